Background: an optimization exercise with open tools, aiming at small area, a short achievable clock period and few clock cycles per item. Do not read the settings as production practice.
RTL that was checked went through simulation tests only; none was proved equivalent to the original.
Order is by start time. A run may have started before the one above it ended, and the first run may already hold edits.
The series may have gaps, and a smaller design here may also do less where the tests do not look.
Only the layout flow was run in runs 1 to 4, 6 to 9, 14, 15, 17 to 22, 27, 31, 34, 35, 41 and 44; the RTL was not checked for function there.
No activity file was given, so power comes from the tool's default toggle rates.

### config.mk
export PLATFORM = sky130hd
export DESIGN_NAME = execute_divide
export DESIGN_NICKNAME = execute_divide
export VERILOG_FILES = /design/flow/design.v
export SDC_FILE = /design/flow/constraint.sdc
export NUM_CORES = 4
export LEC_CHECK = 0
export CAP_MARGIN = 20
export CORE_MARGIN = 2
export CORE_UTILIZATION = 40
export SLEW_MARGIN = 20
### constraint.sdc
create_clock -name core_clock -period 7.0 [get_ports {clk}]
set_input_delay 1.4000 -clock core_clock [delete_from_list [all_inputs] [get_ports {clk}]]
set_output_delay 1.4000 -clock core_clock [all_outputs]
set_load 0.01 [all_outputs]
### design.v
module execute_divide(input wire              clk,
                      input wire              reset,
                      input wire              enable,
                      input wire 	      unsigned_div,
                      output wire             done,
                      input wire [32-1:0] in_a,
                      input wire [32-1:0] in_b,
                      output reg [32-1:0] out,
                      output reg              ov
                      );
   reg [1:0]                                   state;
   reg [5:0]                                   count;
   reg [31:0]                                  R;
   reg [31:0]                                  Q;
   reg [31:0]                                  N;  
   reg [31:0]                                  D;  
   reg                                         negate;
   always @(posedge clk) begin
      if (state == 0) begin
         if (enable) begin
            if (in_b == 32'h0) begin
               if (unsigned_div) begin
                  out	<= 32'hffffffff;
               end else if (in_a[31]) begin
                  out <= 32'h80000000;
               end else begin
                  out <= 32'h7fffffff;
               end
               ov 	<= 1;
               state 	<= 2;
            end else if (!unsigned_div &&
                         in_a == 32'h80000000 && in_b == 32'hffffffff) begin
               ov 	<= 1;
               out 	<= 32'h7fffffff;
               state 	<= 2;
            end else begin
               ov 	<= 0;
               state  <= 1;
               count  <= 32;
               Q 	<= 0;
               if (unsigned_div) begin
                  R 	<= {31'h0, in_a[31]};  
                  N   <= {in_a[30:0], 1'b0};
                  D   <= in_b;
               end else begin
                  negate	<= in_a[31] ^ in_b[31];
                  if (in_a[31]) begin  
                     N	<= {-in_a[30:0], 1'b0};
                     R 	<= (in_a == 32'h80000000) ?
                           32'h00000001 :
                           32'h00000000;
                  end else begin
                     N   	<= {in_a[30:0], 1'b0};
                     R 	<= 32'h0;
                  end
                  if (in_b[31]) begin  
                     D   	<= -in_b;
                  end else begin
                     D   	<= in_b;
                  end
               end
            end
         end
      end else if (state == 1) begin
         if (!enable) begin
            state 	<= 0;
         end else begin
            if (R >= D) begin
               Q 	<= {Q[30:0], 1'b1};
               R 	<= {(R-D), N[31]};
            end else begin
               Q    	<= {Q[30:0], 1'b0};
               R    	<= {R[30:0], N[31]};
            end
            N <= {N[30:0], 1'b0};
            if (count != 0) begin
               count 	<= count - 1;
            end else begin
               state 	<= 2;
               if (unsigned_div) begin
                  out <= Q;
               end else begin
                  if (negate)
                    out <= -Q;
                  else
                    out <= Q;
               end
            end
         end
      end else begin  
         if (!enable) begin
            state 	<= 0;
         end
      end
      if (reset) begin
         state  	<= 0;
      end
   end
   assign done = (state == 2);
endmodule  
### run.sh
#!/bin/bash
# synth_recipe.tcl (not shown) runs the flow's synth.tcl, then flattens the netlist and writes it again
# the make line also repeats each setting of config.mk as NAME=value (left out here)
make -C /OpenROAD-flow-scripts/flow DESIGN_CONFIG=/design/flow/config.mk WORK_HOME=/design/flow/orfs CLKGATE_MAP_FILE= SYNTH_SCRIPT=/design/flow/synth_recipe.tcl finish
==> metrics.md, run 1 <==
| Metric | Value |
|---|---|
| Status | `no timing/DRC/antenna violations` |
| Layout Nets | `1227` |
| Async SR Flop Fraction | `0%` |
| Count leader, synth | `edfxtp_1` |
| Synth top area cells | `edfxtp_1, o21ai_0, xnor2_1` |
| Max incr delay on CP | `0.56 ns` |
| Postcts setup bufs | `0` |
| Clk_skew | `0.01406 ns` |
| CTS resizes | `0` |
| Crit path max-delay family | `simple AND/OR/NAND/NOR gates` |
| Vias per Instance | `5.318` |
| Final setup TNS | `0 ns` |
| Inserted Diodes | `0` |
| First-pass GRT wire length | `37690 microns` |
| Initial antenna violation count | `0` |
| Crit-path max FO | `80` |
| CP Capture Point | `N[27]` |
| Mean Syn Cell Area | `9.905 sq um` |
| Hold WC Path Type | `register to register` |
| Slowest CP cell | `or4_4` |
| Final Hold Vio Count | `0` |
| Mapped Nets | `1144` |
| Pleak | `4.448 nW` |
| Reg2reg path depth | `11` |
| Area growth, synth to finish | `19.48%` |
| Clk buf depth | `2` |
| Die area | `0.02697 sq mm` |
| Final setup viols | `0` |
| Post-synthesis cell area | `0.01027 sq mm` |
| Total routing usage reported by global routing | `17.67%` |
| Seq/Total Area, Yosys | `49.21%` |
| Root Driver | `clkbuf_16` |
| DP Area | `0.01162 sq mm` |
| Final min period | `5.110 ns` |
| WP depth | `10` |
| Core ar. | `0.02518 sq mm` |
| Horiz. Die Dim | `164.2 microns` |
| Max-slew violation count | `0` |
| Slew @ Worst Pin | `0.9033 ns` |
| Max cap viols | `0` |
| Most frequent cells after synthesis | `edfxtp_1, nand2_1, o21ai_0` |
| Slew HR | `38.22%` |
| CP Launch Type | `input port` |
| Largest net degree at the start of global routing | `81` |
| CP Class | `input port to register` |
| Later-pin clock latency in the skew report | `0.44 ns` |
| Die Y | `164.2 microns` |
| FF-to-FF End | `R[30]` |
| DRC viols | `0` |
| Pwr per Cell Area | `221.8 mW/mm^2` |
| Max H-tree Level | `4` |
| Synth Flop Type | `edfxtp_1` |
| RSZ-0062 raised after global routing | `no` |
| Hpwl dp | `16340 microns` |
| GP Congestion | `0.8295` |
| Post-Layout Inst Area | `0.01227 sq mm` |
| Worst EP required | `7.09 ns` |
| CP endpoint kind | `register` |
| Most used cell, CP | `or4_4` |
| Worst reg2reg startpoint | `D[0]` |
| DRT Pass-1 Iters | `5` |
| Warnings, synthesis | `1` |
| Post-route ant nets | `0` |
| WL final | `23040 microns` |
| PortBufs | `101` |
| Arr. time, crit path | `5.20 ns` |
| CP cell instances | `clkdlybuf4s50_1 > or4_4 > or3_4 > or4_4 > or4_4 > or4_4 > o21a_1 > inv_1 > a21oi_4 > buf_6` |
| Initial Util | `40.79%` |
| 1st-iter DRT viols | `612` |
| Synth Register Bits | `169` |
| Vias | `7780` |
| Final global-route overflow total | `0` |
| Placed instance count | `1431` |
| Worst R2R Setup Slack | `3.36 ns` |
| Post-synth top area cell | `edfxtp_1` |
| Final non-filler cell total | `1463` |
| Fmax | `195.7 MHz` |
| Beginning of the critical path | `in_a[19]` |
| Number of synthesized flops with an enable pin | `167` |
| Num ports | `102` |
| Yosys top cell area share | `48.82%` |
| WP buf/inv | `3` |
| Cell Rows | `58` |
| CTS tree | `built` |
| Clk sink count | `169` |
| Fin crit share | `73.00%` |
| Synthesized instance count | `1037` |
| Number of global-route vias before repair | `7420` |
| VDD IR-drop max | `0.1334 mV` |
| Clk slew on worst S/H paths | `0.08 ns` |
| Hold Path Cell Cnt | `2` |
| Share of layout cells above drive strength 1 | `5.384%` |
| Hold Buf Count CTS | `0` |
| WL per Instance | `15.75 microns` |
| Num CTS Buffers | `17` |
| Post-synthesis cell type count | `57` |
[how the worst min path moves through the flow]
stage,slack [ns],endpoint,start
6_report,0.53,N[30],N[29]
5_1_grt,0.55,N[12],N[11]
4_1_cts,0.53,N[30],N[29]
3_5_place_dp,0.51,N[13],N[12]
3_3_place_gp,0.50,N[13],N[12]
2_1_floorplan,0.48,N[13],N[12]
[layer usage]
metal / track usage [%] / vias up / wire length (microns)
li1: - / 3925 / -
met1: 24.56 / 3674 / 11260
met2: 28.30 / 160 / 10570
met3: 3.586 / 21 / 956
met4: 4.386 / 0 / 254
met5: 0 / - / 0
[registers in the layout (all words and copies together), names as in the netlist]
name    flops
out        32
Q          32
count       6
ov          1
N          31
negate      1
R          32
D          32
state       2
[per-stage QoR]
step	hold slack (ns)	setup slack, ns	total power [mW]	utilization, %
global placement	0.4968	1.290	1.727	46.12
CTS	0.5320	1.719	2.746	48.72
finish	0.5279	1.890	2.722	48.73
detailed placement	0.5116	1.263	1.731	46.13
global route	0.5547	1.757	2.853	48.73
floorplan	0.4836	1.063	1.578	-
[placed cells by master (no fill, tap or decap), drive strengths merged, types with 8 or more instances in the layout]
| master | synthesis | layout |
|---|---|---|
| nand4 | 14 | 14 |
| o41ai | 11 | 11 |
| a31oi | 11 | 11 |
| clkbuf | 47 | 17 |
| nor3 | 19 | 19 |
| or4 | 10 | 10 |
| or3 | 8 | 8 |
| and2 | 31 | 31 |
| inv | 55 | 59 |
| o31ai | 16 | 16 |
| nor2b | 11 | 11 |
| o21ai | 113 | 113 |
| xor2 | 53 | 53 |
| clkinv | 0 | 10 |
| nand2b | 13 | 13 |
| nand3 | 21 | 21 |
| xnor2 | 63 | 63 |
| nor2 | 59 | 59 |
| nand2 | 116 | 116 |
| nor4 | 9 | 9 |
| buf | 0 | 10 |
| a21o | 14 | 14 |
| edfxtp | 167 | 167 |
| ha | 38 | 38 |
| clkdlybuf4s50 | 0 | 101 |
| a21oi | 69 | 69 |
[area by class of cell]
type                            instances  area (sq um)
Timing Repair Buffer                  111          1090
Inverter                               55         206.4
Clock buffer                           17         425.4
Tap cell                              330         412.9
Clock inverter                         15         225.2
Multi-Input combinational cell        766          4857
Sequential cell                       169          5055
Fill cell                            2293         12910
[logic make-up (layout without fill, tap and decap cells)]
| group | count (synthesis) | count (layout) | synth area share [%] |
|---|---|---|---|
| AND/OR/NAND/NOR | 333 | 333 | 16.06 |
| AO/OA/AOI/OAI | 275 | 275 | 15.97 |
| flip-flops | 169 | 169 | 49.21 |
| XOR/XNOR | 116 | 116 | 9.892 |
| buffers and inverters | 102 | 198 | 3.728 |
| adder cells (fa/ha/maj) | 39 | 39 | 4.824 |
| multiplexers | 3 | 3 | 0.3167 |
[report_power, final]
group	total (mW)	switching, mW	internal (mW)	leakage (nW)
sequential	1.22	0.0324	1.19	1.65
clock	1.01	0.487	0.527	0.311
combinational	0.488	0.284	0.205	2.49
[tightest hold or removal path: stages (launching register included)]
cell	delay, ns
edfxtp_1	0.33
nand2_1	0.04
o21ai_0	0.06
==> run 2, diff against run 1 <==
==> design.v (replaced) <==
module execute_divide(input wire              clk,
                      input wire              reset,
                      input wire              enable,
                      input wire 	      unsigned_div,
                      output wire             done,
                      input wire [32-1:0] in_a,
                      input wire [32-1:0] in_b,
                      output reg [32-1:0] out,
                      output reg              ov
                      );
   reg [1:0]                                   state;
   reg [31:0]                                  R;      
   reg [31:0]                                  D;      
   reg [4:0]                                   count;
   reg                                         b_neg;  
   reg                                         negate;
   wire        a_neg = !unsigned_div && in_a[31];
   wire        b_negi = !unsigned_div && in_b[31];
   wire        b_zero = (in_b == 32'h0);
   wire        s_ovf = !unsigned_div && (in_a == 32'h80000000) &&
               (in_b == 32'hffffffff);
   wire [32:0] sum = {1'b0, R} + {1'b0, D} + {32'h0, !b_neg};
   wire        ge = sum[32];
   function [4:0] lzc(input [31:0] x);
      reg [31:0] y;
      reg [4:0]  n;
      begin
         y = x | 32'h1;
         n[4] = (y[31:16] == 16'h0);  y = n[4] ? {y[15:0], 16'h0} : y;
         n[3] = (y[31:24] == 8'h0);   y = n[3] ? {y[23:0], 8'h0} : y;
         n[2] = (y[31:28] == 4'h0);   y = n[2] ? {y[27:0], 4'h0} : y;
         n[1] = (y[31:30] == 2'h0);   y = n[1] ? {y[29:0], 2'h0} : y;
         n[0] = !y[31];
         lzc = n;
      end
   endfunction
   wire [4:0]  lz_a = lzc(R);
   wire [4:0]  lz_b = lzc(~D);
   wire [4:0]  shamt = lz_b - lz_a;
   wire        f = !b_neg;
   wire [31:0] sh0 = shamt[0] ? {D[30:0], f} : D;
   wire [31:0] sh1 = shamt[1] ? {sh0[29:0], {2{f}}} : sh0;
   wire [31:0] sh2 = shamt[2] ? {sh1[27:0], {4{f}}} : sh1;
   wire [31:0] sh3 = shamt[3] ? {sh2[23:0], {8{f}}} : sh2;
   wire [31:0] sh4 = shamt[4] ? {sh3[15:0], {16{f}}} : sh3;
   always @(posedge clk) begin
      case (state)
        2'd0: begin
           if (enable) begin
              R 	<= a_neg ? -in_a : in_a;
              D 	<= b_negi ? in_b : ~in_b;
              b_neg 	<= b_negi;
              negate 	<= a_neg ^ b_negi;
              if (b_zero) begin
                 if (unsigned_div)
                   out 	<= 32'hffffffff;
                 else if (in_a[31])
                   out 	<= 32'h80000000;
                 else
                   out 	<= 32'h7fffffff;
                 ov 	<= 1;
                 state 	<= 2'd3;
              end else if (s_ovf) begin
                 out 	<= 32'h7fffffff;
                 ov 	<= 1;
                 state 	<= 2'd3;
              end else begin
                 ov 	<= 0;
                 state 	<= 2'd1;
              end
           end
        end
        2'd1: begin
           if (!enable) begin
              state 	<= 2'd0;
           end else if (!ge) begin
              out 	<= 32'h0;
              state 	<= 2'd3;
           end else begin
              if (negate)
                R 	<= sum[31:0];
              D 	<= sh4;
              count 	<= shamt;
              out 	<= {32{negate}};
              state 	<= 2'd2;
           end
        end
        2'd2: begin
           if (!enable) begin
              state 	<= 2'd0;
           end else begin
              if (ge)
                R 	<= sum[31:0];
              out 	<= {out[30:0], ge ^ negate};
              D 	<= {1'b1, D[31:1]};
              count 	<= count - 1;
              if (count == 0)
                state 	<= 2'd3;
           end
        end
        default: begin  
           if (!enable)
             state 	<= 2'd0;
        end
      endcase
      if (reset) begin
         state  	<= 2'd0;
      end
   end
   assign done = (state == 2'd3);
endmodule  
==> run 2 against run 1 <==
Area after synthesis is 2.1% lower. Hold slack better by 0.016 ns. Critical path depth increased by 7. Die area shrank 2.1%. Sequential share of layout area decreased by 14 points. Non-clock buffer count grew 2. Cell area decreased by 4.9%. Flip-flop and latch count decreased by 63. Final cell count rose by 3.4%. Highest routed layer unchanged.
==> metrics.md, run 2 <==
| Metric | Value |
|---|---|
| WL per Instance | `22.23 microns (+41%)` |
| Final setup viols | `0 (unchanged)` |
| Core ar. | `0.02496 sq mm (-0.86%)` |
| PortBufs | `101 (unchanged)` |
| Hpwl dp | `24780 microns (+52%)` |
| Count leader, synth | `a21oi_1` |
| Post-synthesis cell area | `0.01005 sq mm (-2.1%)` |
| Post-route ant nets | `0 (unchanged)` |
| Arr. time, crit path | `6.23 ns (+1.03 ns)` |
| Hold Path Cell Cnt | `2 (unchanged)` |
| CP Launch Type | `register` |
| Num ports | `102 (unchanged)` |
| Die Y | `162.5 microns (-1.0%)` |
| Final Hold Vio Count | `0 (unchanged)` |
| Commonest non-fill, non-tap cell in the layout | `a21oi_1` |
| Layout Nets | `1292 (+5.3%)` |
| Num CTS Buffers | `9 (-8)` |
| Max incr delay on CP | `0.87 ns (+0.31 ns)` |
| Seq/Total Area, Yosys | `31.46% (-18 points)` |
| Initial Util | `40.28% (-0.51 points)` |
| Fmax | `162.7 MHz (-17%)` |
| Synth Register Bits | `106 (-37%)` |
| Async SR Flop Fraction | `0% (unchanged)` |
| Worst EP required | `7.08 ns (about the same)` |
| Later-pin clock latency in the skew report | `0.38 ns (-0.06 ns)` |
| Vias per Instance | `6.283 (+18%)` |
| DRC viols | `0 (unchanged)` |
| Number of global-route vias before repair | `8947 (+21%)` |
| Number of synthesized flops with an enable pin | `104 (-38%)` |
| Mapped Nets | `1230 (+7.5%)` |
| Fin crit share | `87.83% (+15 points)` |
| Clk_skew | `0.01646 ns (+0.002400 ns)` |
| Area growth, synth to finish | `16.04%` |
| Slowest CP cell | `fa_1` |
| WL final | `33630 microns (+46%)` |
| Clk slew on worst S/H paths | `0.09 ns (about the same)` |
| Reg2reg path depth | `17 (+6)` |
| Max cap viols | `0 (unchanged)` |
| CP endpoint kind | `register` |
| First-pass GRT wire length | `51670 microns (+37%)` |
| Inserted Diodes | `0 (unchanged)` |
| Fillers | `2460 (+7.3%)` |
| DRT Pass-1 Iters | `7 (+2)` |
| Crit-path max FO | `25 (-69%)` |
| RSZ-0062 raised after global routing | `no` |
| CP Class | `register to register` |
| Synth top area cells | `edfxtp_1, a21oi_1, mux2i_1` |
| Slew @ Worst Pin | `1.070 ns (+0.1665 ns)` |
| Max-slew violation count | `0 (unchanged)` |
| Synth Flop Type | `edfxtp_1` |
| Horiz. Die Dim | `162.5 microns (-1.0%)` |
| Max H-tree Level | `3 (-1)` |
| Initial antenna violation count | `0 (unchanged)` |
| Postcts setup bufs | `0 (unchanged)` |
| Post-synth top area cell | `edfxtp_1` |
| Clk buf depth | `2 (unchanged)` |
| Final global-route overflow total | `0 (unchanged)` |
| Slew HR | `28.68% (-9.5 points)` |
| Final setup TNS | `0 ns (unchanged)` |
| Most frequent cells in the layout | `a21oi_1, nand2_1, edfxtp_1` |
| Largest net degree at the start of global routing | `54 (-33%)` |
| Yosys top cell area share | `31.06% (-18 points)` |
| Mean Syn Cell Area | `9.010 sq um (-9.0%)` |
| Status | `no timing/DRC/antenna violations` |
| Die area | `0.02642 sq mm (-2.1%)` |
| Vias | `9506 (+22%)` |
| CP cell instances | `or4_4 > nor3_2 > and2_1 > inv_1 > a21oi_1 > a211o_1 > o221a_2 > a21boi_0 > ha_1 > inv_1 > fa_1 > buf_4 > mux4_2 > mux2i_1 > mux2i_1 > mux2i_1 > o221ai_1` |
| Hold WC Path Type | `register to register` |
| Total routing usage reported by global routing | `25.19% (+7.5 points)` |
| GP Congestion | `0.9709 (+17%)` |
| Most used cell, CP | `mux2i_1` |
| Warnings, synthesis | `1 (unchanged)` |
| 1st-iter DRT viols | `1130 (+85%)` |
| Hold Buf Count CTS | `0 (unchanged)` |
| Clk sink count | `106 (-37%)` |
| Top flop regs | `D x32, R x32, out x32` |
| Post-synthesis cell type count | `80 (+40%)` |
| CTS resizes | `0 (unchanged)` |
| Root Driver | `clkbuf_16` |
| CTS tree | `built` |
| Final min period | `6.148 ns (+1.038 ns)` |
| Most frequent cells after synthesis | `a21oi_1, nand2_1, edfxtp_1` |
| Cell Rows | `58 (unchanged)` |
| Synthesized instance count | `1116 (+7.6%)` |
| Share of layout cells above drive strength 1 | `8.453% (+3.1 points)` |
## run 2: path summary, 6_finish.rpt
check	start	to	slack, ns
worst min register to register	state[1]	state[1]	0.54
worst max register to register	R[29]	D[24]	0.85
worst max-delay path	R[29]	D[24]	0.85
worst min-delay path	state[1]	state[1]	0.54
## run 2: layout make-up
type,count,area (sq um),area share (%)
timing repair buffer,113,1101,9.437
multi-input combinational,924,6586,56.45
tap,330,412.9,3.539
sequential,106,3163,27.11
clock buffer,9,225.2,1.930
inverter,24,90.09,0.7721
clock inverter,7,88.84,0.7614
## run 2: cells by family after synthesis
logic type / after synthesis / share of synthesized area [%]
buf+inv: 86 / 3.658
xor+xnor: 90 / 8.176
fa+ha+maj: 46 / 5.948
simple gates: 356 / 17.58
mux: 90 / 11.88
flops: 106 / 31.46
compound gates: 342 / 21.29
## run 2: layer usage
| metal | share of wire, % | track usage (%) | up-vias |
|---|---|---|---|
| met5 | 0 | 0 | - |
| met4 | 2.6 | 8.648 | 0 |
| met3 | 7.8 | 4.456 | 57 |
| met2 | 46 | 39.03 | 403 |
| met1 | 44 | 35.56 | 4663 |
| li1 | - | - | 4383 |
## run 2: metrics by stage
step                      area [sq um]  worst slack (ns)  hold WS [ns]  instances  util, %
after CTS                        11670            0.9524        0.5373       1513    46.74
after global placement           11350            0.9708        0.4971       1497    45.48
after detailed placement         11350            0.9979        0.5211       1497    45.48
after global routing             11670            0.4472        0.5837       1513    46.74
after floorplan                  10050             2.147        0.4587       1116        -
final                            11670            0.8519        0.5440       1513    46.74
## run 2: worst max-delay path: cells and delay by family (launching register included)
family / cells / cell delay [ns]
mux: 4 / 1.23
flops: 1 / 0.45
compound gates: 5 / 1.07
simple gates: 3 / 1.32
fa+ha+maj: 2 / 1.13
buf+inv: 3 / 0.63
Power of run 2 is not shown: the default activity estimate is doubtful for this run.
==> run 3, diff against run 2 <==
--- a/config.mk
+++ b/config.mk
@@ -5,7 +5,9 @@
 export SDC_FILE = /design/flow/constraint.sdc
 export NUM_CORES = 4
 export LEC_CHECK = 0
+export ABC_AREA = 1
 export CAP_MARGIN = 20
 export CORE_MARGIN = 2
 export CORE_UTILIZATION = 40
+export SETUP_SLACK_MARGIN = 4
 export SLEW_MARGIN = 20
==> run 3 against run 2 <==
Clock-buffer cell count is the same. First-iteration DRC count grew 16%. Setup slack gained 1.8 ns. Critical path depth grew 9. Area after synthesis grew 5.4%. Clock skew grew 0.0010 ns. Non-clock buffer count grew 152. Synthesized cell count grew 38%.
==> metrics.md, run 3 <==
| Metric | Value |
|---|---|
| Slew @ Worst Pin | `0.8080 ns (-0.2618 ns)` |
| Clk_skew | `0.01746 ns (+0.0009972 ns)` |
| Hold WC Path Type | `register to register` |
| 1st-iter DRT viols | `1311 (+16%)` |
| CP Launch Type | `register` |
| DRC viols | `0 (unchanged)` |
| Total routing usage reported by global routing | `30.94% (+5.7 points)` |
| WL final | `45680 microns (+36%)` |
| Vias | `12384 (+30%)` |
| Max H-tree Level | `3 (unchanged)` |
| RSZ-0062 raised after global routing | `yes` |
| Fmax | `228.4 MHz (+40%)` |
| WP buf/inv | `5 (+2)` |
| Max-slew violation count | `0 (unchanged)` |
| Die Y | `166.8 microns (+2.6%)` |
| Clk sink count | `106 (unchanged)` |
| Clk slew on worst S/H paths | `0.10 ns (about the same)` |
| Horiz. Die Dim | `166.8 microns (+2.6%)` |
| Fin crit share | `62.54% (-25 points)` |
| Arr. time, crit path | `4.50 ns (-1.73 ns)` |
| Num ports | `102 (unchanged)` |
| Top flop regs | `D x32, R x32, out x32` |
| Vias per Instance | `5.872 (-6.5%)` |
| Synthesized instance count | `1544 (+38%)` |
| Synth Flop Type | `edfxtp_1` |
| Largest net degree at the start of global routing | `73 (+35%)` |
| Most frequent cells in the layout | `nand2_1, inv_1, a21oi_1` |
| Area growth, synth to finish | `44.79%` |
| Max incr delay on CP | `0.51 ns (-0.36 ns)` |
| Layout Nets | `1882 (+46%)` |
| Cell Rows | `59 (+1.7%)` |
| Warnings, synthesis | `1 (unchanged)` |
| Final setup viols | `0 (unchanged)` |
| Fillers | `2351 (-4.4%)` |
| Final global-route overflow total | `0 (unchanged)` |
| Root Driver | `clkbuf_16` |
| Synth Register Bits | `106 (unchanged)` |
| CP Class | `register to register` |
| Crit-path max FO | `9 (-64%)` |
| Async SR Flop Fraction | `0% (unchanged)` |
| WL per Instance | `21.66 microns (-2.5%)` |
| Share of layout cells above drive strength 1 | `28.54% (+20 points)` |
| Number of global-route vias before repair | `11421 (+28%)` |
| Hpwl dp | `29860 microns (+20%)` |
| Synth top area cells | `edfxtp_1, nand2_1, o21ai_0` |
| Later-pin clock latency in the skew report | `0.38 ns (about the same)` |
| Core ar. | `0.02606 sq mm (+4.4%)` |
| Most used cell, CP | `nand2_1` |
| Max cap viols | `0 (unchanged)` |
| Dpl ws | `1.795 ns (+0.7966 ns)` |
| Post-synth top area cell | `edfxtp_1` |
| PortBufs | `101 (unchanged)` |
| First-pass GRT wire length | `66750 microns (+29%)` |
| Count leader, synth | `nand2_1` |
| Final Hold Vio Count | `0 (unchanged)` |
| Yosys top cell area share | `29.46% (-1.6 points)` |
| Status | `no timing/DRC/antenna violations` |
| Final setup TNS | `0 ns (unchanged)` |
| GP Congestion | `0.9413 (-3.0%)` |
| Slowest CP cell | `edfxtp_1` |
| Initial Util | `40.68% (+0.41 points)` |
| Crit path max-delay family | `simple AND/OR/NAND/NOR gates` |
| Worst EP required | `7.12 ns (+0.04 ns)` |
| Initial antenna violation count | `0 (unchanged)` |
| Most frequent cells after synthesis | `nand2_1, o21ai_0, inv_1` |
| Post-synthesis cell area | `0.01060 sq mm (+5.4%)` |
| DRT Pass-1 Iters | `5 (-2)` |
| Hold slack | `0.5140 ns (-0.03001 ns)` |
| Post-route ant nets | `0 (unchanged)` |
| Die area | `0.02782 sq mm (+5.3%)` |
| Slew HR | `46.13% (+17 points)` |
| Final worst setup slack | `2.622 ns (+1.770 ns)` |
| Clk buf depth | `2 (unchanged)` |
| Final min period | `4.378 ns (-1.770 ns)` |
| Seq/Total Area, Yosys | `29.84% (-1.6 points)` |
| Mean Syn Cell Area | `6.866 sq um (-24%)` |
| Number of synthesized flops with an enable pin | `104 (unchanged)` |
| Post-synthesis cell type count | `59 (-26%)` |
| CP endpoint kind | `register` |
| Mapped Nets | `1658 (+35%)` |
| Commonest non-fill, non-tap cell in the layout | `nand2_1` |
| CTS tree | `built` |
| Num CTS Buffers | `9 (unchanged)` |
## run 3: cell count changes in the layout (fill, tap and decap cells not counted), sizes merged, moves of 42 or more
cell	before	now
nand3	12	61
nand2	130	466
o21ai	60	168
inv	28	162
nor2	83	127
clkdlybuf4s50	101	59
buf	12	159
## run 3: logic make-up after synthesis
logic type | after synthesis | share of synthesized area (%)
mux | 28 | 2.644
xor+xnor | 28 | 2.313
compound gates | 402 | 22.41
simple gates | 708 | 28.47
fa+ha+maj | 46 | 5.642
buf+inv | 226 | 8.686
flops | 106 | 29.84
## run 3: per-stage QoR
step,std cells,instance area [sq um],util [%]
2_1_floorplan,1544,10870,-
3_3_place_gp,1925,12000,46.07
3_5_place_dp,1925,12000,46.07
4_1_cts,2054,14220,54.57
5_1_grt,2108,15350,58.89
6_report,2109,15350,58.90
## run 3: layout make-up
| cell class | instances | area, sq um | area share (%) |
|---|---|---|---|
| Timing Repair Buffer | 265 | 2739 | 17.84 |
| Timing Repair inverter | 7 | 65.06 | 0.4239 |
| Tap cell | 335 | 419.2 | 2.731 |
| Sequential cell | 106 | 3166 | 20.62 |
| Multi-Input combinational cell | 1219 | 7958 | 51.84 |
| Antenna cell | 1 | 2.502 | 0.01630 |
| Clock buffer | 9 | 225.2 | 1.467 |
| Inverter | 160 | 686.9 | 4.475 |
| Clock inverter | 7 | 88.84 | 0.5787 |
## run 3: path summary, 6_finish.rpt
path | endpoint | slack [ns] | from | depth (start not counted)
setup / recovery | D[24] | 2.62 | D[26] | 26
hold / removal | state[0] | 0.51 | state[0] | 2
setup reg to reg | D[24] | 2.62 | D[26] | 26
hold reg to reg | state[0] | 0.51 | state[0] | 2
## run 3: per-layer routing
metal	wire, microns	vias up	global-route usage, %
met1	18550	5806	41.73
met4	2272	0	12.74
met5	0	-	0
met3	4476	140	6.606
met2	20380	712	48.28
li1	-	5726	-
## run 3: worst register-to-register path: cells and delay by family (launching register included)
family,cells,cell delay [ns]
compound gates,4,0.45
fa+ha+maj,2,0.62
buf+inv,5,0.63
flops,1,0.51
mux,3,0.71
simple gates,12,1.21
## run 3: repair_timing
| action | in CTS | in global routing |
|---|---|---|
| buffers inserted | 93 | 51 |
| hold endpoints to repair | 0 | 0 |
| pin swaps | 64 | 86 |
| cloned | 20 | 3 |
| setup endpoints to repair | 197 | 191 |
| hold buffers | 0 | 0 |
| gates resized for setup | 254 | 190 |
Power of run 3 is left out: the tool's default activity adds up to more than one toggle a clock period on the data nets, which glitch-free logic cannot reach.
==> run 4, diff against run 3 <==
--- a/config.mk
+++ b/config.mk
@@ -5,7 +5,6 @@
 export SDC_FILE = /design/flow/constraint.sdc
 export NUM_CORES = 4
 export LEC_CHECK = 0
-export ABC_AREA = 1
 export CAP_MARGIN = 20
 export CORE_MARGIN = 2
 export CORE_UTILIZATION = 40
==> run 4 against run 3 <==
Critical path depth shrank 8. Final cell count shrank 18%. Critical path type unchanged. Utilization grew 2.0 points. Clock skew shrank 0.0010 ns. Clock-buffer cell count is the same. Area after synthesis shrank 5.2%. Setup slack lost 0.45 ns. Hold slack gained 0.011 ns. First-iteration DRC count shrank 3.1%. Fmax shrank 9.4%. Still clean.
==> metrics.md, run 4 <==
| Metric | Value |
|---|---|
| Number of global-route vias before repair | `10240 (-10%)` |
| Arr. time, crit path | `4.91 ns (+0.41 ns)` |
| Slowest CP cell | `fa_2` |
| Clk buf depth | `2 (unchanged)` |
| Mean Syn Cell Area | `9.010 sq um (+31%)` |
| PortBufs | `101 (unchanged)` |
| Post-synthesis cell type count | `80 (+36%)` |
| Hpwl dp | `25010 microns (-16%)` |
| Synth Area in Simple Gates | `17.58% (-11 points)` |
| Layout Nets | `1504 (-20%)` |
| Post-synthesis xor/xnor area fraction | `8.176% (+5.9 points)` |
| Slew @ Worst Pin | `1.071 ns (+0.2631 ns)` |
| CP Class | `register to register` |
| Hold Buf Count CTS | `0 (unchanged)` |
| CP Launch Type | `register` |
| Clk sink count | `106 (unchanged)` |
| Final min period | `4.832 ns (+0.4542 ns)` |
| WL per Instance | `23.56 microns (+8.8%)` |
| Horiz. Die Dim | `162.5 microns (-2.6%)` |
| Area growth, synth to finish | `51.18%` |
| DRC viols | `0 (unchanged)` |
| Top flop regs | `D x32, R x32, out x32` |
| DRT Pass-1 Iters | `6 (+1)` |
| Num ports | `102 (unchanged)` |
| Vias | `10896 (-12%)` |
| Slew HR | `28.59% (-18 points)` |
| Initial Util | `40.28% (-0.41 points)` |
| Commonest non-fill, non-tap cell in the layout | `buf_4` |
| Max cap viols | `0 (unchanged)` |
| Synth Area in Compound Gates | `21.29% (-1.1 points)` |
| Adder-cell share of the synthesized area | `5.948% (+0.31 points)` |
| Post-synthesis cell area | `0.01005 sq mm (-5.2%)` |
| Root Driver | `clkbuf_16` |
| Final setup TNS | `0 ns (unchanged)` |
| CTS tree | `built` |
| Cell Rows | `58 (-1.7%)` |
| Final setup viols | `0 (unchanged)` |
| Async SR Flop Fraction | `0% (unchanged)` |
| CP cell instances | `or4_4 > o211ai_1 > and2_4 > buf_12 > a21oi_2 > o21ai_2 > a31oi_1 > buf_4 > a21boi_4 > ha_4 > inv_2 > fa_2 > buf_6 > mux4_2 > mux2i_2 > mux2i_1 > a22oi_2 > o221ai_1` |
| Seq/Total Area, Yosys | `31.46% (+1.6 points)` |
| First-pass GRT wire length | `59230 microns (-11%)` |
| Synthesized instance count | `1116 (-28%)` |
| Warnings, synthesis | `1 (unchanged)` |
| Post-synthesis mux area share | `11.88% (+9.2 points)` |
| Synth top area cells | `edfxtp_1, a21oi_1, mux2i_1` |
| Clk_skew | `0.01646 ns (-0.001001 ns)` |
| Post-route ant nets | `0 (unchanged)` |
| 1st-iter DRT viols | `1271 (-3.1%)` |
| Fin crit share | `69.03% (+6.5 points)` |
| Share of layout cells above drive strength 1 | `36.63% (+8.1 points)` |
| Later-pin clock latency in the skew report | `0.37 ns (about the same)` |
| Total routing usage reported by global routing | `29.09% (-1.8 points)` |
| Num CTS Buffers | `9 (unchanged)` |
| Status | `no timing/DRC/antenna violations` |
| Final Hold Vio Count | `0 (unchanged)` |
| Max H-tree Level | `3 (unchanged)` |
| WP buf/inv | `4 (-1)` |
| Max incr delay on CP | `0.64 ns (+0.13 ns)` |
| Most frequent cells after synthesis | `a21oi_1, nand2_1, edfxtp_1` |
| Most frequent cells in the layout | `buf_4, nand2_1, edfxtp_1` |
| Vias per Instance | `6.317 (+7.6%)` |
| Die area | `0.02642 sq mm (-5.0%)` |
| Initial antenna violation count | `0 (unchanged)` |
| Die Y | `162.5 microns (-2.6%)` |
| Mapped Nets | `1230 (-26%)` |
| Max-slew violation count | `0 (unchanged)` |
| Inserted Diodes | `0 (-1)` |
| Largest family of logic cells by synthesized area | `compound AO/OA/AOI/OAI gates` |
| Core ar. | `0.02496 sq mm (-4.2%)` |
| Hold WC Path Type | `register to register` |
| Synth Flop Type | `edfxtp_1` |
| Crit-path max FO | `6 (-3)` |
| GP Congestion | `0.9657 (+2.6%)` |
| CP endpoint kind | `register` |
| Final global-route overflow total | `0 (unchanged)` |
| Crit path max-delay family | `compound AO/OA/AOI/OAI gates` |
| Synth Register Bits | `106 (unchanged)` |
| Clk slew on worst S/H paths | `0.09 ns (about the same)` |
| Number of synthesized flops with an enable pin | `104 (unchanged)` |
| RSZ-0062 raised after global routing | `yes` |
| Fmax | `206.9 MHz (-9.4%)` |
| Worst EP required | `7.08 ns (-0.04 ns)` |
| Count leader, synth | `a21oi_1` |
| Post-synth top area cell | `edfxtp_1` |
| Largest net degree at the start of global routing | `53 (-27%)` |
| Yosys top cell area share | `31.06% (+1.6 points)` |
| WL final | `40650 microns (-11%)` |
run 4: cell types whose count changed in the layout (fill, tap and decap cells not counted), moves of 24 or more:
| cell | change |
|---|---|
| nand2_1 | -260 |
| inv_1 | -117 |
| o21ai_0 | -62 |
| nand2_2 | -53 |
| a21oi_1 | -50 |
| buf_6 | +45 |
| mux2i_1 | +38 |
| a21oi_2 | +35 |
| xor2_1 | +33 |
| nand3_1 | -27 |
| xnor2_1 | +26 |
| o21ai_1 | -25 |
| dlygate4sd2_1 | -24 |
| o221ai_1 | +24 |
run 4: worst register-to-register path, delay by kind of cell, from the launching register on:
family | cells | cell delay (ns)
AND/OR/NAND/NOR | 2 | 0.76
multiplexers | 3 | 0.98
flip-flops | 1 | 0.42
buffers and inverters | 4 | 0.49
AO/OA/AOI/OAI | 7 | 1.08
adder cells (fa/ha/maj) | 2 | 0.81
run 4: area by class of cell:
class                           instances  area (sq um)
Clock buffer                            9         225.2
Clock inverter                          7         88.84
Fill cell                            2059          9763
Inverter                               24         115.1
Multi-Input combinational cell        929          7940
Sequential cell                       106          3163
Tap cell                              330         412.9
Timing Repair Buffer                  320          3256
run 4: repair_timing:
action / 4_1_cts / 5_1_grt
pin swaps: 88 / 69
gates resized for setup: 255 / 131
endpoints found under the setup margin: 201 / 201
setup buffers: 139 / 54
gates cloned: 11 / 4
run 4: routing by layer:
metal	GRT usage, %	up-vias	wire length [microns]
li1	-	4829	-
met1	39.08	5252	16260
met2	45.57	645	18470
met3	5.093	170	3744
met4	13.96	0	2165
met5	0	-	0
run 4: cell families after synthesis:
| kind of cell | count (synthesis) |
|---|---|
| buf+inv | 86 |
| xor+xnor | 90 |
| flops | 106 |
| simple gates | 356 |
| compound gates | 342 |
| mux | 90 |
| fa+ha+maj | 46 |
run 4: final timing paths:
path,depth (start not counted),slack [ns],from,endpoint
worst max-delay path,18,2.17,R[12],D[16]
worst min register to register,2,0.53,state[1],state[1]
worst min-delay path,2,0.53,state[1],state[1]
worst max register to register,18,2.17,R[12],D[16]
run 4: through the flow:
step                      cells  worst slack [ns]  hold WS (ns)  instance area [sq um]  util [%]
after floorplan            1116             2.747        0.4631                  10540         -
after global placement     1500             1.204        0.5062                  11700     46.87
after detailed placement   1501             1.365        0.5111                  11730     46.98
after CTS                  1667             2.451        0.5246                  14180     56.79
after global routing       1725             2.116        0.5593                  15200     60.89
final                      1725             2.168        0.5253                  15200     60.89
Power of run 4 is left out for the same reason.
==> run 5, diff against run 4 <==
==> design.v (replaced) <==
module execute_divide(input wire              clk,
                      input wire              reset,
                      input wire              enable,
                      input wire 	      unsigned_div,
                      output wire             done,
                      input wire [32-1:0] in_a,
                      input wire [32-1:0] in_b,
                      output reg [32-1:0] out,
                      output reg              ov
                      );
   reg [2:0]                                   state;
   reg [31:0]                                  R;      
   reg [31:0]                                  D;      
   reg [4:0]                                   count;  
   reg                                         b_neg;  
   reg                                         negate;
   function [4:0] lzc(input [31:0] x);
      reg [31:0] y;
      reg [3:0]  q;
      reg [7:0]  nz;
      reg [15:0] l;
      reg        found;
      integer    g;
      begin
         y = x | 32'h1;
         for (g = 0; g < 8; g = g + 1) begin
            q = y[4*g +: 4];
            nz[g] = |q;
            l[2*g +: 2] = q[3] ? 2'd0 : q[2] ? 2'd1 : q[1] ? 2'd2 : 2'd3;
         end
         lzc = 5'd31;
         found = 0;
         for (g = 7; g >= 0; g = g - 1)
           if (!found && nz[g]) begin
              lzc = {3'd7 - g[2:0], l[2*g +: 2]};
              found = 1;
           end
      end
   endfunction
   function [32:0] add33(input [31:0] x, input [31:0] y, input c);
      reg [32:0] g, p, gn, pn, p0;
      integer    i, lvl, d;
      begin
         g = {x & y, c};
         p0 = {x ^ y, 1'b0};
         p = p0;
         for (lvl = 0; lvl < 6; lvl = lvl + 1) begin
            d = 1 << lvl;
            gn = g; pn = p;
            for (i = 0; i < 33; i = i + 1)
              if (i >= d) begin
                 gn[i] = g[i] | (p[i] & g[i-d]);
                 pn[i] = p[i] & p[i-d];
              end
            g = gn; p = pn;
         end
         add33 = {g[32], p0[32:1] ^ g[31:0]};
      end
   endfunction
   wire        a_neg = !unsigned_div && in_a[31];
   wire        b_negi = !unsigned_div && in_b[31];
   wire        b_zero = (in_b == 32'h0);
   wire        s_ovf = !unsigned_div && (in_a == 32'h80000000) &&
               (in_b == 32'hffffffff);
   wire [31:0] b_form = b_negi ? in_b : ~in_b;
   wire [4:0]  lz_a = lzc(a_neg ? {~in_a[30:0], 1'b1} : in_a);
   wire [4:0]  lz_b = lzc(~b_form);
   wire        a_short = lz_a > lz_b;       
   wire        cin = !b_neg || (state == 3'd1);
   wire [32:0] sum = add33(R, D, cin);
   wire        ge = sum[32];
   wire [4:0]  shamt = out[4:0] - count;
   wire        f = !b_neg;
   wire [31:0] sh0 = shamt[0] ? {D[30:0], f} : D;
   wire [31:0] sh1 = shamt[1] ? {sh0[29:0], {2{f}}} : sh0;
   wire [31:0] sh2 = shamt[2] ? {sh1[27:0], {4{f}}} : sh1;
   wire [31:0] sh3 = shamt[3] ? {sh2[23:0], {8{f}}} : sh2;
   wire [31:0] sh4 = shamt[4] ? {sh3[15:0], {16{f}}} : sh3;
   always @(posedge clk) begin
      case (state)
        3'd0: begin
           if (enable) begin
              R 	<= a_neg ? ~in_a : in_a;
              D 	<= a_neg ? 32'h0 : b_form;
              b_neg 	<= b_negi;
              negate 	<= a_neg ^ b_negi;
              count 	<= lz_a;
              if (b_zero) begin
                 if (unsigned_div)
                   out 	<= 32'hffffffff;
                 else if (in_a[31])
                   out 	<= 32'h80000000;
                 else
                   out 	<= 32'h7fffffff;
                 ov 	<= 1;
                 state 	<= 3'd4;
              end else if (s_ovf) begin
                 out 	<= 32'h7fffffff;
                 ov 	<= 1;
                 state 	<= 3'd4;
              end else if (a_short) begin
                 out 	<= 32'h0;
                 ov 	<= 0;
                 state 	<= 3'd4;
              end else begin
                 out 	<= {27'h0, lz_b};
                 ov 	<= 0;
                 state 	<= a_neg ? 3'd1 : 3'd2;
              end
           end
        end
        3'd1: begin
           if (!enable) begin
              state 	<= 3'd0;
           end else begin
              R 	<= sum[31:0];
              D 	<= b_form;
              state 	<= 3'd2;
           end
        end
        3'd2: begin
           if (!enable) begin
              state 	<= 3'd0;
           end else if (!ge) begin
              out 	<= 32'h0;
              state 	<= 3'd4;
           end else begin
              if (negate)
                R 	<= sum[31:0];
              D 	<= sh4;
              count 	<= shamt;
              out 	<= {32{negate}};
              state 	<= 3'd3;
           end
        end
        3'd3: begin
           if (!enable) begin
              state 	<= 3'd0;
           end else begin
              if (ge)
                R 	<= sum[31:0];
              out 	<= {out[30:0], ge ^ negate};
              D 	<= {1'b1, D[31:1]};
              count 	<= count - 1;
              if (count == 0)
                state 	<= 3'd4;
           end
        end
        default: begin  
           if (!enable)
             state 	<= 3'd0;
        end
      endcase
      if (reset) begin
         state  	<= 3'd0;
      end
   end
   assign done = (state == 3'd4);
endmodule  
==> run 5 against run 4 <==
Still clean. Via count decreased by 4.7%. Area after synthesis increased by 0.92%. Sequential share of layout area increased by 2.4 points. Clock skew about the same. Final cell count decreased by 2.4%. Setup slack improved by 0.53 ns. Critical path depth unchanged. Utilization decreased by 6.0 points. Flip-flop and latch count increased by 1. First-iteration DRC count decreased by 25%. Register-to-register slack improved by 1.4 ns. Routed wire length decreased by 7.4%.
==> metrics.md, run 5 <==
| Metric | Value |
|---|---|
| Synth top area cells | `edfxtp_1, xnor2_1, ha_1` |
| Final global-route overflow total | `0 (unchanged)` |
| Async SR Flop Fraction | `0% (unchanged)` |
| Cell Rows | `58 (unchanged)` |
| Placed instance count | `1552 (+3.4%)` |
| Fin crit share | `61.42% (-7.6 points)` |
| GP Congestion | `0.9817 (+1.7%)` |
| Worst EP required | `7.28 ns (+0.20 ns)` |
| Die area | `0.02666 sq mm (+0.90%)` |
| Slew HR | `38.58% (+10 points)` |
| Mapped Nets | `1297 (+5.4%)` |
| Synthesized instance count | `1183 (+6.0%)` |
| Synth Register Bits | `107 (+0.94%)` |
| Post-synthesis cell type count | `75 (-6.3%)` |
| Max cap viols | `0 (unchanged)` |
| Number of global-route vias before repair | `9670 (-5.6%)` |
| Clk slew on worst S/H paths | `0.08 ns (about the same)` |
| Num CTS Buffers | `9 (unchanged)` |
| Hold Buf Count CTS | `0 (unchanged)` |
| Status | `no timing/DRC/antenna violations` |
| Vias per Instance | `6.173 (-2.3%)` |
| 1st-iter DRT viols | `957 (-25%)` |
| DRT Pass-1 Iters | `5 (-1)` |
| Crit-path max FO | `5 (-1)` |
| Total routing usage reported by global routing | `27.47% (-1.6 points)` |
| Share of layout cells above drive strength 1 | `26.76% (-9.9 points)` |
| Max-slew violation count | `0 (unchanged)` |
| Warnings, synthesis | `1 (unchanged)` |
| Mean Syn Cell Area | `8.578 sq um (-4.8%)` |
| Root Driver | `clkbuf_16` |
| Post-layout util | `54.94% (-6.0 points)` |
| Num ports | `102 (unchanged)` |
| Reg2reg path depth | `14 (-4)` |
| Clk buf depth | `2 (unchanged)` |
| Later-pin clock latency in the skew report | `0.37 ns (about the same)` |
| Vias | `10389 (-4.7%)` |
| Most frequent cells in the layout | `nand2_1, edfxtp_1, a21oi_1` |
| Area growth, synth to finish | `35.55%` |
| Core ar. | `0.02504 sq mm (+0.29%)` |
| Max H-tree Level | `3 (unchanged)` |
| Hold slack | `0.5608 ns (+0.03544 ns)` |
| Inserted Diodes | `0 (unchanged)` |
| Final min period | `4.300 ns (-0.5324 ns)` |
| CP endpoint kind | `register` |
| Seq/Total Area, Yosys | `31.37% (-0.090 points)` |
| WL final | `37630 microns (-7.4%)` |
| Largest net degree at the start of global routing | `64 (+21%)` |
| Synth Flop Type | `edfxtp_1` |
| Final non-filler cell total | `1683 (-2.4%)` |
| Horiz. Die Dim | `163.3 microns (+0.45%)` |
| Hold Path Cell Cnt | `1 (-1)` |
| WL per Instance | `22.36 microns (-5.1%)` |
| RSZ-0062 raised after global routing | `yes` |
| CTS tree | `built` |
| PortBufs | `101 (unchanged)` |
| Arr. time, crit path | `4.58 ns (-0.33 ns)` |
| Most frequent cells after synthesis | `nand2_1, a21oi_1, edfxtp_1, o21ai_0, xnor2_1` |
| Initial antenna violation count | `0 (unchanged)` |
| DRC viols | `0 (unchanged)` |
| Yosys top cell area share | `30.78% (-0.28 points)` |
| Post-synthesis cell area | `0.01015 sq mm (+0.92%)` |
| Slew @ Worst Pin | `0.9190 ns (-0.1521 ns)` |
| Post-route ant nets | `0 (unchanged)` |
| Commonest non-fill, non-tap cell in the layout | `nand2_1` |
| Die Y | `163.3 microns (+0.45%)` |
| Clk_skew | `0.01627 ns (-0.0001829 ns)` |
| CP Launch Type | `input port` |
| Count leader, synth | `nand2_1` |
| Layout Nets | `1462 (-2.8%)` |
| Hold WC Path Type | `register to register` |
| Hpwl dp | `24940 microns (-0.28%)` |
| Post-synth top area cell | `edfxtp_1` |
| Final setup viols | `0 (unchanged)` |
| Initial Util | `40.53% (+0.25 points)` |
| Final Hold Vio Count | `0 (unchanged)` |
| Worst R2R Setup Slack | `3.61 ns (+1.44 ns)` |
| Fmax | `232.6 MHz (+12%)` |
| Clk sink count | `107 (+0.94%)` |
| CP Class | `input port to register` |
| Final setup TNS | `0 ns (unchanged)` |
| First-pass GRT wire length | `56220 microns (-5.1%)` |
| Number of synthesized flops with an enable pin | `104 (unchanged)` |
| Top flop regs | `D x32, R x32, out x32` |
-- run 5: cell count changes after synthesis, sizes merged, moves of 16 or more --
cell / change
a21oi: -34
mux4: -22
xnor2: +39
a21o: +32
o21ai: +47
a22oi: +16
a221o: +16
xor2: -35
-- run 5: worst paths after layout --
kind	start	to
setup / recovery	in_a[31]	state[1]
setup reg to reg	D[13]	out[28]
hold reg to reg	out[13]	out[14]
hold / removal	out[13]	out[14]
-- run 5: layout make-up --
cell class / count / area [sq um]
inverters: 33 / 150.1
clock inverters: 7 / 68.82
fillers: 2184 / 11280
multi-input cells: 968 / 7565
flip-flops and latches: 107 / 3188
clock buffers: 9 / 225.2
repair buffers: 227 / 2127
repair inverters: 2 / 17.52
well taps: 330 / 412.9
-- run 5: metal layers --
metal	wire (microns)	vias to the layer above	global-route usage [%]	share of wire (%)
li1	-	4830	-	-
met1	16290	4978	37.79	43
met2	16870	480	42.25	45
met3	2689	101	4.545	7.1
met4	1786	0	12.55	4.7
met5	0	-	0	0
-- run 5: logic make-up after synthesis --
| kind of cell | count (synthesis) | share of synthesized area (%) |
|---|---|---|
| AOI/OAI and AO/OA | 428 | 28.00 |
| xor gates and xnor gates | 94 | 8.113 |
| adders and majority gates | 46 | 5.820 |
| buffers and inverters | 112 | 4.784 |
| DFF | 107 | 31.37 |
| muxes | 61 | 6.215 |
| and+or+nand+nor | 335 | 15.70 |
-- run 5: critical path: stages --
cell      delay (ns)
buf_6           0.07
buf_6           0.10
nor2b_4         0.18
buf_8           0.14
and3_4          0.20
a32oi_4         0.12
nor3b_4         0.26
nand3_2         0.12
o221a_4         0.31
ha_4            0.24
nor2b_4         0.12
o21ai_2         0.11
nand2b_1        0.09
a211oi_2        0.27
nor2_4          0.09
or3_4           0.34
o221a_4         0.24
o31ai_2         0.16
-- run 5: timing repair --
action                                  in CTS  in global routing
setup buffers                               74                 31
resized for setup                          308                117
pin swaps                                   59                 33
cloned                                      10                  0
endpoints found under the setup margin     172                175
-- run 5: through the flow --
step	setup WS, ns	instance area, sq um
global placement	1.214	11520
floorplan	2.551	10340
CTS	2.764	13160
detailed placement	1.150	11520
global route	2.589	13750
finish	2.700	13750
Testbench counts for the RTL of run 5, summed over its fixed seeds: cycles 31,511, items 3,200.
Power of run 5 is not shown: the default activity estimate is doubtful for this run.
==> run 6, diff against run 5 <==
--- a/design.v
+++ b/design.v
@@ -65,7 +65,6 @@
    wire [31:0] b_form = b_negi ? in_b : ~in_b;
    wire [4:0]  lz_a = lzc(a_neg ? {~in_a[30:0], 1'b1} : in_a);
    wire [4:0]  lz_b = lzc(~b_form);
-   wire        a_short = lz_a > lz_b;       
    wire        cin = !b_neg || (state == 3'd1);
    wire [32:0] sum = add33(R, D, cin);
    wire        ge = sum[32];
@@ -97,10 +96,6 @@
               end else if (s_ovf) begin
                  out 	<= 32'h7fffffff;
                  ov 	<= 1;
-                 state 	<= 3'd4;
-              end else if (a_short) begin
-                 out 	<= 32'h0;
-                 ov 	<= 0;
                  state 	<= 3'd4;
               end else begin
                  out 	<= {27'h0, lz_b};
--- a/config.mk
+++ b/config.mk
@@ -8,5 +8,5 @@
 export CAP_MARGIN = 20
 export CORE_MARGIN = 2
 export CORE_UTILIZATION = 40
-export SETUP_SLACK_MARGIN = 4
+export SETUP_SLACK_MARGIN = 2.5
 export SLEW_MARGIN = 20
==> run 6 against run 5 <==
Largest cell class unchanged. Highest routed layer is now met5. First-iteration DRC count increased by 18%. Fmax down 1.3%. Clock-buffer cell count is the same. Critical path depth shrank 8. Routed wire length is 8.3% lower. Hold slack got worse by 0.00071 ns. Non-clock buffer count is 112 lower. Utilization shrank 7.3 points. Global-route usage down 1.9 points. Clock skew is essentially flat. Final cell count is 7.7% lower. Cell area shrank 15%.
==> metrics.md, run 6 <==
| Metric | Value |
|---|---|
| Mean Syn Cell Area | `8.551 sq um (-0.31%)` |
| Vias per Instance | `6.182 (+0.15%)` |
| DRC viols | `0 (unchanged)` |
| Die area | `0.02638 sq mm (-1.1%)` |
| Seq/Total Area, Yosys | `31.71% (+0.34 points)` |
| Post-route ant nets | `0 (unchanged)` |
| Synth top area cells | `edfxtp_1, xnor2_1, o21ai_0` |
| Max incr delay on CP | `0.61 ns (+0.27 ns)` |
| Number of synthesized flops with an enable pin | `104 (unchanged)` |
| Num CTS Buffers | `9 (unchanged)` |
| Slew @ Worst Pin | `1.083 ns (+0.1637 ns)` |
| Slew HR | `27.55% (-11 points)` |
| Area growth, synth to finish | `16.02%` |
| Most frequent cells in the layout | `o21ai_0, nand2_1, edfxtp_1` |
| Initial Util | `41.04% (+0.51 points)` |
| FF-to-FF End | `D[30]` |
| Final setup TNS | `0 ns (unchanged)` |
| Most frequent cells after synthesis | `o21ai_0, nand2_1, edfxtp_1` |
| Cell Rows | `57 (-1.7%)` |
| Max cap viols | `0 (unchanged)` |
| Final min period | `4.355 ns (+0.05482 ns)` |
| CP cell instances | `clkdlybuf4s50_1 > nand2b_1 > inv_4 > buf_4 > mux2i_1 > o311a_1 > o21a_1 > nor3_1 > a311oi_1 > o21ai_1` |
| Beginning of the critical path | `unsigned_div` |
| Vias | `9601 (-7.6%)` |
| Clk buf depth | `2 (unchanged)` |
| Final setup viols | `0 (unchanged)` |
| RSZ-0062 raised after global routing | `yes` |
| Worst reg2reg startpoint | `state[0]` |
| Synthesized instance count | `1174 (-0.76%)` |
| WL final | `34520 microns (-8.3%)` |
| Status | `no timing/DRC/antenna violations` |
| Crit-path max FO | `32 (+27)` |
| Arr. time, crit path | `4.48 ns (-0.10 ns)` |
| Post-Layout Inst Area | `0.01165 sq mm (-15%)` |
| Async SR Flop Fraction | `0% (unchanged)` |
| WP buf/inv | `3 (unchanged)` |
| Reg2reg path depth | `8 (-6)` |
| Post-synth top area cell | `edfxtp_1` |
| Root Driver | `clkbuf_16` |
| Max H-tree Level | `3 (unchanged)` |
| Hold Path Cell Cnt | `1 (unchanged)` |
| Share of layout cells above drive strength 1 | `7.166% (-20 points)` |
| Die Y | `162.4 microns (-0.53%)` |
| Initial antenna violation count | `2 (+2)` |
| Postcts setup bufs | `0 (-100%)` |
| Final non-filler cell total | `1553 (-7.7%)` |
| Max-slew violation count | `0 (unchanged)` |
| Worst EP required | `7.12 ns (-0.16 ns)` |
| Crit path max-delay family | `buffers and inverters` |
| Hpwl dp | `26020 microns (+4.3%)` |
| Worst R2R Setup Slack | `2.83 ns (-0.78 ns)` |
| Horiz. Die Dim | `162.4 microns (-0.53%)` |
| Yosys top cell area share | `31.11% (+0.33 points)` |
| CP Launch Type | `input port` |
| WL per Instance | `22.23 microns (-0.60%)` |
| Post-synthesis cell area | `0.01004 sq mm (-1.1%)` |
| Commonest non-fill, non-tap cell in the layout | `o21ai_0` |
| GP Congestion | `0.9420 (-4.0%)` |
| Post-synthesis cell type count | `81 (+8.0%)` |
| Core ar. | `0.02446 sq mm (-2.3%)` |
| Fin crit share | `62.21% (+0.78 points)` |
| Warnings, synthesis | `1 (unchanged)` |
| Clk sink count | `107 (unchanged)` |
| Layout Nets | `1331 (-9.0%)` |
| Mapped Nets | `1282 (-1.2%)` |
| Num ports | `102 (unchanged)` |
| Number of global-route vias before repair | `8625 (-11%)` |
| First-pass GRT wire length | `51840 microns (-7.8%)` |
| DRT Pass-1 Iters | `7 (+2)` |
| Hold Crit Endpoint | `out[30]` |
| Later-pin clock latency in the skew report | `0.37 ns (about the same)` |
| CP Class | `input port to register` |
| Slowest CP cell | `clkdlybuf4s50_1` |
| Hold_sp | `out[29]` |
| Final Hold Vio Count | `0 (unchanged)` |
| Total routing usage reported by global routing | `25.62% (-1.9 points)` |
| Synth Flop Type | `edfxtp_1` |
| DP Area | `0.01125 sq mm (-2.3%)` |
| PortBufs | `101 (unchanged)` |
| Final global-route overflow total | `0 (unchanged)` |
| Fmax | `229.6 MHz (-1.3%)` |
| Placed instance count | `1533 (-1.2%)` |
| Synth Register Bits | `107 (unchanged)` |
| Count leader, synth | `o21ai_0` |
| Largest net degree at the start of global routing | `61 (-4.7%)` |
| Clk slew on worst S/H paths | `0.09 ns (about the same)` |
| Top flop regs | `D x32, R x32, out x32` |
| 1st-iter DRT viols | `1133 (+18%)` |
| CP endpoint kind | `register` |
| Hold WC Path Type | `register to register` |
| CTS tree | `built` |
| Clk_skew | `0.01626 ns (-0.00001570 ns)` |
run 6: changes by cell type in the layout (fill, tap and decap cells not counted), moves of 15 or more:
cell / previous run / this run
o221ai_1: 18 / 1
buf_2: 16 / 0
buf_6: 29 / 0
dlygate4sd2_1: 22 / 0
o21ai_0: 79 / 124
clkdlybuf4s50_1: 37 / 101
a22oi_1: 17 / 2
buf_4: 91 / 12
run 6: worst max-delay path by stage:
| stage | cells past startpoint | end | slack [ns] |
|---|---|---|---|
| final | 10 | out[0] | 2.65 |
| after global routing | 10 | out[0] | 2.40 |
| after CTS | 10 | out[0] | 2.59 |
| after detailed placement | 10 | out[0] | 2.19 |
| after global placement | 9 | count[2] | 2.29 |
| after floorplan | 9 | R[0] | 2.90 |
run 6: cell families (layout without fill, tap and decap cells):
logic type | count (synthesis) | after routing | share of synthesized area, %
AOI/OAI and AO/OA | 419 | 420 | 26.82
and+or+nand+nor | 345 | 345 | 17.00
DFF | 107 | 107 | 31.71
buffers and inverters | 105 | 158 | 4.475
xor gates and xnor gates | 95 | 95 | 8.364
muxes | 63 | 63 | 6.494
adders and majority gates | 40 | 40 | 5.135
other | 0 | 1 | 0
run 6: repair_timing:
action,4_1_cts,5_1_grt
hold buffers,0,0
endpoints found under the setup margin,0,32
gates resized for setup,0,4
run 6: cell type report:
type / count / area, sq um
repair buffers: 115 / 1156
diodes: 1 / 2.502
well taps: 324 / 405.4
inverters: 27 / 103.9
clock inverters: 7 / 83.83
flip-flops and latches: 107 / 3183
multi-input cells: 963 / 6486
clock buffers: 9 / 225.2
fillers: 2359 / 12820
run 6: stage by stage:
| stage | setup slack [ns] | util, % | hold WS (ns) |
|---|---|---|---|
| after floorplan | 2.899 | - | 0.5758 |
| after global placement | 2.286 | 46.01 | 0.5432 |
| after detailed placement | 2.194 | 46.01 | 0.5363 |
| after CTS | 2.587 | 47.27 | 0.5662 |
| after global routing | 2.397 | 47.61 | 0.5906 |
| final | 2.645 | 47.61 | 0.5601 |
run 6: layer usage:
metal	GRT usage [%]	vias up	part of all wire (%)
li1	-	4552	-
met1	37.33	4541	45
met2	39.28	449	45
met3	3.641	57	7.2
met4	8.045	2	2.7
met5	0	-	0.038
run 6: worst register-to-register path, cell delays in order (launching register included):
cell	delay, ns
dfxtp_1	0.93
or3b_1	0.50
a22oi_2	0.32
a22oi_1	0.18
nand2_1	0.19
a31oi_1	0.19
o21ai_2	0.42
o21ba_2	0.79
a21boi_1	0.35
Power of run 6 is not shown: the default activity estimate is doubtful for this run.
==> run 7, diff against run 6 <==
--- a/config.mk
+++ b/config.mk
@@ -8,5 +8,4 @@
 export CAP_MARGIN = 20
 export CORE_MARGIN = 2
 export CORE_UTILIZATION = 40
-export SETUP_SLACK_MARGIN = 2.5
 export SLEW_MARGIN = 20
==> run 7 against run 6 <==
Still clean. Flip-flop and latch count unchanged. Global-route usage unchanged. Final cell count about the same. Via count shrank 0.39%. Die area unchanged. Critical path depth unchanged. Register-to-register slack lost 0.02 ns. Setup slack got worse by 0.17 ns. Area after synthesis did not move. Largest cell class unchanged.
==> metrics.md, run 7 <==
| Metric | Value |
|---|---|
| Status | `no timing/DRC/antenna violations` |
| Clk slew on worst S/H paths | `0.09 ns (about the same)` |
| Die Y | `162.4 microns (unchanged)` |
| Layout Nets | `1330 (-0.075%)` |
| Total routing usage reported by global routing | `25.62% (unchanged)` |
| Max-slew violation count | `0 (unchanged)` |
| Slew HR | `26.38% (-1.2 points)` |
| CTS tree | `built` |
| Area growth, synth to finish | `15.80%` |
| Yosys top cell area share | `31.11% (unchanged)` |
| Share of layout cells above drive strength 1 | `7.090% (-0.076 points)` |
| Clk sink count | `107 (unchanged)` |
| GP Congestion | `0.9420 (unchanged)` |
| Final global-route overflow total | `0 (unchanged)` |
| Arr. time, crit path | `4.65 ns (+0.17 ns)` |
| Num CTS Buffers | `9 (unchanged)` |
| Initial Util | `41.04% (unchanged)` |
| Synth top area cells | `edfxtp_1, xnor2_1, o21ai_0` |
| Initial antenna violation count | `2 (unchanged)` |
| Post-synth top area cell | `edfxtp_1` |
| Hold Buf Count CTS | `0 (unchanged)` |
| Worst R2R Setup Slack | `2.81 ns (-0.02 ns)` |
| WL final | `34310 microns (-0.61%)` |
| Num ports | `102 (unchanged)` |
| Number of global-route vias before repair | `8625 (unchanged)` |
| Vias | `9564 (-0.39%)` |
| Mean Syn Cell Area | `8.551 sq um (unchanged)` |
| Synth Flop Type | `edfxtp_1` |
| RSZ-0062 raised after global routing | `no` |
| Top flop regs | `D x32, R x32, out x32` |
| Later-pin clock latency in the skew report | `0.37 ns (about the same)` |
| Reg2reg path depth | `8 (unchanged)` |
| Max cap viols | `0 (unchanged)` |
| Count leader, synth | `o21ai_0` |
| CP endpoint kind | `register` |
| Final Hold Vio Count | `0 (unchanged)` |
| Hold Path Cell Cnt | `1 (unchanged)` |
| Mapped Nets | `1282 (unchanged)` |
| Postcts setup bufs | `0 (unchanged)` |
| Async SR Flop Fraction | `0% (unchanged)` |
| Post-synthesis cell type count | `81 (unchanged)` |
| Cell Rows | `57 (unchanged)` |
| Number of synthesized flops with an enable pin | `104 (unchanged)` |
| Commonest non-fill, non-tap cell in the layout | `o21ai_0` |
| Max H-tree Level | `3 (unchanged)` |
| Most frequent cells in the layout | `o21ai_0, nand2_1, edfxtp_1` |
| Fmax | `221.0 MHz (-3.8%)` |
| WL per Instance | `22.11 microns (-0.54%)` |
| Synth Register Bits | `107 (unchanged)` |
| 1st-iter DRT viols | `1056 (-6.8%)` |
| CTS resizes | `0 (unchanged)` |
| Hpwl dp | `26020 microns (unchanged)` |
| Vias per Instance | `6.162 (-0.32%)` |
| Post-route ant nets | `0 (unchanged)` |
| Root Driver | `clkbuf_16` |
| Final setup viols | `0 (unchanged)` |
| Synthesized instance count | `1174 (unchanged)` |
| Clk buf depth | `2 (unchanged)` |
| Post-synthesis cell area | `0.01004 sq mm (unchanged)` |
| First-pass GRT wire length | `51840 microns (unchanged)` |
| Crit-path max FO | `32 (unchanged)` |
| Clk_skew | `0.01577 ns (-0.0004907 ns)` |
| Seq/Total Area, Yosys | `31.71% (unchanged)` |
| Die area | `0.02638 sq mm (unchanged)` |
| Hold WC Path Type | `register to register` |
| CP Class | `input port to register` |
| Warnings, synthesis | `1 (unchanged)` |
| CP Launch Type | `input port` |
| Final min period | `4.524 ns (+0.1698 ns)` |
| Most frequent cells after synthesis | `o21ai_0, nand2_1, edfxtp_1` |
| Fin crit share | `64.63% (+2.4 points)` |
| Largest net degree at the start of global routing | `61 (unchanged)` |
| Worst EP required | `7.12 ns (about the same)` |
| Core ar. | `0.02446 sq mm (unchanged)` |
| PortBufs | `101 (unchanged)` |
| Slew @ Worst Pin | `1.100 ns (+0.01756 ns)` |
| Horiz. Die Dim | `162.4 microns (unchanged)` |
| Final setup TNS | `0 ns (unchanged)` |
| DRC viols | `0 (unchanged)` |
| DRT Pass-1 Iters | `5 (-2)` |
==> run 7: cell counts after synthesis <==
No cell type changed its count.
==> run 7: area by class of cell <==
cell class | count | area (sq um)
Antenna cell | 1 | 2.502
Clock inverter | 7 | 83.83
Inverter | 27 | 101.3
Tap cell | 324 | 405.4
Sequential cell | 107 | 3183
Multi-Input combinational cell | 962 | 6467
Timing Repair Buffer | 115 | 1156
Clock buffer | 9 | 225.2
Fill cell | 2358 | 12840
==> run 7: through the flow <==
step | utilization (%) | cells | hold slack, ns | instance area (sq um) | worst slack, ns
final | 47.52 | 1552 | 0.5637 | 11620 | 2.476
after global routing | 47.52 | 1552 | 0.5906 | 11620 | 2.214
after CTS | 47.27 | 1549 | 0.5662 | 11560 | 2.587
after detailed placement | 46.01 | 1533 | 0.5363 | 11250 | 2.194
after global placement | 46.01 | 1533 | 0.5432 | 11250 | 2.286
after floorplan | - | 1174 | 0.5758 | 10040 | 2.899
==> run 7: per-layer routing <==
| metal | track usage, % | share of wire [%] | up-vias |
|---|---|---|---|
| met3 | 3.641 | 7.3 | 52 |
| met5 | 0 | 0.038 | - |
| li1 | - | - | 4536 |
| met2 | 39.28 | 45 | 431 |
| met1 | 37.33 | 45 | 4543 |
| met4 | 8.045 | 2.5 | 2 |
==> run 7: logic make-up after synthesis <==
logic type	count (synthesis)	synth area share, %
adders and majority gates	40	5.135
xor gates and xnor gates	95	8.364
buffers and inverters	105	4.475
muxes	63	6.494
and+or+nand+nor	345	17.00
DFF	107	31.71
AOI/OAI and AO/OA	419	26.82
==> run 7: worst paths after layout <==
kind | startpoint | to
worst max register to register | state[0] | D[30]
worst min register to register | out[29] | out[30]
worst max-delay path | unsigned_div | out[0]
worst min-delay path | out[29] | out[30]
==> run 7: critical path: stages <==
cell and delay, ns:
clkdlybuf4s50_1 0.58, nand2b_1 0.42, inv_2 0.58, buf_4 0.49, mux2i_1 0.40, o311a_1 0.23, o21a_1 0.12, nor3_1 0.05
a311oi_1 0.28, o21ai_1 0.09
Power of run 7 is not shown: the default activity estimate is doubtful for this run.
==> run 8, diff against run 7 <==
==> design.v (replaced) <==
module execute_divide(input wire              clk,
                      input wire              reset,
                      input wire              enable,
                      input wire 	      unsigned_div,
                      output wire             done,
                      input wire [32-1:0] in_a,
                      input wire [32-1:0] in_b,
                      output reg [32-1:0] out,
                      output reg              ov
                      );
   reg                                         st_idle;
   reg                                         st_neg;
   reg                                         st_prep;
   reg                                         st_iter;
   reg                                         st_done;
   reg [32:0]                                  R;      
   reg [31:0]                                  D;      
   reg [4:0]                                   count;  
   reg                                         b_neg;  
   reg                                         negate;
   function [4:0] lzc(input [31:0] x);
      reg [31:0] y;
      reg [3:0]  q;
      reg [7:0]  nz;
      reg [15:0] l;
      reg        found;
      integer    g;
      begin
         y = x | 32'h1;
         for (g = 0; g < 8; g = g + 1) begin
            q = y[4*g +: 4];
            nz[g] = |q;
            l[2*g +: 2] = q[3] ? 2'd0 : q[2] ? 2'd1 : q[1] ? 2'd2 : 2'd3;
         end
         lzc = 5'd31;
         found = 0;
         for (g = 7; g >= 0; g = g - 1)
           if (!found && nz[g]) begin
              lzc = {3'd7 - g[2:0], l[2*g +: 2]};
              found = 1;
           end
      end
   endfunction
   function [32:0] add33(input [32:0] x, input [32:0] y, input c);
      reg [33:0] g, p, gn, pn, p0;
      integer    i, lvl, d;
      begin
         g = {x & y, c};
         p0 = {x ^ y, 1'b0};
         p = p0;
         for (lvl = 0; lvl < 6; lvl = lvl + 1) begin
            d = 1 << lvl;
            gn = g; pn = p;
            for (i = 0; i < 34; i = i + 1)
              if (i >= d) begin
                 gn[i] = g[i] | (p[i] & g[i-d]);
                 pn[i] = p[i] & p[i-d];
              end
            g = gn; p = pn;
         end
         add33 = p0[33:1] ^ g[32:0];
      end
   endfunction
   wire        a_neg = !unsigned_div && in_a[31];
   wire        b_negi = !unsigned_div && in_b[31];
   wire        b_zero = (in_b == 32'h0);
   wire        s_ovf = !unsigned_div && (in_a == 32'h80000000) &&
               (in_b == 32'hffffffff);
   wire        special = b_zero || s_ovf;
   wire [31:0] b_form = b_negi ? in_b : ~in_b;
   wire [4:0]  lz_a = lzc(in_a ^ {!unsigned_div && in_a[31], in_a[31:1]});
   wire [4:0]  lz_b = lzc(in_b ^ {!unsigned_div && in_b[31], in_b[31:1]});
   wire        r_neg = R[32];
   wire [32:0] dsub = {!st_neg, D};
   wire [32:0] sum = add33(R, r_neg ? ~dsub : dsub,
                           st_neg || (r_neg ? b_neg : !b_neg));
   wire        ge = !sum[32];
   wire [4:0]  shamt = out[4:0] - count;
   wire        f = !b_neg;
   wire [31:0] sh0 = shamt[0] ? {D[30:0], f} : D;
   wire [31:0] sh1 = shamt[1] ? {sh0[29:0], {2{f}}} : sh0;
   wire [31:0] sh2 = shamt[2] ? {sh1[27:0], {4{f}}} : sh1;
   wire [31:0] sh3 = shamt[3] ? {sh2[23:0], {8{f}}} : sh2;
   wire [31:0] sh4 = shamt[4] ? {sh3[15:0], {16{f}}} : sh3;
   always @(posedge clk) begin
      st_idle 	<= reset || !enable;
      st_neg 	<= !reset && enable && st_idle && !special && a_neg;
      st_prep 	<= !reset && enable && ((st_idle && !special && !a_neg) || st_neg);
      st_iter 	<= !reset && enable && ((st_prep && ge) || (st_iter && count != 0));
      st_done 	<= !reset && enable && ((st_idle && special) || (st_prep && !ge) ||
                                        (st_iter && count == 0) || st_done);
   end
   always @(posedge clk) begin
      if (st_idle) begin
         R 	<= {1'b0, a_neg ? ~in_a : in_a};
         D 	<= a_neg ? 32'h0 : b_form;
         b_neg 	<= b_negi;
         negate <= a_neg ^ b_negi;
         count 	<= lz_a;
         ov 	<= special;
         if (b_zero) begin
            if (unsigned_div)
              out <= 32'hffffffff;
            else if (in_a[31])
              out <= 32'h80000000;
            else
              out <= 32'h7fffffff;
         end else if (s_ovf) begin
            out <= 32'h7fffffff;
         end else begin
            out <= {27'h0, lz_b};
         end
      end
      if (st_neg) begin
         R 	<= sum;
         D 	<= b_form;
         count 	<= count - 1;
      end
      if (st_prep) begin
         if (negate)
           R 	<= sum;
         D 	<= sh4;
         count 	<= shamt;
         out 	<= {32{negate && ge}};
      end
      if (st_iter) begin
         R 	<= sum;
         D 	<= {1'b1, D[31:1]};
         count 	<= count - 1;
         out 	<= {out[30:0], ge ^ negate};
      end
   end
   assign done = st_done;
endmodule  
--- a/config.mk
+++ b/config.mk
@@ -8,4 +8,5 @@
 export CAP_MARGIN = 20
 export CORE_MARGIN = 2
 export CORE_UTILIZATION = 40
+export SETUP_SLACK_MARGIN = 2.5
 export SLEW_MARGIN = 20
==> run 8 against run 7 <==
Still clean. Global-route usage fell by 1.5 points. Register-to-register slack about the same. Routed wire length rose by 2.1%. Setup slack better by 0.33 ns. Non-clock buffer count is 3 higher. Cell area is 8.1% higher. Critical path depth is 1 higher. Utilization decreased by 0.90 points. Area after synthesis rose by 9.4%. Fmax grew 8.0%. Critical path type is now register to register.
==> metrics.md, run 8 <==
| Metric | Value |
|---|---|
| Largest net degree at the start of global routing | `76 (+25%)` |
| Fin crit share | `59.87% (-4.8 points)` |
| Final non-filler cell total | `1732 (+12%)` |
| Clk_skew | `0.01603 ns (+0.0002627 ns)` |
| Inserted Diodes | `0 (-1)` |
| Arr. time, crit path | `4.33 ns (-0.32 ns)` |
| Mean Syn Cell Area | `8.223 sq um (-3.8%)` |
| CP endpoint kind | `register` |
| Pleak | `5.513 nW` |
| WL final | `35020 microns (+2.1%)` |
| Synth top area cells | `edfxtp_1, ha_1, dfxtp_1` |
| Top flop regs | `R x33, D x32, out x32` |
| Slew HR | `22.81% (-3.6 points)` |
| Num ports | `102 (unchanged)` |
| 1st-iter DRT viols | `1152 (+9.1%)` |
| Post-synthesis cell area | `0.01099 sq mm (+9.4%)` |
| Mapped Nets | `1489 (+16%)` |
| DP Area | `0.01224 sq mm (+8.8%)` |
| Max H-tree Level | `3 (unchanged)` |
| DRC viols | `0 (unchanged)` |
| Yosys top cell area share | `19.41% (-12 points)` |
| Most frequent cells after synthesis | `nand2_1, o21ai_0, inv_1` |
| Dpl ws | `2.522 ns (+0.3288 ns)` |
| Later-pin clock latency in the skew report | `0.38 ns (about the same)` |
| Core ar. | `0.02695 sq mm (+10%)` |
| Crit-path max FO | `34 (+6.3%)` |
| Post-synth top area cell | `edfxtp_1` |
| Num CTS Buffers | `9 (unchanged)` |
| Clk slew on worst S/H paths | `0.10 ns (about the same)` |
| Initial Util | `40.76% (-0.27 points)` |
| Most frequent cells in the layout | `nand2_1, clkdlybuf4s50_1, o21ai_0` |
| Final global-route overflow total | `0 (unchanged)` |
| Hold Buf Count CTS | `0 (unchanged)` |
| GP Congestion | `0.9429 (about the same)` |
| Worst reg2reg startpoint | `out[0]` |
| Pwr per Cell Area | `338.3 mW/mm^2` |
| Fmax | `238.6 MHz (+8.0%)` |
| Area growth, synth to finish | `14.38%` |
| Hold_sp | `R[8]` |
| Final Hold Vio Count | `0 (unchanged)` |
| CP Class | `register to register` |
| Post-route ant nets | `0 (unchanged)` |
| Horiz. Die Dim | `169.7 microns (+4.5%)` |
| Count leader, synth | `nand2_1` |
| Number of synthesized flops with an enable pin | `71 (-32%)` |
| Die area | `0.02880 sq mm (+9.2%)` |
| Hold WC Path Type | `register to register` |
| Clk sink count | `110 (+2.8%)` |
| Cell Rows | `60 (+5.3%)` |
| Slew @ Worst Pin | `1.147 ns (+0.04705 ns)` |
| Vias | `10267 (+7.4%)` |
| Share of layout cells above drive strength 1 | `7.189% (+0.099 points)` |
| Initial antenna violation count | `0 (-2)` |
| Most flops, register | `R` |
| PortBufs | `101 (unchanged)` |
| Status | `no timing/DRC/antenna violations` |
| Synth Register Bits | `110 (+2.8%)` |
| Async SR Flop Fraction | `0% (unchanged)` |
| Commonest non-fill, non-tap cell in the layout | `nand2_1` |
| Synthesized instance count | `1336 (+14%)` |
| RSZ-0062 raised after global routing | `no` |
| Beginning of the critical path | `out[0]` |
| First-pass GRT wire length | `54300 microns (+4.8%)` |
| Warnings, synthesis | `1 (unchanged)` |
| Placed instance count | `1716 (+12%)` |
| Number of global-route vias before repair | `9608 (+11%)` |
| Synth Flop Type | `edfxtp_1` |
| Final worst setup slack | `2.809 ns (+0.3335 ns)` |
| Clk buf depth | `2 (unchanged)` |
| WL per Instance | `20.22 microns (-8.5%)` |
| Final setup TNS | `0 ns (unchanged)` |
| Seq/Total Area, Yosys | `26.51% (-5.2 points)` |
| Number of flip-flops in the largest register | `33` |
| Worst R2R Setup Slack | `2.81 ns (about the same)` |
| Fillers | `2669 (+13%)` |
| Die Y | `169.7 microns (+4.5%)` |
| CTS tree | `built` |
| Worst EP required | `7.14 ns (+0.02 ns)` |
| Vias per Instance | `5.928 (-3.8%)` |
| Max-slew violation count | `0 (unchanged)` |
| Max cap viols | `0 (unchanged)` |
| Final min period | `4.191 ns (-0.3335 ns)` |
| DRT Pass-1 Iters | `6 (+1)` |
| Total routing usage reported by global routing | `24.15% (-1.5 points)` |
| Post-Layout Inst Area | `0.01257 sq mm (+8.1%)` |
| CP Launch Type | `register` |
| Hpwl dp | `26320 microns (+1.1%)` |
| Layout Nets | `1539 (+16%)` |
| Post-synthesis cell type count | `75 (-7.4%)` |
| Final setup viols | `0 (unchanged)` |
| VDD IR-drop max | `0.1536 mV` |
| Root Driver | `clkbuf_16` |
## run 8: changes by cell type after synthesis, moves of 29 or more
cell and change:
inv_1 +59, nand2_1 +52, xor2_1 +47, ha_1 +45
dfxtp_1 +36, edfxtp_1 -33, a21oi_1 -32, nand3_2 +29
## run 8: area by class of cell
class | count | area [sq um] | area share, %
Tap cell | 341 | 426.7 | 3.395
Multi-Input combinational cell | 1060 | 7441 | 59.22
Clock buffer | 9 | 225.2 | 1.792
Timing Repair Buffer | 118 | 1139 | 9.061
Clock inverter | 7 | 88.84 | 0.7070
Inverter | 87 | 326.6 | 2.599
Sequential cell | 110 | 2919 | 23.23
## run 8: layer usage
layer	up-vias	global-route usage (%)	share of wire (%)	routed length, microns
met2	404	36.89	44	15230
met3	41	3.521	7.6	2670
met5	-	0	0	0
met1	4904	35.04	47	16340
li1	4918	-	-	-
met4	0	7.507	2.2	771
## run 8: logic make-up after synthesis
family	after synthesis	share of synthesized area (%)
and+or+nand+nor	424	19.32
xor gates and xnor gates	141	11.24
AOI/OAI and AO/OA	362	21.83
buffers and inverters	166	6.219
muxes	48	5.057
DFF	110	26.51
adders and majority gates	85	9.818
## run 8: critical path, stage by stage (launching register included)
cell,delay (ns)
edfxtp_1,0.47
inv_1,0.11
ha_1,0.15
inv_1,0.06
fa_2,0.78
buf_4,0.47
mux2_2,0.40
o21ai_0,0.27
o21ai_0,0.26
o21ai_0,0.47
o22ai_1,0.18
a221o_1,0.30
## run 8: repair_timing
| item | 4_1_cts | 5_1_grt |
|---|---|---|
| endpoints found under the setup margin | 0 | 31 |
| gates resized for setup | 0 | 1 |
| buffers inserted | 0 | 0 |
## run 8: path summary, 6_finish.rpt
| check | depth (start not counted) | endpoint |
|---|---|---|
| setup / recovery | 11 | D[26] |
| hold / removal | 2 | R[8] |
| setup reg to reg | 11 | D[26] |
| hold reg to reg | 2 | R[8] |
## run 8: where the power goes
part	leakage [nW]	internal, mW	switching (mW)
registers	1.11	0.843	0.165
clock network	0.153	0.262	0.308
logic	4.25	1.06	1.61
## run 8: through the flow
step / hold slack [ns] / total power, mW / utilization, %
2_1_floorplan: 0.4686 / 2.894 / -
3_3_place_gp: 0.4837 / 3.611 / 45.43
3_5_place_dp: 0.4898 / 3.626 / 45.43
4_1_cts: 0.5142 / 4.210 / 46.60
5_1_grt: 0.5409 / 4.556 / 46.62
6_report: 0.5124 / 4.251 / 46.62
==> run 9, diff against run 8 <==
--- a/config.mk
+++ b/config.mk
@@ -8,5 +8,4 @@
 export CAP_MARGIN = 20
 export CORE_MARGIN = 2
 export CORE_UTILIZATION = 40
-export SETUP_SLACK_MARGIN = 2.5
 export SLEW_MARGIN = 20
==> run 9 against run 8 <==
Largest power group unchanged. Critical path depth did not move. Critical path type unchanged. Still clean on timing, DRC and antenna. Sequential share of layout area barely moved. Sequential power barely moved. Clock-buffer cell count did not move. Global-route usage did not move. Cell area barely moved. Setup slack got worse by 0.20 ns.
==> metrics.md, run 9 <==
| Metric | Value |
|---|---|
| Slew @ Worst Pin | `1.131 ns (-0.01679 ns)` |
| CTS resizes | `0 (unchanged)` |
| Post-route ant nets | `0 (unchanged)` |
| Most frequent cells in the layout | `nand2_1, clkdlybuf4s50_1, o21ai_0` |
| Final setup TNS | `0 ns (unchanged)` |
| Num ports | `102 (unchanged)` |
| Hold slack | `0.5115 ns (-0.0008670 ns)` |
| Total power | `4.250 mW (about the same)` |
| Vias | `10268 (+0.0097%)` |
| VDD IR-drop max | `0.1537 mV (about the same)` |
| Area growth, synth to finish | `14.36% (about the same)` |
| PortBufs | `101 (unchanged)` |
| DP Area | `0.01224 sq mm (unchanged)` |
| Final Hold Vio Count | `0 (unchanged)` |
| Multi-input gate area | `0.007441 sq mm (unchanged)` |
| Status | `no timing/DRC/antenna violations` |
| Hold WC Path Type | `register to register` |
| Seq. cell area | `0.002917 sq mm (about the same)` |
| WL per Instance | `20.19 microns (-0.11%)` |
| Clk sink count | `110 (unchanged)` |
| Share of layout cells above drive strength 1 | `7.189% (unchanged)` |
| Later-pin clock latency in the skew report | `0.39 ns (about the same)` |
| WP buf/inv | `1 (-2)` |
| CP cell instances | `xor2_1 > ha_1 > a21oi_1 > a21oi_1 > o21ai_0 > nor2_1 > a2111o_1 > a211oi_2 > or3_1 > buf_4 > nand3_1` |
| Reg2reg path depth | `11 (unchanged)` |
| CTS tree | `built` |
| Mapped Nets | `1489 (unchanged)` |
| Top flop regs | `R x33, D x32, out x32` |
| Yosys top cell area share | `19.41% (unchanged)` |
| Max cap viols | `0 (unchanged)` |
| Fmax | `227.8 MHz (-4.5%)` |
| Max-slew violation count | `0 (unchanged)` |
| Hold Path Cell Cnt | `2 (unchanged)` |
| Max incr delay on CP | `0.95 ns (+0.17 ns)` |
| Most flops, register | `R` |
| Hold Buf Count CTS | `0 (unchanged)` |
| Synthesized instance count | `1336 (unchanged)` |
| Horiz. Die Dim | `169.7 microns (unchanged)` |
| Switching Share | `49.06% (about the same)` |
| CP Class | `register to register` |
| Number of synthesized flops with an enable pin | `71 (unchanged)` |
| Die Y | `169.7 microns (unchanged)` |
| DRT Pass-1 Iters | `5 (-1)` |
| GP Congestion | `0.9429 (unchanged)` |
| Slew HR | `23.93% (+1.1 points)` |
| Die area | `0.02880 sq mm (unchanged)` |
| Slowest CP cell | `dfxtp_2` |
| Warnings, synthesis | `1 (unchanged)` |
| Post-Layout Inst Area | `0.01256 sq mm (about the same)` |
| Core ar. | `0.02695 sq mm (unchanged)` |
| Post-synthesis cell type count | `75 (unchanged)` |
| Cell Rows | `60 (unchanged)` |
| Worst EP required | `7.12 ns (-0.02 ns)` |
| Pint | `2.165 mW (about the same)` |
| Logic pwr share | `62.9% (about the same)` |
| Vias per Instance | `5.928 (about the same)` |
| Count leader, synth | `nand2_1` |
| Part of the power in registers | `23.7% (about the same)` |
| Final setup viols | `0 (unchanged)` |
| Largest net degree at the start of global routing | `76 (unchanged)` |
| Pleak | `5.513 nW (about the same)` |
| Clock Power Share | `13.4% (about the same)` |
| Number of global-route vias before repair | `9608 (unchanged)` |
| Max H-tree Level | `3 (unchanged)` |
| WL final | `34980 microns (-0.11%)` |
| Clk buf depth | `2 (unchanged)` |
| Clk slew on worst S/H paths | `0.09 ns (about the same)` |
| Fillers | `2668 (-0.037%)` |
| Synth Flop Type | `edfxtp_1` |
| Post-synth top area cell | `edfxtp_1` |
| DRC viols | `0 (unchanged)` |
| Crit-path max FO | `34 (unchanged)` |
| Fin crit share | `62.71% (+2.8 points)` |
| Postcts setup bufs | `0 (unchanged)` |
| First-pass GRT wire length | `54300 microns (unchanged)` |
| Crit path max-delay family | `compound AO/OA/AOI/OAI gates` |
| Number of flip-flops in the largest register | `33 (unchanged)` |
| Worst R2R Setup Slack | `2.61 ns (-0.20 ns)` |
| Hold_sp | `R[8]` |
| Initial Util | `40.76% (unchanged)` |
| CP endpoint kind | `register` |
| Async SR Flop Fraction | `0% (unchanged)` |
| Hold Crit Endpoint | `R[8]` |
| Mean Syn Cell Area | `8.223 sq um (unchanged)` |
| Hpwl dp | `26320 microns (unchanged)` |
| Initial antenna violation count | `0 (unchanged)` |
| Dpl ws | `2.522 ns (unchanged)` |
| Synth Register Bits | `110 (unchanged)` |
| Layout Nets | `1539 (unchanged)` |
| Beginning of the critical path | `R[32]` |
| 1st-iter DRT viols | `1152 (unchanged)` |
| Arr. time, crit path | `4.51 ns (+0.18 ns)` |
| RSZ-0062 raised after global routing | `no` |
| Final worst setup slack | `2.610 ns (-0.1991 ns)` |
| Commonest non-fill, non-tap cell in the layout | `nand2_1` |
| Seq/Total Area, Yosys | `26.51% (unchanged)` |
| Synth top area cells | `edfxtp_1, ha_1, dfxtp_1` |
| Num CTS Buffers | `9 (unchanged)` |
| Root Driver | `clkbuf_16` |
| Post-synthesis cell area | `0.01099 sq mm (unchanged)` |
| Clk_skew | `0.01933 ns (+0.003301 ns)` |
| Total routing usage reported by global routing | `24.15% (unchanged)` |
| Net Switching | `2.085 mW (about the same)` |
| Most used cell, CP | `a21oi_1` |
| Final global-route overflow total | `0 (unchanged)` |
| CP Launch Type | `register` |
| Worst reg2reg startpoint | `R[32]` |
| Final min period | `4.390 ns (+0.1991 ns)` |
| Most frequent cells after synthesis | `nand2_1, o21ai_0, inv_1` |
| Inserted Diodes | `0 (unchanged)` |
| FF-to-FF End | `out[1]` |
| Pwr per Cell Area | `338.3 mW/mm^2 (about the same)` |
run 9: cell counts after synthesis:
No cell type changed its count.
run 9: how the worst max path moves through the flow:
stage,slack (ns),endpoint,cells after the start
after floorplan,3.15,out[11],9
after CTS,2.64,out[1],11
after detailed placement,2.52,out[0],9
after global routing,2.29,out[1],11
final,2.61,out[1],11
after global placement,2.58,out[0],9
run 9: per-stage QoR:
stage / utilization [%] / cells
detailed placement: 45.43 / 1716
global route: 46.62 / 1732
CTS: 46.60 / 1732
finish: 46.62 / 1732
floorplan: - / 1336
global placement: 45.43 / 1716
run 9: power groups by stage:
stage	sequential (mW)	combinational [mW]	clock (mW)
floorplan	0.946	1.95	0
global placement	1.01	2.60	0
detailed placement	1.02	2.61	0
CTS	1.00	2.63	0.582
global route	1.02	2.93	0.603
finish	1.01	2.67	0.570
run 9: worst min-delay path, stage by stage (launching register included):
cell      delay (ns)
dfxtp_1         0.34
o211ai_1        0.08
o21ai_0         0.06
run 9: area by class of cell:
| type | instances | share of cell area, % |
|---|---|---|
| Multi-Input combinational cell | 1060 | 59.23 |
| Sequential cell | 110 | 23.21 |
| Timing Repair Buffer | 118 | 9.063 |
| Tap cell | 341 | 3.396 |
| Inverter | 87 | 2.599 |
| Clock buffer | 9 | 1.793 |
| Clock inverter | 7 | 0.7071 |
run 9: layer usage:
| layer | share of wire [%] | global-route usage [%] |
|---|---|---|
| met5 | 0 | 0 |
| met4 | 2.2 | 7.507 |
| met3 | 7.6 | 3.521 |
| met2 | 44 | 36.89 |
| met1 | 47 | 35.04 |
run 9: logic make-up after synthesis:
| logic type | Yosys count | synth area share [%] |
|---|---|---|
| AND/OR/NAND/NOR | 424 | 19.32 |
| buffers and inverters | 166 | 6.219 |
| multiplexers | 48 | 5.057 |
| adder cells (fa/ha/maj) | 85 | 9.818 |
| XOR/XNOR | 141 | 11.24 |
| flip-flops | 110 | 26.51 |
| AO/OA/AOI/OAI | 362 | 21.83 |
==> run 10, diff against run 9 <==
==> design.v: back to that of run 5 <==
--- a/config.mk
+++ b/config.mk
@@ -8,4 +8,5 @@
 export CAP_MARGIN = 20
 export CORE_MARGIN = 2
 export CORE_UTILIZATION = 40
+export SETUP_SLACK_MARGIN = 2.5
 export SLEW_MARGIN = 20
==> run 10 against run 9 <==
Clock skew fell by 0.0044 ns. Fmax rose by 0.62%. Synthesized cell count fell by 11%. Still clean on timing, DRC and antenna. Die area fell by 7.5%. Via count fell by 4.0%. First-iteration DRC count fell by 4.5%. Utilization rose by 3.0 points. Clock-buffer cell count did not move.
==> metrics.md, run 10 <==
| Metric | Value |
|---|---|
| Crit-path max FO | `6 (-82%)` |
| Num CTS Buffers | `9 (unchanged)` |
| Horiz. Die Dim | `163.3 microns (-3.8%)` |
| Total routing usage reported by global routing | `25.58% (+1.4 points)` |
| Clk_skew | `0.01495 ns (-0.004385 ns)` |
| Arr. time, crit path | `4.65 ns (+0.14 ns)` |
| Root Driver | `clkbuf_16` |
| Vias per Instance | `6.105 (+3.0%)` |
| Slew HR | `48.10% (+24 points)` |
| Most frequent cells in the layout | `nand2_1, edfxtp_1, a21oi_1` |
| Fin crit share | `62.32% (-0.39 points)` |
| Synth Register Bits | `107 (-2.7%)` |
| GP Congestion | `0.9141 (-3.1%)` |
| Post-synthesis cell area | `0.01015 sq mm (-7.6%)` |
| Slowest CP cell | `clkdlybuf4s50_1` |
| Clk sink count | `107 (-2.7%)` |
| Worst EP required | `7.29 ns (+0.17 ns)` |
| Post-route ant nets | `0 (unchanged)` |
| Most frequent cells after synthesis | `nand2_1, a21oi_1, edfxtp_1, o21ai_0, xnor2_1` |
| FF-to-FF End | `out[0]` |
| Core ar. | `0.02504 sq mm (-7.1%)` |
| CP cell instances | `clkdlybuf4s50_1 > nor4_2 > nand2_1 > o21ai_2 > o2111ai_1 > a21oi_1 > o21ai_0 > o2bb2ai_2 > ha_1 > nand3_1 > o22ai_1 > nor2_4 > or3_4 > o31a_1 > o21ai_1` |
| Final global-route overflow total | `0 (unchanged)` |
| Final setup TNS | `0 ns (unchanged)` |
| Async SR Flop Fraction | `0% (unchanged)` |
| Met3 WL post-DR | `2246 microns (-16%)` |
| Die Y | `163.3 microns (-3.8%)` |
| Die area | `0.02666 sq mm (-7.5%)` |
| Top flop regs | `D x32, R x32, out x32` |
| DRC viols | `0 (unchanged)` |
| Initial Util | `40.53% (-0.23 points)` |
| Reg2reg path depth | `12 (+1)` |
| Cell Rows | `58 (-3.3%)` |
| Hpwl dp | `25130 microns (-4.5%)` |
| Inserted Diodes | `0 (unchanged)` |
| Synth Flop Type | `edfxtp_1` |
| PortBufs | `101 (unchanged)` |
| Num ports | `102 (unchanged)` |
| Final min period | `4.363 ns (-0.02725 ns)` |
| Max H-tree Level | `3 (unchanged)` |
| CP Launch Type | `input port` |
| Highest metal used | `met4` |
| Hold Buf Count CTS | `0 (unchanged)` |
| WL final | `35030 microns (+0.16%)` |
| Post-layout util | `49.61% (+3.0 points)` |
| Clk slew on worst S/H paths | `0.08 ns (about the same)` |
| Synthesized instance count | `1183 (-11%)` |
| 1st-iter DRT viols | `1100 (-4.5%)` |
| Fmax | `229.2 MHz (+0.62%)` |
| Met2 WL | `16250 microns (+6.5%)` |
| Commonest non-fill, non-tap cell in the layout | `nand2_1` |
| Post-synthesis cell type count | `75 (unchanged)` |
| Status | `no timing/DRC/antenna violations` |
| Number of global-route vias before repair | `9177 (-4.5%)` |
| Max cap viols | `0 (unchanged)` |
| Count leader, synth | `nand2_1` |
| Warnings, synthesis | `1 (unchanged)` |
| Hold WC Path Type | `register to register` |
| Post-synth top area cell | `edfxtp_1` |
| Worst reg2reg startpoint | `D[0]` |
| CP Class | `input port to register` |
| Initial antenna violation count | `0 (unchanged)` |
| Final Hold Vio Count | `0 (unchanged)` |
| CP endpoint kind | `register` |
| Worst R2R Setup Slack | `2.91 ns (+0.30 ns)` |
| Max-slew violation count | `0 (unchanged)` |
| DRT Pass-1 Iters | `6 (+1)` |
| RSZ-0062 raised after global routing | `no` |
| Vias | `9860 (-4.0%)` |
| Hold Crit Endpoint | `out[20]` |
| Slew @ Worst Pin | `0.7677 ns (-0.3628 ns)` |
| Final setup viols | `0 (unchanged)` |
| Number of synthesized flops with an enable pin | `104 (+46%)` |
| Mapped Nets | `1297 (-13%)` |
| Area growth, synth to finish | `22.39%` |
| Hold_sp | `out[19]` |
| Hold Path Cell Cnt | `1 (-1)` |
| Wl on met1 | `15190 microns (-6.7%)` |
| First-pass GRT wire length | `52430 microns (-3.5%)` |
| Crit path max-delay family | `compound AO/OA/AOI/OAI gates` |
| Yosys top cell area share | `30.78% (+11 points)` |
| WL per Instance | `21.69 microns (+7.4%)` |
| WP buf/inv | `1 (unchanged)` |
| Max incr delay on CP | `0.53 ns (-0.42 ns)` |
| Synth top area cells | `edfxtp_1, xnor2_1, ha_1` |
| Mean Syn Cell Area | `8.578 sq um (+4.3%)` |
| Layout Nets | `1394 (-9.4%)` |
| CTS tree | `built` |
| Clk buf depth | `2 (unchanged)` |
| Largest net degree at the start of global routing | `60 (-21%)` |
| Share of layout cells above drive strength 1 | `15.72% (+8.5 points)` |
| Seq/Total Area, Yosys | `31.37% (+4.9 points)` |
| Later-pin clock latency in the skew report | `0.37 ns (-0.02 ns)` |
run 10: cell count changes after synthesis, sizes merged, moves of 19 or more:
cell	delta
edfxtp	+33
xor2	-51
a221oi	-21
nand2	-48
nand3	-37
o211ai	-36
ha	-39
dfxtp	-36
a21oi	+41
o221ai	+19
a21o	+21
inv	-53
run 10: final cells by class:
type,instances,area (sq um)
flip-flops and latches,107,3183
clock inverters,7,85.08
fillers,2381,12620
repair buffers,162,1469
well taps,330,412.9
clock buffers,9,225.2
multi-input cells,965,6874
inverters,33,150.1
repair inverters,2,20.02
run 10: logic make-up after synthesis:
kind of cell | after synthesis | synth area share, %
mux | 61 | 6.215
buf+inv | 112 | 4.784
flops | 107 | 31.37
compound gates | 428 | 28.00
simple gates | 335 | 15.70
xor+xnor | 94 | 8.113
fa+ha+maj | 46 | 5.820
run 10: worst max-delay path by stage:
| stage | startpoint | endpoint | cells past startpoint | slack (ns) |
|---|---|---|---|---|
| 2_1_floorplan | unsigned_div | state[1] | 18 | 2.51 |
| 3_3_place_gp | unsigned_div | state[1] | 16 | 1.15 |
| 3_5_place_dp | unsigned_div | state[1] | 16 | 1.01 |
| 4_1_cts | in_a[16] | state[1] | 15 | 2.50 |
| 5_1_grt | in_a[10] | out[0] | 17 | 2.45 |
| 6_report | in_a[11] | state[0] | 15 | 2.64 |
run 10: repair_timing:
action | in CTS | in global routing
cloned | 1 | 2
buffers inserted | 25 | 17
setup endpoints to repair | 34 | 34
gates resized for setup | 94 | 85
pin swaps | 19 | 25
run 10: per-layer routing:
metal  vias up  GRT usage (%)
met5         -              0
met4         0          9.574
met3        83          3.758
met2       406          40.51
met1      4692          35.35
li1       4679              -
run 10: metrics by stage:
stage          hold slack, ns  instance area (sq um)  setup slack, ns  cells
6_report               0.5626                  12420            2.637   1615
5_1_grt                0.5902                  12420            2.454   1615
4_1_cts                0.5605                  12120            2.504   1595
3_5_place_dp           0.5351                  11450            1.015   1553
3_3_place_gp           0.5317                  11450            1.150   1553
2_1_floorplan          0.5577                  10220            2.507   1183
Testbench counts for the RTL of run 10, summed over its fixed seeds: cycles 31,511, items 3,200.
Power of run 10 is not shown: the default activity estimate is doubtful for this run.
==> run 11, diff against run 10 <==
==> design.v (replaced) <==
module execute_divide(input wire              clk,
                      input wire              reset,
                      input wire              enable,
                      input wire 	      unsigned_div,
                      output wire             done,
                      input wire [32-1:0] in_a,
                      input wire [32-1:0] in_b,
                      output reg [32-1:0] out,
                      output reg              ov
                      );
   reg                                         st_idle;
   reg                                         st_neg;
   reg                                         st_prep;
   reg                                         st_iter;
   reg                                         st_done;
   reg [32:0]                                  R;      
   reg [31:0]                                  D;      
   reg [4:0]                                   lza;    
   reg [4:0]                                   lzb;    
   reg [4:0]                                   count;  
   reg                                         b_neg;  
   reg                                         negate;
   function [4:0] lzc(input [31:0] x);
      reg [31:0] y;
      reg [3:0]  q;
      reg [7:0]  nz;
      reg [15:0] l;
      reg        found;
      integer    g;
      begin
         y = x | 32'h1;
         for (g = 0; g < 8; g = g + 1) begin
            q = y[4*g +: 4];
            nz[g] = |q;
            l[2*g +: 2] = q[3] ? 2'd0 : q[2] ? 2'd1 : q[1] ? 2'd2 : 2'd3;
         end
         lzc = 5'd31;
         found = 0;
         for (g = 7; g >= 0; g = g - 1)
           if (!found && nz[g]) begin
              lzc = {3'd7 - g[2:0], l[2*g +: 2]};
              found = 1;
           end
      end
   endfunction
   function [32:0] add33(input [32:0] x, input [32:0] y, input c);
      reg [33:0] g, p, gn, pn, p0;
      integer    i, lvl, d;
      begin
         g = {x & y, c};
         p0 = {x ^ y, 1'b0};
         p = p0;
         for (lvl = 0; lvl < 6; lvl = lvl + 1) begin
            d = 1 << lvl;
            gn = g; pn = p;
            for (i = 0; i < 34; i = i + 1)
              if (i >= d) begin
                 gn[i] = g[i] | (p[i] & g[i-d]);
                 pn[i] = p[i] & p[i-d];
              end
            g = gn; p = pn;
         end
         add33 = p0[33:1] ^ g[32:0];
      end
   endfunction
   wire        a_neg = !unsigned_div && in_a[31];
   wire        b_negi = !unsigned_div && in_b[31];
   wire        b_zero = (in_b == 32'h0);
   wire        s_ovf = !unsigned_div && (in_a == 32'h80000000) &&
               (in_b == 32'hffffffff);
   wire        special = b_zero || s_ovf;
   wire [31:0] b_form = b_negi ? in_b : ~in_b;
   wire [4:0]  lz_a = lzc(in_a ^ {!unsigned_div && in_a[31], in_a[31:1]});
   wire [4:0]  lz_b = lzc(in_b ^ {!unsigned_div && in_b[31], in_b[31:1]});
   wire        r_neg = R[32];
   wire [32:0] dsub = {!st_neg, D};
   wire [32:0] sum = add33(R, r_neg ? ~dsub : dsub,
                           st_neg || (r_neg ? b_neg : !b_neg));
   wire        ge = !sum[32];
   wire [4:0]  sg = lzb & ~lza;
   wire [4:0]  sp = lzb ^ ~lza;
   wire [4:0]  sc = {sg[3] | (sp[3] & sg[2]) | (sp[3] & sp[2] & sg[1]) |
                     (sp[3] & sp[2] & sp[1] & sg[0]) | (sp[3] & sp[2] & sp[1] & sp[0]),
                     sg[2] | (sp[2] & sg[1]) | (sp[2] & sp[1] & sg[0]) | (sp[2] & sp[1] & sp[0]),
                     sg[1] | (sp[1] & sg[0]) | (sp[1] & sp[0]),
                     sg[0] | sp[0],
                     1'b1};
   wire [4:0]  shamt = sp ^ sc;
   wire        a_short = lza > lzb;
   wire        f = !b_neg;
   wire [31:0] sh0 = shamt[0] ? {D[30:0], f} : D;
   wire [31:0] sh1 = shamt[1] ? {sh0[29:0], {2{f}}} : sh0;
   wire [31:0] sh2 = shamt[2] ? {sh1[27:0], {4{f}}} : sh1;
   wire [31:0] sh3 = shamt[3] ? {sh2[23:0], {8{f}}} : sh2;
   wire [31:0] sh4 = shamt[4] ? {sh3[15:0], {16{f}}} : sh3;
   always @(posedge clk) begin
      st_idle 	<= reset || !enable;
      st_neg 	<= !reset && enable && st_idle && !special && a_neg;
      st_prep 	<= !reset && enable && ((st_idle && !special && !a_neg) || st_neg);
      st_iter 	<= !reset && enable && ((st_prep && ge) || (st_iter && count != 0));
      st_done 	<= !reset && enable && ((st_idle && special) || (st_prep && !ge) ||
                                        (st_iter && count == 0) || st_done);
   end
   always @(posedge clk) begin
      if (st_idle) begin
         R 	<= {1'b0, a_neg ? ~in_a : in_a};
         D 	<= a_neg ? 32'h0 : b_form;
         b_neg 	<= b_negi;
         negate <= a_neg ^ b_negi;
         lza 	<= lz_a;
         lzb 	<= lz_b;
         ov 	<= special;
         if (b_zero) begin
            if (unsigned_div)
              out <= 32'hffffffff;
            else if (in_a[31])
              out <= 32'h80000000;
            else
              out <= 32'h7fffffff;
         end else if (s_ovf) begin
            out <= 32'h7fffffff;
         end else begin
            out <= 32'h0;
         end
      end
      if (st_neg) begin
         R 	<= sum;
         D 	<= b_form;
         lza 	<= lza - 1;
      end
      if (st_prep) begin
         if (negate)
           R 	<= sum;
         D 	<= sh4;
         count 	<= shamt;
         out 	<= {32{negate && ge}};
      end
      if (st_iter) begin
         R 	<= sum;
         D 	<= {1'b1, D[31:1]};
         count 	<= count - 1;
         out 	<= {out[30:0], ge ^ negate};
      end
   end
   assign done = st_done || (st_prep && a_short);
endmodule  
--- a/config.mk
+++ b/config.mk
@@ -8,5 +8,4 @@
 export CAP_MARGIN = 20
 export CORE_MARGIN = 2
 export CORE_UTILIZATION = 40
-export SETUP_SLACK_MARGIN = 2.5
 export SLEW_MARGIN = 20
==> run 11 against run 10 <==
Still clean. Routed wire length shrank 1.3%. Non-clock buffer count shrank 40. First-iteration DRC count shrank 0.91%. Clock skew shrank 0.0047 ns. Hold slack lost 0.057 ns. Sequential share of layout area shrank 1.7 points. Register-to-register slack lost 0.08 ns. Fmax shrank 5.2%. Utilization shrank 2.3 points. Area after synthesis grew 13%. Critical path depth shrank 9. Setup slack lost 0.24 ns.
==> metrics.md, run 11 <==
| Metric | Value |
|---|---|
| Synth top area cells | `edfxtp_1, ha_1, dfxtp_1` |
| Mean Syn Cell Area | `8.340 sq um (-2.8%)` |
| Initial antenna violation count | `0 (unchanged)` |
| WL per Instance | `18.83 microns (-13%)` |
| Number of flip-flops in the largest register | `33` |
| Number of synthesized flops with an enable pin | `81 (-22%)` |
| Most frequent cells after synthesis | `nand2_1, nor2_1, o21ai_0` |
| Synthesized instance count | `1379 (+17%)` |
| Synth Flop Type | `edfxtp_1` |
| Post-synthesis cell type count | `73 (-2.7%)` |
| Total routing usage reported by global routing | `22.62% (-3.0 points)` |
| Final non-filler cell total | `1836 (+14%)` |
| GP Congestion | `0.9226 (+0.93%)` |
| First-pass GRT wire length | `54540 microns (+4.0%)` |
| Inserted Diodes | `0 (unchanged)` |
| Total power | `4.043 mW` |
| Hold WC Path Type | `register to register` |
| Met3 usage | `2.939% (-0.82 points)` |
| Most flops, register | `R` |
| Final min period | `4.602 ns (+0.2392 ns)` |
| Cell Rows | `62 (+6.9%)` |
| Hold_sp | `R[12]` |
| Commonest non-fill, non-tap cell in the layout | `nand2_1` |
| DRC viols | `0 (unchanged)` |
| Max H-tree Level | `4 (+1)` |
| Die Y | `173.6 microns (+6.3%)` |
| Warnings, synthesis | `1 (unchanged)` |
| Clk buf depth | `2 (unchanged)` |
| PortBufs | `101 (unchanged)` |
| Final worst setup slack | `2.398 ns (-0.2392 ns)` |
| GR Util met1 | `32.53% (-2.8 points)` |
| Fillers | `2789 (+17%)` |
| Max cap viols | `0 (unchanged)` |
| Die area | `0.03012 sq mm (+13%)` |
| Later-pin clock latency in the skew report | `0.43 ns (+0.06 ns)` |
| Worst EP required | `5.60 ns (-1.69 ns)` |
| Fmax | `217.3 MHz (-5.2%)` |
| Fin crit share | `65.74% (+3.4 points)` |
| 1st-iter DRT viols | `1090 (-0.91%)` |
| Number of global-route vias before repair | `9843 (+7.3%)` |
| RSZ-0062 raised after global routing | `no` |
| Final global-route overflow total | `0 (unchanged)` |
| Worst R2R Setup Slack | `2.83 ns (-0.08 ns)` |
| Yosys top cell area share | `21.15% (-9.6 points)` |
| Seq/Total Area, Yosys | `27.94% (-3.4 points)` |
| Hpwl dp | `26230 microns (+4.4%)` |
| Num ports | `102 (unchanged)` |
| Slew @ Worst Pin | `1.068 ns (+0.3004 ns)` |
| Count leader, synth | `nand2_1` |
| Met2 GRT Util | `35.27% (-5.2 points)` |
| Final setup viols | `0 (unchanged)` |
| Clk_skew | `0.01029 ns (-0.004660 ns)` |
| Status | `no timing/DRC/antenna violations` |
| Vias | `10553 (+7.0%)` |
| WP buf/inv | `2 (+1)` |
| Layout Nets | `1597 (+15%)` |
| Mapped Nets | `1537 (+19%)` |
| VDD IR-drop max | `0.1886 mV` |
| Horiz. Die Dim | `173.6 microns (+6.3%)` |
| Arr. time, crit path | `3.20 ns (-1.45 ns)` |
| WL final | `34570 microns (-1.3%)` |
| CTS tree | `built` |
| Hold Path Cell Cnt | `2 (+1)` |
| Final setup TNS | `0 ns (unchanged)` |
| Top flop regs | `R x33, D x32, out x32` |
| Pleak | `5.773 nW` |
| Share of layout cells above drive strength 1 | `7.025% (-8.7 points)` |
| Vias per Instance | `5.748 (-5.9%)` |
| Final Hold Vio Count | `0 (unchanged)` |
| Hold Buf Count CTS | `0 (unchanged)` |
| Synth Register Bits | `120 (+12%)` |
| Pwr per Cell Area | `300.4 mW/mm^2` |
| Crit-path max FO | `44 (+38)` |
| Worst reg2reg startpoint | `lza[0]` |
| Area growth, synth to finish | `17.04%` |
| Gr busiest metal | `met2` |
| Slew HR | `28.79% (-19 points)` |
| CP cell instances | `inv_1 > ha_2 > nand2_1 > o21ai_0 > o21bai_1 > clkdlybuf4s50_1` |
| Largest net degree at the start of global routing | `78 (+30%)` |
| Clk slew on worst S/H paths | `0.07 ns (about the same)` |
| Clk sink count | `120 (+12%)` |
| Slowest CP cell | `ha_2` |
| Root Driver | `clkbuf_16` |
| Core ar. | `0.02847 sq mm (+14%)` |
| CP endpoint kind | `output port` |
| Max incr delay on CP | `1.04 ns (+0.51 ns)` |
| Postcts setup bufs | `0 (-100%)` |
| CTS resizes | `0 (-100%)` |
| Placed instance count | `1803 (+16%)` |
| Max-slew violation count | `0 (unchanged)` |
| WP depth | `6 (-9)` |
| Initial Util | `40.40% (-0.13 points)` |
| Most frequent cells in the layout | `nand2_1, clkdlybuf4s50_1, o21ai_0` |
| Async SR Flop Fraction | `0% (unchanged)` |
| Post-route ant nets | `0 (unchanged)` |
| CP Class | `register to output port` |
| FF-to-FF End | `D[16]` |
| CP Launch Type | `register` |
| Dpl ws | `2.569 ns (+1.554 ns)` |
| DRT Pass-1 Iters | `5 (-1)` |
| Post-layout util | `47.28% (-2.3 points)` |
| Hold Crit Endpoint | `R[12]` |
| Reg2reg path depth | `11 (-1)` |
| Post-synth top area cell | `edfxtp_1` |
| Crit path max-delay family | `adder cells` |
| Post-synthesis cell area | `0.01150 sq mm (+13%)` |
| Num CTS Buffers | `17 (+8)` |
run 11: cell count changes after synthesis, sizes merged, moves of 32 or more:
cell	before	now
inv	33	91
xor2	17	68
ha	44	89
nand3	27	69
dfxtp	3	39
a21oi	107	72
o211ai	3	37
nor2	68	100
run 11: worst max-delay path by stage:
stage                     endpoint  slack, ns  startpoint
after global placement      lza[0]       2.70    in_a[31]
final                         done       2.40      lza[0]
after floorplan               done       3.36      lza[0]
after CTS                     done       2.40      lza[0]
after detailed placement    lza[0]       2.57    in_a[31]
after global routing          done       2.23      lza[0]
run 11: kinds of logic after synthesis:
logic type                 Yosys count  share of synthesized area (%)
and+or+nand+nor                    427                          17.25
AOI/OAI and AO/OA                  356                          20.15
buffers and inverters              172                          5.984
xor gates and xnor gates           132                          10.24
DFF                                120                          27.94
adders and majority gates           90                          9.856
muxes                               82                          8.584
run 11: per-layer routing:
metal  share of wire, %  vias to the layer above
li1                   -                     5126
met1                 47                     5007
met2                 45                      379
met3                6.1                       41
met4                2.1                        0
met5                  0                        -
run 11: worst reg2reg max path, stage by stage (launching register included):
cell and delay [ns]:
edfxtp_1 0.43, inv_1 0.09, ha_2 1.04, o21a_1 0.30
o21a_1 0.42, o21a_1 0.22, nor2_1 0.06, buf_4 0.22
nor3_1 0.47, a31oi_1 0.23, a21oi_1 0.29, o21ai_0 0.12
run 11: metrics by stage:
stage | instance area (sq um) | hold slack [ns]
CTS | 13430 | 0.5134
floorplan | 11500 | 0.4686
global route | 13460 | 0.5288
detailed placement | 12830 | 0.4985
global placement | 12830 | 0.4857
finish | 13460 | 0.5061
run 11: where the power goes:
part	internal (mW)	switching [mW]	leakage, nW	total, mW
Combinational	0.885	1.22	4.27	2.11
Clock	0.511	0.405	0.290	0.917
Sequential	0.888	0.132	1.21	1.02
Total	2.28	1.76	5.77	4.04
run 11: cell type report:
| cell class | instances | area, sq um | area share [%] |
|---|---|---|---|
| clock buffer | 17 | 425.4 | 3.160 |
| clock inverter | 15 | 172.7 | 1.283 |
| inverter | 91 | 341.6 | 2.538 |
| multi-input combinational | 1087 | 7642 | 56.78 |
| sequential | 120 | 3217 | 23.90 |
| tap | 384 | 480.5 | 3.569 |
| timing repair buffer | 122 | 1181 | 8.775 |
Testbench counts for the RTL of run 11, summed over its fixed seeds: cycles 31,700, items 3,200.
==> run 12, diff against run 11 <==
--- a/config.mk
+++ b/config.mk
@@ -8,4 +8,5 @@
 export CAP_MARGIN = 20
 export CORE_MARGIN = 2
 export CORE_UTILIZATION = 40
+export SETUP_SLACK_MARGIN = 4.2
 export SLEW_MARGIN = 20
==> run 12 against run 11 <==
First-iteration DRC count rose by 7.2%. Critical endpoint unchanged. Register-to-register slack better by 0.87 ns. Cell area grew 31%. Via count rose by 16%. Critical path type unchanged. Flip-flop and latch count unchanged. Setup slack better by 1.0 ns. Area after synthesis unchanged. Final cell count is 11% higher.
==> metrics.md, run 12 <==
| Metric | Value |
|---|---|
| Max-slew violation count | `0 (unchanged)` |
| Fmax | `279.2 MHz (+28%)` |
| Initial Util | `40.40% (unchanged)` |
| First-pass GRT wire length | `64720 microns (+19%)` |
| Fillers | `2238 (-20%)` |
| Layout Nets | `1794 (+12%)` |
| Hold Path Cell Cnt | `2 (unchanged)` |
| Final global-route overflow total | `0 (unchanged)` |
| Synth top area cells | `edfxtp_1, ha_1, dfxtp_1` |
| Num CTS Buffers | `17 (unchanged)` |
| Worst R2R Setup Slack | `3.70 ns (+0.87 ns)` |
| Hpwl dp | `26610 microns (+1.5%)` |
| Core ar. | `0.02847 sq mm (unchanged)` |
| Root Driver | `clkbuf_16` |
| Final Hold Vio Count | `0 (unchanged)` |
| Warnings, synthesis | `1 (unchanged)` |
| Status | `no timing/DRC/antenna violations` |
| Die Y | `173.6 microns (unchanged)` |
| Post-route ant nets | `0 (unchanged)` |
| Post-layout util | `61.93% (+15 points)` |
| FF-to-FF End | `D[20]` |
| Hold slack | `0.5095 ns (+0.003421 ns)` |
| Commonest non-fill, non-tap cell in the layout | `buf_4` |
| Synth Register Bits | `120 (unchanged)` |
| WL per Instance | `21.69 microns (+15%)` |
| Largest net degree at the start of global routing | `80 (+2.6%)` |
| Max cap viols | `0 (unchanged)` |
| DRC viols | `0 (unchanged)` |
| Slew @ Worst Pin | `0.9426 ns (-0.1255 ns)` |
| Vias per Instance | `6.041 (+5.1%)` |
| Clk sink count | `120 (unchanged)` |
| Synthesized instance count | `1379 (unchanged)` |
| Share of layout cells above drive strength 1 | `40.57% (+34 points)` |
| Clk slew on worst S/H paths | `0.07 ns (about the same)` |
| Worst reg2reg startpoint | `lzb[1]` |
| Hold Buf Count CTS | `0 (unchanged)` |
| Yosys top cell area share | `21.15% (unchanged)` |
| Post-synthesis cell type count | `73 (unchanged)` |
| Most flops, register | `R` |
| Most frequent cells in the layout | `buf_4, nand2_1, nor2_1` |
| Pleak | `7.477 nW (+30%)` |
| Max H-tree Level | `4 (unchanged)` |
| Total routing usage reported by global routing | `27.20% (+4.6 points)` |
| Number of synthesized flops with an enable pin | `81 (unchanged)` |
| Arr. time, crit path | `2.18 ns (-1.02 ns)` |
| Seq/Total Area, Yosys | `27.94% (unchanged)` |
| Reg2reg path depth | `12 (+1)` |
| Later-pin clock latency in the skew report | `0.44 ns (about the same)` |
| DP Area | `0.01327 sq mm (+3.4%)` |
| Post-synth top area cell | `edfxtp_1` |
| Fin crit share | `51.16% (-15 points)` |
| WL final | `44100 microns (+28%)` |
| Hold Crit Endpoint | `R[4]` |
| Top flop regs | `R x33, D x32, out x32` |
| Count leader, synth | `nand2_1` |
| DRT Pass-1 Iters | `6 (+1)` |
| Cell Rows | `62 (unchanged)` |
| Final min period | `3.581 ns (-1.020 ns)` |
| Hold_sp | `R[4]` |
| Worst EP required | `5.60 ns (about the same)` |
| Synth Flop Type | `edfxtp_1` |
| Pwr per Cell Area | `317.5 mW/mm^2 (+5.7%)` |
| Post-synthesis cell area | `0.01150 sq mm (unchanged)` |
| Async SR Flop Fraction | `0% (unchanged)` |
| Final non-filler cell total | `2033 (+11%)` |
| Final setup TNS | `0 ns (unchanged)` |
| Post-Layout Inst Area | `0.01763 sq mm (+31%)` |
| GP Congestion | `0.9227 (about the same)` |
| Area growth, synth to finish | `53.31%` |
| CP Class | `register to output port` |
| VDD IR-drop max | `0.2111 mV (+12%)` |
| Inserted Diodes | `0 (unchanged)` |
| Clk_skew | `0.01479 ns (+0.004508 ns)` |
| PortBufs | `101 (unchanged)` |
| 1st-iter DRT viols | `1169 (+7.2%)` |
| Number of global-route vias before repair | `11632 (+18%)` |
| Placed instance count | `1801 (-0.11%)` |
| Num ports | `102 (unchanged)` |
| Die area | `0.03012 sq mm (unchanged)` |
| Slew HR | `37.16% (+8.4 points)` |
| Clk buf depth | `2 (unchanged)` |
| Vias | `12281 (+16%)` |
| Hold WC Path Type | `register to register` |
| Initial antenna violation count | `0 (unchanged)` |
| Most frequent cells after synthesis | `nand2_1, nor2_1, o21ai_0` |
| Mean Syn Cell Area | `8.340 sq um (unchanged)` |
| Crit-path max FO | `2 (-95%)` |
| CP Launch Type | `register` |
| Final setup viols | `0 (unchanged)` |
| Mapped Nets | `1537 (unchanged)` |
| Number of flip-flops in the largest register | `33 (unchanged)` |
| CTS tree | `built` |
| Horiz. Die Dim | `173.6 microns (unchanged)` |
| CP endpoint kind | `output port` |
| RSZ-0062 raised after global routing | `yes` |
-- run 12: cell count changes in the layout (fill, tap and decap cells not counted), sizes merged, moves of 4 or more --
cell | before | now
clkdlybuf4s50 | 101 | 35
dlygate4sd2 | 0 | 6
clkdlybuf4s15 | 0 | 13
bufbuf | 0 | 4
clkinv | 1 | 5
clkbuf | 17 | 26
buf | 21 | 248
-- run 12: worst max path at each step --
| stage | start | endpoint | slack [ns] |
|---|---|---|---|
| finish | lzb[1] | done | 3.42 |
| global route | lzb[1] | done | 3.37 |
| CTS | lzb[1] | done | 3.50 |
| detailed placement | in_b[15] | out[0] | 2.54 |
| global placement | in_b[15] | out[0] | 2.55 |
| floorplan | in_b[31] | lzb[0] | 3.75 |
-- run 12: worst max-delay path, cell delays in order, from the launching register on --
cell	delay, ns
edfxtp_1	0.50
ha_4	0.33
nor2b_4	0.14
o21a_1	0.15
o21ai_2	0.05
nand2b_1	0.12
a21oi_2	0.07
o21bai_2	0.20
buf_2	0.18
-- run 12: per-stage QoR --
stage          setup WS [ns]  power, mW
2_1_floorplan          3.748      2.600
3_3_place_gp           2.550      3.121
3_5_place_dp           2.544      3.135
4_1_cts                3.503      4.851
5_1_grt                3.368      5.830
6_report               3.419      5.599
-- run 12: area by class of cell --
cell class / count / area (sq um) / share of cell area [%]
well taps: 384 / 480.5 / 2.725
repair buffers: 316 / 3109 / 17.63
clock inverters: 15 / 175.2 / 0.9935
clock buffers: 17 / 425.4 / 2.413
multi-input cells: 1090 / 9813 / 55.66
flip-flops and latches: 120 / 3219 / 18.26
inverters: 91 / 409.1 / 2.320
-- run 12: routing by layer --
metal / part of all wire (%) / vias to the layer above / GRT usage, %
met4: 4.5 / 0 / 10.77
met2: 47 / 659 / 44.25
li1: - / 5543 / -
met3: 7.9 / 166 / 4.408
met5: 0 / - / 0
met1: 40 / 5913 / 36.20
-- run 12: report_power, final --
part | switching (mW) | internal [mW] | leakage, nW
Clock | 0.428 | 0.482 | 0.291
Sequential | 0.135 | 0.888 | 1.21
Combinational | 1.88 | 1.78 | 5.97
-- run 12: cells by family (layout without fill, tap and decap cells) --
| logic type | Yosys count | in the layout | synth area share (%) |
|---|---|---|---|
| compound gates | 356 | 356 | 20.15 |
| fa+ha+maj | 90 | 90 | 9.856 |
| mux | 82 | 82 | 8.584 |
| flops | 120 | 120 | 27.94 |
| xor+xnor | 132 | 132 | 10.24 |
| buf+inv | 172 | 439 | 5.984 |
| simple gates | 427 | 430 | 17.25 |
-- run 12: repair_timing --
item,in CTS,in global routing
setup endpoints to repair,118,92
buffers inserted,123,62
gates resized for setup,507,243
cloned,14,1
pin swaps,100,129
hold endpoints to repair,0,0
==> run 13, diff against run 12 <==
--- a/config.mk
+++ b/config.mk
@@ -7,6 +7,6 @@
 export LEC_CHECK = 0
 export CAP_MARGIN = 20
 export CORE_MARGIN = 2
-export CORE_UTILIZATION = 40
-export SETUP_SLACK_MARGIN = 4.2
+export CORE_UTILIZATION = 55
+export SETUP_SLACK_MARGIN = 3.5
 export SLEW_MARGIN = 20
==> run 13 against run 12 <==
Still clean on timing, DRC and antenna. Fmax increased by 0.29%. Area after synthesis unchanged. Utilization up 5.5 points. Register-to-register slack got worse by 0.13 ns.
==> metrics.md, run 13 <==
| Metric | Value |
|---|---|
| Top flop regs | `R x33, D x32, out x32` |
| Cell Rows | `52 (-16%)` |
| Mean Syn Cell Area | `8.340 sq um (unchanged)` |
| 1st-iter DRT viols | `1141 (-2.4%)` |
| Part of the power in registers | `25.1% (+6.8 points)` |
| Pleak | `6.008 nW (-20%)` |
| Crit-path max FO | `4 (+2)` |
| Hpwl dp | `27190 microns (+2.2%)` |
| Pwr per Cell Area | `297.1 mW/mm^2 (-6.4%)` |
| Slew @ Worst Pin | `1.044 ns (+0.1017 ns)` |
| Horiz. Die Dim | `148.6 microns (-14%)` |
| RSZ-0062 raised after global routing | `yes` |
| WL per Instance | `21.46 microns (-1.1%)` |
| Synthesized instance count | `1379 (unchanged)` |
| Post-synthesis cell area | `0.01150 sq mm (unchanged)` |
| Total power | `4.079 mW (-27%)` |
| Async SR Flop Fraction | `0% (unchanged)` |
| Hold WC Path Type | `register to register` |
| GP Congestion | `1.032 (+12%)` |
| Clock Power Share | `20.6% (+4.3 points)` |
| Num ports | `102 (unchanged)` |
| Commonest non-fill, non-tap cell in the layout | `nand2_1` |
| Clk sink count | `120 (unchanged)` |
| Fin crit share | `51.01% (-0.15 points)` |
| Synth Register Bits | `120 (unchanged)` |
| CP endpoint kind | `output port` |
| Pint | `2.312 mW (-27%)` |
| Initial antenna violation count | `0 (unchanged)` |
| Number of flip-flops in the largest register | `33 (unchanged)` |
| Num CTS Buffers | `17 (unchanged)` |
| VDD IR-drop max | `0.1882 mV (-11%)` |
| Clk_skew | `0.01471 ns (-0.00008760 ns)` |
| Slew HR | `29.64% (-7.5 points)` |
| Logic pwr share | `54.3% (-11 points)` |
| Fillers | `1752 (-22%)` |
| DP Area | `0.01267 sq mm (-4.5%)` |
| Area growth, synth to finish | `19.38%` |
| CP Class | `register to output port` |
| DRT Pass-1 Iters | `5 (-1)` |
| Hold Buf Count CTS | `0 (unchanged)` |
| Yosys top cell area share | `21.15% (unchanged)` |
| Final setup viols | `0 (unchanged)` |
| Die Y | `148.6 microns (-14%)` |
| Root Driver | `clkbuf_16` |
| Final setup TNS | `0 ns (unchanged)` |
| Most flops, register | `R` |
| Final min period | `3.571 ns (-0.01051 ns)` |
| Core ar. | `0.02036 sq mm (-28%)` |
| Switching Share | `43.33% (-0.40 points)` |
| Worst EP required | `5.60 ns (about the same)` |
| Post-synthesis cell type count | `73 (unchanged)` |
| Largest net degree at the start of global routing | `79 (-1.3%)` |
| Count leader, synth | `nand2_1` |
| Max-slew violation count | `0 (unchanged)` |
| PortBufs | `101 (unchanged)` |
| Max H-tree Level | `4 (unchanged)` |
| Seq/Total Area, Yosys | `27.94% (unchanged)` |
| Layout Nets | `1616 (-9.9%)` |
| Later-pin clock latency in the skew report | `0.43 ns (about the same)` |
| Final global-route overflow total | `0 (unchanged)` |
| Final Hold Vio Count | `0 (unchanged)` |
| Net Switching | `1.767 mW (-28%)` |
| Synth top area cells | `edfxtp_1, ha_1, dfxtp_1` |
| Total routing usage reported by global routing | `33.49% (+6.3 points)` |
| Max cap viols | `0 (unchanged)` |
| Fmax | `280.0 MHz (+0.29%)` |
| Mapped Nets | `1537 (unchanged)` |
| Share of layout cells above drive strength 1 | `10.54% (-30 points)` |
| CTS tree | `built` |
| Most frequent cells in the layout | `nand2_1, nor2_1, o21ai_0` |
| Post-layout util | `67.42% (+5.5 points)` |
| Vias | `10916 (-11%)` |
| Status | `no timing/DRC/antenna violations` |
| Synth Flop Type | `edfxtp_1` |
| CP Launch Type | `register` |
| Number of global-route vias before repair | `10406 (-11%)` |
| Clk slew on worst S/H paths | `0.06 ns (about the same)` |
| Die area | `0.02208 sq mm (-27%)` |
| Vias per Instance | `6.270 (+3.8%)` |
| Most frequent cells after synthesis | `nand2_1, nor2_1, o21ai_0` |
| WL final | `37360 microns (-15%)` |
| Warnings, synthesis | `1 (unchanged)` |
| Number of synthesized flops with an enable pin | `81 (unchanged)` |
| Clk buf depth | `2 (unchanged)` |
| DRC viols | `0 (unchanged)` |
| Initial Util | `56.48% (+16 points)` |
| Arr. time, crit path | `2.17 ns (about the same)` |
| Inserted Diodes | `0 (unchanged)` |
| Post-route ant nets | `0 (unchanged)` |
| First-pass GRT wire length | `57360 microns (-11%)` |
| Post-synth top area cell | `edfxtp_1` |
| Post-Layout Inst Area | `0.01373 sq mm (-22%)` |
[run 13: cell counts after synthesis]
No cell type changed its count.
[run 13: critical path, cell delays in order (launching register included)]
cell and delay, ns:
edfxtp_1 0.44, inv_1 0.11, ha_2 0.32, o21a_1 0.15
o21ai_1 0.14, nand2b_1 0.12, a21oi_4 0.23, o21bai_4 0.10
buf_6 0.14
[run 13: cells by family (layout without fill, tap and decap cells)]
group,count (synthesis),count (layout),share of synthesized area (%)
simple gates,427,427,17.25
compound gates,356,356,20.15
buf+inv,172,264,5.984
xor+xnor,132,132,10.24
flops,120,120,27.94
fa+ha+maj,90,90,9.856
mux,82,82,8.584
[run 13: area by class of cell]
| cell class | instances | area [sq um] | area share [%] |
|---|---|---|---|
| Sequential cell | 120 | 3221 | 23.46 |
| Multi-Input combinational cell | 1087 | 7890 | 57.47 |
| Inverter | 91 | 341.6 | 2.488 |
| Clock inverter | 14 | 127.6 | 0.9296 |
| Clock buffer | 18 | 429.2 | 3.126 |
| Timing Repair Buffer | 141 | 1383 | 10.07 |
| Tap cell | 270 | 337.8 | 2.461 |
[run 13: metal layers]
metal	GRT usage (%)	share of wire, %	vias up
met1	45.44	43	5185
met2	53.24	46	484
li1	-	-	5163
met5	0	0	-
met3	5.215	6.6	84
met4	14.48	4.2	0
[run 13: through the flow]
step	setup slack [ns]	std cells	hold WS, ns
after floorplan	3.516	1379	0.4686
after global placement	2.560	1686	0.4879
after detailed placement	2.505	1686	0.4959
after CTS	3.431	1727	0.5117
after global routing	3.396	1741	0.5486
final	3.429	1741	0.5109
[run 13: final timing paths]
kind / from / end / cells after the start / slack, ns
max: lza[2] / done / 8 / 3.43
max reg2reg: lza[0] / D[5] / 10 / 3.57
min reg2reg: R[5] / R[5] / 2 / 0.51
min: R[5] / R[5] / 2 / 0.51
[run 13: power by group through the flow]
stage          registers, mW  logic (mW)  clock network [mW]
2_1_floorplan          0.978        1.57                   0
3_3_place_gp            1.04        2.05                   0
3_5_place_dp            1.04        2.06                   0
4_1_cts                 1.02        2.11               0.844
5_1_grt                 1.04        2.40               0.875
6_report                1.02        2.21               0.841
[run 13: timing repair]
action | CTS | global route
endpoints found under the setup margin | 80 | 65
resized for setup | 35 | 48
setup buffers | 9 | 13
cloned | 0 | 1
hold endpoints to repair | 0 | 0
pin swaps | 9 | 16
==> run 14, diff against run 13 <==
--- a/design.v
+++ b/design.v
@@ -19,7 +19,8 @@
    reg [4:0]                                   lzb;    
    reg [4:0]                                   count;  
    reg                                         b_neg;  
-   reg                                         negate;
+   reg                                         negate;  
+   reg                                         inv_q;   
    function [4:0] lzc(input [31:0] x);
       reg [31:0] y;
       reg [3:0]  q;
@@ -68,10 +69,21 @@
    wire        b_zero = (in_b == 32'h0);
    wire        s_ovf = !unsigned_div && (in_a == 32'h80000000) &&
                (in_b == 32'hffffffff);
-   wire        special = b_zero || s_ovf;
    wire [31:0] b_form = b_negi ? in_b : ~in_b;
-   wire [4:0]  lz_a = lzc(in_a ^ {!unsigned_div && in_a[31], in_a[31:1]});
-   wire [4:0]  lz_b = lzc(in_b ^ {!unsigned_div && in_b[31], in_b[31:1]});
+   wire [31:0] t_a = in_a ^ {!unsigned_div && in_a[31], in_a[31:1]};
+   wire [31:0] t_b = in_b ^ {!unsigned_div && in_b[31], in_b[31:1]};
+   wire [4:0]  lz_a = lzc(t_a);
+   wire [4:0]  lz_b = lzc(t_b);
+   reg  [31:0] a_clear;    
+   integer     k;
+   always @(*) begin
+      a_clear[31] = !t_a[31];
+      for (k = 30; k >= 0; k = k - 1)
+        a_clear[k] = a_clear[k+1] && !t_a[k];
+   end
+   wire        a_short = |(t_b & a_clear) && !a_neg;
+   wire [4:0]  lza_in = b_zero ? {3'b0, !unsigned_div && in_a[31],
+                                  !unsigned_div && !in_a[31]} : lz_a;
    wire        r_neg = R[32];
    wire [32:0] dsub = {!st_neg, D};
    wire [32:0] sum = add33(R, r_neg ? ~dsub : dsub,
@@ -86,7 +98,6 @@
                      sg[0] | sp[0],
                      1'b1};
    wire [4:0]  shamt = sp ^ sc;
-   wire        a_short = lza > lzb;
    wire        f = !b_neg;
    wire [31:0] sh0 = shamt[0] ? {D[30:0], f} : D;
    wire [31:0] sh1 = shamt[1] ? {sh0[29:0], {2{f}}} : sh0;
@@ -95,10 +106,10 @@
    wire [31:0] sh4 = shamt[4] ? {sh3[15:0], {16{f}}} : sh3;
    always @(posedge clk) begin
       st_idle 	<= reset || !enable;
-      st_neg 	<= !reset && enable && st_idle && !special && a_neg;
-      st_prep 	<= !reset && enable && ((st_idle && !special && !a_neg) || st_neg);
+      st_neg 	<= !reset && enable && st_idle && !a_short && a_neg;
+      st_prep 	<= !reset && enable && ((st_idle && !a_short && !a_neg) || st_neg);
       st_iter 	<= !reset && enable && ((st_prep && ge) || (st_iter && count != 0));
-      st_done 	<= !reset && enable && ((st_idle && special) || (st_prep && !ge) ||
+      st_done 	<= !reset && enable && ((st_idle && a_short) || (st_prep && !ge) ||
                                         (st_iter && count == 0) || st_done);
    end
    always @(posedge clk) begin
@@ -107,21 +118,11 @@
          D 	<= a_neg ? 32'h0 : b_form;
          b_neg 	<= b_negi;
          negate <= a_neg ^ b_negi;
-         lza 	<= lz_a;
+         inv_q 	<= (a_neg ^ b_negi) || s_ovf;
+         lza 	<= lza_in;
          lzb 	<= lz_b;
-         ov 	<= special;
-         if (b_zero) begin
-            if (unsigned_div)
-              out <= 32'hffffffff;
-            else if (in_a[31])
-              out <= 32'h80000000;
-            else
-              out <= 32'h7fffffff;
-         end else if (s_ovf) begin
-            out <= 32'h7fffffff;
-         end else begin
-            out <= 32'h0;
-         end
+         ov 	<= b_zero || s_ovf;
+         out 	<= 32'h0;
       end
       if (st_neg) begin
          R 	<= sum;
@@ -133,14 +134,14 @@
            R 	<= sum;
          D 	<= sh4;
          count 	<= shamt;
-         out 	<= {32{negate && ge}};
+         out 	<= {32{inv_q && ge}};
       end
       if (st_iter) begin
          R 	<= sum;
          D 	<= {1'b1, D[31:1]};
          count 	<= count - 1;
-         out 	<= {out[30:0], ge ^ negate};
+         out 	<= {out[30:0], ge ^ inv_q};
       end
    end
-   assign done = st_done || (st_prep && a_short);
+   assign done = st_done;
 endmodule  
--- a/config.mk
+++ b/config.mk
@@ -7,6 +7,6 @@
 export LEC_CHECK = 0
 export CAP_MARGIN = 20
 export CORE_MARGIN = 2
-export CORE_UTILIZATION = 55
+export CORE_UTILIZATION = 40
 export SETUP_SLACK_MARGIN = 3.5
 export SLEW_MARGIN = 20
==> run 14 against run 13 <==
Still clean on timing, DRC and antenna. Sequential share of layout area fell by 0.36 points. Final cell count up 9.3%. First-iteration DRC count rose by 6.9%. Synthesized cell count grew 2.3%. Combinational power increased by 3%. Total power is 4.3% higher. Critical path type is now input port to register. Critical endpoint is now st_done.
==> metrics.md, run 14 <==
| Metric | Value |
|---|---|
| CP endpoint kind | `register` |
| Reg2reg path depth | `12 (+2)` |
| Horiz. Die Dim | `172.5 microns (+16%)` |
| Fmax | `284.6 MHz (+1.6%)` |
| Max-slew violation count | `0 (unchanged)` |
| Seq/Total Area, Yosys | `28.55% (+0.61 points)` |
| Synth Flop Type | `edfxtp_1` |
| CP Class | `input port to register` |
| Num ports | `102 (unchanged)` |
| Warnings, synthesis | `1 (unchanged)` |
| Arr. time, crit path | `3.84 ns (+1.67 ns)` |
| Final setup TNS | `0 ns (unchanged)` |
| Number of flip-flops in the largest register | `33 (unchanged)` |
| DRC viols | `0 (unchanged)` |
| Most flops, register | `R` |
| Initial antenna violation count | `0 (unchanged)` |
| Slew HR | `10.01% (-20 points)` |
| VDD IR-drop max | `0.1810 mV (-3.8%)` |
| Final non-filler cell total | `1903 (+9.3%)` |
| Die area | `0.02977 sq mm (+35%)` |
| FF-to-FF End | `out[10]` |
| CTS tree | `built` |
| CP Launch Type | `input port` |
| Post-route ant nets | `0 (unchanged)` |
| Number of synthesized flops with an enable pin | `82 (+1.2%)` |
| Hold_sp | `R[21]` |
| Core ar. | `0.02786 sq mm (+37%)` |
| Most frequent cells after synthesis | `nand2_1, inv_1, ha_1` |
| Hold Buf Count CTS | `0 (unchanged)` |
| Largest net degree at the start of global routing | `72 (-8.9%)` |
| Root Driver | `clkbuf_16` |
| Hold WC Path Type | `register to register` |
| WL per Instance | `20.74 microns (-3.4%)` |
| Clk slew on worst S/H paths | `0.06 ns (about the same)` |
| PortBufs | `101 (unchanged)` |
| GP Congestion | `0.9594 (-7.0%)` |
| Vias | `10845 (-0.65%)` |
| Crit-path max FO | `4 (unchanged)` |
| Total power | `4.253 mW (+4.3%)` |
| Hold Path Cell Cnt | `2 (unchanged)` |
| Total routing usage reported by global routing | `25.89% (-7.6 points)` |
| Clk sink count | `121 (+0.83%)` |
| Post-synthesis cell area | `0.01136 sq mm (-1.2%)` |
| Synth Register Bits | `121 (+0.83%)` |
| Max H-tree Level | `4 (unchanged)` |
| DRT Pass-1 Iters | `7 (+2)` |
| Final setup viols | `0 (unchanged)` |
| WL final | `39470 microns (+5.6%)` |
| Die Y | `172.5 microns (+16%)` |
| Mean Syn Cell Area | `8.052 sq um (-3.5%)` |
| Clk buf depth | `2 (unchanged)` |
| Yosys top cell area share | `21.67% (+0.53 points)` |
| Post-synthesis cell type count | `73 (unchanged)` |
| Later-pin clock latency in the skew report | `0.44 ns (about the same)` |
| Post-layout util | `50.51% (-17 points)` |
| Async SR Flop Fraction | `0% (unchanged)` |
| Post-synth top area cell | `edfxtp_1` |
| Clk_skew | `0.01581 ns (+0.001101 ns)` |
| Worst reg2reg startpoint | `D[4]` |
| Slew @ Worst Pin | `1.347 ns (+0.3027 ns)` |
| Count leader, synth | `nand2_1` |
| Most frequent cells in the layout | `nand2_1, inv_1, edfxtp_1` |
| Number of global-route vias before repair | `10313 (-0.89%)` |
| Initial Util | `40.78% (-16 points)` |
| Status | `no timing/DRC/antenna violations` |
| Hold slack | `0.5055 ns (-0.005410 ns)` |
| 1st-iter DRT viols | `1220 (+6.9%)` |
| First-pass GRT wire length | `59820 microns (+4.3%)` |
| Pwr per Cell Area | `302.3 mW/mm^2 (+1.7%)` |
| Placed instance count | `1833 (+8.7%)` |
| Fillers | `2711 (+55%)` |
| Inserted Diodes | `0 (unchanged)` |
| Commonest non-fill, non-tap cell in the layout | `nand2_1` |
| Vias per Instance | `5.699 (-9.1%)` |
| Final min period | `3.514 ns (-0.05681 ns)` |
| Final Hold Vio Count | `0 (unchanged)` |
| Mapped Nets | `1569 (+2.1%)` |
| Area growth, synth to finish | `23.84%` |
| Synth top area cells | `edfxtp_1, ha_1, nand2_1` |
| Fin crit share | `50.20% (-0.81 points)` |
| Worst EP required | `7.32 ns (+1.72 ns)` |
| Layout Nets | `1670 (+3.3%)` |
| Num CTS Buffers | `17 (unchanged)` |
| Hpwl dp | `29610 microns (+8.9%)` |
| Worst R2R Setup Slack | `3.57 ns (about the same)` |
| Synthesized instance count | `1411 (+2.3%)` |
| Max cap viols | `0 (unchanged)` |
| Final global-route overflow total | `0 (unchanged)` |
| Share of layout cells above drive strength 1 | `11.54% (+1.0 points)` |
| RSZ-0062 raised after global routing | `yes` |
| Hold Crit Endpoint | `R[21]` |
| Pleak | `6.362 nW (+5.9%)` |
| Cell Rows | `61 (+17%)` |
| Top flop regs | `R x33, D x32, out x32` |
-- run 14: cell count changes in the layout (fill, tap and decap cells not counted), moves of 12 or more --
cell / delta
o21ai_1: +38
nand2_1: +71
mux4_2: -12
clkdlybuf4s50_1: -25
o21ai_0: -28
inv_1: +15
nor2_1: -25
mux2i_1: +18
buf_4: +17
nand3_1: -20
-- run 14: cell families after synthesis --
group,synth area share [%]
AO/OA/AOI/OAI,20.34
XOR/XNOR,10.72
adder cells (fa/ha/maj),9.978
buffers and inverters,6.300
flip-flops,28.55
multiplexers,6.718
AND/OR/NAND/NOR,17.40
-- run 14: how the worst max path moves through the flow --
| stage | from | end | slack, ns | cells past startpoint |
|---|---|---|---|---|
| 4_1_cts | in_b[24] | lzb[0] | 3.50 | 11 |
| 3_3_place_gp | in_a[17] | lza[1] | 2.43 | 11 |
| 3_5_place_dp | R[32] | out[25] | 2.33 | 13 |
| 5_1_grt | in_b[27] | lzb[0] | 3.42 | 11 |
| 2_1_floorplan | in_a[17] | lza[1] | 3.31 | 11 |
| 6_report | in_b[13] | st_done | 3.49 | 9 |
-- run 14: where the power goes --
part	switching [mW]	leakage, nW	total, mW	internal (mW)
clock network	0.374	0.302	0.977	0.603
registers	0.117	1.22	1.00	0.887
logic	1.35	4.84	2.27	0.927
total	1.84	6.36	4.25	2.42
-- run 14: worst max-delay path, stage by stage --
cell             delay, ns
clkdlybuf4s50_1       0.53
xnor2_1               0.58
nor2_1                0.07
o21ai_0               0.17
a31oi_1               0.14
nor4_2                0.31
o31a_1                0.36
o22ai_1               0.11
o21bai_1              0.16
-- run 14: per-layer routing --
| metal | routed length (microns) | up-vias | global-route usage [%] | part of all wire [%] |
|---|---|---|---|---|
| met5 | 0 | - | 0 | 0 |
| met4 | 1824 | 0 | 12.36 | 4.6 |
| met3 | 2640 | 80 | 3.892 | 6.7 |
| met2 | 17840 | 442 | 41.08 | 45 |
| met1 | 17160 | 5103 | 34.62 | 43 |
| li1 | - | 5220 | - | - |
-- run 14: timing repair --
action	4_1_cts	5_1_grt
setup endpoints to repair	75	63
setup buffers	19	16
pin swaps	13	22
gates resized for setup	98	63
gates cloned	1	2
-- run 14: final cells by class --
class | instances | area, sq um | share of cell area (%)
Tap cell | 378 | 473.0 | 3.362
Inverter | 113 | 444.2 | 3.157
Timing Repair Buffer | 155 | 1450 | 10.31
Multi-Input combinational cell | 1104 | 7815 | 55.54
Clock inverter | 15 | 212.7 | 1.512
Sequential cell | 121 | 3249 | 23.09
Clock buffer | 17 | 425.4 | 3.024
-- run 14: metrics by stage --
stage	cell area [sq um]	setup WS [ns]
after CTS	13750	3.503
final	14070	3.486
after global placement	12820	2.434
after global routing	14070	3.422
after detailed placement	12820	2.330
after floorplan	11440	3.308
==> run 15, diff against run 14 <==
--- a/config.mk
+++ b/config.mk
@@ -8,5 +8,5 @@
 export CAP_MARGIN = 20
 export CORE_MARGIN = 2
 export CORE_UTILIZATION = 40
-export SETUP_SLACK_MARGIN = 3.5
+export SETUP_SLACK_MARGIN = 3.8
 export SLEW_MARGIN = 20
==> run 15 against run 14 <==
Global-route usage up 1.1 points. Clock skew down 0.0028 ns. Critical path depth up 2. Area after synthesis unchanged. Cell area up 3.8%. Non-clock buffer count up 20. Fmax up 2.7%. Clock-buffer cell count unchanged. Sequential share of layout area down 0.84 points. Setup slack better by 0.091 ns. Hold slack about the same. Clock power down 8.1%. Critical endpoint is now st_prep. Largest cell class unchanged. Largest power group unchanged. Highest routed layer unchanged.
==> metrics.md, run 15 <==
| Metric | Value |
|---|---|
| Reg2reg path depth | `11 (-1)` |
| Number of global-route vias before repair | `10609 (+2.9%)` |
| Placed instance count | `1831 (-0.11%)` |
| Wl on met1 | `17720 microns (+3.3%)` |
| Fmax | `292.1 MHz (+2.7%)` |
| Hold_sp | `R[2]` |
| Multi-input gate area | `0.008165 sq mm (+4.5%)` |
| Clk_skew | `0.01302 ns (-0.002789 ns)` |
| CTS tree | `built` |
| Vias | `11037 (+1.8%)` |
| Fillers | `2636 (-2.8%)` |
| WP depth | `11 (+2)` |
| Number of flip-flops in the largest register | `33 (unchanged)` |
| Number of synthesized flops with an enable pin | `82 (unchanged)` |
| Crit-path max FO | `2 (-2)` |
| Area growth, synth to finish | `28.56%` |
| Pleak | `6.455 nW (+1.5%)` |
| Num ports | `102 (unchanged)` |
| Post-synthesis cell area | `0.01136 sq mm (unchanged)` |
| Hold Crit Endpoint | `R[2]` |
| Post-synthesis cell type count | `73 (unchanged)` |
| GP Congestion | `0.9736 (+1.5%)` |
| Vias per Instance | `5.736 (+0.66%)` |
| CP cell instances | `clkdlybuf4s50_1 > inv_1 > ha_4 > o21ai_2 > a21oi_1 > o21ai_0 > a21oi_1 > o21a_1 > o31a_1 > a31oi_1 > nor2_1` |
| Hpwl dp | `30100 microns (+1.6%)` |
| Clk slew on worst S/H paths | `0.06 ns (about the same)` |
| Slowest CP cell | `clkdlybuf4s50_1` |
| CP Class | `input port to register` |
| DP Area | `0.01285 sq mm (+0.17%)` |
| Initial Util | `40.78% (unchanged)` |
| Fin crit share | `48.91% (-1.3 points)` |
| Slew @ Worst Pin | `0.9511 ns (-0.3960 ns)` |
| WL per Instance | `21.34 microns (+2.9%)` |
| Top flop regs | `R x33, D x32, out x32` |
| Mean Syn Cell Area | `8.052 sq um (unchanged)` |
| Num CTS Buffers | `17 (unchanged)` |
| Clk sink count | `121 (unchanged)` |
| VDD IR-drop max | `0.2078 mV (+15%)` |
| Status | `no timing/DRC/antenna violations` |
| Max H-tree Level | `4 (unchanged)` |
| FF-to-FF End | `out[0]` |
| CP Launch Type | `input port` |
| Final setup TNS | `0 ns (unchanged)` |
| Later-pin clock latency in the skew report | `0.43 ns (about the same)` |
| Commonest non-fill, non-tap cell in the layout | `nand2_1` |
| Hold WC Path Type | `register to register` |
| Seq. cell area | `0.003251 sq mm (about the same)` |
| Most flops, register | `R` |
| 1st-iter DRT viols | `1194 (-2.1%)` |
| Inserted Diodes | `0 (unchanged)` |
| Hold slack | `0.5054 ns (-0.00009600 ns)` |
| Total routing usage reported by global routing | `26.95% (+1.1 points)` |
| Synth Flop Type | `edfxtp_1` |
| Die Y | `172.5 microns (unchanged)` |
| Share of layout cells above drive strength 1 | `17.27% (+5.7 points)` |
| Highest metal used | `met4` |
| Synth Register Bits | `121 (unchanged)` |
| Core ar. | `0.02786 sq mm (unchanged)` |
| Cell Rows | `61 (unchanged)` |
| Clk buf depth | `2 (unchanged)` |
| Final global-route overflow total | `0 (unchanged)` |
| First-pass GRT wire length | `61870 microns (+3.4%)` |
| Async SR Flop Fraction | `0% (unchanged)` |
| Final setup viols | `0 (unchanged)` |
| Crit path max-delay family | `compound AO/OA/AOI/OAI gates` |
| Slew HR | `36.53% (+27 points)` |
| Most frequent cells in the layout | `nand2_1, inv_1, edfxtp_1` |
| Root Driver | `clkbuf_16` |
| Post-synth top area cell | `edfxtp_1` |
| Met3 WL post-DR | `2616 microns (-0.91%)` |
| Initial antenna violation count | `1 (+1)` |
| Seq/Total Area, Yosys | `28.55% (unchanged)` |
| PortBufs | `101 (unchanged)` |
| Synthesized instance count | `1411 (unchanged)` |
| Max incr delay on CP | `0.53 ns (-0.05 ns)` |
| Max-slew violation count | `0 (unchanged)` |
| Pwr per Cell Area | `298.7 mW/mm^2 (-1.2%)` |
| Worst R2R Setup Slack | `3.61 ns (+0.04 ns)` |
| Final non-filler cell total | `1924 (+1.1%)` |
| Post-Layout Inst Area | `0.01461 sq mm (+3.8%)` |
| Synth top area cells | `edfxtp_1, ha_1, nand2_1` |
| DRC viols | `0 (unchanged)` |
| DRT Pass-1 Iters | `8 (+1)` |
| Most frequent cells after synthesis | `nand2_1, inv_1, ha_1` |
| Warnings, synthesis | `1 (unchanged)` |
| Horiz. Die Dim | `172.5 microns (unchanged)` |
| Yosys top cell area share | `21.67% (unchanged)` |
| Final Hold Vio Count | `0 (unchanged)` |
| Die area | `0.02977 sq mm (unchanged)` |
| Mapped Nets | `1569 (unchanged)` |
| Met2 WL | `18780 microns (+5.3%)` |
| Final min period | `3.423 ns (-0.09072 ns)` |
| Max cap viols | `0 (unchanged)` |
| CP endpoint kind | `register` |
| WP buf/inv | `2 (+1)` |
| Largest net degree at the start of global routing | `72 (unchanged)` |
| Most used cell, CP | `a21oi_1` |
| Worst EP required | `7.31 ns (about the same)` |
| RSZ-0062 raised after global routing | `yes` |
| Post-route ant nets | `0 (unchanged)` |
| WL final | `41060 microns (+4.0%)` |
| Layout Nets | `1691 (+1.3%)` |
| Count leader, synth | `nand2_1` |
| Hold Path Cell Cnt | `2 (unchanged)` |
| Arr. time, crit path | `3.74 ns (-0.10 ns)` |
| Worst reg2reg startpoint | `D[5]` |
## run 15: cell counts after synthesis
No cell type changed its count.
## run 15: report_power, final
part           switching, mW  total, mW  internal, mW
clock network          0.368      0.898         0.531
logic                   1.43       2.46          1.03
registers              0.120       1.01         0.887
total                   1.91       4.36          2.45
## run 15: worst register-to-register path: stages, from the launching register on
cell      delay, ns
edfxtp_1       0.55
xor2_1         0.24
ha_1           0.35
nand2_2        0.08
or4b_4         0.56
a21boi_4       0.22
a31oi_4        0.12
o21a_4         0.24
o311ai_4       0.34
ha_4           0.34
nand2_8        0.13
nand2_2        0.09
## run 15: logic make-up after synthesis
group | count (synthesis) | share of synthesized area (%)
compound gates | 359 | 20.34
xor+xnor | 139 | 10.72
fa+ha+maj | 90 | 9.978
buf+inv | 189 | 6.300
flops | 121 | 28.55
mux | 76 | 6.718
simple gates | 437 | 17.40
## run 15: routing by layer
layer / global-route usage, % / vias to the layer above
met5: 0 / -
met4: 13.53 / 0
met3: 4.024 / 85
met2: 43.14 / 447
met1: 35.50 / 5252
li1: - / 5253
## run 15: cell type report
cell class                      instances  share of cell area (%)
Sequential cell                       121                   22.26
Timing Repair Buffer                  175                   11.49
Multi-Input combinational cell       1105                   55.91
Clock inverter                         15                   1.122
Clock buffer                           17                   2.913
Inverter                              113                   3.075
Tap cell                              378                   3.238
## run 15: through the flow
step / util [%] / total power [mW] / worst slack [ns]
after detailed placement: 46.11 / 3.095 / 2.435
after floorplan: - / 2.504 / 3.309
final: 52.43 / 4.363 / 3.577
after CTS: 50.89 / 4.176 / 3.625
after global placement: 46.11 / 3.078 / 2.450
after global routing: 52.43 / 4.606 / 3.497
## run 15: what timing repair did
action,in CTS,in global routing
hold buffers,0,0
gates cloned,5,3
gates resized for setup,191,82
endpoints found under the setup margin,96,63
buffers inserted,31,22
pin swaps,26,31
## run 15: worst max path at each step
stage | endpoint | start
floorplan | lza[1] | in_a[17]
global placement | lza[1] | in_a[17]
detailed placement | lza[1] | in_a[17]
CTS | st_prep | in_a[19]
global route | out[0] | D[5]
finish | st_prep | in_a[0]
==> run 16, diff against run 15 <==
==> design.v: back to that of run 11 <==
--- a/config.mk
+++ b/config.mk
@@ -8,5 +8,5 @@
 export CAP_MARGIN = 20
 export CORE_MARGIN = 2
 export CORE_UTILIZATION = 40
-export SETUP_SLACK_MARGIN = 3.8
+export SETUP_SLACK_MARGIN = 3.5
 export SLEW_MARGIN = 20
==> run 16 against run 15 <==
Still clean on timing, DRC and antenna. Via count down 2.5%. Register-to-register slack better by 0.02 ns. Setup slack worse by 0.083 ns. Sequential share of layout area grew 0.82 points. Fmax is 2.4% lower. Combinational power is 9.8% lower. Synthesized cell count decreased by 2.3%. Final cell count fell by 3.4%. Area after synthesis increased by 1.2%. Sequential power barely moved. Critical path type is now register to output port. Largest cell class unchanged.
==> metrics.md, run 16 <==
| Metric | Value |
|---|---|
| Status | `no timing/DRC/antenna violations` |
| Final min period | `3.507 ns (+0.08336 ns)` |
| Clk_skew | `0.01419 ns (+0.001176 ns)` |
| Max cap viols | `0 (unchanged)` |
| Clk sink count | `120 (-0.83%)` |
| Reg2reg path depth | `12 (+1)` |
| Clk slew on worst S/H paths | `0.07 ns (about the same)` |
| Hold WC Path Type | `register to register` |
| Fillers | `2771 (+5.1%)` |
| Number of flip-flops in the largest register | `33 (unchanged)` |
| Async SR Flop Fraction | `0% (unchanged)` |
| CTS tree | `built` |
| Hold Buf Count CTS | `0 (unchanged)` |
| RSZ-0062 raised after global routing | `yes` |
| Crit path max-delay family | `flip-flops` |
| Num CTS Buffers | `17 (unchanged)` |
| VDD IR-drop max | `0.1847 mV (-11%)` |
| Synth Flop Type | `edfxtp_1` |
| CP cell instances | `ha_4 > nor2b_4 > o21a_1 > o21ai_1 > nand2b_1 > a21oi_2 > o21bai_2 > buf_2` |
| Count leader, synth | `nand2_1` |
| Final worst setup slack | `3.493 ns (-0.08336 ns)` |
| Largest net degree at the start of global routing | `79 (+9.7%)` |
| Slowest CP cell | `edfxtp_1` |
| Most frequent cells in the layout | `nand2_1, nor2_1, o21ai_0` |
| FF-to-FF End | `D[24]` |
| Post-synthesis cell type count | `73 (unchanged)` |
| Layout Nets | `1619 (-4.3%)` |
| Vias per Instance | `5.794 (+1.0%)` |
| Dpl ws | `2.614 ns (+0.1787 ns)` |
| Final setup TNS | `0 ns (unchanged)` |
| Total power | `4.131 mW (-5.3%)` |
| Pleak | `6.028 nW (-6.6%)` |
| Seq/Total Area, Yosys | `27.94% (-0.61 points)` |
| DRC viols | `0 (unchanged)` |
| Core ar. | `0.02847 sq mm (+2.2%)` |
| Post-synth top area cell | `edfxtp_1` |
| Final non-filler cell total | `1858 (-3.4%)` |
| Max incr delay on CP | `0.50 ns (-0.03 ns)` |
| Top flop regs | `R x33, D x32, out x32` |
| Synth top area cells | `edfxtp_1, ha_1, dfxtp_1` |
| Synth Register Bits | `120 (-0.83%)` |
| DRT Pass-1 Iters | `7 (-1)` |
| Number of global-route vias before repair | `10143 (-4.4%)` |
| Later-pin clock latency in the skew report | `0.44 ns (about the same)` |
| Num ports | `102 (unchanged)` |
| First-pass GRT wire length | `55560 microns (-10%)` |
| Area growth, synth to finish | `21.30%` |
| Hpwl dp | `26220 microns (-13%)` |
| Max-slew violation count | `0 (unchanged)` |
| Synthesized instance count | `1379 (-2.3%)` |
| Initial Util | `40.40% (-0.38 points)` |
| Cell Rows | `62 (+1.6%)` |
| WP buf/inv | `1 (-1)` |
| Initial antenna violation count | `0 (-1)` |
| Placed instance count | `1803 (-1.5%)` |
| CP Capture Point | `done` |
| Post-Layout Inst Area | `0.01395 sq mm (-4.5%)` |
| Met3 WL post-DR | `2239 microns (-14%)` |
| Horiz. Die Dim | `173.6 microns (+0.60%)` |
| Root Driver | `clkbuf_16` |
| Vias | `10766 (-2.5%)` |
| Inserted Diodes | `0 (unchanged)` |
| Multi-input gate area | `0.007885 sq mm (-3.4%)` |
| CP endpoint kind | `output port` |
| DP Area | `0.01283 sq mm (about the same)` |
| Post-layout util | `49.00% (-3.4 points)` |
| CP Launch Type | `register` |
| PortBufs | `101 (unchanged)` |
| Number of synthesized flops with an enable pin | `81 (-1.2%)` |
| GP Congestion | `0.9163 (-5.9%)` |
| Worst R2R Setup Slack | `3.63 ns (+0.02 ns)` |
| Wl on met1 | `16150 microns (-8.8%)` |
| Beginning of the critical path | `lzb[1]` |
| Most flops, register | `R` |
| Mapped Nets | `1537 (-2.0%)` |
| Final Hold Vio Count | `0 (unchanged)` |
| 1st-iter DRT viols | `928 (-22%)` |
| Warnings, synthesis | `1 (unchanged)` |
| Slew @ Worst Pin | `1.041 ns (+0.09022 ns)` |
| Crit-path max FO | `2 (unchanged)` |
| Die Y | `173.6 microns (+0.60%)` |
| Most frequent cells after synthesis | `nand2_1, nor2_1, o21ai_0` |
| Worst reg2reg startpoint | `lza[0]` |
| Max H-tree Level | `4 (unchanged)` |
| Yosys top cell area share | `21.15% (-0.53 points)` |
| Mean Syn Cell Area | `8.340 sq um (+3.6%)` |
| CP Class | `register to output port` |
| Fmax | `285.2 MHz (-2.4%)` |
| Die area | `0.03012 sq mm (+1.2%)` |
| Pwr per Cell Area | `296.1 mW/mm^2 (-0.87%)` |
| Post-synthesis cell area | `0.01150 sq mm (+1.2%)` |
| Arr. time, crit path | `2.11 ns (-1.63 ns)` |
| Fin crit share | `50.10% (+1.2 points)` |
| Share of layout cells above drive strength 1 | `10.99% (-6.3 points)` |
| Met2 WL | `16290 microns (-13%)` |
| Seq. cell area | `0.003219 sq mm (-0.96%)` |
| Total routing usage reported by global routing | `23.20% (-3.8 points)` |
| WL per Instance | `19.21 microns (-10%)` |
| Clk buf depth | `2 (unchanged)` |
| WL final | `35700 microns (-13%)` |
| Final global-route overflow total | `0 (unchanged)` |
| Slew HR | `30.41% (-6.1 points)` |
| Post-route ant nets | `0 (unchanged)` |
| Final setup viols | `0 (unchanged)` |
| Highest metal used | `met4` |
| Worst EP required | `5.60 ns (-1.71 ns)` |
| WP depth | `8 (-3)` |
| Hold slack | `0.5070 ns (+0.001660 ns)` |
| Commonest non-fill, non-tap cell in the layout | `nand2_1` |
| Hold Path Cell Cnt | `2 (unchanged)` |
==> run 16: cell types whose count changed after synthesis, moves of 21 or more <==
cell | before | now
nor2_1 | 73 | 98
nand2_1 | 223 | 151
inv_1 | 113 | 91
o21ai_1 | 42 | 1
nand3_1 | 48 | 69
o21ai_0 | 68 | 98
==> run 16: timing repair <==
action                     in CTS  in global routing
setup buffers                   6                 14
resized for setup              38                 43
pin swaps                       4                 17
setup endpoints to repair      86                 61
gates cloned                    1                  2
==> run 16: final cells by class <==
| class | instances | area share, % |
|---|---|---|
| clock buffer | 17 | 3.049 |
| clock inverter | 15 | 1.256 |
| inverter | 91 | 2.448 |
| multi-input combinational | 1087 | 56.52 |
| sequential | 120 | 23.08 |
| tap | 384 | 3.444 |
| timing repair buffer | 144 | 10.21 |
==> run 16: worst min path at each step <==
stage | from | endpoint | slack [ns]
floorplan | R[12] | R[12] | 0.47
global placement | R[10] | R[10] | 0.49
detailed placement | R[23] | R[23] | 0.50
CTS | R[15] | R[15] | 0.51
global route | R[24] | R[24] | 0.53
finish | R[26] | R[26] | 0.51
==> run 16: cells by family after synthesis <==
logic type	synth area share [%]
mux	8.584
simple gates	17.25
flops	27.94
compound gates	20.15
xor+xnor	10.24
buf+inv	5.984
fa+ha+maj	9.856
==> run 16: worst min-delay path: cells and delay by family, from the launching register on <==
kind | cells | cell delay [ns]
AOI/OAI and AO/OA | 2 | 0.14
DFF | 1 | 0.34
==> run 16: power breakdown <==
part,total (mW),internal [mW],switching (mW),leakage [nW]
clock network,0.901,0.482,0.419,0.291
registers,1.01,0.888,0.126,1.21
logic,2.22,0.947,1.27,4.53
total,4.13,2.32,1.81,6.03
==> run 16: metal layers <==
metal | GRT usage (%) | vias to the layer above
met5 | 0 | -
met3 | 3.004 | 52
met2 | 37.20 | 398
met4 | 8.086 | 0
met1 | 32.18 | 5138
li1 | - | 5178
Testbench counts for the RTL of run 16, summed over its fixed seeds: cycles 31,700, items 3,200.
==> run 17, diff against run 16 <==
--- a/design.v
+++ b/design.v
@@ -17,9 +17,9 @@
    reg [31:0]                                  D;      
    reg [4:0]                                   lza;    
    reg [4:0]                                   lzb;    
-   reg [4:0]                                   count;  
    reg                                         b_neg;  
-   reg                                         negate;
+   reg                                         negate;  
+   reg                                         inv_q;   
    function [4:0] lzc(input [31:0] x);
       reg [31:0] y;
       reg [3:0]  q;
@@ -68,10 +68,21 @@
    wire        b_zero = (in_b == 32'h0);
    wire        s_ovf = !unsigned_div && (in_a == 32'h80000000) &&
                (in_b == 32'hffffffff);
-   wire        special = b_zero || s_ovf;
    wire [31:0] b_form = b_negi ? in_b : ~in_b;
-   wire [4:0]  lz_a = lzc(in_a ^ {!unsigned_div && in_a[31], in_a[31:1]});
-   wire [4:0]  lz_b = lzc(in_b ^ {!unsigned_div && in_b[31], in_b[31:1]});
+   wire [31:0] t_a = in_a ^ {!unsigned_div && in_a[31], in_a[31:1]};
+   wire [31:0] t_b = in_b ^ {!unsigned_div && in_b[31], in_b[31:1]};
+   wire [4:0]  lz_a = lzc(t_a);
+   wire [4:0]  lz_b = lzc(t_b);
+   reg  [31:0] a_clear;    
+   integer     k;
+   always @(*) begin
+      a_clear[31] = !t_a[31];
+      for (k = 30; k >= 0; k = k - 1)
+        a_clear[k] = a_clear[k+1] && !t_a[k];
+   end
+   wire        a_short = |(t_b & a_clear) && !a_neg;
+   wire [4:0]  lza_in = b_zero ? {3'b0, !unsigned_div && in_a[31],
+                                  !unsigned_div && !in_a[31]} : lz_a;
    wire        r_neg = R[32];
    wire [32:0] dsub = {!st_neg, D};
    wire [32:0] sum = add33(R, r_neg ? ~dsub : dsub,
@@ -86,7 +97,6 @@
                      sg[0] | sp[0],
                      1'b1};
    wire [4:0]  shamt = sp ^ sc;
-   wire        a_short = lza > lzb;
    wire        f = !b_neg;
    wire [31:0] sh0 = shamt[0] ? {D[30:0], f} : D;
    wire [31:0] sh1 = shamt[1] ? {sh0[29:0], {2{f}}} : sh0;
@@ -95,52 +105,39 @@
    wire [31:0] sh4 = shamt[4] ? {sh3[15:0], {16{f}}} : sh3;
    always @(posedge clk) begin
       st_idle 	<= reset || !enable;
-      st_neg 	<= !reset && enable && st_idle && !special && a_neg;
-      st_prep 	<= !reset && enable && ((st_idle && !special && !a_neg) || st_neg);
-      st_iter 	<= !reset && enable && ((st_prep && ge) || (st_iter && count != 0));
-      st_done 	<= !reset && enable && ((st_idle && special) || (st_prep && !ge) ||
-                                        (st_iter && count == 0) || st_done);
+      st_neg 	<= !reset && enable && st_idle && !a_short && a_neg;
+      st_prep 	<= !reset && enable && ((st_idle && !a_short && !a_neg) || st_neg);
+      st_iter 	<= !reset && enable && ((st_prep && ge) || (st_iter && lza != 0));
+      st_done 	<= !reset && enable && ((st_idle && a_short) || (st_prep && !ge) ||
+                                        (st_iter && lza == 0) || st_done);
    end
    always @(posedge clk) begin
+      lza 	<= st_idle ? lza_in : st_prep ? shamt : lza - 1;
       if (st_idle) begin
          R 	<= {1'b0, a_neg ? ~in_a : in_a};
          D 	<= a_neg ? 32'h0 : b_form;
          b_neg 	<= b_negi;
          negate <= a_neg ^ b_negi;
-         lza 	<= lz_a;
+         inv_q 	<= (a_neg ^ b_negi) || s_ovf;
          lzb 	<= lz_b;
-         ov 	<= special;
-         if (b_zero) begin
-            if (unsigned_div)
-              out <= 32'hffffffff;
-            else if (in_a[31])
-              out <= 32'h80000000;
-            else
-              out <= 32'h7fffffff;
-         end else if (s_ovf) begin
-            out <= 32'h7fffffff;
-         end else begin
-            out <= 32'h0;
-         end
+         ov 	<= b_zero || s_ovf;
+         out 	<= 32'h0;
       end
       if (st_neg) begin
          R 	<= sum;
          D 	<= b_form;
-         lza 	<= lza - 1;
       end
       if (st_prep) begin
          if (negate)
            R 	<= sum;
          D 	<= sh4;
-         count 	<= shamt;
-         out 	<= {32{negate && ge}};
+         out 	<= {32{inv_q && ge}};
       end
       if (st_iter) begin
          R 	<= sum;
          D 	<= {1'b1, D[31:1]};
-         count 	<= count - 1;
-         out 	<= {out[30:0], ge ^ negate};
+         out 	<= {out[30:0], ge ^ inv_q};
       end
    end
-   assign done = st_done || (st_prep && a_short);
+   assign done = st_done;
 endmodule  
==> run 17 against run 16 <==
Still clean on timing, DRC and antenna. First-iteration DRC count rose by 26%. Combinational power rose by 8%. Hold slack improved by 0.0029 ns. Fmax rose by 0.10%. Global-route usage increased by 2.9 points. Critical path depth increased by 5. Die area decreased by 3.0%. Largest cell class unchanged. Highest routed layer unchanged.
==> metrics.md, run 17 <==
| Metric | Value |
|---|---|
| Vias per Instance | `5.754 (-0.69%)` |
| Initial Util | `40.35% (-0.052 points)` |
| Number of synthesized flops with an enable pin | `72 (-11%)` |
| Root Driver | `clkbuf_16` |
| Number of global-route vias before repair | `10121 (-0.22%)` |
| Total routing usage reported by global routing | `26.14% (+2.9 points)` |
| Clock Power Share | `22.1% (+0.3 points)` |
| Crit-path max FO | `8 (+6)` |
| Commonest non-fill, non-tap cell in the layout | `nand2_1` |
| Arr. time, crit path | `3.80 ns (+1.69 ns)` |
| Most frequent cells after synthesis | `nand2_1, o21ai_0, inv_1` |
| VDD IR-drop max | `0.1941 mV (+5.1%)` |
| Vias | `10801 (+0.33%)` |
| CP Class | `register to register` |
| Fillers | `2633 (-5.0%)` |
| Pleak | `6.242 nW (+3.6%)` |
| Net Switching | `1.877 mW (+3.5%)` |
| Most used cell, CP | `ha_4` |
| Max cap viols | `0 (unchanged)` |
| Post-layout util | `50.85% (+1.8 points)` |
| Later-pin clock latency in the skew report | `0.44 ns (about the same)` |
| Fmax | `285.5 MHz (+0.10%)` |
| CTS tree | `built` |
| Multi-input gate area | `0.008044 sq mm (+2.0%)` |
| Seq. cell area | `0.003049 sq mm (-5.3%)` |
| Area growth, synth to finish | `26.03%` |
| GP Congestion | `0.9419 (+2.8%)` |
| Initial antenna violation count | `0 (unchanged)` |
| Async SR Flop Fraction | `0% (unchanged)` |
| First-pass GRT wire length | `58020 microns (+4.4%)` |
| Post-synth top area cell | `edfxtp_1` |
| WL final | `39010 microns (+9.3%)` |
| Post-route ant nets | `0 (unchanged)` |
| Final min period | `3.503 ns (-0.003620 ns)` |
| Layout Nets | `1643 (+1.5%)` |
| Hold Crit Endpoint | `R[25]` |
| Final Hold Vio Count | `0 (unchanged)` |
| Crit path max-delay family | `compound AO/OA/AOI/OAI gates` |
| 1st-iter DRT viols | `1168 (+26%)` |
| WP buf/inv | `0 (-1)` |
| Num ports | `102 (unchanged)` |
| Fin crit share | `50.05% (-0.052 points)` |
| Final setup TNS | `0 ns (unchanged)` |
| Synthesized instance count | `1383 (+0.29%)` |
| Clk buf depth | `2 (unchanged)` |
| Highest metal used | `met4` |
| Horiz. Die Dim | `170.9 microns (-1.5%)` |
| Clk sink count | `116 (-3.3%)` |
| Seq/Total Area, Yosys | `27.30% (-0.64 points)` |
| Num CTS Buffers | `17 (unchanged)` |
| Max H-tree Level | `4 (unchanged)` |
| DRT Pass-1 Iters | `5 (-2)` |
| Inserted Diodes | `0 (unchanged)` |
| WL per Instance | `20.79 microns (+8.2%)` |
| RSZ-0062 raised after global routing | `yes` |
| Hold WC Path Type | `register to register` |
| CP Launch Type | `register` |
| Die Y | `170.9 microns (-1.5%)` |
| Pwr per Cell Area | `306.5 mW/mm^2 (+3.5%)` |
| Slew HR | `29.96% (-0.46 points)` |
| Hold Buf Count CTS | `0 (unchanged)` |
| Reg2reg path depth | `13 (+1)` |
| Max incr delay on CP | `0.47 ns (-0.03 ns)` |
| Final global-route overflow total | `0 (unchanged)` |
| Hold_sp | `R[25]` |
| Clk slew on worst S/H paths | `0.06 ns (about the same)` |
| Max-slew violation count | `0 (unchanged)` |
| Mapped Nets | `1540 (+0.20%)` |
| CP cell instances | `xor2_2 > ha_4 > nor2_4 > a2111oi_4 > nand4_1 > o22ai_4 > a311oi_4 > o31ai_4 > a31oi_4 > xnor2_2 > ha_4 > nand2_8 > nand2_4` |
| Hold Path Cell Cnt | `2 (unchanged)` |
| FF-to-FF End | `out[28]` |
| Logic pwr share | `55.5% (+1.8 points)` |
| Clk_skew | `0.01521 ns (+0.001020 ns)` |
| Slew @ Worst Pin | `1.050 ns (+0.008205 ns)` |
| Status | `no timing/DRC/antenna violations` |
| Met2 WL | `17590 microns (+8.0%)` |
| Worst EP required | `7.30 ns (+1.70 ns)` |
| Die area | `0.02922 sq mm (-3.0%)` |
| Hpwl dp | `28410 microns (+8.4%)` |
| Top flop regs | `R x33, D x32, out x32` |
| Cell Rows | `61 (-1.6%)` |
| DRC viols | `0 (unchanged)` |
| Number of flip-flops in the largest register | `33 (unchanged)` |
| Final setup viols | `0 (unchanged)` |
| Synth Flop Type | `edfxtp_1` |
| Worst R2R Setup Slack | `3.50 ns (-0.13 ns)` |
| Slowest CP cell | `edfxtp_1` |
| Post-synthesis cell area | `0.01115 sq mm (-3.1%)` |
| Switching Share | `43.60% (-0.31 points)` |
| Count leader, synth | `nand2_1` |
| Synth top area cells | `edfxtp_1, ha_1, dfxtp_1` |
| Wl on met1 | `17140 microns (+6.1%)` |
| CP endpoint kind | `register` |
| Total power | `4.305 mW (+4.2%)` |
| Part of the power in registers | `22.4% (-2.1 points)` |
| Share of layout cells above drive strength 1 | `13.14% (+2.2 points)` |
| Post-synthesis cell type count | `73 (unchanged)` |
| Warnings, synthesis | `1 (unchanged)` |
| Mean Syn Cell Area | `8.060 sq um (-3.4%)` |
| Synth Register Bits | `116 (-3.3%)` |
| Hold slack | `0.5100 ns (+0.002906 ns)` |
| Worst reg2reg startpoint | `D[1]` |
| Pint | `2.428 mW (+4.8%)` |
| Most flops, register | `R` |
| Yosys top cell area share | `19.40% (-1.8 points)` |
| Most frequent cells in the layout | `nand2_1, o21ai_0, inv_1` |
| Largest net degree at the start of global routing | `87 (+10%)` |
| Met3 WL post-DR | `2615 microns (+17%)` |
| Core ar. | `0.02763 sq mm (-3.0%)` |
| PortBufs | `101 (unchanged)` |
-- run 17: worst max path at each step --
stage / from / endpoint / slack [ns] / depth (start not counted)
2_1_floorplan: in_a[24] / st_done / 3.51 / 10
3_3_place_gp: R[32] / out[26] / 2.31 / 13
3_5_place_dp: R[32] / out[30] / 2.17 / 13
4_1_cts: in_b[31] / lzb[3] / 3.46 / 8
5_1_grt: D[1] / out[22] / 3.43 / 13
6_report: D[1] / out[28] / 3.50 / 13
-- run 17: worst reg2reg max path, cell delays in order, from the launching register on --
cell and delay, ns:
edfxtp_1 0.47, xor2_2 0.20, ha_4 0.31, nor2_4 0.04, a2111oi_4 0.38, nand4_1 0.27, o22ai_4 0.27, a311oi_4 0.16
o31ai_4 0.32, a31oi_4 0.16, xnor2_2 0.24, ha_4 0.32, nand2_8 0.13, nand2_4 0.10
-- run 17: metal layers --
| metal | global-route usage [%] | vias to the layer above |
|---|---|---|
| met5 | 0 | - |
| met4 | 13.04 | 0 |
| met3 | 2.660 | 81 |
| met2 | 41.31 | 439 |
| met1 | 35.57 | 5141 |
| li1 | - | 5140 |
-- run 17: final cells by class --
| type | instances | share of cell area [%] |
|---|---|---|
| Clock buffer | 20 | 3.180 |
| Clock inverter | 12 | 1.274 |
| Inverter | 97 | 2.592 |
| Multi-Input combinational cell | 1101 | 57.26 |
| Sequential cell | 116 | 21.70 |
| Tap cell | 378 | 3.367 |
| Timing Repair Buffer | 153 | 10.63 |
-- run 17: logic make-up after synthesis --
kind of cell | after synthesis | share of synthesized area [%]
simple gates | 437 | 17.87
xor+xnor | 133 | 10.52
buf+inv | 171 | 5.915
flops | 116 | 27.30
compound gates | 366 | 21.43
mux | 71 | 6.914
fa+ha+maj | 89 | 10.06
-- run 17: what timing repair did --
| action | 4_1_cts | 5_1_grt |
|---|---|---|
| endpoints found under the hold margin | 0 | 0 |
| pin swaps | 13 | 27 |
| cloned | 2 | 3 |
| setup buffers | 21 | 17 |
| setup endpoints to repair | 75 | 67 |
| gates resized for setup | 46 | 98 |
-- run 17: power by group through the flow --
stage	Sequential, mW	Combinational (mW)	Clock [mW]
3_3_place_gp	0.989	2.07	0
6_report	0.965	2.39	0.951
3_5_place_dp	0.988	2.08	0
5_1_grt	0.972	2.59	0.980
4_1_cts	0.961	2.18	0.953
2_1_floorplan	0.921	1.57	0
-- run 17: per-stage QoR --
step / cells / setup WS (ns) / cell area (sq um)
final: 1877 / 3.497 / 14050
after global routing: 1877 / 3.426 / 14050
after CTS: 1856 / 3.464 / 13520
after detailed placement: 1801 / 2.167 / 12510
after global placement: 1801 / 2.307 / 12510
after floorplan: 1383 / 3.507 / 11190
==> run 18, diff against run 17 <==
--- a/design.v
+++ b/design.v
@@ -68,7 +68,6 @@
    wire        b_zero = (in_b == 32'h0);
    wire        s_ovf = !unsigned_div && (in_a == 32'h80000000) &&
                (in_b == 32'hffffffff);
-   wire [31:0] b_form = b_negi ? in_b : ~in_b;
    wire [31:0] t_a = in_a ^ {!unsigned_div && in_a[31], in_a[31:1]};
    wire [31:0] t_b = in_b ^ {!unsigned_div && in_b[31], in_b[31:1]};
    wire [4:0]  lz_a = lzc(t_a);
@@ -83,10 +82,9 @@
    wire        a_short = |(t_b & a_clear) && !a_neg;
    wire [4:0]  lza_in = b_zero ? {3'b0, !unsigned_div && in_a[31],
                                   !unsigned_div && !in_a[31]} : lz_a;
-   wire        r_neg = R[32];
-   wire [32:0] dsub = {!st_neg, D};
-   wire [32:0] sum = add33(R, r_neg ? ~dsub : dsub,
-                           st_neg || (r_neg ? b_neg : !b_neg));
+   wire        sub = R[32] ^ !b_neg;
+   wire [32:0] dsub = {b_neg ^ st_neg, D};
+   wire [32:0] sum = add33(R, sub ? ~dsub : dsub, sub || st_neg);
    wire        ge = !sum[32];
    wire [4:0]  sg = lzb & ~lza;
    wire [4:0]  sp = lzb ^ ~lza;
@@ -97,7 +95,7 @@
                      sg[0] | sp[0],
                      1'b1};
    wire [4:0]  shamt = sp ^ sc;
-   wire        f = !b_neg;
+   wire        f = 1'b0;
    wire [31:0] sh0 = shamt[0] ? {D[30:0], f} : D;
    wire [31:0] sh1 = shamt[1] ? {sh0[29:0], {2{f}}} : sh0;
    wire [31:0] sh2 = shamt[2] ? {sh1[27:0], {4{f}}} : sh1;
@@ -114,8 +112,8 @@
    always @(posedge clk) begin
       lza 	<= st_idle ? lza_in : st_prep ? shamt : lza - 1;
       if (st_idle) begin
-         R 	<= {1'b0, a_neg ? ~in_a : in_a};
-         D 	<= a_neg ? 32'h0 : b_form;
+         R 	<= {a_neg && !b_negi, a_neg ? ~in_a : in_a};
+         D 	<= a_neg ? 32'h0 : in_b;
          b_neg 	<= b_negi;
          negate <= a_neg ^ b_negi;
          inv_q 	<= (a_neg ^ b_negi) || s_ovf;
@@ -125,7 +123,7 @@
       end
       if (st_neg) begin
          R 	<= sum;
-         D 	<= b_form;
+         D 	<= in_b;
       end
       if (st_prep) begin
          if (negate)
@@ -135,7 +133,7 @@
       end
       if (st_iter) begin
          R 	<= sum;
-         D 	<= {1'b1, D[31:1]};
+         D 	<= {b_neg, D[31:1]};
          out 	<= {out[30:0], ge ^ inv_q};
       end
    end
==> run 18 against run 17 <==
Still clean. Final cell count shrank 6.0%. Clock skew fell by 0.0047 ns. Non-clock buffer count down 7. Fmax fell by 0.49%. Sequential share of layout area up 0.82 points. Flip-flop and latch count is the same. Via count fell by 4.6%. Global-route usage decreased by 0.095 points. Area after synthesis down 2.3%. Routed wire length shrank 5.0%. Critical path depth up 1. Clock power fell by 0.6%. Critical path type unchanged. Critical endpoint is now out[13]. Highest routed layer unchanged.
==> metrics.md, run 18 <==
| Metric | Value |
|---|---|
| Status | `no timing/DRC/antenna violations` |
| Final Hold Vio Count | `0 (unchanged)` |
| CP Class | `register to register` |
| Warnings, synthesis | `1 (unchanged)` |
| Pint | `2.492 mW (+2.6%)` |
| Num CTS Buffers | `17 (unchanged)` |
| Pleak | `5.891 nW (-5.6%)` |
| Max-slew violation count | `0 (unchanged)` |
| Post-synth top area cell | `edfxtp_1` |
| Later-pin clock latency in the skew report | `0.43 ns (about the same)` |
| Final non-filler cell total | `1765 (-6.0%)` |
| Final global-route overflow total | `0 (unchanged)` |
| Seq. cell area | `0.003057 sq mm (+0.25%)` |
| Seq/Total Area, Yosys | `28.02% (+0.72 points)` |
| Synthesized instance count | `1309 (-5.4%)` |
| Layout Nets | `1569 (-4.5%)` |
| GP Congestion | `0.9401 (-0.19%)` |
| Post-route ant nets | `0 (unchanged)` |
| CTS tree | `built` |
| PortBufs | `101 (unchanged)` |
| Clk_skew | `0.01050 ns (-0.004709 ns)` |
| RSZ-0062 raised after global routing | `yes` |
| Pwr per Cell Area | `328.7 mW/mm^2 (+7.2%)` |
| WL per Instance | `20.99 microns (+0.99%)` |
| Net Switching | `1.968 mW (+4.9%)` |
| CP Launch Type | `register` |
| Post-synthesis cell area | `0.01090 sq mm (-2.3%)` |
| Hold Path Cell Cnt | `2 (unchanged)` |
| Final setup TNS | `0 ns (unchanged)` |
| Largest net degree at the start of global routing | `70 (-20%)` |
| Vias per Instance | `5.835 (+1.4%)` |
| 1st-iter DRT viols | `1033 (-12%)` |
| Post-synthesis cell type count | `81 (+11%)` |
| Mean Syn Cell Area | `8.323 sq um (+3.3%)` |
| Most flops, register | `R` |
| Reg2reg path depth | `14 (+1)` |
| Switching Share | `44.13% (+0.53 points)` |
| Fillers | `2596 (-1.4%)` |
| Hold WC Path Type | `register to register` |
| Hold Buf Count CTS | `0 (unchanged)` |
| Arr. time, crit path | `3.81 ns (about the same)` |
| Initial antenna violation count | `0 (unchanged)` |
| Most frequent cells after synthesis | `nand2_1, inv_1, ha_1` |
| Area growth, synth to finish | `24.56%` |
| Clock Power Share | `21.2% (-0.9 points)` |
| Crit-path max FO | `16 (+8)` |
| Most frequent cells in the layout | `nand2_1, inv_1, ha_1` |
| Yosys top cell area share | `20.12% (+0.72 points)` |
| Part of the power in registers | `21.7% (-0.7 points)` |
| Core ar. | `0.02688 sq mm (-2.7%)` |
| Top flop regs | `R x33, D x32, out x32` |
| Synth top area cells | `edfxtp_1, ha_1, dfxtp_1` |
| Final min period | `3.520 ns (+0.01711 ns)` |
| Slew @ Worst Pin | `1.101 ns (+0.05123 ns)` |
| Max cap viols | `0 (unchanged)` |
| Commonest non-fill, non-tap cell in the layout | `nand2_1` |
| Die area | `0.02857 sq mm (-2.2%)` |
| WL final | `37050 microns (-5.0%)` |
| Fin crit share | `50.29% (+0.24 points)` |
| Slew HR | `26.47% (-3.5 points)` |
| Total routing usage reported by global routing | `26.04% (-0.095 points)` |
| DRC viols | `0 (unchanged)` |
| Async SR Flop Fraction | `0% (unchanged)` |
| CP endpoint kind | `register` |
| Initial Util | `40.54% (+0.19 points)` |
| Number of flip-flops in the largest register | `33 (unchanged)` |
| DRT Pass-1 Iters | `6 (+1)` |
| Number of synthesized flops with an enable pin | `73 (+1.4%)` |
| Clk sink count | `116 (unchanged)` |
| Final setup viols | `0 (unchanged)` |
| Share of layout cells above drive strength 1 | `13.34% (+0.20 points)` |
| Hpwl dp | `27720 microns (-2.4%)` |
| Max H-tree Level | `4 (unchanged)` |
| Mapped Nets | `1467 (-4.7%)` |
| Die Y | `169.0 microns (-1.1%)` |
| Logic pwr share | `57.1% (+1.6 points)` |
| Synth Flop Type | `edfxtp_1` |
| Multi-input gate area | `0.007676 sq mm (-4.6%)` |
| VDD IR-drop max | `0.1621 mV (-16%)` |
| Worst EP required | `7.29 ns (about the same)` |
| Clk slew on worst S/H paths | `0.07 ns (about the same)` |
| Horiz. Die Dim | `169.0 microns (-1.1%)` |
| Count leader, synth | `nand2_1` |
| Cell Rows | `60 (-1.6%)` |
| Fmax | `284.1 MHz (-0.49%)` |
| Clk buf depth | `2 (unchanged)` |
| Vias | `10299 (-4.6%)` |
| Inserted Diodes | `0 (unchanged)` |
| Root Driver | `clkbuf_16` |
| First-pass GRT wire length | `57320 microns (-1.2%)` |
| Number of global-route vias before repair | `9782 (-3.3%)` |
| Synth Register Bits | `116 (unchanged)` |
| Placed instance count | `1696 (-5.8%)` |
| Num ports | `102 (unchanged)` |
-- run 18: routing by layer --
metal / global-route usage [%] / up-vias / share of wire (%)
li1: - / 4970 / -
met1: 36.86 / 4913 / 46
met2: 41.34 / 363 / 45
met3: 3.156 / 53 / 5.6
met4: 8.584 / 0 / 2.8
met5: 0 / - / 0
-- run 18: critical path, stage by stage, from the launching register on --
cell	delay [ns]
edfxtp_1	0.47
buf_4	0.22
xor2_4	0.19
buf_12	0.16
xnor2_1	0.16
ha_1	0.40
nand2_1	0.18
nor4_2	0.36
o2bb2ai_2	0.17
o21ai_2	0.10
o21ai_2	0.23
xor2_2	0.24
ha_4	0.25
nand2_8	0.12
nand2_1	0.13
-- run 18: power groups by stage --
stage / logic, mW / registers (mW) / clock network, mW
after floorplan: 1.73 / 0.929 / 0
after global placement: 2.28 / 0.979 / 0
after detailed placement: 2.28 / 0.979 / 0
after CTS: 2.38 / 0.969 / 0.954
after global routing: 2.79 / 0.980 / 0.989
final: 2.55 / 0.970 / 0.945
-- run 18: final cells by class --
cell class	instances	area share [%]
clock inverter	15	1.374
inverter	103	2.904
sequential	116	22.52
tap	341	3.144
multi-input combinational	1027	56.56
clock buffer	17	3.134
timing repair buffer	146	10.36
-- run 18: metrics by stage --
| step | setup WS, ns | cell area (sq um) | hold WS, ns | utilization (%) | power, mW |
|---|---|---|---|---|---|
| 6_report | 3.480 | 13570 | 0.5063 | 50.50 | 4.461 |
| 5_1_grt | 3.374 | 13570 | 0.5498 | 50.50 | 4.764 |
| 4_1_cts | 3.383 | 13220 | 0.5091 | 49.19 | 4.307 |
| 3_5_place_dp | 2.190 | 12180 | 0.4907 | 45.30 | 3.257 |
| 3_3_place_gp | 2.327 | 12180 | 0.4868 | 45.30 | 3.258 |
| 2_1_floorplan | 3.483 | 10920 | 0.4651 | - | 2.662 |
-- run 18: what timing repair did --
| action | in CTS | in global routing |
|---|---|---|
| gates resized for setup | 65 | 57 |
| setup endpoints to repair | 77 | 63 |
| pin swaps | 10 | 22 |
| buffers inserted | 20 | 14 |
| cloned | 2 | 0 |
-- run 18: worst paths after layout --
| kind | from | end | slack, ns |
|---|---|---|---|
| min | R[18] | R[18] | 0.51 |
| max reg2reg | b_neg | out[13] | 3.48 |
| max | b_neg | out[13] | 3.48 |
| min reg2reg | R[18] | R[18] | 0.51 |
-- run 18: logic make-up (layout without fill, tap and decap cells) --
logic type | Yosys count | after routing | synth area share, %
compound gates | 358 | 358 | 21.45
xor+xnor | 102 | 103 | 8.268
simple gates | 392 | 393 | 16.86
mux | 83 | 83 | 8.980
fa+ha+maj | 90 | 90 | 10.40
flops | 116 | 116 | 28.02
buf+inv | 168 | 281 | 6.017
==> run 19, diff against run 18 <==
--- a/config.mk
+++ b/config.mk
@@ -8,5 +8,5 @@
 export CAP_MARGIN = 20
 export CORE_MARGIN = 2
 export CORE_UTILIZATION = 40
-export SETUP_SLACK_MARGIN = 3.5
+export SETUP_SLACK_MARGIN = 3.0
 export SLEW_MARGIN = 20
==> run 19 against run 18 <==
Largest power group unchanged. Area after synthesis did not move. Total power fell by 4.1%. Sequential power fell by 0.4%. Setup slack got worse by 0.36 ns. Die area did not move. Routed wire length fell by 1.6%. Critical path type is now input port to register. Sequential share of layout area rose by 0.91 points. Clock-buffer cell count did not move. Clock skew barely moved. Still clean on timing, DRC and antenna. Register-to-register slack got worse by 0.29 ns. Fmax fell by 9.2%.
==> metrics.md, run 19 <==
| Metric | Value |
|---|---|
| Inserted Diodes | `0 (unchanged)` |
| Logic pwr share | `56.0% (-1.1 points)` |
| Pwr per Cell Area | `327.9 mW/mm^2 (-0.24%)` |
| Core ar. | `0.02688 sq mm (unchanged)` |
| Slew @ Worst Pin | `0.8903 ns (-0.2105 ns)` |
| Beginning of the critical path | `unsigned_div` |
| Initial Util | `40.54% (unchanged)` |
| Num CTS Buffers | `17 (unchanged)` |
| CP Launch Type | `input port` |
| Async SR Flop Fraction | `0% (unchanged)` |
| PortBufs | `101 (unchanged)` |
| Synth Register Bits | `116 (unchanged)` |
| Multi-input gate area | `0.007356 sq mm (-4.2%)` |
| Most frequent cells after synthesis | `nand2_1, inv_1, ha_1` |
| GP Congestion | `0.9634 (+2.5%)` |
| Pint | `2.373 mW (-4.8%)` |
| Warnings, synthesis | `1 (unchanged)` |
| 1st-iter DRT viols | `833 (-19%)` |
| Die Y | `169.0 microns (unchanged)` |
| Cell Rows | `60 (unchanged)` |
| Arr. time, crit path | `4.21 ns (+0.40 ns)` |
| Number of flip-flops in the largest register | `33 (unchanged)` |
| Worst reg2reg startpoint | `b_neg` |
| Crit-path max FO | `34 (+18)` |
| Hold_sp | `R[7]` |
| Post-route ant nets | `0 (unchanged)` |
| Final setup viols | `0 (unchanged)` |
| Part of the power in registers | `22.6% (+0.9 points)` |
| Post-synthesis cell area | `0.01090 sq mm (unchanged)` |
| Layout Nets | `1546 (-1.5%)` |
| Final setup TNS | `0 ns (unchanged)` |
| Num ports | `102 (unchanged)` |
| Clk buf depth | `2 (unchanged)` |
| Later-pin clock latency in the skew report | `0.44 ns (about the same)` |
| Hold Buf Count CTS | `0 (unchanged)` |
| Synth top area cells | `edfxtp_1, ha_1, dfxtp_1` |
| Final worst setup slack | `3.125 ns (-0.3552 ns)` |
| Max-slew violation count | `0 (unchanged)` |
| DRC viols | `0 (unchanged)` |
| Largest net degree at the start of global routing | `70 (unchanged)` |
| Seq. cell area | `0.003057 sq mm (unchanged)` |
| Post-synthesis cell type count | `81 (unchanged)` |
| Die area | `0.02857 sq mm (unchanged)` |
| Net Switching | `1.904 mW (-3.3%)` |
| Fillers | `2623 (+1.0%)` |
| Slew HR | `40.50% (+14 points)` |
| Seq/Total Area, Yosys | `28.02% (unchanged)` |
| CP endpoint kind | `register` |
| Final min period | `3.875 ns (+0.3552 ns)` |
| DRT Pass-1 Iters | `5 (-1)` |
| Share of layout cells above drive strength 1 | `9.208% (-4.1 points)` |
| Number of synthesized flops with an enable pin | `73 (unchanged)` |
| WL per Instance | `20.94 microns (-0.25%)` |
| Clk_skew | `0.01087 ns (+0.0003685 ns)` |
| Switching Share | `44.52% (+0.39 points)` |
| Most frequent cells in the layout | `nand2_1, inv_1, clkdlybuf4s50_1` |
| Mean Syn Cell Area | `8.323 sq um (unchanged)` |
| Hpwl dp | `27610 microns (-0.40%)` |
| Top flop regs | `R x33, D x32, out x32` |
| Clock Power Share | `21.4% (+0.2 points)` |
| Clk slew on worst S/H paths | `0.06 ns (about the same)` |
| Vias | `10259 (-0.39%)` |
| RSZ-0062 raised after global routing | `no` |
| Max cap viols | `0 (unchanged)` |
| Status | `no timing/DRC/antenna violations` |
| Fin crit share | `55.36% (+5.1 points)` |
| WL final | `36480 microns (-1.6%)` |
| CTS tree | `built` |
| Count leader, synth | `nand2_1` |
| Pleak | `5.570 nW (-5.4%)` |
| Yosys top cell area share | `20.12% (unchanged)` |
| Mapped Nets | `1467 (unchanged)` |
| Final global-route overflow total | `0 (unchanged)` |
| Synth Flop Type | `edfxtp_1` |
| Clk sink count | `116 (unchanged)` |
| Synthesized instance count | `1309 (unchanged)` |
| Vias per Instance | `5.889 (+0.93%)` |
| Area growth, synth to finish | `19.71%` |
| First-pass GRT wire length | `55880 microns (-2.5%)` |
| Most flops, register | `R` |
| CP Class | `input port to register` |
| Fmax | `258.0 MHz (-9.2%)` |
| Commonest non-fill, non-tap cell in the layout | `nand2_1` |
| VDD IR-drop max | `0.1720 mV (+6.1%)` |
| Dpl ws | `2.191 ns (+0.001550 ns)` |
| Max H-tree Level | `4 (unchanged)` |
| Final Hold Vio Count | `0 (unchanged)` |
| Number of global-route vias before repair | `9717 (-0.66%)` |
| Root Driver | `clkbuf_16` |
| Hold WC Path Type | `register to register` |
| Total routing usage reported by global routing | `25.50% (-0.54 points)` |
| Worst EP required | `7.33 ns (+0.04 ns)` |
| Post-synth top area cell | `edfxtp_1` |
| Initial antenna violation count | `0 (unchanged)` |
| Horiz. Die Dim | `169.0 microns (unchanged)` |
run 19: cell count changes in the layout (fill, tap and decap cells not counted), moves of 3 or more:
| cell | change |
|---|---|
| nor3_1 | +4 |
| dlymetal6s2s_1 | -11 |
| o21ai_2 | -3 |
| clkinvlp_4 | +3 |
| nor4_1 | +3 |
| ha_4 | -6 |
| ha_1 | +6 |
| dlygate4sd2_1 | -16 |
| clkdlybuf4s50_1 | +30 |
| buf_4 | -19 |
| nand2_1 | +3 |
run 19: timing repair:
item | in CTS | in global routing
endpoints found under the setup margin | 36 | 40
buffers inserted | 3 | 8
resized for setup | 5 | 21
cloned | 1 | 0
pin swaps | 1 | 3
run 19: kinds of logic (layout without fill, tap and decap cells):
logic type / after synthesis / count (layout) / share of synthesized area, %
DFF: 116 / 116 / 28.02
adders and majority gates: 90 / 90 / 10.40
buffers and inverters: 168 / 259 / 6.017
xor gates and xnor gates: 102 / 103 / 8.268
and+or+nand+nor: 392 / 392 / 16.86
AOI/OAI and AO/OA: 358 / 358 / 21.45
muxes: 83 / 83 / 8.980
run 19: metal layers:
metal	up-vias	GRT usage, %	routed length (microns)
met4	0	8.175	903
li1	4935	-	-
met2	353	40.97	16640
met3	52	4.068	2307
met1	4919	35.18	16620
met5	-	0	0
run 19: power groups by stage:
stage	combinational [mW]	sequential, mW	clock, mW
floorplan	1.73	0.928	0
global placement	2.26	0.979	0
detailed placement	2.28	0.979	0
CTS	2.31	0.968	0.927
global route	2.63	0.977	0.951
finish	2.39	0.966	0.916
run 19: area by class of cell:
cell class                 instances  share of cell area, %
multi-input combinational       1026                  56.40
clock inverter                    15                  1.218
clock buffer                      17                  3.262
tap                              341                  3.271
inverter                         103                  2.974
sequential                       116                  23.44
timing repair buffer             124                  9.440
run 19: worst max-delay path, stage by stage:
cell	delay [ns]
clkdlybuf4s50_1	0.73
nand2b_1	0.17
buf_4	0.36
clkinv_2	0.60
ha_1	0.44
a211oi_1	0.24
a211oi_1	0.08
a21o_1	0.18
run 19: path summary, 6_finish.rpt:
| path | endpoint | slack, ns | cells after the start |
|---|---|---|---|
| hold / removal | R[7] | 0.51 | 2 |
| hold reg to reg | R[7] | 0.51 | 2 |
| setup reg to reg | out[0] | 3.19 | 14 |
| setup / recovery | R[32] | 3.12 | 8 |
run 19: stage by stage:
stage	util (%)	instance area, sq um	power [mW]	hold WS, ns	cells
after global placement	45.33	12180	3.242	0.4877	1697
after global routing	48.53	13040	4.560	0.5366	1742
after floorplan	-	10900	2.657	0.4651	1309
final	48.53	13040	4.277	0.5063	1742
after detailed placement	45.43	12210	3.255	0.4911	1698
after CTS	47.91	12880	4.203	0.5092	1734
==> run 20, diff against run 19 <==
--- a/design.v
+++ b/design.v
@@ -12,6 +12,7 @@
    reg                                         st_neg;
    reg                                         st_prep;
    reg                                         st_iter;
+   reg                                         st_zero;
    reg                                         st_done;
    reg [32:0]                                  R;      
    reg [31:0]                                  D;      
@@ -106,7 +107,8 @@
       st_neg 	<= !reset && enable && st_idle && !a_short && a_neg;
       st_prep 	<= !reset && enable && ((st_idle && !a_short && !a_neg) || st_neg);
       st_iter 	<= !reset && enable && ((st_prep && ge) || (st_iter && lza != 0));
-      st_done 	<= !reset && enable && ((st_idle && a_short) || (st_prep && !ge) ||
+      st_zero 	<= !reset && enable && st_prep && !ge && inv_q;
+      st_done 	<= !reset && enable && ((st_idle && a_short) || (st_prep && !ge && !inv_q) || st_zero ||
                                         (st_iter && lza == 0) || st_done);
    end
    always @(posedge clk) begin
@@ -129,13 +131,15 @@
          if (negate)
            R 	<= sum;
          D 	<= sh4;
-         out 	<= {32{inv_q && ge}};
+         out 	<= {32{inv_q}};
       end
       if (st_iter) begin
          R 	<= sum;
          D 	<= {b_neg, D[31:1]};
          out 	<= {out[30:0], ge ^ inv_q};
       end
+      if (st_zero)
+        out 	<= 32'h0;
    end
    assign done = st_done;
 endmodule  
--- a/config.mk
+++ b/config.mk
@@ -8,5 +8,5 @@
 export CAP_MARGIN = 20
 export CORE_MARGIN = 2
 export CORE_UTILIZATION = 40
-export SETUP_SLACK_MARGIN = 3.0
+export SETUP_SLACK_MARGIN = 3.5
 export SLEW_MARGIN = 20
==> run 20 against run 19 <==
Via count is 4.6% higher. Sequential power fell by 3.2%. Global-route usage rose by 1.1 points. First-iteration DRC count is 28% higher. Combinational power rose by 7%. Cell area grew 3.1%. Die area down 1.8%. Area after synthesis decreased by 1.8%. Utilization grew 2.9 points. Still clean. Critical path type unchanged.
==> metrics.md, run 20 <==
| Metric | Value |
|---|---|
| Warnings, synthesis | `1 (unchanged)` |
| Final min period | `3.611 ns (-0.2649 ns)` |
| Slowest CP cell | `clkdlybuf4s50_1` |
| First-pass GRT wire length | `57210 microns (+2.4%)` |
| Fin crit share | `51.58% (-3.8 points)` |
| Mapped Nets | `1530 (+4.3%)` |
| Share of layout cells above drive strength 1 | `14.88% (+5.7 points)` |
| PortBufs | `101 (unchanged)` |
| Most flops, register | `R` |
| Worst EP required | `7.33 ns (about the same)` |
| Clk_skew | `0.01441 ns (+0.003539 ns)` |
| Cell Rows | `59 (-1.7%)` |
| Most frequent cells in the layout | `nand2_1, a21oi_1, o21ai_0` |
| Hpwl dp | `28740 microns (+4.1%)` |
| CP cell instances | `clkdlybuf4s50_1 > xor2_1 > a21oi_1 > o21ai_0 > a31oi_1 > o21ai_1 > a221oi_2 > buf_4 > or3_1 > a31oi_1` |
| Total routing usage reported by global routing | `26.57% (+1.1 points)` |
| CP Class | `input port to register` |
| Hold_sp | `out[31]` |
| Worst reg2reg startpoint | `b_neg` |
| Max incr delay on CP | `0.63 ns (-0.10 ns)` |
| Synth Register Bits | `117 (+0.86%)` |
| Die area | `0.02806 sq mm (-1.8%)` |
| Arr. time, crit path | `3.94 ns (-0.27 ns)` |
| Seq/Total Area, Yosys | `25.74% (-2.3 points)` |
| Pleak | `5.687 nW (+2.1%)` |
| Number of flip-flops in the largest register | `33 (unchanged)` |
| Final non-filler cell total | `1813 (+4.1%)` |
| Placed instance count | `1747 (+2.9%)` |
| RSZ-0062 raised after global routing | `yes` |
| Clk buf depth | `2 (unchanged)` |
| Num CTS Buffers | `17 (unchanged)` |
| Async SR Flop Fraction | `0% (unchanged)` |
| Number of global-route vias before repair | `9820 (+1.1%)` |
| Hold WC Path Type | `register to register` |
| Max-slew violation count | `0 (unchanged)` |
| Final Hold Vio Count | `0 (unchanged)` |
| Die Y | `167.5 microns (-0.90%)` |
| Initial antenna violation count | `1 (+1)` |
| Final setup viols | `0 (unchanged)` |
| DRT Pass-1 Iters | `16 (+11)` |
| Fmax | `277.0 MHz (+7.3%)` |
| Later-pin clock latency in the skew report | `0.42 ns (-0.02 ns)` |
| Largest net degree at the start of global routing | `82 (+17%)` |
| Fillers | `2560 (-2.4%)` |
| Slew HR | `31.41% (-9.1 points)` |
| Count leader, synth | `nand2_1` |
| Pwr per Cell Area | `317.3 mW/mm^2 (-3.2%)` |
| Yosys top cell area share | `14.23% (-5.9 points)` |
| Vias | `10729 (+4.6%)` |
| Num ports | `102 (unchanged)` |
| Mean Syn Cell Area | `7.790 sq um (-6.4%)` |
| Final global-route overflow total | `0 (unchanged)` |
| Most used cell, CP | `a31oi_1` |
| CP endpoint kind | `register` |
| Area growth, synth to finish | `25.74%` |
| Clk sink count | `117 (+0.86%)` |
| Most frequent cells after synthesis | `nand2_1, a21oi_1, o21ai_0` |
| Top flop regs | `R x33, D x32, out x32` |
| WL final | `38110 microns (+4.5%)` |
| Slew @ Worst Pin | `1.029 ns (+0.1386 ns)` |
| Post-synth top area cell | `dfxtp_1` |
| Max cap viols | `0 (unchanged)` |
| DRC viols | `0 (unchanged)` |
| GP Congestion | `1.021 (+6.0%)` |
| 1st-iter DRT viols | `1065 (+28%)` |
| Commonest non-fill, non-tap cell in the layout | `nand2_1` |
| Synth top area cells | `dfxtp_1, edfxtp_1, ha_1` |
| Core ar. | `0.02613 sq mm (-2.8%)` |
| Number of synthesized flops with an enable pin | `41 (-44%)` |
| Synth Flop Type | `dfxtp_1` |
| Beginning of the critical path | `in_b[16]` |
| WL per Instance | `21.02 microns (+0.39%)` |
| Status | `no timing/DRC/antenna violations` |
| Vias per Instance | `5.918 (+0.49%)` |
| Post-synthesis cell area | `0.01070 sq mm (-1.8%)` |
| VDD IR-drop max | `0.2082 mV (+21%)` |
| Post-route ant nets | `0 (unchanged)` |
| Post-synthesis cell type count | `70 (-14%)` |
| Horiz. Die Dim | `167.5 microns (-0.90%)` |
| Synthesized instance count | `1373 (+4.9%)` |
| Inserted Diodes | `0 (unchanged)` |
| CP Launch Type | `input port` |
| Root Driver | `clkbuf_16` |
| Initial Util | `40.93% (+0.39 points)` |
| Crit-path max FO | `4 (-88%)` |
| Clk slew on worst S/H paths | `0.05 ns (about the same)` |
| Final setup TNS | `0 ns (unchanged)` |
| CTS tree | `built` |
| Max H-tree Level | `4 (unchanged)` |
| Layout Nets | `1622 (+4.9%)` |
-- run 20: final cells by class --
cell class	instances	area, sq um	area share (%)
multi-input cells	1081	7943	59.06
flip-flops and latches	117	2759	20.52
inverters	101	412.9	3.070
well taps	335	419.2	3.117
repair inverters	1	5.005	0.03722
repair buffers	146	1386	10.31
clock inverters	9	55.05	0.4094
clock buffers	23	467.9	3.480
-- run 20: repair_timing --
action / in CTS / in global routing
hold endpoints to repair: 0 / 0
resized for setup: 125 / 89
buffers inserted: 15 / 15
pin swaps: 12 / 23
gates cloned: 3 / 1
endpoints found under the setup margin: 66 / 44
hold buffers: 0 / 0
-- run 20: path summary, 6_finish.rpt --
path,to,slack (ns),cells after the start
worst max-delay path,st_done,3.39,10
worst min-delay path,out[31],0.50,2
worst max register to register,st_done,3.41,14
worst min register to register,out[31],0.50,2
-- run 20: cell families (layout without fill, tap and decap cells) --
logic type      count (synthesis)  in the layout  synth area share [%]
flops                         117            117                 25.74
simple gates                  417            417                 18.47
fa+ha+maj                      89             89                 10.48
compound gates                380            380                 21.51
buf+inv                       177            280                 6.247
mux                            82             82                 8.388
xor+xnor                      111            113                 9.160
-- run 20: metrics by stage --
step                      cell area [sq um]  util, %  setup slack, ns  hold WS (ns)  power [mW]
after detailed placement              12070    46.17            2.313        0.4843       3.182
final                                 13450    51.46            3.389        0.4969       4.266
after global placement                12070    46.17            2.365        0.4817       3.158
after global routing                  13450    51.46            3.288        0.5114       4.544
after CTS                             13020    49.80            3.475        0.4961       4.087
after floorplan                       10780        -            3.303        0.4686       2.582
-- run 20: metal layers --
layer,vias to the layer above,wire length [microns],GRT usage [%]
met1,5150,16990,37.03
met2,406,16880,40.23
met4,2,1344,9.376
met5,-,12,0
li1,5101,-,-
met3,70,2884,6.169
-- run 20: power breakdown --
part	leakage [nW]	switching [mW]	total (mW)	internal, mW
sequential	1.08	0.115	0.935	0.819
clock	0.260	0.317	0.784	0.467
combinational	4.35	1.44	2.55	1.10
-- run 20: critical path, delay by kind of cell --
kind,cells,cell delay [ns]
AOI/OAI and AO/OA,6,1.00
xor gates and xnor gates,1,0.42
buffers and inverters,2,0.80
and+or+nand+nor,1,0.32
==> run 21, diff against run 20 <==
--- a/design.v
+++ b/design.v
@@ -113,33 +113,24 @@
    end
    always @(posedge clk) begin
       lza 	<= st_idle ? lza_in : st_prep ? shamt : lza - 1;
+      lzb 	<= lz_b;
+      D 	<= st_idle ? (a_neg ? 32'h0 : in_b) :
+                   st_neg ? in_b :
+                   st_prep ? sh4 :
+                   {b_neg, D[31:1]};
+      if (st_idle)
+        R 	<= {a_neg && !b_negi, a_neg ? ~in_a : in_a};
+      else if (!st_prep || negate)
+        R 	<= sum;
+      out 	<= (st_idle || st_zero) ? 32'h0 :
+                   st_prep ? {32{inv_q}} :
+                   {out[30:0], ge ^ inv_q};
       if (st_idle) begin
-         R 	<= {a_neg && !b_negi, a_neg ? ~in_a : in_a};
-         D 	<= a_neg ? 32'h0 : in_b;
          b_neg 	<= b_negi;
          negate <= a_neg ^ b_negi;
          inv_q 	<= (a_neg ^ b_negi) || s_ovf;
-         lzb 	<= lz_b;
          ov 	<= b_zero || s_ovf;
-         out 	<= 32'h0;
       end
-      if (st_neg) begin
-         R 	<= sum;
-         D 	<= in_b;
-      end
-      if (st_prep) begin
-         if (negate)
-           R 	<= sum;
-         D 	<= sh4;
-         out 	<= {32{inv_q}};
-      end
-      if (st_iter) begin
-         R 	<= sum;
-         D 	<= {b_neg, D[31:1]};
-         out 	<= {out[30:0], ge ^ inv_q};
-      end
-      if (st_zero)
-        out 	<= 32'h0;
    end
    assign done = st_done;
 endmodule  
==> run 21 against run 20 <==
Clock-buffer cell count is 6 lower. Sequential power barely moved. Global-route usage down 1.3 points. Total power rose by 22%. Setup slack lost 0.12 ns. Register-to-register slack got worse by 0.14 ns. Flip-flop and latch count stayed put. Synthesized cell count is 10% lower. Critical path type is now register to register. Critical endpoint is now R[32]. Largest cell class unchanged.
==> metrics.md, run 21 <==
| Metric | Value |
|---|---|
| Share of layout cells above drive strength 1 | `19.43% (+4.5 points)` |
| Pwr per Cell Area | `378.9 mW/mm^2 (+19%)` |
| Clk sink count | `117 (unchanged)` |
| Yosys top cell area share | `14.94% (+0.72 points)` |
| Num ports | `102 (unchanged)` |
| Reg2reg path depth | `15 (+1)` |
| Final non-filler cell total | `1694 (-6.6%)` |
| Initial antenna violation count | `0 (-1)` |
| WL final | `36290 microns (-4.8%)` |
| Seq. cell area | `0.002735 sq mm (-0.86%)` |
| Warnings, synthesis | `1 (unchanged)` |
| Mean Syn Cell Area | `8.467 sq um (+8.7%)` |
| Synth Register Bits | `117 (unchanged)` |
| CTS tree | `built` |
| VDD IR-drop max | `0.1795 mV (-14%)` |
| Layout Nets | `1503 (-7.3%)` |
| Root Driver | `clkbuf_16` |
| FF-to-FF End | `R[32]` |
| Placed instance count | `1620 (-7.3%)` |
| Hpwl dp | `25420 microns (-12%)` |
| CP Class | `register to register` |
| Max H-tree Level | `4 (unchanged)` |
| Clk_skew | `0.01013 ns (-0.004285 ns)` |
| Seq/Total Area, Yosys | `26.15% (+0.42 points)` |
| Post-layout util | `53.02% (+1.6 points)` |
| DP Area | `0.01179 sq mm (-2.3%)` |
| Later-pin clock latency in the skew report | `0.43 ns (about the same)` |
| Worst reg2reg startpoint | `b_neg` |
| First-pass GRT wire length | `54630 microns (-4.5%)` |
| Clk slew on worst S/H paths | `0.07 ns (+0.02 ns)` |
| DRT Pass-1 Iters | `5 (-11)` |
| Total power | `5.191 mW (+22%)` |
| Horiz. Die Dim | `165.6 microns (-1.1%)` |
| Final Hold Vio Count | `0 (unchanged)` |
| Beginning of the critical path | `b_neg` |
| Hold_sp | `out[17]` |
| CP Launch Type | `register` |
| Slew @ Worst Pin | `1.091 ns (+0.06178 ns)` |
| Core ar. | `0.02584 sq mm (-1.1%)` |
| Inserted Diodes | `0 (unchanged)` |
| GP Congestion | `0.9283 (-9.1%)` |
| Arr. time, crit path | `3.90 ns (-0.04 ns)` |
| Die area | `0.02743 sq mm (-2.3%)` |
| Met3 WL post-DR | `2886 microns (about the same)` |
| Num CTS Buffers | `17 (unchanged)` |
| Status | `no timing/DRC/antenna violations` |
| Vias | `10152 (-5.4%)` |
| Cell Rows | `59 (unchanged)` |
| 1st-iter DRT viols | `1061 (-0.38%)` |
| RSZ-0062 raised after global routing | `yes` |
| Mapped Nets | `1391 (-9.1%)` |
| Async SR Flop Fraction | `0% (unchanged)` |
| Final min period | `3.726 ns (+0.1158 ns)` |
| Worst R2R Setup Slack | `3.27 ns (-0.14 ns)` |
| Wl on met1 | `15540 microns (-8.5%)` |
| Highest metal used | `met4` |
| Synth Flop Type | `dfxtp_1` |
| Count leader, synth | `nor2_1` |
| Final setup TNS | `0 ns (unchanged)` |
| Post-synthesis cell area | `0.01045 sq mm (-2.3%)` |
| Max cap viols | `0 (unchanged)` |
| Initial Util | `40.44% (-0.49 points)` |
| Number of flip-flops in the largest register | `33 (unchanged)` |
| Commonest non-fill, non-tap cell in the layout | `nor2_1` |
| Most frequent cells after synthesis | `nor2_1, inv_1, xnor2_1` |
| Hold Crit Endpoint | `out[18]` |
| Worst EP required | `7.18 ns (-0.15 ns)` |
| Post-synthesis cell type count | `71 (+1.4%)` |
| Max-slew violation count | `0 (unchanged)` |
| Hold Path Cell Cnt | `2 (unchanged)` |
| Most flops, register | `R` |
| Synth top area cells | `dfxtp_1, edfxtp_1, ha_1` |
| DRC viols | `0 (unchanged)` |
| Post-synth top area cell | `dfxtp_1` |
| Clk buf depth | `2 (unchanged)` |
| Total routing usage reported by global routing | `25.24% (-1.3 points)` |
| Top flop regs | `R x33, D x32, out x32` |
| Most frequent cells in the layout | `nor2_1, inv_1, o21ai_0` |
| Fillers | `2413 (-5.7%)` |
| Multi-input gate area | `0.008114 sq mm (+2.2%)` |
| CP endpoint kind | `register` |
| Post-route ant nets | `0 (unchanged)` |
| Synthesized instance count | `1234 (-10%)` |
| Pleak | `5.673 nW (-0.24%)` |
| Hold WC Path Type | `register to register` |
| PortBufs | `101 (unchanged)` |
| Crit-path max FO | `7 (+3)` |
| Hold Buf Count CTS | `0 (unchanged)` |
| Number of global-route vias before repair | `9581 (-2.4%)` |
| Slew HR | `27.21% (-4.2 points)` |
| WL per Instance | `21.42 microns (+1.9%)` |
| Final global-route overflow total | `0 (unchanged)` |
| Final setup viols | `0 (unchanged)` |
| Area growth, synth to finish | `31.11%` |
| Post-Layout Inst Area | `0.01370 sq mm (+1.9%)` |
| Fin crit share | `53.23% (+1.7 points)` |
| Die Y | `165.6 microns (-1.1%)` |
| Number of synthesized flops with an enable pin | `39 (-4.9%)` |
| Largest net degree at the start of global routing | `75 (-8.5%)` |
| Fmax | `268.4 MHz (-3.1%)` |
| Met2 WL | `16200 microns (-4.1%)` |
| Vias per Instance | `5.993 (+1.3%)` |
run 21: cell count changes after synthesis, moves of 16 or more:
| cell | before | now |
|---|---|---|
| o21ai_0 | 113 | 93 |
| nand2_1 | 133 | 68 |
| nor2_1 | 101 | 139 |
| clkbuf_1 | 64 | 44 |
| mux4_2 | 4 | 23 |
| nand3_1 | 35 | 19 |
| o211ai_1 | 37 | 18 |
| a21oi_1 | 121 | 69 |
| a22oi_1 | 29 | 0 |
| nor3_1 | 54 | 19 |
| mux2i_1 | 57 | 41 |
| xnor2_1 | 73 | 96 |
run 21: stage by stage:
stage                     setup slack [ns]  hold slack, ns
after floorplan                      3.514          0.4482
after global placement               2.370          0.4476
after detailed placement             2.355          0.4490
after CTS                            3.404          0.4671
after global routing                 3.184          0.4831
final                                3.274          0.4607
run 21: layer usage:
metal	up-vias	global-route usage [%]
li1	4695	-
met1	4862	34.09
met2	510	39.22
met3	85	4.755
met4	0	11.57
met5	-	0
run 21: cell type report:
| type | count | area share [%] |
|---|---|---|
| Clock inverter | 15 | 1.133 |
| Timing Repair Buffer | 150 | 10.85 |
| Multi-Input combinational cell | 963 | 59.23 |
| Clock buffer | 17 | 3.105 |
| Sequential cell | 117 | 19.97 |
| Tap cell | 335 | 3.060 |
| Inverter | 97 | 2.658 |
run 21: cells by family after synthesis:
family / Yosys count / synth area share (%)
and+or+nand+nor: 329 / 14.62
AOI/OAI and AO/OA: 328 / 20.79
buffers and inverters: 158 / 5.832
xor gates and xnor gates: 131 / 11.05
DFF: 117 / 26.15
adders and majority gates: 89 / 10.73
muxes: 82 / 10.83
run 21: critical path, cell delays in order, from the launching register on:
cell      delay [ns]
edfxtp_1        0.41
buf_6           0.15
xor2_4          0.28
buf_12          0.20
buf_4           0.14
xnor2_1         0.06
ha_1            0.33
a211oi_2        0.22
nor2_2          0.08
o41ai_2         0.31
buf_4           0.19
o211a_4         0.19
o211ai_4        0.09
a221oi_4        0.40
xor2_1          0.14
mux2_2          0.28
run 21: worst max path at each step:
stage	end	slack, ns	depth (start not counted)
finish	R[32]	3.27	15
detailed placement	lzb[0]	2.36	10
global route	R[31]	3.18	14
floorplan	R[31]	3.51	12
global placement	lzb[0]	2.37	10
CTS	R[29]	3.40	14
run 21: what timing repair did:
item,4_1_cts,5_1_grt
endpoints found under the setup margin,73,52
pin swaps,26,35
gates resized for setup,94,114
buffers inserted,23,14
gates cloned,3,2
run 21: power breakdown:
part	internal, mW	switching, mW
sequential	0.839	0.0949
clock	0.475	0.404
combinational	1.54	1.84
total	2.86	2.33
==> run 22, diff against run 21 <==
--- a/design.v
+++ b/design.v
@@ -19,6 +19,7 @@
    reg [4:0]                                   lza;    
    reg [4:0]                                   lzb;    
    reg                                         b_neg;  
+   reg                                         sub;    
    reg                                         negate;  
    reg                                         inv_q;   
    function [4:0] lzc(input [31:0] x);
@@ -83,8 +84,7 @@
    wire        a_short = |(t_b & a_clear) && !a_neg;
    wire [4:0]  lza_in = b_zero ? {3'b0, !unsigned_div && in_a[31],
                                   !unsigned_div && !in_a[31]} : lz_a;
-   wire        sub = R[32] ^ !b_neg;
-   wire [32:0] dsub = {b_neg ^ st_neg, D};
+   wire [32:0] dsub = {b_neg && !st_neg, D};
    wire [32:0] sum = add33(R, sub ? ~dsub : dsub, sub || st_neg);
    wire        ge = !sum[32];
    wire [4:0]  sg = lzb & ~lza;
@@ -113,24 +113,38 @@
    end
    always @(posedge clk) begin
       lza 	<= st_idle ? lza_in : st_prep ? shamt : lza - 1;
-      lzb 	<= lz_b;
-      D 	<= st_idle ? (a_neg ? 32'h0 : in_b) :
-                   st_neg ? in_b :
-                   st_prep ? sh4 :
-                   {b_neg, D[31:1]};
-      if (st_idle)
-        R 	<= {a_neg && !b_negi, a_neg ? ~in_a : in_a};
-      else if (!st_prep || negate)
-        R 	<= sum;
-      out 	<= (st_idle || st_zero) ? 32'h0 :
-                   st_prep ? {32{inv_q}} :
-                   {out[30:0], ge ^ inv_q};
       if (st_idle) begin
+         R 	<= {1'b0, a_neg ? ~in_a : in_a};
+         sub 	<= !a_neg && !b_negi;
+         D 	<= a_neg ? 32'h0 : in_b;
          b_neg 	<= b_negi;
          negate <= a_neg ^ b_negi;
          inv_q 	<= (a_neg ^ b_negi) || s_ovf;
+         lzb 	<= lz_b;
          ov 	<= b_zero || s_ovf;
+         out 	<= 32'h0;
       end
+      if (st_neg) begin
+         R 	<= sum;
+         sub 	<= sum[32] ^ !b_neg;
+         D 	<= in_b;
+      end
+      if (st_prep) begin
+         if (negate) begin
+            R 	<= sum;
+            sub <= sum[32] ^ !b_neg;
+         end
+         D 	<= sh4;
+         out 	<= {32{inv_q}};
+      end
+      if (st_iter) begin
+         R 	<= sum;
+         sub 	<= sum[32] ^ !b_neg;
+         D 	<= {b_neg, D[31:1]};
+         out 	<= {out[30:0], ge ^ inv_q};
+      end
+      if (st_zero)
+        out 	<= 32'h0;
    end
    assign done = st_done;
 endmodule  
==> run 22 against run 21 <==
Area after synthesis grew 4.5%. Largest power group unchanged. Global-route usage grew 0.25 points. Largest cell class unchanged. Routed wire length grew 2.2%. Total power shrank 15%.
==> metrics.md, run 22 <==
| Metric | Value |
|---|---|
| Status | `no timing/DRC/antenna violations` |
| GP Congestion | `0.9734 (+4.9%)` |
| Die area | `0.02863 sq mm (+4.4%)` |
| Die Y | `169.2 microns (+2.2%)` |
| Later-pin clock latency in the skew report | `0.43 ns (about the same)` |
| Pwr per Cell Area | `330.2 mW/mm^2 (-13%)` |
| Num ports | `102 (unchanged)` |
| Hpwl dp | `27570 microns (+8.4%)` |
| Async SR Flop Fraction | `0% (unchanged)` |
| Share of layout cells above drive strength 1 | `11.91% (-7.5 points)` |
| Post-synthesis cell area | `0.01092 sq mm (+4.5%)` |
| Number of global-route vias before repair | `9972 (+4.1%)` |
| Most frequent cells after synthesis | `nand2_1, a21oi_1, nor2_1` |
| Most flops, register | `R` |
| Inserted Diodes | `0 (unchanged)` |
| Hold WC Path Type | `register to register` |
| Final min period | `3.496 ns (-0.2300 ns)` |
| Clk_skew | `0.01300 ns (+0.002877 ns)` |
| Area growth, synth to finish | `21.90%` |
| Number of flip-flops in the largest register | `33 (unchanged)` |
| CP endpoint kind | `register` |
| Max cap viols | `0 (unchanged)` |
| Count leader, synth | `nand2_1` |
| Crit-path max FO | `4 (-3)` |
| Slew HR | `43.85% (+17 points)` |
| Clk buf depth | `2 (unchanged)` |
| Total routing usage reported by global routing | `25.49% (+0.25 points)` |
| Final setup TNS | `0 ns (unchanged)` |
| Fmax | `286.0 MHz (+6.6%)` |
| Pleak | `5.651 nW (-0.38%)` |
| Vias per Instance | `5.972 (-0.36%)` |
| Hold Buf Count CTS | `0 (unchanged)` |
| Synthesized instance count | `1373 (+11%)` |
| Num CTS Buffers | `17 (unchanged)` |
| Synth top area cells | `dfxtp_1, edfxtp_1, ha_1` |
| Fillers | `2645 (+9.6%)` |
| WL per Instance | `20.68 microns (-3.5%)` |
| Commonest non-fill, non-tap cell in the layout | `nand2_1` |
| Synth Flop Type | `dfxtp_1` |
| Layout Nets | `1598 (+6.3%)` |
| Mean Syn Cell Area | `7.952 sq um (-6.1%)` |
| Post-synthesis cell type count | `71 (unchanged)` |
| Final setup viols | `0 (unchanged)` |
| Cell Rows | `60 (+1.7%)` |
| CP Class | `input port to register` |
| Root Driver | `clkbuf_16` |
| Initial antenna violation count | `0 (unchanged)` |
| Final Hold Vio Count | `0 (unchanged)` |
| DRC viols | `0 (unchanged)` |
| Top flop regs | `R x33, D x32, out x32` |
| Largest net degree at the start of global routing | `74 (-1.3%)` |
| Max H-tree Level | `4 (unchanged)` |
| Post-route ant nets | `0 (unchanged)` |
| Clk sink count | `118 (+0.85%)` |
| Horiz. Die Dim | `169.2 microns (+2.2%)` |
| Multi-input gate area | `0.008021 sq mm (-1.1%)` |
| Arr. time, crit path | `3.81 ns (-0.09 ns)` |
| Post-synth top area cell | `dfxtp_1` |
| Number of synthesized flops with an enable pin | `41 (+5.1%)` |
| Most frequent cells in the layout | `nand2_1, a21oi_1, o21ai_0` |
| Mapped Nets | `1530 (+10%)` |
| Seq. cell area | `0.002779 sq mm (+1.6%)` |
| Synth Register Bits | `118 (+0.85%)` |
| Max-slew violation count | `0 (unchanged)` |
| 1st-iter DRT viols | `1117 (+5.3%)` |
| WL final | `37090 microns (+2.2%)` |
| RSZ-0062 raised after global routing | `yes` |
| Final global-route overflow total | `0 (unchanged)` |
| DRT Pass-1 Iters | `5 (unchanged)` |
| Core ar. | `0.02688 sq mm (+4.0%)` |
| Initial Util | `40.62% (+0.18 points)` |
| First-pass GRT wire length | `56460 microns (+3.3%)` |
| Vias | `10713 (+5.5%)` |
| CP Launch Type | `input port` |
| Warnings, synthesis | `1 (unchanged)` |
| Fin crit share | `49.95% (-3.3 points)` |
| Yosys top cell area share | `14.12% (-0.83 points)` |
| PortBufs | `101 (unchanged)` |
| Hold slack | `0.4955 ns (+0.03477 ns)` |
| Seq/Total Area, Yosys | `25.40% (-0.76 points)` |
| Clk slew on worst S/H paths | `0.06 ns (about the same)` |
| VDD IR-drop max | `0.1531 mV (-15%)` |
| CTS tree | `built` |
| Slew @ Worst Pin | `0.8411 ns (-0.2495 ns)` |
| Worst EP required | `7.32 ns (+0.14 ns)` |
[run 22: cell types whose count changed after synthesis, moves of 27 or more]
| cell | change |
|---|---|
| a22oi_1 | +30 |
| xnor2_1 | -66 |
| xor2_1 | +30 |
| nor3_1 | +32 |
| nor2_1 | -35 |
| nand2_1 | +39 |
| nand3_1 | +27 |
| a21oi_1 | +36 |
[run 22: timing repair]
item | CTS | global route
endpoints found under the setup margin | 59 | 25
buffers inserted | 10 | 1
pin swaps | 15 | 15
gates cloned | 1 | 0
resized for setup | 88 | 66
[run 22: kinds of logic (layout without fill, tap and decap cells)]
family | after synthesis | after routing | share of synthesized area, %
multiplexers | 85 | 85 | 9.145
AO/OA/AOI/OAI | 405 | 405 | 23.50
buffers and inverters | 175 | 254 | 6.154
adder cells (fa/ha/maj) | 89 | 89 | 10.27
flip-flops | 118 | 118 | 25.40
AND/OR/NAND/NOR | 406 | 407 | 17.79
XOR/XNOR | 95 | 95 | 7.747
[run 22: layout make-up]
cell class / count / area share, %
Clock buffer: 20 / 3.516
Clock inverter: 11 / 0.5359
Inverter: 96 / 2.717
Multi-Input combinational cell: 1081 / 60.27
Sequential cell: 118 / 20.88
Tap cell: 341 / 3.206
Timing Repair Buffer: 127 / 8.875
[run 22: through the flow]
step	power (mW)	area, sq um	std cells	utilization, %	worst slack, ns
after floorplan	2.725	10940	1373	-	3.505
after global placement	3.342	12210	1751	45.45	2.452
after detailed placement	3.355	12210	1751	45.45	2.383
after CTS	4.272	13110	1793	48.78	3.501
after global routing	4.668	13310	1794	49.52	3.459
final	4.395	13310	1794	49.52	3.504
[run 22: power by group]
group | switching [mW] | leakage (nW) | internal [mW] | total [mW]
registers | 0.124 | 1.09 | 0.838 | 0.961
clock network | 0.350 | 0.268 | 0.479 | 0.829
logic | 1.52 | 4.30 | 1.08 | 2.60
[run 22: worst paths after layout]
path / from / to / slack, ns / depth (start not counted)
max: in_a[15] / st_done / 3.50 / 9
min reg2reg: out[31] / out[31] / 0.50 / 2
min: out[31] / out[31] / 0.50 / 2
max reg2reg: sub / st_done / 3.60 / 10
[run 22: routing by layer]
layer	track usage, %	routed length, microns
met4	7.692	914
met1	36.61	17100
met3	3.685	2667
met2	39.61	16410
met5	0	0
[run 22: critical path, cell delays in order]
cell	delay [ns]
clkdlybuf4s50_1	0.51
xor2_1	0.47
nor2_1	0.10
a221o_1	0.33
a211o_1	0.29
a21oi_1	0.18
o211ai_1	0.20
a31oi_1	0.23
a31oi_1	0.10
==> run 23, diff against run 22 <==
--- a/design.v
+++ b/design.v
@@ -113,38 +113,27 @@
    end
    always @(posedge clk) begin
       lza 	<= st_idle ? lza_in : st_prep ? shamt : lza - 1;
+      lzb 	<= lz_b;
+      D 	<= st_idle ? (a_neg ? 32'h0 : in_b) :
+                   st_neg ? in_b :
+                   st_prep ? sh4 :
+                   {b_neg, D[31:1]};
       if (st_idle) begin
          R 	<= {1'b0, a_neg ? ~in_a : in_a};
          sub 	<= !a_neg && !b_negi;
-         D 	<= a_neg ? 32'h0 : in_b;
+      end else if (!st_prep || negate) begin
+         R 	<= sum;
+         sub 	<= sum[32] ^ !b_neg;
+      end
+      out 	<= (st_idle || st_zero) ? 32'h0 :
+                   st_prep ? {32{inv_q}} :
+                   {out[30:0], ge ^ inv_q};
+      if (st_idle) begin
          b_neg 	<= b_negi;
          negate <= a_neg ^ b_negi;
          inv_q 	<= (a_neg ^ b_negi) || s_ovf;
-         lzb 	<= lz_b;
          ov 	<= b_zero || s_ovf;
-         out 	<= 32'h0;
       end
-      if (st_neg) begin
-         R 	<= sum;
-         sub 	<= sum[32] ^ !b_neg;
-         D 	<= in_b;
-      end
-      if (st_prep) begin
-         if (negate) begin
-            R 	<= sum;
-            sub <= sum[32] ^ !b_neg;
-         end
-         D 	<= sh4;
-         out 	<= {32{inv_q}};
-      end
-      if (st_iter) begin
-         R 	<= sum;
-         sub 	<= sum[32] ^ !b_neg;
-         D 	<= {b_neg, D[31:1]};
-         out 	<= {out[30:0], ge ^ inv_q};
-      end
-      if (st_zero)
-        out 	<= 32'h0;
    end
    assign done = st_done;
 endmodule  
==> run 23 against run 22 <==
Flip-flop and latch count unchanged. Synthesized cell count shrank 6.3%. Largest power group unchanged. Combinational power rose by 8.8%. Still clean on timing, DRC and antenna. Highest routed layer unchanged. Largest cell class unchanged. Utilization up 0.60 points. Critical path type is now register to register. Routed wire length shrank 7.3%. Non-clock buffer count rose by 6. Global-route usage is 1.0 points lower. Hold slack got worse by 0.038 ns. Total power grew 5.6%. Clock skew is 0.0037 ns lower. Clock power grew 6.8%.
==> metrics.md, run 23 <==
| Metric | Value |
|---|---|
| Status | `no timing/DRC/antenna violations` |
| Core ar. | `0.02591 sq mm (-3.6%)` |
| Hold slack | `0.4578 ns (-0.03764 ns)` |
| Final setup viols | `0 (unchanged)` |
| Synthesized instance count | `1286 (-6.3%)` |
| Post-synthesis cell area | `0.01049 sq mm (-3.9%)` |
| FF-to-FF End | `R[20]` |
| Largest net degree at the start of global routing | `81 (+9.5%)` |
| Synth Area in Compound Gates | `19.97% (-3.5 points)` |
| Synth Flop Type | `dfxtp_1` |
| Later-pin clock latency in the skew report | `0.43 ns (about the same)` |
| Top flop regs | `R x33, D x32, out x32` |
| Async SR Flop Fraction | `0% (unchanged)` |
| Horiz. Die Dim | `165.9 microns (-1.9%)` |
| Die Y | `165.9 microns (-1.9%)` |
| Hold_sp | `out[30]` |
| Seq. cell area | `0.002755 sq mm (-0.86%)` |
| Commonest non-fill, non-tap cell in the layout | `nor2_1` |
| Post-route ant nets | `0 (unchanged)` |
| Total routing usage reported by global routing | `24.45% (-1.0 points)` |
| Post-synthesis cell type count | `73 (+2.8%)` |
| Mapped Nets | `1443 (-5.7%)` |
| Final global-route overflow total | `0 (unchanged)` |
| WL final | `34390 microns (-7.3%)` |
| Logic pwr share | `61.0% (+1.7 points)` |
| DRC viols | `0 (unchanged)` |
| Max cap viols | `0 (unchanged)` |
| Switching Share | `46.25% (+0.83 points)` |
| Count leader, synth | `nor2_1` |
| Layout Nets | `1534 (-4.0%)` |
| RSZ-0062 raised after global routing | `yes` |
| Hpwl dp | `25760 microns (-6.6%)` |
| Final non-filler cell total | `1725 (-3.8%)` |
| Initial Util | `40.48% (-0.15 points)` |
| Hold Path Cell Cnt | `2 (unchanged)` |
| Num ports | `102 (unchanged)` |
| Clk slew on worst S/H paths | `0.07 ns (about the same)` |
| DRT Pass-1 Iters | `5 (unchanged)` |
| Hold Buf Count CTS | `0 (unchanged)` |
| CP Launch Type | `register` |
| Inserted Diodes | `0 (unchanged)` |
| Max H-tree Level | `4 (unchanged)` |
| Clk sink count | `118 (unchanged)` |
| Part of the power in registers | `19.9% (-2.0 points)` |
| Post-synthesis xor/xnor area fraction | `10.06% (+2.3 points)` |
| PortBufs | `101 (unchanged)` |
| Pwr per Cell Area | `357.4 mW/mm^2 (+8.2%)` |
| Most frequent cells after synthesis | `nor2_1, inv_1, nand2_1` |
| Die area | `0.02753 sq mm (-3.9%)` |
| Yosys top cell area share | `15.08% (+0.96 points)` |
| Seq/Total Area, Yosys | `26.25% (+0.85 points)` |
| Largest family of logic cells by synthesized area | `compound AO/OA/AOI/OAI gates` |
| Fmax | `284.5 MHz (-0.53%)` |
| Pint | `2.495 mW (+4.0%)` |
| Synth Area in Simple Gates | `17.01% (-0.77 points)` |
| Most frequent cells in the layout | `nor2_1, inv_1, nand2_1` |
| Number of global-route vias before repair | `9280 (-6.9%)` |
| Crit-path max FO | `16 (+12)` |
| Vias per Instance | `5.654 (-5.3%)` |
| Final setup TNS | `0 ns (unchanged)` |
| GP Congestion | `0.9273 (-4.7%)` |
| Worst R2R Setup Slack | `3.48 ns (-0.12 ns)` |
| Hold Crit Endpoint | `out[31]` |
| Cell Rows | `59 (-1.7%)` |
| Number of synthesized flops with an enable pin | `39 (-4.9%)` |
| Clock Power Share | `19.1% (+0.2 points)` |
| VDD IR-drop max | `0.1823 mV (+19%)` |
| Multi-input gate area | `0.007614 sq mm (-5.1%)` |
| First-pass GRT wire length | `52900 microns (-6.3%)` |
| Mean Syn Cell Area | `8.155 sq um (+2.6%)` |
| Number of flip-flops in the largest register | `33 (unchanged)` |
| Post-synth top area cell | `dfxtp_1` |
| Root Driver | `clkbuf_16` |
| Worst EP required | `7.15 ns (-0.17 ns)` |
| Worst reg2reg startpoint | `sub` |
| Pleak | `5.571 nW (-1.4%)` |
| Share of layout cells above drive strength 1 | `13.31% (+1.4 points)` |
| Warnings, synthesis | `1 (unchanged)` |
| WL per Instance | `19.94 microns (-3.6%)` |
| Synth top area cells | `dfxtp_1, edfxtp_1, ha_1` |
| Clk buf depth | `2 (unchanged)` |
| CTS tree | `built` |
| Final Hold Vio Count | `0 (unchanged)` |
| Synth Register Bits | `118 (unchanged)` |
| CP Class | `register to register` |
| Most flops, register | `R` |
| Initial antenna violation count | `0 (unchanged)` |
| Max-slew violation count | `0 (unchanged)` |
| CP endpoint kind | `register` |
| Arr. time, crit path | `3.66 ns (-0.15 ns)` |
| Fillers | `2454 (-7.2%)` |
| Post-synthesis mux area share | `9.807% (+0.66 points)` |
| Clk_skew | `0.009301 ns (-0.003703 ns)` |
| Final min period | `3.515 ns (+0.01880 ns)` |
| Area growth, synth to finish | `23.84%` |
| Adder-cell share of the synthesized area | `10.69% (+0.42 points)` |
| Net Switching | `2.147 mW (+7.5%)` |
| Fin crit share | `50.22% (+0.27 points)` |
| Reg2reg path depth | `11 (+1)` |
| Slew HR | `44.18% (+0.33 points)` |
| Num CTS Buffers | `17 (unchanged)` |
| Total power | `4.641 mW (+5.6%)` |
| Hold WC Path Type | `register to register` |
| Placed instance count | `1673 (-4.5%)` |
| 1st-iter DRT viols | `785 (-30%)` |
| Vias | `9754 (-9.0%)` |
| Slew @ Worst Pin | `0.8373 ns (-0.003858 ns)` |
==> run 23: cell count changes in the layout (fill, tap and decap cells not counted), sizes merged, moves of 9 or more <==
cell         before  now
mux2i            57   69
o21ai           112   97
nand3            46   16
a21oi           105   63
o211ai           33    7
nor3             51   26
a311oi           11    2
inv              98  116
xnor2            30   53
nor2            104  139
a22oi            31    7
dlygate4sd2      19    8
==> run 23: kinds of logic after synthesis <==
family / after synthesis
AOI/OAI and AO/OA: 321
xor gates and xnor gates: 118
adders and majority gates: 89
buffers and inverters: 166
DFF: 118
muxes: 94
and+or+nand+nor: 380
==> run 23: worst max-delay path by stage <==
stage	startpoint	endpoint	slack (ns)	cells past startpoint
floorplan	sub	R[20]	3.52	12
global placement	in_a[22]	lza[2]	2.71	9
detailed placement	in_a[22]	lza[2]	2.59	9
CTS	in_a[17]	st_done	3.50	10
global route	sub	R[20]	3.26	11
finish	sub	R[20]	3.48	11
==> run 23: power groups by stage <==
stage / Combinational (mW) / Sequential, mW / Clock (mW)
floorplan: 1.96 / 0.907 / 0
global placement: 2.49 / 0.946 / 0
detailed placement: 2.50 / 0.947 / 0
CTS: 2.64 / 0.924 / 0.898
global route: 3.09 / 0.936 / 0.923
finish: 2.83 / 0.924 / 0.885
==> run 23: per-stage QoR <==
step	cell area, sq um	util, %	setup slack, ns
final	12990	50.12	3.485
after global routing	12990	50.12	3.263
after CTS	12720	49.08	3.500
after detailed placement	11820	45.62	2.594
after global placement	11820	45.62	2.709
after floorplan	10530	-	3.523
==> run 23: area by class of cell <==
class                      instances  share of cell area (%)
multi-input combinational       1003                   58.62
clock inverter                    15                   1.137
timing repair buffer             133                   9.518
tap                              335                   3.227
clock buffer                      17                   3.276
inverter                         104                   3.006
sequential                       118                   21.21
==> run 23: what timing repair did <==
action	CTS	global route
setup endpoints to repair	54	39
pin swaps	8	12
cloned	1	0
resized for setup	83	83
buffers inserted	8	11
==> run 23: metal layers <==
metal	track usage, %	up-vias	part of all wire [%]
li1	-	4760	-
met1	33.57	4600	45
met2	39.55	357	46
met3	4.314	37	6.6
met4	6.843	0	1.9
met5	0	-	0
==> run 23: critical path, cell delays in order, from the launching register on <==
cell       delay (ns)
edfxtp_1         0.36
buf_4            0.18
buf_8            0.17
xor2_1           0.17
ha_1             0.39
a211o_1          0.36
a211o_1          0.35
nor3_2           0.35
o21bai_1         0.18
a2111oi_2        0.47
o21a_1           0.19
a211oi_1         0.04
Testbench counts for the RTL of run 23, summed over its fixed seeds: cycles 32,040, items 3,200.
==> run 24, diff against run 23 <==
--- a/config.mk
+++ b/config.mk
@@ -8,5 +8,5 @@
 export CAP_MARGIN = 20
 export CORE_MARGIN = 2
 export CORE_UTILIZATION = 40
-export SETUP_SLACK_MARGIN = 3.5
+export SETUP_SLACK_MARGIN = 3.7
 export SLEW_MARGIN = 20
==> run 24 against run 23 <==
Clock skew up 0.0020 ns. Area after synthesis unchanged. Non-clock buffer count up 35. Flip-flop and latch count unchanged. Setup slack better by 0.23 ns.
==> metrics.md, run 24 <==
| Metric | Value |
|---|---|
| Crit path max-delay family | `simple AND/OR/NAND/NOR gates` |
| FF-to-FF End | `R[29]` |
| Max incr delay on CP | `0.53 ns (+0.06 ns)` |
| Final Hold Vio Count | `0 (unchanged)` |
| Die Y | `165.9 microns (unchanged)` |
| CP Launch Type | `input port` |
| Async SR Flop Fraction | `0% (unchanged)` |
| Final global-route overflow total | `0 (unchanged)` |
| Final min period | `3.285 ns (-0.2297 ns)` |
| Mean Syn Cell Area | `8.155 sq um (unchanged)` |
| Max-slew violation count | `0 (unchanged)` |
| CTS tree | `built` |
| Initial antenna violation count | `0 (unchanged)` |
| Most frequent cells after synthesis | `nor2_1, inv_1, nand2_1` |
| Synth Register Bits | `118 (unchanged)` |
| Hpwl dp | `25970 microns (+0.81%)` |
| Number of flip-flops in the largest register | `33 (unchanged)` |
| Total power | `5.123 mW (+10%)` |
| Final setup viols | `0 (unchanged)` |
| Worst reg2reg startpoint | `sub` |
| WP buf/inv | `2 (unchanged)` |
| Post-synthesis cell type count | `73 (unchanged)` |
| Cell Rows | `59 (unchanged)` |
| Later-pin clock latency in the skew report | `0.43 ns (about the same)` |
| CP Class | `input port to register` |
| Num CTS Buffers | `17 (unchanged)` |
| GP Congestion | `0.9428 (+1.7%)` |
| Number of synthesized flops with an enable pin | `39 (unchanged)` |
| Number of global-route vias before repair | `9484 (+2.2%)` |
| Slowest CP cell | `or4_1` |
| Horiz. Die Dim | `165.9 microns (unchanged)` |
| Pleak | `5.873 nW (+5.4%)` |
| Max cap viols | `0 (unchanged)` |
| Commonest non-fill, non-tap cell in the layout | `nor2_1` |
| Post-synth top area cell | `dfxtp_1` |
| Status | `no timing/DRC/antenna violations` |
| VDD IR-drop max | `0.1965 mV (+7.8%)` |
| Yosys top cell area share | `15.08% (unchanged)` |
| Total routing usage reported by global routing | `25.02% (+0.57 points)` |
| WL final | `36290 microns (+5.5%)` |
| Largest net degree at the start of global routing | `89 (+9.9%)` |
| Pwr per Cell Area | `368.8 mW/mm^2 (+3.2%)` |
| Area growth, synth to finish | `32.45%` |
| Most frequent cells in the layout | `nor2_1, nand2_1, o21ai_0` |
| Final worst setup slack | `3.715 ns (+0.2297 ns)` |
| Crit-path max FO | `5 (-11)` |
| Vias | `10109 (+3.6%)` |
| Most flops, register | `R` |
| Slew @ Worst Pin | `0.9601 ns (+0.1228 ns)` |
| Fin crit share | `46.93% (-3.3 points)` |
| Clk_skew | `0.01132 ns (+0.002015 ns)` |
| WL per Instance | `20.61 microns (+3.4%)` |
| Root Driver | `clkbuf_16` |
| Hold Crit Endpoint | `out[25]` |
| Clk slew on worst S/H paths | `0.07 ns (about the same)` |
| Synthesized instance count | `1286 (unchanged)` |
| PortBufs | `101 (unchanged)` |
| CP cell instances | `buf_12 > inv_6 > ha_4 > a21o_1 > nor3b_4 > nand3_2 > or4_1 > o31a_1 > nor4b_2 > nor2_1 > o32ai_2` |
| Inserted Diodes | `0 (unchanged)` |
| Hold WC Path Type | `register to register` |
| Hold slack | `0.4576 ns (-0.0001970 ns)` |
| Warnings, synthesis | `1 (unchanged)` |
| Max H-tree Level | `4 (unchanged)` |
| Reg2reg path depth | `12 (+1)` |
| Hold_sp | `out[24]` |
| Worst R2R Setup Slack | `3.72 ns (+0.24 ns)` |
| Count leader, synth | `nor2_1` |
| Num ports | `102 (unchanged)` |
| Fillers | `2412 (-1.7%)` |
| Arr. time, crit path | `3.62 ns (-0.04 ns)` |
| Die area | `0.02753 sq mm (unchanged)` |
| Seq/Total Area, Yosys | `26.25% (unchanged)` |
| Initial Util | `40.48% (unchanged)` |
| DRC viols | `0 (unchanged)` |
| Vias per Instance | `5.740 (+1.5%)` |
| Post-layout util | `53.61% (+3.5 points)` |
| Synth Flop Type | `dfxtp_1` |
| Fmax | `304.4 MHz (+7.0%)` |
| Core ar. | `0.02591 sq mm (unchanged)` |
| Mapped Nets | `1443 (unchanged)` |
| Worst EP required | `7.34 ns (+0.19 ns)` |
| Slew HR | `35.85% (-8.3 points)` |
| CP endpoint kind | `register` |
| DRT Pass-1 Iters | `7 (+2)` |
| First-pass GRT wire length | `54120 microns (+2.3%)` |
| Synth top area cells | `dfxtp_1, edfxtp_1, ha_1` |
| Top flop regs | `R x33, D x32, out x32` |
| RSZ-0062 raised after global routing | `yes` |
| 1st-iter DRT viols | `898 (+14%)` |
| Post-synthesis cell area | `0.01049 sq mm (unchanged)` |
| Clk buf depth | `2 (unchanged)` |
| Hold Path Cell Cnt | `2 (unchanged)` |
| Layout Nets | `1570 (+2.3%)` |
| Post-route ant nets | `0 (unchanged)` |
| Dpl ws | `2.603 ns (+0.009400 ns)` |
| Clk sink count | `118 (unchanged)` |
| Share of layout cells above drive strength 1 | `21.32% (+8.0 points)` |
| Final setup TNS | `0 ns (unchanged)` |
## run 24: cell count changes in the layout (fill, tap and decap cells not counted), moves of 5 or more
cell             delta
ha_4               +19
buf_6               +5
a21oi_1             -5
ha_1               -22
inv_1              -17
dlygate4sd2_1       +9
inv_2              +13
buf_4              +32
clkdlybuf4s50_1    -21
## run 24: final cells by class
cell class,count,area (sq um),share of cell area [%]
timing repair buffer,168,1558,11.21
clock inverter,15,177.7,1.279
inverter,104,405.4,2.918
clock buffer,17,425.4,3.063
multi-input combinational,1004,8149,58.67
tap,335,419.2,3.017
sequential,118,2756,19.84
## run 24: through the flow
step	instance area [sq um]	instances
floorplan	10620	1286
global placement	11910	1672
detailed placement	11910	1672
CTS	13210	1735
global route	13890	1761
finish	13890	1761
## run 24: worst max path at each step
stage	from	end	slack, ns	cells past startpoint
after floorplan	in_b[26]	lzb[1]	3.54	9
after global placement	in_a[30]	lza[2]	2.71	11
after detailed placement	in_b[31]	lzb[1]	2.60	11
after CTS	in_b[28]	lzb[1]	3.50	10
after global routing	sub	R[29]	3.62	12
final	in_b[31]	lzb[1]	3.71	11
## run 24: what timing repair did
action,CTS,global route
endpoints found under the setup margin,64,54
setup buffers,29,24
gates cloned,2,2
hold buffers,0,0
pin swaps,24,52
gates resized for setup,168,189
## run 24: tightest hold or removal path, stage by stage, from the launching register on
cell,delay [ns]
dfxtp_1,0.33
nor2_1,0.04
nor2_1,0.06
## run 24: metal layers
layer  track usage (%)  up-vias  wire [microns]
li1                  -     4842               -
met1             34.30     4844           16340
met2             41.08      374           16820
met3             4.290       49            2286
met4             6.087        0             838
met5                 0        -               0
## run 24: cells by family (layout without fill, tap and decap cells)
logic type | after synthesis | count (layout) | synth area share [%]
adder cells (fa/ha/maj) | 89 | 89 | 10.69
XOR/XNOR | 118 | 118 | 10.06
multiplexers | 94 | 94 | 9.807
AND/OR/NAND/NOR | 380 | 382 | 17.01
AO/OA/AOI/OAI | 321 | 321 | 19.97
buffers and inverters | 166 | 304 | 6.216
flip-flops | 118 | 118 | 26.25
## run 24: report_power, final
group	internal [mW]	total, mW	switching (mW)	leakage (nW)
registers	0.845	0.940	0.0954	1.07
clock network	0.539	0.930	0.391	0.294
logic	1.44	3.25	1.81	4.51
total	2.83	5.12	2.30	5.87
==> run 25, diff against run 24 <==
--- a/config.mk
+++ b/config.mk
@@ -8,5 +8,5 @@
 export CAP_MARGIN = 20
 export CORE_MARGIN = 2
 export CORE_UTILIZATION = 40
-export SETUP_SLACK_MARGIN = 3.7
+export SETUP_SLACK_MARGIN = 3.9
 export SLEW_MARGIN = 20
==> run 25 against run 24 <==
Die area stayed put. Clock power is 4.4% lower. Still clean. Area after synthesis stayed put. Utilization is 1.8 points higher. Clock-buffer cell count stayed put. Sequential share of layout area is 0.63 points lower. Global-route usage is 0.70 points higher. Largest cell class unchanged. Total power is 5.7% higher. Sequential power is 0.5% higher.
==> metrics.md, run 25 <==
| Metric | Value |
|---|---|
| Status | `no timing/DRC/antenna violations` |
| Layout Nets | `1580 (+0.64%)` |
| Count leader, synth | `nor2_1` |
| CP endpoint kind | `register` |
| GP Congestion | `0.9505 (+0.82%)` |
| Mean Syn Cell Area | `8.155 sq um (unchanged)` |
| WL per Instance | `20.62 microns (about the same)` |
| First-pass GRT wire length | `55340 microns (+2.2%)` |
| Logic pwr share | `66.1% (+2.6 points)` |
| Slew HR | `36.89% (+1.0 points)` |
| Met2 GRT Util | `40.38% (-0.70 points)` |
| Num ports | `102 (unchanged)` |
| DRC viols | `0 (unchanged)` |
| Mapped Nets | `1443 (unchanged)` |
| Synth Register Bits | `118 (unchanged)` |
| Yosys top cell area share | `15.08% (unchanged)` |
| Final setup viols | `0 (unchanged)` |
| Arr. time, crit path | `3.65 ns (+0.03 ns)` |
| Net Switching | `2.452 mW (+6.8%)` |
| Reg2reg path depth | `15 (+3)` |
| Final setup TNS | `0 ns (unchanged)` |
| Clk_skew | `0.01085 ns (-0.0004630 ns)` |
| Final Hold Vio Count | `0 (unchanged)` |
| Clk sink count | `118 (unchanged)` |
| Number of synthesized flops with an enable pin | `39 (unchanged)` |
| Pwr per Cell Area | `377.4 mW/mm^2 (+2.3%)` |
| CP Class | `register to register` |
| Commonest non-fill, non-tap cell in the layout | `nor2_1` |
| Clk buf depth | `2 (unchanged)` |
| GR Util met1 | `34.70% (+0.41 points)` |
| Async SR Flop Fraction | `0% (unchanged)` |
| 1st-iter DRT viols | `853 (-5.0%)` |
| Gr busiest metal | `met2` |
| Post-synth top area cell | `dfxtp_1` |
| Number of flip-flops in the largest register | `33 (unchanged)` |
| Final min period | `3.342 ns (+0.05611 ns)` |
| Hold Buf Count CTS | `0 (unchanged)` |
| Synth top area cells | `dfxtp_1, edfxtp_1, ha_1` |
| Most frequent cells in the layout | `nor2_1, nand2_1, o21ai_0` |
| Pleak | `5.868 nW (about the same)` |
| Most flops, register | `R` |
| DRT Pass-1 Iters | `5 (-2)` |
| Initial Util | `40.48% (unchanged)` |
| CTS tree | `built` |
| VDD IR-drop max | `0.1711 mV (-13%)` |
| Switching Share | `45.29% (+0.46 points)` |
| Vias | `10045 (-0.63%)` |
| Post-synthesis cell type count | `73 (unchanged)` |
| Most frequent cells after synthesis | `nor2_1, inv_1, nand2_1` |
| Post-route ant nets | `0 (unchanged)` |
| Number of global-route vias before repair | `9619 (+1.4%)` |
| Die Y | `165.9 microns (unchanged)` |
| Area growth, synth to finish | `36.79%` |
| Pint | `2.962 mW (+4.8%)` |
| RSZ-0062 raised after global routing | `yes` |
| Share of layout cells above drive strength 1 | `25.56% (+4.2 points)` |
| Total routing usage reported by global routing | `25.72% (+0.70 points)` |
| Hold Path Cell Cnt | `2 (unchanged)` |
| Core ar. | `0.02591 sq mm (unchanged)` |
| Clk slew on worst S/H paths | `0.07 ns (about the same)` |
| Max-slew violation count | `0 (unchanged)` |
| Vias per Instance | `5.669 (-1.2%)` |
| Hold WC Path Type | `register to register` |
| Worst EP required | `7.31 ns (-0.03 ns)` |
| CP Launch Type | `register` |
| Warnings, synthesis | `1 (unchanged)` |
| Max cap viols | `0 (unchanged)` |
| Final global-route overflow total | `0 (unchanged)` |
| PortBufs | `101 (unchanged)` |
| Synth Flop Type | `dfxtp_1` |
| Final worst setup slack | `3.659 ns (-0.05611 ns)` |
| Hpwl dp | `26080 microns (+0.44%)` |
| Slew @ Worst Pin | `0.9445 ns (-0.01559 ns)` |
| Part of the power in registers | `17.5% (-0.8 points)` |
| Met3 usage | `4.838% (+0.55 points)` |
| Clock Power Share | `16.4% (-1.8 points)` |
| Die area | `0.02753 sq mm (unchanged)` |
| Total power | `5.414 mW (+5.7%)` |
| Fmax | `299.3 MHz (-1.7%)` |
| Later-pin clock latency in the skew report | `0.43 ns (about the same)` |
| Dpl ws | `2.699 ns (+0.09558 ns)` |
| Initial antenna violation count | `2 (+2)` |
| Post-synthesis cell area | `0.01049 sq mm (unchanged)` |
| Horiz. Die Dim | `165.9 microns (unchanged)` |
| WL final | `36530 microns (+0.68%)` |
| Largest net degree at the start of global routing | `81 (-9.0%)` |
| Max H-tree Level | `4 (unchanged)` |
| Top flop regs | `R x33, D x32, out x32` |
| Cell Rows | `59 (unchanged)` |
| Crit-path max FO | `8 (+3)` |
| Fin crit share | `47.74% (+0.80 points)` |
| Synthesized instance count | `1286 (unchanged)` |
| Seq/Total Area, Yosys | `26.25% (unchanged)` |
| Num CTS Buffers | `17 (unchanged)` |
| Root Driver | `clkbuf_16` |
[run 25: cell counts after synthesis]
Identical to the previous run, type by type.
[run 25: kinds of logic after synthesis]
family,Yosys count,share of synthesized area (%)
compound gates,321,19.97
buf+inv,166,6.216
mux,94,9.807
flops,118,26.25
fa+ha+maj,89,10.69
simple gates,380,17.01
xor+xnor,118,10.06
[run 25: metal layers]
| layer | part of all wire [%] | up-vias |
|---|---|---|
| met1 | 44 | 4741 |
| met5 | 0.027 | - |
| li1 | - | 4838 |
| met3 | 6.7 | 67 |
| met4 | 3.7 | 2 |
| met2 | 45 | 397 |
[run 25: final timing paths]
kind | startpoint | to | slack, ns
min | out[1] | out[2] | 0.46
max reg2reg | sub | out[0] | 3.66
max | sub | out[0] | 3.66
min reg2reg | out[1] | out[2] | 0.46
[run 25: worst max-delay path: stages (launching register included)]
cell	delay, ns
edfxtp_1	0.38
buf_6	0.17
buf_12	0.16
buf_6	0.13
xor2_4	0.20
ha_4	0.33
and4_4	0.24
nand4_1	0.17
a211oi_2	0.26
o31ai_4	0.16
buf_4	0.16
buf_4	0.13
a21oi_4	0.16
mux2i_1	0.26
a21oi_1	0.09
o21a_1	0.21
[run 25: stage by stage]
| stage | area (sq um) | hold slack (ns) | util, % | std cells |
|---|---|---|---|---|
| floorplan | 10690 | 0.4733 | - | 1286 |
| global route | 14340 | 0.4895 | 55.36 | 1771 |
| global placement | 11980 | 0.4400 | 46.24 | 1672 |
| detailed placement | 11980 | 0.4509 | 46.24 | 1672 |
| CTS | 13820 | 0.4626 | 53.34 | 1756 |
| finish | 14350 | 0.4578 | 55.37 | 1772 |
[run 25: power groups by stage]
stage,clock network [mW],registers [mW],logic [mW]
finish,0.889,0.945,3.58
global route,0.925,0.958,3.85
CTS,0.892,0.933,3.18
detailed placement,0,0.935,2.57
global placement,0,0.934,2.56
floorplan,0,0.907,1.99
[run 25: cell type report]
cell class / instances / area (sq um)
Timing Repair Buffer: 179 / 1614
Clock inverter: 15 / 145.1
Tap cell: 335 / 419.2
Inverter: 104 / 402.9
Fill cell: 2343 / 11560
Multi-Input combinational cell: 1003 / 8581
Antenna cell: 1 / 2.502
Sequential cell: 118 / 2756
Clock buffer: 17 / 425.4
[run 25: repair_timing]
item	4_1_cts	5_1_grt
endpoints found under the setup margin	53	59
buffers inserted	47	15
resized for setup	328	113
pin swaps	43	44
cloned	5	0
==> run 26, diff against run 25 <==
--- a/config.mk
+++ b/config.mk
@@ -7,6 +7,7 @@
 export LEC_CHECK = 0
 export CAP_MARGIN = 20
 export CORE_MARGIN = 2
-export CORE_UTILIZATION = 40
-export SETUP_SLACK_MARGIN = 3.9
+export CORE_UTILIZATION = 65
+export PLACE_DENSITY = 0.85
+export SETUP_SLACK_MARGIN = 3.5
 export SLEW_MARGIN = 20
==> run 26 against run 25 <==
Via count rose by 7.2%. Combinational power fell by 17%. Largest power group unchanged. Setup slack got worse by 0.33 ns. Clock power barely moved. Largest cell class unchanged. Clock-buffer cell count did not move. Still clean on timing, DRC and antenna.
==> metrics.md, run 26 <==
| Metric | Value |
|---|---|
| Status | `no timing/DRC/antenna violations` |
| Hold slack | `0.4614 ns (+0.003553 ns)` |
| Share of layout cells above drive strength 1 | `13.89% (-12 points)` |
| Adder-cell share of the synthesized area | `10.69% (unchanged)` |
| DRT Pass-1 Iters | `7 (+2)` |
| Crit-path max FO | `8 (unchanged)` |
| Clk slew on worst S/H paths | `0.07 ns (about the same)` |
| Inserted Diodes | `0 (-1)` |
| Post-synth top area cell | `dfxtp_1` |
| Total routing usage reported by global routing | `38.63% (+13 points)` |
| Core ar. | `0.01583 sq mm (-39%)` |
| GR Util met1 | `48.03% (+13 points)` |
| Async SR Flop Fraction | `0% (unchanged)` |
| Slew @ Worst Pin | `0.8215 ns (-0.1230 ns)` |
| Max H-tree Level | `4 (unchanged)` |
| Initial Util | `66.26% (+26 points)` |
| Clk buf depth | `2 (unchanged)` |
| Final global-route overflow total | `0 (unchanged)` |
| Final setup TNS | `0 ns (unchanged)` |
| Max cap viols | `0 (unchanged)` |
| Number of global-route vias before repair | `9672 (+0.55%)` |
| Hold Path Cell Cnt | `2 (unchanged)` |
| Mapped Nets | `1443 (unchanged)` |
| Most frequent cells after synthesis | `nor2_1, inv_1, nand2_1` |
| Slew HR | `44.84% (+7.9 points)` |
| Synth Area in Compound Gates | `19.97% (unchanged)` |
| Final Hold Vio Count | `0 (unchanged)` |
| Num ports | `102 (unchanged)` |
| Seq/Total Area, Yosys | `26.25% (unchanged)` |
| Clk sink count | `118 (unchanged)` |
| Met3 usage | `7.980% (+3.1 points)` |
| Root Driver | `clkbuf_16` |
| Synthesized instance count | `1286 (unchanged)` |
| Synth Register Bits | `118 (unchanged)` |
| Gr busiest metal | `met2` |
| Post-synthesis mux area share | `9.807% (unchanged)` |
| VDD IR-drop max | `0.2529 mV (+48%)` |
| Met2 GRT Util | `63.06% (+23 points)` |
| First-pass GRT wire length | `50580 microns (-8.6%)` |
| Hold_sp | `out[18]` |
| CP endpoint kind | `register` |
| 1st-iter DRT viols | `1554 (+82%)` |
| Max-slew violation count | `0 (unchanged)` |
| CTS tree | `built` |
| Cell Rows | `46 (-22%)` |
| Worst EP required | `7.37 ns (+0.06 ns)` |
| Largest net degree at the start of global routing | `75 (-7.4%)` |
| Die area | `0.01717 sq mm (-38%)` |
| Count leader, synth | `nor2_1` |
| Hold WC Path Type | `register to register` |
| GP Congestion | `0.9789 (+3.0%)` |
| Most flops, register | `R` |
| Synth top area cells | `dfxtp_1, edfxtp_1, ha_1` |
| Worst reg2reg startpoint | `sub` |
| CP Class | `register to register` |
| Synth Area in Simple Gates | `17.01% (unchanged)` |
| Final worst setup slack | `3.326 ns (-0.3326 ns)` |
| Later-pin clock latency in the skew report | `0.44 ns (about the same)` |
| Num CTS Buffers | `17 (unchanged)` |
| Area growth, synth to finish | `22.82%` |
| Mean Syn Cell Area | `8.155 sq um (unchanged)` |
| Top flop regs | `R x33, D x32, out x32` |
| DP Area | `0.01166 sq mm (-2.7%)` |
| WL per Instance | `22.45 microns (+8.9%)` |
| Horiz. Die Dim | `131.0 microns (-21%)` |
| Final setup viols | `0 (unchanged)` |
| Number of flip-flops in the largest register | `33 (unchanged)` |
| Post-synthesis cell area | `0.01049 sq mm (unchanged)` |
| Vias | `10768 (+7.2%)` |
| Post-synthesis cell type count | `73 (unchanged)` |
| Fmax | `272.2 MHz (-9.1%)` |
| Post-synthesis xor/xnor area fraction | `10.06% (unchanged)` |
| Dpl ws | `2.669 ns (-0.03023 ns)` |
| Pwr per Cell Area | `372.7 mW/mm^2 (-1.2%)` |
| Die Y | `131.0 microns (-21%)` |
| Fin crit share | `52.49% (+4.8 points)` |
| Pleak | `5.483 nW (-6.6%)` |
| Placed instance count | `1553 (-7.1%)` |
| Hpwl dp | `24020 microns (-7.9%)` |
| Commonest non-fill, non-tap cell in the layout | `nor2_1` |
| CP Launch Type | `register` |
| Vias per Instance | `6.709 (+18%)` |
| FF-to-FF End | `R[32]` |
| Warnings, synthesis | `1 (unchanged)` |
| Most frequent cells in the layout | `nor2_1, inv_1, nand2_1` |
| Final min period | `3.674 ns (+0.3326 ns)` |
| Post-route ant nets | `0 (unchanged)` |
| Initial antenna violation count | `0 (-2)` |
| Arr. time, crit path | `4.05 ns (+0.40 ns)` |
| Reg2reg path depth | `13 (-2)` |
| Hold Crit Endpoint | `out[19]` |
| DRC viols | `0 (unchanged)` |
| Largest family of logic cells by synthesized area | `compound AO/OA/AOI/OAI gates` |
| Number of synthesized flops with an enable pin | `39 (unchanged)` |
| Clk_skew | `0.01145 ns (+0.0006017 ns)` |
| WL final | `36030 microns (-1.4%)` |
| Yosys top cell area share | `15.08% (unchanged)` |
| PortBufs | `101 (unchanged)` |
| Post-Layout Inst Area | `0.01288 sq mm (-10%)` |
| Layout Nets | `1533 (-3.0%)` |
| Synth Flop Type | `dfxtp_1` |
| Worst R2R Setup Slack | `3.33 ns (-0.33 ns)` |
| Final non-filler cell total | `1605 (-9.4%)` |
| RSZ-0062 raised after global routing | `yes` |
==> run 26: how the worst max path moves through the flow <==
| stage | start | end | cells after the start |
|---|---|---|---|
| detailed placement | in_a[22] | lza[2] | 9 |
| CTS | sub | R[29] | 11 |
| global placement | in_a[22] | lza[2] | 9 |
| finish | sub | R[32] | 13 |
| global route | sub | st_done | 13 |
| floorplan | sub | R[20] | 12 |
==> run 26: worst max-delay path, cell delays in order (launching register included) <==
cell and delay [ns]:
edfxtp_1 0.54, buf_6 0.21, buf_4 0.25, xor2_1 0.39, ha_4 0.24, and4_4 0.23
nand4_1 0.15, a211oi_2 0.32, o31ai_4 0.15, a211oi_2 0.22, buf_4 0.18, a21oi_4 0.07
or4_1 0.53, nand3_1 0.10
==> run 26: metrics by stage <==
stage / util [%] / power, mW
final: 81.38 / 4.801
after floorplan: - / 2.862
after CTS: 78.64 / 4.384
after detailed placement: 73.69 / 3.428
after global routing: 81.38 / 5.027
after global placement: 73.69 / 3.363
==> run 26: routing by layer <==
layer	part of all wire (%)	vias up
met5	0	-
met4	6.1	0
met3	12	202
met2	46	813
met1	36	4989
li1	-	4764
==> run 26: timing repair <==
action	in CTS	in global routing
pin swaps	9	27
setup endpoints to repair	53	36
endpoints found under the hold margin	0	0
setup buffers	7	12
gates resized for setup	58	108
cloned	0	1
hold buffers	0	0
==> run 26: cell type report <==
class / count / area, sq um
Clock buffer: 17 / 425.4
Clock inverter: 15 / 152.6
Fill cell: 985 / 2947
Inverter: 104 / 390.4
Multi-Input combinational cell: 1003 / 7696
Sequential cell: 118 / 2755
Tap cell: 216 / 270.3
Timing Repair Buffer: 132 / 1191
==> run 26: logic make-up (layout without fill, tap and decap cells) <==
group	Yosys count	in the layout
muxes	94	94
AOI/OAI and AO/OA	321	321
buffers and inverters	166	268
and+or+nand+nor	380	381
adders and majority gates	89	89
DFF	118	118
xor gates and xnor gates	118	118
==> run 26: report_power, final <==
part | total (mW) | switching (mW) | leakage [nW] | internal [mW]
logic | 2.97 | 1.77 | 4.13 | 1.21
clock network | 0.887 | 0.410 | 0.286 | 0.477
registers | 0.940 | 0.0964 | 1.07 | 0.844
==> run 27, diff against run 26 <==
--- a/design.v
+++ b/design.v
@@ -20,6 +20,7 @@
    reg [4:0]                                   lzb;    
    reg                                         b_neg;  
    reg                                         sub;    
+   reg                                         nsub;   
    reg                                         negate;  
    reg                                         inv_q;   
    function [4:0] lzc(input [31:0] x);
@@ -85,7 +86,8 @@
    wire [4:0]  lza_in = b_zero ? {3'b0, !unsigned_div && in_a[31],
                                   !unsigned_div && !in_a[31]} : lz_a;
    wire [32:0] dsub = {b_neg && !st_neg, D};
-   wire [32:0] sum = add33(R, sub ? ~dsub : dsub, sub || st_neg);
+   wire [32:0] sum = add33(R, {dsub[32:16] ^ {17{!nsub}}, dsub[15:0] ^ {16{sub}}},
+                           sub || st_neg);
    wire        ge = !sum[32];
    wire [4:0]  sg = lzb & ~lza;
    wire [4:0]  sp = lzb ^ ~lza;
@@ -121,9 +123,11 @@
       if (st_idle) begin
          R 	<= {1'b0, a_neg ? ~in_a : in_a};
          sub 	<= !a_neg && !b_negi;
+         nsub 	<= a_neg || b_negi;
       end else if (!st_prep || negate) begin
          R 	<= sum;
          sub 	<= sum[32] ^ !b_neg;
+         nsub 	<= sum[32] ^ b_neg;
       end
       out 	<= (st_idle || st_zero) ? 32'h0 :
                    st_prep ? {32{inv_q}} :
--- a/config.mk
+++ b/config.mk
@@ -7,7 +7,7 @@
 export LEC_CHECK = 0
 export CAP_MARGIN = 20
 export CORE_MARGIN = 2
-export CORE_UTILIZATION = 65
-export PLACE_DENSITY = 0.85
+export CORE_UTILIZATION = 55
+export PLACE_DENSITY = 0.75
 export SETUP_SLACK_MARGIN = 3.5
 export SLEW_MARGIN = 20
==> run 27 against run 26 <==
Routed wire length is 8.9% lower. Via count down 6.9%. Setup slack better by 0.20 ns. Flip-flop and latch count increased by 1. Final cell count is 2.0% higher. Total power rose by 8.5%. First-iteration DRC count is 35% lower. Fmax up 5.7%. Register-to-register slack improved by 0.20 ns. Critical path depth is 1 lower. Clock skew barely moved. Critical endpoint is now sub. Largest cell class unchanged.
==> metrics.md, run 27 <==
| Metric | Value |
|---|---|
| Status | `no timing/DRC/antenna violations` |
| Synth top area cells | `dfxtp_1, edfxtp_1, ha_1` |
| GP Congestion | `0.9720 (-0.70%)` |
| Post-synthesis cell area | `0.01022 sq mm (-2.5%)` |
| Final min period | `3.477 ns (-0.1974 ns)` |
| Hold Crit Endpoint | `out[10]` |
| Synthesized instance count | `1290 (+0.31%)` |
| Layout Nets | `1552 (+1.2%)` |
| Hold slack | `0.4566 ns (-0.004814 ns)` |
| Post-route ant nets | `0 (unchanged)` |
| Warnings, synthesis | `1 (unchanged)` |
| Hpwl dp | `24060 microns (+0.15%)` |
| Yosys top cell area share | `15.47% (+0.39 points)` |
| Fillers | `1425 (+45%)` |
| Clk sink count | `119 (+0.85%)` |
| Adder-cell share of the synthesized area | `10.96% (+0.27 points)` |
| Die area | `0.01970 sq mm (+15%)` |
| Crit-path max FO | `13 (+5)` |
| Count leader, synth | `nor2_1` |
| VDD IR-drop max | `0.1985 mV (-22%)` |
| CP endpoint kind | `register` |
| Area growth, synth to finish | `24.72%` |
| Fmax | `287.6 MHz (+5.7%)` |
| Vias per Instance | `6.125 (-8.7%)` |
| Worst R2R Setup Slack | `3.52 ns (+0.20 ns)` |
| Hold_sp | `out[9]` |
| Seq/Total Area, Yosys | `27.21% (+0.97 points)` |
| Largest family of logic cells by synthesized area | `compound AO/OA/AOI/OAI gates` |
| Most frequent cells after synthesis | `nor2_1, nand2_1, inv_1` |
| Most flops, register | `R` |
| Mean Syn Cell Area | `7.926 sq um (-2.8%)` |
| Max-slew violation count | `0 (unchanged)` |
| Hold Buf Count CTS | `0 (unchanged)` |
| Arr. time, crit path | `3.66 ns (-0.39 ns)` |
| Largest net degree at the start of global routing | `71 (-5.3%)` |
| Final Hold Vio Count | `0 (unchanged)` |
| First-pass GRT wire length | `50410 microns (-0.33%)` |
| Num CTS Buffers | `17 (unchanged)` |
| Slew HR | `42.33% (-2.5 points)` |
| Initial Util | `56.53% (-9.7 points)` |
| Seq. cell area | `0.002785 sq mm (+1.1%)` |
| Hold WC Path Type | `register to register` |
| PortBufs | `101 (unchanged)` |
| Clk buf depth | `2 (unchanged)` |
| DRT Pass-1 Iters | `7 (unchanged)` |
| Num ports | `102 (unchanged)` |
| CTS tree | `built` |
| Die Y | `140.3 microns (+7.1%)` |
| Worst reg2reg startpoint | `sub` |
| WL per Instance | `20.06 microns (-11%)` |
| Initial antenna violation count | `0 (unchanged)` |
| Top flop regs | `R x33, D x32, out x32` |
| FF-to-FF End | `sub` |
| Worst EP required | `7.19 ns (-0.18 ns)` |
| Vias | `10027 (-6.9%)` |
| Final setup TNS | `0 ns (unchanged)` |
| Share of layout cells above drive strength 1 | `11.36% (-2.5 points)` |
| Number of global-route vias before repair | `9378 (-3.0%)` |
| Reg2reg path depth | `12 (-1)` |
| RSZ-0062 raised after global routing | `yes` |
| Core ar. | `0.01809 sq mm (+14%)` |
| Commonest non-fill, non-tap cell in the layout | `nor2_1` |
| Clk slew on worst S/H paths | `0.06 ns (about the same)` |
| Final global-route overflow total | `0 (unchanged)` |
| CP Class | `register to register` |
| Async SR Flop Fraction | `0% (unchanged)` |
| Pwr per Cell Area | `408.4 mW/mm^2 (+9.6%)` |
| Final setup viols | `0 (unchanged)` |
| WL final | `32840 microns (-8.9%)` |
| DRC viols | `0 (unchanged)` |
| Post-synth top area cell | `dfxtp_1` |
| Post-synthesis xor/xnor area fraction | `11.47% (+1.4 points)` |
| Slew @ Worst Pin | `0.8641 ns (+0.04261 ns)` |
| Total routing usage reported by global routing | `32.66% (-6.0 points)` |
| Synth Register Bits | `119 (+0.85%)` |
| Most frequent cells in the layout | `nor2_1, nand2_1, inv_1` |
| Post-synthesis mux area share | `7.942% (-1.9 points)` |
| Max H-tree Level | `4 (unchanged)` |
| Max cap viols | `0 (unchanged)` |
| Synth Area in Simple Gates | `17.88% (+0.87 points)` |
| Mapped Nets | `1447 (+0.28%)` |
| Synth Flop Type | `dfxtp_1` |
| Number of synthesized flops with an enable pin | `40 (+2.6%)` |
| Multi-input gate area | `0.007356 sq mm (-4.4%)` |
| Fin crit share | `49.67% (-2.8 points)` |
| Root Driver | `clkbuf_16` |
| Inserted Diodes | `0 (unchanged)` |
| Pleak | `5.564 nW (+1.5%)` |
| Clk_skew | `0.01174 ns (+0.0002894 ns)` |
| Post-synthesis cell type count | `67 (-8.2%)` |
| CP Launch Type | `register` |
| Synth Area in Compound Gates | `18.58% (-1.4 points)` |
| Horiz. Die Dim | `140.3 microns (+7.1%)` |
| Later-pin clock latency in the skew report | `0.43 ns (about the same)` |
| Cell Rows | `49 (+6.5%)` |
| Beginning of the critical path | `sub` |
| Hold Path Cell Cnt | `2 (unchanged)` |
| 1st-iter DRT viols | `1003 (-35%)` |
| Number of flip-flops in the largest register | `33 (unchanged)` |
run 27: cell count changes in the layout (fill, tap and decap cells not counted), sizes merged, moves of 11 or more:
cell | previous run | this run
clkbuf | 33 | 18
mux2 | 20 | 9
nand2 | 99 | 131
a21oi | 63 | 82
xnor2 | 53 | 83
nor2 | 139 | 157
o21a | 19 | 3
xor2 | 64 | 50
run 27: routing by layer:
metal	vias to the layer above	routed length, microns	GRT usage (%)
met2	564	14560	50.80
met4	0	1539	14.62
met5	-	0	0
met1	4639	13710	44.69
met3	97	3027	5.368
li1	4727	-	-
run 27: cells by family after synthesis:
group,count (synthesis)
AOI/OAI and AO/OA,304
and+or+nand+nor,410
xor gates and xnor gates,133
adders and majority gates,89
muxes,80
buffers and inverters,155
DFF,119
run 27: worst max-delay path by stage:
stage	to	depth (start not counted)
after floorplan	sub	13
after global placement	st_done	11
after detailed placement	st_done	11
after CTS	sub	12
after global routing	sub	12
final	sub	12
run 27: critical path: stages (launching register included):
cell      delay, ns
edfxtp_1       0.42
buf_12         0.18
buf_4          0.16
xor2_4         0.19
ha_4           0.33
nand4_1        0.18
a2111o_1       0.45
nand2_1        0.12
nand4_1        0.20
a31o_2         0.27
a211oi_4       0.32
xnor2_1        0.13
mux2_2         0.27
run 27: where the power goes:
part	total [mW]	switching (mW)	internal, mW
logic	3.37	1.95	1.42
clock network	0.872	0.397	0.475
registers	0.965	0.0892	0.876
run 27: what timing repair did:
item,in CTS,in global routing
pin swaps,11,27
cloned,0,1
gates resized for setup,45,74
buffers inserted,17,9
endpoints found under the setup margin,49,39
run 27: cell type report:
| class | instances | area share, % |
|---|---|---|
| Clock buffer | 17 | 3.336 |
| Clock inverter | 15 | 1.168 |
| Inverter | 98 | 2.885 |
| Multi-Input combinational cell | 1017 | 57.68 |
| Sequential cell | 119 | 21.84 |
| Tap cell | 229 | 2.247 |
| Timing Repair Buffer | 142 | 10.84 |
run 27: through the flow:
| step | power (mW) | area [sq um] | utilization [%] | setup WS (ns) | instances |
|---|---|---|---|---|---|
| after global routing | 5.531 | 12750 | 70.51 | 3.426 | 1637 |
| after global placement | 3.854 | 11420 | 63.13 | 2.719 | 1577 |
| after floorplan | 3.223 | 10230 | - | 3.497 | 1290 |
| after detailed placement | 3.893 | 11430 | 63.19 | 2.523 | 1578 |
| final | 5.208 | 12750 | 70.51 | 3.523 | 1637 |
| after CTS | 4.884 | 12350 | 68.28 | 3.408 | 1627 |
==> run 28, diff against run 27 <==
--- a/design.v
+++ b/design.v
@@ -20,7 +20,6 @@
    reg [4:0]                                   lzb;    
    reg                                         b_neg;  
    reg                                         sub;    
-   reg                                         nsub;   
    reg                                         negate;  
    reg                                         inv_q;   
    function [4:0] lzc(input [31:0] x);
@@ -86,8 +85,7 @@
    wire [4:0]  lza_in = b_zero ? {3'b0, !unsigned_div && in_a[31],
                                   !unsigned_div && !in_a[31]} : lz_a;
    wire [32:0] dsub = {b_neg && !st_neg, D};
-   wire [32:0] sum = add33(R, {dsub[32:16] ^ {17{!nsub}}, dsub[15:0] ^ {16{sub}}},
-                           sub || st_neg);
+   wire [32:0] sum = add33(R, sub ? ~dsub : dsub, sub || st_neg);
    wire        ge = !sum[32];
    wire [4:0]  sg = lzb & ~lza;
    wire [4:0]  sp = lzb ^ ~lza;
@@ -123,11 +121,9 @@
       if (st_idle) begin
          R 	<= {1'b0, a_neg ? ~in_a : in_a};
          sub 	<= !a_neg && !b_negi;
-         nsub 	<= a_neg || b_negi;
       end else if (!st_prep || negate) begin
          R 	<= sum;
          sub 	<= sum[32] ^ !b_neg;
-         nsub 	<= sum[32] ^ b_neg;
       end
       out 	<= (st_idle || st_zero) ? 32'h0 :
                    st_prep ? {32{inv_q}} :
==> run 28 against run 27 <==
Largest cell class unchanged. Critical path depth fell by 1. First-iteration DRC count rose by 9.4%. Sequential power fell by 4.0%. Synthesized cell count fell by 0.31%. Global-route usage fell by 0.39 points. Still clean. Register-to-register slack got worse by 0.02 ns. Setup slack got worse by 0.017 ns. Flip-flop and latch count fell by 1.
==> metrics.md, run 28 <==
| Metric | Value |
|---|---|
| Warnings, synthesis | `1 (unchanged)` |
| GP Congestion | `0.9952 (+2.4%)` |
| Final non-filler cell total | `1620 (-1.0%)` |
| Vias per Instance | `6.218 (+1.5%)` |
| Later-pin clock latency in the skew report | `0.44 ns (about the same)` |
| Pwr per Cell Area | `359.4 mW/mm^2 (-12%)` |
| Clk_skew | `0.01191 ns (+0.0001655 ns)` |
| FF-to-FF End | `lza[4]` |
| DRT Pass-1 Iters | `7 (unchanged)` |
| DRC viols | `0 (unchanged)` |
| Vias | `10073 (+0.46%)` |
| Fin crit share | `49.91% (+0.24 points)` |
| WL final | `32960 microns (+0.37%)` |
| Post-synthesis cell type count | `73 (+9.0%)` |
| Final setup viols | `0 (unchanged)` |
| CTS tree | `built` |
| Core ar. | `0.01871 sq mm (+3.4%)` |
| Initial Util | `56.07% (-0.47 points)` |
| Most frequent cells in the layout | `nor2_1, inv_1, nand2_1` |
| Die area | `0.02019 sq mm (+2.5%)` |
| Share of layout cells above drive strength 1 | `11.47% (+0.11 points)` |
| Final Hold Vio Count | `0 (unchanged)` |
| Hold Crit Endpoint | `out[26]` |
| Root Driver | `clkbuf_16` |
| 1st-iter DRT viols | `1097 (+9.4%)` |
| Worst R2R Setup Slack | `3.51 ns (-0.02 ns)` |
| Status | `no timing/DRC/antenna violations` |
| Synth Area in Compound Gates | `19.97% (+1.4 points)` |
| Async SR Flop Fraction | `0% (unchanged)` |
| Hold Path Cell Cnt | `2 (unchanged)` |
| Most flops, register | `R` |
| Num CTS Buffers | `17 (unchanged)` |
| Synthesized instance count | `1286 (-0.31%)` |
| Number of global-route vias before repair | `9403 (+0.27%)` |
| Reg2reg path depth | `11 (-1)` |
| Synth Area in Simple Gates | `17.01% (-0.87 points)` |
| First-pass GRT wire length | `50240 microns (-0.34%)` |
| Final min period | `3.494 ns (+0.01701 ns)` |
| Seq/Total Area, Yosys | `26.25% (-0.97 points)` |
| Initial antenna violation count | `0 (unchanged)` |
| Count leader, synth | `nor2_1` |
| Area growth, synth to finish | `20.41%` |
| Post-synthesis cell area | `0.01049 sq mm (+2.6%)` |
| Clk buf depth | `2 (unchanged)` |
| Slew @ Worst Pin | `0.8164 ns (-0.04772 ns)` |
| Final global-route overflow total | `0 (unchanged)` |
| WL per Instance | `20.34 microns (+1.4%)` |
| Dpl ws | `2.600 ns (+0.07775 ns)` |
| Crit-path max FO | `37 (+24)` |
| Cell Rows | `50 (+2.0%)` |
| Hpwl dp | `23870 microns (-0.81%)` |
| Adder-cell share of the synthesized area | `10.69% (-0.27 points)` |
| Largest net degree at the start of global routing | `74 (+4.2%)` |
| Post-synth top area cell | `dfxtp_1` |
| Post-synthesis mux area share | `9.807% (+1.9 points)` |
| Hold WC Path Type | `register to register` |
| Clk sink count | `118 (-0.84%)` |
| Max H-tree Level | `4 (unchanged)` |
| Max-slew violation count | `0 (unchanged)` |
| Synth Flop Type | `dfxtp_1` |
| Commonest non-fill, non-tap cell in the layout | `nor2_1` |
| Post-synthesis xor/xnor area fraction | `10.06% (-1.4 points)` |
| CP endpoint kind | `register` |
| Fmax | `286.2 MHz (-0.49%)` |
| PortBufs | `101 (unchanged)` |
| Die Y | `142.1 microns (+1.2%)` |
| Final setup TNS | `0 ns (unchanged)` |
| Worst reg2reg startpoint | `lza[0]` |
| Hold Buf Count CTS | `0 (unchanged)` |
| Final worst setup slack | `3.506 ns (-0.01701 ns)` |
| Clk slew on worst S/H paths | `0.06 ns (about the same)` |
| Num ports | `102 (unchanged)` |
| Yosys top cell area share | `15.08% (-0.39 points)` |
| Largest family of logic cells by synthesized area | `compound AO/OA/AOI/OAI gates` |
| Inserted Diodes | `0 (unchanged)` |
| CP Class | `register to register` |
| Pleak | `5.459 nW (-1.9%)` |
| Mapped Nets | `1443 (-0.28%)` |
| Arr. time, crit path | `3.82 ns (+0.16 ns)` |
| Worst EP required | `7.33 ns (+0.14 ns)` |
| CP Launch Type | `register` |
| Number of flip-flops in the largest register | `33 (unchanged)` |
| Number of synthesized flops with an enable pin | `39 (-2.5%)` |
| Horiz. Die Dim | `142.1 microns (+1.2%)` |
| Most frequent cells after synthesis | `nor2_1, inv_1, nand2_1` |
| Post-layout util | `67.51% (-3.0 points)` |
| Layout Nets | `1530 (-1.4%)` |
| Placed instance count | `1570 (-0.51%)` |
| RSZ-0062 raised after global routing | `yes` |
| Mean Syn Cell Area | `8.155 sq um (+2.9%)` |
| Post-route ant nets | `0 (unchanged)` |
| Fillers | `1586 (+11%)` |
| Total routing usage reported by global routing | `32.27% (-0.39 points)` |
| VDD IR-drop max | `0.2183 mV (+10%)` |
| Synth Register Bits | `118 (-0.84%)` |
| Slew HR | `45.18% (+2.9 points)` |
| Synth top area cells | `dfxtp_1, edfxtp_1, ha_1` |
| Hold_sp | `out[25]` |
| Max cap viols | `0 (unchanged)` |
| Top flop regs | `R x33, D x32, out x32` |
run 28: cell count changes after synthesis, sizes merged, moves of 11 or more:
cell and delta:
nand2 -32, xnor2 -30, a21oi -19, nor2 -18
o21a +16, xor2 +14, mux2 +11
run 28: metal layers:
metal | part of all wire [%] | global-route usage [%] | vias up
met5 | 0 | 0 | -
met4 | 4.8 | 15.74 | 0
met3 | 9.3 | 4.711 | 92
met2 | 45 | 52.10 | 580
met1 | 41 | 42.39 | 4652
li1 | - | - | 4749
run 28: per-stage QoR:
| step | cell area (sq um) | hold WS [ns] | total power [mW] |
|---|---|---|---|
| 6_report | 12630 | 0.4622 | 4.539 |
| 5_1_grt | 12630 | 0.4885 | 4.814 |
| 4_1_cts | 12400 | 0.4629 | 4.350 |
| 3_5_place_dp | 11680 | 0.4484 | 3.425 |
| 3_3_place_gp | 11680 | 0.4414 | 3.373 |
| 2_1_floorplan | 10530 | 0.4733 | 2.862 |
run 28: kinds of logic after synthesis:
kind of cell | after synthesis
fa+ha+maj | 89
buf+inv | 166
xor+xnor | 118
compound gates | 321
flops | 118
simple gates | 380
mux | 94
run 28: what timing repair did:
item                       in CTS  in global routing
setup buffers                   5                 12
gates resized for setup        54                 73
pin swaps                       6                  9
cloned                          0                  1
setup endpoints to repair      55                 43
run 28: how the worst max path moves through the flow:
stage	startpoint	to	slack (ns)	cells after the start
floorplan	sub	R[20]	3.52	12
global placement	in_a[22]	lza[2]	2.74	9
detailed placement	in_a[22]	lza[2]	2.60	9
CTS	in_b[16]	st_done	3.50	9
global route	sub	R[20]	3.35	11
finish	lza[0]	lza[4]	3.51	11
run 28: area by class of cell:
class / count / area (sq um) / area share [%]
multi-input combinational: 1003 / 7438 / 58.90
timing repair buffer: 129 / 1176 / 9.313
clock inverter: 15 / 150.1 / 1.189
sequential: 118 / 2755 / 21.82
clock buffer: 17 / 425.4 / 3.369
tap: 234 / 292.8 / 2.318
inverter: 104 / 390.4 / 3.091
run 28: critical path, cell delays in order (launching register included):
cell,delay (ns)
dfxtp_1,0.41
inv_1,0.11
ha_1,0.32
buf_6,0.24
o21a_1,0.24
o21a_1,0.23
o21a_1,0.22
o21ai_1,0.40
nand2_4,0.32
nand2_1,0.40
o21ai_0,0.22
o22ai_1,0.27
run 28: report_power, final:
part           internal [mW]  switching (mW)  total [mW]
sequential             0.843          0.0828       0.926
combinational           1.12            1.61        2.73
clock                  0.476           0.407       0.883
Testbench counts for the RTL of run 28, summed over its fixed seeds: cycles 32,040, items 3,200.
==> run 29, diff against run 28 <==
--- a/config.mk
+++ b/config.mk
@@ -11,3 +11,4 @@
 export PLACE_DENSITY = 0.75
 export SETUP_SLACK_MARGIN = 3.5
 export SLEW_MARGIN = 20
+export TNS_END_PERCENT = 10
==> run 29 against run 28 <==
Sequential power fell by 0.6%. Clock skew barely moved. Synthesized cell count did not move. Area after synthesis did not move. Non-clock buffer count rose by 10. Cell area rose by 1.2%. Utilization rose by 0.79 points. Clock-buffer cell count did not move. Combinational power barely moved. Clock power barely moved. Sequential share of layout area fell by 0.25 points. Critical path depth fell by 1. Critical endpoint is now D[29].
==> metrics.md, run 29 <==
| Metric | Value |
|---|---|
| Status | `no timing/DRC/antenna violations` |
| Hold slack | `0.4589 ns (-0.003241 ns)` |
| Hold Buf Count CTS | `0 (unchanged)` |
| Vias per Instance | `6.159 (-0.94%)` |
| Beginning of the critical path | `lza[0]` |
| Horiz. Die Dim | `142.1 microns (unchanged)` |
| Logic pwr share | `60.4% (+0.2 points)` |
| Root Driver | `clkbuf_16` |
| CP endpoint kind | `register` |
| CP cell instances | `inv_1 > ha_1 > buf_6 > o21a_1 > o21a_1 > or2_2 > o31ai_1 > mux2i_1 > o211a_1 > o21ai_0` |
| WL per Instance | `19.89 microns (-2.2%)` |
| Worst reg2reg startpoint | `lza[0]` |
| Clock Power Share | `19.4% (about the same)` |
| Final min period | `3.579 ns (+0.08505 ns)` |
| Commonest non-fill, non-tap cell in the layout | `nor2_1` |
| Layout Nets | `1540 (+0.65%)` |
| Fillers | `1529 (-3.6%)` |
| Pwr per Cell Area | `356.5 mW/mm^2 (-0.81%)` |
| Initial Util | `56.07% (unchanged)` |
| Hold WC Path Type | `register to register` |
| GP Congestion | `0.9969 (+0.17%)` |
| Post-route ant nets | `0 (unchanged)` |
| Clk_skew | `0.01143 ns (-0.0004813 ns)` |
| Synth Flop Type | `dfxtp_1` |
| Number of flip-flops in the largest register | `33 (unchanged)` |
| Clk buf depth | `2 (unchanged)` |
| Slowest CP cell | `o31ai_1` |
| Switching Share | `46.25% (-0.056 points)` |
| Die area | `0.02019 sq mm (unchanged)` |
| Warnings, synthesis | `1 (unchanged)` |
| Async SR Flop Fraction | `0% (unchanged)` |
| First-pass GRT wire length | `50210 microns (about the same)` |
| CTS tree | `built` |
| VDD IR-drop max | `0.2293 mV (+5.0%)` |
| Synth Register Bits | `118 (unchanged)` |
| Clk sink count | `118 (unchanged)` |
| Fin crit share | `51.13% (+1.2 points)` |
| Final setup viols | `0 (unchanged)` |
| Most frequent cells in the layout | `nor2_1, inv_1, nand2_1` |
| Max-slew violation count | `0 (unchanged)` |
| Final setup TNS | `0 ns (unchanged)` |
| Pleak | `5.467 nW (+0.14%)` |
| Seq. cell area | `0.002755 sq mm (unchanged)` |
| Fmax | `279.4 MHz (-2.4%)` |
| Most frequent cells after synthesis | `nor2_1, inv_1, nand2_1` |
| 1st-iter DRT viols | `908 (-17%)` |
| Synthesized instance count | `1286 (unchanged)` |
| Core ar. | `0.01871 sq mm (unchanged)` |
| Final global-route overflow total | `0 (unchanged)` |
| Die Y | `142.1 microns (unchanged)` |
| Crit path max-delay family | `compound AO/OA/AOI/OAI gates` |
| DRT Pass-1 Iters | `5 (-2)` |
| Synth top area cells | `dfxtp_1, edfxtp_1, ha_1` |
| Number of synthesized flops with an enable pin | `39 (unchanged)` |
| Seq/Total Area, Yosys | `26.25% (unchanged)` |
| Initial antenna violation count | `2 (+2)` |
| Max H-tree Level | `4 (unchanged)` |
| Multi-input gate area | `0.007487 sq mm (+0.66%)` |
| Num CTS Buffers | `17 (unchanged)` |
| Slew @ Worst Pin | `0.8093 ns (-0.007053 ns)` |
| Vias | `10052 (-0.21%)` |
| Final Hold Vio Count | `0 (unchanged)` |
| Post-synthesis cell type count | `73 (unchanged)` |
| Crit-path max FO | `37 (unchanged)` |
| Num ports | `102 (unchanged)` |
| Post-synth top area cell | `dfxtp_1` |
| Pint | `2.448 mW (+0.46%)` |
| Count leader, synth | `nor2_1` |
| Later-pin clock latency in the skew report | `0.43 ns (about the same)` |
| WP buf/inv | `2 (unchanged)` |
| DRC viols | `0 (unchanged)` |
| RSZ-0062 raised after global routing | `yes` |
| Largest net degree at the start of global routing | `61 (-18%)` |
| Cell Rows | `50 (unchanged)` |
| PortBufs | `101 (unchanged)` |
| Yosys top cell area share | `15.08% (unchanged)` |
| Top flop regs | `R x33, D x32, out x32` |
| Most used cell, CP | `o21a_1` |
| CP Class | `register to register` |
| Area growth, synth to finish | `21.82%` |
| Most flops, register | `R` |
| Hold_sp | `out[27]` |
| Part of the power in registers | `20.2% (-0.2 points)` |
| Share of layout cells above drive strength 1 | `12.68% (+1.2 points)` |
| Net Switching | `2.107 mW (+0.23%)` |
| Clk slew on worst S/H paths | `0.07 ns (about the same)` |
| CP Launch Type | `register` |
| Mapped Nets | `1443 (unchanged)` |
| Hpwl dp | `23780 microns (-0.37%)` |
| Max cap viols | `0 (unchanged)` |
| Max incr delay on CP | `0.69 ns (+0.28 ns)` |
| WL final | `32450 microns (-1.5%)` |
| Slew HR | `45.66% (+0.47 points)` |
| Total routing usage reported by global routing | `32.05% (-0.22 points)` |
| Worst EP required | `7.36 ns (+0.03 ns)` |
| Mean Syn Cell Area | `8.155 sq um (unchanged)` |
| Arr. time, crit path | `3.94 ns (+0.12 ns)` |
| Post-synthesis cell area | `0.01049 sq mm (unchanged)` |
| Number of global-route vias before repair | `9431 (+0.30%)` |
-- run 29: changes by cell type in the layout (fill, tap and decap cells not counted), moves of 4 or more --
cell,delta
buf_4,+11
clkbuf_2,-6
clkdlybuf4s50_1,+5
ha_4,+5
clkdlybuf4s15_2,+4
dlymetal6s2s_1,-4
inv_1,-4
-- run 29: cells by family (layout without fill, tap and decap cells) --
kind of cell / after synthesis / after routing / synth area share (%)
AND/OR/NAND/NOR: 380 / 381 / 17.01
AO/OA/AOI/OAI: 321 / 321 / 19.97
adder cells (fa/ha/maj): 89 / 89 / 10.69
flip-flops: 118 / 118 / 26.25
XOR/XNOR: 118 / 118 / 10.06
other: 0 / 2 / 0
buffers and inverters: 166 / 275 / 6.216
multiplexers: 94 / 94 / 9.807
-- run 29: worst reg2reg max path: stages, from the launching register on --
cell	delay, ns
dfxtp_1	0.41
inv_1	0.11
ha_1	0.32
buf_6	0.23
o21a_1	0.24
o21a_1	0.24
or2_2	0.50
o31ai_1	0.70
mux2i_1	0.32
o211a_1	0.30
o21ai_0	0.14
-- run 29: path summary, 6_finish.rpt --
check / slack, ns / endpoint / cells after the start
max: 3.42 / D[29] / 10
min: 0.46 / out[28] / 2
max reg2reg: 3.42 / D[29] / 10
min reg2reg: 0.46 / out[28] / 2
-- run 29: layout make-up --
type,instances,area share (%)
Timing Repair Buffer,139,9.921
Multi-Input combinational cell,1003,58.60
Clock buffer,17,3.330
Clock inverter,15,1.175
Inverter,104,3.075
Tap cell,234,2.292
Antenna cell,2,0.03917
Sequential cell,118,21.56
-- run 29: through the flow --
stage | utilization (%) | instance area, sq um | setup WS (ns) | power, mW | std cells
floorplan | - | 10530 | 3.499 | 2.862 | 1286
global placement | 62.47 | 11690 | 2.718 | 3.400 | 1571
detailed placement | 62.47 | 11690 | 2.659 | 3.425 | 1571
CTS | 66.38 | 12420 | 3.385 | 4.363 | 1611
global route | 68.29 | 12770 | 3.381 | 4.841 | 1631
finish | 68.30 | 12780 | 3.421 | 4.555 | 1632
-- run 29: timing repair --
action | in CTS | in global routing
setup endpoints to repair | 50 | 44
buffers inserted | 8 | 18
gates cloned | 0 | 1
pin swaps | 5 | 12
gates resized for setup | 56 | 79
-- run 29: power by group through the flow --
| stage | clock, mW | sequential, mW | combinational, mW |
|---|---|---|---|
| floorplan | 0 | 0.907 | 1.96 |
| global placement | 0 | 0.946 | 2.45 |
| detailed placement | 0 | 0.948 | 2.48 |
| CTS | 0.884 | 0.919 | 2.56 |
| global route | 0.910 | 0.932 | 3.00 |
| finish | 0.883 | 0.920 | 2.75 |
-- run 29: metal layers --
layer,routed length (microns),part of all wire [%],global-route usage [%],vias up
li1,-,-,-,4792
met1,13660,42,41.52,4658
met2,14290,44,49.66,510
met3,2663,8.2,6.763,92
met4,1838,5.7,18.16,0
met5,0,0,0,-
==> run 30, diff against run 29 <==
--- a/config.mk
+++ b/config.mk
@@ -8,7 +8,7 @@
 export CAP_MARGIN = 20
 export CORE_MARGIN = 2
 export CORE_UTILIZATION = 55
+export CTS_BUF_LIST = sky130_fd_sc_hd__clkbuf_4 sky130_fd_sc_hd__clkbuf_8
 export PLACE_DENSITY = 0.75
 export SETUP_SLACK_MARGIN = 3.5
 export SLEW_MARGIN = 20
-export TNS_END_PERCENT = 10
==> run 30 against run 29 <==
Total power is 4.5% lower. Sequential power is 0.7% higher. Final cell count is 0.74% lower. Still clean. Clock power is 27% lower.
==> metrics.md, run 30 <==
| Metric | Value |
|---|---|
| Root Driver | `clkbuf_8` |
| Final setup TNS | `0 ns (unchanged)` |
| Max H-tree Level | `4 (unchanged)` |
| Mapped Nets | `1443 (unchanged)` |
| Most flops, register | `R` |
| Num CTS Buffers | `17 (unchanged)` |
| Area growth, synth to finish | `18.85%` |
| Count leader, synth | `nor2_1` |
| Beginning of the critical path | `sub` |
| Seq/Total Area, Yosys | `26.25% (unchanged)` |
| Post-synthesis cell type count | `73 (unchanged)` |
| GP Congestion | `0.9952 (-0.17%)` |
| Synth top area cells | `dfxtp_1, edfxtp_1, ha_1` |
| Hold WC Path Type | `register to register` |
| Final global-route overflow total | `0 (unchanged)` |
| Num ports | `102 (unchanged)` |
| Max-slew violation count | `0 (unchanged)` |
| Yosys top cell area share | `15.08% (unchanged)` |
| CP Class | `register to register` |
| Worst R2R Setup Slack | `3.52 ns (+0.09 ns)` |
| Commonest non-fill, non-tap cell in the layout | `nor2_1` |
| Inserted Diodes | `0 (-2)` |
| Synth Register Bits | `118 (unchanged)` |
| Clk buf depth | `2 (unchanged)` |
| Number of flip-flops in the largest register | `33 (unchanged)` |
| Die Y | `142.1 microns (unchanged)` |
| Vias | `10062 (+0.099%)` |
| Initial Util | `56.07% (unchanged)` |
| Mean Syn Cell Area | `8.155 sq um (unchanged)` |
| Slew @ Worst Pin | `0.8086 ns (-0.0007557 ns)` |
| Fmax | `287.0 MHz (+2.7%)` |
| PortBufs | `101 (unchanged)` |
| Total power | `4.349 mW (-4.5%)` |
| Crit-path max FO | `10 (-73%)` |
| Pleak | `5.369 nW (-1.8%)` |
| Top flop regs | `R x33, D x32, out x32` |
| First-pass GRT wire length | `49820 microns (-0.78%)` |
| DRT Pass-1 Iters | `6 (+1)` |
| WL final | `32600 microns (+0.46%)` |
| Core ar. | `0.01871 sq mm (unchanged)` |
| CTS tree | `built` |
| Arr. time, crit path | `3.78 ns (-0.16 ns)` |
| RSZ-0062 raised after global routing | `yes` |
| Vias per Instance | `6.211 (+0.84%)` |
| Fin crit share | `49.78% (-1.3 points)` |
| DRC viols | `0 (unchanged)` |
| CP endpoint kind | `register` |
| CP Launch Type | `register` |
| Share of layout cells above drive strength 1 | `11.83% (-0.85 points)` |
| Reg2reg path depth | `10 (unchanged)` |
| WL per Instance | `20.13 microns (+1.2%)` |
| Number of global-route vias before repair | `9389 (-0.45%)` |
| Synth Flop Type | `dfxtp_1` |
| CP Capture Point | `R[20]` |
| Cell Rows | `50 (unchanged)` |
| Dpl ws | `2.600 ns (-0.05851 ns)` |
| Die area | `0.02019 sq mm (unchanged)` |
| Synthesized instance count | `1286 (unchanged)` |
| Worst EP required | `7.29 ns (-0.07 ns)` |
| Horiz. Die Dim | `142.1 microns (unchanged)` |
| FF-to-FF End | `R[20]` |
| Most frequent cells in the layout | `nor2_1, inv_1, nand2_1` |
| Total routing usage reported by global routing | `31.77% (-0.28 points)` |
| Final setup viols | `0 (unchanged)` |
| Clk sink count | `118 (unchanged)` |
| 1st-iter DRT viols | `873 (-3.9%)` |
| Post-synth top area cell | `dfxtp_1` |
| Max cap viols | `0 (unchanged)` |
| Final min period | `3.485 ns (-0.09398 ns)` |
| Warnings, synthesis | `1 (unchanged)` |
| Clk slew on worst S/H paths | `0.09 ns (+0.02 ns)` |
| Hold Buf Count CTS | `0 (unchanged)` |
| Initial antenna violation count | `0 (-2)` |
| Worst reg2reg startpoint | `sub` |
| Post-route ant nets | `0 (unchanged)` |
| Async SR Flop Fraction | `0% (unchanged)` |
| Layout Nets | `1530 (-0.65%)` |
| Number of synthesized flops with an enable pin | `39 (unchanged)` |
| Largest net degree at the start of global routing | `74 (+21%)` |
| Final Hold Vio Count | `0 (unchanged)` |
| Pwr per Cell Area | `348.9 mW/mm^2 (-2.1%)` |
| Later-pin clock latency in the skew report | `0.47 ns (+0.04 ns)` |
| Status | `no timing/DRC/antenna violations` |
| Hpwl dp | `23870 microns (+0.37%)` |
| Most frequent cells after synthesis | `nor2_1, inv_1, nand2_1` |
| Clk_skew | `0.01878 ns (+0.007353 ns)` |
| Final worst setup slack | `3.515 ns (+0.09398 ns)` |
| Post-synthesis cell area | `0.01049 sq mm (unchanged)` |
| Slew HR | `45.71% (+0.051 points)` |
| VDD IR-drop max | `0.2047 mV (-11%)` |
==> run 30: cell counts after synthesis <==
Identical to the previous run, type by type.
==> run 30: final cells by class <==
type                       count  area, sq um
multi-input combinational   1003         7461
clock inverter                15        150.1
tap                          234        292.8
fill                        1638         6241
inverter                     104        390.4
timing repair buffer         129         1181
clock buffer                  17        234.0
sequential                   118         2755
==> run 30: worst min-delay path by stage <==
stage | startpoint | end | slack (ns) | depth (start not counted)
finish | out[25] | out[26] | 0.46 | 2
global route | out[30] | out[31] | 0.49 | 2
CTS | out[25] | out[26] | 0.46 | 2
detailed placement | out[26] | out[27] | 0.45 | 2
global placement | out[9] | out[10] | 0.44 | 2
floorplan | st_iter | st_iter | 0.47 | 2
==> run 30: per-layer routing <==
| layer | global-route usage (%) | up-vias | part of all wire (%) |
|---|---|---|---|
| met5 | 0 | - | 0 |
| met4 | 16.74 | 0 | 5.2 |
| met3 | 5.720 | 103 | 8.6 |
| met2 | 49.63 | 536 | 45 |
| met1 | 41.94 | 4662 | 42 |
| li1 | - | 4761 | - |
==> run 30: cell families after synthesis <==
kind of cell	count (synthesis)	share of synthesized area, %
AOI/OAI and AO/OA	321	19.97
muxes	94	9.807
DFF	118	26.25
buffers and inverters	166	6.216
xor gates and xnor gates	118	10.06
and+or+nand+nor	380	17.01
adders and majority gates	89	10.69
==> run 30: timing repair <==
action                     4_1_cts  5_1_grt
setup buffers                    5       12
gates resized for setup         50       76
setup endpoints to repair       55       45
cloned                           1        0
pin swaps                        5       11
==> run 30: worst max-delay path: stages (launching register included) <==
cell       delay, ns
edfxtp_1        0.45
buf_12          0.19
xor2_1          0.24
ha_1            0.36
a211o_1         0.36
a211o_1         0.35
nor3_2          0.36
o21bai_1        0.18
a2111oi_2       0.42
nor4b_1         0.12
a211oi_1        0.28
==> run 30: power by group <==
group	switching, mW	internal (mW)	total, mW
clock	0.380	0.268	0.648
combinational	1.63	1.15	2.78
sequential	0.0839	0.842	0.926
total	2.09	2.26	4.35
==> run 30: metrics by stage <==
step | instance area [sq um] | hold slack (ns) | cells | utilization, %
4_1_cts | 12230 | 0.4594 | 1608 | 65.36
5_1_grt | 12460 | 0.4921 | 1620 | 66.64
6_report | 12460 | 0.4559 | 1620 | 66.64
3_3_place_gp | 11680 | 0.4414 | 1570 | 62.43
2_1_floorplan | 10530 | 0.4733 | 1286 | -
3_5_place_dp | 11680 | 0.4484 | 1570 | 62.43
==> run 31, diff against run 30 <==
--- a/design.v
+++ b/design.v
@@ -106,13 +106,13 @@
       st_idle 	<= reset || !enable;
       st_neg 	<= !reset && enable && st_idle && !a_short && a_neg;
       st_prep 	<= !reset && enable && ((st_idle && !a_short && !a_neg) || st_neg);
-      st_iter 	<= !reset && enable && ((st_prep && ge) || (st_iter && lza != 0));
+      st_iter 	<= !reset && enable && ((st_prep && ge) || (st_iter && lza != lzb));
       st_zero 	<= !reset && enable && st_prep && !ge && inv_q;
       st_done 	<= !reset && enable && ((st_idle && a_short) || (st_prep && !ge && !inv_q) || st_zero ||
-                                        (st_iter && lza == 0) || st_done);
+                                        (st_iter && lza == lzb) || st_done);
    end
    always @(posedge clk) begin
-      lza 	<= st_idle ? lza_in : st_prep ? shamt : lza - 1;
+      lza 	<= st_idle ? lza_in : st_neg ? lza - 1 : st_iter ? lza + 1 : lza;
       lzb 	<= lz_b;
       D 	<= st_idle ? (a_neg ? 32'h0 : in_b) :
                    st_neg ? in_b :
--- a/config.mk
+++ b/config.mk
@@ -8,7 +8,7 @@
 export CAP_MARGIN = 20
 export CORE_MARGIN = 2
 export CORE_UTILIZATION = 55
-export CTS_BUF_LIST = sky130_fd_sc_hd__clkbuf_4 sky130_fd_sc_hd__clkbuf_8
+export CTS_BUF_LIST = sky130_fd_sc_hd__clkbuf_8
 export PLACE_DENSITY = 0.75
 export SETUP_SLACK_MARGIN = 3.5
 export SLEW_MARGIN = 20
==> run 31 against run 30 <==
Critical path depth is 5 higher. Fmax is 3.7% lower. Synthesized cell count is 0.39% higher. Non-clock buffer count is 9 higher. Total power is 6.7% lower. Combinational power is about 10% lower. First-iteration DRC count is 9.6% higher. Sequential power is 0.6% lower. Largest power group unchanged. Global-route usage is 0.20 points higher. Utilization is 0.70 points higher. Area after synthesis is 1.8% lower. Routed wire length is 1.4% higher. Highest routed layer unchanged.
==> metrics.md, run 31 <==
| Metric | Value |
|---|---|
| Root Driver | `clkbuf_8` |
| Initial antenna violation count | `0 (unchanged)` |
| VDD IR-drop max | `0.1903 mV (-7.0%)` |
| Vias per Instance | `6.093 (-1.9%)` |
| Final setup TNS | `0 ns (unchanged)` |
| CP Class | `register to register` |
| Post-synthesis cell area | `0.01030 sq mm (-1.8%)` |
| Number of global-route vias before repair | `9266 (-1.3%)` |
| Count leader, synth | `nor2_1` |
| Final min period | `3.618 ns (+0.1328 ns)` |
| Post-Layout Inst Area | `0.01247 sq mm (about the same)` |
| DRC viols | `0 (unchanged)` |
| Num ports | `102 (unchanged)` |
| Hold Buf Count CTS | `0 (unchanged)` |
| Horiz. Die Dim | `140.9 microns (-0.86%)` |
| Total power | `4.060 mW (-6.7%)` |
| PortBufs | `101 (unchanged)` |
| CTS tree | `built` |
| Final Hold Vio Count | `0 (unchanged)` |
| Warnings, synthesis | `1 (unchanged)` |
| Clk_skew | `0.02062 ns (+0.001840 ns)` |
| Crit-path max FO | `5 (-5)` |
| Met3 usage | `5.061% (-0.66 points)` |
| Vias | `9974 (-0.87%)` |
| Total routing usage reported by global routing | `31.97% (+0.20 points)` |
| WL final | `33050 microns (+1.4%)` |
| Seq/Total Area, Yosys | `27.20% (+0.96 points)` |
| Post-route ant nets | `0 (unchanged)` |
| Area growth, synth to finish | `21.02%` |
| Final global-route overflow total | `0 (unchanged)` |
| Cell Rows | `50 (unchanged)` |
| Max H-tree Level | `4 (unchanged)` |
| Number of synthesized flops with an enable pin | `44 (+13%)` |
| Max-slew violation count | `0 (unchanged)` |
| Later-pin clock latency in the skew report | `0.48 ns (about the same)` |
| Status | `no timing/DRC/antenna violations` |
| Most frequent cells in the layout | `nor2_1, nand2_1, clkdlybuf4s50_1` |
| Most flops, register | `R` |
| Synth top area cells | `dfxtp_1, edfxtp_1, ha_1` |
| Post-synthesis cell type count | `74 (+1.4%)` |
| Mean Syn Cell Area | `7.980 sq um (-2.1%)` |
| Clk slew on worst S/H paths | `0.09 ns (about the same)` |
| Gr busiest metal | `met2` |
| 1st-iter DRT viols | `957 (+9.6%)` |
| Synth Flop Type | `dfxtp_1` |
| Number of flip-flops in the largest register | `33 (unchanged)` |
| CP endpoint kind | `register` |
| Hold WC Path Type | `register to register` |
| Die Y | `140.9 microns (-0.86%)` |
| Async SR Flop Fraction | `0% (unchanged)` |
| CP Launch Type | `register` |
| Most frequent cells after synthesis | `nor2_1, nand2_1, inv_1` |
| Clk sink count | `118 (unchanged)` |
| WL per Instance | `20.19 microns (+0.31%)` |
| First-pass GRT wire length | `49450 microns (-0.75%)` |
| Die area | `0.01984 sq mm (-1.7%)` |
| Mapped Nets | `1450 (+0.49%)` |
| Max cap viols | `0 (unchanged)` |
| Post-synth top area cell | `dfxtp_1` |
| Layout Nets | `1549 (+1.2%)` |
| GP Congestion | `0.9858 (-0.94%)` |
| Met2 GRT Util | `54.48% (+4.8 points)` |
| Yosys top cell area share | `14.38% (-0.70 points)` |
| Hpwl dp | `24310 microns (+1.9%)` |
| Pleak | `5.475 nW (+2.0%)` |
| Inserted Diodes | `0 (unchanged)` |
| Slew HR | `31.02% (-15 points)` |
| Share of layout cells above drive strength 1 | `9.622% (-2.2 points)` |
| Pwr per Cell Area | `325.6 mW/mm^2 (-6.7%)` |
| Fmax | `276.4 MHz (-3.7%)` |
| Final setup viols | `0 (unchanged)` |
| Synthesized instance count | `1291 (+0.39%)` |
| Commonest non-fill, non-tap cell in the layout | `nor2_1` |
| RSZ-0062 raised after global routing | `yes` |
| Fin crit share | `51.68% (+1.9 points)` |
| Arr. time, crit path | `4.02 ns (+0.24 ns)` |
| DP Area | `0.01149 sq mm (-1.6%)` |
| Top flop regs | `R x33, D x32, out x32` |
| Num CTS Buffers | `17 (unchanged)` |
| Slew @ Worst Pin | `1.033 ns (+0.2249 ns)` |
| Initial Util | `55.64% (-0.43 points)` |
| DRT Pass-1 Iters | `6 (unchanged)` |
| GR Util met1 | `40.10% (-1.8 points)` |
| Clk buf depth | `2 (unchanged)` |
| Synth Register Bits | `118 (unchanged)` |
| Core ar. | `0.01852 sq mm (-1.0%)` |
| Worst EP required | `7.40 ns (+0.11 ns)` |
| Largest net degree at the start of global routing | `68 (-8.1%)` |
[run 31: routing by layer]
metal  share of wire (%)  vias up
li1                    -     4722
met1                  40     4644
met2                  47      521
met3                 8.6       87
met4                 4.6        0
met5                   0        -
[run 31: path summary, 6_finish.rpt]
kind	cells past startpoint	slack (ns)	to	startpoint
worst max-delay path	15	3.38	out[0]	sub
worst min-delay path	2	0.47	out[20]	out[19]
worst max register to register	15	3.38	out[0]	sub
worst min register to register	2	0.47	out[20]	out[19]
[run 31: area by class of cell]
cell class	instances	area, sq um
Timing Repair Buffer	138	1404
Multi-Input combinational cell	1024	7236
Clock inverter	15	155.1
Fill cell	1572	6050
Clock buffer	17	234.0
Inverter	91	341.6
Tap cell	234	292.8
Sequential cell	118	2805
[run 31: metrics by stage]
step | util [%] | std cells | hold slack, ns | worst slack (ns)
after floorplan | - | 1291 | 0.4819 | 3.606
final | 67.33 | 1637 | 0.4667 | 3.382
after detailed placement | 62.07 | 1579 | 0.4549 | 2.438
after global routing | 67.33 | 1637 | 0.4864 | 3.313
after CTS | 64.97 | 1617 | 0.4640 | 3.444
after global placement | 62.07 | 1579 | 0.4438 | 2.555
[run 31: repair_timing]
action,4_1_cts,5_1_grt
pin swaps,7,16
setup buffers,6,16
endpoints found under the hold margin,0,0
setup endpoints to repair,34,50
gates cloned,0,4
gates resized for setup,20,51
[run 31: cells by family after synthesis]
| family | synth area share, % |
|---|---|
| multiplexers | 7.748 |
| AND/OR/NAND/NOR | 17.97 |
| adder cells (fa/ha/maj) | 11.20 |
| buffers and inverters | 5.550 |
| flip-flops | 27.20 |
| AO/OA/AOI/OAI | 18.79 |
| XOR/XNOR | 11.54 |
[run 31: power by group]
part           total (mW)  switching [mW]  internal, mW
Clock               0.636           0.369         0.267
Combinational        2.50            1.46          1.04
Sequential          0.920          0.0826         0.838
Total                4.06            1.91          2.15
[run 31: worst max-delay path, stage by stage, from the launching register on]
cell and delay [ns]:
edfxtp_1 0.45, buf_4 0.19, buf_12 0.14, xor2_1 0.16, ha_1 0.39, nand3_2 0.10, or3_4 0.40, a211o_1 0.29
a21oi_4 0.22, o21ba_4 0.19, o2111a_1 0.23, a211oi_4 0.07, buf_4 0.14, buf_4 0.13, or3_1 0.30, a21boi_1 0.14
==> run 32, diff against run 31 <==
--- a/design.v
+++ b/design.v
@@ -106,13 +106,13 @@
       st_idle 	<= reset || !enable;
       st_neg 	<= !reset && enable && st_idle && !a_short && a_neg;
       st_prep 	<= !reset && enable && ((st_idle && !a_short && !a_neg) || st_neg);
-      st_iter 	<= !reset && enable && ((st_prep && ge) || (st_iter && lza != lzb));
+      st_iter 	<= !reset && enable && ((st_prep && ge) || (st_iter && lza != 0));
       st_zero 	<= !reset && enable && st_prep && !ge && inv_q;
       st_done 	<= !reset && enable && ((st_idle && a_short) || (st_prep && !ge && !inv_q) || st_zero ||
-                                        (st_iter && lza == lzb) || st_done);
+                                        (st_iter && lza == 0) || st_done);
    end
    always @(posedge clk) begin
-      lza 	<= st_idle ? lza_in : st_neg ? lza - 1 : st_iter ? lza + 1 : lza;
+      lza 	<= st_idle ? lza_in : st_prep ? shamt : lza - 1;
       lzb 	<= lz_b;
       D 	<= st_idle ? (a_neg ? 32'h0 : in_b) :
                    st_neg ? in_b :
==> run 32 against run 31 <==
Setup slack better by 0.13 ns. Total power up 7.1%. Sequential share of layout area down 0.39 points. Cell area about the same. Synthesized cell count down 0.39%. Hold slack worse by 0.011 ns. Global-route usage down 0.20 points. Largest power group unchanged. Clock skew down 0.0018 ns. First-iteration DRC count down 8.8%. Die area up 1.7%. Critical path type unchanged.
==> metrics.md, run 32 <==
| Metric | Value |
|---|---|
| Status | `no timing/DRC/antenna violations` |
| Later-pin clock latency in the skew report | `0.47 ns (about the same)` |
| Largest net degree at the start of global routing | `74 (+8.8%)` |
| Number of flip-flops in the largest register | `33 (unchanged)` |
| Pwr per Cell Area | `348.9 mW/mm^2 (+7.2%)` |
| Slew HR | `45.71% (+15 points)` |
| Cell Rows | `50 (unchanged)` |
| Hpwl dp | `23870 microns (-1.8%)` |
| Core ar. | `0.01871 sq mm (+1.0%)` |
| Clk sink count | `118 (unchanged)` |
| Count leader, synth | `nor2_1` |
| Clk_skew | `0.01878 ns (-0.001840 ns)` |
| Final min period | `3.485 ns (-0.1328 ns)` |
| CP Class | `register to register` |
| Final setup TNS | `0 ns (unchanged)` |
| Post-synth top area cell | `dfxtp_1` |
| Total routing usage reported by global routing | `31.77% (-0.20 points)` |
| Vias per Instance | `6.211 (+1.9%)` |
| Arr. time, crit path | `3.78 ns (-0.24 ns)` |
| Clk slew on worst S/H paths | `0.09 ns (about the same)` |
| Root Driver | `clkbuf_8` |
| Fmax | `287.0 MHz (+3.8%)` |
| Post-synthesis cell type count | `73 (-1.4%)` |
| Total power | `4.349 mW (+7.1%)` |
| Num CTS Buffers | `17 (unchanged)` |
| Number of synthesized flops with an enable pin | `39 (-11%)` |
| Commonest non-fill, non-tap cell in the layout | `nor2_1` |
| Mean Syn Cell Area | `8.155 sq um (+2.2%)` |
| Clk buf depth | `2 (unchanged)` |
| Most frequent cells in the layout | `nor2_1, inv_1, nand2_1` |
| DRC viols | `0 (unchanged)` |
| Worst EP required | `7.29 ns (-0.11 ns)` |
| Mapped Nets | `1443 (-0.48%)` |
| Async SR Flop Fraction | `0% (unchanged)` |
| WL per Instance | `20.13 microns (-0.31%)` |
| Top flop regs | `R x33, D x32, out x32` |
| Initial Util | `56.07% (+0.43 points)` |
| Max-slew violation count | `0 (unchanged)` |
| Final non-filler cell total | `1620 (-1.0%)` |
| Met2 WL | `14510 microns (-6.4%)` |
| Post-layout util | `66.64% (-0.70 points)` |
| Pleak | `5.369 nW (-1.9%)` |
| Share of layout cells above drive strength 1 | `11.83% (+2.2 points)` |
| CP Launch Type | `register` |
| Yosys top cell area share | `15.08% (+0.70 points)` |
| Placed instance count | `1570 (-0.57%)` |
| Final Hold Vio Count | `0 (unchanged)` |
| Die area | `0.02019 sq mm (+1.7%)` |
| Hold WC Path Type | `register to register` |
| Inserted Diodes | `0 (unchanged)` |
| Vias | `10062 (+0.88%)` |
| Die Y | `142.1 microns (+0.87%)` |
| Most frequent cells after synthesis | `nor2_1, inv_1, nand2_1` |
| Most flops, register | `R` |
| Synth Flop Type | `dfxtp_1` |
| Horiz. Die Dim | `142.1 microns (+0.87%)` |
| Crit-path max FO | `10 (+5)` |
| Synth top area cells | `dfxtp_1, edfxtp_1, ha_1` |
| Final global-route overflow total | `0 (unchanged)` |
| Warnings, synthesis | `1 (unchanged)` |
| Slew @ Worst Pin | `0.8086 ns (-0.2249 ns)` |
| Worst R2R Setup Slack | `3.52 ns (+0.13 ns)` |
| PortBufs | `101 (unchanged)` |
| Number of global-route vias before repair | `9389 (+1.3%)` |
| RSZ-0062 raised after global routing | `yes` |
| Layout Nets | `1530 (-1.2%)` |
| Highest metal used | `met4` |
| CTS tree | `built` |
| Final setup viols | `0 (unchanged)` |
| Initial antenna violation count | `0 (unchanged)` |
| Area growth, synth to finish | `18.85%` |
| Hold slack | `0.4559 ns (-0.01080 ns)` |
| Synth Register Bits | `118 (unchanged)` |
| Fin crit share | `49.78% (-1.9 points)` |
| 1st-iter DRT viols | `873 (-8.8%)` |
| CP endpoint kind | `register` |
| WL final | `32600 microns (-1.3%)` |
| GP Congestion | `0.9952 (+0.95%)` |
| Wl on met1 | `13620 microns (+3.1%)` |
| Num ports | `102 (unchanged)` |
| Met3 WL post-DR | `2789 microns (-1.4%)` |
| Max cap viols | `0 (unchanged)` |
| Post-synthesis cell area | `0.01049 sq mm (+1.8%)` |
| DRT Pass-1 Iters | `6 (unchanged)` |
| VDD IR-drop max | `0.2047 mV (+7.6%)` |
| Post-route ant nets | `0 (unchanged)` |
| Seq/Total Area, Yosys | `26.25% (-0.96 points)` |
| Synthesized instance count | `1286 (-0.39%)` |
| Max H-tree Level | `4 (unchanged)` |
| First-pass GRT wire length | `49820 microns (+0.75%)` |
-- run 32: cell families (layout without fill, tap and decap cells) --
group | Yosys count | count (layout) | synth area share (%)
AOI/OAI and AO/OA | 321 | 321 | 19.97
xor gates and xnor gates | 118 | 118 | 10.06
adders and majority gates | 89 | 89 | 10.69
buffers and inverters | 166 | 265 | 6.216
DFF | 118 | 118 | 26.25
muxes | 94 | 94 | 9.807
and+or+nand+nor | 380 | 381 | 17.01
-- run 32: stage by stage --
stage	setup WS, ns	instance area [sq um]
finish	3.515	12460
global route	3.276	12460
CTS	3.503	12230
detailed placement	2.600	11680
global placement	2.743	11680
floorplan	3.523	10530
-- run 32: critical path: stages, from the launching register on --
cell	delay [ns]
edfxtp_1	0.45
buf_12	0.19
xor2_1	0.24
ha_1	0.36
a211o_1	0.36
a211o_1	0.35
nor3_2	0.36
o21bai_1	0.18
a2111oi_2	0.42
nor4b_1	0.12
a211oi_1	0.28
-- run 32: path summary, 6_finish.rpt --
| check | start | endpoint | depth (start not counted) |
|---|---|---|---|
| worst min-delay path | out[25] | out[26] | 2 |
| worst min register to register | out[25] | out[26] | 2 |
| worst max register to register | sub | R[20] | 10 |
| worst max-delay path | sub | R[20] | 10 |
-- run 32: layout make-up --
| class | instances | area [sq um] |
|---|---|---|
| multi-input combinational | 1003 | 7461 |
| fill | 1638 | 6241 |
| sequential | 118 | 2755 |
| timing repair buffer | 129 | 1181 |
| inverter | 104 | 390.4 |
| tap | 234 | 292.8 |
| clock buffer | 17 | 234.0 |
| clock inverter | 15 | 150.1 |
-- run 32: repair_timing --
item / CTS / global route
hold buffers: 0 / 0
pin swaps: 5 / 11
endpoints found under the hold margin: 0 / 0
cloned: 1 / 0
setup endpoints to repair: 55 / 45
buffers inserted: 5 / 12
resized for setup: 50 / 76
-- run 32: power by group --
| part | total (mW) | internal, mW | switching [mW] |
|---|---|---|---|
| sequential | 0.926 | 0.842 | 0.0839 |
| combinational | 2.78 | 1.15 | 1.63 |
| clock | 0.648 | 0.268 | 0.380 |
| total | 4.35 | 2.26 | 2.09 |
-- run 32: per-layer routing --
metal  GRT usage (%)  vias up
li1                -     4761
met1           41.94     4662
met2           49.63      536
met3           5.720      103
met4           16.74        0
met5               0        -
Testbench counts for the RTL of run 32, summed over its fixed seeds: cycles 32,040, items 3,200.
==> run 33, diff against run 32 <==
--- a/config.mk
+++ b/config.mk
@@ -10,5 +10,5 @@
 export CORE_UTILIZATION = 55
 export CTS_BUF_LIST = sky130_fd_sc_hd__clkbuf_8
 export PLACE_DENSITY = 0.75
-export SETUP_SLACK_MARGIN = 3.5
+export SETUP_SLACK_MARGIN = 3.6
 export SLEW_MARGIN = 20
==> run 33 against run 32 <==
Global-route usage grew 0.31 points. Die area stayed put. Combinational power rose by 5%. Final cell count is 0.25% higher. Sequential power is 0.5% lower. Largest cell class unchanged. Clock-buffer cell count stayed put. First-iteration DRC count fell by 3.3%. Fmax rose by 1.8%. Sequential share of layout area shrank 0.64 points. Via count fell by 0.79%. Flip-flop and latch count unchanged. Register-to-register slack gained 0.06 ns.
==> metrics.md, run 33 <==
| Metric | Value |
|---|---|
| Hpwl dp | `24090 microns (+0.94%)` |
| Core ar. | `0.01871 sq mm (unchanged)` |
| Clk_skew | `0.01706 ns (-0.001722 ns)` |
| Reg2reg path depth | `11 (+1)` |
| Number of flip-flops in the largest register | `33 (unchanged)` |
| Max H-tree Level | `4 (unchanged)` |
| Clk buf depth | `2 (unchanged)` |
| Post-synth top area cell | `dfxtp_1` |
| Total routing usage reported by global routing | `32.08% (+0.31 points)` |
| Pleak | `5.439 nW (+1.3%)` |
| Pint | `2.310 mW (+2.4%)` |
| Num CTS Buffers | `17 (unchanged)` |
| Clock Power Share | `14.0% (-0.9 points)` |
| Synthesized instance count | `1286 (unchanged)` |
| Mean Syn Cell Area | `8.155 sq um (unchanged)` |
| Vias | `9983 (-0.79%)` |
| Slew @ Worst Pin | `0.8660 ns (+0.05740 ns)` |
| Final min period | `3.423 ns (-0.06207 ns)` |
| Slew HR | `42.27% (-3.4 points)` |
| Share of layout cells above drive strength 1 | `15.25% (+3.4 points)` |
| Net Switching | `2.156 mW (+3.0%)` |
| GP Congestion | `0.9785 (-1.7%)` |
| VDD IR-drop max | `0.2516 mV (+23%)` |
| Fin crit share | `48.90% (-0.89 points)` |
| Fmax | `292.2 MHz (+1.8%)` |
| CTS tree | `built` |
| DRC viols | `0 (unchanged)` |
| PortBufs | `101 (unchanged)` |
| Beginning of the critical path | `sub` |
| Top flop regs | `R x33, D x32, out x32` |
| Count leader, synth | `nor2_1` |
| Part of the power in registers | `20.6% (-0.7 points)` |
| Most frequent cells in the layout | `nor2_1, inv_1, nand2_1` |
| Area growth, synth to finish | `22.37%` |
| Number of synthesized flops with an enable pin | `39 (unchanged)` |
| Post-synthesis cell type count | `73 (unchanged)` |
| Max-slew violation count | `0 (unchanged)` |
| Async SR Flop Fraction | `0% (unchanged)` |
| Hold Crit Endpoint | `out[31]` |
| Most flops, register | `R` |
| Hold Path Cell Cnt | `2 (unchanged)` |
| First-pass GRT wire length | `50270 microns (+0.91%)` |
| Largest net degree at the start of global routing | `61 (-18%)` |
| Hold_sp | `out[30]` |
| Layout Nets | `1534 (+0.26%)` |
| Arr. time, crit path | `3.73 ns (-0.05 ns)` |
| Initial antenna violation count | `0 (unchanged)` |
| Hold WC Path Type | `register to register` |
| Horiz. Die Dim | `142.1 microns (unchanged)` |
| Post-layout util | `68.61% (+2.0 points)` |
| Synth Flop Type | `dfxtp_1` |
| Post-synthesis cell area | `0.01049 sq mm (unchanged)` |
| Worst R2R Setup Slack | `3.58 ns (+0.06 ns)` |
| Post-route ant nets | `0 (unchanged)` |
| Status | `no timing/DRC/antenna violations` |
| Placed instance count | `1572 (+0.13%)` |
| Pwr per Cell Area | `348.0 mW/mm^2 (-0.27%)` |
| 1st-iter DRT viols | `844 (-3.3%)` |
| RSZ-0062 raised after global routing | `yes` |
| DP Area | `0.01170 sq mm (+0.21%)` |
| Yosys top cell area share | `15.08% (unchanged)` |
| Warnings, synthesis | `1 (unchanged)` |
| Num ports | `102 (unchanged)` |
| Post-Layout Inst Area | `0.01283 sq mm (+3.0%)` |
| Max cap viols | `0 (unchanged)` |
| Worst reg2reg startpoint | `sub` |
| CP Class | `register to register` |
| Synth Register Bits | `118 (unchanged)` |
| Final global-route overflow total | `0 (unchanged)` |
| Crit-path max FO | `13 (+3)` |
| Initial Util | `56.07% (unchanged)` |
| Hold slack | `0.4677 ns (+0.01180 ns)` |
| Later-pin clock latency in the skew report | `0.46 ns (about the same)` |
| Commonest non-fill, non-tap cell in the layout | `nor2_1` |
| Seq/Total Area, Yosys | `26.25% (unchanged)` |
| CP Launch Type | `register` |
| Most frequent cells after synthesis | `nor2_1, inv_1, nand2_1` |
| Die area | `0.02019 sq mm (unchanged)` |
| Die Y | `142.1 microns (unchanged)` |
| CP endpoint kind | `register` |
| Cell Rows | `50 (unchanged)` |
| Mapped Nets | `1443 (unchanged)` |
| Clk slew on worst S/H paths | `0.09 ns (about the same)` |
| Synth top area cells | `dfxtp_1, edfxtp_1, ha_1` |
| Inserted Diodes | `0 (unchanged)` |
| Final setup viols | `0 (unchanged)` |
| FF-to-FF End | `sub` |
| WL final | `32790 microns (+0.58%)` |
| Switching Share | `48.27% (+0.16 points)` |
| Number of global-route vias before repair | `9272 (-1.2%)` |
| Final non-filler cell total | `1624 (+0.25%)` |
| Worst EP required | `7.31 ns (+0.02 ns)` |
| Vias per Instance | `6.147 (-1.0%)` |
| Root Driver | `clkbuf_8` |
| WL per Instance | `20.19 microns (+0.33%)` |
| Logic pwr share | `65.3% (+1.5 points)` |
| Final setup TNS | `0 ns (unchanged)` |
| DRT Pass-1 Iters | `6 (unchanged)` |
| Clk sink count | `118 (unchanged)` |
| Final Hold Vio Count | `0 (unchanged)` |
## run 33: cell counts after synthesis
Identical to the previous run, type by type.
## run 33: critical path, cell delays in order, from the launching register on
cell	delay, ns
edfxtp_1	0.44
buf_6	0.25
xor2_1	0.33
ha_1	0.36
a21o_1	0.22
a21oi_2	0.23
o311ai_4	0.17
o31ai_4	0.41
a211oi_4	0.15
a21oi_4	0.24
xnor3_1	0.34
o21ai_1	0.13
## run 33: repair_timing
action | in CTS | in global routing
hold endpoints to repair | 0 | 0
buffers inserted | 3 | 16
cloned | 1 | 0
endpoints found under the setup margin | 48 | 56
pin swaps | 6 | 20
hold buffers | 0 | 0
gates resized for setup | 93 | 127
## run 33: power groups by stage
stage / sequential (mW) / combinational (mW) / clock (mW)
global placement: 0.930 / 2.49 / 0
CTS: 0.920 / 2.65 / 0.634
global route: 0.936 / 3.14 / 0.665
finish: 0.921 / 2.92 / 0.626
detailed placement: 0.932 / 2.52 / 0
floorplan: 0.907 / 1.96 / 0
## run 33: layout make-up
cell class | instances | area [sq um]
inverters | 104 | 395.4
well taps | 234 | 292.8
clock buffers | 17 | 234.0
clock inverters | 15 | 150.1
flip-flops and latches | 118 | 2755
multi-input cells | 1003 | 7764
fillers | 1561 | 5872
repair buffers | 133 | 1242
## run 33: worst max path at each step
stage / end / depth (start not counted)
floorplan: lzb[1] / 9
global placement: lza[2] / 9
detailed placement: lzb[1] / 11
CTS: D[31] / 9
global route: R[29] / 11
finish: sub / 11
## run 33: layer usage
metal | global-route usage [%] | wire (microns) | vias up
li1 | - | - | 4761
met1 | 43.22 | 13930 | 4641
met2 | 49.00 | 14330 | 499
met3 | 6.427 | 2786 | 82
met4 | 16.11 | 1744 | 0
met5 | 0 | 0 | -
## run 33: cell families (layout without fill, tap and decap cells)
| kind of cell | count (synthesis) | after routing | synth area share, % |
|---|---|---|---|
| and+or+nand+nor | 380 | 381 | 17.01 |
| AOI/OAI and AO/OA | 321 | 321 | 19.97 |
| buffers and inverters | 166 | 269 | 6.216 |
| xor gates and xnor gates | 118 | 118 | 10.06 |
| DFF | 118 | 118 | 26.25 |
| muxes | 94 | 94 | 9.807 |
| adders and majority gates | 89 | 89 | 10.69 |
## run 33: through the flow
stage	setup WS (ns)	total power [mW]
after CTS	3.559	4.205
after detailed placement	2.705	3.452
after global routing	3.477	4.741
final	3.577	4.466
after global placement	2.759	3.419
after floorplan	3.537	2.863
==> run 34, diff against run 33 <==
--- a/design.v
+++ b/design.v
@@ -113,27 +113,38 @@
    end
    always @(posedge clk) begin
       lza 	<= st_idle ? lza_in : st_prep ? shamt : lza - 1;
-      lzb 	<= lz_b;
-      D 	<= st_idle ? (a_neg ? 32'h0 : in_b) :
-                   st_neg ? in_b :
-                   st_prep ? sh4 :
-                   {b_neg, D[31:1]};
       if (st_idle) begin
          R 	<= {1'b0, a_neg ? ~in_a : in_a};
          sub 	<= !a_neg && !b_negi;
-      end else if (!st_prep || negate) begin
-         R 	<= sum;
-         sub 	<= sum[32] ^ !b_neg;
-      end
-      out 	<= (st_idle || st_zero) ? 32'h0 :
-                   st_prep ? {32{inv_q}} :
-                   {out[30:0], ge ^ inv_q};
-      if (st_idle) begin
+         D 	<= a_neg ? 32'h0 : in_b;
          b_neg 	<= b_negi;
          negate <= a_neg ^ b_negi;
          inv_q 	<= (a_neg ^ b_negi) || s_ovf;
+         lzb 	<= lz_b;
          ov 	<= b_zero || s_ovf;
+         out 	<= 32'h0;
       end
+      if (st_neg) begin
+         R 	<= sum;
+         sub 	<= sum[32] ^ !b_neg;
+         D 	<= in_b;
+      end
+      if (st_prep) begin
+         if (negate) begin
+            R 	<= sum;
+            sub <= sum[32] ^ !b_neg;
+         end
+         D 	<= sh4;
+         out 	<= {32{inv_q}};
+      end
+      if (st_iter) begin
+         R 	<= sum;
+         sub 	<= sum[32] ^ !b_neg;
+         D 	<= {b_neg, D[31:1]};
+         out 	<= {out[30:0], ge ^ inv_q};
+      end
+      if (st_zero)
+        out 	<= 32'h0;
    end
    assign done = st_done;
 endmodule  
--- a/config.mk
+++ b/config.mk
@@ -10,5 +10,5 @@
 export CORE_UTILIZATION = 55
 export CTS_BUF_LIST = sky130_fd_sc_hd__clkbuf_8
 export PLACE_DENSITY = 0.75
-export SETUP_SLACK_MARGIN = 3.6
+export SETUP_SLACK_MARGIN = 3.5
 export SLEW_MARGIN = 20
==> run 34 against run 33 <==
Critical path type unchanged. Total power shrank 3.6%. First-iteration DRC count grew 52%. Sequential power grew 4.9%. Via count grew 12%. Area after synthesis grew 4.1%. Routed wire length grew 9.8%. Global-route usage grew 1.3 points. Still clean on timing, DRC and antenna. Largest power group unchanged. Clock power grew 7.7%. Fmax shrank 1.8%. Flip-flop and latch count is the same. Clock skew shrank 0.00061 ns. Cell area grew 2.9%.
==> metrics.md, run 34 <==
| Metric | Value |
|---|---|
| Most frequent cells after synthesis | `nand2_1, a21oi_1, nor2_1` |
| Status | `no timing/DRC/antenna violations` |
| PortBufs | `101 (unchanged)` |
| Final global-route overflow total | `0 (unchanged)` |
| WL final | `36000 microns (+9.8%)` |
| Switching Share | `47.15% (-1.1 points)` |
| Final non-filler cell total | `1729 (+6.5%)` |
| Post-synthesis xor/xnor area fraction | `7.747% (-2.3 points)` |
| WL per Instance | `20.82 microns (+3.1%)` |
| Seq/Total Area, Yosys | `25.40% (-0.85 points)` |
| Yosys top cell area share | `14.12% (-0.96 points)` |
| Hold Path Cell Cnt | `2 (unchanged)` |
| VDD IR-drop max | `0.1745 mV (-31%)` |
| Number of synthesized flops with an enable pin | `41 (+5.1%)` |
| Crit-path max FO | `8 (-5)` |
| Worst reg2reg startpoint | `sub` |
| DRC viols | `0 (unchanged)` |
| Most flops, register | `R` |
| CTS tree | `built` |
| Worst EP required | `7.36 ns (+0.05 ns)` |
| Share of layout cells above drive strength 1 | `12.91% (-2.3 points)` |
| Placed instance count | `1674 (+6.5%)` |
| Clk_skew | `0.01645 ns (-0.0006120 ns)` |
| CP Class | `register to register` |
| Final Hold Vio Count | `0 (unchanged)` |
| Pint | `2.276 mW (-1.5%)` |
| Fin crit share | `49.79% (+0.90 points)` |
| Final worst setup slack | `3.514 ns (-0.06286 ns)` |
| Commonest non-fill, non-tap cell in the layout | `nand2_1` |
| Final setup TNS | `0 ns (unchanged)` |
| Area growth, synth to finish | `20.95%` |
| Part of the power in registers | `22.4% (+1.8 points)` |
| Post-route ant nets | `0 (unchanged)` |
| Synth Register Bits | `118 (unchanged)` |
| RSZ-0062 raised after global routing | `yes` |
| Max cap viols | `0 (unchanged)` |
| Hold_sp | `out[31]` |
| Post-synth top area cell | `dfxtp_1` |
| CP endpoint kind | `register` |
| Total routing usage reported by global routing | `33.40% (+1.3 points)` |
| Async SR Flop Fraction | `0% (unchanged)` |
| Number of flip-flops in the largest register | `33 (unchanged)` |
| Largest family of logic cells by synthesized area | `compound AO/OA/AOI/OAI gates` |
| Largest net degree at the start of global routing | `91 (+49%)` |
| CP Launch Type | `register` |
| Post-synthesis cell area | `0.01092 sq mm (+4.1%)` |
| Later-pin clock latency in the skew report | `0.47 ns (about the same)` |
| 1st-iter DRT viols | `1280 (+52%)` |
| Clock Power Share | `15.7% (+1.7 points)` |
| Clk slew on worst S/H paths | `0.09 ns (about the same)` |
| Worst R2R Setup Slack | `3.51 ns (-0.06 ns)` |
| Inserted Diodes | `0 (unchanged)` |
| Vias | `11159 (+12%)` |
| Arr. time, crit path | `3.84 ns (+0.11 ns)` |
| Warnings, synthesis | `1 (unchanged)` |
| Horiz. Die Dim | `144.9 microns (+2.0%)` |
| Count leader, synth | `nand2_1` |
| FF-to-FF End | `R[25]` |
| Hold WC Path Type | `register to register` |
| Reg2reg path depth | `11 (unchanged)` |
| Beginning of the critical path | `sub` |
| Root Driver | `clkbuf_8` |
| Synth Area in Simple Gates | `17.79% (+0.77 points)` |
| Number of global-route vias before repair | `9940 (+7.2%)` |
| Cell Rows | `51 (+2.0%)` |
| Num CTS Buffers | `17 (unchanged)` |
| Pwr per Cell Area | `326.0 mW/mm^2 (-6.3%)` |
| Clk sink count | `118 (unchanged)` |
| Hpwl dp | `25870 microns (+7.4%)` |
| Synthesized instance count | `1373 (+6.8%)` |
| Vias per Instance | `6.454 (+5.0%)` |
| Hold Crit Endpoint | `out[31]` |
| Logic pwr share | `61.9% (-3.4 points)` |
| Slew @ Worst Pin | `0.9644 ns (+0.09839 ns)` |
| Net Switching | `2.030 mW (-5.8%)` |
| Max-slew violation count | `0 (unchanged)` |
| Layout Nets | `1608 (+4.8%)` |
| Synth top area cells | `dfxtp_1, edfxtp_1, ha_1` |
| Post-synthesis mux area share | `9.145% (-0.66 points)` |
| Post-layout util | `67.85% (-0.76 points)` |
| Core ar. | `0.01946 sq mm (+4.0%)` |
| GP Congestion | `1.059 (+8.3%)` |
| Most frequent cells in the layout | `nand2_1, a21oi_1, nor2_1` |
| Die area | `0.02099 sq mm (+4.0%)` |
| Mean Syn Cell Area | `7.952 sq um (-2.5%)` |
| Fmax | `286.9 MHz (-1.8%)` |
| Final min period | `3.486 ns (+0.06286 ns)` |
| Max H-tree Level | `4 (unchanged)` |
| Synth Flop Type | `dfxtp_1` |
| Top flop regs | `R x33, D x32, out x32` |
| Synth Area in Compound Gates | `23.50% (+3.5 points)` |
| First-pass GRT wire length | `53570 microns (+6.6%)` |
| Mapped Nets | `1530 (+6.0%)` |
| Num ports | `102 (unchanged)` |
| Final setup viols | `0 (unchanged)` |
| DRT Pass-1 Iters | `6 (unchanged)` |
| Post-synthesis cell type count | `71 (-2.7%)` |
| Dpl ws | `2.550 ns (-0.1543 ns)` |
| Adder-cell share of the synthesized area | `10.27% (-0.42 points)` |
| Die Y | `144.9 microns (+2.0%)` |
| Initial Util | `56.10% (about the same)` |
| Pleak | `5.682 nW (+4.5%)` |
| Slew HR | `35.71% (-6.6 points)` |
| Initial antenna violation count | `0 (unchanged)` |
| Clk buf depth | `2 (unchanged)` |
==> run 34: cell count changes after synthesis, moves of 10 or more <==
cell / change
a22oi_1: +23
clkbuf_1: +24
nor2_1: -35
nand3_1: +30
xnor2_1: -23
mux2i_1: -12
inv_1: -10
o211ai_1: +25
nor3_1: +25
a21oi_1: +43
==> run 34: worst max-delay path by stage <==
| stage | end | slack [ns] | depth (start not counted) |
|---|---|---|---|
| floorplan | lza[1] | 3.51 | 9 |
| global placement | lza[1] | 2.64 | 10 |
| detailed placement | lza[1] | 2.55 | 10 |
| CTS | R[17] | 3.50 | 12 |
| global route | R[17] | 3.39 | 12 |
| finish | R[25] | 3.51 | 11 |
==> run 34: cell families (layout without fill, tap and decap cells) <==
family                     Yosys count  in the layout
AOI/OAI and AO/OA                  405            405
xor gates and xnor gates            95             95
adders and majority gates           89             89
buffers and inverters              175            265
DFF                                118            118
muxes                               85             85
and+or+nand+nor                    406            407
==> run 34: final cells by class <==
class / instances / area, sq um
clock inverters: 15 / 163.9
clock buffers: 17 / 234.0
multi-input cells: 1081 / 8035
well taps: 265 / 331.6
inverters: 96 / 360.3
fillers: 1604 / 6257
repair buffers: 137 / 1301
flip-flops and latches: 118 / 2779
==> run 34: what timing repair did <==
item                       4_1_cts  5_1_grt
cloned                           0        1
hold endpoints to repair         0        0
pin swaps                       11       19
buffers inserted                11       11
resized for setup               53       98
hold buffers                     0        0
setup endpoints to repair       58       35
==> run 34: worst max-delay path, stage by stage, from the launching register on <==
cell      delay, ns
dfxtp_4        0.45
buf_4          0.16
xor2_1         0.31
ha_1           0.40
a21oi_1        0.24
o21ai_1        0.13
a311oi_1       0.41
nor3b_2        0.34
a211oi_1       0.12
o31ai_1        0.43
nand3_1        0.13
a31o_2         0.25
==> run 34: through the flow <==
stage	hold slack, ns	total power [mW]	cell area [sq um]
finish	0.4916	4.305	13210
CTS	0.4951	4.059	12710
detailed placement	0.4782	3.326	12110
global route	0.5232	4.558	13210
floorplan	0.4657	2.725	10940
global placement	0.4771	3.294	12110
==> run 34: layer usage <==
layer  share of wire [%]  global-route usage [%]
met1                  41                   45.61
met2                  45                   51.61
met3                  10                   8.259
met4                 3.7                   11.39
met5                   0                       0
==> run 34: power groups by stage <==
stage / clock (mW) / sequential (mW) / combinational [mW]
after CTS: 0.682 / 0.954 / 2.42
after global placement: 0 / 0.971 / 2.32
after floorplan: 0 / 0.928 / 1.80
after detailed placement: 0 / 0.972 / 2.35
after global routing: 0.711 / 0.981 / 2.87
final: 0.674 / 0.966 / 2.67
==> run 35, diff against run 34 <==
--- a/design.v
+++ b/design.v
@@ -20,6 +20,7 @@
    reg [4:0]                                   lzb;    
    reg                                         b_neg;  
    reg                                         sub;    
+   reg                                         nsub;   
    reg                                         negate;  
    reg                                         inv_q;   
    function [4:0] lzc(input [31:0] x);
@@ -85,7 +86,8 @@
    wire [4:0]  lza_in = b_zero ? {3'b0, !unsigned_div && in_a[31],
                                   !unsigned_div && !in_a[31]} : lz_a;
    wire [32:0] dsub = {b_neg && !st_neg, D};
-   wire [32:0] sum = add33(R, sub ? ~dsub : dsub, sub || st_neg);
+   wire [32:0] sum = add33(R, {dsub[32:16] ^ {17{!nsub}}, dsub[15:0] ^ {16{sub}}},
+                           sub || st_neg);
    wire        ge = !sum[32];
    wire [4:0]  sg = lzb & ~lza;
    wire [4:0]  sp = lzb ^ ~lza;
@@ -113,38 +115,29 @@
    end
    always @(posedge clk) begin
       lza 	<= st_idle ? lza_in : st_prep ? shamt : lza - 1;
+      lzb 	<= lz_b;
+      D 	<= st_idle ? (a_neg ? 32'h0 : in_b) :
+                   st_neg ? in_b :
+                   st_prep ? sh4 :
+                   {b_neg, D[31:1]};
       if (st_idle) begin
          R 	<= {1'b0, a_neg ? ~in_a : in_a};
          sub 	<= !a_neg && !b_negi;
-         D 	<= a_neg ? 32'h0 : in_b;
+         nsub 	<= a_neg || b_negi;
+      end else if (!st_prep || negate) begin
+         R 	<= sum;
+         sub 	<= sum[32] ^ !b_neg;
+         nsub 	<= sum[32] ^ b_neg;
+      end
+      out 	<= (st_idle || st_zero) ? 32'h0 :
+                   st_prep ? {32{inv_q}} :
+                   {out[30:0], ge ^ inv_q};
+      if (st_idle) begin
          b_neg 	<= b_negi;
          negate <= a_neg ^ b_negi;
          inv_q 	<= (a_neg ^ b_negi) || s_ovf;
-         lzb 	<= lz_b;
          ov 	<= b_zero || s_ovf;
-         out 	<= 32'h0;
       end
-      if (st_neg) begin
-         R 	<= sum;
-         sub 	<= sum[32] ^ !b_neg;
-         D 	<= in_b;
-      end
-      if (st_prep) begin
-         if (negate) begin
-            R 	<= sum;
-            sub <= sum[32] ^ !b_neg;
-         end
-         D 	<= sh4;
-         out 	<= {32{inv_q}};
-      end
-      if (st_iter) begin
-         R 	<= sum;
-         sub 	<= sum[32] ^ !b_neg;
-         D 	<= {b_neg, D[31:1]};
-         out 	<= {out[30:0], ge ^ inv_q};
-      end
-      if (st_zero)
-        out 	<= 32'h0;
    end
    assign done = st_done;
 endmodule  
==> run 35 against run 34 <==
Global-route usage shrank 1.1 points. Sequential share of layout area grew 1.1 points. Setup slack gained 0.0072 ns. Cell area shrank 4.9%. Hold slack lost 0.030 ns. Die area shrank 6.2%. First-iteration DRC count shrank 27%. Clock power shrank 5.6%. Combinational power grew 27%. Utilization grew 1.6 points. Clock skew grew 0.0012 ns. Clock-buffer cell count is the same. Highest routed layer unchanged.
==> metrics.md, run 35 <==
| Metric | Value |
|---|---|
| Status | `no timing/DRC/antenna violations` |
| Met2 GRT Util | `49.64% (-2.0 points)` |
| Root Driver | `clkbuf_8` |
| Max cap viols | `0 (unchanged)` |
| Final setup viols | `0 (unchanged)` |
| Warnings, synthesis | `1 (unchanged)` |
| PortBufs | `101 (unchanged)` |
| Met3 usage | `4.718% (-3.5 points)` |
| Clk sink count | `119 (+0.85%)` |
| Count leader, synth | `nor2_1` |
| Max H-tree Level | `4 (unchanged)` |
| Crit-path max FO | `13 (+5)` |
| Synth top area cells | `dfxtp_1, edfxtp_1, ha_1` |
| 1st-iter DRT viols | `930 (-27%)` |
| First-pass GRT wire length | `49940 microns (-6.8%)` |
| CP endpoint kind | `register` |
| Area growth, synth to finish | `22.77%` |
| Async SR Flop Fraction | `0% (unchanged)` |
| Post-route ant nets | `0 (unchanged)` |
| CTS tree | `built` |
| Hold Buf Count CTS | `0 (unchanged)` |
| RSZ-0062 raised after global routing | `yes` |
| Total routing usage reported by global routing | `32.32% (-1.1 points)` |
| Synth Register Bits | `119 (+0.85%)` |
| Pwr per Cell Area | `398.1 mW/mm^2 (+22%)` |
| Final worst setup slack | `3.522 ns (+0.007230 ns)` |
| Arr. time, crit path | `3.71 ns (-0.13 ns)` |
| WL per Instance | `19.76 microns (-5.1%)` |
| Pleak | `5.416 nW (-4.7%)` |
| Fmax | `287.5 MHz (+0.21%)` |
| Num CTS Buffers | `17 (unchanged)` |
| Inserted Diodes | `0 (unchanged)` |
| Synthesized instance count | `1290 (-6.0%)` |
| Layout Nets | `1551 (-3.5%)` |
| Max-slew violation count | `0 (unchanged)` |
| Mapped Nets | `1447 (-5.4%)` |
| VDD IR-drop max | `0.1990 mV (+14%)` |
| Final min period | `3.478 ns (-0.007230 ns)` |
| Later-pin clock latency in the skew report | `0.47 ns (about the same)` |
| Share of layout cells above drive strength 1 | `11.51% (-1.4 points)` |
| Hpwl dp | `24060 microns (-7.0%)` |
| Post-synthesis cell area | `0.01022 sq mm (-6.3%)` |
| CP Class | `register to register` |
| Core ar. | `0.01809 sq mm (-7.1%)` |
| Post-synth top area cell | `dfxtp_1` |
| Final global-route overflow total | `0 (unchanged)` |
| Number of flip-flops in the largest register | `33 (unchanged)` |
| Synth Flop Type | `dfxtp_1` |
| GR Util met1 | `44.66% (-0.95 points)` |
| Post-layout util | `69.41% (+1.6 points)` |
| Number of global-route vias before repair | `9296 (-6.5%)` |
| Vias | `9986 (-11%)` |
| Initial Util | `56.53% (+0.44 points)` |
| DRT Pass-1 Iters | `7 (+1)` |
| Initial antenna violation count | `0 (unchanged)` |
| Slew HR | `41.61% (+5.9 points)` |
| Hold WC Path Type | `register to register` |
| Num ports | `102 (unchanged)` |
| Clk slew on worst S/H paths | `0.09 ns (about the same)` |
| Dpl ws | `2.523 ns (-0.02789 ns)` |
| Final Hold Vio Count | `0 (unchanged)` |
| Yosys top cell area share | `15.47% (+1.3 points)` |
| Clk_skew | `0.01761 ns (+0.001158 ns)` |
| Largest net degree at the start of global routing | `71 (-22%)` |
| Die Y | `140.3 microns (-3.1%)` |
| Cell Rows | `49 (-3.9%)` |
| Die area | `0.01970 sq mm (-6.2%)` |
| Most frequent cells in the layout | `nor2_1, nand2_1, inv_1` |
| CP Launch Type | `register` |
| Horiz. Die Dim | `140.3 microns (-3.1%)` |
| Commonest non-fill, non-tap cell in the layout | `nor2_1` |
| WL final | `32330 microns (-10%)` |
| DRC viols | `0 (unchanged)` |
| Most flops, register | `R` |
| Most frequent cells after synthesis | `nor2_1, nand2_1, inv_1` |
| Top flop regs | `R x33, D x32, out x32` |
| Clk buf depth | `2 (unchanged)` |
| Gr busiest metal | `met2` |
| Slew @ Worst Pin | `0.8749 ns (-0.08943 ns)` |
| Final setup TNS | `0 ns (unchanged)` |
| Vias per Instance | `6.104 (-5.4%)` |
| Worst EP required | `7.23 ns (-0.13 ns)` |
| GP Congestion | `0.9720 (-8.2%)` |
| Post-synthesis cell type count | `67 (-5.6%)` |
| Number of synthesized flops with an enable pin | `40 (-2.4%)` |
| Mean Syn Cell Area | `7.926 sq um (-0.32%)` |
| Seq/Total Area, Yosys | `27.21% (+1.8 points)` |
| Fin crit share | `49.69% (-0.10 points)` |
| Worst R2R Setup Slack | `3.52 ns (about the same)` |
==> run 35: cell types whose count changed in the layout (fill, tap and decap cells not counted), sizes merged, moves of 10 or more <==
cell	delta
mux4	-10
a22oi	-31
o21ai	-17
nand3	-24
xnor2	+53
clkdlybuf4s50	+22
nor2	+53
mux2i	+14
xor2	-14
nor3	-33
nand2	+24
o211ai	-22
a21oi	-23
a311oi	-10
==> run 35: cells by family after synthesis <==
logic type / synth area share (%)
XOR/XNOR: 11.47
adder cells (fa/ha/maj): 10.96
AO/OA/AOI/OAI: 18.58
AND/OR/NAND/NOR: 17.88
multiplexers: 7.942
flip-flops: 27.21
buffers and inverters: 5.959
==> run 35: power breakdown <==
group	leakage (nW)	total, mW	internal [mW]	switching (mW)
sequential	1.08	0.966	0.875	0.0910
clock	0.193	0.636	0.267	0.369
combinational	4.14	3.40	1.44	1.95
total	5.42	5.00	2.58	2.41
==> run 35: area by class of cell <==
type                    count  area (sq um)
clock buffers              17         234.0
clock inverters            15         148.9
fillers                  1449          5533
inverters                  98         367.9
multi-input cells        1017          7370
flip-flops and latches    119          2785
well taps                 229         286.5
repair buffers            141          1361
==> run 35: timing repair <==
| item | CTS | global route |
|---|---|---|
| endpoints found under the setup margin | 46 | 38 |
| gates resized for setup | 38 | 77 |
| pin swaps | 11 | 26 |
| setup buffers | 15 | 10 |
| cloned | 0 | 1 |
==> run 35: path summary, 6_finish.rpt <==
kind	endpoint	depth (start not counted)	from
worst max-delay path	sub	12	sub
worst min-delay path	out[10]	2	out[9]
worst max register to register	sub	12	sub
worst min register to register	out[10]	2	out[9]
==> run 35: layer usage <==
| layer | vias to the layer above | wire [microns] |
|---|---|---|
| li1 | 4717 | - |
| met1 | 4650 | 13630 |
| met3 | 96 | 2992 |
| met4 | 0 | 1498 |
| met2 | 523 | 14210 |
| met5 | - | 0 |
==> run 35: critical path, cell delays in order, from the launching register on <==
cell and delay [ns]:
edfxtp_1 0.43, buf_12 0.18, buf_4 0.16, xor2_4 0.19, ha_4 0.33, nand4_1 0.18, a2111o_1 0.47, nand2_2 0.09
nand4_1 0.19, a31o_2 0.28, a211oi_4 0.32, xnor2_1 0.13, mux2_2 0.27
==> run 35: through the flow <==
step                std cells  hold WS (ns)  total power [mW]  area, sq um
finish                   1636        0.4621             4.998        12550
global route             1636        0.4952             5.322        12550
CTS                      1625        0.4638             4.627        12100
detailed placement       1578        0.4472             3.893        11430
global placement         1577        0.4389             3.854        11420
floorplan                1290        0.4588             3.223        10230
==> run 36, diff against run 35 <==
--- a/design.v
+++ b/design.v
@@ -20,7 +20,6 @@
    reg [4:0]                                   lzb;    
    reg                                         b_neg;  
    reg                                         sub;    
-   reg                                         nsub;   
    reg                                         negate;  
    reg                                         inv_q;   
    function [4:0] lzc(input [31:0] x);
@@ -86,8 +85,7 @@
    wire [4:0]  lza_in = b_zero ? {3'b0, !unsigned_div && in_a[31],
                                   !unsigned_div && !in_a[31]} : lz_a;
    wire [32:0] dsub = {b_neg && !st_neg, D};
-   wire [32:0] sum = add33(R, {dsub[32:16] ^ {17{!nsub}}, dsub[15:0] ^ {16{sub}}},
-                           sub || st_neg);
+   wire [32:0] sum = add33(R, sub ? ~dsub : dsub, sub || st_neg);
    wire        ge = !sum[32];
    wire [4:0]  sg = lzb & ~lza;
    wire [4:0]  sp = lzb ^ ~lza;
@@ -104,13 +102,15 @@
    wire [31:0] sh2 = shamt[2] ? {sh1[27:0], {4{f}}} : sh1;
    wire [31:0] sh3 = shamt[3] ? {sh2[23:0], {8{f}}} : sh2;
    wire [31:0] sh4 = shamt[4] ? {sh3[15:0], {16{f}}} : sh3;
+   wire        neg_short = {1'b0, lza} > {1'b0, lzb} + 6'd1;
    always @(posedge clk) begin
       st_idle 	<= reset || !enable;
       st_neg 	<= !reset && enable && st_idle && !a_short && a_neg;
-      st_prep 	<= !reset && enable && ((st_idle && !a_short && !a_neg) || st_neg);
+      st_prep 	<= !reset && enable && ((st_idle && !a_short && !a_neg) || (st_neg && !neg_short));
       st_iter 	<= !reset && enable && ((st_prep && ge) || (st_iter && lza != 0));
       st_zero 	<= !reset && enable && st_prep && !ge && inv_q;
-      st_done 	<= !reset && enable && ((st_idle && a_short) || (st_prep && !ge && !inv_q) || st_zero ||
+      st_done 	<= !reset && enable && ((st_idle && a_short) || (st_neg && neg_short) ||
+                                        (st_prep && !ge && !inv_q) || st_zero ||
                                         (st_iter && lza == 0) || st_done);
    end
    always @(posedge clk) begin
@@ -123,13 +123,11 @@
       if (st_idle) begin
          R 	<= {1'b0, a_neg ? ~in_a : in_a};
          sub 	<= !a_neg && !b_negi;
-         nsub 	<= a_neg || b_negi;
       end else if (!st_prep || negate) begin
          R 	<= sum;
          sub 	<= sum[32] ^ !b_neg;
-         nsub 	<= sum[32] ^ b_neg;
       end
-      out 	<= (st_idle || st_zero) ? 32'h0 :
+      out 	<= (st_idle || st_neg || st_zero) ? 32'h0 :
                    st_prep ? {32{inv_q}} :
                    {out[30:0], ge ^ inv_q};
       if (st_idle) begin
--- a/config.mk
+++ b/config.mk
@@ -10,5 +10,5 @@
 export CORE_UTILIZATION = 55
 export CTS_BUF_LIST = sky130_fd_sc_hd__clkbuf_8
 export PLACE_DENSITY = 0.75
-export SETUP_SLACK_MARGIN = 3.5
+export SETUP_SLACK_MARGIN = 3.4
 export SLEW_MARGIN = 20
==> run 36 against run 35 <==
Fmax decreased by 1.1%. Sequential share of layout area increased by 0.054 points. Flip-flop and latch count decreased by 1. Final cell count increased by 1.3%. Clock power about the same. Hold slack got worse by 0.0047 ns. Cell area decreased by 1.4%. Total power decreased by 14%. Routed wire length increased by 5.9%. Clock skew decreased by 0.00069 ns. Die area increased by 3.5%. Utilization decreased by 3.7 points. Critical path type is now input port to register.
==> metrics.md, run 36 <==
| Metric | Value |
|---|---|
| Status | `no timing/DRC/antenna violations` |
| Yosys top cell area share | `14.92% (-0.54 points)` |
| Post-synth top area cell | `dfxtp_1` |
| Horiz. Die Dim | `142.8 microns (+1.8%)` |
| Count leader, synth | `nand2_1` |
| Die area | `0.02039 sq mm (+3.5%)` |
| Vias | `10138 (+1.5%)` |
| Pleak | `5.283 nW (-2.5%)` |
| Clk sink count | `118 (-0.84%)` |
| Hold_sp | `out[29]` |
| Hold WC Path Type | `register to register` |
| Mean Syn Cell Area | `8.115 sq um (+2.4%)` |
| Pwr per Cell Area | `347.2 mW/mm^2 (-13%)` |
| Part of the power in registers | `21.7% (+2.4 points)` |
| Fillers | `1684 (+16%)` |
| Core ar. | `0.01883 sq mm (+4.1%)` |
| Crit-path max FO | `4 (-9)` |
| Final Hold Vio Count | `0 (unchanged)` |
| CP Launch Type | `input port` |
| Post-synthesis mux area share | `7.851% (-0.091 points)` |
| Hold Crit Endpoint | `out[30]` |
| Post-route ant nets | `0 (unchanged)` |
| Met3 usage | `4.829% (+0.11 points)` |
| Seq/Total Area, Yosys | `25.97% (-1.2 points)` |
| Warnings, synthesis | `1 (unchanged)` |
| Post-synthesis cell type count | `75 (+12%)` |
| Post-synthesis cell area | `0.01060 sq mm (+3.6%)` |
| Layout Nets | `1548 (-0.19%)` |
| Mapped Nets | `1469 (+1.5%)` |
| Reg2reg path depth | `13 (+1)` |
| Synth Area in Simple Gates | `16.62% (-1.3 points)` |
| Slew @ Worst Pin | `0.9537 ns (+0.07872 ns)` |
| Final global-route overflow total | `0 (unchanged)` |
| Number of flip-flops in the largest register | `33 (unchanged)` |
| VDD IR-drop max | `0.1941 mV (-2.5%)` |
| Arr. time, crit path | `3.91 ns (+0.20 ns)` |
| Final min period | `3.515 ns (+0.03702 ns)` |
| Root Driver | `clkbuf_8` |
| Switching Share | `47.87% (-0.42 points)` |
| FF-to-FF End | `R[25]` |
| Cell Rows | `50 (+2.0%)` |
| Synth top area cells | `dfxtp_1, ha_1, edfxtp_1` |
| Pint | `2.241 mW (-13%)` |
| Worst reg2reg startpoint | `sub` |
| Clk_skew | `0.01692 ns (-0.0006858 ns)` |
| Post-synthesis xor/xnor area fraction | `11.82% (+0.35 points)` |
| Num ports | `102 (unchanged)` |
| Largest family of logic cells by synthesized area | `compound AO/OA/AOI/OAI gates` |
| CP Class | `input port to register` |
| Hpwl dp | `26960 microns (+12%)` |
| Synth Area in Compound Gates | `20.52% (+1.9 points)` |
| Most flops, register | `R` |
| Max cap viols | `0 (unchanged)` |
| DRT Pass-1 Iters | `6 (-1)` |
| Most frequent cells in the layout | `nand2_1, a21oi_1, clkdlybuf4s50_1` |
| Clock Power Share | `14.7% (+2.0 points)` |
| Synth Register Bits | `118 (-0.84%)` |
| Most frequent cells after synthesis | `nand2_1, a21oi_1, inv_1` |
| Vias per Instance | `6.115 (+0.18%)` |
| Final setup viols | `0 (unchanged)` |
| Fin crit share | `50.22% (+0.53 points)` |
| Fmax | `284.5 MHz (-1.1%)` |
| Slowest CP cell | `clkdlybuf4s50_1` |
| Share of layout cells above drive strength 1 | `7.439% (-4.1 points)` |
| Number of synthesized flops with an enable pin | `39 (-2.5%)` |
| Net Switching | `2.058 mW (-15%)` |
| Largest net degree at the start of global routing | `103 (+45%)` |
| Final worst setup slack | `3.485 ns (-0.03702 ns)` |
| Max H-tree Level | `4 (unchanged)` |
| Dpl ws | `2.684 ns (+0.1618 ns)` |
| Worst R2R Setup Slack | `3.52 ns (about the same)` |
| Initial Util | `56.28% (-0.25 points)` |
| Met2 GRT Util | `52.58% (+2.9 points)` |
| Number of global-route vias before repair | `9299 (+0.032%)` |
| Async SR Flop Fraction | `0% (unchanged)` |
| Num CTS Buffers | `17 (unchanged)` |
| DRC viols | `0 (unchanged)` |
| GR Util met1 | `45.03% (+0.37 points)` |
| WL final | `34220 microns (+5.9%)` |
| Logic pwr share | `63.6% (-4.4 points)` |
| Total power | `4.299 mW (-14%)` |
| Worst EP required | `7.40 ns (+0.17 ns)` |
| GP Congestion | `0.9921 (+2.1%)` |
| Inserted Diodes | `0 (unchanged)` |
| WL per Instance | `20.64 microns (+4.5%)` |
| PortBufs | `101 (unchanged)` |
| Synth Flop Type | `dfxtp_1` |
| Hold Buf Count CTS | `0 (unchanged)` |
| Clk slew on worst S/H paths | `0.08 ns (about the same)` |
| Slew HR | `36.42% (-5.2 points)` |
| CTS tree | `built` |
| Later-pin clock latency in the skew report | `0.46 ns (about the same)` |
| Clk buf depth | `2 (unchanged)` |
| Area growth, synth to finish | `16.84%` |
| Initial antenna violation count | `0 (unchanged)` |
| Commonest non-fill, non-tap cell in the layout | `nand2_1` |
| Max-slew violation count | `0 (unchanged)` |
| Total routing usage reported by global routing | `33.42% (+1.1 points)` |
| CP endpoint kind | `register` |
| Final setup TNS | `0 ns (unchanged)` |
| Synthesized instance count | `1306 (+1.2%)` |
| Top flop regs | `R x33, D x32, out x32` |
| Die Y | `142.8 microns (+1.8%)` |
| Max incr delay on CP | `0.50 ns (+0.03 ns)` |
| Hold Path Cell Cnt | `2 (unchanged)` |
| 1st-iter DRT viols | `1055 (+13%)` |
| First-pass GRT wire length | `51510 microns (+3.1%)` |
| Hold slack | `0.4574 ns (-0.004716 ns)` |
| Gr busiest metal | `met2` |
| Adder-cell share of the synthesized area | `11.29% (+0.32 points)` |
| CP cell instances | `clkdlybuf4s50_1 > xnor2_1 > and4b_1 > and2_4 > nand3_2 > nor3_1 > a2111oi_4 > o211ai_1 > o21a_1` |
| Post-layout util | `65.75% (-3.7 points)` |
| RSZ-0062 raised after global routing | `yes` |
[run 36: changes by cell type after synthesis, moves of 8 or more]
cell      previous run  this run
a211oi_1            13        21
xor2_1              50        72
mux2i_1             71        82
nor2_1             157        75
a22oi_1              0        10
nand3_1             22        11
a21oi_1             82       118
o21ai_0             95        74
o32ai_1              1         9
mux2_2               9         1
nand2_1            131       140
nor3_1              18        40
xnor2_1             82        66
[run 36: what timing repair did]
action / 4_1_cts / 5_1_grt
gates resized for setup: 10 / 15
buffers inserted: 5 / 1
setup endpoints to repair: 44 / 31
pin swaps: 0 / 2
[run 36: critical path: cells and delay by family]
kind	cells	cell delay, ns
AO/OA/AOI/OAI	3	0.41
buffers and inverters	1	0.50
XOR/XNOR	1	0.49
AND/OR/NAND/NOR	4	1.12
[run 36: power groups by stage]
stage / registers, mW / logic (mW) / clock network (mW)
after global routing: 0.940 / 2.99 / 0.662
after CTS: 0.930 / 2.64 / 0.633
after detailed placement: 0.955 / 2.59 / 0
final: 0.932 / 2.73 / 0.633
after global placement: 0.950 / 2.56 / 0
after floorplan: 0.904 / 2.03 / 0
[run 36: cell families after synthesis]
kind of cell             count (synthesis)
flip-flops                             118
AO/OA/AOI/OAI                          343
buffers and inverters                  159
XOR/XNOR                               140
adder cells (fa/ha/maj)                 95
multiplexers                            83
AND/OR/NAND/NOR                        368
[run 36: how the worst max path moves through the flow]
| stage | from | endpoint |
|---|---|---|
| after floorplan | in_a[22] | lza[0] |
| after global placement | unsigned_div | lza[0] |
| after detailed placement | in_a[22] | lza[0] |
| after CTS | in_a[26] | lza[0] |
| after global routing | sub | R[25] |
| final | in_a[29] | lza[0] |
[run 36: metal layers]
layer / vias to the layer above / share of wire [%] / routed length (microns)
met5: - / 0 / 0
met4: 0 / 5.7 / 1967
met3: 98 / 8.4 / 2870
met2: 540 / 44 / 14980
met1: 4682 / 42 / 14400
li1: 4818 / - / -
[run 36: cell type report]
| cell class | instances | area (sq um) | share of cell area (%) |
|---|---|---|---|
| Multi-Input combinational cell | 1029 | 7376 | 59.57 |
| Tap cell | 260 | 325.3 | 2.627 |
| Inverter | 99 | 371.6 | 3.001 |
| Timing Repair Buffer | 120 | 1165 | 9.408 |
| Clock inverter | 15 | 156.4 | 1.263 |
| Sequential cell | 118 | 2754 | 22.24 |
| Clock buffer | 17 | 234.0 | 1.890 |
[run 36: metrics by stage]
step                      area (sq um)  instances
after global routing             12380       1658
after CTS                        12260       1656
after floorplan                  10600       1306
after global placement           11790       1619
after detailed placement         11790       1619
final                            12380       1658
Testbench counts for the RTL of run 36, summed over its fixed seeds: cycles 31,717, items 3,200.
==> run 37, diff against run 36 <==
--- a/design.v
+++ b/design.v
@@ -127,7 +127,8 @@
          R 	<= sum;
          sub 	<= sum[32] ^ !b_neg;
       end
-      out 	<= (st_idle || st_neg || st_zero) ? 32'h0 :
+      if (!st_done)
+        out 	<= (st_idle || st_neg || st_zero) ? 32'h0 :
                    st_prep ? {32{inv_q}} :
                    {out[30:0], ge ^ inv_q};
       if (st_idle) begin
==> run 37 against run 36 <==
Total power rose by 6.1%. Flip-flop and latch count did not move. Clock-buffer cell count did not move. Fmax fell by 0.14%. Cell area rose by 4.5%. Clock skew barely moved. Largest power group unchanged.
==> metrics.md, run 37 <==
| Metric | Value |
|---|---|
| Max cap viols | `0 (unchanged)` |
| Final setup viols | `0 (unchanged)` |
| Mapped Nets | `1478 (+0.61%)` |
| VDD IR-drop max | `0.1756 mV (-9.5%)` |
| Seq/Total Area, Yosys | `27.86% (+1.9 points)` |
| Synth Register Bits | `118 (unchanged)` |
| Die Y | `145.6 microns (+2.0%)` |
| Most used cell, CP | `nor3_1` |
| Worst R2R Setup Slack | `3.54 ns (+0.02 ns)` |
| Slew HR | `34.27% (-2.2 points)` |
| Area growth, synth to finish | `17.31%` |
| Max H-tree Level | `4 (unchanged)` |
| Layout Nets | `1566 (+1.2%)` |
| Switching Share | `46.91% (-0.97 points)` |
| Root Driver | `clkbuf_8` |
| Max incr delay on CP | `0.57 ns (+0.07 ns)` |
| Initial Util | `56.31% (about the same)` |
| Synth top area cells | `edfxtp_1, ha_1, dfxtp_1` |
| Pwr per Cell Area | `352.5 mW/mm^2 (+1.5%)` |
| Synthesized instance count | `1315 (+0.69%)` |
| Share of layout cells above drive strength 1 | `7.910% (+0.47 points)` |
| Beginning of the critical path | `in_a[13]` |
| Clk slew on worst S/H paths | `0.07 ns (about the same)` |
| Core ar. | `0.01959 sq mm (+4.0%)` |
| Hold Buf Count CTS | `0 (unchanged)` |
| Final Hold Vio Count | `0 (unchanged)` |
| CTS tree | `built` |
| Vias per Instance | `6.069 (-0.75%)` |
| PortBufs | `101 (unchanged)` |
| Final non-filler cell total | `1681 (+1.4%)` |
| Part of the power in registers | `22.1% (+0.4 points)` |
| Final worst setup slack | `3.480 ns (-0.004950 ns)` |
| Placed instance count | `1633 (+0.86%)` |
| DRT Pass-1 Iters | `5 (-1)` |
| CP Launch Type | `input port` |
| Later-pin clock latency in the skew report | `0.47 ns (about the same)` |
| Total power | `4.561 mW (+6.1%)` |
| GP Congestion | `0.9717 (-2.1%)` |
| WL per Instance | `20.77 microns (+0.64%)` |
| Worst EP required | `7.32 ns (-0.08 ns)` |
| Worst reg2reg startpoint | `sub` |
| Cell Rows | `51 (+2.0%)` |
| Pleak | `5.601 nW (+6.0%)` |
| Status | `no timing/DRC/antenna violations` |
| Yosys top cell area share | `19.33% (+4.4 points)` |
| Hold Path Cell Cnt | `2 (unchanged)` |
| Fin crit share | `50.29% (+0.071 points)` |
| Number of synthesized flops with an enable pin | `71 (+82%)` |
| Async SR Flop Fraction | `0% (unchanged)` |
| Arr. time, crit path | `3.84 ns (-0.07 ns)` |
| RSZ-0062 raised after global routing | `yes` |
| CP endpoint kind | `register` |
| Most frequent cells in the layout | `nand2_1, a21oi_1, inv_1` |
| Post-route ant nets | `0 (unchanged)` |
| Hpwl dp | `27470 microns (+1.9%)` |
| FF-to-FF End | `out[0]` |
| Post-synthesis cell area | `0.01103 sq mm (+4.1%)` |
| Num ports | `102 (unchanged)` |
| 1st-iter DRT viols | `899 (-15%)` |
| Inserted Diodes | `0 (unchanged)` |
| DRC viols | `0 (unchanged)` |
| Final min period | `3.520 ns (+0.004950 ns)` |
| Clk sink count | `118 (unchanged)` |
| Initial antenna violation count | `0 (unchanged)` |
| Largest net degree at the start of global routing | `64 (-38%)` |
| Max-slew violation count | `0 (unchanged)` |
| WL final | `34920 microns (+2.0%)` |
| Mean Syn Cell Area | `8.388 sq um (+3.4%)` |
| Most flops, register | `R` |
| Count leader, synth | `nand2_1` |
| Most frequent cells after synthesis | `nand2_1, a21oi_1, inv_1` |
| Clock Power Share | `13.0% (-1.7 points)` |
| Slowest CP cell | `o41ai_1` |
| First-pass GRT wire length | `53080 microns (+3.1%)` |
| Hold WC Path Type | `register to register` |
| Clk_skew | `0.01702 ns (+0.0001048 ns)` |
| Logic pwr share | `64.9% (+1.3 points)` |
| Net Switching | `2.140 mW (+4.0%)` |
| Final setup TNS | `0 ns (unchanged)` |
| Number of global-route vias before repair | `9640 (+3.7%)` |
| Pint | `2.422 mW (+8.1%)` |
| Top flop regs | `R x33, D x32, out x32` |
| Dpl ws | `2.572 ns (-0.1127 ns)` |
| Horiz. Die Dim | `145.6 microns (+2.0%)` |
| Vias | `10202 (+0.63%)` |
| Slew @ Worst Pin | `0.9848 ns (+0.03117 ns)` |
| Crit path max-delay family | `simple AND/OR/NAND/NOR gates` |
| Die area | `0.02120 sq mm (+4.0%)` |
| Total routing usage reported by global routing | `32.45% (-0.97 points)` |
| WP buf/inv | `2 (+1)` |
| Reg2reg path depth | `12 (-1)` |
| Post-synth top area cell | `edfxtp_1` |
| Synth Flop Type | `edfxtp_1` |
| CP Class | `input port to register` |
| Final global-route overflow total | `0 (unchanged)` |
| Number of flip-flops in the largest register | `33 (unchanged)` |
| Fmax | `284.1 MHz (-0.14%)` |
| Fillers | `1680 (-0.24%)` |
| Hold slack | `0.5150 ns (+0.05755 ns)` |
| Num CTS Buffers | `17 (unchanged)` |
| Clk buf depth | `2 (unchanged)` |
| Hold Crit Endpoint | `R[32]` |
| Commonest non-fill, non-tap cell in the layout | `nand2_1` |
| Crit-path max FO | `4 (unchanged)` |
| CP cell instances | `clkdlybuf4s50_1 > inv_1 > ha_1 > nor2_1 > nor3_1 > nor3_1 > nor4_1 > o41ai_1 > a21oi_1` |
| Post-synthesis cell type count | `76 (+1.3%)` |
| Warnings, synthesis | `1 (unchanged)` |
| Hold_sp | `R[32]` |
==> run 37: metrics by stage <==
step                cell area, sq um  util, %
floorplan                      11030        -
detailed placement             12280    62.66
CTS                            12750    65.10
finish                         12940    66.05
global placement               12260    62.59
global route                   12940    66.05
==> run 37: tightest hold or removal path: stages (launching register included) <==
cell and delay, ns:
dfxtp_1 0.33, nand3b_1 0.08, o31ai_1 0.06
==> run 37: how the worst max path moves through the flow <==
stage	cells past startpoint	to	slack, ns
after detailed placement	10	st_done	2.57
after global placement	10	st_done	2.66
after floorplan	10	st_done	3.47
after global routing	12	out[0]	3.38
after CTS	10	st_done	3.40
final	9	lza[1]	3.48
==> run 37: power groups by stage <==
stage	combinational, mW	sequential [mW]	clock [mW]
after floorplan	2.18	0.990	0
after global placement	2.79	1.03	0
after detailed placement	2.82	1.03	0
after CTS	2.86	1.01	0.599
after global routing	3.22	1.02	0.623
final	2.96	1.01	0.595
==> run 37: final cells by class <==
cell class | count | area [sq um] | area share [%]
Multi-Input combinational cell | 1032 | 7508 | 58.03
Sequential cell | 118 | 3074 | 23.76
Timing Repair Buffer | 132 | 1277 | 9.872
Inverter | 102 | 382.9 | 2.959
Tap cell | 265 | 331.6 | 2.562
Clock buffer | 17 | 234.0 | 1.808
Clock inverter | 15 | 131.4 | 1.015
==> run 37: cell families (layout without fill, tap and decap cells) <==
kind of cell | count (synthesis) | in the layout | share of synthesized area (%)
AOI/OAI and AO/OA | 365 | 365 | 20.49
and+or+nand+nor | 337 | 337 | 14.97
buffers and inverters | 165 | 266 | 5.762
xor gates and xnor gates | 142 | 142 | 11.60
DFF | 118 | 118 | 27.86
adders and majority gates | 95 | 95 | 10.84
muxes | 93 | 93 | 8.473
==> run 37: layer usage <==
| layer | part of all wire [%] | wire length, microns | global-route usage, % |
|---|---|---|---|
| met1 | 42 | 14780 | 42.89 |
| met2 | 46 | 16080 | 52.56 |
| met3 | 7.5 | 2615 | 4.984 |
| met4 | 4.1 | 1445 | 14.90 |
| met5 | 0 | 0 | 0 |
==> run 37: what timing repair did <==
item | CTS | global route
hold endpoints to repair | 0 | 0
gates resized for setup | 21 | 32
pin swaps | 11 | 6
cloned | 0 | 0
buffers inserted | 9 | 6
endpoints found under the setup margin | 41 | 38
Testbench counts for the RTL of run 37, summed over its fixed seeds: cycles 31,717, items 3,200.
==> run 38, diff against run 37 <==
--- a/design.v
+++ b/design.v
@@ -127,8 +127,7 @@
          R 	<= sum;
          sub 	<= sum[32] ^ !b_neg;
       end
-      if (!st_done)
-        out 	<= (st_idle || st_neg || st_zero) ? 32'h0 :
+      out 	<= (st_idle || st_neg || st_zero) ? 32'h0 :
                    st_prep ? {32{inv_q}} :
                    {out[30:0], ge ^ inv_q};
       if (st_idle) begin
--- a/config.mk
+++ b/config.mk
@@ -10,5 +10,5 @@
 export CORE_UTILIZATION = 55
 export CTS_BUF_LIST = sky130_fd_sc_hd__clkbuf_8
 export PLACE_DENSITY = 0.75
-export SETUP_SLACK_MARGIN = 3.4
+export SETUP_SLACK_MARGIN = 3.5
 export SLEW_MARGIN = 20
==> run 38 against run 37 <==
Still clean on timing, DRC and antenna. First-iteration DRC count rose by 8.1%. Area after synthesis decreased by 3.9%. Final cell count shrank 1.0%. Largest cell class unchanged.
==> metrics.md, run 38 <==
| Metric | Value |
|---|---|
| Most frequent cells in the layout | `nand2_1, a21oi_1, inv_1` |
| Max-slew violation count | `0 (unchanged)` |
| Synth top area cells | `dfxtp_1, ha_1, edfxtp_1` |
| Crit-path max FO | `4 (unchanged)` |
| Later-pin clock latency in the skew report | `0.46 ns (about the same)` |
| Switching Share | `47.83% (+0.92 points)` |
| Met3 usage | `4.594% (-0.39 points)` |
| Number of flip-flops in the largest register | `33 (unchanged)` |
| Net Switching | `2.076 mW (-3.0%)` |
| First-pass GRT wire length | `51610 microns (-2.8%)` |
| PortBufs | `101 (unchanged)` |
| Clock Power Share | `14.6% (+1.6 points)` |
| Number of global-route vias before repair | `9320 (-3.3%)` |
| Post-layout util | `66.39% (+0.33 points)` |
| CP Class | `input port to register` |
| Post-synthesis cell type count | `75 (-1.3%)` |
| Number of synthesized flops with an enable pin | `39 (-45%)` |
| Pwr per Cell Area | `347.2 mW/mm^2 (-1.5%)` |
| Top flop regs | `R x33, D x32, out x32` |
| Mean Syn Cell Area | `8.115 sq um (-3.3%)` |
| Max H-tree Level | `4 (unchanged)` |
| Max cap viols | `0 (unchanged)` |
| WL per Instance | `20.63 microns (-0.70%)` |
| VDD IR-drop max | `0.1945 mV (+11%)` |
| Yosys top cell area share | `14.92% (-4.4 points)` |
| Die area | `0.02039 sq mm (-3.8%)` |
| Total power | `4.340 mW (-4.8%)` |
| Status | `no timing/DRC/antenna violations` |
| Final min period | `3.436 ns (-0.08470 ns)` |
| Pint | `2.264 mW (-6.5%)` |
| Max incr delay on CP | `0.50 ns (-0.07 ns)` |
| WL final | `34330 microns (-1.7%)` |
| Slew HR | `36.73% (+2.5 points)` |
| Count leader, synth | `nand2_1` |
| Final Hold Vio Count | `0 (unchanged)` |
| Clk buf depth | `2 (unchanged)` |
| Initial Util | `56.28% (about the same)` |
| Most frequent cells after synthesis | `nand2_1, a21oi_1, inv_1` |
| Warnings, synthesis | `1 (unchanged)` |
| Vias | `10179 (-0.23%)` |
| Initial antenna violation count | `0 (unchanged)` |
| Largest net degree at the start of global routing | `103 (+61%)` |
| CTS tree | `built` |
| Vias per Instance | `6.117 (+0.79%)` |
| Post-synthesis cell area | `0.01060 sq mm (-3.9%)` |
| Layout Nets | `1554 (-0.77%)` |
| RSZ-0062 raised after global routing | `yes` |
| Fmax | `291.1 MHz (+2.5%)` |
| 1st-iter DRT viols | `972 (+8.1%)` |
| GR Util met1 | `45.22% (+2.3 points)` |
| Seq/Total Area, Yosys | `25.97% (-1.9 points)` |
| Fin crit share | `49.08% (-1.2 points)` |
| Post-synth top area cell | `dfxtp_1` |
| Gr busiest metal | `met2` |
| Synthesized instance count | `1306 (-0.68%)` |
| Slew @ Worst Pin | `0.9480 ns (-0.03687 ns)` |
| Worst EP required | `7.40 ns (+0.08 ns)` |
| Hold slack | `0.4575 ns (-0.05748 ns)` |
| Met2 GRT Util | `52.63% (+0.072 points)` |
| Post-route ant nets | `0 (unchanged)` |
| Root Driver | `clkbuf_8` |
| Core ar. | `0.01883 sq mm (-3.9%)` |
| Hold WC Path Type | `register to register` |
| Most flops, register | `R` |
| Area growth, synth to finish | `17.96%` |
| Clk sink count | `118 (unchanged)` |
| Num CTS Buffers | `17 (unchanged)` |
| Async SR Flop Fraction | `0% (unchanged)` |
| Mapped Nets | `1469 (-0.61%)` |
| Arr. time, crit path | `3.83 ns (about the same)` |
| Final global-route overflow total | `0 (unchanged)` |
| Slowest CP cell | `clkdlybuf4s50_1` |
| Logic pwr share | `64.0% (-0.9 points)` |
| Part of the power in registers | `21.5% (-0.6 points)` |
| CP Launch Type | `input port` |
| DRT Pass-1 Iters | `7 (+2)` |
| Die Y | `142.8 microns (-1.9%)` |
| Synth Flop Type | `dfxtp_1` |
| Final setup TNS | `0 ns (unchanged)` |
| Clk slew on worst S/H paths | `0.08 ns (about the same)` |
| Pleak | `5.347 nW (-4.5%)` |
| Hpwl dp | `26960 microns (-1.8%)` |
| Synth Register Bits | `118 (unchanged)` |
| CP cell instances | `clkdlybuf4s50_1 > xnor2_1 > and4b_1 > and2_4 > nand3_4 > nor2b_4 > and3_4 > a2111oi_2 > o211ai_1 > o21a_1` |
| Inserted Diodes | `0 (unchanged)` |
| Cell Rows | `50 (-2.0%)` |
| GP Congestion | `0.9921 (+2.1%)` |
| Total routing usage reported by global routing | `33.48% (+1.0 points)` |
| Share of layout cells above drive strength 1 | `8.262% (+0.35 points)` |
| DRC viols | `0 (unchanged)` |
| Commonest non-fill, non-tap cell in the layout | `nand2_1` |
| Clk_skew | `0.01597 ns (-0.001053 ns)` |
| Final setup viols | `0 (unchanged)` |
| Num ports | `102 (unchanged)` |
| CP endpoint kind | `register` |
| Horiz. Die Dim | `142.8 microns (-1.9%)` |
[run 38: area by class of cell]
class	instances	area, sq um
multi-input cells	1029	7435
repair buffers	126	1225
clock buffers	17	234.0
flip-flops and latches	118	2754
clock inverters	15	156.4
fillers	1656	6330
well taps	260	325.3
inverters	99	371.6
[run 38: metrics by stage]
stage	cells	cell area (sq um)	setup slack, ns
after floorplan	1306	10600	3.684
after global placement	1619	11790	2.784
after detailed placement	1619	11790	2.684
after CTS	1656	12290	3.515
after global routing	1664	12500	3.364
final	1664	12500	3.564
[run 38: critical path, delay by kind of cell]
family                    cells  cell delay (ns)
xor gates and xnor gates      1             0.48
buffers and inverters         1             0.50
AOI/OAI and AO/OA             3             0.39
and+or+nand+nor               5             1.06
[run 38: path summary, 6_finish.rpt]
check,startpoint,endpoint,slack [ns],cells after the start
hold / removal,out[29],out[30],0.46,2
setup reg to reg,sub,sub,3.57,12
hold reg to reg,out[29],out[30],0.46,2
setup / recovery,in_a[29],lza[0],3.56,10
[run 38: repair_timing]
action,in CTS,in global routing
hold buffers,0,0
endpoints found under the setup margin,58,24
setup buffers,5,7
gates resized for setup,14,25
pin swaps,0,7
[run 38: per-layer routing]
layer | vias to the layer above | part of all wire, %
met5 | - | 0
met4 | 0 | 5.7
met3 | 101 | 8.0
met2 | 573 | 44
met1 | 4680 | 42
li1 | 4825 | -
[run 38: cells by family after synthesis]
kind of cell / share of synthesized area (%)
multiplexers: 7.851
AO/OA/AOI/OAI: 20.52
adder cells (fa/ha/maj): 11.29
buffers and inverters: 5.927
flip-flops: 25.97
XOR/XNOR: 11.82
AND/OR/NAND/NOR: 16.62
[run 38: power by group through the flow]
stage / clock network, mW / logic [mW] / registers, mW
6_report: 0.632 / 2.78 / 0.932
5_1_grt: 0.662 / 3.03 / 0.940
4_1_cts: 0.633 / 2.65 / 0.930
3_5_place_dp: 0 / 2.59 / 0.955
3_3_place_gp: 0 / 2.56 / 0.950
2_1_floorplan: 0 / 2.03 / 0.904
Testbench counts for the RTL of run 38, summed over its fixed seeds: cycles 31,717, items 3,200.
==> run 39, diff against run 38 <==
--- a/config.mk
+++ b/config.mk
@@ -7,8 +7,8 @@
 export LEC_CHECK = 0
 export CAP_MARGIN = 20
 export CORE_MARGIN = 2
-export CORE_UTILIZATION = 55
+export CORE_UTILIZATION = 50
 export CTS_BUF_LIST = sky130_fd_sc_hd__clkbuf_8
-export PLACE_DENSITY = 0.75
+export PLACE_DENSITY = 0.7
 export SETUP_SLACK_MARGIN = 3.5
 export SLEW_MARGIN = 20
==> run 39 against run 38 <==
Largest power group unchanged. Total power is 1.7% higher. Non-clock buffer count fell by 2. Still clean on timing, DRC and antenna. Critical endpoint is now st_prep. Cell area increased by 0.76%. Clock skew rose by 0.0010 ns.
==> metrics.md, run 39 <==
| Metric | Value |
|---|---|
| Post-synth top area cell | `dfxtp_1` |
| Area growth, synth to finish | `18.85%` |
| Largest family of logic cells by synthesized area | `compound AO/OA/AOI/OAI gates` |
| Num ports | `102 (unchanged)` |
| Hold Path Cell Cnt | `2 (unchanged)` |
| Post-synthesis cell area | `0.01060 sq mm (unchanged)` |
| Most flops, register | `R` |
| Final min period | `3.415 ns (-0.02094 ns)` |
| Pwr per Cell Area | `350.6 mW/mm^2 (+0.97%)` |
| Core ar. | `0.02089 sq mm (+11%)` |
| First-pass GRT wire length | `52200 microns (+1.1%)` |
| Number of flip-flops in the largest register | `33 (unchanged)` |
| DRC viols | `0 (unchanged)` |
| Initial Util | `50.73% (-5.5 points)` |
| Most frequent cells in the layout | `nand2_1, a21oi_1, inv_1` |
| FF-to-FF End | `lza[4]` |
| Slew HR | `28.26% (-8.5 points)` |
| WL per Instance | `20.67 microns (+0.20%)` |
| Max cap viols | `0 (unchanged)` |
| Hpwl dp | `26960 microns (about the same)` |
| Final setup viols | `0 (unchanged)` |
| Fillers | `1879 (+13%)` |
| Largest net degree at the start of global routing | `103 (unchanged)` |
| Layout Nets | `1552 (-0.13%)` |
| Pleak | `5.384 nW (+0.68%)` |
| Root Driver | `clkbuf_8` |
| Crit-path max FO | `5 (+1)` |
| Die area | `0.02238 sq mm (+9.7%)` |
| Hold Buf Count CTS | `0 (unchanged)` |
| DRT Pass-1 Iters | `5 (-2)` |
| Clk_skew | `0.01698 ns (+0.001010 ns)` |
| Synth top area cells | `dfxtp_1, ha_1, edfxtp_1` |
| Reg2reg path depth | `11 (-1)` |
| Cell Rows | `53 (+6.0%)` |
| Die Y | `149.6 microns (+4.7%)` |
| Top flop regs | `R x33, D x32, out x32` |
| Total routing usage reported by global routing | `30.91% (-2.6 points)` |
| Fin crit share | `48.78% (-0.30 points)` |
| Synth Register Bits | `118 (unchanged)` |
| Later-pin clock latency in the skew report | `0.47 ns (about the same)` |
| Arr. time, crit path | `3.80 ns (-0.03 ns)` |
| Yosys top cell area share | `14.92% (unchanged)` |
| Post-layout util | `60.30% (-6.1 points)` |
| Warnings, synthesis | `1 (unchanged)` |
| Max-slew violation count | `0 (unchanged)` |
| Hold Crit Endpoint | `out[30]` |
| Worst reg2reg startpoint | `lza[0]` |
| 1st-iter DRT viols | `977 (+0.51%)` |
| Number of synthesized flops with an enable pin | `39 (unchanged)` |
| Mapped Nets | `1469 (unchanged)` |
| Synth Flop Type | `dfxtp_1` |
| Synth Area in Compound Gates | `20.52% (unchanged)` |
| Clk slew on worst S/H paths | `0.08 ns (about the same)` |
| RSZ-0062 raised after global routing | `yes` |
| Clk buf depth | `2 (unchanged)` |
| Post-Layout Inst Area | `0.01260 sq mm (+0.76%)` |
| Vias per Instance | `5.951 (-2.7%)` |
| Commonest non-fill, non-tap cell in the layout | `nand2_1` |
| Number of global-route vias before repair | `9368 (+0.52%)` |
| Inserted Diodes | `0 (unchanged)` |
| PortBufs | `101 (unchanged)` |
| Final Hold Vio Count | `0 (unchanged)` |
| Post-synthesis cell type count | `75 (unchanged)` |
| Clk sink count | `118 (unchanged)` |
| VDD IR-drop max | `0.1536 mV (-21%)` |
| Synthesized instance count | `1306 (unchanged)` |
| Initial antenna violation count | `0 (unchanged)` |
| GP Congestion | `0.9825 (-0.97%)` |
| Post-synthesis xor/xnor area fraction | `11.82% (unchanged)` |
| WL final | `34670 microns (+0.99%)` |
| Vias | `9980 (-2.0%)` |
| Num CTS Buffers | `17 (unchanged)` |
| Worst EP required | `7.39 ns (about the same)` |
| CP endpoint kind | `register` |
| Synth Area in Simple Gates | `16.62% (unchanged)` |
| DP Area | `0.01183 sq mm (+0.31%)` |
| Slew @ Worst Pin | `1.076 ns (+0.1281 ns)` |
| Hold WC Path Type | `register to register` |
| Most frequent cells after synthesis | `nand2_1, a21oi_1, inv_1` |
| Status | `no timing/DRC/antenna violations` |
| Seq/Total Area, Yosys | `25.97% (unchanged)` |
| Async SR Flop Fraction | `0% (unchanged)` |
| Fmax | `292.9 MHz (+0.61%)` |
| Share of layout cells above drive strength 1 | `8.702% (+0.44 points)` |
| CP Launch Type | `input port` |
| Final global-route overflow total | `0 (unchanged)` |
| Final setup TNS | `0 ns (unchanged)` |
| Count leader, synth | `nand2_1` |
| Max H-tree Level | `4 (unchanged)` |
| Adder-cell share of the synthesized area | `11.29% (unchanged)` |
| CTS tree | `built` |
| Post-synthesis mux area share | `7.851% (unchanged)` |
| CP Class | `input port to register` |
| Post-route ant nets | `0 (unchanged)` |
| Worst R2R Setup Slack | `3.60 ns (+0.03 ns)` |
| Mean Syn Cell Area | `8.115 sq um (unchanged)` |
| Hold_sp | `out[29]` |
| Horiz. Die Dim | `149.6 microns (+4.7%)` |
[run 39: changes by cell type in the layout (fill, tap and decap cells not counted), moves of 3 or more]
cell	change
a21oi_1	-3
a21oi_2	+4
clkinv_4	+3
buf_4	-6
xor2_1	-3
[run 39: worst max-delay path, cell delays in order]
cell and delay [ns]:
clkdlybuf4s50_1 0.53, xnor2_1 0.44, a21oi_1 0.23, nor2_1 0.27
nor2_1 0.13, o211ai_1 0.18, o21ai_1 0.12, or3_1 0.36
a21oi_1 0.14
[run 39: final cells by class]
class	count	area, sq um	share of cell area [%]
Tap cell	275	344.1	2.732
Timing Repair Buffer	124	1265	10.04
Clock buffer	17	234.0	1.858
Inverter	99	375.4	2.980
Sequential cell	118	2754	21.86
Clock inverter	15	168.9	1.341
Multi-Input combinational cell	1029	7455	59.18
[run 39: logic make-up (layout without fill, tap and decap cells)]
family,after synthesis,after routing
adders and majority gates,95,95
xor gates and xnor gates,140,140
and+or+nand+nor,368,368
DFF,118,118
buffers and inverters,159,255
AOI/OAI and AO/OA,343,343
muxes,83,83
[run 39: worst max-delay path by stage]
stage | startpoint | endpoint | slack [ns] | cells after the start
4_1_cts | unsigned_div | D[7] | 3.50 | 6
6_report | in_b[10] | st_prep | 3.59 | 9
3_5_place_dp | in_a[22] | st_done | 2.74 | 10
3_3_place_gp | in_a[26] | lza[0] | 2.83 | 11
2_1_floorplan | in_a[22] | lza[0] | 3.68 | 9
5_1_grt | sub | sub | 3.46 | 12
[run 39: metal layers]
layer / part of all wire, % / up-vias / track usage (%)
li1: - / 4808 / -
met1: 43 / 4608 / 40.15
met2: 45 / 462 / 49.24
met3: 6.6 / 102 / 4.268
met4: 6.2 / 0 / 17.67
met5: 0 / - / 0
[run 39: through the flow]
| stage | setup slack, ns | hold slack (ns) | std cells | power [mW] |
|---|---|---|---|---|
| 3_5_place_dp | 2.744 | 0.4492 | 1636 | 3.549 |
| 6_report | 3.585 | 0.4574 | 1677 | 4.416 |
| 2_1_floorplan | 3.684 | 0.4706 | 1306 | 2.936 |
| 4_1_cts | 3.499 | 0.4601 | 1670 | 4.258 |
| 3_3_place_gp | 2.830 | 0.4500 | 1636 | 3.522 |
| 5_1_grt | 3.463 | 0.4820 | 1677 | 4.703 |
[run 39: where the power goes]
part	switching [mW]	total, mW	internal (mW)	leakage (nW)
clock	0.337	0.662	0.325	0.204
sequential	0.0855	0.926	0.840	1.07
combinational	1.68	2.83	1.15	4.11
[run 39: what timing repair did]
| item | in CTS | in global routing |
|---|---|---|
| pin swaps | 1 | 7 |
| setup buffers | 1 | 5 |
| endpoints found under the setup margin | 23 | 28 |
| gates cloned | 1 | 0 |
| gates resized for setup | 13 | 41 |
==> run 40, diff against run 39 <==
--- a/design.v
+++ b/design.v
@@ -127,7 +127,8 @@
          R 	<= sum;
          sub 	<= sum[32] ^ !b_neg;
       end
-      out 	<= (st_idle || st_neg || st_zero) ? 32'h0 :
+      if (!st_done)
+        out 	<= (st_idle || st_neg || st_zero) ? 32'h0 :
                    st_prep ? {32{inv_q}} :
                    {out[30:0], ge ^ inv_q};
       if (st_idle) begin
--- a/config.mk
+++ b/config.mk
@@ -7,8 +7,8 @@
 export LEC_CHECK = 0
 export CAP_MARGIN = 20
 export CORE_MARGIN = 2
-export CORE_UTILIZATION = 50
+export CORE_UTILIZATION = 55
 export CTS_BUF_LIST = sky130_fd_sc_hd__clkbuf_8
-export PLACE_DENSITY = 0.7
+export PLACE_DENSITY = 0.75
 export SETUP_SLACK_MARGIN = 3.5
 export SLEW_MARGIN = 20
==> run 40 against run 39 <==
Largest power group unchanged. Sequential power grew 9%. Sequential share of layout area grew 1.6 points. Total power grew 4.9%. Final cell count is essentially flat. Still clean on timing, DRC and antenna. First-iteration DRC count shrank 10%. Clock-buffer cell count is the same. Critical endpoint is now st_done. Setup slack lost 0.071 ns. Routed wire length grew 2.1%. Area after synthesis grew 4.1%. Via count grew 2.1%. Non-clock buffer count grew 5.
==> metrics.md, run 40 <==
| Metric | Value |
|---|---|
| Most used cell, CP | `a21oi_1` |
| Final worst setup slack | `3.514 ns (-0.07092 ns)` |
| Pwr per Cell Area | `353.6 mW/mm^2 (+0.85%)` |
| Slew @ Worst Pin | `0.9574 ns (-0.1186 ns)` |
| Share of layout cells above drive strength 1 | `9.837% (+1.1 points)` |
| CP cell instances | `clkdlybuf4s50_1 > inv_1 > ha_1 > a21oi_1 > o21bai_1 > a21oi_1 > a31o_2 > a21oi_2 > a211oi_2 > o221a_1 > o22ai_1` |
| Yosys top cell area share | `19.33% (+4.4 points)` |
| Final setup TNS | `0 ns (unchanged)` |
| Max cap viols | `0 (unchanged)` |
| CP endpoint kind | `register` |
| Root Driver | `clkbuf_8` |
| Number of flip-flops in the largest register | `33 (unchanged)` |
| Die Y | `145.6 microns (-2.7%)` |
| Dpl ws | `2.531 ns (-0.2132 ns)` |
| 1st-iter DRT viols | `875 (-10%)` |
| Crit-path max FO | `4 (-1)` |
| Pleak | `5.723 nW (+6.3%)` |
| CP Class | `input port to register` |
| Arr. time, crit path | `3.81 ns (about the same)` |
| Core ar. | `0.01959 sq mm (-6.2%)` |
| WL per Instance | `21.10 microns (+2.1%)` |
| Seq/Total Area, Yosys | `27.86% (+1.9 points)` |
| Synthesized instance count | `1315 (+0.69%)` |
| Top flop regs | `R x33, D x32, out x32` |
| Initial antenna violation count | `0 (unchanged)` |
| Commonest non-fill, non-tap cell in the layout | `nand2_1` |
| Cell Rows | `51 (-3.8%)` |
| Largest net degree at the start of global routing | `82 (-20%)` |
| Clk slew on worst S/H paths | `0.07 ns (about the same)` |
| Synth top area cells | `edfxtp_1, ha_1, dfxtp_1` |
| Number of synthesized flops with an enable pin | `71 (+82%)` |
| Fmax | `286.9 MHz (-2.0%)` |
| Count leader, synth | `nand2_1` |
| CTS tree | `built` |
| Post-route ant nets | `0 (unchanged)` |
| Slowest CP cell | `clkdlybuf4s50_1` |
| Die area | `0.02120 sq mm (-5.2%)` |
| DRC viols | `0 (unchanged)` |
| CP Launch Type | `input port` |
| Number of global-route vias before repair | `9723 (+3.8%)` |
| Final Hold Vio Count | `0 (unchanged)` |
| Area growth, synth to finish | `18.77% (about the same)` |
| Post-synthesis cell area | `0.01103 sq mm (+4.1%)` |
| Synth Flop Type | `edfxtp_1` |
| Hold WC Path Type | `register to register` |
| Status | `no timing/DRC/antenna violations` |
| Post-synthesis cell type count | `76 (+1.3%)` |
| Hpwl dp | `27510 microns (+2.1%)` |
| Clk_skew | `0.01276 ns (-0.004224 ns)` |
| WL final | `35400 microns (+2.1%)` |
| Worst EP required | `7.33 ns (-0.06 ns)` |
| Fin crit share | `49.79% (+1.0 points)` |
| Horiz. Die Dim | `145.6 microns (-2.7%)` |
| Num ports | `102 (unchanged)` |
| PortBufs | `101 (unchanged)` |
| First-pass GRT wire length | `54020 microns (+3.5%)` |
| Final setup viols | `0 (unchanged)` |
| Mapped Nets | `1478 (+0.61%)` |
| GP Congestion | `1.029 (+4.7%)` |
| Max H-tree Level | `4 (unchanged)` |
| Mean Syn Cell Area | `8.388 sq um (+3.4%)` |
| RSZ-0062 raised after global routing | `yes` |
| Slew HR | `36.10% (+7.8 points)` |
| Total power | `4.632 mW (+4.9%)` |
| Most frequent cells in the layout | `nand2_1, a21oi_1, inv_1` |
| Post-synth top area cell | `edfxtp_1` |
| Final min period | `3.486 ns (+0.07092 ns)` |
| Final global-route overflow total | `0 (unchanged)` |
| Most frequent cells after synthesis | `nand2_1, a21oi_1, inv_1` |
| Num CTS Buffers | `17 (unchanged)` |
| Hold slack | `0.4975 ns (+0.04012 ns)` |
| Inserted Diodes | `0 (unchanged)` |
| Total routing usage reported by global routing | `32.89% (+2.0 points)` |
| Vias per Instance | `6.071 (+2.0%)` |
| Warnings, synthesis | `1 (unchanged)` |
| VDD IR-drop max | `0.1696 mV (+10%)` |
| Layout Nets | `1563 (+0.71%)` |
| Most flops, register | `R` |
| Clk buf depth | `2 (unchanged)` |
| DRT Pass-1 Iters | `5 (unchanged)` |
| Later-pin clock latency in the skew report | `0.46 ns (about the same)` |
| Initial Util | `56.31% (+5.6 points)` |
| Async SR Flop Fraction | `0% (unchanged)` |
| Max incr delay on CP | `0.56 ns (+0.03 ns)` |
| Vias | `10187 (+2.1%)` |
| Max-slew violation count | `0 (unchanged)` |
| Clk sink count | `118 (unchanged)` |
| Synth Register Bits | `118 (unchanged)` |
## run 40: cell types whose count changed after synthesis, sizes merged, moves of 9 or more
cell	change
nand2	-9
o21ai	+16
nor3	-14
a31oi	-10
dfxtp	-32
edfxtp	+32
## run 40: cell families after synthesis
group	count (synthesis)	synth area share (%)
AO/OA/AOI/OAI	365	20.49
XOR/XNOR	142	11.60
adder cells (fa/ha/maj)	95	10.84
buffers and inverters	165	5.762
flip-flops	118	27.86
multiplexers	93	8.473
AND/OR/NAND/NOR	337	14.97
## run 40: area by class of cell
| cell class | instances | area, sq um |
|---|---|---|
| clock inverter | 15 | 130.1 |
| fill | 1721 | 6489 |
| timing repair buffer | 129 | 1297 |
| clock buffer | 17 | 234.0 |
| inverter | 102 | 382.9 |
| multi-input combinational | 1032 | 7651 |
| sequential | 118 | 3074 |
| tap | 265 | 331.6 |
## run 40: routing by layer
layer	global-route usage [%]	part of all wire, %	up-vias
met3	4.734	6.8	78
met1	43.55	42	4811
met4	15.34	4.6	0
met2	53.29	47	416
li1	-	-	4882
met5	0	0	-
## run 40: power breakdown
group          internal (mW)  switching [mW]  leakage (nW)  total [mW]
Clock                  0.280           0.313         0.176       0.593
Sequential             0.904           0.101          1.19        1.01
Combinational           1.27            1.76          4.36        3.03
## run 40: final timing paths
| kind | start | endpoint | slack [ns] | cells past startpoint |
|---|---|---|---|---|
| worst min-delay path | st_iter | st_iter | 0.50 | 1 |
| worst max register to register | sub | out[0] | 3.55 | 12 |
| worst min register to register | st_iter | st_iter | 0.50 | 1 |
| worst max-delay path | in_b[22] | st_done | 3.51 | 11 |
## run 40: repair_timing
| item | CTS | global route |
|---|---|---|
| setup buffers | 9 | 2 |
| hold buffers | 0 | 0 |
| gates cloned | 0 | 1 |
| endpoints found under the setup margin | 47 | 46 |
| resized for setup | 38 | 71 |
| pin swaps | 9 | 9 |
## run 40: stage by stage
step           instance area, sq um  utilization [%]  instances
2_1_floorplan                 11040                -       1315
3_3_place_gp                  12280            62.69       1633
3_5_place_dp                  12280            62.69       1633
4_1_cts                       12840            65.53       1674
5_1_grt                       13100            66.88       1678
6_report                      13100            66.88       1678
## run 40: worst max-delay path, delay by kind of cell
| kind | cells | cell delay, ns |
|---|---|---|
| compound gates | 8 | 1.45 |
| buf+inv | 2 | 0.63 |
| fa+ha+maj | 1 | 0.33 |
Testbench counts for the RTL of run 40, summed over its fixed seeds: cycles 31,717, items 3,200.
==> run 41, diff against run 40 <==
--- a/design.v
+++ b/design.v
@@ -45,26 +45,6 @@
            end
       end
    endfunction
-   function [32:0] add33(input [32:0] x, input [32:0] y, input c);
-      reg [33:0] g, p, gn, pn, p0;
-      integer    i, lvl, d;
-      begin
-         g = {x & y, c};
-         p0 = {x ^ y, 1'b0};
-         p = p0;
-         for (lvl = 0; lvl < 6; lvl = lvl + 1) begin
-            d = 1 << lvl;
-            gn = g; pn = p;
-            for (i = 0; i < 34; i = i + 1)
-              if (i >= d) begin
-                 gn[i] = g[i] | (p[i] & g[i-d]);
-                 pn[i] = p[i] & p[i-d];
-              end
-            g = gn; p = pn;
-         end
-         add33 = p0[33:1] ^ g[32:0];
-      end
-   endfunction
    wire        a_neg = !unsigned_div && in_a[31];
    wire        b_negi = !unsigned_div && in_b[31];
    wire        b_zero = (in_b == 32'h0);
@@ -85,7 +65,7 @@
    wire [4:0]  lza_in = b_zero ? {3'b0, !unsigned_div && in_a[31],
                                   !unsigned_div && !in_a[31]} : lz_a;
    wire [32:0] dsub = {b_neg && !st_neg, D};
-   wire [32:0] sum = add33(R, sub ? ~dsub : dsub, sub || st_neg);
+   wire [32:0] sum = R + (sub ? ~dsub : dsub) + {32'h0, sub || st_neg};
    wire        ge = !sum[32];
    wire [4:0]  sg = lzb & ~lza;
    wire [4:0]  sp = lzb ^ ~lza;
@@ -127,8 +107,7 @@
          R 	<= sum;
          sub 	<= sum[32] ^ !b_neg;
       end
-      if (!st_done)
-        out 	<= (st_idle || st_neg || st_zero) ? 32'h0 :
+      out 	<= (st_idle || st_neg || st_zero) ? 32'h0 :
                    st_prep ? {32{inv_q}} :
                    {out[30:0], ge ^ inv_q};
       if (st_idle) begin
==> run 41 against run 40 <==
Still clean on timing, DRC and antenna. Area after synthesis down 3.9%. Synthesized cell count down 0.91%. Die area down 3.8%. Clock-buffer cell count up 1. Total power up 1.6%. Critical path depth up 4. Clock skew up 0.011 ns. Register-to-register slack worse by 0.08 ns. Routed wire length up 2.4%.
==> metrics.md, run 41 <==
| Metric | Value |
|---|---|
| Status | `no timing/DRC/antenna violations` |
| WL final | `36240 microns (+2.4%)` |
| Mean Syn Cell Area | `8.138 sq um (-3.0%)` |
| Final setup viols | `0 (unchanged)` |
| Initial Util | `56.31% (about the same)` |
| Count leader, synth | `nand2_1` |
| Clk slew on worst S/H paths | `0.08 ns (about the same)` |
| First-pass GRT wire length | `54590 microns (+1.1%)` |
| Max cap viols | `0 (unchanged)` |
| Root Driver | `clkbuf_8` |
| Pleak | `5.637 nW (-1.5%)` |
| Hpwl dp | `27440 microns (-0.28%)` |
| Fmax | `283.2 MHz (-1.3%)` |
| Area growth, synth to finish | `23.08%` |
| Commonest non-fill, non-tap cell in the layout | `nand2_1` |
| Mapped Nets | `1466 (-0.81%)` |
| Inserted Diodes | `0 (unchanged)` |
| Layout Nets | `1567 (+0.26%)` |
| Seq/Total Area, Yosys | `25.96% (-1.9 points)` |
| Slew HR | `30.34% (-5.8 points)` |
| Most frequent cells after synthesis | `nand2_1, a21oi_1, inv_1` |
| Num CTS Buffers | `17 (unchanged)` |
| Multi-input gate area | `0.007740 sq mm (+1.2%)` |
| Slew @ Worst Pin | `1.042 ns (+0.08492 ns)` |
| Post-synthesis cell type count | `89 (+17%)` |
| Max incr delay on CP | `0.43 ns (-0.13 ns)` |
| Hold WC Path Type | `register to register` |
| Async SR Flop Fraction | `0% (unchanged)` |
| CP endpoint kind | `register` |
| Final min period | `3.530 ns (+0.04486 ns)` |
| CP cell instances | `buf_6 > buf_6 > xnor2_4 > fa_2 > fa_2 > nor2b_2 > o31a_1 > o221a_4 > o21ai_4 > a21oi_4 > o2111ai_4 > a31oi_4 > buf_12 > mux2i_1 > mux2_1` |
| Max H-tree Level | `4 (unchanged)` |
| Yosys top cell area share | `14.91% (-4.4 points)` |
| Clk_skew | `0.02382 ns (+0.01106 ns)` |
| CP Launch Type | `register` |
| CTS tree | `built` |
| Core ar. | `0.01883 sq mm (-3.9%)` |
| Post-route ant nets | `0 (unchanged)` |
| Later-pin clock latency in the skew report | `0.47 ns (about the same)` |
| Die area | `0.02041 sq mm (-3.8%)` |
| Placed instance count | `1618 (-0.92%)` |
| Number of synthesized flops with an enable pin | `39 (-45%)` |
| Horiz. Die Dim | `142.9 microns (-1.9%)` |
| 1st-iter DRT viols | `1075 (+23%)` |
| Slowest CP cell | `edfxtp_1` |
| Worst EP required | `7.36 ns (+0.03 ns)` |
| Total routing usage reported by global routing | `35.46% (+2.6 points)` |
| Number of flip-flops in the largest register | `33 (unchanged)` |
| DRC viols | `0 (unchanged)` |
| Clk buf depth | `2 (unchanged)` |
| Fillers | `1540 (-11%)` |
| Top flop regs | `R x33, D x32, out x32` |
| Synth top area cells | `dfxtp_1, edfxtp_1, ha_1` |
| Vias per Instance | `6.151 (+1.3%)` |
| DRT Pass-1 Iters | `6 (+1)` |
| RSZ-0062 raised after global routing | `yes` |
| Seq. cell area | `0.002758 sq mm (-10%)` |
| Max-slew violation count | `0 (unchanged)` |
| Warnings, synthesis | `1 (unchanged)` |
| Final non-filler cell total | `1677 (-0.060%)` |
| Synthesized instance count | `1303 (-0.91%)` |
| WL per Instance | `21.61 microns (+2.4%)` |
| Fin crit share | `50.44% (+0.64 points)` |
| Arr. time, crit path | `3.89 ns (+0.08 ns)` |
| Cell Rows | `50 (-2.0%)` |
| Post-synthesis cell area | `0.01060 sq mm (-3.9%)` |
| Final Hold Vio Count | `0 (unchanged)` |
| Initial antenna violation count | `0 (unchanged)` |
| PortBufs | `101 (unchanged)` |
| Crit-path max FO | `4 (unchanged)` |
| Final global-route overflow total | `0 (unchanged)` |
| Num ports | `102 (unchanged)` |
| Number of global-route vias before repair | `9768 (+0.46%)` |
| GP Congestion | `1.007 (-2.1%)` |
| Pwr per Cell Area | `360.5 mW/mm^2 (+2.0%)` |
| Vias | `10316 (+1.3%)` |
| Final setup TNS | `0 ns (unchanged)` |
| Synth Register Bits | `118 (unchanged)` |
| Post-layout util | `69.31% (+2.4 points)` |
| CP Class | `register to register` |
| Post-synth top area cell | `dfxtp_1` |
| Synth Flop Type | `dfxtp_1` |
| VDD IR-drop max | `0.1987 mV (+17%)` |
| Most frequent cells in the layout | `nand2_1, a21oi_1, inv_1` |
| Largest net degree at the start of global routing | `98 (+20%)` |
| Die Y | `142.9 microns (-1.9%)` |
| Clk sink count | `118 (unchanged)` |
| Share of layout cells above drive strength 1 | `11.79% (+1.9 points)` |
| Most flops, register | `R` |
| Total power | `4.705 mW (+1.6%)` |
-- run 41: changes by cell type in the layout (fill, tap and decap cells not counted), sizes merged, moves of 10 or more --
cell	previous run	this run
o21ai	91	70
edfxtp	71	39
nor2	68	89
a31oi	4	14
buf	27	41
dfxtp	47	79
-- run 41: layout make-up --
type | count | share of cell area, %
timing repair buffer | 142 | 11.07
multi-input combinational | 1021 | 59.30
tap | 260 | 2.493
sequential | 118 | 21.13
clock inverter | 14 | 1.112
inverter | 104 | 2.991
clock buffer | 18 | 1.898
-- run 41: through the flow --
stage	cell area [sq um]	setup slack (ns)	hold WS (ns)
after CTS	12550	3.398	0.4575
after global routing	13050	3.308	0.4721
after global placement	11830	2.148	0.4489
after detailed placement	11830	2.329	0.4558
final	13050	3.470	0.4559
after floorplan	10610	3.506	0.4805
-- run 41: where the power goes --
group / switching (mW) / total [mW] / internal, mW
registers: 0.0829 / 0.932 / 0.849
logic: 1.79 / 3.12 / 1.32
clock network: 0.302 / 0.655 / 0.353
-- run 41: path summary, 6_finish.rpt --
path / cells after the start / slack, ns / to / startpoint
max: 15 / 3.47 / out[0] / sub
min: 2 / 0.46 / out[30] / out[29]
max reg2reg: 15 / 3.47 / out[0] / sub
min reg2reg: 2 / 0.46 / out[30] / out[29]
-- run 41: cell families (layout without fill, tap and decap cells) --
group | Yosys count | count (layout) | share of synthesized area (%)
xor gates and xnor gates | 131 | 131 | 11.16
buffers and inverters | 164 | 278 | 6.006
muxes | 85 | 85 | 8.047
and+or+nand+nor | 378 | 378 | 17.55
DFF | 118 | 118 | 25.96
AOI/OAI and AO/OA | 332 | 332 | 19.93
adders and majority gates | 95 | 95 | 11.35
-- run 41: what timing repair did --
item                       CTS  global route
pin swaps                   18            25
gates cloned                 1             0
buffers inserted             9            17
hold buffers                 0             0
gates resized for setup     70            65
setup endpoints to repair   56            34
-- run 41: worst max-delay path: cells and delay by family, from the launching register on --
family / cells / cell delay [ns]
adder cells (fa/ha/maj): 2 / 0.78
AO/OA/AOI/OAI: 6 / 1.02
XOR/XNOR: 1 / 0.12
buffers and inverters: 3 / 0.41
multiplexers: 2 / 0.53
flip-flops: 1 / 0.43
AND/OR/NAND/NOR: 1 / 0.14
-- run 41: layer usage --
layer  routed length, microns  GRT usage [%]  vias to the layer above
li1                         -              -                     4825
met1                    15330          48.44                     4836
met2                    16140          54.18                      548
met3                     3047          5.768                      107
met4                     1718          18.08                        0
met5                        0              0                        -
==> run 42, diff against run 41 <==
--- a/design.v
+++ b/design.v
@@ -45,6 +45,26 @@
            end
       end
    endfunction
+   function [32:0] add33(input [32:0] x, input [32:0] y, input c);
+      reg [33:0] g, p, gn, pn, p0;
+      integer    i, lvl, d;
+      begin
+         g = {x & y, c};
+         p0 = {x ^ y, 1'b0};
+         p = p0;
+         for (lvl = 0; lvl < 6; lvl = lvl + 1) begin
+            d = 1 << lvl;
+            gn = g; pn = p;
+            for (i = 0; i < 34; i = i + 1)
+              if (i >= d) begin
+                 gn[i] = g[i] | (p[i] & g[i-d]);
+                 pn[i] = p[i] & p[i-d];
+              end
+            g = gn; p = pn;
+         end
+         add33 = p0[33:1] ^ g[32:0];
+      end
+   endfunction
    wire        a_neg = !unsigned_div && in_a[31];
    wire        b_negi = !unsigned_div && in_b[31];
    wire        b_zero = (in_b == 32'h0);
@@ -65,7 +85,7 @@
    wire [4:0]  lza_in = b_zero ? {3'b0, !unsigned_div && in_a[31],
                                   !unsigned_div && !in_a[31]} : lz_a;
    wire [32:0] dsub = {b_neg && !st_neg, D};
-   wire [32:0] sum = R + (sub ? ~dsub : dsub) + {32'h0, sub || st_neg};
+   wire [32:0] sum = add33(R, sub ? ~dsub : dsub, sub || st_neg);
    wire        ge = !sum[32];
    wire [4:0]  sg = lzb & ~lza;
    wire [4:0]  sp = lzb ^ ~lza;
--- a/config.mk
+++ b/config.mk
@@ -9,6 +9,7 @@
 export CORE_MARGIN = 2
 export CORE_UTILIZATION = 55
 export CTS_BUF_LIST = sky130_fd_sc_hd__clkbuf_8
+export GPL_ROUTABILITY_DRIVEN = 0
 export PLACE_DENSITY = 0.75
 export SETUP_SLACK_MARGIN = 3.5
 export SLEW_MARGIN = 20
==> run 42 against run 41 <==
Highest routed layer is now met5. Critical path type is now input port to register. Total power decreased by 5.8%. Largest cell class unchanged. Clock skew fell by 0.0033 ns. Synthesized cell count up 0.23%. Non-clock buffer count down 17. Fmax rose by 0.99%.
==> metrics.md, run 42 <==
| Metric | Value |
|---|---|
| Status | `no timing/DRC/antenna violations` |
| Mean Syn Cell Area | `8.115 sq um (-0.29%)` |
| DRT Pass-1 Iters | `5 (-1)` |
| Final setup viols | `0 (unchanged)` |
| Commonest non-fill, non-tap cell in the layout | `nand2_1` |
| Pwr per Cell Area | `353.0 mW/mm^2 (-2.1%)` |
| Count leader, synth | `nand2_1` |
| Final global-route overflow total | `0 (unchanged)` |
| Async SR Flop Fraction | `0% (unchanged)` |
| Number of synthesized flops with an enable pin | `39 (unchanged)` |
| WL per Instance | `20.33 microns (-5.9%)` |
| Post-synthesis cell area | `0.01060 sq mm (about the same)` |
| Synth Register Bits | `118 (unchanged)` |
| Initial antenna violation count | `1 (+1)` |
| Final non-filler cell total | `1664 (-0.78%)` |
| Hold Path Cell Cnt | `2 (unchanged)` |
| Number of global-route vias before repair | `9419 (-3.6%)` |
| Root Driver | `clkbuf_8` |
| Worst R2R Setup Slack | `3.60 ns (+0.13 ns)` |
| Max-slew violation count | `0 (unchanged)` |
| Total routing usage reported by global routing | `33.11% (-2.3 points)` |
| Num CTS Buffers | `17 (unchanged)` |
| Max H-tree Level | `4 (unchanged)` |
| FF-to-FF End | `D[30]` |
| Seq/Total Area, Yosys | `25.97% (about the same)` |
| CP Class | `input port to register` |
| Clk buf depth | `2 (unchanged)` |
| Max cap viols | `0 (unchanged)` |
| Warnings, synthesis | `1 (unchanged)` |
| Share of layout cells above drive strength 1 | `9.052% (-2.7 points)` |
| Clk sink count | `118 (unchanged)` |
| WL final | `33820 microns (-6.7%)` |
| Largest net degree at the start of global routing | `59 (-40%)` |
| Final worst setup slack | `3.504 ns (+0.03471 ns)` |
| Most frequent cells after synthesis | `nand2_1, a21oi_1, inv_1` |
| Horiz. Die Dim | `142.8 microns (about the same)` |
| CP Launch Type | `input port` |
| DRC viols | `0 (unchanged)` |
| Reg2reg path depth | `11 (-4)` |
| Most flops, register | `R` |
| Final Hold Vio Count | `0 (unchanged)` |
| Dpl ws | `2.815 ns (+0.4860 ns)` |
| Clk slew on worst S/H paths | `0.09 ns (about the same)` |
| Post-synthesis cell type count | `75 (-16%)` |
| Hold_sp | `out[16]` |
| Initial Util | `56.28% (about the same)` |
| Layout Nets | `1553 (-0.89%)` |
| Post-route ant nets | `0 (unchanged)` |
| Worst EP required | `7.40 ns (+0.04 ns)` |
| Area growth, synth to finish | `18.52%` |
| Slew @ Worst Pin | `1.071 ns (+0.02885 ns)` |
| RSZ-0062 raised after global routing | `yes` |
| Crit-path max FO | `4 (unchanged)` |
| VDD IR-drop max | `0.1725 mV (-13%)` |
| Vias per Instance | `6.091 (-0.98%)` |
| Top flop regs | `R x33, D x32, out x32` |
| Synth top area cells | `dfxtp_1, ha_1, edfxtp_1` |
| First-pass GRT wire length | `51460 microns (-5.7%)` |
| Num ports | `102 (unchanged)` |
| Pleak | `5.362 nW (-4.9%)` |
| Die Y | `142.8 microns (about the same)` |
| Synthesized instance count | `1306 (+0.23%)` |
| Most frequent cells in the layout | `nand2_1, a21oi_1, inv_1, clkdlybuf4s50_1, ha_1` |
| Hpwl dp | `25770 microns (-6.1%)` |
| PortBufs | `101 (unchanged)` |
| Final min period | `3.496 ns (-0.03471 ns)` |
| Yosys top cell area share | `14.92% (about the same)` |
| Core ar. | `0.01883 sq mm (unchanged)` |
| Post-synth top area cell | `dfxtp_1` |
| 1st-iter DRT viols | `1167 (+8.6%)` |
| Synth Flop Type | `dfxtp_1` |
| Worst reg2reg startpoint | `lza[0]` |
| Number of flip-flops in the largest register | `33 (unchanged)` |
| Hold Crit Endpoint | `out[17]` |
| CTS tree | `built` |
| Placed instance count | `1619 (+0.062%)` |
| Later-pin clock latency in the skew report | `0.47 ns (about the same)` |
| Fmax | `286.1 MHz (+0.99%)` |
| Vias | `10136 (-1.7%)` |
| Hold WC Path Type | `register to register` |
| Cell Rows | `50 (unchanged)` |
| CP endpoint kind | `register` |
| Final setup TNS | `0 ns (unchanged)` |
| Slew HR | `28.59% (-1.8 points)` |
| Die area | `0.02039 sq mm (about the same)` |
| Arr. time, crit path | `3.89 ns (about the same)` |
| Mapped Nets | `1469 (+0.20%)` |
| Fin crit share | `49.94% (-0.50 points)` |
| Clk_skew | `0.02051 ns (-0.003306 ns)` |
[run 42: repair_timing]
action / 4_1_cts / 5_1_grt
buffers inserted: 2 / 8
cloned: 0 / 1
pin swaps: 1 / 17
setup endpoints to repair: 25 / 24
hold buffers: 0 / 0
gates resized for setup: 11 / 41
[run 42: power by group]
group          switching (mW)  total (mW)  internal (mW)
logic                    1.68        2.87           1.19
registers              0.0925       0.933          0.840
clock network           0.359       0.626          0.267
total                    2.14        4.43           2.30
[run 42: worst max-delay path, stage by stage]
cell,delay [ns]
clkdlybuf4s50_1,0.63
inv_1,0.08
ha_1,0.36
nor4_1,0.44
and3_1,0.29
nand3_1,0.15
nor3_1,0.24
o31ai_1,0.11
a21oi_1,0.19
[run 42: layer usage]
layer  vias up  track usage (%)  part of all wire (%)
met5         -                0                  0.15
met4         2            17.51                   5.6
met3       102            5.533                   7.9
met2       531            52.56                    45
met1      4682            43.26                    41
li1       4819                -                     -
[run 42: worst max-delay path by stage]
stage                      start  cells past startpoint       to  slack (ns)
global route                 sub                     12    R[20]        3.41
finish                  in_b[25]                      9   lzb[1]        3.50
floorplan               in_a[22]                      9   lza[0]        3.68
global placement        in_a[22]                     10   lza[0]        2.92
CTS                 unsigned_div                      5    inv_q        3.49
detailed placement      in_a[22]                     10  st_done        2.81
[run 42: kinds of logic (layout without fill, tap and decap cells)]
logic type,Yosys count,count (layout),synth area share [%]
other,0,1,0
multiplexers,83,83,7.851
adder cells (fa/ha/maj),95,95,11.29
flip-flops,118,118,25.97
buffers and inverters,159,256,5.927
AO/OA/AOI/OAI,343,343,20.52
AND/OR/NAND/NOR,368,368,16.62
XOR/XNOR,140,140,11.82
[run 42: metrics by stage]
step	total power, mW	instance area, sq um	util [%]	hold WS, ns
floorplan	2.936	10600	-	0.4706
global placement	3.488	11790	62.62	0.4506
detailed placement	3.532	11790	62.62	0.4540
CTS	4.192	12250	65.04	0.4638
global route	4.704	12560	66.69	0.4851
finish	4.433	12560	66.70	0.4629
[run 42: final cells by class]
| cell class | count | area (sq um) |
|---|---|---|
| Clock buffer | 17 | 234.0 |
| Antenna cell | 1 | 2.502 |
| Multi-Input combinational cell | 1029 | 7481 |
| Fill cell | 1617 | 6270 |
| Sequential cell | 118 | 2754 |
| Clock inverter | 15 | 147.6 |
| Timing Repair Buffer | 125 | 1241 |
| Tap cell | 260 | 325.3 |
| Inverter | 99 | 375.4 |
Testbench counts for the RTL of run 42, summed over its fixed seeds: cycles 31,717, items 3,200.
==> run 43, diff against run 42 <==
--- a/config.mk
+++ b/config.mk
@@ -5,11 +5,10 @@
 export SDC_FILE = /design/flow/constraint.sdc
 export NUM_CORES = 4
 export LEC_CHECK = 0
-export CAP_MARGIN = 20
+export CAP_MARGIN = 5
 export CORE_MARGIN = 2
 export CORE_UTILIZATION = 55
 export CTS_BUF_LIST = sky130_fd_sc_hd__clkbuf_8
-export GPL_ROUTABILITY_DRIVEN = 0
 export PLACE_DENSITY = 0.75
 export SETUP_SLACK_MARGIN = 3.5
-export SLEW_MARGIN = 20
+export SLEW_MARGIN = 5
==> run 43 against run 42 <==
Utilization is 0.41 points lower. Register-to-register slack worse by 0.02 ns. Final cell count stayed put. Clock skew is 0.0030 ns lower. Critical path depth is 1 higher. Flip-flop and latch count stayed put. First-iteration DRC count is 12% lower. Synthesized cell count stayed put. Die area stayed put. Critical path type unchanged. Critical endpoint is now lza[0].
==> metrics.md, run 43 <==
| Metric | Value |
|---|---|
| Status | `no timing/DRC/antenna violations` |
| Core ar. | `0.01883 sq mm (unchanged)` |
| Mapped Nets | `1469 (unchanged)` |
| Slew HR | `22.19% (-6.4 points)` |
| Num ports | `102 (unchanged)` |
| Pleak | `5.341 nW (-0.39%)` |
| PortBufs | `101 (unchanged)` |
| Fin crit share | `49.09% (-0.85 points)` |
| CP endpoint kind | `register` |
| VDD IR-drop max | `0.1929 mV (+12%)` |
| WL final | `34460 microns (+1.9%)` |
| Vias | `10145 (+0.089%)` |
| Post-synth top area cell | `dfxtp_1` |
| Max cap viols | `0 (unchanged)` |
| Max-slew violation count | `0 (unchanged)` |
| Later-pin clock latency in the skew report | `0.46 ns (about the same)` |
| Slowest CP cell | `clkdlybuf4s50_1` |
| Clk sink count | `118 (unchanged)` |
| Fmax | `291.0 MHz (+1.7%)` |
| Post-synthesis cell area | `0.01060 sq mm (unchanged)` |
| Cell Rows | `50 (unchanged)` |
| WL per Instance | `20.71 microns (+1.9%)` |
| Final Hold Vio Count | `0 (unchanged)` |
| Number of flip-flops in the largest register | `33 (unchanged)` |
| Layout Nets | `1554 (+0.064%)` |
| Hold WC Path Type | `register to register` |
| Crit-path max FO | `4 (unchanged)` |
| Post-layout util | `66.29% (-0.41 points)` |
| Most frequent cells in the layout | `nand2_1, a21oi_1, inv_1` |
| Clk slew on worst S/H paths | `0.08 ns (about the same)` |
| Hpwl dp | `26960 microns (+4.6%)` |
| Final global-route overflow total | `0 (unchanged)` |
| Largest net degree at the start of global routing | `103 (+75%)` |
| Initial antenna violation count | `0 (-1)` |
| Slew @ Worst Pin | `1.163 ns (+0.09165 ns)` |
| Max H-tree Level | `4 (unchanged)` |
| Synth Register Bits | `118 (unchanged)` |
| CP Launch Type | `input port` |
| Mean Syn Cell Area | `8.115 sq um (unchanged)` |
| DRT Pass-1 Iters | `5 (unchanged)` |
| Top flop regs | `R x33, D x32, out x32` |
| Number of synthesized flops with an enable pin | `39 (unchanged)` |
| Hold slack | `0.4574 ns (-0.005443 ns)` |
| RSZ-0062 raised after global routing | `yes` |
| Hold Buf Count CTS | `0 (unchanged)` |
| Seq/Total Area, Yosys | `25.97% (unchanged)` |
| Max incr delay on CP | `0.51 ns (-0.12 ns)` |
| CP Class | `input port to register` |
| Initial Util | `56.28% (unchanged)` |
| Worst R2R Setup Slack | `3.58 ns (-0.02 ns)` |
| CTS tree | `built` |
| Total routing usage reported by global routing | `33.48% (+0.37 points)` |
| Arr. time, crit path | `3.83 ns (-0.06 ns)` |
| Horiz. Die Dim | `142.8 microns (unchanged)` |
| Synthesized instance count | `1306 (unchanged)` |
| Num CTS Buffers | `17 (unchanged)` |
| Pwr per Cell Area | `347.5 mW/mm^2 (-1.6%)` |
| Worst EP required | `7.39 ns (about the same)` |
| Inserted Diodes | `0 (-1)` |
| Most frequent cells after synthesis | `nand2_1, a21oi_1, inv_1` |
| Final setup viols | `0 (unchanged)` |
| Async SR Flop Fraction | `0% (unchanged)` |
| Vias per Instance | `6.097 (about the same)` |
| Clk_skew | `0.01754 ns (-0.002972 ns)` |
| Die area | `0.02039 sq mm (unchanged)` |
| Count leader, synth | `nand2_1` |
| Root Driver | `clkbuf_8` |
| Yosys top cell area share | `14.92% (unchanged)` |
| Final min period | `3.436 ns (-0.05962 ns)` |
| Die Y | `142.8 microns (unchanged)` |
| Total power | `4.338 mW (-2.2%)` |
| Post-synthesis cell type count | `75 (unchanged)` |
| Commonest non-fill, non-tap cell in the layout | `nand2_1` |
| Clk buf depth | `2 (unchanged)` |
| CP cell instances | `clkdlybuf4s50_1 > xnor2_1 > and4b_1 > and2_4 > nand3_4 > nor2b_4 > and3_4 > a2111oi_2 > o211ai_1 > o21a_1` |
| Area growth, synth to finish | `17.79%` |
| Synth top area cells | `dfxtp_1, ha_1, edfxtp_1` |
| Most flops, register | `R` |
| Final setup TNS | `0 ns (unchanged)` |
| First-pass GRT wire length | `51610 microns (+0.30%)` |
| Synth Flop Type | `dfxtp_1` |
| Share of layout cells above drive strength 1 | `8.048% (-1.0 points)` |
| DRC viols | `0 (unchanged)` |
| GP Congestion | `0.9921` |
| 1st-iter DRT viols | `1027 (-12%)` |
| Number of global-route vias before repair | `9320 (-1.1%)` |
| Post-route ant nets | `0 (unchanged)` |
| Warnings, synthesis | `1 (unchanged)` |
==> run 43: cell counts after synthesis <==
No cell type changed its count.
==> run 43: repair_timing <==
item / in CTS / in global routing
buffers inserted: 5 / 7
pin swaps: 0 / 7
gates resized for setup: 14 / 25
endpoints found under the setup margin: 58 / 30
cloned: 0 / 1
==> run 43: cells by family (layout without fill, tap and decap cells) <==
logic type      count (synthesis)  after routing  synth area share, %
simple gates                  368            369                16.62
buf+inv                       159            256                5.927
xor+xnor                      140            140                11.82
flops                         118            118                25.97
mux                            83             83                7.851
compound gates                343            343                20.52
fa+ha+maj                      95             95                11.29
==> run 43: worst max-delay path: cells and delay by family <==
kind | cells | cell delay (ns)
compound gates | 3 | 0.39
buf+inv | 1 | 0.51
simple gates | 5 | 1.05
xor+xnor | 1 | 0.47
==> run 43: layout make-up <==
cell class,instances,area (sq um)
multi-input combinational,1030,7437
fill,1663,6347
sequential,118,2754
timing repair buffer,125,1205
inverter,99,371.6
tap,260,325.3
clock buffer,17,234.0
clock inverter,15,156.4
==> run 43: routing by layer <==
metal	up-vias	wire length (microns)	GRT usage, %
met2	534	15290	52.63
met5	-	0	0
met4	0	1821	16.62
met3	89	2752	4.594
li1	4827	-	-
met1	4695	14600	45.22
==> run 43: path summary, 6_finish.rpt <==
check | from | to | depth (start not counted)
hold reg to reg | out[29] | out[30] | 2
setup / recovery | in_a[29] | lza[0] | 10
setup reg to reg | sub | sub | 12
hold / removal | out[29] | out[30] | 2
==> run 43: power breakdown <==
| group | total, mW | switching (mW) | internal (mW) |
|---|---|---|---|
| Sequential | 0.931 | 0.0906 | 0.841 |
| Clock | 0.630 | 0.335 | 0.295 |
| Combinational | 2.78 | 1.65 | 1.13 |
| Total | 4.34 | 2.07 | 2.26 |
==> run 43: through the flow <==
stage | setup slack, ns | cells | cell area [sq um]
after floorplan | 3.684 | 1306 | 10600
after global placement | 2.784 | 1619 | 11790
after detailed placement | 2.684 | 1619 | 11790
after CTS | 3.515 | 1656 | 12290
after global routing | 3.364 | 1664 | 12480
final | 3.564 | 1664 | 12480
==> run 44, diff against run 43 <==
--- a/design.v
+++ b/design.v
@@ -107,14 +107,14 @@
       st_idle 	<= reset || !enable;
       st_neg 	<= !reset && enable && st_idle && !a_short && a_neg;
       st_prep 	<= !reset && enable && ((st_idle && !a_short && !a_neg) || (st_neg && !neg_short));
-      st_iter 	<= !reset && enable && ((st_prep && ge) || (st_iter && lza != 0));
+      st_iter 	<= !reset && enable && ((st_prep && ge) || (st_iter && lza != lzb));
       st_zero 	<= !reset && enable && st_prep && !ge && inv_q;
       st_done 	<= !reset && enable && ((st_idle && a_short) || (st_neg && neg_short) ||
                                         (st_prep && !ge && !inv_q) || st_zero ||
-                                        (st_iter && lza == 0) || st_done);
+                                        (st_iter && lza == lzb) || st_done);
    end
    always @(posedge clk) begin
-      lza 	<= st_idle ? lza_in : st_prep ? shamt : lza - 1;
+      lza 	<= st_idle ? lza_in : st_neg ? lza - 1 : st_iter ? lza + 1 : lza;
       lzb 	<= lz_b;
       D 	<= st_idle ? (a_neg ? 32'h0 : in_b) :
                    st_neg ? in_b :
==> run 44 against run 43 <==
Still clean. Area after synthesis grew 1.7%. Clock skew shrank 0.0021 ns. Critical path depth grew 4. Cell area increased by 6.3%. Flip-flop and latch count unchanged. Sequential power fell by 0.6%. Die area rose by 1.6%. Fmax decreased by 2.3%. Synthesized cell count rose by 1.0%. Setup slack got worse by 0.083 ns. Critical path type is now register to register. Critical endpoint is now sub.
==> metrics.md, run 44 <==
| Metric | Value |
|---|---|
| First-pass GRT wire length | `52410 microns (+1.6%)` |
| Number of global-route vias before repair | `9811 (+5.3%)` |
| Slew HR | `31.44% (+9.2 points)` |
| CP Class | `register to register` |
| Initial antenna violation count | `0 (unchanged)` |
| Vias per Instance | `6.100 (about the same)` |
| Cell Rows | `51 (+2.0%)` |
| Most frequent cells in the layout | `nand2_1, a21oi_1, inv_1, mux2i_1, clkdlybuf4s50_1` |
| Post-synth top area cell | `dfxtp_1` |
| DRT Pass-1 Iters | `7 (+2)` |
| Fmax | `284.2 MHz (-2.3%)` |
| Number of synthesized flops with an enable pin | `44 (+13%)` |
| Worst EP required | `7.31 ns (-0.08 ns)` |
| Seq/Total Area, Yosys | `26.01% (+0.036 points)` |
| Pleak | `5.722 nW (+7.1%)` |
| Inserted Diodes | `0 (unchanged)` |
| Pwr per Cell Area | `356.2 mW/mm^2 (+2.5%)` |
| Share of layout cells above drive strength 1 | `11.17% (+3.1 points)` |
| Mean Syn Cell Area | `8.169 sq um (+0.67%)` |
| Highest metal used | `met4` |
| Synthesized instance count | `1319 (+1.0%)` |
| 1st-iter DRT viols | `1033 (+0.58%)` |
| Arr. time, crit path | `3.82 ns (about the same)` |
| Commonest non-fill, non-tap cell in the layout | `nand2_1` |
| Max-slew violation count | `0 (unchanged)` |
| Post-route ant nets | `0 (unchanged)` |
| Count leader, synth | `nand2_1` |
| Die Y | `144.0 microns (+0.81%)` |
| CP cell instances | `buf_6 > buf_12 > xor2_4 > ha_1 > o21ai_2 > nor4b_4 > nor4b_4 > o41ai_4 > buf_4 > o21ai_4 > a21oi_4 > o311a_4 > xnor3_1 > o21ai_1` |
| CTS tree | `built` |
| Most flops, register | `R` |
| Area growth, synth to finish | `23.17%` |
| Max H-tree Level | `4 (unchanged)` |
| Crit-path max FO | `9 (+5)` |
| DRC viols | `0 (unchanged)` |
| Status | `no timing/DRC/antenna violations` |
| Top flop regs | `R x33, D x32, out x32` |
| Num CTS Buffers | `17 (unchanged)` |
| WL per Instance | `20.31 microns (-2.0%)` |
| Met3 WL post-DR | `2442 microns (-11%)` |
| Vias | `10351 (+2.0%)` |
| Warnings, synthesis | `1 (unchanged)` |
| Root Driver | `clkbuf_8` |
| PortBufs | `101 (unchanged)` |
| Most used cell, CP | `nor4b_4` |
| Hpwl dp | `25480 microns (-5.5%)` |
| Num ports | `102 (unchanged)` |
| Synth Register Bits | `118 (unchanged)` |
| Final Hold Vio Count | `0 (unchanged)` |
| Hold WC Path Type | `register to register` |
| Multi-input gate area | `0.007910 sq mm (+6.4%)` |
| CP Launch Type | `register` |
| Later-pin clock latency in the skew report | `0.47 ns (about the same)` |
| Clk_skew | `0.01544 ns (-0.002096 ns)` |
| GP Congestion | `0.9740 (-1.8%)` |
| Synth Flop Type | `dfxtp_1` |
| Clk buf depth | `2 (unchanged)` |
| Initial Util | `55.73% (-0.55 points)` |
| Post-synthesis cell type count | `79 (+5.3%)` |
| Synth top area cells | `dfxtp_1, edfxtp_1, ha_1` |
| Post-synthesis cell area | `0.01078 sq mm (+1.7%)` |
| Die area | `0.02073 sq mm (+1.6%)` |
| Final setup TNS | `0 ns (unchanged)` |
| Seq. cell area | `0.002804 sq mm (+1.8%)` |
| Final setup viols | `0 (unchanged)` |
| Clk sink count | `118 (unchanged)` |
| Final min period | `3.519 ns (+0.08263 ns)` |
| Mapped Nets | `1484 (+1.0%)` |
| Core ar. | `0.01933 sq mm (+2.7%)` |
| Hold slack | `0.4621 ns (+0.004666 ns)` |
| Number of flip-flops in the largest register | `33 (unchanged)` |
| Final global-route overflow total | `0 (unchanged)` |
| CP endpoint kind | `register` |
| Yosys top cell area share | `13.75% (-1.2 points)` |
| Most frequent cells after synthesis | `nand2_1, a21oi_1, ha_1` |
| Horiz. Die Dim | `144.0 microns (+0.81%)` |
| Total routing usage reported by global routing | `33.13% (-0.35 points)` |
| Largest net degree at the start of global routing | `66 (-36%)` |
| RSZ-0062 raised after global routing | `yes` |
| Fillers | `1583 (-4.8%)` |
| Clk slew on worst S/H paths | `0.09 ns (about the same)` |
| Slew @ Worst Pin | `1.026 ns (-0.1369 ns)` |
| Wl on met1 | `14070 microns (-3.6%)` |
| Layout Nets | `1584 (+1.9%)` |
| Slowest CP cell | `nor4b_4` |
| Max incr delay on CP | `0.39 ns (-0.12 ns)` |
| VDD IR-drop max | `0.2041 mV (+5.8%)` |
| Fin crit share | `50.27% (+1.2 points)` |
| Met2 WL | `16210 microns (+6.0%)` |
| WL final | `34460 microns (about the same)` |
| Async SR Flop Fraction | `0% (unchanged)` |
| Max cap viols | `0 (unchanged)` |
## run 44: cell count changes in the layout (fill, tap and decap cells not counted), moves of 10 or more
cell             before  now
ha_4                  3   13
nand2_1             140  157
buf_4                22   38
xor2_1               70   54
dlymetal6s2s_1        3   13
inv_1                99   87
nor3_1               39   25
ha_1                 90   80
clkdlybuf4s50_1      97   83
## run 44: per-layer routing
layer	track usage [%]	vias up
met2	55.31	496
li1	-	4904
met4	17.13	0
met3	4.735	101
met5	0	-
met1	41.75	4850
## run 44: layout make-up
class                   count  area share, %
inverters                  94          2.659
multi-input cells        1043          59.60
clock buffers              17          1.763
clock inverters            15          1.546
flip-flops and latches    118          21.13
well taps                 265          2.498
repair buffers            145          10.80
## run 44: final timing paths
kind / startpoint / end / slack [ns] / depth (start not counted)
worst max-delay path: sub / sub / 3.48 / 14
worst min-delay path: out[28] / out[29] / 0.46 / 2
worst max register to register: sub / sub / 3.48 / 14
worst min register to register: out[28] / out[29] / 0.46 / 2
## run 44: power breakdown
part           leakage [nW]  internal (mW)  switching [mW]
combinational          4.41           1.32            1.75
sequential             1.08          0.845          0.0802
clock                 0.227          0.371           0.359
total                  5.72           2.53            2.19
## run 44: critical path, delay by kind of cell, from the launching register on
kind / cells / cell delay, ns
xor+xnor: 2 / 0.53
flops: 1 / 0.38
compound gates: 6 / 1.08
buf+inv: 3 / 0.50
simple gates: 2 / 0.54
fa+ha+maj: 1 / 0.31
## run 44: through the flow
stage	cell area (sq um)	power [mW]	cells	util, %	setup WS (ns)
after CTS	12950	4.527	1690	67.00	3.486
final	13270	4.727	1697	68.64	3.481
after global placement	12040	3.497	1637	62.29	2.659
after detailed placement	12040	3.531	1637	62.29	2.542
after global routing	13270	5.001	1697	68.64	3.420
after floorplan	10810	2.913	1319	-	3.518
## run 44: kinds of logic after synthesis
logic type	share of synthesized area, %
and+or+nand+nor	16.16
AOI/OAI and AO/OA	20.86
buffers and inverters	5.713
adders and majority gates	11.40
DFF	26.01
xor gates and xnor gates	11.32
muxes	8.535
## run 44: timing repair
item / in CTS / in global routing
gates resized for setup: 51 / 59
pin swaps: 20 / 16
setup buffers: 19 / 7
setup endpoints to repair: 31 / 27
cloned: 2 / 0
hold buffers: 0 / 0

[afterwards: timing with drivers on the ports]
In the flow no input, the clock included, has a driving cell. The finished layouts below were timed again as built, in two steps.
Step 1 sets driving cells, clkbuf_16 on the clock port and buf_2 on the other inputs (assumed; they add their load-dependent delay and slew).
Step 2 times the ports against the registers' clock, not the clock port: input delays grow and output delays shrink by t, the midpoint of the rising clock arrivals with the driver on.
Slacks: ideal ports / drivers / drivers and shift; pairs: ideal ports / drivers.
run | t, ns | setup WS [ns] | worst slew at a driven data input, ns
run 1 | 0.481 | 1.890 / 1.915 / 1.434 | 0.06
run 2 | 0.419 | 0.852 / 0.852 / 0.852 | 0.04
run 3 | 0.424 | 2.622 / 2.622 / 2.622 | 0.07
run 4 | 0.414 | 2.168 / 2.168 / 2.168 | 0.07
run 5 | 0.415 | 2.700 / 2.715 / 2.300 | 0.06
run 6 | 0.410 | 2.645 / 2.673 / 2.263 | 0.08
run 7 | 0.411 | 2.476 / 2.504 / 2.092 | 0.08
run 8 | 0.429 | 2.809 / 2.809 / 2.445 | 0.04
run 9 | 0.429 | 2.610 / 2.610 / 2.460 | 0.04
run 10 | 0.405 | 2.637 / 2.658 / 2.252 | 0.05
run 11 | 0.475 | 2.398 / 2.348 / 2.544 | 0.03
run 12 | 0.488 | 3.419 / 3.366 / 3.434 | 0.07
run 13 | 0.467 | 3.429 / 3.380 / 3.118 | 0.05
run 14 | 0.479 | 3.486 / 3.511 / 3.032 | 0.06
run 15 | 0.476 | 3.577 / 3.605 / 3.129 | 0.06
run 16 | 0.484 | 3.493 / 3.441 / 3.077 | 0.04
run 17 | 0.481 | 3.497 / 3.497 / 3.108 | 0.04
run 18 | 0.477 | 3.480 / 3.480 / 3.106 | 0.07
run 19 | 0.490 | 3.125 / 3.143 / 2.653 | 0.07
run 20 | 0.460 | 3.389 / 3.409 / 2.950 | 0.06
run 21 | 0.466 | 3.274 / 3.274 / 3.067 | 0.04
run 22 | 0.474 | 3.504 / 3.525 / 3.051 | 0.07
run 23 | 0.478 | 3.485 / 3.485 / 3.120 | 0.07
run 24 | 0.475 | 3.715 / 3.672 / 3.197 | 0.09
run 25 | 0.477 | 3.658 / 3.658 / 3.306 | 0.10
run 26 | 0.481 | 3.326 / 3.326 / 2.952 | 0.06
run 27 | 0.477 | 3.523 / 3.523 / 3.077 | 0.04
run 28 | 0.482 | 3.506 / 3.506 / 3.060 | 0.05
run 29 | 0.479 | 3.421 / 3.421 / 3.026 | 0.06
run 30 | 0.506 | 3.515 / 3.515 / 3.068 | 0.05
run 31 | 0.520 | 3.382 / 3.382 / 3.013 | 0.04
run 32 | 0.506 | 3.515 / 3.515 / 3.068 | 0.05
run 33 | 0.492 | 3.577 / 3.577 / 3.152 | 0.07
run 34 | 0.507 | 3.514 / 3.514 / 3.025 | 0.04
run 35 | 0.510 | 3.522 / 3.522 / 3.093 | 0.04
run 36 | 0.490 | 3.485 / 3.499 / 3.009 | 0.04
run 37 | 0.502 | 3.480 / 3.496 / 2.994 | 0.05
run 38 | 0.490 | 3.564 / 3.568 / 3.089 | 0.04
run 39 | 0.502 | 3.585 / 3.599 / 3.097 | 0.04
run 40 | 0.491 | 3.514 / 3.512 / 3.021 | 0.04
run 41 | 0.503 | 3.470 / 3.470 / 3.012 | 0.04
run 42 | 0.506 | 3.504 / 3.517 / 3.012 | 0.04
run 43 | 0.487 | 3.564 / 3.575 / 3.092 | 0.04
run 44 | 0.504 | 3.481 / 3.481 / 3.065 | 0.04
After both steps every run listed still meets setup and hold. The setup slack of run 24, which loses most, moves by -0.043 ns with the drivers and by -0.518 ns with both steps.
